This design comes from an exercise in tuning for small area and a short achievable clock period on the open sky130 flow, not from production work. Only simulation tests tie the RTL to the original design; equivalence was not proved. The runs stand in the order in which they began. Some may have run side by side, so a run need not build on the results above it, and the first need not be the original design. The series may have gaps, and a smaller design here may also do less where the tests do not look. Power is estimated from default activity; no workload was simulated.

### design/flow/config.mk
export PLATFORM = sky130hd
export DESIGN_NAME = ALU_Top
export DESIGN_NICKNAME = ALU_Top
export VERILOG_FILES = /design/flow/design.v
export SDC_FILE = /design/flow/constraint.sdc
export NUM_CORES = 4
export LEC_CHECK = 0
export CAP_MARGIN = 20
export CORE_MARGIN = 2
export CORE_UTILIZATION = 40
export SLEW_MARGIN = 20
### design/flow/constraint.sdc
create_clock -name core_clock -period 95.0 [get_ports {CLK}]
set_input_delay 19.0000 -clock core_clock [delete_from_list [all_inputs] [get_ports {CLK}]]
set_output_delay 19.0000 -clock core_clock [all_outputs]
set_load 0.01 [all_outputs]
### design/flow/design.v
module DECODER(
input  wire [3:2] ALU_FUN,
output reg Arith_Enable,
output reg Logic_Enable,
output reg CMP_Enable, 
output reg Shift_Enable
);
always @(*)
   begin
     Arith_Enable   = 1'b0;
	 Logic_Enable = 1'b0;
	 CMP_Enable   = 1'b0;
	 Shift_Enable = 1'b0;
     case(ALU_FUN)
	     2'b00 : Arith_Enable = 1'b1;
	     2'b01 : Logic_Enable = 1'b1;
	     2'b10 : CMP_Enable   = 1'b1;
	     2'b11 : Shift_Enable = 1'b1;
	  endcase
   end 
 endmodule
module ARITHMETIC_UNIT #(parameter width = 16 , Arith_width = width + width )(
input wire signed [width-1:0] A,
input wire signed [width-1:0] B, 
input wire [1:0] ALU_FUN,
input wire Arith_Enable,
input wire CLK,
input wire RST,
output reg signed [Arith_width-1:0] Arith_OUT,
output reg        Carry_OUT,
output reg        Arith_Flag
);
reg [Arith_width-1:0] Arith_OUT0;
reg                   Carry_OUT0;
reg                   Arith_Flag0;
always @(posedge CLK, negedge RST)
  begin 
    if(!RST)
	 begin
	    Arith_OUT <= 'b0;
		Carry_OUT <= 16'b0;
		Arith_Flag<= 1'b0;
	 end
	else
	 begin
	    Arith_OUT <= Arith_OUT0;
		if(Arith_Enable)
		  Carry_OUT <= Carry_OUT0;
		Arith_Flag<= Arith_Flag0;
	 end
  end
always @(*)
  begin
     if(Arith_Enable)
	 begin
	     Arith_Flag0 = 1'b1;
	     case(ALU_FUN)
		     2'b00 : {Carry_OUT0,Arith_OUT0} = A+B;
			 2'b01 : {Carry_OUT0,Arith_OUT0} = A-B;
			 2'b10 : {Carry_OUT0,Arith_OUT0} = A*B;
			 2'b11 : {Carry_OUT0,Arith_OUT0} = (B == 0) ? 1'sb0 : A/B;
		  endcase
	 end
	 else
	   begin
	     Arith_OUT0  = 'b0;
		 Carry_OUT0  = 1'b0;
		 Arith_Flag0 = 1'b0;
	   end
  end
endmodule
module LOGIC_UNIT #(parameter width = 16 , Logic_width = width)(
input wire  [width-1:0] A,
input wire  [width-1:0] B, 
input wire [1:0] ALU_FUN,
input wire Logic_Enable,
input wire CLK,
input wire RST,
output reg [Logic_width-1:0] Logic_OUT,
output reg         Logic_Flag
);
reg [Logic_width-1:0] Logic_OUT0; 
reg                   Logic_Flag0 ;
always @(posedge CLK, negedge RST)
  begin
    if(!RST)
	 begin
	    Logic_OUT <= 'b0;
		Logic_Flag<= 1'b0;
	 end
	else
	 begin
	  Logic_OUT <= Logic_OUT0;
		Logic_Flag<= Logic_Flag0;
	 end
  end
always @(*)
  begin
     if(Logic_Enable)
	 begin
	     Logic_Flag0 = 1'b1;
	     case(ALU_FUN)
		   2'b00 : Logic_OUT0 = A&B;
			 2'b01 : Logic_OUT0 = A|B;
			 2'b10 : Logic_OUT0 = ~(A&B);
			 2'b11 : Logic_OUT0 = ~(A|B);
		  endcase
	 end
	 else
	   begin
	     Logic_OUT0  = 'b0;
		 Logic_Flag0 = 1'b0;
	   end
  end
endmodule
module CMP_UNIT #(parameter width = 16 , CMP_width   = width )(
input wire  [width-1:0] A,
input wire  [width-1:0] B, 
input wire [1:0] ALU_FUN,
input wire CMP_Enable,
input wire CLK,
input wire RST,
output reg [CMP_width-1:0] CMP_OUT,
output reg         CMP_Flag
);
reg [CMP_width-1:0] CMP_OUT0;
reg                 CMP_Flag0 ;
reg [CMP_width-1:0] EQ ;
reg [CMP_width-1:0] GR ; 
reg [CMP_width-1:0] LW;
always @(posedge CLK , negedge RST)
  begin
    if(!RST)
	 begin
	    CMP_OUT <= 'b0;
		CMP_Flag<= 1'b0;
	 end
	else
	 begin
	    CMP_OUT <= CMP_OUT0;
		CMP_Flag<= CMP_Flag0;
	 end
  end
always @(*)
  begin
     if(A==B)
       EQ ='b1;
     else 
       EQ ='b0;
     if(A>B)
       GR ='b10;
     else 
       GR ='b0;
     if(A<B)
       LW ='b11;
     else 
       LW ='b0;
     if(CMP_Enable)
	   begin
	     CMP_Flag0 = 1'b1;
	     case(ALU_FUN)
		     2'b00 : CMP_OUT0 = 'b0;
			 2'b01 : CMP_OUT0 = EQ;
			 2'b10 : CMP_OUT0 = GR;
			 2'b11 : CMP_OUT0 = LW;
		  endcase
	   end
	 else
	   begin
	     CMP_OUT0  = 'b0;
		 CMP_Flag0 = 1'b0;
	   end
  end
endmodule
module SHIFT_UNIT #(parameter width = 16 , Shift_width = width)(
input wire  [width-1:0] A,
input wire  [width-1:0] B, 
input wire [1:0] ALU_FUN,
input wire Shift_Enable,
input wire CLK,
input wire RST,
output reg [Shift_width-1:0] Shift_OUT,
output reg         Shift_Flag
);
reg [Shift_width-1:0] Shift_OUT0;
reg                   Shift_Flag0 ;
always @(posedge CLK, negedge RST)
  begin
    if(!RST)
	 begin
	    Shift_OUT <= 'b0;
		Shift_Flag<= 1'b0;
	 end
	else
	 begin
	    Shift_OUT <= Shift_OUT0;
		Shift_Flag<= Shift_Flag0;
	 end
  end
always @(*)
  begin
     if(Shift_Enable)
	 begin
	     Shift_Flag0 = 1'b1;
	     case(ALU_FUN)
		     2'b00 : Shift_OUT0 = A>>1'b1;
			 2'b01 : Shift_OUT0 = A<<1'b1;
			 2'b10 : Shift_OUT0 = B>>1'b1;
			 2'b11 : Shift_OUT0 = B<<1'b1;
		  endcase
	 end
	 else
	   begin
	     Shift_OUT0  = 'b0;
		 Shift_Flag0 = 1'b0;
	   end
  end
endmodule
module ALU_Top #(parameter width = 16 ,
                   Arith_width = width + width ,
                   Logic_width = width,	
                   CMP_width   = width,
                   Shift_width = width)(
input wire [width-1:0] A,
input wire [width-1:0] B,
input wire CLK,
input wire RST,
input wire [3:0] ALU_FUN,
output wire [Arith_width-1:0]  Arith_OUT,
output wire                    Carry_OUT,
output wire                    Arith_Flag,
output wire [Logic_width-1:0]  Logic_OUT,  
output wire                    Logic_Flag,
output wire [CMP_width-1:0]    CMP_OUT,    
output wire                    CMP_Flag,
output wire [Shift_width-1:0]  Shift_OUT,
output wire                    Shift_Flag
);
wire Arith_Enable ,Logic_Enable , CMP_Enable , Shift_Enable;
DECODER u_decoder(
.ALU_FUN(ALU_FUN[3:2]),
.Arith_Enable(Arith_Enable),
.Logic_Enable(Logic_Enable),
.CMP_Enable(CMP_Enable),
.Shift_Enable(Shift_Enable)
);
ARITHMETIC_UNIT #(.width(width),.Arith_width(Arith_width)) u_arithmatic(
.A(A),
.B(B),
.ALU_FUN(ALU_FUN[1:0]),
.CLK(CLK),
.RST(RST),
.Arith_Enable(Arith_Enable),
.Arith_OUT(Arith_OUT),
.Carry_OUT(Carry_OUT),
.Arith_Flag(Arith_Flag)
);
LOGIC_UNIT #(.width(width),.Logic_width(Logic_width)) u_logic(
.A(A),
.B(B),
.ALU_FUN(ALU_FUN[1:0]),
.CLK(CLK),
.RST(RST),
.Logic_Enable(Logic_Enable),
.Logic_OUT(Logic_OUT),
.Logic_Flag(Logic_Flag)
);
CMP_UNIT #(.width(width),.CMP_width(CMP_width)) u_cmp(
.A(A),
.B(B),
.ALU_FUN(ALU_FUN[1:0]),
.CLK(CLK),
.RST(RST),
.CMP_Enable(CMP_Enable),
.CMP_OUT(CMP_OUT),
.CMP_Flag(CMP_Flag)
);
SHIFT_UNIT #(.width(width),.Shift_width(Shift_width)) u_shift(
.A(A),
.B(B),
.ALU_FUN(ALU_FUN[1:0]),
.CLK(CLK),
.RST(RST),
.Shift_Enable(Shift_Enable),
.Shift_OUT(Shift_OUT),
.Shift_Flag(Shift_Flag)
);
endmodule
### design/flow/run.sh
#!/bin/bash
# synth_recipe.tcl (not shown) runs the flow's synth.tcl, then flattens the netlist and writes it again
# the make line also repeats each setting of config.mk as NAME=value (left out here)
make -C /OpenROAD-flow-scripts/flow DESIGN_CONFIG=/design/flow/config.mk WORK_HOME=/design/flow/orfs CLKGATE_MAP_FILE= SYNTH_SCRIPT=/design/flow/synth_recipe.tcl finish
==> flow_summary.toml, run 1 <==
[run_status]
outcome = "complete, no violations"

[sta]
setup_ws_ns = 3.97
timing.clock.skew_ns = 0
fmax_ghz = 0.0110
report.final.setup_viol = 0
report.final.slew_viol_count = 0
finalSetupTns_ns = 0
fin_crit_sh = 0.958
tightestPinTransition_ns = 1.20
report.final.hold_viol_count = 0
final_critical_path_time_including_i_o_delays_and_setup_ns = 91.03
slew_headroom = 0.203

[placed_design]
place.port_buffers = 108
globalplace.congestion = 1.03
hpwl_um = 154000
detailed_place.area_um2 = 54600
dpl_worst_slack_ns = -2.02

[setup_path]
crit_type = "in -> reg"
required_ns = 95.22
crit_path_end_kind = "flip-flop"
cp_common_cell = "sky130_fd_sc_hd__ha_1"
worstRegToRegCells = 2
cp_slowest_stage_delay_ns = 0.59
worst-endpoint-arrival_ns = 91.25
path_max_fanout = 22
worst_path_dominant_cell_family = "compound AO/OA/AOI/OAI gates"
type_of_origin_of_the_critical_path = "input pin"
path_depth = 329
path_buf_inv = 42
critical_path.slowest_cell = "sky130_fd_sc_hd__or4_1"

[final_layout]
final_layout_size_suffix_gt1_frac = 0.153
antenna_cells_inserted = 0
most_common_cell_after_layout_fill_and_taps_aside = "sky130_fd_sc_hd__buf_4"
flip_flop_and_latch_area_um2 = 1780
layout_common_cells = "sky130_fd_sc_hd__buf_4, sky130_fd_sc_hd__ha_1, sky130_fd_sc_hd__nand2_1, sky130_fd_sc_hd__nor2_1, sky130_fd_sc_hd__inv_1"
layout.filler_cells = 11607
multiInputGateArea_um2 = 43300
final_area_um2 = 55700
final_net_count = 8063
area.growth.synth_to_final_pct = 20.0

[routing]
drt-pass1-iter-count = 8
avgViaCountPerCell = 5.93
drt_drc_violations_left = 0
detail_route.iter0.violations = 4882
route.final.wire_length_um = 191000
num_vias = 50914
drtAntennaViolNets = 0
routedWlPerCell_um = 22.2

[clock_tree]
cts.sink_count = 71
clock_slew_at_the_register_clock_pins_of_the_worst_setup_and_hold_paths_ns = 0.08
clk_latency_ns = 0.38
cts_root_buf = "sky130_fd_sc_hd__clkbuf_16"
clock_tree.htree_level_count = 3
post_cts_hold_buffer_count = 0
number_of_clock_buffers_inserted_by_tritoncts = 9
tritoncts = "built"
cts_max_path_buffers = 2

[global_route]
overflow = 0
grt.busiest_layer = "met2"
grt_met3_usage = 0.0433
vias_in_the_first_global_route = 48702
grtUsageMet1 = 0.442
track_usage = 0.313
grt_use_met2 = 0.492
grt_start_max_net_pins = 62
grt_antenna_before_repair = 4
wire_length_of_the_first_global_routing_pass_um = 290000

[synthesis]
synth_simple_gate_area_share = 0.210
number_of_flops_mapped_to_enable_cells_by_yosys = 0
yosysWarningCount = 5
post_synth_instance_area_um2 = 46400
synth_seq_area_share = 0.0383
synthDistinctLibCells = 113
post_synth.cell_area_avg_um2 = 7.38
synth_compound_gate_area_share = 0.272
synth_top_family_by_area = "adder cells"
yosys-mux-area-fraction = 0.0297
ys_async_sr_fraction = 1.00
synthFlopType = "sky130_fd_sc_hd__dfrtp_1"
postSynthCellCount = 6281
ys_ff_latch = 71
synthAdderAreaFrac = 0.301
synthXorXnorAreaFrac = 0.0882

[worst_hold_path]
hold_depth = 2
hold_path_class = "reg -> reg"

[die]
overall_die_height_um = 345
die_width_um = 345
core.rowCount = 124
coreArea_um2 = 115000
floorplan.initialDensity = 0.404
fp.dieArea_um2 = 119000
io_pins = 123

[flow_run]
cap_violations = 0
## area by class of cell
| class | count | area share |
|---|---|---|
| repair buffers | 821 | 0.118 |
| inverters | 497 | 0.0335 |
| clock inverters | 7 | 0.00139 |
| flip-flops and latches | 71 | 0.0319 |
| multi-input cells | 5666 | 0.778 |
| clock buffers | 9 | 0.00405 |
| well taps | 1512 | 0.0340 |
## worst paths after layout
check / start / endpoint / slack [ns]
max in group asynchronous: RST / u_shift.Shift_OUT[11] / 75.42
setup reg to reg: u_arithmatic.Carry_OUT / u_arithmatic.Carry_OUT / 94.20
setup / recovery: B[1] / u_arithmatic.Arith_OUT[26] / 3.97
hold / removal: u_arithmatic.Carry_OUT / u_arithmatic.Carry_OUT / 0.70
min in group asynchronous: RST / u_arithmatic.Arith_OUT[19] / 18.47
hold reg to reg: u_arithmatic.Carry_OUT / u_arithmatic.Carry_OUT / 0.70
## through the flow
step / util / instances / hold WS, ns
6_report: 0.485 / 8583 / 0.701
5_1_grt: 0.485 / 8583 / 0.752
4_1_cts: 0.479 / 8574 / 0.692
2_1_floorplan: - / 6463 / 0.545
3_5_place_dp: 0.476 / 8558 / 0.675
3_3_place_gp: 0.476 / 8558 / 0.688
## state kept, by name, indices dropped and copies added (netlist names)
signal                   cells
u_arithmatic.Carry_OUT       1
u_cmp.CMP_OUT                2
u_arithmatic.Arith_Flag      1
u_cmp.CMP_Flag               1
u_shift.Shift_Flag           1
u_logic.Logic_Flag           1
u_shift.Shift_OUT           16
u_arithmatic.Arith_OUT      32
u_logic.Logic_OUT           16
## metal layers
metal / vias to the layer above / part of all wire / routed length, um
li1: 24025 / - / -
met1: 24371 / 0.45 / 85500
met2: 2203 / 0.43 / 82600
met3: 311 / 0.085 / 16200
met4: 4 / 0.033 / 6380
met5: - / 0.00013 / 25
## cells by family after synthesis
group / Yosys count
compound gates: 1880
xor+xnor: 467
fa+ha+maj: 959
buf+inv: 726
flops: 71
mux: 113
other cells: 2
simple gates: 2063
## synthesized netlist by cell type, drive strengths merged, types with 105 or more instances
cell type | instances | area [um^2]
nand3 | 105 | 531
inv | 488 | 1830
fa | 264 | 5290
nor3 | 179 | 901
xor2 | 159 | 1390
clkbuf | 155 | 582
a21oi | 473 | 2380
o21ai | 341 | 1720
nand2 | 633 | 2390
nor2 | 596 | 2260
ha | 695 | 8700
o21a | 137 | 1030
xnor2 | 308 | 2700
a21o | 215 | 1610
## timing repair
action,4_1_cts,5_1_grt
pin swaps,0,12
resized for setup,12,147
endpoints found under the hold margin,0,0
endpoints found under the setup margin,33,33
buffers inserted,0,9
## worst min-delay path, delay by kind of cell, from the launching register on
kind | cells | cell delay [ns]
DFF | 1 | 0.48
and+or+nand+nor | 1 | 0.10
AOI/OAI and AO/OA | 1 | 0.08
Power of run 1 is not shown: default switching activity piles up to over one toggle a cycle in this logic, so the estimate is an artifact.
==> run 2, diff against run 1 <==
==> design/flow/design.v (replaced) <==
module DECODER(
input  wire [3:2] ALU_FUN,
output wire Arith_Enable,
output wire Logic_Enable,
output wire CMP_Enable,
output wire Shift_Enable
);
assign Arith_Enable = ~ALU_FUN[3] & ~ALU_FUN[2];
assign Logic_Enable = ~ALU_FUN[3] &  ALU_FUN[2];
assign CMP_Enable   =  ALU_FUN[3] & ~ALU_FUN[2];
assign Shift_Enable =  ALU_FUN[3] &  ALU_FUN[2];
endmodule
module MUL_UNIT(
input  wire [15:0] A,
input  wire [15:0] B,
output wire [31:0] P
);
wire pp0_0 = A[0] & B[0];
wire pp0_1 = A[0] & B[1];
wire pp0_2 = A[0] & B[2];
wire pp0_3 = A[0] & B[3];
wire pp0_4 = A[0] & B[4];
wire pp0_5 = A[0] & B[5];
wire pp0_6 = A[0] & B[6];
wire pp0_7 = A[0] & B[7];
wire pp0_8 = A[0] & B[8];
wire pp0_9 = A[0] & B[9];
wire pp0_10 = A[0] & B[10];
wire pp0_11 = A[0] & B[11];
wire pp0_12 = A[0] & B[12];
wire pp0_13 = A[0] & B[13];
wire pp0_14 = A[0] & B[14];
wire pp0_15 = ~(A[0] & B[15]);
wire pp1_0 = A[1] & B[0];
wire pp1_1 = A[1] & B[1];
wire pp1_2 = A[1] & B[2];
wire pp1_3 = A[1] & B[3];
wire pp1_4 = A[1] & B[4];
wire pp1_5 = A[1] & B[5];
wire pp1_6 = A[1] & B[6];
wire pp1_7 = A[1] & B[7];
wire pp1_8 = A[1] & B[8];
wire pp1_9 = A[1] & B[9];
wire pp1_10 = A[1] & B[10];
wire pp1_11 = A[1] & B[11];
wire pp1_12 = A[1] & B[12];
wire pp1_13 = A[1] & B[13];
wire pp1_14 = A[1] & B[14];
wire pp1_15 = ~(A[1] & B[15]);
wire pp2_0 = A[2] & B[0];
wire pp2_1 = A[2] & B[1];
wire pp2_2 = A[2] & B[2];
wire pp2_3 = A[2] & B[3];
wire pp2_4 = A[2] & B[4];
wire pp2_5 = A[2] & B[5];
wire pp2_6 = A[2] & B[6];
wire pp2_7 = A[2] & B[7];
wire pp2_8 = A[2] & B[8];
wire pp2_9 = A[2] & B[9];
wire pp2_10 = A[2] & B[10];
wire pp2_11 = A[2] & B[11];
wire pp2_12 = A[2] & B[12];
wire pp2_13 = A[2] & B[13];
wire pp2_14 = A[2] & B[14];
wire pp2_15 = ~(A[2] & B[15]);
wire pp3_0 = A[3] & B[0];
wire pp3_1 = A[3] & B[1];
wire pp3_2 = A[3] & B[2];
wire pp3_3 = A[3] & B[3];
wire pp3_4 = A[3] & B[4];
wire pp3_5 = A[3] & B[5];
wire pp3_6 = A[3] & B[6];
wire pp3_7 = A[3] & B[7];
wire pp3_8 = A[3] & B[8];
wire pp3_9 = A[3] & B[9];
wire pp3_10 = A[3] & B[10];
wire pp3_11 = A[3] & B[11];
wire pp3_12 = A[3] & B[12];
wire pp3_13 = A[3] & B[13];
wire pp3_14 = A[3] & B[14];
wire pp3_15 = ~(A[3] & B[15]);
wire pp4_0 = A[4] & B[0];
wire pp4_1 = A[4] & B[1];
wire pp4_2 = A[4] & B[2];
wire pp4_3 = A[4] & B[3];
wire pp4_4 = A[4] & B[4];
wire pp4_5 = A[4] & B[5];
wire pp4_6 = A[4] & B[6];
wire pp4_7 = A[4] & B[7];
wire pp4_8 = A[4] & B[8];
wire pp4_9 = A[4] & B[9];
wire pp4_10 = A[4] & B[10];
wire pp4_11 = A[4] & B[11];
wire pp4_12 = A[4] & B[12];
wire pp4_13 = A[4] & B[13];
wire pp4_14 = A[4] & B[14];
wire pp4_15 = ~(A[4] & B[15]);
wire pp5_0 = A[5] & B[0];
wire pp5_1 = A[5] & B[1];
wire pp5_2 = A[5] & B[2];
wire pp5_3 = A[5] & B[3];
wire pp5_4 = A[5] & B[4];
wire pp5_5 = A[5] & B[5];
wire pp5_6 = A[5] & B[6];
wire pp5_7 = A[5] & B[7];
wire pp5_8 = A[5] & B[8];
wire pp5_9 = A[5] & B[9];
wire pp5_10 = A[5] & B[10];
wire pp5_11 = A[5] & B[11];
wire pp5_12 = A[5] & B[12];
wire pp5_13 = A[5] & B[13];
wire pp5_14 = A[5] & B[14];
wire pp5_15 = ~(A[5] & B[15]);
wire pp6_0 = A[6] & B[0];
wire pp6_1 = A[6] & B[1];
wire pp6_2 = A[6] & B[2];
wire pp6_3 = A[6] & B[3];
wire pp6_4 = A[6] & B[4];
wire pp6_5 = A[6] & B[5];
wire pp6_6 = A[6] & B[6];
wire pp6_7 = A[6] & B[7];
wire pp6_8 = A[6] & B[8];
wire pp6_9 = A[6] & B[9];
wire pp6_10 = A[6] & B[10];
wire pp6_11 = A[6] & B[11];
wire pp6_12 = A[6] & B[12];
wire pp6_13 = A[6] & B[13];
wire pp6_14 = A[6] & B[14];
wire pp6_15 = ~(A[6] & B[15]);
wire pp7_0 = A[7] & B[0];
wire pp7_1 = A[7] & B[1];
wire pp7_2 = A[7] & B[2];
wire pp7_3 = A[7] & B[3];
wire pp7_4 = A[7] & B[4];
wire pp7_5 = A[7] & B[5];
wire pp7_6 = A[7] & B[6];
wire pp7_7 = A[7] & B[7];
wire pp7_8 = A[7] & B[8];
wire pp7_9 = A[7] & B[9];
wire pp7_10 = A[7] & B[10];
wire pp7_11 = A[7] & B[11];
wire pp7_12 = A[7] & B[12];
wire pp7_13 = A[7] & B[13];
wire pp7_14 = A[7] & B[14];
wire pp7_15 = ~(A[7] & B[15]);
wire pp8_0 = A[8] & B[0];
wire pp8_1 = A[8] & B[1];
wire pp8_2 = A[8] & B[2];
wire pp8_3 = A[8] & B[3];
wire pp8_4 = A[8] & B[4];
wire pp8_5 = A[8] & B[5];
wire pp8_6 = A[8] & B[6];
wire pp8_7 = A[8] & B[7];
wire pp8_8 = A[8] & B[8];
wire pp8_9 = A[8] & B[9];
wire pp8_10 = A[8] & B[10];
wire pp8_11 = A[8] & B[11];
wire pp8_12 = A[8] & B[12];
wire pp8_13 = A[8] & B[13];
wire pp8_14 = A[8] & B[14];
wire pp8_15 = ~(A[8] & B[15]);
wire pp9_0 = A[9] & B[0];
wire pp9_1 = A[9] & B[1];
wire pp9_2 = A[9] & B[2];
wire pp9_3 = A[9] & B[3];
wire pp9_4 = A[9] & B[4];
wire pp9_5 = A[9] & B[5];
wire pp9_6 = A[9] & B[6];
wire pp9_7 = A[9] & B[7];
wire pp9_8 = A[9] & B[8];
wire pp9_9 = A[9] & B[9];
wire pp9_10 = A[9] & B[10];
wire pp9_11 = A[9] & B[11];
wire pp9_12 = A[9] & B[12];
wire pp9_13 = A[9] & B[13];
wire pp9_14 = A[9] & B[14];
wire pp9_15 = ~(A[9] & B[15]);
wire pp10_0 = A[10] & B[0];
wire pp10_1 = A[10] & B[1];
wire pp10_2 = A[10] & B[2];
wire pp10_3 = A[10] & B[3];
wire pp10_4 = A[10] & B[4];
wire pp10_5 = A[10] & B[5];
wire pp10_6 = A[10] & B[6];
wire pp10_7 = A[10] & B[7];
wire pp10_8 = A[10] & B[8];
wire pp10_9 = A[10] & B[9];
wire pp10_10 = A[10] & B[10];
wire pp10_11 = A[10] & B[11];
wire pp10_12 = A[10] & B[12];
wire pp10_13 = A[10] & B[13];
wire pp10_14 = A[10] & B[14];
wire pp10_15 = ~(A[10] & B[15]);
wire pp11_0 = A[11] & B[0];
wire pp11_1 = A[11] & B[1];
wire pp11_2 = A[11] & B[2];
wire pp11_3 = A[11] & B[3];
wire pp11_4 = A[11] & B[4];
wire pp11_5 = A[11] & B[5];
wire pp11_6 = A[11] & B[6];
wire pp11_7 = A[11] & B[7];
wire pp11_8 = A[11] & B[8];
wire pp11_9 = A[11] & B[9];
wire pp11_10 = A[11] & B[10];
wire pp11_11 = A[11] & B[11];
wire pp11_12 = A[11] & B[12];
wire pp11_13 = A[11] & B[13];
wire pp11_14 = A[11] & B[14];
wire pp11_15 = ~(A[11] & B[15]);
wire pp12_0 = A[12] & B[0];
wire pp12_1 = A[12] & B[1];
wire pp12_2 = A[12] & B[2];
wire pp12_3 = A[12] & B[3];
wire pp12_4 = A[12] & B[4];
wire pp12_5 = A[12] & B[5];
wire pp12_6 = A[12] & B[6];
wire pp12_7 = A[12] & B[7];
wire pp12_8 = A[12] & B[8];
wire pp12_9 = A[12] & B[9];
wire pp12_10 = A[12] & B[10];
wire pp12_11 = A[12] & B[11];
wire pp12_12 = A[12] & B[12];
wire pp12_13 = A[12] & B[13];
wire pp12_14 = A[12] & B[14];
wire pp12_15 = ~(A[12] & B[15]);
wire pp13_0 = A[13] & B[0];
wire pp13_1 = A[13] & B[1];
wire pp13_2 = A[13] & B[2];
wire pp13_3 = A[13] & B[3];
wire pp13_4 = A[13] & B[4];
wire pp13_5 = A[13] & B[5];
wire pp13_6 = A[13] & B[6];
wire pp13_7 = A[13] & B[7];
wire pp13_8 = A[13] & B[8];
wire pp13_9 = A[13] & B[9];
wire pp13_10 = A[13] & B[10];
wire pp13_11 = A[13] & B[11];
wire pp13_12 = A[13] & B[12];
wire pp13_13 = A[13] & B[13];
wire pp13_14 = A[13] & B[14];
wire pp13_15 = ~(A[13] & B[15]);
wire pp14_0 = A[14] & B[0];
wire pp14_1 = A[14] & B[1];
wire pp14_2 = A[14] & B[2];
wire pp14_3 = A[14] & B[3];
wire pp14_4 = A[14] & B[4];
wire pp14_5 = A[14] & B[5];
wire pp14_6 = A[14] & B[6];
wire pp14_7 = A[14] & B[7];
wire pp14_8 = A[14] & B[8];
wire pp14_9 = A[14] & B[9];
wire pp14_10 = A[14] & B[10];
wire pp14_11 = A[14] & B[11];
wire pp14_12 = A[14] & B[12];
wire pp14_13 = A[14] & B[13];
wire pp14_14 = A[14] & B[14];
wire pp14_15 = ~(A[14] & B[15]);
wire pp15_0 = ~(A[15] & B[0]);
wire pp15_1 = ~(A[15] & B[1]);
wire pp15_2 = ~(A[15] & B[2]);
wire pp15_3 = ~(A[15] & B[3]);
wire pp15_4 = ~(A[15] & B[4]);
wire pp15_5 = ~(A[15] & B[5]);
wire pp15_6 = ~(A[15] & B[6]);
wire pp15_7 = ~(A[15] & B[7]);
wire pp15_8 = ~(A[15] & B[8]);
wire pp15_9 = ~(A[15] & B[9]);
wire pp15_10 = ~(A[15] & B[10]);
wire pp15_11 = ~(A[15] & B[11]);
wire pp15_12 = ~(A[15] & B[12]);
wire pp15_13 = ~(A[15] & B[13]);
wire pp15_14 = ~(A[15] & B[14]);
wire pp15_15 = A[15] & B[15];
wire fs0 = pp0_2 ^ pp1_1 ^ pp2_0;
wire fc0 = (pp0_2 & pp1_1) | ((pp0_2 ^ pp1_1) & pp2_0);
wire fs1 = pp0_3 ^ pp1_2 ^ pp2_1;
wire fc1 = (pp0_3 & pp1_2) | ((pp0_3 ^ pp1_2) & pp2_1);
wire fs2 = pp3_0 ^ fc0 ^ fs1;
wire fc2 = (pp3_0 & fc0) | ((pp3_0 ^ fc0) & fs1);
wire fs3 = pp0_4 ^ pp1_3 ^ pp2_2;
wire fc3 = (pp0_4 & pp1_3) | ((pp0_4 ^ pp1_3) & pp2_2);
wire fs4 = pp3_1 ^ pp4_0 ^ fc1;
wire fc4 = (pp3_1 & pp4_0) | ((pp3_1 ^ pp4_0) & fc1);
wire fs5 = fs3 ^ fc2 ^ fs4;
wire fc5 = (fs3 & fc2) | ((fs3 ^ fc2) & fs4);
wire fs6 = pp0_5 ^ pp1_4 ^ pp2_3;
wire fc6 = (pp0_5 & pp1_4) | ((pp0_5 ^ pp1_4) & pp2_3);
wire fs7 = pp3_2 ^ pp4_1 ^ pp5_0;
wire fc7 = (pp3_2 & pp4_1) | ((pp3_2 ^ pp4_1) & pp5_0);
wire fs8 = fc3 ^ fs6 ^ fs7;
wire fc8 = (fc3 & fs6) | ((fc3 ^ fs6) & fs7);
wire fs9 = fc4 ^ fs8 ^ fc5;
wire fc9 = (fc4 & fs8) | ((fc4 ^ fs8) & fc5);
wire fs10 = pp0_6 ^ pp1_5 ^ pp2_4;
wire fc10 = (pp0_6 & pp1_5) | ((pp0_6 ^ pp1_5) & pp2_4);
wire fs11 = pp3_3 ^ pp4_2 ^ pp5_1;
wire fc11 = (pp3_3 & pp4_2) | ((pp3_3 ^ pp4_2) & pp5_1);
wire fs12 = pp6_0 ^ fc6 ^ fc7;
wire fc12 = (pp6_0 & fc6) | ((pp6_0 ^ fc6) & fc7);
wire fs13 = fs10 ^ fs11 ^ fc8;
wire fc13 = (fs10 & fs11) | ((fs10 ^ fs11) & fc8);
wire fs14 = fs12 ^ fs13 ^ fc9;
wire fc14 = (fs12 & fs13) | ((fs12 ^ fs13) & fc9);
wire fs15 = pp0_7 ^ pp1_6 ^ pp2_5;
wire fc15 = (pp0_7 & pp1_6) | ((pp0_7 ^ pp1_6) & pp2_5);
wire fs16 = pp3_4 ^ pp4_3 ^ pp5_2;
wire fc16 = (pp3_4 & pp4_3) | ((pp3_4 ^ pp4_3) & pp5_2);
wire fs17 = pp6_1 ^ pp7_0 ^ fc10;
wire fc17 = (pp6_1 & pp7_0) | ((pp6_1 ^ pp7_0) & fc10);
wire fs18 = fc11 ^ fs15 ^ fs16;
wire fc18 = (fc11 & fs15) | ((fc11 ^ fs15) & fs16);
wire fs19 = fc12 ^ fs17 ^ fs18;
wire fc19 = (fc12 & fs17) | ((fc12 ^ fs17) & fs18);
wire fs20 = fc13 ^ fs19 ^ fc14;
wire fc20 = (fc13 & fs19) | ((fc13 ^ fs19) & fc14);
wire fs21 = pp0_8 ^ pp1_7 ^ pp2_6;
wire fc21 = (pp0_8 & pp1_7) | ((pp0_8 ^ pp1_7) & pp2_6);
wire fs22 = pp3_5 ^ pp4_4 ^ pp5_3;
wire fc22 = (pp3_5 & pp4_4) | ((pp3_5 ^ pp4_4) & pp5_3);
wire fs23 = pp6_2 ^ pp7_1 ^ pp8_0;
wire fc23 = (pp6_2 & pp7_1) | ((pp6_2 ^ pp7_1) & pp8_0);
wire fs24 = fc15 ^ fc16 ^ fs21;
wire fc24 = (fc15 & fc16) | ((fc15 ^ fc16) & fs21);
wire fs25 = fs22 ^ fs23 ^ fc17;
wire fc25 = (fs22 & fs23) | ((fs22 ^ fs23) & fc17);
wire fs26 = fc18 ^ fs24 ^ fs25;
wire fc26 = (fc18 & fs24) | ((fc18 ^ fs24) & fs25);
wire fs27 = fc19 ^ fs26 ^ fc20;
wire fc27 = (fc19 & fs26) | ((fc19 ^ fs26) & fc20);
wire fs28 = pp0_9 ^ pp1_8 ^ pp2_7;
wire fc28 = (pp0_9 & pp1_8) | ((pp0_9 ^ pp1_8) & pp2_7);
wire fs29 = pp3_6 ^ pp4_5 ^ pp5_4;
wire fc29 = (pp3_6 & pp4_5) | ((pp3_6 ^ pp4_5) & pp5_4);
wire fs30 = pp6_3 ^ pp7_2 ^ pp8_1;
wire fc30 = (pp6_3 & pp7_2) | ((pp6_3 ^ pp7_2) & pp8_1);
wire fs31 = pp9_0 ^ fc21 ^ fc22;
wire fc31 = (pp9_0 & fc21) | ((pp9_0 ^ fc21) & fc22);
wire fs32 = fc23 ^ fs28 ^ fs29;
wire fc32 = (fc23 & fs28) | ((fc23 ^ fs28) & fs29);
wire fs33 = fs30 ^ fc24 ^ fs31;
wire fc33 = (fs30 & fc24) | ((fs30 ^ fc24) & fs31);
wire fs34 = fs32 ^ fc25 ^ fs33;
wire fc34 = (fs32 & fc25) | ((fs32 ^ fc25) & fs33);
wire fs35 = fc26 ^ fs34 ^ fc27;
wire fc35 = (fc26 & fs34) | ((fc26 ^ fs34) & fc27);
wire fs36 = pp0_10 ^ pp10_0 ^ pp1_9;
wire fc36 = (pp0_10 & pp10_0) | ((pp0_10 ^ pp10_0) & pp1_9);
wire fs37 = pp2_8 ^ pp3_7 ^ pp4_6;
wire fc37 = (pp2_8 & pp3_7) | ((pp2_8 ^ pp3_7) & pp4_6);
wire fs38 = pp5_5 ^ pp6_4 ^ pp7_3;
wire fc38 = (pp5_5 & pp6_4) | ((pp5_5 ^ pp6_4) & pp7_3);
wire fs39 = pp8_2 ^ pp9_1 ^ fc28;
wire fc39 = (pp8_2 & pp9_1) | ((pp8_2 ^ pp9_1) & fc28);
wire fs40 = fc29 ^ fc30 ^ fs36;
wire fc40 = (fc29 & fc30) | ((fc29 ^ fc30) & fs36);
wire fs41 = fs37 ^ fs38 ^ fc31;
wire fc41 = (fs37 & fs38) | ((fs37 ^ fs38) & fc31);
wire fs42 = fc32 ^ fs39 ^ fs40;
wire fc42 = (fc32 & fs39) | ((fc32 ^ fs39) & fs40);
wire fs43 = fs41 ^ fc33 ^ fs42;
wire fc43 = (fs41 & fc33) | ((fs41 ^ fc33) & fs42);
wire fs44 = fc34 ^ fs43 ^ fc35;
wire fc44 = (fc34 & fs43) | ((fc34 ^ fs43) & fc35);
wire fs45 = pp0_11 ^ pp10_1 ^ pp11_0;
wire fc45 = (pp0_11 & pp10_1) | ((pp0_11 ^ pp10_1) & pp11_0);
wire fs46 = pp1_10 ^ pp2_9 ^ pp3_8;
wire fc46 = (pp1_10 & pp2_9) | ((pp1_10 ^ pp2_9) & pp3_8);
wire fs47 = pp4_7 ^ pp5_6 ^ pp6_5;
wire fc47 = (pp4_7 & pp5_6) | ((pp4_7 ^ pp5_6) & pp6_5);
wire fs48 = pp7_4 ^ pp8_3 ^ pp9_2;
wire fc48 = (pp7_4 & pp8_3) | ((pp7_4 ^ pp8_3) & pp9_2);
wire fs49 = fc36 ^ fc37 ^ fc38;
wire fc49 = (fc36 & fc37) | ((fc36 ^ fc37) & fc38);
wire fs50 = fs45 ^ fs46 ^ fs47;
wire fc50 = (fs45 & fs46) | ((fs45 ^ fs46) & fs47);
wire fs51 = fs48 ^ fc39 ^ fc40;
wire fc51 = (fs48 & fc39) | ((fs48 ^ fc39) & fc40);
wire fs52 = fs49 ^ fs50 ^ fc41;
wire fc52 = (fs49 & fs50) | ((fs49 ^ fs50) & fc41);
wire fs53 = fc42 ^ fs51 ^ fs52;
wire fc53 = (fc42 & fs51) | ((fc42 ^ fs51) & fs52);
wire fs54 = fc43 ^ fs53 ^ fc44;
wire fc54 = (fc43 & fs53) | ((fc43 ^ fs53) & fc44);
wire fs55 = pp0_12 ^ pp10_2 ^ pp11_1;
wire fc55 = (pp0_12 & pp10_2) | ((pp0_12 ^ pp10_2) & pp11_1);
wire fs56 = pp12_0 ^ pp1_11 ^ pp2_10;
wire fc56 = (pp12_0 & pp1_11) | ((pp12_0 ^ pp1_11) & pp2_10);
wire fs57 = pp3_9 ^ pp4_8 ^ pp5_7;
wire fc57 = (pp3_9 & pp4_8) | ((pp3_9 ^ pp4_8) & pp5_7);
wire fs58 = pp6_6 ^ pp7_5 ^ pp8_4;
wire fc58 = (pp6_6 & pp7_5) | ((pp6_6 ^ pp7_5) & pp8_4);
wire fs59 = pp9_3 ^ fc45 ^ fc46;
wire fc59 = (pp9_3 & fc45) | ((pp9_3 ^ fc45) & fc46);
wire fs60 = fc47 ^ fc48 ^ fs55;
wire fc60 = (fc47 & fc48) | ((fc47 ^ fc48) & fs55);
wire fs61 = fs56 ^ fs57 ^ fs58;
wire fc61 = (fs56 & fs57) | ((fs56 ^ fs57) & fs58);
wire fs62 = fc49 ^ fc50 ^ fs59;
wire fc62 = (fc49 & fc50) | ((fc49 ^ fc50) & fs59);
wire fs63 = fs60 ^ fs61 ^ fc51;
wire fc63 = (fs60 & fs61) | ((fs60 ^ fs61) & fc51);
wire fs64 = fs62 ^ fc52 ^ fs63;
wire fc64 = (fs62 & fc52) | ((fs62 ^ fc52) & fs63);
wire fs65 = fc53 ^ fs64 ^ fc54;
wire fc65 = (fc53 & fs64) | ((fc53 ^ fs64) & fc54);
wire fs66 = pp0_13 ^ pp10_3 ^ pp11_2;
wire fc66 = (pp0_13 & pp10_3) | ((pp0_13 ^ pp10_3) & pp11_2);
wire fs67 = pp12_1 ^ pp13_0 ^ pp1_12;
wire fc67 = (pp12_1 & pp13_0) | ((pp12_1 ^ pp13_0) & pp1_12);
wire fs68 = pp2_11 ^ pp3_10 ^ pp4_9;
wire fc68 = (pp2_11 & pp3_10) | ((pp2_11 ^ pp3_10) & pp4_9);
wire fs69 = pp5_8 ^ pp6_7 ^ pp7_6;
wire fc69 = (pp5_8 & pp6_7) | ((pp5_8 ^ pp6_7) & pp7_6);
wire fs70 = pp8_5 ^ pp9_4 ^ fc55;
wire fc70 = (pp8_5 & pp9_4) | ((pp8_5 ^ pp9_4) & fc55);
wire fs71 = fc56 ^ fc57 ^ fc58;
wire fc71 = (fc56 & fc57) | ((fc56 ^ fc57) & fc58);
wire fs72 = fs66 ^ fs67 ^ fs68;
wire fc72 = (fs66 & fs67) | ((fs66 ^ fs67) & fs68);
wire fs73 = fs69 ^ fc59 ^ fc60;
wire fc73 = (fs69 & fc59) | ((fs69 ^ fc59) & fc60);
wire fs74 = fc61 ^ fs70 ^ fs71;
wire fc74 = (fc61 & fs70) | ((fc61 ^ fs70) & fs71);
wire fs75 = fs72 ^ fc62 ^ fs73;
wire fc75 = (fs72 & fc62) | ((fs72 ^ fc62) & fs73);
wire fs76 = fs74 ^ fc63 ^ fs75;
wire fc76 = (fs74 & fc63) | ((fs74 ^ fc63) & fs75);
wire fs77 = fc64 ^ fs76 ^ fc65;
wire fc77 = (fc64 & fs76) | ((fc64 ^ fs76) & fc65);
wire fs78 = pp0_14 ^ pp10_4 ^ pp11_3;
wire fc78 = (pp0_14 & pp10_4) | ((pp0_14 ^ pp10_4) & pp11_3);
wire fs79 = pp12_2 ^ pp13_1 ^ pp14_0;
wire fc79 = (pp12_2 & pp13_1) | ((pp12_2 ^ pp13_1) & pp14_0);
wire fs80 = pp1_13 ^ pp2_12 ^ pp3_11;
wire fc80 = (pp1_13 & pp2_12) | ((pp1_13 ^ pp2_12) & pp3_11);
wire fs81 = pp4_10 ^ pp5_9 ^ pp6_8;
wire fc81 = (pp4_10 & pp5_9) | ((pp4_10 ^ pp5_9) & pp6_8);
wire fs82 = pp7_7 ^ pp8_6 ^ pp9_5;
wire fc82 = (pp7_7 & pp8_6) | ((pp7_7 ^ pp8_6) & pp9_5);
wire fs83 = fc66 ^ fc67 ^ fc68;
wire fc83 = (fc66 & fc67) | ((fc66 ^ fc67) & fc68);
wire fs84 = fc69 ^ fs78 ^ fs79;
wire fc84 = (fc69 & fs78) | ((fc69 ^ fs78) & fs79);
wire fs85 = fs80 ^ fs81 ^ fs82;
wire fc85 = (fs80 & fs81) | ((fs80 ^ fs81) & fs82);
wire fs86 = fc70 ^ fc71 ^ fc72;
wire fc86 = (fc70 & fc71) | ((fc70 ^ fc71) & fc72);
wire fs87 = fs83 ^ fs84 ^ fs85;
wire fc87 = (fs83 & fs84) | ((fs83 ^ fs84) & fs85);
wire fs88 = fc73 ^ fc74 ^ fs86;
wire fc88 = (fc73 & fc74) | ((fc73 ^ fc74) & fs86);
wire fs89 = fs87 ^ fc75 ^ fs88;
wire fc89 = (fs87 & fc75) | ((fs87 ^ fc75) & fs88);
wire fs90 = fc76 ^ fs89 ^ fc77;
wire fc90 = (fc76 & fs89) | ((fc76 ^ fs89) & fc77);
wire fs91 = pp0_15 ^ pp10_5 ^ pp11_4;
wire fc91 = (pp0_15 & pp10_5) | ((pp0_15 ^ pp10_5) & pp11_4);
wire fs92 = pp12_3 ^ pp13_2 ^ pp14_1;
wire fc92 = (pp12_3 & pp13_2) | ((pp12_3 ^ pp13_2) & pp14_1);
wire fs93 = pp15_0 ^ pp1_14 ^ pp2_13;
wire fc93 = (pp15_0 & pp1_14) | ((pp15_0 ^ pp1_14) & pp2_13);
wire fs94 = pp3_12 ^ pp4_11 ^ pp5_10;
wire fc94 = (pp3_12 & pp4_11) | ((pp3_12 ^ pp4_11) & pp5_10);
wire fs95 = pp6_9 ^ pp7_8 ^ pp8_7;
wire fc95 = (pp6_9 & pp7_8) | ((pp6_9 ^ pp7_8) & pp8_7);
wire fs96 = pp9_6 ^ fc78 ^ fc79;
wire fc96 = (pp9_6 & fc78) | ((pp9_6 ^ fc78) & fc79);
wire fs97 = fc80 ^ fc81 ^ fc82;
wire fc97 = (fc80 & fc81) | ((fc80 ^ fc81) & fc82);
wire fs98 = fs91 ^ fs92 ^ fs93;
wire fc98 = (fs91 & fs92) | ((fs91 ^ fs92) & fs93);
wire fs99 = fs94 ^ fs95 ^ fc83;
wire fc99 = (fs94 & fs95) | ((fs94 ^ fs95) & fc83);
wire fs100 = fc84 ^ fc85 ^ fs96;
wire fc100 = (fc84 & fc85) | ((fc84 ^ fc85) & fs96);
wire fs101 = fs97 ^ fs98 ^ fs99;
wire fc101 = (fs97 & fs98) | ((fs97 ^ fs98) & fs99);
wire fs102 = fc86 ^ fc87 ^ fs100;
wire fc102 = (fc86 & fc87) | ((fc86 ^ fc87) & fs100);
wire fs103 = fc88 ^ fs101 ^ fs102;
wire fc103 = (fc88 & fs101) | ((fc88 ^ fs101) & fs102);
wire fs104 = fc89 ^ fs103 ^ fc90;
wire fc104 = (fc89 & fs103) | ((fc89 ^ fs103) & fc90);
wire fs105 = 1'b1 ^ pp10_6 ^ pp11_5;
wire fc105 = (1'b1 & pp10_6) | ((1'b1 ^ pp10_6) & pp11_5);
wire fs106 = pp12_4 ^ pp13_3 ^ pp14_2;
wire fc106 = (pp12_4 & pp13_3) | ((pp12_4 ^ pp13_3) & pp14_2);
wire fs107 = pp15_1 ^ pp1_15 ^ pp2_14;
wire fc107 = (pp15_1 & pp1_15) | ((pp15_1 ^ pp1_15) & pp2_14);
wire fs108 = pp3_13 ^ pp4_12 ^ pp5_11;
wire fc108 = (pp3_13 & pp4_12) | ((pp3_13 ^ pp4_12) & pp5_11);
wire fs109 = pp6_10 ^ pp7_9 ^ pp8_8;
wire fc109 = (pp6_10 & pp7_9) | ((pp6_10 ^ pp7_9) & pp8_8);
wire fs110 = pp9_7 ^ fc91 ^ fc92;
wire fc110 = (pp9_7 & fc91) | ((pp9_7 ^ fc91) & fc92);
wire fs111 = fc93 ^ fc94 ^ fc95;
wire fc111 = (fc93 & fc94) | ((fc93 ^ fc94) & fc95);
wire fs112 = fs105 ^ fs106 ^ fs107;
wire fc112 = (fs105 & fs106) | ((fs105 ^ fs106) & fs107);
wire fs113 = fs108 ^ fs109 ^ fc96;
wire fc113 = (fs108 & fs109) | ((fs108 ^ fs109) & fc96);
wire fs114 = fc97 ^ fc98 ^ fs110;
wire fc114 = (fc97 & fc98) | ((fc97 ^ fc98) & fs110);
wire fs115 = fs111 ^ fs112 ^ fc99;
wire fc115 = (fs111 & fs112) | ((fs111 ^ fs112) & fc99);
wire fs116 = fs113 ^ fc100 ^ fs114;
wire fc116 = (fs113 & fc100) | ((fs113 ^ fc100) & fs114);
wire fs117 = fs115 ^ fc101 ^ fc102;
wire fc117 = (fs115 & fc101) | ((fs115 ^ fc101) & fc102);
wire fs118 = fs116 ^ fc103 ^ fs117;
wire fc118 = (fs116 & fc103) | ((fs116 ^ fc103) & fs117);
wire fs119 = pp10_7 ^ pp11_6 ^ pp12_5;
wire fc119 = (pp10_7 & pp11_6) | ((pp10_7 ^ pp11_6) & pp12_5);
wire fs120 = pp13_4 ^ pp14_3 ^ pp15_2;
wire fc120 = (pp13_4 & pp14_3) | ((pp13_4 ^ pp14_3) & pp15_2);
wire fs121 = pp2_15 ^ pp3_14 ^ pp4_13;
wire fc121 = (pp2_15 & pp3_14) | ((pp2_15 ^ pp3_14) & pp4_13);
wire fs122 = pp5_12 ^ pp6_11 ^ pp7_10;
wire fc122 = (pp5_12 & pp6_11) | ((pp5_12 ^ pp6_11) & pp7_10);
wire fs123 = pp8_9 ^ pp9_8 ^ fc105;
wire fc123 = (pp8_9 & pp9_8) | ((pp8_9 ^ pp9_8) & fc105);
wire fs124 = fc106 ^ fc107 ^ fc108;
wire fc124 = (fc106 & fc107) | ((fc106 ^ fc107) & fc108);
wire fs125 = fc109 ^ fs119 ^ fs120;
wire fc125 = (fc109 & fs119) | ((fc109 ^ fs119) & fs120);
wire fs126 = fs121 ^ fs122 ^ fc110;
wire fc126 = (fs121 & fs122) | ((fs121 ^ fs122) & fc110);
wire fs127 = fc111 ^ fc112 ^ fs123;
wire fc127 = (fc111 & fc112) | ((fc111 ^ fc112) & fs123);
wire fs128 = fs124 ^ fs125 ^ fc113;
wire fc128 = (fs124 & fs125) | ((fs124 ^ fs125) & fc113);
wire fs129 = fs126 ^ fc114 ^ fs127;
wire fc129 = (fs126 & fc114) | ((fs126 ^ fc114) & fs127);
wire fs130 = fc115 ^ fs128 ^ fc116;
wire fc130 = (fc115 & fs128) | ((fc115 ^ fs128) & fc116);
wire fs131 = fs129 ^ fc117 ^ fs130;
wire fc131 = (fs129 & fc117) | ((fs129 ^ fc117) & fs130);
wire fs132 = pp10_8 ^ pp11_7 ^ pp12_6;
wire fc132 = (pp10_8 & pp11_7) | ((pp10_8 ^ pp11_7) & pp12_6);
wire fs133 = pp13_5 ^ pp14_4 ^ pp15_3;
wire fc133 = (pp13_5 & pp14_4) | ((pp13_5 ^ pp14_4) & pp15_3);
wire fs134 = pp3_15 ^ pp4_14 ^ pp5_13;
wire fc134 = (pp3_15 & pp4_14) | ((pp3_15 ^ pp4_14) & pp5_13);
wire fs135 = pp6_12 ^ pp7_11 ^ pp8_10;
wire fc135 = (pp6_12 & pp7_11) | ((pp6_12 ^ pp7_11) & pp8_10);
wire fs136 = pp9_9 ^ fc119 ^ fc120;
wire fc136 = (pp9_9 & fc119) | ((pp9_9 ^ fc119) & fc120);
wire fs137 = fc121 ^ fc122 ^ fs132;
wire fc137 = (fc121 & fc122) | ((fc121 ^ fc122) & fs132);
wire fs138 = fs133 ^ fs134 ^ fs135;
wire fc138 = (fs133 & fs134) | ((fs133 ^ fs134) & fs135);
wire fs139 = fc123 ^ fc124 ^ fc125;
wire fc139 = (fc123 & fc124) | ((fc123 ^ fc124) & fc125);
wire fs140 = fs136 ^ fs137 ^ fs138;
wire fc140 = (fs136 & fs137) | ((fs136 ^ fs137) & fs138);
wire fs141 = fc126 ^ fc127 ^ fs139;
wire fc141 = (fc126 & fc127) | ((fc126 ^ fc127) & fs139);
wire fs142 = fs140 ^ fc128 ^ fc129;
wire fc142 = (fs140 & fc128) | ((fs140 ^ fc128) & fc129);
wire fs143 = fs141 ^ fc130 ^ fs142;
wire fc143 = (fs141 & fc130) | ((fs141 ^ fc130) & fs142);
wire fs144 = pp10_9 ^ pp11_8 ^ pp12_7;
wire fc144 = (pp10_9 & pp11_8) | ((pp10_9 ^ pp11_8) & pp12_7);
wire fs145 = pp13_6 ^ pp14_5 ^ pp15_4;
wire fc145 = (pp13_6 & pp14_5) | ((pp13_6 ^ pp14_5) & pp15_4);
wire fs146 = pp4_15 ^ pp5_14 ^ pp6_13;
wire fc146 = (pp4_15 & pp5_14) | ((pp4_15 ^ pp5_14) & pp6_13);
wire fs147 = pp7_12 ^ pp8_11 ^ pp9_10;
wire fc147 = (pp7_12 & pp8_11) | ((pp7_12 ^ pp8_11) & pp9_10);
wire fs148 = fc132 ^ fc133 ^ fc134;
wire fc148 = (fc132 & fc133) | ((fc132 ^ fc133) & fc134);
wire fs149 = fc135 ^ fs144 ^ fs145;
wire fc149 = (fc135 & fs144) | ((fc135 ^ fs144) & fs145);
wire fs150 = fs146 ^ fs147 ^ fc136;
wire fc150 = (fs146 & fs147) | ((fs146 ^ fs147) & fc136);
wire fs151 = fc137 ^ fc138 ^ fs148;
wire fc151 = (fc137 & fc138) | ((fc137 ^ fc138) & fs148);
wire fs152 = fs149 ^ fs150 ^ fc139;
wire fc152 = (fs149 & fs150) | ((fs149 ^ fs150) & fc139);
wire fs153 = fc140 ^ fs151 ^ fc141;
wire fc153 = (fc140 & fs151) | ((fc140 ^ fs151) & fc141);
wire fs154 = fs152 ^ fc142 ^ fs153;
wire fc154 = (fs152 & fc142) | ((fs152 ^ fc142) & fs153);
wire fs155 = pp10_10 ^ pp11_9 ^ pp12_8;
wire fc155 = (pp10_10 & pp11_9) | ((pp10_10 ^ pp11_9) & pp12_8);
wire fs156 = pp13_7 ^ pp14_6 ^ pp15_5;
wire fc156 = (pp13_7 & pp14_6) | ((pp13_7 ^ pp14_6) & pp15_5);
wire fs157 = pp5_15 ^ pp6_14 ^ pp7_13;
wire fc157 = (pp5_15 & pp6_14) | ((pp5_15 ^ pp6_14) & pp7_13);
wire fs158 = pp8_12 ^ pp9_11 ^ fc144;
wire fc158 = (pp8_12 & pp9_11) | ((pp8_12 ^ pp9_11) & fc144);
wire fs159 = fc145 ^ fc146 ^ fc147;
wire fc159 = (fc145 & fc146) | ((fc145 ^ fc146) & fc147);
wire fs160 = fs155 ^ fs156 ^ fs157;
wire fc160 = (fs155 & fs156) | ((fs155 ^ fs156) & fs157);
wire fs161 = fc148 ^ fc149 ^ fs158;
wire fc161 = (fc148 & fc149) | ((fc148 ^ fc149) & fs158);
wire fs162 = fs159 ^ fs160 ^ fc150;
wire fc162 = (fs159 & fs160) | ((fs159 ^ fs160) & fc150);
wire fs163 = fc151 ^ fs161 ^ fs162;
wire fc163 = (fc151 & fs161) | ((fc151 ^ fs161) & fs162);
wire fs164 = fc152 ^ fc153 ^ fs163;
wire fc164 = (fc152 & fc153) | ((fc152 ^ fc153) & fs163);
wire fs165 = pp10_11 ^ pp11_10 ^ pp12_9;
wire fc165 = (pp10_11 & pp11_10) | ((pp10_11 ^ pp11_10) & pp12_9);
wire fs166 = pp13_8 ^ pp14_7 ^ pp15_6;
wire fc166 = (pp13_8 & pp14_7) | ((pp13_8 ^ pp14_7) & pp15_6);
wire fs167 = pp6_15 ^ pp7_14 ^ pp8_13;
wire fc167 = (pp6_15 & pp7_14) | ((pp6_15 ^ pp7_14) & pp8_13);
wire fs168 = pp9_12 ^ fc155 ^ fc156;
wire fc168 = (pp9_12 & fc155) | ((pp9_12 ^ fc155) & fc156);
wire fs169 = fc157 ^ fs165 ^ fs166;
wire fc169 = (fc157 & fs165) | ((fc157 ^ fs165) & fs166);
wire fs170 = fs167 ^ fc158 ^ fc159;
wire fc170 = (fs167 & fc158) | ((fs167 ^ fc158) & fc159);
wire fs171 = fc160 ^ fs168 ^ fs169;
wire fc171 = (fc160 & fs168) | ((fc160 ^ fs168) & fs169);
wire fs172 = fs170 ^ fc161 ^ fs171;
wire fc172 = (fs170 & fc161) | ((fs170 ^ fc161) & fs171);
wire fs173 = fc162 ^ fs172 ^ fc163;
wire fc173 = (fc162 & fs172) | ((fc162 ^ fs172) & fc163);
wire fs174 = pp10_12 ^ pp11_11 ^ pp12_10;
wire fc174 = (pp10_12 & pp11_11) | ((pp10_12 ^ pp11_11) & pp12_10);
wire fs175 = pp13_9 ^ pp14_8 ^ pp15_7;
wire fc175 = (pp13_9 & pp14_8) | ((pp13_9 ^ pp14_8) & pp15_7);
wire fs176 = pp7_15 ^ pp8_14 ^ pp9_13;
wire fc176 = (pp7_15 & pp8_14) | ((pp7_15 ^ pp8_14) & pp9_13);
wire fs177 = fc165 ^ fc166 ^ fc167;
wire fc177 = (fc165 & fc166) | ((fc165 ^ fc166) & fc167);
wire fs178 = fs174 ^ fs175 ^ fs176;
wire fc178 = (fs174 & fs175) | ((fs174 ^ fs175) & fs176);
wire fs179 = fc168 ^ fc169 ^ fs177;
wire fc179 = (fc168 & fc169) | ((fc168 ^ fc169) & fs177);
wire fs180 = fs178 ^ fc170 ^ fc171;
wire fc180 = (fs178 & fc170) | ((fs178 ^ fc170) & fc171);
wire fs181 = fs179 ^ fs180 ^ fc172;
wire fc181 = (fs179 & fs180) | ((fs179 ^ fs180) & fc172);
wire fs182 = pp10_13 ^ pp11_12 ^ pp12_11;
wire fc182 = (pp10_13 & pp11_12) | ((pp10_13 ^ pp11_12) & pp12_11);
wire fs183 = pp13_10 ^ pp14_9 ^ pp15_8;
wire fc183 = (pp13_10 & pp14_9) | ((pp13_10 ^ pp14_9) & pp15_8);
wire fs184 = pp8_15 ^ pp9_14 ^ fc174;
wire fc184 = (pp8_15 & pp9_14) | ((pp8_15 ^ pp9_14) & fc174);
wire fs185 = fc175 ^ fc176 ^ fs182;
wire fc185 = (fc175 & fc176) | ((fc175 ^ fc176) & fs182);
wire fs186 = fs183 ^ fc177 ^ fc178;
wire fc186 = (fs183 & fc177) | ((fs183 ^ fc177) & fc178);
wire fs187 = fs184 ^ fs185 ^ fc179;
wire fc187 = (fs184 & fs185) | ((fs184 ^ fs185) & fc179);
wire fs188 = fs186 ^ fc180 ^ fs187;
wire fc188 = (fs186 & fc180) | ((fs186 ^ fc180) & fs187);
wire fs189 = pp10_14 ^ pp11_13 ^ pp12_12;
wire fc189 = (pp10_14 & pp11_13) | ((pp10_14 ^ pp11_13) & pp12_12);
wire fs190 = pp13_11 ^ pp14_10 ^ pp15_9;
wire fc190 = (pp13_11 & pp14_10) | ((pp13_11 ^ pp14_10) & pp15_9);
wire fs191 = pp9_15 ^ fc182 ^ fc183;
wire fc191 = (pp9_15 & fc182) | ((pp9_15 ^ fc182) & fc183);
wire fs192 = fs189 ^ fs190 ^ fc184;
wire fc192 = (fs189 & fs190) | ((fs189 ^ fs190) & fc184);
wire fs193 = fc185 ^ fs191 ^ fs192;
wire fc193 = (fc185 & fs191) | ((fc185 ^ fs191) & fs192);
wire fs194 = fc186 ^ fc187 ^ fs193;
wire fc194 = (fc186 & fc187) | ((fc186 ^ fc187) & fs193);
wire fs195 = pp10_15 ^ pp11_14 ^ pp12_13;
wire fc195 = (pp10_15 & pp11_14) | ((pp10_15 ^ pp11_14) & pp12_13);
wire fs196 = pp13_12 ^ pp14_11 ^ pp15_10;
wire fc196 = (pp13_12 & pp14_11) | ((pp13_12 ^ pp14_11) & pp15_10);
wire fs197 = fc189 ^ fc190 ^ fs195;
wire fc197 = (fc189 & fc190) | ((fc189 ^ fc190) & fs195);
wire fs198 = fs196 ^ fc191 ^ fs197;
wire fc198 = (fs196 & fc191) | ((fs196 ^ fc191) & fs197);
wire fs199 = fc192 ^ fs198 ^ fc193;
wire fc199 = (fc192 & fs198) | ((fc192 ^ fs198) & fc193);
wire fs200 = pp11_15 ^ pp12_14 ^ pp13_13;
wire fc200 = (pp11_15 & pp12_14) | ((pp11_15 ^ pp12_14) & pp13_13);
wire fs201 = pp14_12 ^ pp15_11 ^ fc195;
wire fc201 = (pp14_12 & pp15_11) | ((pp14_12 ^ pp15_11) & fc195);
wire fs202 = fc196 ^ fs200 ^ fc197;
wire fc202 = (fc196 & fs200) | ((fc196 ^ fs200) & fc197);
wire fs203 = fs201 ^ fc198 ^ fs202;
wire fc203 = (fs201 & fc198) | ((fs201 ^ fc198) & fs202);
wire fs204 = pp12_15 ^ pp13_14 ^ pp14_13;
wire fc204 = (pp12_15 & pp13_14) | ((pp12_15 ^ pp13_14) & pp14_13);
wire fs205 = pp15_12 ^ fc200 ^ fs204;
wire fc205 = (pp15_12 & fc200) | ((pp15_12 ^ fc200) & fs204);
wire fs206 = fc201 ^ fs205 ^ fc202;
wire fc206 = (fc201 & fs205) | ((fc201 ^ fs205) & fc202);
wire fs207 = pp13_15 ^ pp14_14 ^ pp15_13;
wire fc207 = (pp13_15 & pp14_14) | ((pp13_15 ^ pp14_14) & pp15_13);
wire fs208 = fc204 ^ fs207 ^ fc205;
wire fc208 = (fc204 & fs207) | ((fc204 ^ fs207) & fc205);
wire fs209 = pp14_15 ^ pp15_14 ^ fc207;
wire fc209 = (pp14_15 & pp15_14) | ((pp14_15 ^ pp15_14) & fc207);
wire [31:0] ra = {1'b1, pp15_15, fs209, fs208, fc203, fs203, fc194, fc188, fc181, fs181, fc164, fc154, fc143, fc131, fc118, fs118, fs104, fs90, fs77, fs65, fs54, fs44, fs35, fs27, fs20, fs14, fs9, fs5, fs2, fs0, pp0_1, pp0_0};
wire [31:0] rb = {1'b0, fc209, fc208, fc206, fs206, fc199, fs199, fs194, fs188, fc173, fs173, fs164, fs154, fs143, fs131, fc104, 1'b0, 1'b0, 1'b0, 1'b0, 1'b0, 1'b0, 1'b0, 1'b0, 1'b0, 1'b0, 1'b0, 1'b0, 1'b0, 1'b0, pp1_0, 1'b0};
wire [32:0] cc;
assign cc[0] = 1'b0;
genvar gi;
generate for (gi = 0; gi < 32; gi = gi + 1) begin : fin
  assign P[gi] = ra[gi] ^ rb[gi] ^ cc[gi];
  assign cc[gi+1] = (ra[gi] & rb[gi]) | (ra[gi] & cc[gi]) | (rb[gi] & cc[gi]);
end endgenerate
endmodule
module DIV_UNIT(
input  wire [15:0] A,
input  wire [15:0] B,
output wire [16:0] Q
);
wire [15:0] a = A[15] ? (~A + 16'd1) : A;
wire [15:0] b = B[15] ? (~B + 16'd1) : B;
wire [15:0] nb = ~b;
wire [15:0] q;
wire [0:0] r0, g0_0, t0_0, x0;
assign r0 = a[15];
assign g0_0 = r0 & nb[0:0];
assign t0_0 = r0 | nb[0:0];
assign q[15] = ~|b[15:1] & t0_0[0];
wire [0:0] c0 = {1'b1};
wire [0:0] m0 = r0 ^ ({1{q[15]}} & (b[0:0] ~^ c0));
wire [1:0] r1, g1_0, t1_0, x1;
assign r1 = {m0, a[14]};
assign g1_0 = r1 & nb[1:0];
assign t1_0 = r1 | nb[1:0];
wire G1_0 = g1_0[1] | (t1_0[1] & t1_0[0]);
assign q[14] = ~|b[15:2] & G1_0;
wire [1:0] c1 = {t1_0[0], 1'b1};
wire [1:0] m1 = r1 ^ ({2{q[14]}} & (b[1:0] ~^ c1));
wire [2:0] r2, g2_0, t2_0, x2;
assign r2 = {m1, a[13]};
assign g2_0 = r2 & nb[2:0];
assign t2_0 = r2 | nb[2:0];
wire G2_0 = g2_0[1] | (t2_0[1] & t2_0[0]);
wire G2_1 = g2_0[2] | (t2_0[2] & G2_0);
assign q[13] = ~|b[15:3] & G2_1;
wire [2:0] c2 = {G2_0, t2_0[0], 1'b1};
wire [2:0] m2 = r2 ^ ({3{q[13]}} & (b[2:0] ~^ c2));
wire [3:0] r3, g3_0, t3_0, x3;
assign r3 = {m2, a[12]};
assign g3_0 = r3 & nb[3:0];
assign t3_0 = r3 | nb[3:0];
wire G3_0 = g3_0[1] | (t3_0[1] & t3_0[0]);
wire G3_1 = g3_0[2] | (t3_0[2] & G3_0);
wire G3_2 = g3_0[3] | (t3_0[3] & G3_1);
assign q[12] = ~|b[15:4] & G3_2;
wire [3:0] c3 = {G3_1, G3_0, t3_0[0], 1'b1};
wire [3:0] m3 = r3 ^ ({4{q[12]}} & (b[3:0] ~^ c3));
wire [4:0] r4, g4_0, t4_0, x4;
assign r4 = {m3, a[11]};
assign g4_0 = r4 & nb[4:0];
assign t4_0 = r4 | nb[4:0];
wire G4_0 = g4_0[1] | (t4_0[1] & t4_0[0]);
wire G4_1 = g4_0[2] | (t4_0[2] & G4_0);
wire G4_2 = g4_0[3] | (t4_0[3] & G4_1);
wire G4_3 = g4_0[4] | (t4_0[4] & G4_2);
assign q[11] = ~|b[15:5] & G4_3;
wire [4:0] c4 = {G4_2, G4_1, G4_0, t4_0[0], 1'b1};
wire [4:0] m4 = r4 ^ ({5{q[11]}} & (b[4:0] ~^ c4));
wire [5:0] r5, g5_0, t5_0, x5;
assign r5 = {m4, a[10]};
assign g5_0 = r5 & nb[5:0];
assign t5_0 = r5 | nb[5:0];
wire G5_0 = g5_0[1] | (t5_0[1] & t5_0[0]);
wire G5_1 = g5_0[2] | (t5_0[2] & G5_0);
wire G5_2 = g5_0[3] | (t5_0[3] & G5_1);
wire G5_3 = g5_0[4] | (t5_0[4] & G5_2);
wire G5_4 = g5_0[5] | (t5_0[5] & G5_3);
assign q[10] = ~|b[15:6] & G5_4;
wire [5:0] c5 = {G5_3, G5_2, G5_1, G5_0, t5_0[0], 1'b1};
wire [5:0] m5 = r5 ^ ({6{q[10]}} & (b[5:0] ~^ c5));
wire [6:0] r6, g6_0, t6_0, x6;
assign r6 = {m5, a[9]};
assign g6_0 = r6 & nb[6:0];
assign t6_0 = r6 | nb[6:0];
wire G6_0 = g6_0[1] | (t6_0[1] & t6_0[0]);
wire G6_1 = g6_0[2] | (t6_0[2] & G6_0);
wire G6_2 = g6_0[3] | (t6_0[3] & G6_1);
wire G6_3 = g6_0[4] | (t6_0[4] & G6_2);
wire G6_4 = g6_0[5] | (t6_0[5] & G6_3);
wire G6_5 = g6_0[6] | (t6_0[6] & G6_4);
assign q[9] = ~|b[15:7] & G6_5;
wire [6:0] c6 = {G6_4, G6_3, G6_2, G6_1, G6_0, t6_0[0], 1'b1};
wire [6:0] m6 = r6 ^ ({7{q[9]}} & (b[6:0] ~^ c6));
wire [7:0] r7, g7_0, t7_0, x7;
assign r7 = {m6, a[8]};
assign g7_0 = r7 & nb[7:0];
assign t7_0 = r7 | nb[7:0];
wire G7_0 = g7_0[1] | (t7_0[1] & t7_0[0]);
wire G7_1 = g7_0[2] | (t7_0[2] & G7_0);
wire G7_2 = g7_0[3] | (t7_0[3] & G7_1);
wire G7_3 = g7_0[4] | (t7_0[4] & G7_2);
wire G7_4 = g7_0[5] | (t7_0[5] & G7_3);
wire G7_5 = g7_0[6] | (t7_0[6] & G7_4);
wire G7_6 = g7_0[7] | (t7_0[7] & G7_5);
assign q[8] = ~|b[15:8] & G7_6;
wire [7:0] c7 = {G7_5, G7_4, G7_3, G7_2, G7_1, G7_0, t7_0[0], 1'b1};
wire [7:0] m7 = r7 ^ ({8{q[8]}} & (b[7:0] ~^ c7));
wire [8:0] r8, g8_0, t8_0, x8;
assign r8 = {m7, a[7]};
assign g8_0 = r8 & nb[8:0];
assign t8_0 = r8 | nb[8:0];
wire G8_0 = g8_0[1] | (t8_0[1] & t8_0[0]);
wire G8_1 = g8_0[2] | (t8_0[2] & G8_0);
wire G8_2 = g8_0[3] | (t8_0[3] & G8_1);
wire G8_3 = g8_0[4] | (t8_0[4] & G8_2);
wire G8_4 = g8_0[5] | (t8_0[5] & G8_3);
wire G8_5 = g8_0[6] | (t8_0[6] & G8_4);
wire G8_6 = g8_0[7] | (t8_0[7] & G8_5);
wire G8_7 = g8_0[8] | (t8_0[8] & G8_6);
assign q[7] = ~|b[15:9] & G8_7;
wire [8:0] c8 = {G8_6, G8_5, G8_4, G8_3, G8_2, G8_1, G8_0, t8_0[0], 1'b1};
wire [8:0] m8 = r8 ^ ({9{q[7]}} & (b[8:0] ~^ c8));
wire [9:0] r9, g9_0, t9_0, x9;
assign r9 = {m8, a[6]};
assign g9_0 = r9 & nb[9:0];
assign t9_0 = r9 | nb[9:0];
wire G9_0 = g9_0[1] | (t9_0[1] & t9_0[0]);
wire G9_1 = g9_0[2] | (t9_0[2] & G9_0);
wire G9_2 = g9_0[3] | (t9_0[3] & G9_1);
wire G9_3 = g9_0[4] | (t9_0[4] & G9_2);
wire G9_4 = g9_0[5] | (t9_0[5] & G9_3);
wire G9_5 = g9_0[6] | (t9_0[6] & G9_4);
wire G9_6 = g9_0[7] | (t9_0[7] & G9_5);
wire G9_7 = g9_0[8] | (t9_0[8] & G9_6);
wire G9_8 = g9_0[9] | (t9_0[9] & G9_7);
assign q[6] = ~|b[15:10] & G9_8;
wire [9:0] c9 = {G9_7, G9_6, G9_5, G9_4, G9_3, G9_2, G9_1, G9_0, t9_0[0], 1'b1};
wire [9:0] m9 = r9 ^ ({10{q[6]}} & (b[9:0] ~^ c9));
wire [10:0] r10, g10_0, t10_0, x10;
assign r10 = {m9, a[5]};
assign g10_0 = r10 & nb[10:0];
assign t10_0 = r10 | nb[10:0];
wire G10_0 = g10_0[1] | (t10_0[1] & t10_0[0]);
wire G10_1 = g10_0[2] | (t10_0[2] & G10_0);
wire G10_2 = g10_0[3] | (t10_0[3] & G10_1);
wire G10_3 = g10_0[4] | (t10_0[4] & G10_2);
wire G10_4 = g10_0[5] | (t10_0[5] & G10_3);
wire G10_5 = g10_0[6] | (t10_0[6] & G10_4);
wire G10_6 = g10_0[7] | (t10_0[7] & G10_5);
wire G10_7 = g10_0[8] | (t10_0[8] & G10_6);
wire G10_8 = g10_0[9] | (t10_0[9] & G10_7);
wire G10_9 = g10_0[10] | (t10_0[10] & G10_8);
assign q[5] = ~|b[15:11] & G10_9;
wire [10:0] c10 = {G10_8, G10_7, G10_6, G10_5, G10_4, G10_3, G10_2, G10_1, G10_0, t10_0[0], 1'b1};
wire [10:0] m10 = r10 ^ ({11{q[5]}} & (b[10:0] ~^ c10));
wire [11:0] r11, g11_0, t11_0, x11;
assign r11 = {m10, a[4]};
assign g11_0 = r11 & nb[11:0];
assign t11_0 = r11 | nb[11:0];
wire G11_0 = g11_0[1] | (t11_0[1] & t11_0[0]);
wire G11_1 = g11_0[2] | (t11_0[2] & G11_0);
wire G11_2 = g11_0[3] | (t11_0[3] & G11_1);
wire G11_3 = g11_0[4] | (t11_0[4] & G11_2);
wire G11_4 = g11_0[5] | (t11_0[5] & G11_3);
wire G11_5 = g11_0[6] | (t11_0[6] & G11_4);
wire G11_6 = g11_0[7] | (t11_0[7] & G11_5);
wire G11_7 = g11_0[8] | (t11_0[8] & G11_6);
wire G11_8 = g11_0[9] | (t11_0[9] & G11_7);
wire G11_9 = g11_0[10] | (t11_0[10] & G11_8);
wire G11_10 = g11_0[11] | (t11_0[11] & G11_9);
assign q[4] = ~|b[15:12] & G11_10;
wire [11:0] c11 = {G11_9, G11_8, G11_7, G11_6, G11_5, G11_4, G11_3, G11_2, G11_1, G11_0, t11_0[0], 1'b1};
wire [11:0] m11 = r11 ^ ({12{q[4]}} & (b[11:0] ~^ c11));
wire [12:0] r12, g12_0, t12_0, x12;
assign r12 = {m11, a[3]};
assign g12_0 = r12 & nb[12:0];
assign t12_0 = r12 | nb[12:0];
wire G12_0 = g12_0[1] | (t12_0[1] & t12_0[0]);
wire G12_1 = g12_0[2] | (t12_0[2] & G12_0);
wire G12_2 = g12_0[3] | (t12_0[3] & G12_1);
wire G12_3 = g12_0[4] | (t12_0[4] & G12_2);
wire G12_4 = g12_0[5] | (t12_0[5] & G12_3);
wire G12_5 = g12_0[6] | (t12_0[6] & G12_4);
wire G12_6 = g12_0[7] | (t12_0[7] & G12_5);
wire G12_7 = g12_0[8] | (t12_0[8] & G12_6);
wire G12_8 = g12_0[9] | (t12_0[9] & G12_7);
wire G12_9 = g12_0[10] | (t12_0[10] & G12_8);
wire G12_10 = g12_0[11] | (t12_0[11] & G12_9);
wire G12_11 = g12_0[12] | (t12_0[12] & G12_10);
assign q[3] = ~|b[15:13] & G12_11;
wire [12:0] c12 = {G12_10, G12_9, G12_8, G12_7, G12_6, G12_5, G12_4, G12_3, G12_2, G12_1, G12_0, t12_0[0], 1'b1};
wire [12:0] m12 = r12 ^ ({13{q[3]}} & (b[12:0] ~^ c12));
wire [13:0] r13, g13_0, t13_0, x13;
assign r13 = {m12, a[2]};
assign g13_0 = r13 & nb[13:0];
assign t13_0 = r13 | nb[13:0];
wire G13_0 = g13_0[1] | (t13_0[1] & t13_0[0]);
wire G13_1 = g13_0[2] | (t13_0[2] & G13_0);
wire G13_2 = g13_0[3] | (t13_0[3] & G13_1);
wire G13_3 = g13_0[4] | (t13_0[4] & G13_2);
wire G13_4 = g13_0[5] | (t13_0[5] & G13_3);
wire G13_5 = g13_0[6] | (t13_0[6] & G13_4);
wire G13_6 = g13_0[7] | (t13_0[7] & G13_5);
wire G13_7 = g13_0[8] | (t13_0[8] & G13_6);
wire G13_8 = g13_0[9] | (t13_0[9] & G13_7);
wire G13_9 = g13_0[10] | (t13_0[10] & G13_8);
wire G13_10 = g13_0[11] | (t13_0[11] & G13_9);
wire G13_11 = g13_0[12] | (t13_0[12] & G13_10);
wire G13_12 = g13_0[13] | (t13_0[13] & G13_11);
assign q[2] = ~|b[15:14] & G13_12;
wire [13:0] c13 = {G13_11, G13_10, G13_9, G13_8, G13_7, G13_6, G13_5, G13_4, G13_3, G13_2, G13_1, G13_0, t13_0[0], 1'b1};
wire [13:0] m13 = r13 ^ ({14{q[2]}} & (b[13:0] ~^ c13));
wire [14:0] r14, g14_0, t14_0, x14;
assign r14 = {m13, a[1]};
assign g14_0 = r14 & nb[14:0];
assign t14_0 = r14 | nb[14:0];
wire G14_0 = g14_0[1] | (t14_0[1] & t14_0[0]);
wire G14_1 = g14_0[2] | (t14_0[2] & G14_0);
wire G14_2 = g14_0[3] | (t14_0[3] & G14_1);
wire G14_3 = g14_0[4] | (t14_0[4] & G14_2);
wire G14_4 = g14_0[5] | (t14_0[5] & G14_3);
wire G14_5 = g14_0[6] | (t14_0[6] & G14_4);
wire G14_6 = g14_0[7] | (t14_0[7] & G14_5);
wire G14_7 = g14_0[8] | (t14_0[8] & G14_6);
wire G14_8 = g14_0[9] | (t14_0[9] & G14_7);
wire G14_9 = g14_0[10] | (t14_0[10] & G14_8);
wire G14_10 = g14_0[11] | (t14_0[11] & G14_9);
wire G14_11 = g14_0[12] | (t14_0[12] & G14_10);
wire G14_12 = g14_0[13] | (t14_0[13] & G14_11);
wire G14_13 = g14_0[14] | (t14_0[14] & G14_12);
assign q[1] = ~|b[15:15] & G14_13;
wire [14:0] c14 = {G14_12, G14_11, G14_10, G14_9, G14_8, G14_7, G14_6, G14_5, G14_4, G14_3, G14_2, G14_1, G14_0, t14_0[0], 1'b1};
wire [14:0] m14 = r14 ^ ({15{q[1]}} & (b[14:0] ~^ c14));
wire [15:0] r15, g15_0, t15_0, x15;
assign r15 = {m14, a[0]};
assign g15_0 = r15 & nb[15:0];
assign t15_0 = r15 | nb[15:0];
wire G15_0 = g15_0[1] | (t15_0[1] & t15_0[0]);
wire G15_1 = g15_0[2] | (t15_0[2] & G15_0);
wire G15_2 = g15_0[3] | (t15_0[3] & G15_1);
wire G15_3 = g15_0[4] | (t15_0[4] & G15_2);
wire G15_4 = g15_0[5] | (t15_0[5] & G15_3);
wire G15_5 = g15_0[6] | (t15_0[6] & G15_4);
wire G15_6 = g15_0[7] | (t15_0[7] & G15_5);
wire G15_7 = g15_0[8] | (t15_0[8] & G15_6);
wire G15_8 = g15_0[9] | (t15_0[9] & G15_7);
wire G15_9 = g15_0[10] | (t15_0[10] & G15_8);
wire G15_10 = g15_0[11] | (t15_0[11] & G15_9);
wire G15_11 = g15_0[12] | (t15_0[12] & G15_10);
wire G15_12 = g15_0[13] | (t15_0[13] & G15_11);
wire G15_13 = g15_0[14] | (t15_0[14] & G15_12);
wire G15_14 = g15_0[15] | (t15_0[15] & G15_13);
assign q[0] = 1'b1 & G15_14;
wire        bz  = ~|B;
wire        neg = A[15] ^ B[15];
wire [16:0] qq  = {1'b0, q & {16{~bz}}};
assign Q = neg ? (~qq + 17'd1) : qq;
endmodule
module LOGIC_UNIT(
input  wire [15:0] A,
input  wire [15:0] B,
input  wire [1:0]  ALU_FUN,
output wire [15:0] Y
);
assign Y = (ALU_FUN[0] ? (A | B) : (A & B)) ^ {16{ALU_FUN[1]}};
endmodule
module CMP_UNIT(
input  wire [1:0] ALU_FUN,
input  wire       eq,    
input  wire       ge,    
output wire [1:0] Y
);
wire hit = (ALU_FUN == 2'b01) ? eq :
           (ALU_FUN == 2'b10) ? (ge & ~eq) :
           (ALU_FUN == 2'b11) ? ~ge : 1'b0;
assign Y = ALU_FUN & {2{hit}};
endmodule
module SHIFT_UNIT(
input  wire [15:0] A,
input  wire [15:0] B,
input  wire [1:0]  ALU_FUN,
output wire [15:0] Y
);
wire [15:0] x = ALU_FUN[1] ? B : A;
assign Y = ALU_FUN[0] ? {x[14:0], 1'b0} : {1'b0, x[15:1]};
endmodule
module ALU_Top #(parameter width = 16 ,
                   Arith_width = width + width ,
                   Logic_width = width,
                   CMP_width   = width,
                   Shift_width = width)(
input wire [width-1:0] A,
input wire [width-1:0] B,
input wire CLK,
input wire RST,
input wire [3:0] ALU_FUN,
output reg  [Arith_width-1:0]  Arith_OUT,
output reg                     Carry_OUT,
output reg                     Arith_Flag,
output reg  [Logic_width-1:0]  Logic_OUT,
output reg                     Logic_Flag,
output reg  [CMP_width-1:0]    CMP_OUT,
output reg                     CMP_Flag,
output reg  [Shift_width-1:0]  Shift_OUT,
output reg                     Shift_Flag
);
wire Arith_Enable, Logic_Enable, CMP_Enable, Shift_Enable;
DECODER u_decoder(
.ALU_FUN(ALU_FUN[3:2]),
.Arith_Enable(Arith_Enable),
.Logic_Enable(Logic_Enable),
.CMP_Enable(CMP_Enable),
.Shift_Enable(Shift_Enable)
);
wire        sub = ALU_FUN[0] | ALU_FUN[3];
wire [15:0] bx  = B ^ {16{sub}};
wire [16:0] s16 = {1'b0, A} + {1'b0, bx} + {16'b0, sub};
wire        c16 = s16[16];                   
wire        sgn = A[15] ^ bx[15] ^ c16;      
wire        eq  = &(A ~^ B);
wire [31:0] prod;
wire [16:0] quot;
MUL_UNIT u_mul(.A(A), .B(B), .P(prod));
DIV_UNIT u_div(.A(A), .B(B), .Q(quot));
reg [32:0] arith;
always @(*) begin
  case (ALU_FUN[1:0])
    2'b00, 2'b01: arith = {{16{sgn}}, sgn, s16[15:0]};
    2'b10:        arith = {prod[31], prod};
    default:      arith = {{16{quot[16]}}, quot};
  endcase
end
wire [15:0] logic_res;
LOGIC_UNIT u_logic(.A(A), .B(B), .ALU_FUN(ALU_FUN[1:0]), .Y(logic_res));
wire [1:0] cmp_res;
CMP_UNIT u_cmp(.ALU_FUN(ALU_FUN[1:0]), .eq(eq), .ge(c16), .Y(cmp_res));
wire [15:0] shift_res;
SHIFT_UNIT u_shift(.A(A), .B(B), .ALU_FUN(ALU_FUN[1:0]), .Y(shift_res));
always @(posedge CLK, negedge RST) begin
  if (!RST) begin
    Arith_OUT  <= 32'b0;
    Carry_OUT  <= 1'b0;
    Arith_Flag <= 1'b0;
    Logic_OUT  <= 16'b0;
    Logic_Flag <= 1'b0;
    CMP_OUT    <= 16'b0;
    CMP_Flag   <= 1'b0;
    Shift_OUT  <= 16'b0;
    Shift_Flag <= 1'b0;
  end else begin
    Arith_OUT  <= arith[31:0] & {32{Arith_Enable}};
    if (Arith_Enable)
      Carry_OUT <= arith[32];
    Arith_Flag <= Arith_Enable;
    Logic_OUT  <= logic_res & {16{Logic_Enable}};
    Logic_Flag <= Logic_Enable;
    CMP_OUT    <= {14'b0, cmp_res & {2{CMP_Enable}}};
    CMP_Flag   <= CMP_Enable;
    Shift_OUT  <= shift_res & {16{Shift_Enable}};
    Shift_Flag <= Shift_Enable;
  end
end
endmodule
--- a/design/flow/config.mk
+++ b/design/flow/config.mk
@@ -5,6 +5,7 @@
 export SDC_FILE = /design/flow/constraint.sdc
 export NUM_CORES = 4
 export LEC_CHECK = 0
+export ABC_AREA = 1
 export CAP_MARGIN = 20
 export CORE_MARGIN = 2
 export CORE_UTILIZATION = 40
==> run 2 against run 1 <==
  * Still clean
  * Flip-flop and latch count did not move
  * Fmax rose by 130%
  * Worst setup slack improved by 51 ns
  * Register-to-register slack improved by 0.13 ns
  * Design area fell by 62%
  * Utilization fell by 4.0 points
  * Critical path depth fell by 142
  * Synthesized cell count fell by 53%
  * Die area fell by 57%
==> flow_summary.toml, run 2 <==
[run_status]
outcome = "complete, no violations"

[power_and_ir_drop]
p_leak_uw = 0.0118
power.ir.vdd_worst_mv = 0.0235
power_per_cell_area_nw_per_um2 = 17.6

[sta]
timing.clock.skew_ns = 0
report.final.hold_viol_count = 0
report.final.slew_viol_count = 0
tightestPinTransition_ns = 0.973
grt_setup_unrepaired = "no"
setup_ws_ns = 54.63
finalSetupTns_ns = 0
fmax_ghz = 0.0248
final_critical_path_time_including_i_o_delays_and_setup_ns = 40.37
fin_crit_sh = 0.425
report.final.setup_viol = 0
slew_headroom = 0.351

[final_layout]
layout_common_cells = "sky130_fd_sc_hd__nand2_1, sky130_fd_sc_hd__inv_1, sky130_fd_sc_hd__fa_1, sky130_fd_sc_hd__nor2_1, sky130_fd_sc_hd__nand3_1"
final_net_count = 3342
area.growth.synth_to_final_pct = 9.45
layout.filler_cells = 4985
top_register = "Arith_OUT"
final_area_um2 = 21400
top_regs = "Arith_OUT: 32 flops, Logic_OUT: 16 flops, Shift_OUT: 16 flops"
largest_register_ff_count = 32
final_layout_size_suffix_gt1_frac = 0.0862
postLayoutCoreUtil = 0.446
final_cell_count_no_fill = 3632
antenna_cells_inserted = 0
most_common_cell_after_layout_fill_and_taps_aside = "sky130_fd_sc_hd__nand2_1"

[flow_run]
cap_violations = 0

[global_route]
grt_antenna_before_repair = 0
wire_length_of_the_first_global_routing_pass_um = 103000
grt_start_max_net_pins = 72
track_usage = 0.262
vias_in_the_first_global_route = 18544
overflow = 0

[setup_path]
crit_path_end_kind = "flip-flop"
crit_type = "in -> reg"
crit_path_end = "Arith_OUT[18]"
critical_path.slowest_cell = "sky130_fd_sc_hd__buf_4"
worstRegToRegCells = 1
worst-endpoint-arrival_ns = 40.55
worstReg2RegEnd = "Carry_OUT"
required_ns = 95.18
worstReg2RegStart = "Carry_OUT"
cp_common_cell = "sky130_fd_sc_hd__nand3_2"
setup.worst_path.start = "B[0]"
cp_slowest_stage_delay_ns = 0.55
path_depth = 187
worst_path_dominant_cell_family = "simple AND/OR/NAND/NOR gates"
type_of_origin_of_the_critical_path = "input pin"
worst-r2r-setup-slack_ns = 94.33
path_buf_inv = 24
path_max_fanout = 52

[synthesis]
synth.top_cells.by_count = "sky130_fd_sc_hd__nand2_1, sky130_fd_sc_hd__inv_1, sky130_fd_sc_hd__fa_1"
ys_ff_latch = 71
synth_seq_area_share = 0.0910
synth_simple_gate_area_share = 0.336
yosys.area.top_type_share = 0.231
yosys-mux-area-fraction = 0
synth_area_leaders = "sky130_fd_sc_hd__fa_1, sky130_fd_sc_hd__nand2_1, sky130_fd_sc_hd__inv_1, sky130_fd_sc_hd__dfrtp_1, sky130_fd_sc_hd__xor2_1"
post_synth_instance_area_um2 = 19500
ys_async_sr_fraction = 1.00
synthFlopType = "sky130_fd_sc_hd__dfrtp_1"
postSynthCellCount = 2977
post_synth.cell_area_avg_um2 = 6.56
synth_top_family_by_area = "simple AND/OR/NAND/NOR gates"
synthAdderAreaFrac = 0.274
yosysWarningCount = 1
synthXorXnorAreaFrac = 0.0623
synth_top_area_cell = "sky130_fd_sc_hd__fa_1"
yosysMostFrequentCell = "sky130_fd_sc_hd__nand2_1"
synth_compound_gate_area_share = 0.0733
number_of_flops_mapped_to_enable_cells_by_yosys = 0
synthDistinctLibCells = 58

[die]
overall_die_height_um = 225
core.rowCount = 80
floorplan.initialDensity = 0.407
io_pins = 123
coreArea_um2 = 47900
die_width_um = 225
fp.dieArea_um2 = 50600

[placed_design]
globalplace.congestion = 0.924
hpwl_um = 48800
dpl_worst_slack_ns = 54.42
detailed_place.area_um2 = 21100
place.port_buffers = 108
dp.cells = 3616

[clock_tree]
cts_post_setup_buffers_inserted = 0
post_cts_resized = 0
cts_root_buf = "sky130_fd_sc_hd__clkbuf_16"
tritoncts = "built"
clock_tree.htree_level_count = 3
clk_latency_ns = 0.36
post_cts_hold_buffer_count = 0
cts.sink_count = 71
cts_max_path_buffers = 2
number_of_clock_buffers_inserted_by_tritoncts = 9
clock_slew_at_the_register_clock_pins_of_the_worst_setup_and_hold_paths_ns = 0.06

[routing]
met3_length_um = 5430
drtAntennaViolNets = 0
routedWlPerCell_um = 17.8
avgViaCountPerCell = 5.23
drt-pass1-iter-count = 5
num_vias = 18992
drt_drc_violations_left = 0
topmost_layer_with_routed_signal_wires = "met4"
route.final.wire_length_um = 64800
drt-met1-wl_um = 27900
met2RoutedLength_um = 29400
detail_route.iter0.violations = 1615

[worst_hold_path]
hold_path_class = "reg -> reg"
hold_depth = 1
==> run 2: changes by cell type after synthesis, sizes merged, moves of 163 or more <==
| cell | before | now |
|---|---|---|
| ha | 695 | 67 |
| nor2 | 596 | 201 |
| a21oi | 473 | 84 |
| xnor2 | 308 | 7 |
| nand2 | 633 | 864 |
| o21ai | 341 | 113 |
| a21o | 215 | 2 |
| inv | 488 | 651 |
==> run 2: logic make-up (layout without fill, tap and decap cells) <==
logic type               Yosys count  after routing
buffers and inverters            798            825
AND/OR/NAND/NOR                 1424           1424
XOR/XNOR                         136            136
AO/OA/AOI/OAI                    255            255
other                              1             14
adder cells (fa/ha/maj)          292            292
flip-flops                        71             71
==> run 2: stage by stage <==
stage | hold WS [ns] | total power [uW]
global placement | 0.487 | 338
detailed placement | 0.508 | 341
finish | 0.527 | 377
global route | 0.553 | 423
floorplan | 0.518 | 245
CTS | 0.521 | 381
==> run 2: worst min path at each step <==
stage	from	to
3_3_place_gp	Carry_OUT	Carry_OUT
5_1_grt	Carry_OUT	Carry_OUT
4_1_cts	Carry_OUT	Carry_OUT
3_5_place_dp	Carry_OUT	Carry_OUT
2_1_floorplan	Carry_OUT	Carry_OUT
6_report	Carry_OUT	Carry_OUT
==> run 2: where the power goes <==
part           internal [uW]  switching, uW
sequential              34.0           1.56
combinational            123            182
clock                   20.5           15.5
==> run 2: cell type report <==
type                            count  area, um^2  share of cell area
Clock buffer                       10         229              0.0107
Clock inverter                      6        68.8             0.00322
Timing Repair Buffer              155        1430              0.0667
Multi-Input combinational cell   2121       14600               0.685
Inverter                          654        2460               0.115
Sequential cell                    71        1780              0.0831
Tap cell                          615         769              0.0360
==> run 2: routing by layer <==
layer | vias to the layer above | global-route usage
li1 | 9018 | -
met1 | 9086 | 0.354
met2 | 761 | 0.425
met3 | 127 | 0.0475
met4 | 0 | 0.0831
met5 | - | 0
==> run 3, diff against run 2 <==
==> design/flow/design.v (replaced) <==
module DECODER(
input  wire [3:2] ALU_FUN,
output wire Arith_Enable,
output wire Logic_Enable,
output wire CMP_Enable,
output wire Shift_Enable
);
assign Arith_Enable = ~ALU_FUN[3] & ~ALU_FUN[2];
assign Logic_Enable = ~ALU_FUN[3] &  ALU_FUN[2];
assign CMP_Enable   =  ALU_FUN[3] & ~ALU_FUN[2];
assign Shift_Enable =  ALU_FUN[3] &  ALU_FUN[2];
endmodule
module MUL_UNIT(
input  wire [15:0] A,
input  wire [15:0] B,
output wire [31:0] P
);
wire [17:0] bb = {B[15], B, 1'b0};
wire [16:0] ax = {A[15], A};
wire [17:0] ay = {A[15], A, 1'b0};
wire neg0 = bb[2];
wire one0 = bb[1] ^ bb[0];
wire two0 = (bb[2] & ~bb[1] & ~bb[0]) | (~bb[2] & bb[1] & bb[0]);
wire [16:0] x0 = A ^ {16{neg0}};
wire [16:0] pp0;
assign pp0[0] = (one0 & x0[0]) | (two0 & neg0);
assign pp0[15:1] = ({15{one0}} & x0[15:1]) | ({15{two0}} & x0[14:0]);
assign pp0[16] = (one0 | two0) & x0[15];
wire neg1 = bb[4];
wire one1 = bb[3] ^ bb[2];
wire two1 = (bb[4] & ~bb[3] & ~bb[2]) | (~bb[4] & bb[3] & bb[2]);
wire [16:0] x1 = A ^ {16{neg1}};
wire [16:0] pp1;
assign pp1[0] = (one1 & x1[0]) | (two1 & neg1);
assign pp1[15:1] = ({15{one1}} & x1[15:1]) | ({15{two1}} & x1[14:0]);
assign pp1[16] = (one1 | two1) & x1[15];
wire neg2 = bb[6];
wire one2 = bb[5] ^ bb[4];
wire two2 = (bb[6] & ~bb[5] & ~bb[4]) | (~bb[6] & bb[5] & bb[4]);
wire [16:0] x2 = A ^ {16{neg2}};
wire [16:0] pp2;
assign pp2[0] = (one2 & x2[0]) | (two2 & neg2);
assign pp2[15:1] = ({15{one2}} & x2[15:1]) | ({15{two2}} & x2[14:0]);
assign pp2[16] = (one2 | two2) & x2[15];
wire neg3 = bb[8];
wire one3 = bb[7] ^ bb[6];
wire two3 = (bb[8] & ~bb[7] & ~bb[6]) | (~bb[8] & bb[7] & bb[6]);
wire [16:0] x3 = A ^ {16{neg3}};
wire [16:0] pp3;
assign pp3[0] = (one3 & x3[0]) | (two3 & neg3);
assign pp3[15:1] = ({15{one3}} & x3[15:1]) | ({15{two3}} & x3[14:0]);
assign pp3[16] = (one3 | two3) & x3[15];
wire neg4 = bb[10];
wire one4 = bb[9] ^ bb[8];
wire two4 = (bb[10] & ~bb[9] & ~bb[8]) | (~bb[10] & bb[9] & bb[8]);
wire [16:0] x4 = A ^ {16{neg4}};
wire [16:0] pp4;
assign pp4[0] = (one4 & x4[0]) | (two4 & neg4);
assign pp4[15:1] = ({15{one4}} & x4[15:1]) | ({15{two4}} & x4[14:0]);
assign pp4[16] = (one4 | two4) & x4[15];
wire neg5 = bb[12];
wire one5 = bb[11] ^ bb[10];
wire two5 = (bb[12] & ~bb[11] & ~bb[10]) | (~bb[12] & bb[11] & bb[10]);
wire [16:0] x5 = A ^ {16{neg5}};
wire [16:0] pp5;
assign pp5[0] = (one5 & x5[0]) | (two5 & neg5);
assign pp5[15:1] = ({15{one5}} & x5[15:1]) | ({15{two5}} & x5[14:0]);
assign pp5[16] = (one5 | two5) & x5[15];
wire neg6 = bb[14];
wire one6 = bb[13] ^ bb[12];
wire two6 = (bb[14] & ~bb[13] & ~bb[12]) | (~bb[14] & bb[13] & bb[12]);
wire [16:0] x6 = A ^ {16{neg6}};
wire [16:0] pp6;
assign pp6[0] = (one6 & x6[0]) | (two6 & neg6);
assign pp6[15:1] = ({15{one6}} & x6[15:1]) | ({15{two6}} & x6[14:0]);
assign pp6[16] = (one6 | two6) & x6[15];
wire neg7 = bb[16];
wire one7 = bb[15] ^ bb[14];
wire two7 = (bb[16] & ~bb[15] & ~bb[14]) | (~bb[16] & bb[15] & bb[14]);
wire [16:0] x7 = A ^ {16{neg7}};
wire [16:0] pp7;
assign pp7[0] = (one7 & x7[0]) | (two7 & neg7);
assign pp7[15:1] = ({15{one7}} & x7[15:1]) | ({15{two7}} & x7[14:0]);
assign pp7[16] = (one7 | two7) & x7[15];
wire fs0 = (neg1 & (one1 | two1)) ^ pp0[2] ^ pp1[0];
wire fc0 = ((neg1 & (one1 | two1)) & pp0[2]) | (((neg1 & (one1 | two1)) ^ pp0[2]) & pp1[0]);
wire fs1 = pp0[3] ^ pp1[1] ^ fc0;
wire fc1 = (pp0[3] & pp1[1]) | ((pp0[3] ^ pp1[1]) & fc0);
wire fs2 = (neg2 & (one2 | two2)) ^ pp0[4] ^ pp1[2];
wire fc2 = ((neg2 & (one2 | two2)) & pp0[4]) | (((neg2 & (one2 | two2)) ^ pp0[4]) & pp1[2]);
wire fs3 = pp2[0] ^ fs2 ^ fc1;
wire fc3 = (pp2[0] & fs2) | ((pp2[0] ^ fs2) & fc1);
wire fs4 = pp0[5] ^ pp1[3] ^ pp2[1];
wire fc4 = (pp0[5] & pp1[3]) | ((pp0[5] ^ pp1[3]) & pp2[1]);
wire fs5 = fc2 ^ fs4 ^ fc3;
wire fc5 = (fc2 & fs4) | ((fc2 ^ fs4) & fc3);
wire fs6 = (neg3 & (one3 | two3)) ^ pp0[6] ^ pp1[4];
wire fc6 = ((neg3 & (one3 | two3)) & pp0[6]) | (((neg3 & (one3 | two3)) ^ pp0[6]) & pp1[4]);
wire fs7 = pp2[2] ^ pp3[0] ^ fc4;
wire fc7 = (pp2[2] & pp3[0]) | ((pp2[2] ^ pp3[0]) & fc4);
wire fs8 = fs6 ^ fs7 ^ fc5;
wire fc8 = (fs6 & fs7) | ((fs6 ^ fs7) & fc5);
wire fs9 = pp0[7] ^ pp1[5] ^ pp2[3];
wire fc9 = (pp0[7] & pp1[5]) | ((pp0[7] ^ pp1[5]) & pp2[3]);
wire fs10 = pp3[1] ^ fc6 ^ fs9;
wire fc10 = (pp3[1] & fc6) | ((pp3[1] ^ fc6) & fs9);
wire fs11 = fc7 ^ fs10 ^ fc8;
wire fc11 = (fc7 & fs10) | ((fc7 ^ fs10) & fc8);
wire fs12 = (neg4 & (one4 | two4)) ^ pp0[8] ^ pp1[6];
wire fc12 = ((neg4 & (one4 | two4)) & pp0[8]) | (((neg4 & (one4 | two4)) ^ pp0[8]) & pp1[6]);
wire fs13 = pp2[4] ^ pp3[2] ^ pp4[0];
wire fc13 = (pp2[4] & pp3[2]) | ((pp2[4] ^ pp3[2]) & pp4[0]);
wire fs14 = fc9 ^ fs12 ^ fs13;
wire fc14 = (fc9 & fs12) | ((fc9 ^ fs12) & fs13);
wire fs15 = fc10 ^ fs14 ^ fc11;
wire fc15 = (fc10 & fs14) | ((fc10 ^ fs14) & fc11);
wire fs16 = pp0[9] ^ pp1[7] ^ pp2[5];
wire fc16 = (pp0[9] & pp1[7]) | ((pp0[9] ^ pp1[7]) & pp2[5]);
wire fs17 = pp3[3] ^ pp4[1] ^ fc12;
wire fc17 = (pp3[3] & pp4[1]) | ((pp3[3] ^ pp4[1]) & fc12);
wire fs18 = fc13 ^ fs16 ^ fs17;
wire fc18 = (fc13 & fs16) | ((fc13 ^ fs16) & fs17);
wire fs19 = fc14 ^ fs18 ^ fc15;
wire fc19 = (fc14 & fs18) | ((fc14 ^ fs18) & fc15);
wire fs20 = (neg5 & (one5 | two5)) ^ pp0[10] ^ pp1[8];
wire fc20 = ((neg5 & (one5 | two5)) & pp0[10]) | (((neg5 & (one5 | two5)) ^ pp0[10]) & pp1[8]);
wire fs21 = pp2[6] ^ pp3[4] ^ pp4[2];
wire fc21 = (pp2[6] & pp3[4]) | ((pp2[6] ^ pp3[4]) & pp4[2]);
wire fs22 = pp5[0] ^ fc16 ^ fs20;
wire fc22 = (pp5[0] & fc16) | ((pp5[0] ^ fc16) & fs20);
wire fs23 = fs21 ^ fc17 ^ fs22;
wire fc23 = (fs21 & fc17) | ((fs21 ^ fc17) & fs22);
wire fs24 = fc18 ^ fs23 ^ fc19;
wire fc24 = (fc18 & fs23) | ((fc18 ^ fs23) & fc19);
wire fs25 = pp0[11] ^ pp1[9] ^ pp2[7];
wire fc25 = (pp0[11] & pp1[9]) | ((pp0[11] ^ pp1[9]) & pp2[7]);
wire fs26 = pp3[5] ^ pp4[3] ^ pp5[1];
wire fc26 = (pp3[5] & pp4[3]) | ((pp3[5] ^ pp4[3]) & pp5[1]);
wire fs27 = fc20 ^ fc21 ^ fs25;
wire fc27 = (fc20 & fc21) | ((fc20 ^ fc21) & fs25);
wire fs28 = fs26 ^ fc22 ^ fs27;
wire fc28 = (fs26 & fc22) | ((fs26 ^ fc22) & fs27);
wire fs29 = fc23 ^ fs28 ^ fc24;
wire fc29 = (fc23 & fs28) | ((fc23 ^ fs28) & fc24);
wire fs30 = (neg6 & (one6 | two6)) ^ pp0[12] ^ pp1[10];
wire fc30 = ((neg6 & (one6 | two6)) & pp0[12]) | (((neg6 & (one6 | two6)) ^ pp0[12]) & pp1[10]);
wire fs31 = pp2[8] ^ pp3[6] ^ pp4[4];
wire fc31 = (pp2[8] & pp3[6]) | ((pp2[8] ^ pp3[6]) & pp4[4]);
wire fs32 = pp5[2] ^ pp6[0] ^ fc25;
wire fc32 = (pp5[2] & pp6[0]) | ((pp5[2] ^ pp6[0]) & fc25);
wire fs33 = fc26 ^ fs30 ^ fs31;
wire fc33 = (fc26 & fs30) | ((fc26 ^ fs30) & fs31);
wire fs34 = fs32 ^ fc27 ^ fs33;
wire fc34 = (fs32 & fc27) | ((fs32 ^ fc27) & fs33);
wire fs35 = fc28 ^ fs34 ^ fc29;
wire fc35 = (fc28 & fs34) | ((fc28 ^ fs34) & fc29);
wire fs36 = pp0[13] ^ pp1[11] ^ pp2[9];
wire fc36 = (pp0[13] & pp1[11]) | ((pp0[13] ^ pp1[11]) & pp2[9]);
wire fs37 = pp3[7] ^ pp4[5] ^ pp5[3];
wire fc37 = (pp3[7] & pp4[5]) | ((pp3[7] ^ pp4[5]) & pp5[3]);
wire fs38 = pp6[1] ^ fc30 ^ fc31;
wire fc38 = (pp6[1] & fc30) | ((pp6[1] ^ fc30) & fc31);
wire fs39 = fs36 ^ fs37 ^ fc32;
wire fc39 = (fs36 & fs37) | ((fs36 ^ fs37) & fc32);
wire fs40 = fs38 ^ fc33 ^ fs39;
wire fc40 = (fs38 & fc33) | ((fs38 ^ fc33) & fs39);
wire fs41 = fc34 ^ fs40 ^ fc35;
wire fc41 = (fc34 & fs40) | ((fc34 ^ fs40) & fc35);
wire fs42 = (neg7 & (one7 | two7)) ^ pp0[14] ^ pp1[12];
wire fc42 = ((neg7 & (one7 | two7)) & pp0[14]) | (((neg7 & (one7 | two7)) ^ pp0[14]) & pp1[12]);
wire fs43 = pp2[10] ^ pp3[8] ^ pp4[6];
wire fc43 = (pp2[10] & pp3[8]) | ((pp2[10] ^ pp3[8]) & pp4[6]);
wire fs44 = pp5[4] ^ pp6[2] ^ pp7[0];
wire fc44 = (pp5[4] & pp6[2]) | ((pp5[4] ^ pp6[2]) & pp7[0]);
wire fs45 = fc36 ^ fc37 ^ fs42;
wire fc45 = (fc36 & fc37) | ((fc36 ^ fc37) & fs42);
wire fs46 = fs43 ^ fs44 ^ fc38;
wire fc46 = (fs43 & fs44) | ((fs43 ^ fs44) & fc38);
wire fs47 = fs45 ^ fc39 ^ fs46;
wire fc47 = (fs45 & fc39) | ((fs45 ^ fc39) & fs46);
wire fs48 = fc40 ^ fs47 ^ fc41;
wire fc48 = (fc40 & fs47) | ((fc40 ^ fs47) & fc41);
wire fs49 = pp0[15] ^ pp1[13] ^ pp2[11];
wire fc49 = (pp0[15] & pp1[13]) | ((pp0[15] ^ pp1[13]) & pp2[11]);
wire fs50 = pp3[9] ^ pp4[7] ^ pp5[5];
wire fc50 = (pp3[9] & pp4[7]) | ((pp3[9] ^ pp4[7]) & pp5[5]);
wire fs51 = pp6[3] ^ pp7[1] ^ fc42;
wire fc51 = (pp6[3] & pp7[1]) | ((pp6[3] ^ pp7[1]) & fc42);
wire fs52 = fc43 ^ fc44 ^ fs49;
wire fc52 = (fc43 & fc44) | ((fc43 ^ fc44) & fs49);
wire fs53 = fs50 ^ fs51 ^ fc45;
wire fc53 = (fs50 & fs51) | ((fs50 ^ fs51) & fc45);
wire fs54 = fs52 ^ fc46 ^ fs53;
wire fc54 = (fs52 & fc46) | ((fs52 ^ fc46) & fs53);
wire fs55 = fc47 ^ fs54 ^ fc48;
wire fc55 = (fc47 & fs54) | ((fc47 ^ fs54) & fc48);
wire fs56 = 1'b1 ^ pp1[14] ^ pp2[12];
wire fc56 = (1'b1 & pp1[14]) | ((1'b1 ^ pp1[14]) & pp2[12]);
wire fs57 = pp3[10] ^ pp4[8] ^ pp5[6];
wire fc57 = (pp3[10] & pp4[8]) | ((pp3[10] ^ pp4[8]) & pp5[6]);
wire fs58 = pp6[4] ^ pp7[2] ^ ~pp0[16];
wire fc58 = (pp6[4] & pp7[2]) | ((pp6[4] ^ pp7[2]) & ~pp0[16]);
wire fs59 = fc49 ^ fc50 ^ fs56;
wire fc59 = (fc49 & fc50) | ((fc49 ^ fc50) & fs56);
wire fs60 = fs57 ^ fs58 ^ fc51;
wire fc60 = (fs57 & fs58) | ((fs57 ^ fs58) & fc51);
wire fs61 = fc52 ^ fs59 ^ fs60;
wire fc61 = (fc52 & fs59) | ((fc52 ^ fs59) & fs60);
wire fs62 = fc53 ^ fs61 ^ fc54;
wire fc62 = (fc53 & fs61) | ((fc53 ^ fs61) & fc54);
wire fs63 = 1'b1 ^ pp1[15] ^ pp2[13];
wire fc63 = (1'b1 & pp1[15]) | ((1'b1 ^ pp1[15]) & pp2[13]);
wire fs64 = pp3[11] ^ pp4[9] ^ pp5[7];
wire fc64 = (pp3[11] & pp4[9]) | ((pp3[11] ^ pp4[9]) & pp5[7]);
wire fs65 = pp6[5] ^ pp7[3] ^ fc56;
wire fc65 = (pp6[5] & pp7[3]) | ((pp6[5] ^ pp7[3]) & fc56);
wire fs66 = fc57 ^ fc58 ^ fs63;
wire fc66 = (fc57 & fc58) | ((fc57 ^ fc58) & fs63);
wire fs67 = fs64 ^ fs65 ^ fc59;
wire fc67 = (fs64 & fs65) | ((fs64 ^ fs65) & fc59);
wire fs68 = fs66 ^ fc60 ^ fs67;
wire fc68 = (fs66 & fc60) | ((fs66 ^ fc60) & fs67);
wire fs69 = fc61 ^ fs68 ^ fc62;
wire fc69 = (fc61 & fs68) | ((fc61 ^ fs68) & fc62);
wire fs70 = pp2[14] ^ pp3[12] ^ pp4[10];
wire fc70 = (pp2[14] & pp3[12]) | ((pp2[14] ^ pp3[12]) & pp4[10]);
wire fs71 = pp5[8] ^ pp6[6] ^ pp7[4];
wire fc71 = (pp5[8] & pp6[6]) | ((pp5[8] ^ pp6[6]) & pp7[4]);
wire fs72 = ~pp1[16] ^ fc63 ^ fc64;
wire fc72 = (~pp1[16] & fc63) | ((~pp1[16] ^ fc63) & fc64);
wire fs73 = fs70 ^ fs71 ^ fc65;
wire fc73 = (fs70 & fs71) | ((fs70 ^ fs71) & fc65);
wire fs74 = fs72 ^ fc66 ^ fs73;
wire fc74 = (fs72 & fc66) | ((fs72 ^ fc66) & fs73);
wire fs75 = fc67 ^ fs74 ^ fc68;
wire fc75 = (fc67 & fs74) | ((fc67 ^ fs74) & fc68);
wire fs76 = 1'b1 ^ pp2[15] ^ pp3[13];
wire fc76 = (1'b1 & pp2[15]) | ((1'b1 ^ pp2[15]) & pp3[13]);
wire fs77 = pp4[11] ^ pp5[9] ^ pp6[7];
wire fc77 = (pp4[11] & pp5[9]) | ((pp4[11] ^ pp5[9]) & pp6[7]);
wire fs78 = pp7[5] ^ fc70 ^ fc71;
wire fc78 = (pp7[5] & fc70) | ((pp7[5] ^ fc70) & fc71);
wire fs79 = fs76 ^ fs77 ^ fc72;
wire fc79 = (fs76 & fs77) | ((fs76 ^ fs77) & fc72);
wire fs80 = fs78 ^ fc73 ^ fs79;
wire fc80 = (fs78 & fc73) | ((fs78 ^ fc73) & fs79);
wire fs81 = fc74 ^ fs80 ^ fc75;
wire fc81 = (fc74 & fs80) | ((fc74 ^ fs80) & fc75);
wire fs82 = pp3[14] ^ pp4[12] ^ pp5[10];
wire fc82 = (pp3[14] & pp4[12]) | ((pp3[14] ^ pp4[12]) & pp5[10]);
wire fs83 = pp6[8] ^ pp7[6] ^ ~pp2[16];
wire fc83 = (pp6[8] & pp7[6]) | ((pp6[8] ^ pp7[6]) & ~pp2[16]);
wire fs84 = fc76 ^ fc77 ^ fs82;
wire fc84 = (fc76 & fc77) | ((fc76 ^ fc77) & fs82);
wire fs85 = fs83 ^ fc78 ^ fs84;
wire fc85 = (fs83 & fc78) | ((fs83 ^ fc78) & fs84);
wire fs86 = fc79 ^ fs85 ^ fc80;
wire fc86 = (fc79 & fs85) | ((fc79 ^ fs85) & fc80);
wire fs87 = 1'b1 ^ pp3[15] ^ pp4[13];
wire fc87 = (1'b1 & pp3[15]) | ((1'b1 ^ pp3[15]) & pp4[13]);
wire fs88 = pp5[11] ^ pp6[9] ^ pp7[7];
wire fc88 = (pp5[11] & pp6[9]) | ((pp5[11] ^ pp6[9]) & pp7[7]);
wire fs89 = fc82 ^ fc83 ^ fs87;
wire fc89 = (fc82 & fc83) | ((fc82 ^ fc83) & fs87);
wire fs90 = fs88 ^ fc84 ^ fs89;
wire fc90 = (fs88 & fc84) | ((fs88 ^ fc84) & fs89);
wire fs91 = fc85 ^ fs90 ^ fc86;
wire fc91 = (fc85 & fs90) | ((fc85 ^ fs90) & fc86);
wire fs92 = pp4[14] ^ pp5[12] ^ pp6[10];
wire fc92 = (pp4[14] & pp5[12]) | ((pp4[14] ^ pp5[12]) & pp6[10]);
wire fs93 = pp7[8] ^ ~pp3[16] ^ fc87;
wire fc93 = (pp7[8] & ~pp3[16]) | ((pp7[8] ^ ~pp3[16]) & fc87);
wire fs94 = fc88 ^ fs92 ^ fs93;
wire fc94 = (fc88 & fs92) | ((fc88 ^ fs92) & fs93);
wire fs95 = fc89 ^ fc90 ^ fs94;
wire fc95 = (fc89 & fc90) | ((fc89 ^ fc90) & fs94);
wire fs96 = 1'b1 ^ pp4[15] ^ pp5[13];
wire fc96 = (1'b1 & pp4[15]) | ((1'b1 ^ pp4[15]) & pp5[13]);
wire fs97 = pp6[11] ^ pp7[9] ^ fc92;
wire fc97 = (pp6[11] & pp7[9]) | ((pp6[11] ^ pp7[9]) & fc92);
wire fs98 = fs96 ^ fc93 ^ fs97;
wire fc98 = (fs96 & fc93) | ((fs96 ^ fc93) & fs97);
wire fs99 = fc94 ^ fs98 ^ fc95;
wire fc99 = (fc94 & fs98) | ((fc94 ^ fs98) & fc95);
wire fs100 = pp5[14] ^ pp6[12] ^ pp7[10];
wire fc100 = (pp5[14] & pp6[12]) | ((pp5[14] ^ pp6[12]) & pp7[10]);
wire fs101 = ~pp4[16] ^ fc96 ^ fs100;
wire fc101 = (~pp4[16] & fc96) | ((~pp4[16] ^ fc96) & fs100);
wire fs102 = fc97 ^ fs101 ^ fc98;
wire fc102 = (fc97 & fs101) | ((fc97 ^ fs101) & fc98);
wire fs103 = 1'b1 ^ pp5[15] ^ pp6[13];
wire fc103 = (1'b1 & pp5[15]) | ((1'b1 ^ pp5[15]) & pp6[13]);
wire fs104 = pp7[11] ^ fc100 ^ fs103;
wire fc104 = (pp7[11] & fc100) | ((pp7[11] ^ fc100) & fs103);
wire fs105 = fc101 ^ fs104 ^ fc102;
wire fc105 = (fc101 & fs104) | ((fc101 ^ fs104) & fc102);
wire fs106 = pp6[14] ^ pp7[12] ^ ~pp5[16];
wire fc106 = (pp6[14] & pp7[12]) | ((pp6[14] ^ pp7[12]) & ~pp5[16]);
wire fs107 = fc103 ^ fs106 ^ fc104;
wire fc107 = (fc103 & fs106) | ((fc103 ^ fs106) & fc104);
wire fs108 = 1'b1 ^ pp6[15] ^ pp7[13];
wire fc108 = (1'b1 & pp6[15]) | ((1'b1 ^ pp6[15]) & pp7[13]);
wire fs109 = fc106 ^ fs108 ^ fc107;
wire fc109 = (fc106 & fs108) | ((fc106 ^ fs108) & fc107);
wire fs110 = pp7[14] ^ ~pp6[16] ^ fc108;
wire fc110 = (pp7[14] & ~pp6[16]) | ((pp7[14] ^ ~pp6[16]) & fc108);
wire fs111 = 1'b1 ^ pp7[15] ^ fc110;
wire fc111 = (1'b1 & pp7[15]) | ((1'b1 ^ pp7[15]) & fc110);
wire [31:0] ra = {1'b1, ~pp7[16], fs111, fs110, fs109, fs107, fs105, fs102, fs99, fs95, fs91, fs86, fs81, fs75, fs69, fs62, fs55, fs48, fs41, fs35, fs29, fs24, fs19, fs15, fs11, fs8, fs5, fs3, fs1, fs0, pp0[1], (neg0 & (one0 | two0))};
wire [31:0] rb = {1'b0, fc111, 1'b0, fc109, 1'b0, fc105, 1'b0, fc99, 1'b0, fc91, 1'b0, fc81, 1'b0, fc69, 1'b0, fc55, 1'b0, 1'b0, 1'b0, 1'b0, 1'b0, 1'b0, 1'b0, 1'b0, 1'b0, 1'b0, 1'b0, 1'b0, 1'b0, 1'b0, 1'b0, pp0[0]};
wire [32:0] cc;
assign cc[0] = 1'b0;
genvar gi;
generate for (gi = 0; gi < 32; gi = gi + 1) begin : fin
  assign P[gi] = ra[gi] ^ rb[gi] ^ cc[gi];
  assign cc[gi+1] = (ra[gi] & rb[gi]) | ((ra[gi] ^ rb[gi]) & cc[gi]);
end endgenerate
endmodule
module DIV_UNIT(
input  wire [15:0] A,
input  wire [15:0] B,
output wire [16:0] Q
);
wire [15:0] a = A[15] ? (~A + 16'd1) : A;
wire [15:0] b = B[15] ? (~B + 16'd1) : B;
wire [15:0] nb = ~b;
wire [15:0] q;
wire [0:0] r0, g0_0, t0_0, x0;
assign r0 = a[15];
assign g0_0 = r0 & nb[0:0];
assign t0_0 = r0 | nb[0:0];
assign q[15] = ~|b[15:1] & t0_0[0];
wire [0:0] c0 = {1'b1};
wire [0:0] m0 = r0 ^ ({1{q[15]}} & (b[0:0] ~^ c0));
wire [1:0] r1, g1_0, t1_0, x1;
assign r1 = {m0, a[14]};
assign g1_0 = r1 & nb[1:0];
assign t1_0 = r1 | nb[1:0];
wire G1_0 = g1_0[1] | (t1_0[1] & t1_0[0]);
assign q[14] = ~|b[15:2] & G1_0;
wire [1:0] c1 = {t1_0[0], 1'b1};
wire [1:0] m1 = r1 ^ ({2{q[14]}} & (b[1:0] ~^ c1));
wire [2:0] r2, g2_0, t2_0, x2;
assign r2 = {m1, a[13]};
assign g2_0 = r2 & nb[2:0];
assign t2_0 = r2 | nb[2:0];
wire G2_0 = g2_0[1] | (t2_0[1] & t2_0[0]);
wire G2_1 = g2_0[2] | (t2_0[2] & G2_0);
assign q[13] = ~|b[15:3] & G2_1;
wire [2:0] c2 = {G2_0, t2_0[0], 1'b1};
wire [2:0] m2 = r2 ^ ({3{q[13]}} & (b[2:0] ~^ c2));
wire [3:0] r3, g3_0, t3_0, x3;
assign r3 = {m2, a[12]};
assign g3_0 = r3 & nb[3:0];
assign t3_0 = r3 | nb[3:0];
wire G3_0 = g3_0[1] | (t3_0[1] & t3_0[0]);
wire G3_1 = g3_0[3] | (t3_0[3] & g3_0[2]);
wire T3_1 = t3_0[3] & t3_0[2];
wire G3_2 = g3_0[2] | (t3_0[2] & G3_0);
wire G3_3 = G3_1 | (T3_1 & G3_0);
assign q[12] = ~|b[15:4] & G3_3;
wire [3:0] c3 = {G3_2, G3_0, t3_0[0], 1'b1};
wire [3:0] m3 = r3 ^ ({4{q[12]}} & (b[3:0] ~^ c3));
wire [4:0] r4, g4_0, t4_0, x4;
assign r4 = {m3, a[11]};
assign g4_0 = r4 & nb[4:0];
assign t4_0 = r4 | nb[4:0];
wire G4_0 = g4_0[1] | (t4_0[1] & t4_0[0]);
wire G4_1 = g4_0[3] | (t4_0[3] & g4_0[2]);
wire T4_1 = t4_0[3] & t4_0[2];
wire G4_2 = g4_0[2] | (t4_0[2] & G4_0);
wire G4_3 = G4_1 | (T4_1 & G4_0);
wire G4_4 = g4_0[4] | (t4_0[4] & G4_3);
assign q[11] = ~|b[15:5] & G4_4;
wire [4:0] c4 = {G4_3, G4_2, G4_0, t4_0[0], 1'b1};
wire [4:0] m4 = r4 ^ ({5{q[11]}} & (b[4:0] ~^ c4));
wire [5:0] r5, g5_0, t5_0, x5;
assign r5 = {m4, a[10]};
assign g5_0 = r5 & nb[5:0];
assign t5_0 = r5 | nb[5:0];
wire G5_0 = g5_0[1] | (t5_0[1] & t5_0[0]);
wire G5_1 = g5_0[3] | (t5_0[3] & g5_0[2]);
wire T5_1 = t5_0[3] & t5_0[2];
wire G5_2 = g5_0[5] | (t5_0[5] & g5_0[4]);
wire T5_2 = t5_0[5] & t5_0[4];
wire G5_3 = g5_0[2] | (t5_0[2] & G5_0);
wire G5_4 = G5_1 | (T5_1 & G5_0);
wire G5_5 = g5_0[4] | (t5_0[4] & G5_4);
wire G5_6 = G5_2 | (T5_2 & G5_4);
assign q[10] = ~|b[15:6] & G5_6;
wire [5:0] c5 = {G5_5, G5_4, G5_3, G5_0, t5_0[0], 1'b1};
wire [5:0] m5 = r5 ^ ({6{q[10]}} & (b[5:0] ~^ c5));
wire [6:0] r6, g6_0, t6_0, x6;
assign r6 = {m5, a[9]};
assign g6_0 = r6 & nb[6:0];
assign t6_0 = r6 | nb[6:0];
wire G6_0 = g6_0[1] | (t6_0[1] & t6_0[0]);
wire G6_1 = g6_0[3] | (t6_0[3] & g6_0[2]);
wire T6_1 = t6_0[3] & t6_0[2];
wire G6_2 = g6_0[5] | (t6_0[5] & g6_0[4]);
wire T6_2 = t6_0[5] & t6_0[4];
wire G6_3 = g6_0[2] | (t6_0[2] & G6_0);
wire G6_4 = G6_1 | (T6_1 & G6_0);
wire G6_5 = g6_0[6] | (t6_0[6] & G6_2);
wire T6_5 = t6_0[6] & T6_2;
wire G6_6 = g6_0[4] | (t6_0[4] & G6_4);
wire G6_7 = G6_2 | (T6_2 & G6_4);
wire G6_8 = G6_5 | (T6_5 & G6_4);
assign q[9] = ~|b[15:7] & G6_8;
wire [6:0] c6 = {G6_7, G6_6, G6_4, G6_3, G6_0, t6_0[0], 1'b1};
wire [6:0] m6 = r6 ^ ({7{q[9]}} & (b[6:0] ~^ c6));
wire [7:0] r7, g7_0, t7_0, x7;
assign r7 = {m6, a[8]};
assign g7_0 = r7 & nb[7:0];
assign t7_0 = r7 | nb[7:0];
wire G7_0 = g7_0[1] | (t7_0[1] & t7_0[0]);
wire G7_1 = g7_0[3] | (t7_0[3] & g7_0[2]);
wire T7_1 = t7_0[3] & t7_0[2];
wire G7_2 = g7_0[5] | (t7_0[5] & g7_0[4]);
wire T7_2 = t7_0[5] & t7_0[4];
wire G7_3 = g7_0[7] | (t7_0[7] & g7_0[6]);
wire T7_3 = t7_0[7] & t7_0[6];
wire G7_4 = g7_0[2] | (t7_0[2] & G7_0);
wire G7_5 = G7_1 | (T7_1 & G7_0);
wire G7_6 = g7_0[6] | (t7_0[6] & G7_2);
wire T7_6 = t7_0[6] & T7_2;
wire G7_7 = G7_3 | (T7_3 & G7_2);
wire T7_7 = T7_3 & T7_2;
wire G7_8 = g7_0[4] | (t7_0[4] & G7_5);
wire G7_9 = G7_2 | (T7_2 & G7_5);
wire G7_10 = G7_6 | (T7_6 & G7_5);
wire G7_11 = G7_7 | (T7_7 & G7_5);
assign q[8] = ~|b[15:8] & G7_11;
wire [7:0] c7 = {G7_10, G7_9, G7_8, G7_5, G7_4, G7_0, t7_0[0], 1'b1};
wire [7:0] m7 = r7 ^ ({8{q[8]}} & (b[7:0] ~^ c7));
wire [8:0] r8, g8_0, t8_0, x8;
assign r8 = {m7, a[7]};
assign g8_0 = r8 & nb[8:0];
assign t8_0 = r8 | nb[8:0];
wire G8_0 = g8_0[1] | (t8_0[1] & t8_0[0]);
wire G8_1 = g8_0[3] | (t8_0[3] & g8_0[2]);
wire T8_1 = t8_0[3] & t8_0[2];
wire G8_2 = g8_0[5] | (t8_0[5] & g8_0[4]);
wire T8_2 = t8_0[5] & t8_0[4];
wire G8_3 = g8_0[7] | (t8_0[7] & g8_0[6]);
wire T8_3 = t8_0[7] & t8_0[6];
wire G8_4 = g8_0[2] | (t8_0[2] & G8_0);
wire G8_5 = G8_1 | (T8_1 & G8_0);
wire G8_6 = g8_0[6] | (t8_0[6] & G8_2);
wire T8_6 = t8_0[6] & T8_2;
wire G8_7 = G8_3 | (T8_3 & G8_2);
wire T8_7 = T8_3 & T8_2;
wire G8_8 = g8_0[4] | (t8_0[4] & G8_5);
wire G8_9 = G8_2 | (T8_2 & G8_5);
wire G8_10 = G8_6 | (T8_6 & G8_5);
wire G8_11 = G8_7 | (T8_7 & G8_5);
wire G8_12 = g8_0[8] | (t8_0[8] & G8_11);
assign q[7] = ~|b[15:9] & G8_12;
wire [8:0] c8 = {G8_11, G8_10, G8_9, G8_8, G8_5, G8_4, G8_0, t8_0[0], 1'b1};
wire [8:0] m8 = r8 ^ ({9{q[7]}} & (b[8:0] ~^ c8));
wire [9:0] r9, g9_0, t9_0, x9;
assign r9 = {m8, a[6]};
assign g9_0 = r9 & nb[9:0];
assign t9_0 = r9 | nb[9:0];
wire G9_0 = g9_0[1] | (t9_0[1] & t9_0[0]);
wire G9_1 = g9_0[3] | (t9_0[3] & g9_0[2]);
wire T9_1 = t9_0[3] & t9_0[2];
wire G9_2 = g9_0[5] | (t9_0[5] & g9_0[4]);
wire T9_2 = t9_0[5] & t9_0[4];
wire G9_3 = g9_0[7] | (t9_0[7] & g9_0[6]);
wire T9_3 = t9_0[7] & t9_0[6];
wire G9_4 = g9_0[9] | (t9_0[9] & g9_0[8]);
wire T9_4 = t9_0[9] & t9_0[8];
wire G9_5 = g9_0[2] | (t9_0[2] & G9_0);
wire G9_6 = G9_1 | (T9_1 & G9_0);
wire G9_7 = g9_0[6] | (t9_0[6] & G9_2);
wire T9_7 = t9_0[6] & T9_2;
wire G9_8 = G9_3 | (T9_3 & G9_2);
wire T9_8 = T9_3 & T9_2;
wire G9_9 = g9_0[4] | (t9_0[4] & G9_6);
wire G9_10 = G9_2 | (T9_2 & G9_6);
wire G9_11 = G9_7 | (T9_7 & G9_6);
wire G9_12 = G9_8 | (T9_8 & G9_6);
wire G9_13 = g9_0[8] | (t9_0[8] & G9_12);
wire G9_14 = G9_4 | (T9_4 & G9_12);
assign q[6] = ~|b[15:10] & G9_14;
wire [9:0] c9 = {G9_13, G9_12, G9_11, G9_10, G9_9, G9_6, G9_5, G9_0, t9_0[0], 1'b1};
wire [9:0] m9 = r9 ^ ({10{q[6]}} & (b[9:0] ~^ c9));
wire [10:0] r10, g10_0, t10_0, x10;
assign r10 = {m9, a[5]};
assign g10_0 = r10 & nb[10:0];
assign t10_0 = r10 | nb[10:0];
wire G10_0 = g10_0[1] | (t10_0[1] & t10_0[0]);
wire G10_1 = g10_0[3] | (t10_0[3] & g10_0[2]);
wire T10_1 = t10_0[3] & t10_0[2];
wire G10_2 = g10_0[5] | (t10_0[5] & g10_0[4]);
wire T10_2 = t10_0[5] & t10_0[4];
wire G10_3 = g10_0[7] | (t10_0[7] & g10_0[6]);
wire T10_3 = t10_0[7] & t10_0[6];
wire G10_4 = g10_0[9] | (t10_0[9] & g10_0[8]);
wire T10_4 = t10_0[9] & t10_0[8];
wire G10_5 = g10_0[2] | (t10_0[2] & G10_0);
wire G10_6 = G10_1 | (T10_1 & G10_0);
wire G10_7 = g10_0[6] | (t10_0[6] & G10_2);
wire T10_7 = t10_0[6] & T10_2;
wire G10_8 = G10_3 | (T10_3 & G10_2);
wire T10_8 = T10_3 & T10_2;
wire G10_9 = g10_0[10] | (t10_0[10] & G10_4);
wire T10_9 = t10_0[10] & T10_4;
wire G10_10 = g10_0[4] | (t10_0[4] & G10_6);
wire G10_11 = G10_2 | (T10_2 & G10_6);
wire G10_12 = G10_7 | (T10_7 & G10_6);
wire G10_13 = G10_8 | (T10_8 & G10_6);
wire G10_14 = g10_0[8] | (t10_0[8] & G10_13);
wire G10_15 = G10_4 | (T10_4 & G10_13);
wire G10_16 = G10_9 | (T10_9 & G10_13);
assign q[5] = ~|b[15:11] & G10_16;
wire [10:0] c10 = {G10_15, G10_14, G10_13, G10_12, G10_11, G10_10, G10_6, G10_5, G10_0, t10_0[0], 1'b1};
wire [10:0] m10 = r10 ^ ({11{q[5]}} & (b[10:0] ~^ c10));
wire [11:0] r11, g11_0, t11_0, x11;
assign r11 = {m10, a[4]};
assign g11_0 = r11 & nb[11:0];
assign t11_0 = r11 | nb[11:0];
wire G11_0 = g11_0[1] | (t11_0[1] & t11_0[0]);
wire G11_1 = g11_0[3] | (t11_0[3] & g11_0[2]);
wire T11_1 = t11_0[3] & t11_0[2];
wire G11_2 = g11_0[5] | (t11_0[5] & g11_0[4]);
wire T11_2 = t11_0[5] & t11_0[4];
wire G11_3 = g11_0[7] | (t11_0[7] & g11_0[6]);
wire T11_3 = t11_0[7] & t11_0[6];
wire G11_4 = g11_0[9] | (t11_0[9] & g11_0[8]);
wire T11_4 = t11_0[9] & t11_0[8];
wire G11_5 = g11_0[11] | (t11_0[11] & g11_0[10]);
wire T11_5 = t11_0[11] & t11_0[10];
wire G11_6 = g11_0[2] | (t11_0[2] & G11_0);
wire G11_7 = G11_1 | (T11_1 & G11_0);
wire G11_8 = g11_0[6] | (t11_0[6] & G11_2);
wire T11_8 = t11_0[6] & T11_2;
wire G11_9 = G11_3 | (T11_3 & G11_2);
wire T11_9 = T11_3 & T11_2;
wire G11_10 = g11_0[10] | (t11_0[10] & G11_4);
wire T11_10 = t11_0[10] & T11_4;
wire G11_11 = G11_5 | (T11_5 & G11_4);
wire T11_11 = T11_5 & T11_4;
wire G11_12 = g11_0[4] | (t11_0[4] & G11_7);
wire G11_13 = G11_2 | (T11_2 & G11_7);
wire G11_14 = G11_8 | (T11_8 & G11_7);
wire G11_15 = G11_9 | (T11_9 & G11_7);
wire G11_16 = g11_0[8] | (t11_0[8] & G11_15);
wire G11_17 = G11_4 | (T11_4 & G11_15);
wire G11_18 = G11_10 | (T11_10 & G11_15);
wire G11_19 = G11_11 | (T11_11 & G11_15);
assign q[4] = ~|b[15:12] & G11_19;
wire [11:0] c11 = {G11_18, G11_17, G11_16, G11_15, G11_14, G11_13, G11_12, G11_7, G11_6, G11_0, t11_0[0], 1'b1};
wire [11:0] m11 = r11 ^ ({12{q[4]}} & (b[11:0] ~^ c11));
wire [12:0] r12, g12_0, t12_0, x12;
assign r12 = {m11, a[3]};
assign g12_0 = r12 & nb[12:0];
assign t12_0 = r12 | nb[12:0];
wire G12_0 = g12_0[1] | (t12_0[1] & t12_0[0]);
wire G12_1 = g12_0[3] | (t12_0[3] & g12_0[2]);
wire T12_1 = t12_0[3] & t12_0[2];
wire G12_2 = g12_0[5] | (t12_0[5] & g12_0[4]);
wire T12_2 = t12_0[5] & t12_0[4];
wire G12_3 = g12_0[7] | (t12_0[7] & g12_0[6]);
wire T12_3 = t12_0[7] & t12_0[6];
wire G12_4 = g12_0[9] | (t12_0[9] & g12_0[8]);
wire T12_4 = t12_0[9] & t12_0[8];
wire G12_5 = g12_0[11] | (t12_0[11] & g12_0[10]);
wire T12_5 = t12_0[11] & t12_0[10];
wire G12_6 = g12_0[2] | (t12_0[2] & G12_0);
wire G12_7 = G12_1 | (T12_1 & G12_0);
wire G12_8 = g12_0[6] | (t12_0[6] & G12_2);
wire T12_8 = t12_0[6] & T12_2;
wire G12_9 = G12_3 | (T12_3 & G12_2);
wire T12_9 = T12_3 & T12_2;
wire G12_10 = g12_0[10] | (t12_0[10] & G12_4);
wire T12_10 = t12_0[10] & T12_4;
wire G12_11 = G12_5 | (T12_5 & G12_4);
wire T12_11 = T12_5 & T12_4;
wire G12_12 = g12_0[4] | (t12_0[4] & G12_7);
wire G12_13 = G12_2 | (T12_2 & G12_7);
wire G12_14 = G12_8 | (T12_8 & G12_7);
wire G12_15 = G12_9 | (T12_9 & G12_7);
wire G12_16 = g12_0[12] | (t12_0[12] & G12_11);
wire T12_16 = t12_0[12] & T12_11;
wire G12_17 = g12_0[8] | (t12_0[8] & G12_15);
wire G12_18 = G12_4 | (T12_4 & G12_15);
wire G12_19 = G12_10 | (T12_10 & G12_15);
wire G12_20 = G12_11 | (T12_11 & G12_15);
wire G12_21 = G12_16 | (T12_16 & G12_15);
assign q[3] = ~|b[15:13] & G12_21;
wire [12:0] c12 = {G12_20, G12_19, G12_18, G12_17, G12_15, G12_14, G12_13, G12_12, G12_7, G12_6, G12_0, t12_0[0], 1'b1};
wire [12:0] m12 = r12 ^ ({13{q[3]}} & (b[12:0] ~^ c12));
wire [13:0] r13, g13_0, t13_0, x13;
assign r13 = {m12, a[2]};
assign g13_0 = r13 & nb[13:0];
assign t13_0 = r13 | nb[13:0];
wire G13_0 = g13_0[1] | (t13_0[1] & t13_0[0]);
wire G13_1 = g13_0[3] | (t13_0[3] & g13_0[2]);
wire T13_1 = t13_0[3] & t13_0[2];
wire G13_2 = g13_0[5] | (t13_0[5] & g13_0[4]);
wire T13_2 = t13_0[5] & t13_0[4];
wire G13_3 = g13_0[7] | (t13_0[7] & g13_0[6]);
wire T13_3 = t13_0[7] & t13_0[6];
wire G13_4 = g13_0[9] | (t13_0[9] & g13_0[8]);
wire T13_4 = t13_0[9] & t13_0[8];
wire G13_5 = g13_0[11] | (t13_0[11] & g13_0[10]);
wire T13_5 = t13_0[11] & t13_0[10];
wire G13_6 = g13_0[13] | (t13_0[13] & g13_0[12]);
wire T13_6 = t13_0[13] & t13_0[12];
wire G13_7 = g13_0[2] | (t13_0[2] & G13_0);
wire G13_8 = G13_1 | (T13_1 & G13_0);
wire G13_9 = g13_0[6] | (t13_0[6] & G13_2);
wire T13_9 = t13_0[6] & T13_2;
wire G13_10 = G13_3 | (T13_3 & G13_2);
wire T13_10 = T13_3 & T13_2;
wire G13_11 = g13_0[10] | (t13_0[10] & G13_4);
wire T13_11 = t13_0[10] & T13_4;
wire G13_12 = G13_5 | (T13_5 & G13_4);
wire T13_12 = T13_5 & T13_4;
wire G13_13 = g13_0[4] | (t13_0[4] & G13_8);
wire G13_14 = G13_2 | (T13_2 & G13_8);
wire G13_15 = G13_9 | (T13_9 & G13_8);
wire G13_16 = G13_10 | (T13_10 & G13_8);
wire G13_17 = g13_0[12] | (t13_0[12] & G13_12);
wire T13_17 = t13_0[12] & T13_12;
wire G13_18 = G13_6 | (T13_6 & G13_12);
wire T13_18 = T13_6 & T13_12;
wire G13_19 = g13_0[8] | (t13_0[8] & G13_16);
wire G13_20 = G13_4 | (T13_4 & G13_16);
wire G13_21 = G13_11 | (T13_11 & G13_16);
wire G13_22 = G13_12 | (T13_12 & G13_16);
wire G13_23 = G13_17 | (T13_17 & G13_16);
wire G13_24 = G13_18 | (T13_18 & G13_16);
assign q[2] = ~|b[15:14] & G13_24;
wire [13:0] c13 = {G13_23, G13_22, G13_21, G13_20, G13_19, G13_16, G13_15, G13_14, G13_13, G13_8, G13_7, G13_0, t13_0[0], 1'b1};
wire [13:0] m13 = r13 ^ ({14{q[2]}} & (b[13:0] ~^ c13));
wire [14:0] r14, g14_0, t14_0, x14;
assign r14 = {m13, a[1]};
assign g14_0 = r14 & nb[14:0];
assign t14_0 = r14 | nb[14:0];
wire G14_0 = g14_0[1] | (t14_0[1] & t14_0[0]);
wire G14_1 = g14_0[3] | (t14_0[3] & g14_0[2]);
wire T14_1 = t14_0[3] & t14_0[2];
wire G14_2 = g14_0[5] | (t14_0[5] & g14_0[4]);
wire T14_2 = t14_0[5] & t14_0[4];
wire G14_3 = g14_0[7] | (t14_0[7] & g14_0[6]);
wire T14_3 = t14_0[7] & t14_0[6];
wire G14_4 = g14_0[9] | (t14_0[9] & g14_0[8]);
wire T14_4 = t14_0[9] & t14_0[8];
wire G14_5 = g14_0[11] | (t14_0[11] & g14_0[10]);
wire T14_5 = t14_0[11] & t14_0[10];
wire G14_6 = g14_0[13] | (t14_0[13] & g14_0[12]);
wire T14_6 = t14_0[13] & t14_0[12];
wire G14_7 = g14_0[2] | (t14_0[2] & G14_0);
wire G14_8 = G14_1 | (T14_1 & G14_0);
wire G14_9 = g14_0[6] | (t14_0[6] & G14_2);
wire T14_9 = t14_0[6] & T14_2;
wire G14_10 = G14_3 | (T14_3 & G14_2);
wire T14_10 = T14_3 & T14_2;
wire G14_11 = g14_0[10] | (t14_0[10] & G14_4);
wire T14_11 = t14_0[10] & T14_4;
wire G14_12 = G14_5 | (T14_5 & G14_4);
wire T14_12 = T14_5 & T14_4;
wire G14_13 = g14_0[14] | (t14_0[14] & G14_6);
wire T14_13 = t14_0[14] & T14_6;
wire G14_14 = g14_0[4] | (t14_0[4] & G14_8);
wire G14_15 = G14_2 | (T14_2 & G14_8);
wire G14_16 = G14_9 | (T14_9 & G14_8);
wire G14_17 = G14_10 | (T14_10 & G14_8);
wire G14_18 = g14_0[12] | (t14_0[12] & G14_12);
wire T14_18 = t14_0[12] & T14_12;
wire G14_19 = G14_6 | (T14_6 & G14_12);
wire T14_19 = T14_6 & T14_12;
wire G14_20 = G14_13 | (T14_13 & G14_12);
wire T14_20 = T14_13 & T14_12;
wire G14_21 = g14_0[8] | (t14_0[8] & G14_17);
wire G14_22 = G14_4 | (T14_4 & G14_17);
wire G14_23 = G14_11 | (T14_11 & G14_17);
wire G14_24 = G14_12 | (T14_12 & G14_17);
wire G14_25 = G14_18 | (T14_18 & G14_17);
wire G14_26 = G14_19 | (T14_19 & G14_17);
wire G14_27 = G14_20 | (T14_20 & G14_17);
assign q[1] = ~|b[15:15] & G14_27;
wire [14:0] c14 = {G14_26, G14_25, G14_24, G14_23, G14_22, G14_21, G14_17, G14_16, G14_15, G14_14, G14_8, G14_7, G14_0, t14_0[0], 1'b1};
wire [14:0] m14 = r14 ^ ({15{q[1]}} & (b[14:0] ~^ c14));
wire [15:0] r15, g15_0, t15_0, x15;
assign r15 = {m14, a[0]};
assign g15_0 = r15 & nb[15:0];
assign t15_0 = r15 | nb[15:0];
wire G15_0 = g15_0[1] | (t15_0[1] & t15_0[0]);
wire G15_1 = g15_0[3] | (t15_0[3] & g15_0[2]);
wire T15_1 = t15_0[3] & t15_0[2];
wire G15_2 = g15_0[5] | (t15_0[5] & g15_0[4]);
wire T15_2 = t15_0[5] & t15_0[4];
wire G15_3 = g15_0[7] | (t15_0[7] & g15_0[6]);
wire T15_3 = t15_0[7] & t15_0[6];
wire G15_4 = g15_0[9] | (t15_0[9] & g15_0[8]);
wire T15_4 = t15_0[9] & t15_0[8];
wire G15_5 = g15_0[11] | (t15_0[11] & g15_0[10]);
wire T15_5 = t15_0[11] & t15_0[10];
wire G15_6 = g15_0[13] | (t15_0[13] & g15_0[12]);
wire T15_6 = t15_0[13] & t15_0[12];
wire G15_7 = g15_0[15] | (t15_0[15] & g15_0[14]);
wire T15_7 = t15_0[15] & t15_0[14];
wire G15_8 = g15_0[2] | (t15_0[2] & G15_0);
wire G15_9 = G15_1 | (T15_1 & G15_0);
wire G15_10 = g15_0[6] | (t15_0[6] & G15_2);
wire T15_10 = t15_0[6] & T15_2;
wire G15_11 = G15_3 | (T15_3 & G15_2);
wire T15_11 = T15_3 & T15_2;
wire G15_12 = g15_0[10] | (t15_0[10] & G15_4);
wire T15_12 = t15_0[10] & T15_4;
wire G15_13 = G15_5 | (T15_5 & G15_4);
wire T15_13 = T15_5 & T15_4;
wire G15_14 = g15_0[14] | (t15_0[14] & G15_6);
wire T15_14 = t15_0[14] & T15_6;
wire G15_15 = G15_7 | (T15_7 & G15_6);
wire T15_15 = T15_7 & T15_6;
wire G15_16 = g15_0[4] | (t15_0[4] & G15_9);
wire G15_17 = G15_2 | (T15_2 & G15_9);
wire G15_18 = G15_10 | (T15_10 & G15_9);
wire G15_19 = G15_11 | (T15_11 & G15_9);
wire G15_20 = g15_0[12] | (t15_0[12] & G15_13);
wire T15_20 = t15_0[12] & T15_13;
wire G15_21 = G15_6 | (T15_6 & G15_13);
wire T15_21 = T15_6 & T15_13;
wire G15_22 = G15_14 | (T15_14 & G15_13);
wire T15_22 = T15_14 & T15_13;
wire G15_23 = G15_15 | (T15_15 & G15_13);
wire T15_23 = T15_15 & T15_13;
wire G15_24 = g15_0[8] | (t15_0[8] & G15_19);
wire G15_25 = G15_4 | (T15_4 & G15_19);
wire G15_26 = G15_12 | (T15_12 & G15_19);
wire G15_27 = G15_13 | (T15_13 & G15_19);
wire G15_28 = G15_20 | (T15_20 & G15_19);
wire G15_29 = G15_21 | (T15_21 & G15_19);
wire G15_30 = G15_22 | (T15_22 & G15_19);
wire G15_31 = G15_23 | (T15_23 & G15_19);
assign q[0] = 1'b1 & G15_31;
wire        bz  = ~|B;
wire        neg = A[15] ^ B[15];
wire [16:0] qq  = {1'b0, q & {16{~bz}}};
assign Q = neg ? (~qq + 17'd1) : qq;
endmodule
module LOGIC_UNIT(
input  wire [15:0] A,
input  wire [15:0] B,
input  wire [1:0]  ALU_FUN,
input  wire        En,
output wire [15:0] Y
);
wire v0 = En &  ALU_FUN[1];                 
wire v1 = En & (ALU_FUN[0] ^ ALU_FUN[1]);   
wire v2 = En & ~ALU_FUN[1];                 
assign Y = (A & B & {16{v2}}) | (~A & ~B & {16{v0}}) | ((A ^ B) & {16{v1}});
endmodule
module CMP_UNIT(
input  wire [1:0] ALU_FUN,
input  wire       eq,    
input  wire       ge,    
output wire [1:0] Y
);
wire hit = (ALU_FUN == 2'b01) ? eq :
           (ALU_FUN == 2'b10) ? (ge & ~eq) :
           (ALU_FUN == 2'b11) ? ~ge : 1'b0;
assign Y = ALU_FUN & {2{hit}};
endmodule
module SHIFT_UNIT(
input  wire [15:0] A,
input  wire [15:0] B,
input  wire [1:0]  ALU_FUN,
input  wire        En,
output wire [15:0] Y
);
wire sar = En & ~ALU_FUN[1] & ~ALU_FUN[0];
wire sal = En & ~ALU_FUN[1] &  ALU_FUN[0];
wire sbr = En &  ALU_FUN[1] & ~ALU_FUN[0];
wire sbl = En &  ALU_FUN[1] &  ALU_FUN[0];
assign Y = ({1'b0, A[15:1]} & {16{sar}}) | ({A[14:0], 1'b0} & {16{sal}}) |
           ({1'b0, B[15:1]} & {16{sbr}}) | ({B[14:0], 1'b0} & {16{sbl}});
endmodule
module ALU_Top #(parameter width = 16 ,
                   Arith_width = width + width ,
                   Logic_width = width,
                   CMP_width   = width,
                   Shift_width = width)(
input wire [width-1:0] A,
input wire [width-1:0] B,
input wire CLK,
input wire RST,
input wire [3:0] ALU_FUN,
output reg  [Arith_width-1:0]  Arith_OUT,
output reg                     Carry_OUT,
output reg                     Arith_Flag,
output reg  [Logic_width-1:0]  Logic_OUT,
output reg                     Logic_Flag,
output reg  [CMP_width-1:0]    CMP_OUT,
output reg                     CMP_Flag,
output reg  [Shift_width-1:0]  Shift_OUT,
output reg                     Shift_Flag
);
wire Arith_Enable, Logic_Enable, CMP_Enable, Shift_Enable;
DECODER u_decoder(
.ALU_FUN(ALU_FUN[3:2]),
.Arith_Enable(Arith_Enable),
.Logic_Enable(Logic_Enable),
.CMP_Enable(CMP_Enable),
.Shift_Enable(Shift_Enable)
);
wire        sub = ALU_FUN[0] | ALU_FUN[3];
wire [15:0] bx  = B ^ {16{sub}};
wire [16:0] s16 = {1'b0, A} + {1'b0, bx} + {16'b0, sub};
wire        c16 = s16[16];                   
wire        sgn = A[15] ^ bx[15] ^ c16;      
wire        eq  = &(A ~^ B);
wire [31:0] prod;
wire [16:0] quot;
MUL_UNIT u_mul(.A(A), .B(B), .P(prod));
DIV_UNIT u_div(.A(A), .B(B), .Q(quot));
reg [32:0] arith;
always @(*) begin
  case (ALU_FUN[1:0])
    2'b00, 2'b01: arith = {{16{sgn}}, sgn, s16[15:0]};
    2'b10:        arith = {prod[31], prod};
    default:      arith = {{16{quot[16]}}, quot};
  endcase
end
wire [15:0] logic_res;
LOGIC_UNIT u_logic(.A(A), .B(B), .ALU_FUN(ALU_FUN[1:0]), .En(Logic_Enable), .Y(logic_res));
wire [1:0] cmp_res;
CMP_UNIT u_cmp(.ALU_FUN(ALU_FUN[1:0]), .eq(eq), .ge(c16), .Y(cmp_res));
wire [15:0] shift_res;
SHIFT_UNIT u_shift(.A(A), .B(B), .ALU_FUN(ALU_FUN[1:0]), .En(Shift_Enable), .Y(shift_res));
always @(posedge CLK, negedge RST) begin
  if (!RST) begin
    Arith_OUT  <= 32'b0;
    Carry_OUT  <= 1'b0;
    Arith_Flag <= 1'b0;
    Logic_OUT  <= 16'b0;
    Logic_Flag <= 1'b0;
    CMP_OUT    <= 16'b0;
    CMP_Flag   <= 1'b0;
    Shift_OUT  <= 16'b0;
    Shift_Flag <= 1'b0;
  end else begin
    Arith_OUT  <= arith[31:0] & {32{Arith_Enable}};
    if (Arith_Enable)
      Carry_OUT <= arith[32];
    Arith_Flag <= Arith_Enable;
    Logic_OUT  <= logic_res;
    Logic_Flag <= Logic_Enable;
    CMP_OUT    <= {14'b0, cmp_res & {2{CMP_Enable}}};
    CMP_Flag   <= CMP_Enable;
    Shift_OUT  <= shift_res;
    Shift_Flag <= Shift_Enable;
  end
end
endmodule
==> run 3 against run 2 <==
  * Still clean
  * First-iteration DRC count rose by 12%
  * Worst setup slack better by 2.3 ns
  * Design area up 0.53%
  * Combinational power rose by 17%
  * Flip-flop and latch count is the same
  * Routed wire length up 6.7%
  * Fmax increased by 6.0%
  * Largest cell class unchanged
  * Largest power group unchanged
==> flow_summary.toml, run 3 <==
[synthesis]
ys_ff_latch = 71
synth_area_leaders = "sky130_fd_sc_hd__nand2_1, sky130_fd_sc_hd__fa_1, sky130_fd_sc_hd__dfrtp_1, sky130_fd_sc_hd__nand3_1, sky130_fd_sc_hd__inv_1"
ys_async_sr_fraction = 1.00
synthFlopType = "sky130_fd_sc_hd__dfrtp_1"
post_synth_instance_area_um2 = 20200
synthDistinctLibCells = 71
yosysWarningCount = 1
postSynthCellCount = 3050
post_synth.cell_area_avg_um2 = 6.61
synth_seq_area_share = 0.0881
synth.top_cells.by_count = "sky130_fd_sc_hd__nand2_1, sky130_fd_sc_hd__inv_1, sky130_fd_sc_hd__nand3_1"
yosys.area.top_type_share = 0.134
yosysMostFrequentCell = "sky130_fd_sc_hd__nand2_1"
number_of_flops_mapped_to_enable_cells_by_yosys = 0
synth_top_area_cell = "sky130_fd_sc_hd__nand2_1"

[global_route]
track_usage = 0.258
grt_start_max_net_pins = 72
overflow = 0
grt_antenna_before_repair = 1
vias_in_the_first_global_route = 19807
wire_length_of_the_first_global_routing_pass_um = 109000

[clock_tree]
tritoncts = "built"
number_of_clock_buffers_inserted_by_tritoncts = 9
cts_max_path_buffers = 2
cts_post_setup_buffers_inserted = 0
post_cts_resized = 0
clk_latency_ns = 0.36
clock_tree.htree_level_count = 3
clock_slew_at_the_register_clock_pins_of_the_worst_setup_and_hold_paths_ns = 0.07
post_cts_hold_buffer_count = 0
cts_root_buf = "sky130_fd_sc_hd__clkbuf_16"
cts.sink_count = 71

[die]
overall_die_height_um = 229
floorplan.initialDensity = 0.404
core.rowCount = 82
coreArea_um2 = 50000
io_pins = 123
fp.dieArea_um2 = 52200
die_width_um = 229

[sta]
setup_ws_ns = 56.91
tightestPinTransition_ns = 1.11
report.final.slew_viol_count = 0
slew_headroom = 0.256
grt_setup_unrepaired = "no"
finalSetupTns_ns = 0
report.final.hold_viol_count = 0
final_critical_path_time_including_i_o_delays_and_setup_ns = 38.09
fin_crit_sh = 0.401
report.final.setup_viol = 0
timing.clock.skew_ns = 0
fmax_ghz = 0.0263

[routing]
avgViaCountPerCell = 5.55
drtAntennaViolNets = 0
drt-pass1-iter-count = 6
detail_route.iter0.violations = 1808
routedWlPerCell_um = 18.5
num_vias = 20744
drt_drc_violations_left = 0
route.final.wire_length_um = 69200

[placed_design]
dpl_worst_slack_ns = 56.77
hpwl_um = 54000
globalplace.congestion = 0.914
place.port_buffers = 108

[setup_path]
setup.worst_path.start = "B[9]"
path_depth = 142
cp_slowest_stage_delay_ns = 0.55
worst_path_dominant_cell_family = "simple AND/OR/NAND/NOR gates"
crit_type = "in -> reg"
cp_common_cell = "sky130_fd_sc_hd__nand2_1"
type_of_origin_of_the_critical_path = "input pin"
worst-endpoint-arrival_ns = 38.31
worst-r2r-setup-slack_ns = 94.29
required_ns = 95.22
critical_path.slowest_cell = "sky130_fd_sc_hd__nor2_4"
path_max_fanout = 24
crit_path_end_kind = "flip-flop"
worstReg2RegStart = "Carry_OUT"
crit_path_end = "Carry_OUT"
worstReg2RegEnd = "Carry_OUT"
path_buf_inv = 14
worstRegToRegCells = 2

[run_status]
outcome = "complete, no violations"

[flow_run]
cap_violations = 0

[final_layout]
largest_register_ff_count = 32
top_regs = "Arith_OUT: 32 flops, Logic_OUT: 16 flops, Shift_OUT: 16 flops"
area.growth.synth_to_final_pct = 6.51
final_net_count = 3309
postLayoutCoreUtil = 0.430
top_register = "Arith_OUT"
most_common_cell_after_layout_fill_and_taps_aside = "sky130_fd_sc_hd__nand2_1"
final_layout_size_suffix_gt1_frac = 0.124
layout.filler_cells = 5280
layout_common_cells = "sky130_fd_sc_hd__nand2_1, sky130_fd_sc_hd__inv_1, sky130_fd_sc_hd__nand3_1, sky130_fd_sc_hd__nor2_1, sky130_fd_sc_hd__xor2_1"

[power_and_ir_drop]
p_leak_uw = 0.0108
power.ir.vdd_worst_mv = 0.0274
power_per_cell_area_nw_per_um2 = 19.9

[worst_hold_path]
hold_path_class = "reg -> reg"
==> run 3: layer usage <==
metal / up-vias / share of wire / GRT usage
met5: - / 0 / 0
met4: 0 / 0.028 / 0.0786
met3: 130 / 0.065 / 0.0223
met2: 846 / 0.46 / 0.431
met1: 9832 / 0.45 / 0.353
li1: 9936 / - / -
==> run 3: worst min path at each step <==
stage,from,end,slack [ns],cells past startpoint
5_1_grt,Carry_OUT,Carry_OUT,0.60,2
4_1_cts,Carry_OUT,Carry_OUT,0.57,2
6_report,Carry_OUT,Carry_OUT,0.56,2
3_3_place_gp,Carry_OUT,Carry_OUT,0.51,2
3_5_place_dp,Carry_OUT,Carry_OUT,0.55,2
2_1_floorplan,Carry_OUT,Carry_OUT,0.52,2
==> run 3: layout make-up <==
| cell class | instances | area [um^2] | share of cell area |
|---|---|---|---|
| inverter | 428 | 1660 | 0.0771 |
| clock inverter | 7 | 71.3 | 0.00332 |
| antenna | 1 | 2.50 | 0.000116 |
| clock buffer | 9 | 225 | 0.0105 |
| tap | 672 | 841 | 0.0391 |
| timing repair buffer | 144 | 1340 | 0.0623 |
| sequential | 71 | 1780 | 0.0827 |
| multi-input combinational | 2409 | 15600 | 0.725 |
==> run 3: tightest hold or removal path: stages, from the launching register on <==
cell                      delay [ns]
sky130_fd_sc_hd__dfrtp_1        0.38
sky130_fd_sc_hd__nand2_1        0.06
sky130_fd_sc_hd__o21ai_0        0.08
==> run 3: through the flow <==
stage / std cells / cell area, um^2 / hold WS (ns) / power [uW]
2_1_floorplan: 3063 / 20200 / 0.516 / 269
3_3_place_gp: 3724 / 21200 / 0.506 / 382
3_5_place_dp: 3724 / 21200 / 0.549 / 382
4_1_cts: 3740 / 21500 / 0.566 / 421
5_1_grt: 3740 / 21500 / 0.599 / 467
6_report: 3741 / 21500 / 0.563 / 428
==> run 3: where the power goes <==
group / switching (uW) / internal, uW / total [uW] / leakage (uW)
Clock: 16.7 / 18.5 / 35.3 / 0.000146
Sequential: 1.94 / 33.6 / 35.6 / 0.000957
Combinational: 224 / 133 / 357 / 0.00972
Total: 243 / 185 / 428 / 0.0108
==> run 3: cells by family (layout without fill, tap and decap cells) <==
family                     count (synthesis)  count (layout)  share of synthesized area
AOI/OAI and AO/OA                        409             409                      0.129
xor gates and xnor gates                 172             172                     0.0756
adders and majority gates                208             208                      0.171
buffers and inverters                    583             588                      0.143
DFF                                       71              71                     0.0881
other                                      1              15                   0.000186
and+or+nand+nor                         1606            1606                      0.393
==> run 4, diff against run 3 <==
--- a/design/flow/config.mk
+++ b/design/flow/config.mk
@@ -8,5 +8,6 @@
 export ABC_AREA = 1
 export CAP_MARGIN = 20
 export CORE_MARGIN = 2
-export CORE_UTILIZATION = 40
+export CORE_UTILIZATION = 70
+export PLACE_DENSITY = 0.8
 export SLEW_MARGIN = 20
==> run 4 against run 3 <==
  * Routed wire length up 1.9%
  * Largest power group unchanged
  * Worst setup slack worse by 0.59 ns
  * Sequential share of layout area up 0.13 points
  * Still clean on timing, DRC and antenna
  * Global-route usage up 20 points
  * Critical endpoint is now Arith_OUT[20]
  * Cell count down 7.7%
  * Design area down 1.6%
  * Worst hold slack worse by 0.056 ns
  * Combinational power down 4%
  * Flip-flop and latch count unchanged
  * Count of clock-buffer cells in the layout unchanged
  * Register-to-register slack better by 0.05 ns
  * Critical path depth up 2
==> flow_summary.toml, run 4 <==
[placed_design]
hpwl_um = 54300
detailed_place.area_um2 = 20800
globalplace.congestion = 1.07
place.port_buffers = 108

[clock_tree]
cts_root_buf = "sky130_fd_sc_hd__clkbuf_16"
post_cts_resized = 0
cts_post_setup_buffers_inserted = 0
post_cts_hold_buffer_count = 0
cts.sink_count = 71
number_of_clock_buffers_inserted_by_tritoncts = 9
cts_max_path_buffers = 2
clock_slew_at_the_register_clock_pins_of_the_worst_setup_and_hold_paths_ns = 0.07
tritoncts = "built"
clock_tree.htree_level_count = 3
clk_latency_ns = 0.35

[run_status]
outcome = "complete, no violations"

[final_layout]
area.growth.synth_to_final_pct = 4.81
top_register = "Arith_OUT"
top_regs = "Arith_OUT: 32 flops, Logic_OUT: 16 flops, Shift_OUT: 16 flops"
largest_register_ff_count = 32
postLayoutCoreUtil = 0.741
layout_common_cells = "sky130_fd_sc_hd__nand2_1, sky130_fd_sc_hd__inv_1, sky130_fd_sc_hd__nand3_1, sky130_fd_sc_hd__nor2_1, sky130_fd_sc_hd__xor2_1"
antenna_cells_inserted = 0
final_area_um2 = 21100
final_layout_size_suffix_gt1_frac = 0.124
final_net_count = 3310
most_common_cell_after_layout_fill_and_taps_aside = "sky130_fd_sc_hd__nand2_1"

[routing]
drtAntennaViolNets = 0
detail_route.iter0.violations = 2901
drt_drc_violations_left = 0
drt-pass1-iter-count = 8
num_vias = 22013
avgViaCountPerCell = 6.38
routedWlPerCell_um = 20.4
route.final.wire_length_um = 70500

[synthesis]
post_synth_instance_area_um2 = 20200
yosysMostFrequentCell = "sky130_fd_sc_hd__nand2_1"
yosys.area.top_type_share = 0.134
ys_async_sr_fraction = 1.00
synthDistinctLibCells = 71
synthFlopType = "sky130_fd_sc_hd__dfrtp_1"
ys_ff_latch = 71
synth.top_cells.by_count = "sky130_fd_sc_hd__nand2_1, sky130_fd_sc_hd__inv_1, sky130_fd_sc_hd__nand3_1"
synth_top_area_cell = "sky130_fd_sc_hd__nand2_1"
synth_seq_area_share = 0.0881
yosysWarningCount = 1
number_of_flops_mapped_to_enable_cells_by_yosys = 0
postSynthCellCount = 3050
synth_area_leaders = "sky130_fd_sc_hd__nand2_1, sky130_fd_sc_hd__fa_1, sky130_fd_sc_hd__dfrtp_1, sky130_fd_sc_hd__nand3_1, sky130_fd_sc_hd__inv_1"
post_synth.cell_area_avg_um2 = 6.61

[global_route]
overflow = 0
grt_antenna_before_repair = 0
wire_length_of_the_first_global_routing_pass_um = 109000
grt_start_max_net_pins = 72
track_usage = 0.457
vias_in_the_first_global_route = 20943

[sta]
finalSetupTns_ns = 0
slew_headroom = 0.231
report.final.setup_viol = 0
fmax_ghz = 0.0259
timing.clock.skew_ns = 0
report.final.hold_viol_count = 0
grt_setup_unrepaired = "no"
final_critical_path_time_including_i_o_delays_and_setup_ns = 38.67
tightestPinTransition_ns = 1.14
fin_crit_sh = 0.407
report.final.slew_viol_count = 0

[setup_path]
cp_slowest_stage_delay_ns = 0.62
crit_type = "in -> reg"
type_of_origin_of_the_critical_path = "input pin"
worst-endpoint-arrival_ns = 38.88
worst-r2r-setup-slack_ns = 94.34
crit_path_end_kind = "flip-flop"
path_max_fanout = 25
required_ns = 95.21
critical_path.slowest_cell = "sky130_fd_sc_hd__inv_1"

[power_and_ir_drop]
power_per_cell_area_nw_per_um2 = 19.5
post-layout-total-power_uw = 413
p_leak_uw = 0.0108
power.ir.vdd_worst_mv = 0.0295

[die]
overall_die_height_um = 174
core.rowCount = 62
floorplan.initialDensity = 0.707
fp.dieArea_um2 = 30200
coreArea_um2 = 28500
die_width_um = 174
io_pins = 123

[flow_run]
cap_violations = 0

[worst_hold_path]
hold_path_class = "reg -> reg"
run 4: cell counts after synthesis:
Identical to the previous run, type by type.
run 4: routing by layer:
layer,routed length (um),vias up,global-route usage
met3,11000,383,0.166
met1,26000,10070,0.571
met4,4380,0,0.243
met2,29000,1614,0.689
met5,0,-,0
li1,-,9946,-
run 4: where the power goes:
part / switching [uW] / internal (uW)
Clock: 15.7 / 20.7
Combinational: 213 / 129
Sequential: 1.25 / 33.6
run 4: cells by family (layout without fill, tap and decap cells):
logic type / Yosys count / count (layout) / share of synthesized area
AO/OA/AOI/OAI: 409 / 409 / 0.129
XOR/XNOR: 172 / 172 / 0.0756
adder cells (fa/ha/maj): 208 / 208 / 0.171
buffers and inverters: 583 / 589 / 0.143
flip-flops: 71 / 71 / 0.0881
other: 1 / 14 / 0.000186
AND/OR/NAND/NOR: 1606 / 1606 / 0.393
run 4: final timing paths:
check | start | end | depth (start not counted)
worst min register to register | Carry_OUT | Carry_OUT | 2
worst min-delay path | Carry_OUT | Carry_OUT | 2
max in group asynchronous | RST | Logic_OUT[2] | 1
min in group asynchronous | RST | Arith_OUT[22] | 1
worst max register to register | Carry_OUT | Carry_OUT | 2
worst max-delay path | B[1] | Arith_OUT[20] | 144
run 4: worst max-delay path, delay by kind of cell:
kind	cells	cell delay (ns)
buffers and inverters	15	2.80
and+or+nand+nor	119	14.58
adders and majority gates	2	0.53
xor gates and xnor gates	1	0.25
AOI/OAI and AO/OA	7	1.64
run 4: layout make-up:
type | count | area [um^2]
repair buffers | 145 | 1350
inverters | 428 | 1660
clock inverters | 7 | 80.1
flip-flops and latches | 71 | 1780
clock buffers | 9 | 225
well taps | 384 | 480
multi-input cells | 2409 | 15600
fillers | 2329 | 7400
run 4: through the flow:
| stage | cells | hold slack [ns] | setup WS (ns) |
|---|---|---|---|
| after floorplan | 3063 | 0.516 | 61.02 |
| after global placement | 3437 | 0.484 | 57.48 |
| after detailed placement | 3437 | 0.498 | 56.60 |
| after CTS | 3453 | 0.514 | 56.92 |
| after global routing | 3453 | 0.549 | 54.61 |
| final | 3453 | 0.507 | 56.33 |
==> run 5, diff against run 4 <==
==> design/flow/flow/run.sh (new file) <==
#!/bin/bash
set -euo pipefail
W=$(pwd)
ABC_SCRIPT="$W/flow/abc_map.script"
{
  head -n 1 synth_recipe.tcl
  cat <<EOT
proc abc {args} {
  set i [lsearch -exact \$args -script]
  if {\$i >= 0} { lset args [expr {\$i + 1}] {$ABC_SCRIPT} }
  puts "own flow: abc \$args"
  yosys abc {*}\$args
}
EOT
  tail -n +2 synth_recipe.tcl
} > own_synth.tcl
grep -q '^SYNTH_SCRIPT=\|SYNTH_SCRIPT=' standard.sh
sed "s#SYNTH_SCRIPT=[^ ']*#SYNTH_SCRIPT=$W/own_synth.tcl#" standard.sh > own_standard.sh
grep -q "SYNTH_SCRIPT=$W/own_synth.tcl" own_standard.sh
bash own_standard.sh > own_flow_make.log 2>&1
test -f out/final.def
==> design/flow/flow/abc_map.script (new file) <==
strash
dch
map -D 18000
topo
stime -c
buffer -c
upsize -c
dnsize -c
==> design/flow/standard.sh (new file) <==
#!/bin/bash
# synth_recipe.tcl (not shown) runs the flow's synth.tcl, then flattens the netlist and writes it again
# the make line also repeats each setting of config.mk as NAME=value (left out here)
make -C /OpenROAD-flow-scripts/flow DESIGN_CONFIG=/design/flow/config.mk WORK_HOME=/design/flow/orfs CLKGATE_MAP_FILE= SYNTH_SCRIPT=/design/flow/synth_recipe.tcl "${@:-finish}"
--- a/design/flow/config.mk
+++ b/design/flow/config.mk
@@ -8,6 +8,5 @@
 export ABC_AREA = 1
 export CAP_MARGIN = 20
 export CORE_MARGIN = 2
-export CORE_UTILIZATION = 70
-export PLACE_DENSITY = 0.8
+export CORE_UTILIZATION = 40
 export SLEW_MARGIN = 20
removed: design/flow/run.sh
==> run 5 against run 4 <==
  * Sequential share of layout area increased by 1.3 points
  * Clock skew unchanged
  * First-iteration DRC count decreased by 38%
  * Utilization decreased by 30 points
  * Worst hold slack got worse by 0.024 ns
  * Power increased by 9.3%
  * Combinational power increased by 11%
  * Die area increased by 44%
  * Cell count decreased by 17%
  * Clock power increased by 7.1%
  * Synthesized cell count decreased by 25%
  * Worst setup slack got worse by 5.6 ns
  * Critical path type unchanged
==> flow_summary.toml, run 5 <==
[setup_path]
path_max_fanout = 22
crit_path_end_kind = "flip-flop"
cp_common_cell = "sky130_fd_sc_hd__nand2_1"
path_buf_inv = 19
worst_path_dominant_cell_family = "simple AND/OR/NAND/NOR gates"
worstRegToRegCells = 1
worstReg2RegStart = "Carry_OUT"
required_ns = 95.26
worstReg2RegEnd = "Carry_OUT"
setup.worst_path.start = "B[1]"
crit_path_end = "Carry_OUT"
worst-r2r-setup-slack_ns = 94.36
path_depth = 155
worst-endpoint-arrival_ns = 44.51
cp_slowest_stage_delay_ns = 0.59
critical_path.slowest_cell = "sky130_fd_sc_hd__a21boi_2"
crit_type = "in -> reg"
type_of_origin_of_the_critical_path = "input pin"

[clock_tree]
clock_slew_at_the_register_clock_pins_of_the_worst_setup_and_hold_paths_ns = 0.06
cts.sink_count = 71
cts_max_path_buffers = 2
post_cts_hold_buffer_count = 0
cts_root_buf = "sky130_fd_sc_hd__clkbuf_16"
clock_tree.htree_level_count = 3
clk_latency_ns = 0.37
post_cts_resized = 0
tritoncts = "built"
cts_post_setup_buffers_inserted = 0
number_of_clock_buffers_inserted_by_tritoncts = 9

[die]
core.rowCount = 75
floorplan.initialDensity = 0.403
die_width_um = 209
coreArea_um2 = 41700
io_pins = 123
fp.dieArea_um2 = 43600
overall_die_height_um = 209

[placed_design]
globalplace.congestion = 0.936
dp.cells = 2853
place.port_buffers = 108
dpl_worst_slack_ns = 50.47
hpwl_um = 46500

[final_layout]
largest_register_ff_count = 32
postLayoutCoreUtil = 0.439
final_layout_size_suffix_gt1_frac = 0.103
area.growth.synth_to_final_pct = 9.09
final_net_count = 2571
top_regs = "Arith_OUT: 32 flops, Logic_OUT: 16 flops, Shift_OUT: 16 flops"
most_common_cell_after_layout_fill_and_taps_aside = "sky130_fd_sc_hd__nor2_1"
layout_common_cells = "sky130_fd_sc_hd__nor2_1, sky130_fd_sc_hd__nand2_1, sky130_fd_sc_hd__xor2_1, sky130_fd_sc_hd__inv_1, sky130_fd_sc_hd__a21oi_1"
top_register = "Arith_OUT"
final_cell_count_no_fill = 2871

[routing]
drt_drc_violations_left = 0
drtAntennaViolNets = 0
avgViaCountPerCell = 5.69
route.final.wire_length_um = 60700
routedWlPerCell_um = 21.1
detail_route.iter0.violations = 1794
num_vias = 16344
drt-pass1-iter-count = 5

[power_and_ir_drop]
post-layout-total-power_uw = 452
power.ir.vdd_worst_mv = 0.0576
p_leak_uw = 0.00816
power_per_cell_area_nw_per_um2 = 24.7

[synthesis]
synth_area_leaders = "sky130_fd_sc_hd__fa_1, sky130_fd_sc_hd__xor2_1, sky130_fd_sc_hd__dfrtp_1, sky130_fd_sc_hd__ha_1, sky130_fd_sc_hd__nor2_1"
ys_async_sr_fraction = 1.00
synth.top_cells.by_count = "sky130_fd_sc_hd__nor2_1, sky130_fd_sc_hd__nand2_1, sky130_fd_sc_hd__xor2_1"
yosysMostFrequentCell = "sky130_fd_sc_hd__nor2_1"
synth_seq_area_share = 0.106
post_synth_instance_area_um2 = 16800
ys_ff_latch = 71
postSynthCellCount = 2294
yosys.area.top_type_share = 0.135
synthDistinctLibCells = 82
synthFlopType = "sky130_fd_sc_hd__dfrtp_1"
synth_top_area_cell = "sky130_fd_sc_hd__fa_1"
number_of_flops_mapped_to_enable_cells_by_yosys = 0
post_synth.cell_area_avg_um2 = 7.32
yosysWarningCount = 1

[sta]
fin_crit_sh = 0.466
timing.clock.skew_ns = 0
grt_setup_unrepaired = "no"
tightestPinTransition_ns = 1.07
final_critical_path_time_including_i_o_delays_and_setup_ns = 44.25
slew_headroom = 0.286
report.final.setup_viol = 0
report.final.slew_viol_count = 0
setup_ws_ns = 50.75
report.final.hold_viol_count = 0
finalSetupTns_ns = 0
fmax_ghz = 0.0226

[run_status]
outcome = "complete, no violations"

[global_route]
vias_in_the_first_global_route = 15543
grt_start_max_net_pins = 72
track_usage = 0.276
wire_length_of_the_first_global_routing_pass_um = 92500
grt_antenna_before_repair = 2
overflow = 0

[flow_run]
cap_violations = 0

[worst_hold_path]
hold_path_class = "reg -> reg"
## run 5: cell types whose count changed after synthesis, moves of 14 or more
cell / previous run / this run
sky130_fd_sc_hd__nand4_1: 88 / 4
sky130_fd_sc_hd__nand2_1: 722 / 266
sky130_fd_sc_hd__inv_1: 380 / 224
sky130_fd_sc_hd__clkbuf_8: 40 / 26
sky130_fd_sc_hd__a21oi_1: 101 / 169
sky130_fd_sc_hd__nand2_4: 35 / 6
sky130_fd_sc_hd__nand3_2: 44 / 14
sky130_fd_sc_hd__a22oi_1: 96 / 113
sky130_fd_sc_hd__nand3_1: 346 / 76
sky130_fd_sc_hd__xor2_1: 147 / 231
sky130_fd_sc_hd__nand2_2: 122 / 40
sky130_fd_sc_hd__nor2_1: 151 / 279
sky130_fd_sc_hd__xnor2_1: 24 / 55
## run 5: logic make-up after synthesis
family	Yosys count	synth area share
buf+inv	408	0.117
other cells	1	0.000223
fa+ha+maj	210	0.207
xor+xnor	297	0.161
compound gates	531	0.199
flops	71	0.106
simple gates	776	0.211
## run 5: how the worst min path moves through the flow
stage	slack, ns	startpoint	to	depth (start not counted)
floorplan	0.52	Carry_OUT	Carry_OUT	1
global placement	0.47	Carry_OUT	Carry_OUT	1
detailed placement	0.48	Carry_OUT	Carry_OUT	1
CTS	0.49	Carry_OUT	Carry_OUT	1
global route	0.52	Carry_OUT	Carry_OUT	1
finish	0.48	Carry_OUT	Carry_OUT	1
## run 5: where the power goes
group | leakage (uW) | switching [uW] | internal, uW | total, uW
logic | 0.00704 | 238 | 140 | 378
registers | 0.000957 | 1.09 | 33.7 | 34.8
clock network | 0.000162 | 15.7 | 23.3 | 39.0
total | 0.00816 | 255 | 197 | 452
## run 5: metal layers
layer  vias to the layer above  routed length [um]  global-route usage
met2                       817               27300               0.439
met3                       152                5510              0.0568
met4                         0                2860               0.125
li1                       7597                   -                   -
met5                         -                   0                   0
met1                      7778               25100               0.361
## run 5: layout make-up
class	instances	area [um^2]
multi-input cells	1828	13100
flip-flops and latches	71	1780
fillers	4298	23400
inverters	268	1020
clock buffers	13	280
clock inverters	3	47.5
well taps	539	674
repair buffers	147	1370
diodes	2	5.00
## run 5: stage by stage
stage	hold WS, ns	cell area, um^2
3_5_place_dp	0.481	18000
4_1_cts	0.493	18300
6_report	0.484	18300
5_1_grt	0.519	18300
2_1_floorplan	0.518	16800
3_3_place_gp	0.471	18000
==> run 6, diff against run 5 <==
--- a/design/flow/design.v
+++ b/design/flow/design.v
@@ -754,7 +754,9 @@
 wire v0 = En &  ALU_FUN[1];                 
 wire v1 = En & (ALU_FUN[0] ^ ALU_FUN[1]);   
 wire v2 = En & ~ALU_FUN[1];                 
-assign Y = (A & B & {16{v2}}) | (~A & ~B & {16{v0}}) | ((A ^ B) & {16{v1}});
+wire [15:0] both = A & B;
+wire [15:0] any  = A | B;
+assign Y = (both & {16{v2}}) | (~both & any & {16{v1}}) | (~any & {16{v0}});
 endmodule
 module CMP_UNIT(
 input  wire [1:0] ALU_FUN,
@@ -811,22 +813,27 @@
 );
 wire        sub = ALU_FUN[0] | ALU_FUN[3];
 wire [15:0] bx  = B ^ {16{sub}};
-wire [16:0] s16 = {1'b0, A} + {1'b0, bx} + {16'b0, sub};
-wire        c16 = s16[16];                   
+wire [15:0] s16;
+wire [16:0] cy;
+assign cy[0] = sub;
+genvar gi;
+generate for (gi = 0; gi < 16; gi = gi + 1) begin : add
+  assign s16[gi]  = A[gi] ^ bx[gi] ^ cy[gi];
+  assign cy[gi+1] = (A[gi] & bx[gi]) | ((A[gi] ^ bx[gi]) & cy[gi]);
+end endgenerate
+wire        c16 = cy[16];                    
 wire        sgn = A[15] ^ bx[15] ^ c16;      
-wire        eq  = &(A ~^ B);
+wire        eq  = ~|s16;                     
 wire [31:0] prod;
 wire [16:0] quot;
 MUL_UNIT u_mul(.A(A), .B(B), .P(prod));
 DIV_UNIT u_div(.A(A), .B(B), .Q(quot));
-reg [32:0] arith;
-always @(*) begin
-  case (ALU_FUN[1:0])
-    2'b00, 2'b01: arith = {{16{sgn}}, sgn, s16[15:0]};
-    2'b10:        arith = {prod[31], prod};
-    default:      arith = {{16{quot[16]}}, quot};
-  endcase
-end
+wire sel_s = Arith_Enable & ~ALU_FUN[1];
+wire sel_m = Arith_Enable &  ALU_FUN[1] & ~ALU_FUN[0];
+wire sel_d = Arith_Enable &  ALU_FUN[1] &  ALU_FUN[0];
+wire [32:0] arith = ({33{sel_s}} & {{16{sgn}}, sgn, s16}) |
+                    ({33{sel_m}} & {prod[31], prod}) |
+                    ({33{sel_d}} & {{16{quot[16]}}, quot});
 wire [15:0] logic_res;
 LOGIC_UNIT u_logic(.A(A), .B(B), .ALU_FUN(ALU_FUN[1:0]), .En(Logic_Enable), .Y(logic_res));
 wire [1:0] cmp_res;
@@ -845,7 +852,7 @@
     Shift_OUT  <= 16'b0;
     Shift_Flag <= 1'b0;
   end else begin
-    Arith_OUT  <= arith[31:0] & {32{Arith_Enable}};
+    Arith_OUT  <= arith[31:0];
     if (Arith_Enable)
       Carry_OUT <= arith[32];
     Arith_Flag <= Arith_Enable;
==> design/flow/run.sh (new file) <==
#!/bin/bash
# synth_recipe.tcl (not shown) runs the flow's synth.tcl, then flattens the netlist and writes it again
# the make line also repeats each setting of config.mk as NAME=value (left out here)
make -C /OpenROAD-flow-scripts/flow DESIGN_CONFIG=/design/flow/config.mk WORK_HOME=/design/flow/orfs CLKGATE_MAP_FILE= SYNTH_SCRIPT=/design/flow/synth_recipe.tcl finish
removed: design/flow/flow/run.sh
removed: design/flow/flow/abc_map.script
removed: design/flow/standard.sh
==> run 6 against run 5 <==
  * Still clean
  * Clock power shrank 9.5%
  * Via count grew 24%
  * Sequential share of layout area shrank 1.4 points
  * Register-to-register slack is essentially flat
  * Utilization shrank 1.0 points
  * Worst hold slack gained 0.026 ns
  * Global-route usage shrank 1.6 points
  * Flip-flop and latch count is the same
  * Synthesized cell count grew 29%
  * Critical path depth shrank 13
  * Highest routed layer unchanged
==> flow_summary.toml, run 6 <==
[run_status]
outcome = "complete, no violations"

[synthesis]
synth.top_cells.by_count = "sky130_fd_sc_hd__nand2_1, sky130_fd_sc_hd__nand3_1, sky130_fd_sc_hd__inv_1"
synthXorXnorAreaFrac = 0.0783
synth_compound_gate_area_share = 0.106
yosys.area.top_type_share = 0.139
ys_ff_latch = 71
synthAdderAreaFrac = 0.175
synth_top_family_by_area = "simple AND/OR/NAND/NOR gates"
synthDistinctLibCells = 74
post_synth_instance_area_um2 = 20300
ys_async_sr_fraction = 1.00
number_of_flops_mapped_to_enable_cells_by_yosys = 0
post_synth.cell_area_avg_um2 = 6.84
synth_top_area_cell = "sky130_fd_sc_hd__nand2_1"
synth_area_leaders = "sky130_fd_sc_hd__nand2_1, sky130_fd_sc_hd__fa_1, sky130_fd_sc_hd__dfrtp_1, sky130_fd_sc_hd__nand3_1, sky130_fd_sc_hd__xor2_1"
yosysWarningCount = 1
yosysMostFrequentCell = "sky130_fd_sc_hd__nand2_1"
postSynthCellCount = 2962
synth_simple_gate_area_share = 0.408
yosys-mux-area-fraction = 0
synth_seq_area_share = 0.0877
synthFlopType = "sky130_fd_sc_hd__dfrtp_1"

[die]
core.rowCount = 82
coreArea_um2 = 50100
die_width_um = 229
io_pins = 123
fp.dieArea_um2 = 52500
floorplan.initialDensity = 0.405
overall_die_height_um = 229

[global_route]
grt_start_max_net_pins = 59
grt.busiest_layer = "met2"
overflow = 0
track_usage = 0.259
wire_length_of_the_first_global_routing_pass_um = 109000
grt_met3_usage = 0.0352
grt_use_met2 = 0.441
grtUsageMet1 = 0.331
vias_in_the_first_global_route = 19888
grt_antenna_before_repair = 0

[clock_tree]
post_cts_hold_buffer_count = 0
clock_tree.htree_level_count = 3
post_cts_resized = 0
clock_slew_at_the_register_clock_pins_of_the_worst_setup_and_hold_paths_ns = 0.06
cts_post_setup_buffers_inserted = 0
tritoncts = "built"
cts_root_buf = "sky130_fd_sc_hd__clkbuf_16"
clk_latency_ns = 0.35
number_of_clock_buffers_inserted_by_tritoncts = 9
cts_max_path_buffers = 2
cts.sink_count = 71

[sta]
fmax_ghz = 0.0268
setup_ws_ns = 57.71
whs_ns = 0.509
finalSetupTns_ns = 0
fin_crit_sh = 0.393
slew_headroom = 0.232
grt_setup_unrepaired = "no"
report.final.setup_viol = 0
tightestPinTransition_ns = 1.15
timing.clock.skew_ns = 0
report.final.slew_viol_count = 0
report.final.hold_viol_count = 0
final_critical_path_time_including_i_o_delays_and_setup_ns = 37.29

[routing]
avgViaCountPerCell = 5.56
routedWlPerCell_um = 18.9
num_vias = 20344
drt-pass1-iter-count = 6
detail_route.iter0.violations = 1858
route.final.wire_length_um = 69000
drt_drc_violations_left = 0
drtAntennaViolNets = 0

[setup_path]
worst-endpoint-arrival_ns = 37.51
crit_type = "in -> reg"
cp_slowest_stage_delay_ns = 0.75
path_max_fanout = 22
required_ns = 95.22
cp_common_cell = "sky130_fd_sc_hd__nand2_1"
type_of_origin_of_the_critical_path = "input pin"
crit_path_end_kind = "flip-flop"
critical_path.slowest_cell = "sky130_fd_sc_hd__clkinv_1"

[final_layout]
final_cell_count_no_fill = 3656
top_regs = "Arith_OUT: 32 flops, Logic_OUT: 16 flops, Shift_OUT: 16 flops"
most_common_cell_after_layout_fill_and_taps_aside = "sky130_fd_sc_hd__nand2_1"
final_layout_size_suffix_gt1_frac = 0.148
layout_common_cells = "sky130_fd_sc_hd__nand2_1, sky130_fd_sc_hd__nand3_1, sky130_fd_sc_hd__inv_1, sky130_fd_sc_hd__xor2_1, sky130_fd_sc_hd__fa_1"
antenna_cells_inserted = 0
largest_register_ff_count = 32
top_register = "Arith_OUT"
final_net_count = 3223
area.growth.synth_to_final_pct = 6.01

[placed_design]
hpwl_um = 53200
dp.cells = 3640
dpl_worst_slack_ns = 57.57
globalplace.congestion = 0.953
place.port_buffers = 108

[flow_run]
cap_violations = 0

[power_and_ir_drop]
p_leak_uw = 0.0108
power.ir.vdd_worst_mv = 0.0272
power_per_cell_area_nw_per_um2 = 18.9

[worst_hold_path]
hold_path_class = "reg -> reg"
[run 6: stage by stage]
| stage | instance area (um^2) | utilization | total power (uW) |
|---|---|---|---|
| after floorplan | 20300 | - | 275 |
| after global placement | 21200 | 0.423 | 365 |
| after detailed placement | 21200 | 0.423 | 367 |
| after CTS | 21500 | 0.429 | 407 |
| after global routing | 21500 | 0.429 | 447 |
| final | 21500 | 0.429 | 406 |
[run 6: cell families (layout without fill, tap and decap cells)]
kind of cell / count (synthesis) / after routing
flops: 71 / 71
fa+ha+maj: 206 / 206
other cells: 1 / 14
buf+inv: 554 / 563
compound gates: 325 / 325
simple gates: 1629 / 1629
xor+xnor: 176 / 176
[run 6: final cells by class]
type                    instances  area [um^2]
fillers                      5237        28600
multi-input cells            2350        15600
flip-flops and latches         71         1780
inverters                     397         1560
repair buffers                150         1380
well taps                     672          841
clock buffers                   9          225
clock inverters                 7         77.6
[run 6: power by group]
part           switching [uW]  internal [uW]  total [uW]
registers                2.56           34.7        37.2
logic                     207            126         333
clock network            14.7           20.6        35.3
[run 6: final timing paths]
check	from	to	slack (ns)	depth (start not counted)
setup / recovery	B[1]	Carry_OUT	57.71	142
hold / removal	Carry_OUT	Carry_OUT	0.51	2
setup reg to reg	Carry_OUT	Carry_OUT	94.35	2
hold reg to reg	Carry_OUT	Carry_OUT	0.51	2
max in group asynchronous	RST	Logic_OUT[15]	75.46	2
min in group asynchronous	RST	Logic_OUT[1]	18.51	1
[run 6: layer usage]
metal,part of all wire,up-vias
li1,-,9628
met1,0.42,9669
met2,0.47,884
met3,0.069,163
met4,0.041,0
met5,0,-
[run 6: critical path, delay by kind of cell]
kind	cells	cell delay, ns
AND/OR/NAND/NOR	120	13.71
buffers and inverters	13	2.67
AO/OA/AOI/OAI	7	1.50
adder cells (fa/ha/maj)	2	0.52
==> run 7, diff against run 6 <==
==> design/flow/flow/run.sh (new file) <==
#!/bin/bash
set -euo pipefail
W=$(pwd)
ABC_SCRIPT="$W/flow/abc_map.script"
{
  head -n 1 synth_recipe.tcl
  cat <<EOT
proc abc {args} {
  set i [lsearch -exact \$args -script]
  if {\$i >= 0} { lset args [expr {\$i + 1}] {$ABC_SCRIPT} }
  puts "own flow: abc \$args"
  yosys abc {*}\$args
}
EOT
  tail -n +2 synth_recipe.tcl
} > own_synth.tcl
grep -q '^SYNTH_SCRIPT=\|SYNTH_SCRIPT=' standard.sh
sed "s#SYNTH_SCRIPT=[^ ']*#SYNTH_SCRIPT=$W/own_synth.tcl#" standard.sh > own_standard.sh
grep -q "SYNTH_SCRIPT=$W/own_synth.tcl" own_standard.sh
bash own_standard.sh > own_flow_make.log 2>&1
test -f out/final.def
==> design/flow/flow/abc_map.script (new file) <==
strash
dch
map -B 0.9
topo
stime -c
buffer -c
dnsize -c
==> design/flow/standard.sh (new file) <==
#!/bin/bash
# synth_recipe.tcl (not shown) runs the flow's synth.tcl, then flattens the netlist and writes it again
# the make line also repeats each setting of config.mk as NAME=value (left out here)
make -C /OpenROAD-flow-scripts/flow DESIGN_CONFIG=/design/flow/config.mk WORK_HOME=/design/flow/orfs CLKGATE_MAP_FILE= SYNTH_SCRIPT=/design/flow/synth_recipe.tcl "${@:-finish}"
removed: design/flow/run.sh
==> run 7 against run 6 <==
  * Register-to-register slack better by 0.02 ns
  * Power down 9.2%
  * Critical path type unchanged
  * Highest routed layer unchanged
  * Design area shrank 7.2%
  * Count of clock-buffer cells in the layout unchanged
  * Via count down 0.81%
  * Utilization increased by 1.3 points
==> flow_summary.toml, run 7 <==
[run_status]
outcome = "complete, no violations"

[synthesis]
yosysMostFrequentCell = "sky130_fd_sc_hd__nand2_1"
synth_seq_area_share = 0.0978
synthXorXnorAreaFrac = 0.0848
synthDistinctLibCells = 42
synth_simple_gate_area_share = 0.385
number_of_flops_mapped_to_enable_cells_by_yosys = 0
synth_area_leaders = "sky130_fd_sc_hd__nand2_1, sky130_fd_sc_hd__fa_1, sky130_fd_sc_hd__nand3_1, sky130_fd_sc_hd__dfrtp_1, sky130_fd_sc_hd__inv_1"
ys_ff_latch = 71
synthAdderAreaFrac = 0.195
yosys.area.top_type_share = 0.188
synthFlopType = "sky130_fd_sc_hd__dfrtp_1"
synth.top_cells.by_count = "sky130_fd_sc_hd__nand2_1, sky130_fd_sc_hd__nand3_1, sky130_fd_sc_hd__inv_1"
yosysWarningCount = 1
yosys-mux-area-fraction = 0
post_synth_instance_area_um2 = 18200
ys_async_sr_fraction = 1.00
synth_top_area_cell = "sky130_fd_sc_hd__nand2_1"
post_synth.cell_area_avg_um2 = 6.13
synth_top_family_by_area = "simple AND/OR/NAND/NOR gates"
synth_compound_gate_area_share = 0.110
postSynthCellCount = 2962

[setup_path]
type_of_origin_of_the_critical_path = "input pin"
cp_common_cell = "sky130_fd_sc_hd__nand2_1"
critical_path.slowest_cell = "sky130_fd_sc_hd__nor2_1"
worst-endpoint-arrival_ns = 41.91
worst_path_dominant_cell_family = "simple AND/OR/NAND/NOR gates"
cp_slowest_stage_delay_ns = 0.80
crit_type = "in -> reg"
setup.worst_path.start = "B[2]"
path_max_fanout = 22
required_ns = 95.26
worstReg2RegStart = "Carry_OUT"
crit_path_end_kind = "flip-flop"
path_buf_inv = 17

[global_route]
track_usage = 0.283
wire_length_of_the_first_global_routing_pass_um = 104000
overflow = 0
vias_in_the_first_global_route = 18650
grt_antenna_before_repair = 1
grt_start_max_net_pins = 64

[sta]
fmax_ghz = 0.0240
report.final.hold_viol_count = 0
report.final.slew_viol_count = 0
setup_ws_ns = 53.35
slew_headroom = 0.268
fin_crit_sh = 0.438
finalSetupTns_ns = 0
timing.clock.skew_ns = 0
report.final.setup_viol = 0
whs_ns = 0.500
final_critical_path_time_including_i_o_delays_and_setup_ns = 41.65
grt_setup_unrepaired = "no"
tightestPinTransition_ns = 1.09

[die]
core.rowCount = 78
io_pins = 123
floorplan.initialDensity = 0.403
fp.dieArea_um2 = 47100
overall_die_height_um = 217
die_width_um = 217
coreArea_um2 = 45100

[routing]
drtAntennaViolNets = 0
routedWlPerCell_um = 18.9
num_vias = 20180
detail_route.iter0.violations = 2066
drt_drc_violations_left = 0
avgViaCountPerCell = 5.61
drt-pass1-iter-count = 7
route.final.wire_length_um = 67900

[power_and_ir_drop]
power_frac_comb = 0.804
p_int_uw = 166
p_leak_uw = 0.0105
power_per_cell_area_nw_per_um2 = 18.5
switching_share = 0.548
netSwitchingPower_uw = 202
power.ir.vdd_worst_mv = 0.0249
share_seq_of_total_power = 0.099
clockPowerShare = 0.098

[final_layout]
postLayoutCoreUtil = 0.442
top_register = "Arith_OUT"
final_cell_count_no_fill = 3596
largest_register_ff_count = 32
area.growth.synth_to_final_pct = 9.69
layout_common_cells = "sky130_fd_sc_hd__nand2_1, sky130_fd_sc_hd__nand3_1, sky130_fd_sc_hd__inv_1, sky130_fd_sc_hd__nor2_1, sky130_fd_sc_hd__xor2_1"
most_common_cell_after_layout_fill_and_taps_aside = "sky130_fd_sc_hd__nand2_1"
final_layout_size_suffix_gt1_frac = 0.0274
final_net_count = 3233
top_regs = "Arith_OUT: 32 flops, Logic_OUT: 16 flops, Shift_OUT: 16 flops"

[clock_tree]
clk_latency_ns = 0.38
cts_max_path_buffers = 2
tritoncts = "built"
post_cts_resized = 0
cts.sink_count = 71
clock_slew_at_the_register_clock_pins_of_the_worst_setup_and_hold_paths_ns = 0.07
clock_tree.htree_level_count = 3
post_cts_hold_buffer_count = 0
number_of_clock_buffers_inserted_by_tritoncts = 9
cts_post_setup_buffers_inserted = 0
cts_root_buf = "sky130_fd_sc_hd__clkbuf_16"

[worst_hold_path]
hold_path_startpoint = "Carry_OUT"
hold_path_class = "reg -> reg"

[placed_design]
hpwl_um = 52500
dpl_worst_slack_ns = 53.30
dp.cells = 3576
place.port_buffers = 108
globalplace.congestion = 0.980

[flow_run]
cap_violations = 0
-- run 7: final cells by class --
cell class,count,area (um^2)
antenna,2,5.00
clock buffer,9,225
clock inverter,7,61.3
fill,4799,25200
inverter,397,1490
multi-input combinational,2350,14200
sequential,71,1780
tap,600,751
timing repair buffer,160,1460
-- run 7: kinds of logic after synthesis --
family | after synthesis
other | 1
DFF | 71
AOI/OAI and AO/OA | 325
buffers and inverters | 554
adders and majority gates | 206
and+or+nand+nor | 1629
xor gates and xnor gates | 176
-- run 7: per-stage QoR --
| stage | cell area (um^2) | total power (uW) |
|---|---|---|
| floorplan | 18200 | 249 |
| global route | 19900 | 413 |
| CTS | 19900 | 372 |
| detailed placement | 19600 | 333 |
| global placement | 19600 | 330 |
| finish | 19900 | 368 |
-- run 7: worst register-to-register path: stages, from the launching register on --
cell	delay [ns]
sky130_fd_sc_hd__dfrtp_1	0.38
sky130_fd_sc_hd__nand2_1	0.07
sky130_fd_sc_hd__nand3_1	0.07
-- run 7: final timing paths --
path	end	slack (ns)	cells after the start
max in group asynchronous	Arith_OUT[0]	75.50	2
worst min register to register	Carry_OUT	0.50	2
worst max register to register	Carry_OUT	94.37	2
worst min-delay path	Carry_OUT	0.50	2
worst max-delay path	Arith_OUT[30]	53.35	142
min in group asynchronous	Arith_OUT[19]	18.43	1
-- run 7: routing by layer --
layer | wire length (um) | part of all wire | vias to the layer above | GRT usage
met2 | 32000 | 0.47 | 929 | 0.475
met5 | 0 | 0 | - | 0
met3 | 4860 | 0.072 | 157 | 0.0347
met1 | 28500 | 0.42 | 9452 | 0.371
met4 | 2620 | 0.039 | 0 | 0.112
li1 | - | - | 9642 | -
-- run 7: power by group through the flow --
stage          clock network, uW  logic, uW  registers (uW)
3_5_place_dp                   0        296            36.9
4_1_cts                     36.6        299            36.4
3_3_place_gp                   0        293            36.9
5_1_grt                     37.9        339            36.7
2_1_floorplan                  0        210            38.8
6_report                    35.9        296            36.4
==> run 8, diff against run 7 <==
--- a/design/flow/design.v
+++ b/design/flow/design.v
@@ -321,15 +321,24 @@
 input  wire [15:0] B,
 output wire [16:0] Q
 );
-wire [15:0] a = A[15] ? (~A + 16'd1) : A;
-wire [15:0] b = B[15] ? (~B + 16'd1) : B;
+wire [15:0] aor, bor;
+assign aor[0] = 1'b0;
+assign bor[0] = 1'b0;
+genvar gk;
+generate for (gk = 1; gk < 16; gk = gk + 1) begin : mag
+  assign aor[gk] = aor[gk-1] | A[gk-1];
+  assign bor[gk] = bor[gk-1] | B[gk-1];
+end endgenerate
+wire [15:0] a = A ^ (aor & {16{A[15]}});
+wire [15:0] b = B ^ (bor & {16{B[15]}});
 wire [15:0] nb = ~b;
 wire [15:0] q;
 wire [0:0] r0, g0_0, t0_0, x0;
 assign r0 = a[15];
 assign g0_0 = r0 & nb[0:0];
 assign t0_0 = r0 | nb[0:0];
-assign q[15] = ~|b[15:1] & t0_0[0];
+wire hz0 = B[15] ? ((&B[15:1]) & (|B[0:0])) : ~|B[15:1];
+assign q[15] = hz0 & t0_0[0];
 wire [0:0] c0 = {1'b1};
 wire [0:0] m0 = r0 ^ ({1{q[15]}} & (b[0:0] ~^ c0));
 wire [1:0] r1, g1_0, t1_0, x1;
@@ -337,7 +346,8 @@
 assign g1_0 = r1 & nb[1:0];
 assign t1_0 = r1 | nb[1:0];
 wire G1_0 = g1_0[1] | (t1_0[1] & t1_0[0]);
-assign q[14] = ~|b[15:2] & G1_0;
+wire hz1 = B[15] ? ((&B[15:2]) & (|B[1:0])) : ~|B[15:2];
+assign q[14] = hz1 & G1_0;
 wire [1:0] c1 = {t1_0[0], 1'b1};
 wire [1:0] m1 = r1 ^ ({2{q[14]}} & (b[1:0] ~^ c1));
 wire [2:0] r2, g2_0, t2_0, x2;
@@ -346,7 +356,8 @@
 assign t2_0 = r2 | nb[2:0];
 wire G2_0 = g2_0[1] | (t2_0[1] & t2_0[0]);
 wire G2_1 = g2_0[2] | (t2_0[2] & G2_0);
-assign q[13] = ~|b[15:3] & G2_1;
+wire hz2 = B[15] ? ((&B[15:3]) & (|B[2:0])) : ~|B[15:3];
+assign q[13] = hz2 & G2_1;
 wire [2:0] c2 = {G2_0, t2_0[0], 1'b1};
 wire [2:0] m2 = r2 ^ ({3{q[13]}} & (b[2:0] ~^ c2));
 wire [3:0] r3, g3_0, t3_0, x3;
@@ -358,7 +369,8 @@
 wire T3_1 = t3_0[3] & t3_0[2];
 wire G3_2 = g3_0[2] | (t3_0[2] & G3_0);
 wire G3_3 = G3_1 | (T3_1 & G3_0);
-assign q[12] = ~|b[15:4] & G3_3;
+wire hz3 = B[15] ? ((&B[15:4]) & (|B[3:0])) : ~|B[15:4];
+assign q[12] = hz3 & G3_3;
 wire [3:0] c3 = {G3_2, G3_0, t3_0[0], 1'b1};
 wire [3:0] m3 = r3 ^ ({4{q[12]}} & (b[3:0] ~^ c3));
 wire [4:0] r4, g4_0, t4_0, x4;
@@ -371,7 +383,8 @@
 wire G4_2 = g4_0[2] | (t4_0[2] & G4_0);
 wire G4_3 = G4_1 | (T4_1 & G4_0);
 wire G4_4 = g4_0[4] | (t4_0[4] & G4_3);
-assign q[11] = ~|b[15:5] & G4_4;
+wire hz4 = B[15] ? ((&B[15:5]) & (|B[4:0])) : ~|B[15:5];
+assign q[11] = hz4 & G4_4;
 wire [4:0] c4 = {G4_3, G4_2, G4_0, t4_0[0], 1'b1};
 wire [4:0] m4 = r4 ^ ({5{q[11]}} & (b[4:0] ~^ c4));
 wire [5:0] r5, g5_0, t5_0, x5;
@@ -387,7 +400,8 @@
 wire G5_4 = G5_1 | (T5_1 & G5_0);
 wire G5_5 = g5_0[4] | (t5_0[4] & G5_4);
 wire G5_6 = G5_2 | (T5_2 & G5_4);
-assign q[10] = ~|b[15:6] & G5_6;
+wire hz5 = B[15] ? ((&B[15:6]) & (|B[5:0])) : ~|B[15:6];
+assign q[10] = hz5 & G5_6;
 wire [5:0] c5 = {G5_5, G5_4, G5_3, G5_0, t5_0[0], 1'b1};
 wire [5:0] m5 = r5 ^ ({6{q[10]}} & (b[5:0] ~^ c5));
 wire [6:0] r6, g6_0, t6_0, x6;
@@ -406,7 +420,8 @@
 wire G6_6 = g6_0[4] | (t6_0[4] & G6_4);
 wire G6_7 = G6_2 | (T6_2 & G6_4);
 wire G6_8 = G6_5 | (T6_5 & G6_4);
-assign q[9] = ~|b[15:7] & G6_8;
+wire hz6 = B[15] ? ((&B[15:7]) & (|B[6:0])) : ~|B[15:7];
+assign q[9] = hz6 & G6_8;
 wire [6:0] c6 = {G6_7, G6_6, G6_4, G6_3, G6_0, t6_0[0], 1'b1};
 wire [6:0] m6 = r6 ^ ({7{q[9]}} & (b[6:0] ~^ c6));
 wire [7:0] r7, g7_0, t7_0, x7;
@@ -430,7 +445,8 @@
 wire G7_9 = G7_2 | (T7_2 & G7_5);
 wire G7_10 = G7_6 | (T7_6 & G7_5);
 wire G7_11 = G7_7 | (T7_7 & G7_5);
-assign q[8] = ~|b[15:8] & G7_11;
+wire hz7 = B[15] ? ((&B[15:8]) & (|B[7:0])) : ~|B[15:8];
+assign q[8] = hz7 & G7_11;
 wire [7:0] c7 = {G7_10, G7_9, G7_8, G7_5, G7_4, G7_0, t7_0[0], 1'b1};
 wire [7:0] m7 = r7 ^ ({8{q[8]}} & (b[7:0] ~^ c7));
 wire [8:0] r8, g8_0, t8_0, x8;
@@ -455,7 +471,8 @@
 wire G8_10 = G8_6 | (T8_6 & G8_5);
 wire G8_11 = G8_7 | (T8_7 & G8_5);
 wire G8_12 = g8_0[8] | (t8_0[8] & G8_11);
-assign q[7] = ~|b[15:9] & G8_12;
+wire hz8 = B[15] ? ((&B[15:9]) & (|B[8:0])) : ~|B[15:9];
+assign q[7] = hz8 & G8_12;
 wire [8:0] c8 = {G8_11, G8_10, G8_9, G8_8, G8_5, G8_4, G8_0, t8_0[0], 1'b1};
 wire [8:0] m8 = r8 ^ ({9{q[7]}} & (b[8:0] ~^ c8));
 wire [9:0] r9, g9_0, t9_0, x9;
@@ -483,7 +500,8 @@
 wire G9_12 = G9_8 | (T9_8 & G9_6);
 wire G9_13 = g9_0[8] | (t9_0[8] & G9_12);
 wire G9_14 = G9_4 | (T9_4 & G9_12);
-assign q[6] = ~|b[15:10] & G9_14;
+wire hz9 = B[15] ? ((&B[15:10]) & (|B[9:0])) : ~|B[15:10];
+assign q[6] = hz9 & G9_14;
 wire [9:0] c9 = {G9_13, G9_12, G9_11, G9_10, G9_9, G9_6, G9_5, G9_0, t9_0[0], 1'b1};
 wire [9:0] m9 = r9 ^ ({10{q[6]}} & (b[9:0] ~^ c9));
 wire [10:0] r10, g10_0, t10_0, x10;
@@ -514,7 +532,8 @@
 wire G10_14 = g10_0[8] | (t10_0[8] & G10_13);
 wire G10_15 = G10_4 | (T10_4 & G10_13);
 wire G10_16 = G10_9 | (T10_9 & G10_13);
-assign q[5] = ~|b[15:11] & G10_16;
+wire hz10 = B[15] ? ((&B[15:11]) & (|B[10:0])) : ~|B[15:11];
+assign q[5] = hz10 & G10_16;
 wire [10:0] c10 = {G10_15, G10_14, G10_13, G10_12, G10_11, G10_10, G10_6, G10_5, G10_0, t10_0[0], 1'b1};
 wire [10:0] m10 = r10 ^ ({11{q[5]}} & (b[10:0] ~^ c10));
 wire [11:0] r11, g11_0, t11_0, x11;
@@ -550,7 +569,8 @@
 wire G11_17 = G11_4 | (T11_4 & G11_15);
 wire G11_18 = G11_10 | (T11_10 & G11_15);
 wire G11_19 = G11_11 | (T11_11 & G11_15);
-assign q[4] = ~|b[15:12] & G11_19;
+wire hz11 = B[15] ? ((&B[15:12]) & (|B[11:0])) : ~|B[15:12];
+assign q[4] = hz11 & G11_19;
 wire [11:0] c11 = {G11_18, G11_17, G11_16, G11_15, G11_14, G11_13, G11_12, G11_7, G11_6, G11_0, t11_0[0], 1'b1};
 wire [11:0] m11 = r11 ^ ({12{q[4]}} & (b[11:0] ~^ c11));
 wire [12:0] r12, g12_0, t12_0, x12;
@@ -589,7 +609,8 @@
 wire G12_19 = G12_10 | (T12_10 & G12_15);
 wire G12_20 = G12_11 | (T12_11 & G12_15);
 wire G12_21 = G12_16 | (T12_16 & G12_15);
-assign q[3] = ~|b[15:13] & G12_21;
+wire hz12 = B[15] ? ((&B[15:13]) & (|B[12:0])) : ~|B[15:13];
+assign q[3] = hz12 & G12_21;
 wire [12:0] c12 = {G12_20, G12_19, G12_18, G12_17, G12_15, G12_14, G12_13, G12_12, G12_7, G12_6, G12_0, t12_0[0], 1'b1};
 wire [12:0] m12 = r12 ^ ({13{q[3]}} & (b[12:0] ~^ c12));
 wire [13:0] r13, g13_0, t13_0, x13;
@@ -633,7 +654,8 @@
 wire G13_22 = G13_12 | (T13_12 & G13_16);
 wire G13_23 = G13_17 | (T13_17 & G13_16);
 wire G13_24 = G13_18 | (T13_18 & G13_16);
-assign q[2] = ~|b[15:14] & G13_24;
+wire hz13 = B[15] ? ((&B[15:14]) & (|B[13:0])) : ~|B[15:14];
+assign q[2] = hz13 & G13_24;
 wire [13:0] c13 = {G13_23, G13_22, G13_21, G13_20, G13_19, G13_16, G13_15, G13_14, G13_13, G13_8, G13_7, G13_0, t13_0[0], 1'b1};
 wire [13:0] m13 = r13 ^ ({14{q[2]}} & (b[13:0] ~^ c13));
 wire [14:0] r14, g14_0, t14_0, x14;
@@ -682,7 +704,8 @@
 wire G14_25 = G14_18 | (T14_18 & G14_17);
 wire G14_26 = G14_19 | (T14_19 & G14_17);
 wire G14_27 = G14_20 | (T14_20 & G14_17);
-assign q[1] = ~|b[15:15] & G14_27;
+wire hz14 = B[15] ? ((&B[15:15]) & (|B[14:0])) : ~|B[15:15];
+assign q[1] = hz14 & G14_27;
 wire [14:0] c14 = {G14_26, G14_25, G14_24, G14_23, G14_22, G14_21, G14_17, G14_16, G14_15, G14_14, G14_8, G14_7, G14_0, t14_0[0], 1'b1};
 wire [14:0] m14 = r14 ^ ({15{q[1]}} & (b[14:0] ~^ c14));
 wire [15:0] r15, g15_0, t15_0, x15;
@@ -742,7 +765,13 @@
 wire        bz  = ~|B;
 wire        neg = A[15] ^ B[15];
 wire [16:0] qq  = {1'b0, q & {16{~bz}}};
-assign Q = neg ? (~qq + 17'd1) : qq;
+wire [16:0] qor;
+assign qor[0] = 1'b0;
+assign qor[1] = 1'b0;
+generate for (gk = 2; gk < 17; gk = gk + 1) begin : qmag
+  assign qor[gk] = qor[gk-1] | qq[gk-1];
+end endgenerate
+assign Q = qq ^ ({16'b0, 1'b0} | ({17{neg}} & (qor | {{16{qq[0]}}, 1'b0})));
 endmodule
 module LOGIC_UNIT(
 input  wire [15:0] A,
==> design/flow/run.sh (new file) <==
#!/bin/bash
# synth_recipe.tcl (not shown) runs the flow's synth.tcl, then flattens the netlist and writes it again
# the make line also repeats each setting of config.mk as NAME=value (left out here)
make -C /OpenROAD-flow-scripts/flow DESIGN_CONFIG=/design/flow/config.mk WORK_HOME=/design/flow/orfs CLKGATE_MAP_FILE= SYNTH_SCRIPT=/design/flow/synth_recipe.tcl finish
removed: design/flow/flow/run.sh
removed: design/flow/flow/abc_map.script
removed: design/flow/standard.sh
==> run 8 against run 7 <==
  * Still clean on timing, DRC and antenna
  * Global-route usage down 0.88 points
  * Worst hold slack better by 0.015 ns
  * Non-clock buffer count down 7
  * Utilization down 0.59 points
  * Sequential share of layout area down 0.42 points
  * Critical path type unchanged
==> flow_summary.toml, run 8 <==
[sta]
timing.clock.skew_ns = 0
whs_ns = 0.515
report.final.setup_viol = 0
report.final.hold_viol_count = 0
final_critical_path_time_including_i_o_delays_and_setup_ns = 36.03
fin_crit_sh = 0.379
report.final.slew_viol_count = 0
grt_setup_unrepaired = "no"
slew_headroom = 0.234
fmax_ghz = 0.0278
tightestPinTransition_ns = 1.15
finalSetupTns_ns = 0

[final_layout]
top_register = "Arith_OUT"
layout.filler_cells = 5005
largest_register_ff_count = 32
layout_common_cells = "sky130_fd_sc_hd__nand2_1, sky130_fd_sc_hd__nand3_1, sky130_fd_sc_hd__inv_1, sky130_fd_sc_hd__xor2_1, sky130_fd_sc_hd__fa_1"
final_layout_size_suffix_gt1_frac = 0.0823
most_common_cell_after_layout_fill_and_taps_aside = "sky130_fd_sc_hd__nand2_1"
top_regs = "Arith_OUT: 32 flops, Logic_OUT: 16 flops, Shift_OUT: 16 flops"
area.growth.synth_to_final_pct = 7.37
final_net_count = 3255
final_cell_count_no_fill = 3628
antenna_cells_inserted = 0

[global_route]
track_usage = 0.274
grt_start_max_net_pins = 72
overflow = 0
grt_antenna_before_repair = 0
vias_in_the_first_global_route = 19386
wire_length_of_the_first_global_routing_pass_um = 108000

[clock_tree]
clk_latency_ns = 0.38
cts.sink_count = 71
number_of_clock_buffers_inserted_by_tritoncts = 9
clock_tree.htree_level_count = 3
tritoncts = "built"
cts_max_path_buffers = 2
post_cts_resized = 0
post_cts_hold_buffer_count = 0
cts_post_setup_buffers_inserted = 0
cts_root_buf = "sky130_fd_sc_hd__clkbuf_16"
clock_slew_at_the_register_clock_pins_of_the_worst_setup_and_hold_paths_ns = 0.06

[worst_hold_path]
hold_path_startpoint = "Carry_OUT"
hold_path_class = "reg -> reg"

[die]
fp.dieArea_um2 = 50500
io_pins = 123
overall_die_height_um = 225
coreArea_um2 = 47900
core.rowCount = 80
die_width_um = 225
floorplan.initialDensity = 0.406

[synthesis]
synth_area_leaders = "sky130_fd_sc_hd__nand2_1, sky130_fd_sc_hd__fa_1, sky130_fd_sc_hd__nand3_1, sky130_fd_sc_hd__dfrtp_1, sky130_fd_sc_hd__xor2_1"
synthFlopType = "sky130_fd_sc_hd__dfrtp_1"
yosysWarningCount = 1
yosysMostFrequentCell = "sky130_fd_sc_hd__nand2_1"
synth_seq_area_share = 0.0912
post_synth_instance_area_um2 = 19500
synth.top_cells.by_count = "sky130_fd_sc_hd__nand2_1, sky130_fd_sc_hd__nand3_1, sky130_fd_sc_hd__inv_1"
number_of_flops_mapped_to_enable_cells_by_yosys = 0
postSynthCellCount = 2999
synth_top_area_cell = "sky130_fd_sc_hd__nand2_1"
post_synth.cell_area_avg_um2 = 6.49
ys_ff_latch = 71
ys_async_sr_fraction = 1.00
yosys.area.top_type_share = 0.159
synthDistinctLibCells = 73

[setup_path]
required_ns = 95.23
cp_slowest_stage_delay_ns = 0.86
cp_common_cell = "sky130_fd_sc_hd__nand2_1"
type_of_origin_of_the_critical_path = "input pin"
crit_path_end_kind = "flip-flop"
worst-endpoint-arrival_ns = 36.25
critical_path.slowest_cell = "sky130_fd_sc_hd__clkdlybuf4s50_1"
crit_type = "in -> reg"
path_max_fanout = 28
setup.worst_path.start = "A[2]"
worstReg2RegStart = "Carry_OUT"

[routing]
num_vias = 20604
routedWlPerCell_um = 19.1
avgViaCountPerCell = 5.68
detail_route.iter0.violations = 1836
drt_drc_violations_left = 0
route.final.wire_length_um = 69400
drt-pass1-iter-count = 6
drtAntennaViolNets = 0

[power_and_ir_drop]
post-layout-total-power_uw = 402
power.ir.vdd_worst_mv = 0.0285
power_per_cell_area_nw_per_um2 = 19.2
p_leak_uw = 0.0107

[flow_run]
cap_violations = 0

[placed_design]
place.port_buffers = 108
dp.cells = 3612
globalplace.congestion = 0.956
hpwl_um = 53700

[run_status]
outcome = "complete, no violations"
## run 8: cell type report
cell class,count,area (um^2),area share
clock buffers,11,253,0.0121
clock inverters,5,80.1,0.00383
inverters,394,1510,0.0724
multi-input cells,2379,15100,0.722
flip-flops and latches,71,1780,0.0850
well taps,615,769,0.0368
repair buffers,153,1410,0.0674
## run 8: critical path: cells and delay by family
family	cells	cell delay (ns)
AO/OA/AOI/OAI	3	0.71
buffers and inverters	6	1.56
AND/OR/NAND/NOR	127	14.90
## run 8: per-layer routing
| metal | global-route usage | share of wire | vias to the layer above |
|---|---|---|---|
| met5 | 0 | 0 | - |
| met4 | 0.107 | 0.041 | 0 |
| met1 | 0.374 | 0.44 | 9775 |
| met2 | 0.436 | 0.44 | 910 |
| li1 | - | - | 9757 |
| met3 | 0.0425 | 0.073 | 162 |
## run 8: kinds of logic (layout without fill, tap and decap cells)
family / Yosys count / after routing / share of synthesized area
flip-flops: 71 / 71 / 0.0912
AND/OR/NAND/NOR: 1635 / 1635 / 0.392
adder cells (fa/ha/maj): 209 / 209 / 0.184
other: 1 / 14 / 0.000193
XOR/XNOR: 188 / 188 / 0.0849
buffers and inverters: 562 / 563 / 0.138
AO/OA/AOI/OAI: 333 / 333 / 0.110
## run 8: power breakdown
group	total, uW	internal (uW)	switching (uW)
Combinational	325	123	201
Sequential	37.1	34.7	2.36
Clock	40.6	24.4	16.2
Total	402	182	220
## run 8: through the flow
stage	cell area, um^2	setup slack, ns	utilization
after detailed placement	20600	58.92	0.429
after global routing	20900	56.87	0.436
after CTS	20900	59.29	0.436
final	20900	58.97	0.436
after floorplan	19500	63.08	-
after global placement	20600	59.26	0.429
## run 8: final timing paths
check	endpoint	slack [ns]	cells past startpoint
setup / recovery	Arith_OUT[3]	58.97	136
hold / removal	Carry_OUT	0.52	2
setup reg to reg	Carry_OUT	94.33	2
hold reg to reg	Carry_OUT	0.52	2
max in group asynchronous	Logic_OUT[14]	75.82	1
min in group asynchronous	Shift_OUT[7]	18.65	1
==> run 9, diff against run 8 <==
--- a/design/flow/design.v
+++ b/design/flow/design.v
@@ -365,403 +365,219 @@
 assign g3_0 = r3 & nb[3:0];
 assign t3_0 = r3 | nb[3:0];
 wire G3_0 = g3_0[1] | (t3_0[1] & t3_0[0]);
-wire G3_1 = g3_0[3] | (t3_0[3] & g3_0[2]);
-wire T3_1 = t3_0[3] & t3_0[2];
-wire G3_2 = g3_0[2] | (t3_0[2] & G3_0);
-wire G3_3 = G3_1 | (T3_1 & G3_0);
+wire G3_1 = g3_0[2] | (t3_0[2] & G3_0);
+wire G3_2 = g3_0[3] | (t3_0[3] & G3_1);
 wire hz3 = B[15] ? ((&B[15:4]) & (|B[3:0])) : ~|B[15:4];
-assign q[12] = hz3 & G3_3;
-wire [3:0] c3 = {G3_2, G3_0, t3_0[0], 1'b1};
+assign q[12] = hz3 & G3_2;
+wire [3:0] c3 = {G3_1, G3_0, t3_0[0], 1'b1};
 wire [3:0] m3 = r3 ^ ({4{q[12]}} & (b[3:0] ~^ c3));
 wire [4:0] r4, g4_0, t4_0, x4;
 assign r4 = {m3, a[11]};
 assign g4_0 = r4 & nb[4:0];
 assign t4_0 = r4 | nb[4:0];
 wire G4_0 = g4_0[1] | (t4_0[1] & t4_0[0]);
-wire G4_1 = g4_0[3] | (t4_0[3] & g4_0[2]);
-wire T4_1 = t4_0[3] & t4_0[2];
-wire G4_2 = g4_0[2] | (t4_0[2] & G4_0);
-wire G4_3 = G4_1 | (T4_1 & G4_0);
-wire G4_4 = g4_0[4] | (t4_0[4] & G4_3);
+wire G4_1 = g4_0[2] | (t4_0[2] & G4_0);
+wire G4_2 = g4_0[3] | (t4_0[3] & G4_1);
+wire G4_3 = g4_0[4] | (t4_0[4] & G4_2);
 wire hz4 = B[15] ? ((&B[15:5]) & (|B[4:0])) : ~|B[15:5];
-assign q[11] = hz4 & G4_4;
-wire [4:0] c4 = {G4_3, G4_2, G4_0, t4_0[0], 1'b1};
+assign q[11] = hz4 & G4_3;
+wire [4:0] c4 = {G4_2, G4_1, G4_0, t4_0[0], 1'b1};
 wire [4:0] m4 = r4 ^ ({5{q[11]}} & (b[4:0] ~^ c4));
 wire [5:0] r5, g5_0, t5_0, x5;
 assign r5 = {m4, a[10]};
 assign g5_0 = r5 & nb[5:0];
 assign t5_0 = r5 | nb[5:0];
 wire G5_0 = g5_0[1] | (t5_0[1] & t5_0[0]);
-wire G5_1 = g5_0[3] | (t5_0[3] & g5_0[2]);
-wire T5_1 = t5_0[3] & t5_0[2];
-wire G5_2 = g5_0[5] | (t5_0[5] & g5_0[4]);
-wire T5_2 = t5_0[5] & t5_0[4];
-wire G5_3 = g5_0[2] | (t5_0[2] & G5_0);
-wire G5_4 = G5_1 | (T5_1 & G5_0);
-wire G5_5 = g5_0[4] | (t5_0[4] & G5_4);
-wire G5_6 = G5_2 | (T5_2 & G5_4);
+wire G5_1 = g5_0[2] | (t5_0[2] & G5_0);
+wire G5_2 = g5_0[3] | (t5_0[3] & G5_1);
+wire G5_3 = g5_0[4] | (t5_0[4] & G5_2);
+wire G5_4 = g5_0[5] | (t5_0[5] & G5_3);
 wire hz5 = B[15] ? ((&B[15:6]) & (|B[5:0])) : ~|B[15:6];
-assign q[10] = hz5 & G5_6;
-wire [5:0] c5 = {G5_5, G5_4, G5_3, G5_0, t5_0[0], 1'b1};
+assign q[10] = hz5 & G5_4;
+wire [5:0] c5 = {G5_3, G5_2, G5_1, G5_0, t5_0[0], 1'b1};
 wire [5:0] m5 = r5 ^ ({6{q[10]}} & (b[5:0] ~^ c5));
 wire [6:0] r6, g6_0, t6_0, x6;
 assign r6 = {m5, a[9]};
 assign g6_0 = r6 & nb[6:0];
 assign t6_0 = r6 | nb[6:0];
 wire G6_0 = g6_0[1] | (t6_0[1] & t6_0[0]);
-wire G6_1 = g6_0[3] | (t6_0[3] & g6_0[2]);
-wire T6_1 = t6_0[3] & t6_0[2];
-wire G6_2 = g6_0[5] | (t6_0[5] & g6_0[4]);
-wire T6_2 = t6_0[5] & t6_0[4];
-wire G6_3 = g6_0[2] | (t6_0[2] & G6_0);
-wire G6_4 = G6_1 | (T6_1 & G6_0);
-wire G6_5 = g6_0[6] | (t6_0[6] & G6_2);
-wire T6_5 = t6_0[6] & T6_2;
-wire G6_6 = g6_0[4] | (t6_0[4] & G6_4);
-wire G6_7 = G6_2 | (T6_2 & G6_4);
-wire G6_8 = G6_5 | (T6_5 & G6_4);
+wire G6_1 = g6_0[2] | (t6_0[2] & G6_0);
+wire G6_2 = g6_0[3] | (t6_0[3] & G6_1);
+wire G6_3 = g6_0[4] | (t6_0[4] & G6_2);
+wire G6_4 = g6_0[5] | (t6_0[5] & G6_3);
+wire G6_5 = g6_0[6] | (t6_0[6] & G6_4);
 wire hz6 = B[15] ? ((&B[15:7]) & (|B[6:0])) : ~|B[15:7];
-assign q[9] = hz6 & G6_8;
-wire [6:0] c6 = {G6_7, G6_6, G6_4, G6_3, G6_0, t6_0[0], 1'b1};
+assign q[9] = hz6 & G6_5;
+wire [6:0] c6 = {G6_4, G6_3, G6_2, G6_1, G6_0, t6_0[0], 1'b1};
 wire [6:0] m6 = r6 ^ ({7{q[9]}} & (b[6:0] ~^ c6));
 wire [7:0] r7, g7_0, t7_0, x7;
 assign r7 = {m6, a[8]};
 assign g7_0 = r7 & nb[7:0];
 assign t7_0 = r7 | nb[7:0];
 wire G7_0 = g7_0[1] | (t7_0[1] & t7_0[0]);
-wire G7_1 = g7_0[3] | (t7_0[3] & g7_0[2]);
-wire T7_1 = t7_0[3] & t7_0[2];
-wire G7_2 = g7_0[5] | (t7_0[5] & g7_0[4]);
-wire T7_2 = t7_0[5] & t7_0[4];
-wire G7_3 = g7_0[7] | (t7_0[7] & g7_0[6]);
-wire T7_3 = t7_0[7] & t7_0[6];
-wire G7_4 = g7_0[2] | (t7_0[2] & G7_0);
-wire G7_5 = G7_1 | (T7_1 & G7_0);
-wire G7_6 = g7_0[6] | (t7_0[6] & G7_2);
-wire T7_6 = t7_0[6] & T7_2;
-wire G7_7 = G7_3 | (T7_3 & G7_2);
-wire T7_7 = T7_3 & T7_2;
-wire G7_8 = g7_0[4] | (t7_0[4] & G7_5);
-wire G7_9 = G7_2 | (T7_2 & G7_5);
-wire G7_10 = G7_6 | (T7_6 & G7_5);
-wire G7_11 = G7_7 | (T7_7 & G7_5);
+wire G7_1 = g7_0[2] | (t7_0[2] & G7_0);
+wire G7_2 = g7_0[3] | (t7_0[3] & G7_1);
+wire G7_3 = g7_0[4] | (t7_0[4] & G7_2);
+wire G7_4 = g7_0[5] | (t7_0[5] & G7_3);
+wire G7_5 = g7_0[6] | (t7_0[6] & G7_4);
+wire G7_6 = g7_0[7] | (t7_0[7] & G7_5);
 wire hz7 = B[15] ? ((&B[15:8]) & (|B[7:0])) : ~|B[15:8];
-assign q[8] = hz7 & G7_11;
-wire [7:0] c7 = {G7_10, G7_9, G7_8, G7_5, G7_4, G7_0, t7_0[0], 1'b1};
+assign q[8] = hz7 & G7_6;
+wire [7:0] c7 = {G7_5, G7_4, G7_3, G7_2, G7_1, G7_0, t7_0[0], 1'b1};
 wire [7:0] m7 = r7 ^ ({8{q[8]}} & (b[7:0] ~^ c7));
 wire [8:0] r8, g8_0, t8_0, x8;
 assign r8 = {m7, a[7]};
 assign g8_0 = r8 & nb[8:0];
 assign t8_0 = r8 | nb[8:0];
 wire G8_0 = g8_0[1] | (t8_0[1] & t8_0[0]);
-wire G8_1 = g8_0[3] | (t8_0[3] & g8_0[2]);
-wire T8_1 = t8_0[3] & t8_0[2];
-wire G8_2 = g8_0[5] | (t8_0[5] & g8_0[4]);
-wire T8_2 = t8_0[5] & t8_0[4];
-wire G8_3 = g8_0[7] | (t8_0[7] & g8_0[6]);
-wire T8_3 = t8_0[7] & t8_0[6];
-wire G8_4 = g8_0[2] | (t8_0[2] & G8_0);
-wire G8_5 = G8_1 | (T8_1 & G8_0);
-wire G8_6 = g8_0[6] | (t8_0[6] & G8_2);
-wire T8_6 = t8_0[6] & T8_2;
-wire G8_7 = G8_3 | (T8_3 & G8_2);
-wire T8_7 = T8_3 & T8_2;
-wire G8_8 = g8_0[4] | (t8_0[4] & G8_5);
-wire G8_9 = G8_2 | (T8_2 & G8_5);
-wire G8_10 = G8_6 | (T8_6 & G8_5);
-wire G8_11 = G8_7 | (T8_7 & G8_5);
-wire G8_12 = g8_0[8] | (t8_0[8] & G8_11);
+wire G8_1 = g8_0[2] | (t8_0[2] & G8_0);
+wire G8_2 = g8_0[3] | (t8_0[3] & G8_1);
+wire G8_3 = g8_0[4] | (t8_0[4] & G8_2);
+wire G8_4 = g8_0[5] | (t8_0[5] & G8_3);
+wire G8_5 = g8_0[6] | (t8_0[6] & G8_4);
+wire G8_6 = g8_0[7] | (t8_0[7] & G8_5);
+wire G8_7 = g8_0[8] | (t8_0[8] & G8_6);
 wire hz8 = B[15] ? ((&B[15:9]) & (|B[8:0])) : ~|B[15:9];
-assign q[7] = hz8 & G8_12;
-wire [8:0] c8 = {G8_11, G8_10, G8_9, G8_8, G8_5, G8_4, G8_0, t8_0[0], 1'b1};
+assign q[7] = hz8 & G8_7;
+wire [8:0] c8 = {G8_6, G8_5, G8_4, G8_3, G8_2, G8_1, G8_0, t8_0[0], 1'b1};
 wire [8:0] m8 = r8 ^ ({9{q[7]}} & (b[8:0] ~^ c8));
 wire [9:0] r9, g9_0, t9_0, x9;
 assign r9 = {m8, a[6]};
 assign g9_0 = r9 & nb[9:0];
 assign t9_0 = r9 | nb[9:0];
 wire G9_0 = g9_0[1] | (t9_0[1] & t9_0[0]);
-wire G9_1 = g9_0[3] | (t9_0[3] & g9_0[2]);
-wire T9_1 = t9_0[3] & t9_0[2];
-wire G9_2 = g9_0[5] | (t9_0[5] & g9_0[4]);
-wire T9_2 = t9_0[5] & t9_0[4];
-wire G9_3 = g9_0[7] | (t9_0[7] & g9_0[6]);
-wire T9_3 = t9_0[7] & t9_0[6];
-wire G9_4 = g9_0[9] | (t9_0[9] & g9_0[8]);
-wire T9_4 = t9_0[9] & t9_0[8];
-wire G9_5 = g9_0[2] | (t9_0[2] & G9_0);
-wire G9_6 = G9_1 | (T9_1 & G9_0);
-wire G9_7 = g9_0[6] | (t9_0[6] & G9_2);
-wire T9_7 = t9_0[6] & T9_2;
-wire G9_8 = G9_3 | (T9_3 & G9_2);
-wire T9_8 = T9_3 & T9_2;
-wire G9_9 = g9_0[4] | (t9_0[4] & G9_6);
-wire G9_10 = G9_2 | (T9_2 & G9_6);
-wire G9_11 = G9_7 | (T9_7 & G9_6);
-wire G9_12 = G9_8 | (T9_8 & G9_6);
-wire G9_13 = g9_0[8] | (t9_0[8] & G9_12);
-wire G9_14 = G9_4 | (T9_4 & G9_12);
+wire G9_1 = g9_0[2] | (t9_0[2] & G9_0);
+wire G9_2 = g9_0[3] | (t9_0[3] & G9_1);
+wire G9_3 = g9_0[4] | (t9_0[4] & G9_2);
+wire G9_4 = g9_0[5] | (t9_0[5] & G9_3);
+wire G9_5 = g9_0[6] | (t9_0[6] & G9_4);
+wire G9_6 = g9_0[7] | (t9_0[7] & G9_5);
+wire G9_7 = g9_0[8] | (t9_0[8] & G9_6);
+wire G9_8 = g9_0[9] | (t9_0[9] & G9_7);
 wire hz9 = B[15] ? ((&B[15:10]) & (|B[9:0])) : ~|B[15:10];
-assign q[6] = hz9 & G9_14;
-wire [9:0] c9 = {G9_13, G9_12, G9_11, G9_10, G9_9, G9_6, G9_5, G9_0, t9_0[0], 1'b1};
+assign q[6] = hz9 & G9_8;
+wire [9:0] c9 = {G9_7, G9_6, G9_5, G9_4, G9_3, G9_2, G9_1, G9_0, t9_0[0], 1'b1};
 wire [9:0] m9 = r9 ^ ({10{q[6]}} & (b[9:0] ~^ c9));
 wire [10:0] r10, g10_0, t10_0, x10;
 assign r10 = {m9, a[5]};
 assign g10_0 = r10 & nb[10:0];
 assign t10_0 = r10 | nb[10:0];
 wire G10_0 = g10_0[1] | (t10_0[1] & t10_0[0]);
-wire G10_1 = g10_0[3] | (t10_0[3] & g10_0[2]);
-wire T10_1 = t10_0[3] & t10_0[2];
-wire G10_2 = g10_0[5] | (t10_0[5] & g10_0[4]);
-wire T10_2 = t10_0[5] & t10_0[4];
-wire G10_3 = g10_0[7] | (t10_0[7] & g10_0[6]);
-wire T10_3 = t10_0[7] & t10_0[6];
-wire G10_4 = g10_0[9] | (t10_0[9] & g10_0[8]);
-wire T10_4 = t10_0[9] & t10_0[8];
-wire G10_5 = g10_0[2] | (t10_0[2] & G10_0);
-wire G10_6 = G10_1 | (T10_1 & G10_0);
-wire G10_7 = g10_0[6] | (t10_0[6] & G10_2);
-wire T10_7 = t10_0[6] & T10_2;
-wire G10_8 = G10_3 | (T10_3 & G10_2);
-wire T10_8 = T10_3 & T10_2;
-wire G10_9 = g10_0[10] | (t10_0[10] & G10_4);
-wire T10_9 = t10_0[10] & T10_4;
-wire G10_10 = g10_0[4] | (t10_0[4] & G10_6);
-wire G10_11 = G10_2 | (T10_2 & G10_6);
-wire G10_12 = G10_7 | (T10_7 & G10_6);
-wire G10_13 = G10_8 | (T10_8 & G10_6);
-wire G10_14 = g10_0[8] | (t10_0[8] & G10_13);
-wire G10_15 = G10_4 | (T10_4 & G10_13);
-wire G10_16 = G10_9 | (T10_9 & G10_13);
+wire G10_1 = g10_0[2] | (t10_0[2] & G10_0);
+wire G10_2 = g10_0[3] | (t10_0[3] & G10_1);
+wire G10_3 = g10_0[4] | (t10_0[4] & G10_2);
+wire G10_4 = g10_0[5] | (t10_0[5] & G10_3);
+wire G10_5 = g10_0[6] | (t10_0[6] & G10_4);
+wire G10_6 = g10_0[7] | (t10_0[7] & G10_5);
+wire G10_7 = g10_0[8] | (t10_0[8] & G10_6);
+wire G10_8 = g10_0[9] | (t10_0[9] & G10_7);
+wire G10_9 = g10_0[10] | (t10_0[10] & G10_8);
 wire hz10 = B[15] ? ((&B[15:11]) & (|B[10:0])) : ~|B[15:11];
-assign q[5] = hz10 & G10_16;
-wire [10:0] c10 = {G10_15, G10_14, G10_13, G10_12, G10_11, G10_10, G10_6, G10_5, G10_0, t10_0[0], 1'b1};
+assign q[5] = hz10 & G10_9;
+wire [10:0] c10 = {G10_8, G10_7, G10_6, G10_5, G10_4, G10_3, G10_2, G10_1, G10_0, t10_0[0], 1'b1};
 wire [10:0] m10 = r10 ^ ({11{q[5]}} & (b[10:0] ~^ c10));
 wire [11:0] r11, g11_0, t11_0, x11;
 assign r11 = {m10, a[4]};
 assign g11_0 = r11 & nb[11:0];
 assign t11_0 = r11 | nb[11:0];
 wire G11_0 = g11_0[1] | (t11_0[1] & t11_0[0]);
-wire G11_1 = g11_0[3] | (t11_0[3] & g11_0[2]);
-wire T11_1 = t11_0[3] & t11_0[2];
-wire G11_2 = g11_0[5] | (t11_0[5] & g11_0[4]);
-wire T11_2 = t11_0[5] & t11_0[4];
-wire G11_3 = g11_0[7] | (t11_0[7] & g11_0[6]);
-wire T11_3 = t11_0[7] & t11_0[6];
-wire G11_4 = g11_0[9] | (t11_0[9] & g11_0[8]);
-wire T11_4 = t11_0[9] & t11_0[8];
-wire G11_5 = g11_0[11] | (t11_0[11] & g11_0[10]);
-wire T11_5 = t11_0[11] & t11_0[10];
-wire G11_6 = g11_0[2] | (t11_0[2] & G11_0);
-wire G11_7 = G11_1 | (T11_1 & G11_0);
-wire G11_8 = g11_0[6] | (t11_0[6] & G11_2);
-wire T11_8 = t11_0[6] & T11_2;
-wire G11_9 = G11_3 | (T11_3 & G11_2);
-wire T11_9 = T11_3 & T11_2;
-wire G11_10 = g11_0[10] | (t11_0[10] & G11_4);
-wire T11_10 = t11_0[10] & T11_4;
-wire G11_11 = G11_5 | (T11_5 & G11_4);
-wire T11_11 = T11_5 & T11_4;
-wire G11_12 = g11_0[4] | (t11_0[4] & G11_7);
-wire G11_13 = G11_2 | (T11_2 & G11_7);
-wire G11_14 = G11_8 | (T11_8 & G11_7);
-wire G11_15 = G11_9 | (T11_9 & G11_7);
-wire G11_16 = g11_0[8] | (t11_0[8] & G11_15);
-wire G11_17 = G11_4 | (T11_4 & G11_15);
-wire G11_18 = G11_10 | (T11_10 & G11_15);
-wire G11_19 = G11_11 | (T11_11 & G11_15);
+wire G11_1 = g11_0[2] | (t11_0[2] & G11_0);
+wire G11_2 = g11_0[3] | (t11_0[3] & G11_1);
+wire G11_3 = g11_0[4] | (t11_0[4] & G11_2);
+wire G11_4 = g11_0[5] | (t11_0[5] & G11_3);
+wire G11_5 = g11_0[6] | (t11_0[6] & G11_4);
+wire G11_6 = g11_0[7] | (t11_0[7] & G11_5);
+wire G11_7 = g11_0[8] | (t11_0[8] & G11_6);
+wire G11_8 = g11_0[9] | (t11_0[9] & G11_7);
+wire G11_9 = g11_0[10] | (t11_0[10] & G11_8);
+wire G11_10 = g11_0[11] | (t11_0[11] & G11_9);
 wire hz11 = B[15] ? ((&B[15:12]) & (|B[11:0])) : ~|B[15:12];
-assign q[4] = hz11 & G11_19;
-wire [11:0] c11 = {G11_18, G11_17, G11_16, G11_15, G11_14, G11_13, G11_12, G11_7, G11_6, G11_0, t11_0[0], 1'b1};
+assign q[4] = hz11 & G11_10;
+wire [11:0] c11 = {G11_9, G11_8, G11_7, G11_6, G11_5, G11_4, G11_3, G11_2, G11_1, G11_0, t11_0[0], 1'b1};
 wire [11:0] m11 = r11 ^ ({12{q[4]}} & (b[11:0] ~^ c11));
 wire [12:0] r12, g12_0, t12_0, x12;
 assign r12 = {m11, a[3]};
 assign g12_0 = r12 & nb[12:0];
 assign t12_0 = r12 | nb[12:0];
 wire G12_0 = g12_0[1] | (t12_0[1] & t12_0[0]);
-wire G12_1 = g12_0[3] | (t12_0[3] & g12_0[2]);
-wire T12_1 = t12_0[3] & t12_0[2];
-wire G12_2 = g12_0[5] | (t12_0[5] & g12_0[4]);
-wire T12_2 = t12_0[5] & t12_0[4];
-wire G12_3 = g12_0[7] | (t12_0[7] & g12_0[6]);
-wire T12_3 = t12_0[7] & t12_0[6];
-wire G12_4 = g12_0[9] | (t12_0[9] & g12_0[8]);
-wire T12_4 = t12_0[9] & t12_0[8];
-wire G12_5 = g12_0[11] | (t12_0[11] & g12_0[10]);
-wire T12_5 = t12_0[11] & t12_0[10];
-wire G12_6 = g12_0[2] | (t12_0[2] & G12_0);
-wire G12_7 = G12_1 | (T12_1 & G12_0);
-wire G12_8 = g12_0[6] | (t12_0[6] & G12_2);
-wire T12_8 = t12_0[6] & T12_2;
-wire G12_9 = G12_3 | (T12_3 & G12_2);
-wire T12_9 = T12_3 & T12_2;
-wire G12_10 = g12_0[10] | (t12_0[10] & G12_4);
-wire T12_10 = t12_0[10] & T12_4;
-wire G12_11 = G12_5 | (T12_5 & G12_4);
-wire T12_11 = T12_5 & T12_4;
-wire G12_12 = g12_0[4] | (t12_0[4] & G12_7);
-wire G12_13 = G12_2 | (T12_2 & G12_7);
-wire G12_14 = G12_8 | (T12_8 & G12_7);
-wire G12_15 = G12_9 | (T12_9 & G12_7);
-wire G12_16 = g12_0[12] | (t12_0[12] & G12_11);
-wire T12_16 = t12_0[12] & T12_11;
-wire G12_17 = g12_0[8] | (t12_0[8] & G12_15);
-wire G12_18 = G12_4 | (T12_4 & G12_15);
-wire G12_19 = G12_10 | (T12_10 & G12_15);
-wire G12_20 = G12_11 | (T12_11 & G12_15);
-wire G12_21 = G12_16 | (T12_16 & G12_15);
+wire G12_1 = g12_0[2] | (t12_0[2] & G12_0);
+wire G12_2 = g12_0[3] | (t12_0[3] & G12_1);
+wire G12_3 = g12_0[4] | (t12_0[4] & G12_2);
+wire G12_4 = g12_0[5] | (t12_0[5] & G12_3);
+wire G12_5 = g12_0[6] | (t12_0[6] & G12_4);
+wire G12_6 = g12_0[7] | (t12_0[7] & G12_5);
+wire G12_7 = g12_0[8] | (t12_0[8] & G12_6);
+wire G12_8 = g12_0[9] | (t12_0[9] & G12_7);
+wire G12_9 = g12_0[10] | (t12_0[10] & G12_8);
+wire G12_10 = g12_0[11] | (t12_0[11] & G12_9);
+wire G12_11 = g12_0[12] | (t12_0[12] & G12_10);
 wire hz12 = B[15] ? ((&B[15:13]) & (|B[12:0])) : ~|B[15:13];
-assign q[3] = hz12 & G12_21;
-wire [12:0] c12 = {G12_20, G12_19, G12_18, G12_17, G12_15, G12_14, G12_13, G12_12, G12_7, G12_6, G12_0, t12_0[0], 1'b1};
+assign q[3] = hz12 & G12_11;
+wire [12:0] c12 = {G12_10, G12_9, G12_8, G12_7, G12_6, G12_5, G12_4, G12_3, G12_2, G12_1, G12_0, t12_0[0], 1'b1};
 wire [12:0] m12 = r12 ^ ({13{q[3]}} & (b[12:0] ~^ c12));
 wire [13:0] r13, g13_0, t13_0, x13;
 assign r13 = {m12, a[2]};
 assign g13_0 = r13 & nb[13:0];
 assign t13_0 = r13 | nb[13:0];
 wire G13_0 = g13_0[1] | (t13_0[1] & t13_0[0]);
-wire G13_1 = g13_0[3] | (t13_0[3] & g13_0[2]);
-wire T13_1 = t13_0[3] & t13_0[2];
-wire G13_2 = g13_0[5] | (t13_0[5] & g13_0[4]);
-wire T13_2 = t13_0[5] & t13_0[4];
-wire G13_3 = g13_0[7] | (t13_0[7] & g13_0[6]);
-wire T13_3 = t13_0[7] & t13_0[6];
-wire G13_4 = g13_0[9] | (t13_0[9] & g13_0[8]);
-wire T13_4 = t13_0[9] & t13_0[8];
-wire G13_5 = g13_0[11] | (t13_0[11] & g13_0[10]);
-wire T13_5 = t13_0[11] & t13_0[10];
-wire G13_6 = g13_0[13] | (t13_0[13] & g13_0[12]);
-wire T13_6 = t13_0[13] & t13_0[12];
-wire G13_7 = g13_0[2] | (t13_0[2] & G13_0);
-wire G13_8 = G13_1 | (T13_1 & G13_0);
-wire G13_9 = g13_0[6] | (t13_0[6] & G13_2);
-wire T13_9 = t13_0[6] & T13_2;
-wire G13_10 = G13_3 | (T13_3 & G13_2);
-wire T13_10 = T13_3 & T13_2;
-wire G13_11 = g13_0[10] | (t13_0[10] & G13_4);
-wire T13_11 = t13_0[10] & T13_4;
-wire G13_12 = G13_5 | (T13_5 & G13_4);
-wire T13_12 = T13_5 & T13_4;
-wire G13_13 = g13_0[4] | (t13_0[4] & G13_8);
-wire G13_14 = G13_2 | (T13_2 & G13_8);
-wire G13_15 = G13_9 | (T13_9 & G13_8);
-wire G13_16 = G13_10 | (T13_10 & G13_8);
-wire G13_17 = g13_0[12] | (t13_0[12] & G13_12);
-wire T13_17 = t13_0[12] & T13_12;
-wire G13_18 = G13_6 | (T13_6 & G13_12);
-wire T13_18 = T13_6 & T13_12;
-wire G13_19 = g13_0[8] | (t13_0[8] & G13_16);
-wire G13_20 = G13_4 | (T13_4 & G13_16);
-wire G13_21 = G13_11 | (T13_11 & G13_16);
-wire G13_22 = G13_12 | (T13_12 & G13_16);
-wire G13_23 = G13_17 | (T13_17 & G13_16);
-wire G13_24 = G13_18 | (T13_18 & G13_16);
+wire G13_1 = g13_0[2] | (t13_0[2] & G13_0);
+wire G13_2 = g13_0[3] | (t13_0[3] & G13_1);
+wire G13_3 = g13_0[4] | (t13_0[4] & G13_2);
+wire G13_4 = g13_0[5] | (t13_0[5] & G13_3);
+wire G13_5 = g13_0[6] | (t13_0[6] & G13_4);
+wire G13_6 = g13_0[7] | (t13_0[7] & G13_5);
+wire G13_7 = g13_0[8] | (t13_0[8] & G13_6);
+wire G13_8 = g13_0[9] | (t13_0[9] & G13_7);
+wire G13_9 = g13_0[10] | (t13_0[10] & G13_8);
+wire G13_10 = g13_0[11] | (t13_0[11] & G13_9);
+wire G13_11 = g13_0[12] | (t13_0[12] & G13_10);
+wire G13_12 = g13_0[13] | (t13_0[13] & G13_11);
 wire hz13 = B[15] ? ((&B[15:14]) & (|B[13:0])) : ~|B[15:14];
-assign q[2] = hz13 & G13_24;
-wire [13:0] c13 = {G13_23, G13_22, G13_21, G13_20, G13_19, G13_16, G13_15, G13_14, G13_13, G13_8, G13_7, G13_0, t13_0[0], 1'b1};
+assign q[2] = hz13 & G13_12;
+wire [13:0] c13 = {G13_11, G13_10, G13_9, G13_8, G13_7, G13_6, G13_5, G13_4, G13_3, G13_2, G13_1, G13_0, t13_0[0], 1'b1};
 wire [13:0] m13 = r13 ^ ({14{q[2]}} & (b[13:0] ~^ c13));
 wire [14:0] r14, g14_0, t14_0, x14;
 assign r14 = {m13, a[1]};
 assign g14_0 = r14 & nb[14:0];
 assign t14_0 = r14 | nb[14:0];
 wire G14_0 = g14_0[1] | (t14_0[1] & t14_0[0]);
-wire G14_1 = g14_0[3] | (t14_0[3] & g14_0[2]);
-wire T14_1 = t14_0[3] & t14_0[2];
-wire G14_2 = g14_0[5] | (t14_0[5] & g14_0[4]);
-wire T14_2 = t14_0[5] & t14_0[4];
-wire G14_3 = g14_0[7] | (t14_0[7] & g14_0[6]);
-wire T14_3 = t14_0[7] & t14_0[6];
-wire G14_4 = g14_0[9] | (t14_0[9] & g14_0[8]);
-wire T14_4 = t14_0[9] & t14_0[8];
-wire G14_5 = g14_0[11] | (t14_0[11] & g14_0[10]);
-wire T14_5 = t14_0[11] & t14_0[10];
-wire G14_6 = g14_0[13] | (t14_0[13] & g14_0[12]);
-wire T14_6 = t14_0[13] & t14_0[12];
-wire G14_7 = g14_0[2] | (t14_0[2] & G14_0);
-wire G14_8 = G14_1 | (T14_1 & G14_0);
-wire G14_9 = g14_0[6] | (t14_0[6] & G14_2);
-wire T14_9 = t14_0[6] & T14_2;
-wire G14_10 = G14_3 | (T14_3 & G14_2);
-wire T14_10 = T14_3 & T14_2;
-wire G14_11 = g14_0[10] | (t14_0[10] & G14_4);
-wire T14_11 = t14_0[10] & T14_4;
-wire G14_12 = G14_5 | (T14_5 & G14_4);
-wire T14_12 = T14_5 & T14_4;
-wire G14_13 = g14_0[14] | (t14_0[14] & G14_6);
-wire T14_13 = t14_0[14] & T14_6;
-wire G14_14 = g14_0[4] | (t14_0[4] & G14_8);
-wire G14_15 = G14_2 | (T14_2 & G14_8);
-wire G14_16 = G14_9 | (T14_9 & G14_8);
-wire G14_17 = G14_10 | (T14_10 & G14_8);
-wire G14_18 = g14_0[12] | (t14_0[12] & G14_12);
-wire T14_18 = t14_0[12] & T14_12;
-wire G14_19 = G14_6 | (T14_6 & G14_12);
-wire T14_19 = T14_6 & T14_12;
-wire G14_20 = G14_13 | (T14_13 & G14_12);
-wire T14_20 = T14_13 & T14_12;
-wire G14_21 = g14_0[8] | (t14_0[8] & G14_17);
-wire G14_22 = G14_4 | (T14_4 & G14_17);
-wire G14_23 = G14_11 | (T14_11 & G14_17);
-wire G14_24 = G14_12 | (T14_12 & G14_17);
-wire G14_25 = G14_18 | (T14_18 & G14_17);
-wire G14_26 = G14_19 | (T14_19 & G14_17);
-wire G14_27 = G14_20 | (T14_20 & G14_17);
+wire G14_1 = g14_0[2] | (t14_0[2] & G14_0);
+wire G14_2 = g14_0[3] | (t14_0[3] & G14_1);
+wire G14_3 = g14_0[4] | (t14_0[4] & G14_2);
+wire G14_4 = g14_0[5] | (t14_0[5] & G14_3);
+wire G14_5 = g14_0[6] | (t14_0[6] & G14_4);
+wire G14_6 = g14_0[7] | (t14_0[7] & G14_5);
+wire G14_7 = g14_0[8] | (t14_0[8] & G14_6);
+wire G14_8 = g14_0[9] | (t14_0[9] & G14_7);
+wire G14_9 = g14_0[10] | (t14_0[10] & G14_8);
+wire G14_10 = g14_0[11] | (t14_0[11] & G14_9);
+wire G14_11 = g14_0[12] | (t14_0[12] & G14_10);
+wire G14_12 = g14_0[13] | (t14_0[13] & G14_11);
+wire G14_13 = g14_0[14] | (t14_0[14] & G14_12);
 wire hz14 = B[15] ? ((&B[15:15]) & (|B[14:0])) : ~|B[15:15];
-assign q[1] = hz14 & G14_27;
-wire [14:0] c14 = {G14_26, G14_25, G14_24, G14_23, G14_22, G14_21, G14_17, G14_16, G14_15, G14_14, G14_8, G14_7, G14_0, t14_0[0], 1'b1};
+assign q[1] = hz14 & G14_13;
+wire [14:0] c14 = {G14_12, G14_11, G14_10, G14_9, G14_8, G14_7, G14_6, G14_5, G14_4, G14_3, G14_2, G14_1, G14_0, t14_0[0], 1'b1};
 wire [14:0] m14 = r14 ^ ({15{q[1]}} & (b[14:0] ~^ c14));
 wire [15:0] r15, g15_0, t15_0, x15;
 assign r15 = {m14, a[0]};
 assign g15_0 = r15 & nb[15:0];
 assign t15_0 = r15 | nb[15:0];
 wire G15_0 = g15_0[1] | (t15_0[1] & t15_0[0]);
-wire G15_1 = g15_0[3] | (t15_0[3] & g15_0[2]);
-wire T15_1 = t15_0[3] & t15_0[2];
-wire G15_2 = g15_0[5] | (t15_0[5] & g15_0[4]);
-wire T15_2 = t15_0[5] & t15_0[4];
-wire G15_3 = g15_0[7] | (t15_0[7] & g15_0[6]);
-wire T15_3 = t15_0[7] & t15_0[6];
-wire G15_4 = g15_0[9] | (t15_0[9] & g15_0[8]);
-wire T15_4 = t15_0[9] & t15_0[8];
-wire G15_5 = g15_0[11] | (t15_0[11] & g15_0[10]);
-wire T15_5 = t15_0[11] & t15_0[10];
-wire G15_6 = g15_0[13] | (t15_0[13] & g15_0[12]);
-wire T15_6 = t15_0[13] & t15_0[12];
-wire G15_7 = g15_0[15] | (t15_0[15] & g15_0[14]);
-wire T15_7 = t15_0[15] & t15_0[14];
-wire G15_8 = g15_0[2] | (t15_0[2] & G15_0);
-wire G15_9 = G15_1 | (T15_1 & G15_0);
-wire G15_10 = g15_0[6] | (t15_0[6] & G15_2);
-wire T15_10 = t15_0[6] & T15_2;
-wire G15_11 = G15_3 | (T15_3 & G15_2);
-wire T15_11 = T15_3 & T15_2;
-wire G15_12 = g15_0[10] | (t15_0[10] & G15_4);
-wire T15_12 = t15_0[10] & T15_4;
-wire G15_13 = G15_5 | (T15_5 & G15_4);
-wire T15_13 = T15_5 & T15_4;
-wire G15_14 = g15_0[14] | (t15_0[14] & G15_6);
-wire T15_14 = t15_0[14] & T15_6;
-wire G15_15 = G15_7 | (T15_7 & G15_6);
-wire T15_15 = T15_7 & T15_6;
-wire G15_16 = g15_0[4] | (t15_0[4] & G15_9);
-wire G15_17 = G15_2 | (T15_2 & G15_9);
-wire G15_18 = G15_10 | (T15_10 & G15_9);
-wire G15_19 = G15_11 | (T15_11 & G15_9);
-wire G15_20 = g15_0[12] | (t15_0[12] & G15_13);
-wire T15_20 = t15_0[12] & T15_13;
-wire G15_21 = G15_6 | (T15_6 & G15_13);
-wire T15_21 = T15_6 & T15_13;
-wire G15_22 = G15_14 | (T15_14 & G15_13);
-wire T15_22 = T15_14 & T15_13;
-wire G15_23 = G15_15 | (T15_15 & G15_13);
-wire T15_23 = T15_15 & T15_13;
-wire G15_24 = g15_0[8] | (t15_0[8] & G15_19);
-wire G15_25 = G15_4 | (T15_4 & G15_19);
-wire G15_26 = G15_12 | (T15_12 & G15_19);
-wire G15_27 = G15_13 | (T15_13 & G15_19);
-wire G15_28 = G15_20 | (T15_20 & G15_19);
-wire G15_29 = G15_21 | (T15_21 & G15_19);
-wire G15_30 = G15_22 | (T15_22 & G15_19);
-wire G15_31 = G15_23 | (T15_23 & G15_19);
-assign q[0] = 1'b1 & G15_31;
+wire G15_1 = g15_0[2] | (t15_0[2] & G15_0);
+wire G15_2 = g15_0[3] | (t15_0[3] & G15_1);
+wire G15_3 = g15_0[4] | (t15_0[4] & G15_2);
+wire G15_4 = g15_0[5] | (t15_0[5] & G15_3);
+wire G15_5 = g15_0[6] | (t15_0[6] & G15_4);
+wire G15_6 = g15_0[7] | (t15_0[7] & G15_5);
+wire G15_7 = g15_0[8] | (t15_0[8] & G15_6);
+wire G15_8 = g15_0[9] | (t15_0[9] & G15_7);
+wire G15_9 = g15_0[10] | (t15_0[10] & G15_8);
+wire G15_10 = g15_0[11] | (t15_0[11] & G15_9);
+wire G15_11 = g15_0[12] | (t15_0[12] & G15_10);
+wire G15_12 = g15_0[13] | (t15_0[13] & G15_11);
+wire G15_13 = g15_0[14] | (t15_0[14] & G15_12);
+wire G15_14 = g15_0[15] | (t15_0[15] & G15_13);
+assign q[0] = 1'b1 & G15_14;
 wire        bz  = ~|B;
 wire        neg = A[15] ^ B[15];
 wire [16:0] qq  = {1'b0, q & {16{~bz}}};
==> run 9 against run 8 <==
  * Still clean on timing, DRC and antenna
  * Non-clock buffer count fell by 2
  * Die area down 12%
  * Clock power decreased by 5%
==> flow_summary.toml, run 9 <==
[setup_path]
cp_common_cell = "sky130_fd_sc_hd__nand3_2"
critical_path.slowest_cell = "sky130_fd_sc_hd__clkdlybuf4s50_1"
type_of_origin_of_the_critical_path = "input pin"
crit_type = "in -> reg"
crit_path_end_kind = "flip-flop"
cp_slowest_stage_delay_ns = 0.86
required_ns = 95.21
worst-endpoint-arrival_ns = 39.18
path_max_fanout = 17

[sta]
final_critical_path_time_including_i_o_delays_and_setup_ns = 38.97
report.final.slew_viol_count = 0
fin_crit_sh = 0.410
timing.clock.skew_ns = 0
finalSetupTns_ns = 0
grt_setup_unrepaired = "no"
tightestPinTransition_ns = 0.943
slew_headroom = 0.368
report.final.setup_viol = 0
fmax_ghz = 0.0257
setup_ws_ns = 56.03
report.final.hold_viol_count = 0

[clock_tree]
clock_slew_at_the_register_clock_pins_of_the_worst_setup_and_hold_paths_ns = 0.06
cts_max_path_buffers = 2
post_cts_hold_buffer_count = 0
cts_root_buf = "sky130_fd_sc_hd__clkbuf_16"
cts.sink_count = 71
post_cts_resized = 0
tritoncts = "built"
number_of_clock_buffers_inserted_by_tritoncts = 9
cts_post_setup_buffers_inserted = 0
clock_tree.htree_level_count = 3
clk_latency_ns = 0.35

[global_route]
vias_in_the_first_global_route = 16221
wire_length_of_the_first_global_routing_pass_um = 94300
grt_start_max_net_pins = 74
grt_antenna_before_repair = 2
overflow = 0
track_usage = 0.273

[synthesis]
ys_async_sr_fraction = 1.00
postSynthCellCount = 2509
synth_top_area_cell = "sky130_fd_sc_hd__fa_1"
yosysMostFrequentCell = "sky130_fd_sc_hd__nand2_1"
synth_area_leaders = "sky130_fd_sc_hd__fa_1, sky130_fd_sc_hd__nand2_1, sky130_fd_sc_hd__xor2_1, sky130_fd_sc_hd__dfrtp_1, sky130_fd_sc_hd__nand3_1"
synthFlopType = "sky130_fd_sc_hd__dfrtp_1"
yosysWarningCount = 1
number_of_flops_mapped_to_enable_cells_by_yosys = 0
ys_ff_latch = 71
post_synth.cell_area_avg_um2 = 6.79
yosys.area.top_type_share = 0.150
post_synth_instance_area_um2 = 17000
synth.top_cells.by_count = "sky130_fd_sc_hd__nand2_1, sky130_fd_sc_hd__inv_1, sky130_fd_sc_hd__nand3_1"
synthDistinctLibCells = 58
synth_seq_area_share = 0.104

[final_layout]
top_regs = "Arith_OUT: 32 flops, Logic_OUT: 16 flops, Shift_OUT: 16 flops"
postLayoutCoreUtil = 0.448
top_register = "Arith_OUT"
final_layout_size_suffix_gt1_frac = 0.0849
final_area_um2 = 18800
layout_common_cells = "sky130_fd_sc_hd__nand2_1, sky130_fd_sc_hd__inv_1, sky130_fd_sc_hd__nand3_1, sky130_fd_sc_hd__xor2_1, sky130_fd_sc_hd__fa_1"
most_common_cell_after_layout_fill_and_taps_aside = "sky130_fd_sc_hd__nand2_1"
area.growth.synth_to_final_pct = 10.6
final_net_count = 2787
largest_register_ff_count = 32

[power_and_ir_drop]
power_frac_comb = 0.793
share_seq_of_total_power = 0.100
clockPowerShare = 0.107
power.ir.vdd_worst_mv = 0.0174
switching_share = 0.529
power_per_cell_area_nw_per_um2 = 19.2
p_int_uw = 170
netSwitchingPower_uw = 192
p_leak_uw = 0.00917

[routing]
route.final.wire_length_um = 60500
drt-pass1-iter-count = 7
routedWlPerCell_um = 19.6
num_vias = 17163
drtAntennaViolNets = 0
drt_drc_violations_left = 0
detail_route.iter0.violations = 1873
avgViaCountPerCell = 5.56

[die]
fp.dieArea_um2 = 44300
die_width_um = 210
overall_die_height_um = 210
floorplan.initialDensity = 0.405
coreArea_um2 = 42000
io_pins = 123
core.rowCount = 75

[placed_design]
globalplace.congestion = 0.939
detailed_place.area_um2 = 18500
hpwl_um = 46400
dpl_worst_slack_ns = 55.95
place.port_buffers = 108

[worst_hold_path]
hold_path_class = "reg -> reg"

[run_status]
outcome = "complete, no violations"

[flow_run]
cap_violations = 0
run 9: changes by cell type after synthesis, sizes merged, moves of 14 or more:
cell   delta
nand2   -234
o21ai    -19
xnor2    +14
xor2     +50
nand4    -68
buf      -25
nor2     -27
nand3   -131
inv      -35
run 9: routing by layer:
metal | GRT usage | up-vias | routed length, um
li1 | - | 8085 | -
met1 | 0.404 | 8100 | 27700
met2 | 0.409 | 864 | 25200
met3 | 0.0493 | 114 | 5850
met4 | 0.0697 | 0 | 1710
met5 | 0 | - | 0
run 9: critical path, delay by kind of cell:
family	cells	cell delay [ns]
AOI/OAI and AO/OA	6	1.83
xor gates and xnor gates	8	1.90
and+or+nand+nor	141	13.90
buffers and inverters	15	2.47
run 9: kinds of logic after synthesis:
kind of cell    after synthesis  synth area share
simple gates               1172             0.323
compound gates              310             0.116
buf+inv                     494             0.117
other cells                   1          0.000220
fa+ha+maj                   209             0.210
flops                        71             0.104
xor+xnor                    252             0.130
run 9: through the flow:
stage | total power (uW) | hold slack [ns] | cells
after CTS | 359 | 0.511 | 3084
final | 362 | 0.514 | 3086
after detailed placement | 318 | 0.497 | 3068
after floorplan | 231 | 0.530 | 2522
after global routing | 404 | 0.560 | 3086
after global placement | 317 | 0.490 | 3068
run 9: worst paths after layout:
path	slack, ns	cells after the start	end	start
max	56.03	170	Arith_OUT[17]	A[2]
min reg2reg	0.51	2	Carry_OUT	Carry_OUT
min in group asynchronous	18.50	1	Shift_OUT[0]	RST
min	0.51	2	Carry_OUT	Carry_OUT
max reg2reg	94.36	2	Carry_OUT	Carry_OUT
max in group asynchronous	75.52	2	CMP_OUT[0]	RST
run 9: final cells by class:
type | instances | area [um^2]
Antenna cell | 2 | 5.00
Clock buffer | 9 | 225
Clock inverter | 7 | 103
Fill cell | 4318 | 23200
Inverter | 350 | 1320
Multi-Input combinational cell | 1957 | 13400
Sequential cell | 71 | 1780
Tap cell | 539 | 674
Timing Repair Buffer | 151 | 1390
run 9: power groups by stage:
stage                     Sequential (uW)  Clock, uW  Combinational (uW)
after global placement               36.7          0                 281
after floorplan                      38.7          0                 192
after global routing                 36.6       40.4                 327
after CTS                            36.2       39.2                 284
final                                36.1       38.6                 287
after detailed placement             36.8          0                 281
==> run 10, diff against run 9 <==
--- a/design/flow/design.v
+++ b/design/flow/design.v
@@ -596,12 +596,10 @@
 input  wire        En,
 output wire [15:0] Y
 );
-wire v0 = En &  ALU_FUN[1];                 
-wire v1 = En & (ALU_FUN[0] ^ ALU_FUN[1]);   
-wire v2 = En & ~ALU_FUN[1];                 
-wire [15:0] both = A & B;
-wire [15:0] any  = A | B;
-assign Y = (both & {16{v2}}) | (~both & any & {16{v1}}) | (~any & {16{v0}});
+wire en_t = En & ~ALU_FUN[1];    
+wire en_n = En &  ALU_FUN[1];    
+wire [15:0] t = (A & B) | (A & {16{ALU_FUN[0]}}) | (B & {16{ALU_FUN[0]}});
+assign Y = (t & {16{en_t}}) | (~t & {16{en_n}});
 endmodule
 module CMP_UNIT(
 input  wire [1:0] ALU_FUN,
@@ -621,12 +619,10 @@
 input  wire        En,
 output wire [15:0] Y
 );
-wire sar = En & ~ALU_FUN[1] & ~ALU_FUN[0];
-wire sal = En & ~ALU_FUN[1] &  ALU_FUN[0];
-wire sbr = En &  ALU_FUN[1] & ~ALU_FUN[0];
-wire sbl = En &  ALU_FUN[1] &  ALU_FUN[0];
-assign Y = ({1'b0, A[15:1]} & {16{sar}}) | ({A[14:0], 1'b0} & {16{sal}}) |
-           ({1'b0, B[15:1]} & {16{sbr}}) | ({B[14:0], 1'b0} & {16{sbl}});
+wire [15:0] x = ALU_FUN[1] ? B : A;
+wire en_r = En & ~ALU_FUN[0];
+wire en_l = En &  ALU_FUN[0];
+assign Y = ({1'b0, x[15:1]} & {16{en_r}}) | ({x[14:0], 1'b0} & {16{en_l}});
 endmodule
 module ALU_Top #(parameter width = 16 ,
                    Arith_width = width + width ,
==> run 10 against run 9 <==
  * Register-to-register slack lost 0.02 ns
  * First-iteration DRC count shrank 14%
  * Utilization shrank 0.56 points
  * Sequential power is essentially flat
  * Routed wire length shrank 4.3%
  * Fmax shrank 0.34%
  * Global-route usage shrank 0.69 points
  * Sequential share of layout area grew 0.18 points
  * Clock power shrank 9.6%
  * Critical path type unchanged
  * Largest cell class unchanged
==> flow_summary.toml, run 10 <==
[routing]
route.final.wire_length_um = 57900
detail_route.iter0.violations = 1615
drtAntennaViolNets = 0
drt-pass1-iter-count = 7
drt_drc_violations_left = 0
num_vias = 16756
routedWlPerCell_um = 19.0
avgViaCountPerCell = 5.50

[clock_tree]
number_of_clock_buffers_inserted_by_tritoncts = 9
cts_root_buf = "sky130_fd_sc_hd__clkbuf_16"
clock_tree.htree_level_count = 3
tritoncts = "built"
clk_latency_ns = 0.36
post_cts_hold_buffer_count = 0
post_cts_resized = 0
cts.sink_count = 71
cts_post_setup_buffers_inserted = 0
cts_max_path_buffers = 2
clock_slew_at_the_register_clock_pins_of_the_worst_setup_and_hold_paths_ns = 0.06

[setup_path]
required_ns = 95.22
worst-r2r-setup-slack_ns = 94.34
worstReg2RegStart = "Carry_OUT"
worstReg2RegEnd = "Carry_OUT"
crit_type = "in -> reg"
worst-endpoint-arrival_ns = 39.32
cp_slowest_stage_delay_ns = 0.91
critical_path.slowest_cell = "sky130_fd_sc_hd__clkdlybuf4s50_1"
cp_common_cell = "sky130_fd_sc_hd__nand3_2"
crit_path_end_kind = "flip-flop"
path_max_fanout = 17
type_of_origin_of_the_critical_path = "input pin"
worstRegToRegCells = 2

[die]
overall_die_height_um = 209
floorplan.initialDensity = 0.404
fp.dieArea_um2 = 43800
coreArea_um2 = 41800
io_pins = 123
die_width_um = 209
core.rowCount = 75

[placed_design]
globalplace.congestion = 0.949
hpwl_um = 44500
place.port_buffers = 108

[synthesis]
synthFlopType = "sky130_fd_sc_hd__dfrtp_1"
ys_async_sr_fraction = 1.00
number_of_flops_mapped_to_enable_cells_by_yosys = 0
ys_ff_latch = 71
synth.top_cells.by_count = "sky130_fd_sc_hd__nand2_1, sky130_fd_sc_hd__inv_1, sky130_fd_sc_hd__nand3_1"
yosys.area.top_type_share = 0.152
post_synth.cell_area_avg_um2 = 6.81
synthDistinctLibCells = 63
yosysWarningCount = 1
synth_area_leaders = "sky130_fd_sc_hd__fa_1, sky130_fd_sc_hd__nand2_1, sky130_fd_sc_hd__xor2_1, sky130_fd_sc_hd__dfrtp_1, sky130_fd_sc_hd__nand3_1"
synth_top_area_cell = "sky130_fd_sc_hd__fa_1"
yosysMostFrequentCell = "sky130_fd_sc_hd__nand2_1"
postSynthCellCount = 2473
post_synth_instance_area_um2 = 16900
synth_seq_area_share = 0.105

[sta]
slew_headroom = 0.294
tightestPinTransition_ns = 1.06
finalSetupTns_ns = 0
fin_crit_sh = 0.412
whs_ns = 0.518
report.final.hold_viol_count = 0
grt_setup_unrepaired = "no"
final_critical_path_time_including_i_o_delays_and_setup_ns = 39.10
timing.clock.skew_ns = 0
fmax_ghz = 0.0256
report.final.setup_viol = 0
report.final.slew_viol_count = 0

[global_route]
grt_start_max_net_pins = 72
track_usage = 0.266
vias_in_the_first_global_route = 16318
wire_length_of_the_first_global_routing_pass_um = 91200
grt_antenna_before_repair = 0
overflow = 0

[final_layout]
layout.filler_cells = 4344
final_layout_size_suffix_gt1_frac = 0.0841
top_regs = "Arith_OUT: 32 flops, Logic_OUT: 16 flops, Shift_OUT: 16 flops"
top_register = "Arith_OUT"
final_net_count = 2724
antenna_cells_inserted = 0
area.growth.synth_to_final_pct = 9.69
largest_register_ff_count = 32
most_common_cell_after_layout_fill_and_taps_aside = "sky130_fd_sc_hd__nand2_1"
layout_common_cells = "sky130_fd_sc_hd__nand2_1, sky130_fd_sc_hd__inv_1, sky130_fd_sc_hd__nand3_1, sky130_fd_sc_hd__xor2_1, sky130_fd_sc_hd__o21ai_0"

[flow_run]
cap_violations = 0

[worst_hold_path]
hold_path_startpoint = "Carry_OUT"
timing.hold.worst_endpoint = "Carry_OUT"
hold_depth = 2
hold_path_class = "reg -> reg"

[run_status]
outcome = "complete, no violations"

[power_and_ir_drop]
post-layout-total-power_uw = 350
p_leak_uw = 0.00895
power.ir.vdd_worst_mv = 0.0133
power_per_cell_area_nw_per_um2 = 18.9
run 10: cell types whose count changed in the layout (fill, tap and decap cells not counted), moves of 5 or more:
cell                      delta
sky130_fd_sc_hd__inv_2      -15
sky130_fd_sc_hd__ha_1       -26
sky130_fd_sc_hd__o21ai_0    +30
sky130_fd_sc_hd__nand3_1    -22
sky130_fd_sc_hd__or2_1       +5
sky130_fd_sc_hd__nor2_1      +5
sky130_fd_sc_hd__inv_1      +14
sky130_fd_sc_hd__nand2_2    +17
sky130_fd_sc_hd__nand2_1    -37
run 10: worst max path at each step:
| stage | startpoint | endpoint | slack [ns] | cells after the start |
|---|---|---|---|---|
| finish | A[4] | Arith_OUT[18] | 55.90 | 171 |
| global route | A[4] | Arith_OUT[31] | 53.28 | 176 |
| CTS | A[4] | Arith_OUT[31] | 56.14 | 167 |
| detailed placement | A[4] | Arith_OUT[18] | 55.84 | 174 |
| global placement | A[4] | Arith_OUT[31] | 56.32 | 176 |
| floorplan | B[13] | Arith_OUT[22] | 60.21 | 168 |
run 10: cell type report:
type	instances	area (um^2)	share of cell area
flip-flops and latches	71	1780	0.0961
multi-input cells	1925	13000	0.705
well taps	539	674	0.0365
clock inverters	6	68.8	0.00372
repair buffers	151	1390	0.0753
inverters	345	1310	0.0709
clock buffers	10	229	0.0124
run 10: worst max-delay path, delay by kind of cell:
family                 cells  cell delay (ns)
XOR/XNOR                   7             1.68
buffers and inverters     13             2.30
AO/OA/AOI/OAI              6             1.64
AND/OR/NAND/NOR          145            14.59
run 10: power breakdown:
part | internal [uW] | switching, uW | leakage, uW | total (uW)
logic | 111 | 168 | 0.00785 | 279
clock network | 20.5 | 14.4 | 0.000143 | 34.9
registers | 34.6 | 1.77 | 0.000955 | 36.3
run 10: routing by layer:
layer  global-route usage  share of wire
met3               0.0425          0.078
met5                    0              0
met4               0.0975          0.035
met2                0.421           0.44
met1                0.367           0.45
run 10: kinds of logic (layout without fill, tap and decap cells):
logic type                 after synthesis  after routing  share of synthesized area
adders and majority gates              183            183                      0.193
xor gates and xnor gates               252            252                      0.131
and+or+nand+nor                       1137           1137                      0.317
buffers and inverters                  490            512                      0.126
DFF                                     71             71                      0.105
other                                    1             14                   0.000223
AOI/OAI and AO/OA                      339            339                      0.127
run 10: stage by stage:
| step | instances | instance area [um^2] | util | worst slack (ns) |
|---|---|---|---|---|
| 3_3_place_gp | 3031 | 18200 | 0.436 | 56.32 |
| 3_5_place_dp | 3031 | 18200 | 0.436 | 55.84 |
| 5_1_grt | 3047 | 18500 | 0.443 | 53.28 |
| 6_report | 3047 | 18500 | 0.443 | 55.90 |
| 2_1_floorplan | 2486 | 16900 | - | 60.21 |
| 4_1_cts | 3047 | 18500 | 0.443 | 56.14 |
==> run 11, diff against run 10 <==
--- a/design/flow/config.mk
+++ b/design/flow/config.mk
@@ -8,5 +8,5 @@
 export ABC_AREA = 1
 export CAP_MARGIN = 20
 export CORE_MARGIN = 2
-export CORE_UTILIZATION = 40
+export CORE_UTILIZATION = 55
 export SLEW_MARGIN = 20
==> run 11 against run 10 <==
  * Routed wire length is 5.1% lower
  * Global-route usage is 8.2 points higher
  * Flip-flop and latch count stayed put
  * Still clean
  * Power is 1.8% lower
  * Utilization is 16 points higher
  * Clock power is 3% higher
  * Largest power group unchanged
  * Fmax is 0.32% higher
==> flow_summary.toml, run 11 <==
[global_route]
track_usage = 0.349
overflow = 0
grt_start_max_net_pins = 72
vias_in_the_first_global_route = 15623
wire_length_of_the_first_global_routing_pass_um = 86200
grt_antenna_before_repair = 0

[setup_path]
cp_slowest_stage_delay_ns = 0.63
type_of_origin_of_the_critical_path = "input pin"
cp_common_cell = "sky130_fd_sc_hd__nand3_2"
worst-endpoint-arrival_ns = 39.19
crit_path_end_kind = "flip-flop"
path_max_fanout = 17
setup.worst_path.start = "B[12]"
crit_type = "in -> reg"
critical_path.slowest_cell = "sky130_fd_sc_hd__clkdlybuf4s50_1"
required_ns = 95.21
worstReg2RegStart = "Carry_OUT"

[sta]
report.final.hold_viol_count = 0
grt_setup_unrepaired = "no"
final_critical_path_time_including_i_o_delays_and_setup_ns = 38.98
finalSetupTns_ns = 0
report.final.setup_viol = 0
tightestPinTransition_ns = 1.04
fmax_ghz = 0.0257
fin_crit_sh = 0.410
slew_headroom = 0.304
timing.clock.skew_ns = 0
report.final.slew_viol_count = 0

[power_and_ir_drop]
p_leak_uw = 0.00895
power.ir.vdd_worst_mv = 0.0424
post-layout-total-power_uw = 344
power_per_cell_area_nw_per_um2 = 18.8

[routing]
route.final.wire_length_um = 54900
routedWlPerCell_um = 18.9
num_vias = 16704
detail_route.iter0.violations = 1738
drt-pass1-iter-count = 6
drtAntennaViolNets = 0
avgViaCountPerCell = 5.75
drt_drc_violations_left = 0

[placed_design]
place.port_buffers = 108
globalplace.congestion = 0.938
hpwl_um = 42800

[synthesis]
number_of_flops_mapped_to_enable_cells_by_yosys = 0
yosysWarningCount = 1
ys_ff_latch = 71
synth_seq_area_share = 0.105
synthAdderAreaFrac = 0.193
synthXorXnorAreaFrac = 0.131
ys_async_sr_fraction = 1.00
synth_area_leaders = "sky130_fd_sc_hd__fa_1, sky130_fd_sc_hd__nand2_1, sky130_fd_sc_hd__xor2_1, sky130_fd_sc_hd__dfrtp_1, sky130_fd_sc_hd__nand3_1"
post_synth_instance_area_um2 = 16900
yosys.area.top_type_share = 0.152
synth_top_area_cell = "sky130_fd_sc_hd__fa_1"
synth_compound_gate_area_share = 0.127
synthFlopType = "sky130_fd_sc_hd__dfrtp_1"
yosysMostFrequentCell = "sky130_fd_sc_hd__nand2_1"
post_synth.cell_area_avg_um2 = 6.81
synth_simple_gate_area_share = 0.317
yosys-mux-area-fraction = 0
postSynthCellCount = 2473
synth.top_cells.by_count = "sky130_fd_sc_hd__nand2_1, sky130_fd_sc_hd__inv_1, sky130_fd_sc_hd__nand3_1"
synthDistinctLibCells = 63
synth_top_family_by_area = "simple AND/OR/NAND/NOR gates"

[final_layout]
top_regs = "Arith_OUT: 32 flops, Logic_OUT: 16 flops, Shift_OUT: 16 flops"
layout_common_cells = "sky130_fd_sc_hd__nand2_1, sky130_fd_sc_hd__inv_1, sky130_fd_sc_hd__nand3_1, sky130_fd_sc_hd__xor2_1, sky130_fd_sc_hd__o21ai_0"
final_layout_size_suffix_gt1_frac = 0.0837
largest_register_ff_count = 32
layout.filler_cells = 2899
postLayoutCoreUtil = 0.603
most_common_cell_after_layout_fill_and_taps_aside = "sky130_fd_sc_hd__nand2_1"
top_register = "Arith_OUT"
area.growth.synth_to_final_pct = 8.64
antenna_cells_inserted = 0
final_net_count = 2724

[die]
overall_die_height_um = 179
fp.dieArea_um2 = 32100
die_width_um = 179
io_pins = 123
coreArea_um2 = 30300
core.rowCount = 64
floorplan.initialDensity = 0.555

[clock_tree]
clock_tree.htree_level_count = 3
post_cts_hold_buffer_count = 0
post_cts_resized = 0
cts_post_setup_buffers_inserted = 0
tritoncts = "built"
clk_latency_ns = 0.34
cts.sink_count = 71
clock_slew_at_the_register_clock_pins_of_the_worst_setup_and_hold_paths_ns = 0.08
cts_max_path_buffers = 2
number_of_clock_buffers_inserted_by_tritoncts = 9
cts_root_buf = "sky130_fd_sc_hd__clkbuf_16"

[run_status]
outcome = "complete, no violations"

[worst_hold_path]
hold_path_startpoint = "Carry_OUT"
hold_path_class = "reg -> reg"

[flow_run]
cap_violations = 0
[run 11: cell counts after synthesis]
No cell type changed its count.
[run 11: stage by stage]
step / hold slack, ns / cell area, um^2 / setup slack (ns) / std cells
floorplan: 0.532 / 16900 / 60.21 / 2486
global placement: 0.497 / 18000 / 56.64 / 2888
detailed placement: 0.499 / 18000 / 55.98 / 2888
CTS: 0.512 / 18300 / 56.27 / 2904
global route: 0.532 / 18300 / 53.46 / 2904
finish: 0.504 / 18300 / 56.02 / 2904
[run 11: layout make-up]
type	instances	area, um^2	share of cell area
clock buffers	11	243	0.0133
inverters	345	1310	0.0716
repair buffers	151	1400	0.0763
multi-input cells	1925	13000	0.712
well taps	396	495	0.0271
flip-flops and latches	71	1780	0.0970
clock inverters	5	57.6	0.00314
[run 11: report_power, final]
| part | total [uW] | internal (uW) | switching, uW |
|---|---|---|---|
| Sequential | 36.1 | 34.5 | 1.55 |
| Combinational | 272 | 109 | 163 |
| Clock | 35.9 | 21.1 | 14.8 |
| Total | 344 | 164 | 179 |
[run 11: metal layers]
| metal | GRT usage | part of all wire |
|---|---|---|
| met1 | 0.513 | 0.45 |
| met4 | 0.0796 | 0.019 |
| met2 | 0.527 | 0.42 |
| met3 | 0.0659 | 0.10 |
| met5 | 0 | 0 |
[run 11: worst max-delay path, delay by kind of cell]
family | cells | cell delay (ns)
adders and majority gates | 1 | 0.28
and+or+nand+nor | 147 | 14.67
xor gates and xnor gates | 7 | 1.61
buffers and inverters | 14 | 2.05
AOI/OAI and AO/OA | 5 | 1.54
[run 11: worst paths after layout]
kind                            endpoint  slack, ns  depth (start not counted)
min in group asynchronous  Arith_OUT[19]      18.78                          1
max reg2reg                    Carry_OUT      94.35                          2
max in group asynchronous   Arith_OUT[7]      75.58                          1
min reg2reg                    Carry_OUT       0.50                          2
min                            Carry_OUT       0.50                          2
max                        Arith_OUT[16]      56.02                        174
[run 11: logic make-up (layout without fill, tap and decap cells)]
| kind of cell | Yosys count | after routing |
|---|---|---|
| adders and majority gates | 183 | 183 |
| AOI/OAI and AO/OA | 339 | 339 |
| xor gates and xnor gates | 252 | 252 |
| DFF | 71 | 71 |
| and+or+nand+nor | 1137 | 1137 |
| buffers and inverters | 490 | 512 |
| other | 1 | 14 |
==> run 12, diff against run 11 <==
--- a/design/flow/config.mk
+++ b/design/flow/config.mk
@@ -8,5 +8,6 @@
 export ABC_AREA = 1
 export CAP_MARGIN = 20
 export CORE_MARGIN = 2
-export CORE_UTILIZATION = 55
+export CORE_UTILIZATION = 40
+export PLACE_DENSITY = 0.75
 export SLEW_MARGIN = 20
==> run 12 against run 11 <==
  * Global-route usage decreased by 9.1 points
  * Sequential power barely moved
  * Non-clock buffer count shrank 5
  * Area after synthesis is the same
  * Cell count up 4.8%
  * Clock skew unchanged
  * Fmax decreased by 0.73%
  * Die area increased by 37%
  * Design area rose by 0.70%
  * Register-to-register slack lost 0.03 ns
  * Critical path type unchanged
==> flow_summary.toml, run 12 <==
[setup_path]
path_buf_inv = 16
type_of_origin_of_the_critical_path = "input pin"
worst_path_dominant_cell_family = "simple AND/OR/NAND/NOR gates"
worst-endpoint-arrival_ns = 39.53
required_ns = 95.26
critical_path.slowest_cell = "sky130_fd_sc_hd__clkdlybuf4s50_1"
cp_common_cell = "sky130_fd_sc_hd__nand3_2"
worst-r2r-setup-slack_ns = 94.32
worstReg2RegStart = "Carry_OUT"
worstRegToRegCells = 2
path_max_fanout = 17
crit_type = "in -> reg"
cp_slowest_stage_delay_ns = 0.94
crit_path_end_kind = "flip-flop"
worstReg2RegEnd = "Carry_OUT"

[sta]
tightestPinTransition_ns = 1.07
report.final.slew_viol_count = 0
fin_crit_sh = 0.413
slew_headroom = 0.289
grt_setup_unrepaired = "no"
final_critical_path_time_including_i_o_delays_and_setup_ns = 39.27
fmax_ghz = 0.0255
report.final.hold_viol_count = 0
report.final.setup_viol = 0
finalSetupTns_ns = 0
timing.clock.skew_ns = 0

[synthesis]
yosysWarningCount = 1
postSynthCellCount = 2473
post_synth.cell_area_avg_um2 = 6.81
synth_top_area_cell = "sky130_fd_sc_hd__fa_1"
post_synth_instance_area_um2 = 16900
number_of_flops_mapped_to_enable_cells_by_yosys = 0
yosysMostFrequentCell = "sky130_fd_sc_hd__nand2_1"
synth_area_leaders = "sky130_fd_sc_hd__fa_1, sky130_fd_sc_hd__nand2_1, sky130_fd_sc_hd__xor2_1, sky130_fd_sc_hd__dfrtp_1, sky130_fd_sc_hd__nand3_1"
synthFlopType = "sky130_fd_sc_hd__dfrtp_1"
synth.top_cells.by_count = "sky130_fd_sc_hd__nand2_1, sky130_fd_sc_hd__inv_1, sky130_fd_sc_hd__nand3_1"
ys_ff_latch = 71
ys_async_sr_fraction = 1.00
synth_seq_area_share = 0.105
yosys.area.top_type_share = 0.152
synthDistinctLibCells = 63

[routing]
drt_drc_violations_left = 0
routedWlPerCell_um = 18.8
num_vias = 17259
drtAntennaViolNets = 0
route.final.wire_length_um = 57200
drt-pass1-iter-count = 7
detail_route.iter0.violations = 1682
avgViaCountPerCell = 5.67

[final_layout]
final_net_count = 2719
postLayoutCoreUtil = 0.441
layout.filler_cells = 4216
area.growth.synth_to_final_pct = 9.40
final_layout_size_suffix_gt1_frac = 0.0827
largest_register_ff_count = 32
layout_common_cells = "sky130_fd_sc_hd__nand2_1, sky130_fd_sc_hd__inv_1, sky130_fd_sc_hd__nand3_1, sky130_fd_sc_hd__xor2_1, sky130_fd_sc_hd__o21ai_0"
antenna_cells_inserted = 0
top_regs = "Arith_OUT: 32 flops, Logic_OUT: 16 flops, Shift_OUT: 16 flops"
most_common_cell_after_layout_fill_and_taps_aside = "sky130_fd_sc_hd__nand2_1"
top_register = "Arith_OUT"

[worst_hold_path]
hold_depth = 2
timing.hold.worst_endpoint = "Carry_OUT"
hold_path_startpoint = "Carry_OUT"
hold_path_class = "reg -> reg"

[global_route]
track_usage = 0.257
vias_in_the_first_global_route = 16630
grt_start_max_net_pins = 72
grt_antenna_before_repair = 3
wire_length_of_the_first_global_routing_pass_um = 89600
overflow = 0

[die]
overall_die_height_um = 209
coreArea_um2 = 41800
fp.dieArea_um2 = 43800
io_pins = 123
core.rowCount = 75
die_width_um = 209
floorplan.initialDensity = 0.404

[flow_run]
cap_violations = 0

[placed_design]
hpwl_um = 43600
place.port_buffers = 108
globalplace.congestion = 1.01

[clock_tree]
post_cts_resized = 0
tritoncts = "built"
clock_slew_at_the_register_clock_pins_of_the_worst_setup_and_hold_paths_ns = 0.06
cts_max_path_buffers = 2
cts_root_buf = "sky130_fd_sc_hd__clkbuf_16"
cts.sink_count = 71
post_cts_hold_buffer_count = 0
clk_latency_ns = 0.34
cts_post_setup_buffers_inserted = 0
clock_tree.htree_level_count = 3
number_of_clock_buffers_inserted_by_tritoncts = 9

[run_status]
outcome = "complete, no violations"

[power_and_ir_drop]
p_leak_uw = 0.00891
power_per_cell_area_nw_per_um2 = 19.1
power.ir.vdd_worst_mv = 0.0209
[run 12: cell counts after synthesis]
Identical to the previous run, type by type.
[run 12: where the power goes]
part	internal (uW)	switching, uW	total [uW]
Clock	18.2	14.2	32.4
Sequential	34.5	1.40	35.9
Combinational	112	172	284
[run 12: routing by layer]
metal  wire [um]  up-vias  track usage
met5          31        -            0
met4        2270        6        0.100
met3        5210      170       0.0401
met2       25800      841        0.417
met1       23900     8252        0.345
li1            -     7990            -
[run 12: area by class of cell]
cell class | count | area, um^2 | area share
repair buffers | 146 | 1350 | 0.0733
clock inverters | 7 | 63.8 | 0.00346
well taps | 539 | 674 | 0.0366
multi-input cells | 1925 | 13000 | 0.707
clock buffers | 9 | 225 | 0.0122
inverters | 345 | 1310 | 0.0711
flip-flops and latches | 71 | 1780 | 0.0964
[run 12: worst register-to-register path, stage by stage, from the launching register on]
cell,delay (ns)
sky130_fd_sc_hd__dfrtp_1,0.39
sky130_fd_sc_hd__nand2_1,0.08
sky130_fd_sc_hd__nand3_1,0.07
[run 12: cell families (layout without fill, tap and decap cells)]
| logic type | Yosys count | in the layout | synth area share |
|---|---|---|---|
| AND/OR/NAND/NOR | 1137 | 1137 | 0.317 |
| flip-flops | 71 | 71 | 0.105 |
| buffers and inverters | 490 | 507 | 0.126 |
| other | 1 | 14 | 0.000223 |
| AO/OA/AOI/OAI | 339 | 339 | 0.127 |
| XOR/XNOR | 252 | 252 | 0.131 |
| adder cells (fa/ha/maj) | 183 | 183 | 0.193 |
[run 12: worst max path at each step]
stage / start / to / slack [ns] / depth (start not counted)
floorplan: B[13] / Arith_OUT[22] / 60.21 / 168
global placement: A[4] / Arith_OUT[24] / 56.70 / 169
detailed placement: A[4] / Arith_OUT[30] / 55.78 / 170
CTS: A[4] / Arith_OUT[30] / 56.06 / 170
global route: A[4] / Arith_OUT[16] / 53.40 / 178
finish: A[4] / Arith_OUT[30] / 55.73 / 171
[run 12: through the flow]
stage | hold slack [ns] | cell area (um^2) | instances | total power, uW | setup WS, ns
final | 0.541 | 18400 | 3042 | 352 | 55.73
after global routing | 0.569 | 18400 | 3042 | 387 | 53.40
after CTS | 0.550 | 18400 | 3042 | 350 | 56.06
after detailed placement | 0.513 | 18100 | 3026 | 315 | 55.78
after global placement | 0.494 | 18100 | 3026 | 310 | 56.70
after floorplan | 0.532 | 16900 | 2486 | 231 | 60.21
==> run 13, diff against run 12 <==
--- a/design/flow/design.v
+++ b/design/flow/design.v
@@ -563,21 +563,55 @@
 assign g15_0 = r15 & nb[15:0];
 assign t15_0 = r15 | nb[15:0];
 wire G15_0 = g15_0[1] | (t15_0[1] & t15_0[0]);
-wire G15_1 = g15_0[2] | (t15_0[2] & G15_0);
-wire G15_2 = g15_0[3] | (t15_0[3] & G15_1);
-wire G15_3 = g15_0[4] | (t15_0[4] & G15_2);
-wire G15_4 = g15_0[5] | (t15_0[5] & G15_3);
-wire G15_5 = g15_0[6] | (t15_0[6] & G15_4);
-wire G15_6 = g15_0[7] | (t15_0[7] & G15_5);
-wire G15_7 = g15_0[8] | (t15_0[8] & G15_6);
-wire G15_8 = g15_0[9] | (t15_0[9] & G15_7);
-wire G15_9 = g15_0[10] | (t15_0[10] & G15_8);
-wire G15_10 = g15_0[11] | (t15_0[11] & G15_9);
-wire G15_11 = g15_0[12] | (t15_0[12] & G15_10);
-wire G15_12 = g15_0[13] | (t15_0[13] & G15_11);
-wire G15_13 = g15_0[14] | (t15_0[14] & G15_12);
-wire G15_14 = g15_0[15] | (t15_0[15] & G15_13);
-assign q[0] = 1'b1 & G15_14;
+wire G15_1 = g15_0[3] | (t15_0[3] & g15_0[2]);
+wire T15_1 = t15_0[3] & t15_0[2];
+wire G15_2 = g15_0[5] | (t15_0[5] & g15_0[4]);
+wire T15_2 = t15_0[5] & t15_0[4];
+wire G15_3 = g15_0[7] | (t15_0[7] & g15_0[6]);
+wire T15_3 = t15_0[7] & t15_0[6];
+wire G15_4 = g15_0[9] | (t15_0[9] & g15_0[8]);
+wire T15_4 = t15_0[9] & t15_0[8];
+wire G15_5 = g15_0[11] | (t15_0[11] & g15_0[10]);
+wire T15_5 = t15_0[11] & t15_0[10];
+wire G15_6 = g15_0[13] | (t15_0[13] & g15_0[12]);
+wire T15_6 = t15_0[13] & t15_0[12];
+wire G15_7 = g15_0[15] | (t15_0[15] & g15_0[14]);
+wire T15_7 = t15_0[15] & t15_0[14];
+wire G15_8 = g15_0[2] | (t15_0[2] & G15_0);
+wire G15_9 = G15_1 | (T15_1 & G15_0);
+wire G15_10 = g15_0[6] | (t15_0[6] & G15_2);
+wire T15_10 = t15_0[6] & T15_2;
+wire G15_11 = G15_3 | (T15_3 & G15_2);
+wire T15_11 = T15_3 & T15_2;
+wire G15_12 = g15_0[10] | (t15_0[10] & G15_4);
+wire T15_12 = t15_0[10] & T15_4;
+wire G15_13 = G15_5 | (T15_5 & G15_4);
+wire T15_13 = T15_5 & T15_4;
+wire G15_14 = g15_0[14] | (t15_0[14] & G15_6);
+wire T15_14 = t15_0[14] & T15_6;
+wire G15_15 = G15_7 | (T15_7 & G15_6);
+wire T15_15 = T15_7 & T15_6;
+wire G15_16 = g15_0[4] | (t15_0[4] & G15_9);
+wire G15_17 = G15_2 | (T15_2 & G15_9);
+wire G15_18 = G15_10 | (T15_10 & G15_9);
+wire G15_19 = G15_11 | (T15_11 & G15_9);
+wire G15_20 = g15_0[12] | (t15_0[12] & G15_13);
+wire T15_20 = t15_0[12] & T15_13;
+wire G15_21 = G15_6 | (T15_6 & G15_13);
+wire T15_21 = T15_6 & T15_13;
+wire G15_22 = G15_14 | (T15_14 & G15_13);
+wire T15_22 = T15_14 & T15_13;
+wire G15_23 = G15_15 | (T15_15 & G15_13);
+wire T15_23 = T15_15 & T15_13;
+wire G15_24 = g15_0[8] | (t15_0[8] & G15_19);
+wire G15_25 = G15_4 | (T15_4 & G15_19);
+wire G15_26 = G15_12 | (T15_12 & G15_19);
+wire G15_27 = G15_13 | (T15_13 & G15_19);
+wire G15_28 = G15_20 | (T15_20 & G15_19);
+wire G15_29 = G15_21 | (T15_21 & G15_19);
+wire G15_30 = G15_22 | (T15_22 & G15_19);
+wire G15_31 = G15_23 | (T15_23 & G15_19);
+assign q[0] = 1'b1 & G15_31;
 wire        bz  = ~|B;
 wire        neg = A[15] ^ B[15];
 wire [16:0] qq  = {1'b0, q & {16{~bz}}};
--- a/design/flow/config.mk
+++ b/design/flow/config.mk
@@ -9,5 +9,4 @@
 export CAP_MARGIN = 20
 export CORE_MARGIN = 2
 export CORE_UTILIZATION = 40
-export PLACE_DENSITY = 0.75
 export SLEW_MARGIN = 20
==> run 13 against run 12 <==
  * Utilization is 0.73 points higher
  * Routed wire length is 2.1% higher
  * Clock power is 3% higher
  * Largest power group unchanged
  * Power is 4.1% lower
  * Still clean on timing, DRC and antenna
  * Cell count is 0.30% higher
  * Critical endpoint is now Arith_OUT[28]
  * Via count is 1.7% lower
  * Largest cell class unchanged
==> flow_summary.toml, run 13 <==
[synthesis]
yosys.area.top_type_share = 0.153
post_synth.cell_area_avg_um2 = 6.73
postSynthCellCount = 2491
synthFlopType = "sky130_fd_sc_hd__dfrtp_1"
yosysMostFrequentCell = "sky130_fd_sc_hd__nand2_1"
ys_async_sr_fraction = 1.00
ys_ff_latch = 71
synthAdderAreaFrac = 0.194
synth_simple_gate_area_share = 0.322
synthDistinctLibCells = 59
number_of_flops_mapped_to_enable_cells_by_yosys = 0
yosysWarningCount = 1
synthXorXnorAreaFrac = 0.131
synth_seq_area_share = 0.106
synth_area_leaders = "sky130_fd_sc_hd__fa_1, sky130_fd_sc_hd__nand2_1, sky130_fd_sc_hd__xor2_1, sky130_fd_sc_hd__dfrtp_1, sky130_fd_sc_hd__nand3_1"
synth_top_family_by_area = "simple AND/OR/NAND/NOR gates"
synth_top_area_cell = "sky130_fd_sc_hd__fa_1"
synth.top_cells.by_count = "sky130_fd_sc_hd__nand2_1, sky130_fd_sc_hd__inv_1, sky130_fd_sc_hd__nand3_1"
post_synth_instance_area_um2 = 16800
yosys-mux-area-fraction = 0
synth_compound_gate_area_share = 0.127

[setup_path]
crit_type = "in -> reg"
cp_common_cell = "sky130_fd_sc_hd__nand3_2"
crit_path_end_kind = "flip-flop"
worst-endpoint-arrival_ns = 38.62
required_ns = 95.18
worstRegToRegCells = 2
worstReg2RegStart = "Carry_OUT"
path_max_fanout = 23
worstReg2RegEnd = "Carry_OUT"
critical_path.slowest_cell = "sky130_fd_sc_hd__clkdlybuf4s50_1"
type_of_origin_of_the_critical_path = "input pin"
worst-r2r-setup-slack_ns = 94.30
cp_slowest_stage_delay_ns = 1.16

[final_layout]
top_register = "Arith_OUT"
largest_register_ff_count = 32
antenna_cells_inserted = 0
final_layout_size_suffix_gt1_frac = 0.0798
final_net_count = 2735
layout.filler_cells = 4261
layout_common_cells = "sky130_fd_sc_hd__nand2_1, sky130_fd_sc_hd__inv_1, sky130_fd_sc_hd__nand3_1, sky130_fd_sc_hd__xor2_1, sky130_fd_sc_hd__o21ai_0"
area.growth.synth_to_final_pct = 10.1
top_regs = "Arith_OUT: 32 flops, Logic_OUT: 16 flops, Shift_OUT: 16 flops"
most_common_cell_after_layout_fill_and_taps_aside = "sky130_fd_sc_hd__nand2_1"

[run_status]
outcome = "complete, no violations"

[power_and_ir_drop]
power.ir.vdd_worst_mv = 0.0144
power_per_cell_area_nw_per_um2 = 18.3
post-layout-total-power_uw = 338
p_leak_uw = 0.00903

[sta]
grt_setup_unrepaired = "no"
finalSetupTns_ns = 0
tightestPinTransition_ns = 1.07
timing.clock.skew_ns = 0
final_critical_path_time_including_i_o_delays_and_setup_ns = 38.44
report.final.setup_viol = 0
report.final.slew_viol_count = 0
whs_ns = 0.539
report.final.hold_viol_count = 0
slew_headroom = 0.287
fin_crit_sh = 0.405
fmax_ghz = 0.0260

[flow_run]
cap_violations = 0

[worst_hold_path]
hold_path_class = "reg -> reg"
hold_path_startpoint = "Carry_OUT"
timing.hold.worst_endpoint = "Carry_OUT"
hold_depth = 2

[die]
io_pins = 123
floorplan.initialDensity = 0.408
coreArea_um2 = 41100
overall_die_height_um = 209
core.rowCount = 74
fp.dieArea_um2 = 43600
die_width_um = 209

[routing]
drt_drc_violations_left = 0
routedWlPerCell_um = 19.1
num_vias = 16961
avgViaCountPerCell = 5.56
drt-pass1-iter-count = 6
drtAntennaViolNets = 0
detail_route.iter0.violations = 1767
route.final.wire_length_um = 58400

[global_route]
track_usage = 0.269
overflow = 0
grt_start_max_net_pins = 72
grt_antenna_before_repair = 1
wire_length_of_the_first_global_routing_pass_um = 92400
vias_in_the_first_global_route = 16268

[clock_tree]
clk_latency_ns = 0.35
cts_post_setup_buffers_inserted = 0
cts_max_path_buffers = 2
cts_root_buf = "sky130_fd_sc_hd__clkbuf_16"
tritoncts = "built"
clock_tree.htree_level_count = 3
cts.sink_count = 71
post_cts_resized = 0
clock_slew_at_the_register_clock_pins_of_the_worst_setup_and_hold_paths_ns = 0.07
number_of_clock_buffers_inserted_by_tritoncts = 9
post_cts_hold_buffer_count = 0

[placed_design]
place.port_buffers = 108
globalplace.congestion = 0.968
hpwl_um = 44700
## run 13: changes by cell type after synthesis, moves of 9 or more
cell / before / now
sky130_fd_sc_hd__buf_6: 13 / 4
sky130_fd_sc_hd__clkbuf_1: 58 / 72
sky130_fd_sc_hd__inv_2: 14 / 23
sky130_fd_sc_hd__nand2_1: 605 / 623
sky130_fd_sc_hd__nand2_2: 33 / 21
sky130_fd_sc_hd__nand3_1: 243 / 259
sky130_fd_sc_hd__nand4_1: 41 / 50
## run 13: layer usage
layer	GRT usage	routed length, um
met3	0.0394	4610
met4	0.0746	1540
met5	0	0
met2	0.417	25300
met1	0.390	27000
## run 13: power by group
part | internal [uW] | total [uW] | switching, uW
Combinational | 107 | 268 | 161
Sequential | 34.6 | 36.5 | 1.96
Clock | 17.9 | 33.5 | 15.6
Total | 159 | 338 | 179
## run 13: how the worst max path moves through the flow
stage | startpoint | endpoint | slack, ns
after floorplan | B[13] | Arith_OUT[27] | 60.77
after global placement | A[12] | Arith_OUT[28] | 56.86
after detailed placement | A[2] | Arith_OUT[28] | 56.43
after CTS | A[2] | Arith_OUT[28] | 56.73
after global routing | A[2] | Arith_OUT[7] | 54.04
final | A[12] | Arith_OUT[28] | 56.56
## run 13: worst max-delay path: cells and delay by family
kind	cells	cell delay (ns)
AND/OR/NAND/NOR	138	13.51
buffers and inverters	15	2.89
XOR/XNOR	7	1.69
AO/OA/AOI/OAI	5	1.51
## run 13: area by class of cell
cell class,instances,area (um^2),area share
Clock inverter,6,45.0,0.00244
Inverter,347,1310,0.0707
Timing Repair Buffer,147,1360,0.0738
Multi-Input combinational cell,1938,13100,0.708
Tap cell,532,666,0.0361
Clock buffer,10,229,0.0124
Sequential cell,71,1780,0.0963
## run 13: logic make-up after synthesis
kind of cell | count (synthesis)
xor gates and xnor gates | 251
and+or+nand+nor | 1151
adders and majority gates | 183
buffers and inverters | 495
other | 1
DFF | 71
AOI/OAI and AO/OA | 339
## run 13: per-stage QoR
step           setup slack (ns)  std cells  utilization  area [um^2]
2_1_floorplan             60.77       2504            -        16800
3_3_place_gp              56.86       3035        0.442        18200
3_5_place_dp              56.43       3035        0.442        18200
4_1_cts                   56.73       3051        0.449        18400
5_1_grt                   54.04       3051        0.449        18500
6_report                  56.56       3051        0.449        18500
==> run 14, diff against run 13 <==
--- a/design/flow/design.v
+++ b/design/flow/design.v
@@ -331,287 +331,400 @@
 end endgenerate
 wire [15:0] a = A ^ (aor & {16{A[15]}});
 wire [15:0] b = B ^ (bor & {16{B[15]}});
-wire [15:0] nb = ~b;
+wire [17:0] b3 = {2'b0, b} + {1'b0, b, 1'b0};
+wire [15:0] nb1 = ~b;
+wire [15:0] nb2 = ~{b[14:0], 1'b0};
+wire [17:0] nb3 = ~b3;
 wire [15:0] q;
-wire [0:0] r0, g0_0, t0_0, x0;
-assign r0 = a[15];
-assign g0_0 = r0 & nb[0:0];
-assign t0_0 = r0 | nb[0:0];
-wire hz0 = B[15] ? ((&B[15:1]) & (|B[0:0])) : ~|B[15:1];
-assign q[15] = hz0 & t0_0[0];
-wire [0:0] c0 = {1'b1};
-wire [0:0] m0 = r0 ^ ({1{q[15]}} & (b[0:0] ~^ c0));
-wire [1:0] r1, g1_0, t1_0, x1;
-assign r1 = {m0, a[14]};
-assign g1_0 = r1 & nb[1:0];
-assign t1_0 = r1 | nb[1:0];
-wire G1_0 = g1_0[1] | (t1_0[1] & t1_0[0]);
-wire hz1 = B[15] ? ((&B[15:2]) & (|B[1:0])) : ~|B[15:2];
-assign q[14] = hz1 & G1_0;
-wire [1:0] c1 = {t1_0[0], 1'b1};
-wire [1:0] m1 = r1 ^ ({2{q[14]}} & (b[1:0] ~^ c1));
-wire [2:0] r2, g2_0, t2_0, x2;
-assign r2 = {m1, a[13]};
-assign g2_0 = r2 & nb[2:0];
-assign t2_0 = r2 | nb[2:0];
-wire G2_0 = g2_0[1] | (t2_0[1] & t2_0[0]);
-wire G2_1 = g2_0[2] | (t2_0[2] & G2_0);
-wire hz2 = B[15] ? ((&B[15:3]) & (|B[2:0])) : ~|B[15:3];
-assign q[13] = hz2 & G2_1;
-wire [2:0] c2 = {G2_0, t2_0[0], 1'b1};
-wire [2:0] m2 = r2 ^ ({3{q[13]}} & (b[2:0] ~^ c2));
-wire [3:0] r3, g3_0, t3_0, x3;
-assign r3 = {m2, a[12]};
-assign g3_0 = r3 & nb[3:0];
-assign t3_0 = r3 | nb[3:0];
-wire G3_0 = g3_0[1] | (t3_0[1] & t3_0[0]);
-wire G3_1 = g3_0[2] | (t3_0[2] & G3_0);
-wire G3_2 = g3_0[3] | (t3_0[3] & G3_1);
-wire hz3 = B[15] ? ((&B[15:4]) & (|B[3:0])) : ~|B[15:4];
-assign q[12] = hz3 & G3_2;
-wire [3:0] c3 = {G3_1, G3_0, t3_0[0], 1'b1};
-wire [3:0] m3 = r3 ^ ({4{q[12]}} & (b[3:0] ~^ c3));
-wire [4:0] r4, g4_0, t4_0, x4;
-assign r4 = {m3, a[11]};
-assign g4_0 = r4 & nb[4:0];
-assign t4_0 = r4 | nb[4:0];
-wire G4_0 = g4_0[1] | (t4_0[1] & t4_0[0]);
-wire G4_1 = g4_0[2] | (t4_0[2] & G4_0);
-wire G4_2 = g4_0[3] | (t4_0[3] & G4_1);
-wire G4_3 = g4_0[4] | (t4_0[4] & G4_2);
-wire hz4 = B[15] ? ((&B[15:5]) & (|B[4:0])) : ~|B[15:5];
-assign q[11] = hz4 & G4_3;
-wire [4:0] c4 = {G4_2, G4_1, G4_0, t4_0[0], 1'b1};
-wire [4:0] m4 = r4 ^ ({5{q[11]}} & (b[4:0] ~^ c4));
-wire [5:0] r5, g5_0, t5_0, x5;
-assign r5 = {m4, a[10]};
-assign g5_0 = r5 & nb[5:0];
-assign t5_0 = r5 | nb[5:0];
-wire G5_0 = g5_0[1] | (t5_0[1] & t5_0[0]);
-wire G5_1 = g5_0[2] | (t5_0[2] & G5_0);
-wire G5_2 = g5_0[3] | (t5_0[3] & G5_1);
-wire G5_3 = g5_0[4] | (t5_0[4] & G5_2);
-wire G5_4 = g5_0[5] | (t5_0[5] & G5_3);
-wire hz5 = B[15] ? ((&B[15:6]) & (|B[5:0])) : ~|B[15:6];
-assign q[10] = hz5 & G5_4;
-wire [5:0] c5 = {G5_3, G5_2, G5_1, G5_0, t5_0[0], 1'b1};
-wire [5:0] m5 = r5 ^ ({6{q[10]}} & (b[5:0] ~^ c5));
-wire [6:0] r6, g6_0, t6_0, x6;
-assign r6 = {m5, a[9]};
-assign g6_0 = r6 & nb[6:0];
-assign t6_0 = r6 | nb[6:0];
-wire G6_0 = g6_0[1] | (t6_0[1] & t6_0[0]);
-wire G6_1 = g6_0[2] | (t6_0[2] & G6_0);
-wire G6_2 = g6_0[3] | (t6_0[3] & G6_1);
-wire G6_3 = g6_0[4] | (t6_0[4] & G6_2);
-wire G6_4 = g6_0[5] | (t6_0[5] & G6_3);
-wire G6_5 = g6_0[6] | (t6_0[6] & G6_4);
-wire hz6 = B[15] ? ((&B[15:7]) & (|B[6:0])) : ~|B[15:7];
-assign q[9] = hz6 & G6_5;
-wire [6:0] c6 = {G6_4, G6_3, G6_2, G6_1, G6_0, t6_0[0], 1'b1};
-wire [6:0] m6 = r6 ^ ({7{q[9]}} & (b[6:0] ~^ c6));
-wire [7:0] r7, g7_0, t7_0, x7;
-assign r7 = {m6, a[8]};
-assign g7_0 = r7 & nb[7:0];
-assign t7_0 = r7 | nb[7:0];
-wire G7_0 = g7_0[1] | (t7_0[1] & t7_0[0]);
-wire G7_1 = g7_0[2] | (t7_0[2] & G7_0);
-wire G7_2 = g7_0[3] | (t7_0[3] & G7_1);
-wire G7_3 = g7_0[4] | (t7_0[4] & G7_2);
-wire G7_4 = g7_0[5] | (t7_0[5] & G7_3);
-wire G7_5 = g7_0[6] | (t7_0[6] & G7_4);
-wire G7_6 = g7_0[7] | (t7_0[7] & G7_5);
-wire hz7 = B[15] ? ((&B[15:8]) & (|B[7:0])) : ~|B[15:8];
-assign q[8] = hz7 & G7_6;
-wire [7:0] c7 = {G7_5, G7_4, G7_3, G7_2, G7_1, G7_0, t7_0[0], 1'b1};
-wire [7:0] m7 = r7 ^ ({8{q[8]}} & (b[7:0] ~^ c7));
-wire [8:0] r8, g8_0, t8_0, x8;
-assign r8 = {m7, a[7]};
-assign g8_0 = r8 & nb[8:0];
-assign t8_0 = r8 | nb[8:0];
-wire G8_0 = g8_0[1] | (t8_0[1] & t8_0[0]);
-wire G8_1 = g8_0[2] | (t8_0[2] & G8_0);
-wire G8_2 = g8_0[3] | (t8_0[3] & G8_1);
-wire G8_3 = g8_0[4] | (t8_0[4] & G8_2);
-wire G8_4 = g8_0[5] | (t8_0[5] & G8_3);
-wire G8_5 = g8_0[6] | (t8_0[6] & G8_4);
-wire G8_6 = g8_0[7] | (t8_0[7] & G8_5);
-wire G8_7 = g8_0[8] | (t8_0[8] & G8_6);
-wire hz8 = B[15] ? ((&B[15:9]) & (|B[8:0])) : ~|B[15:9];
-assign q[7] = hz8 & G8_7;
-wire [8:0] c8 = {G8_6, G8_5, G8_4, G8_3, G8_2, G8_1, G8_0, t8_0[0], 1'b1};
-wire [8:0] m8 = r8 ^ ({9{q[7]}} & (b[8:0] ~^ c8));
-wire [9:0] r9, g9_0, t9_0, x9;
-assign r9 = {m8, a[6]};
-assign g9_0 = r9 & nb[9:0];
-assign t9_0 = r9 | nb[9:0];
-wire G9_0 = g9_0[1] | (t9_0[1] & t9_0[0]);
-wire G9_1 = g9_0[2] | (t9_0[2] & G9_0);
-wire G9_2 = g9_0[3] | (t9_0[3] & G9_1);
-wire G9_3 = g9_0[4] | (t9_0[4] & G9_2);
-wire G9_4 = g9_0[5] | (t9_0[5] & G9_3);
-wire G9_5 = g9_0[6] | (t9_0[6] & G9_4);
-wire G9_6 = g9_0[7] | (t9_0[7] & G9_5);
-wire G9_7 = g9_0[8] | (t9_0[8] & G9_6);
-wire G9_8 = g9_0[9] | (t9_0[9] & G9_7);
-wire hz9 = B[15] ? ((&B[15:10]) & (|B[9:0])) : ~|B[15:10];
-assign q[6] = hz9 & G9_8;
-wire [9:0] c9 = {G9_7, G9_6, G9_5, G9_4, G9_3, G9_2, G9_1, G9_0, t9_0[0], 1'b1};
-wire [9:0] m9 = r9 ^ ({10{q[6]}} & (b[9:0] ~^ c9));
-wire [10:0] r10, g10_0, t10_0, x10;
-assign r10 = {m9, a[5]};
-assign g10_0 = r10 & nb[10:0];
-assign t10_0 = r10 | nb[10:0];
-wire G10_0 = g10_0[1] | (t10_0[1] & t10_0[0]);
-wire G10_1 = g10_0[2] | (t10_0[2] & G10_0);
-wire G10_2 = g10_0[3] | (t10_0[3] & G10_1);
-wire G10_3 = g10_0[4] | (t10_0[4] & G10_2);
-wire G10_4 = g10_0[5] | (t10_0[5] & G10_3);
-wire G10_5 = g10_0[6] | (t10_0[6] & G10_4);
-wire G10_6 = g10_0[7] | (t10_0[7] & G10_5);
-wire G10_7 = g10_0[8] | (t10_0[8] & G10_6);
-wire G10_8 = g10_0[9] | (t10_0[9] & G10_7);
-wire G10_9 = g10_0[10] | (t10_0[10] & G10_8);
-wire hz10 = B[15] ? ((&B[15:11]) & (|B[10:0])) : ~|B[15:11];
-assign q[5] = hz10 & G10_9;
-wire [10:0] c10 = {G10_8, G10_7, G10_6, G10_5, G10_4, G10_3, G10_2, G10_1, G10_0, t10_0[0], 1'b1};
-wire [10:0] m10 = r10 ^ ({11{q[5]}} & (b[10:0] ~^ c10));
-wire [11:0] r11, g11_0, t11_0, x11;
-assign r11 = {m10, a[4]};
-assign g11_0 = r11 & nb[11:0];
-assign t11_0 = r11 | nb[11:0];
-wire G11_0 = g11_0[1] | (t11_0[1] & t11_0[0]);
-wire G11_1 = g11_0[2] | (t11_0[2] & G11_0);
-wire G11_2 = g11_0[3] | (t11_0[3] & G11_1);
-wire G11_3 = g11_0[4] | (t11_0[4] & G11_2);
-wire G11_4 = g11_0[5] | (t11_0[5] & G11_3);
-wire G11_5 = g11_0[6] | (t11_0[6] & G11_4);
-wire G11_6 = g11_0[7] | (t11_0[7] & G11_5);
-wire G11_7 = g11_0[8] | (t11_0[8] & G11_6);
-wire G11_8 = g11_0[9] | (t11_0[9] & G11_7);
-wire G11_9 = g11_0[10] | (t11_0[10] & G11_8);
-wire G11_10 = g11_0[11] | (t11_0[11] & G11_9);
-wire hz11 = B[15] ? ((&B[15:12]) & (|B[11:0])) : ~|B[15:12];
-assign q[4] = hz11 & G11_10;
-wire [11:0] c11 = {G11_9, G11_8, G11_7, G11_6, G11_5, G11_4, G11_3, G11_2, G11_1, G11_0, t11_0[0], 1'b1};
-wire [11:0] m11 = r11 ^ ({12{q[4]}} & (b[11:0] ~^ c11));
-wire [12:0] r12, g12_0, t12_0, x12;
-assign r12 = {m11, a[3]};
-assign g12_0 = r12 & nb[12:0];
-assign t12_0 = r12 | nb[12:0];
-wire G12_0 = g12_0[1] | (t12_0[1] & t12_0[0]);
-wire G12_1 = g12_0[2] | (t12_0[2] & G12_0);
-wire G12_2 = g12_0[3] | (t12_0[3] & G12_1);
-wire G12_3 = g12_0[4] | (t12_0[4] & G12_2);
-wire G12_4 = g12_0[5] | (t12_0[5] & G12_3);
-wire G12_5 = g12_0[6] | (t12_0[6] & G12_4);
-wire G12_6 = g12_0[7] | (t12_0[7] & G12_5);
-wire G12_7 = g12_0[8] | (t12_0[8] & G12_6);
-wire G12_8 = g12_0[9] | (t12_0[9] & G12_7);
-wire G12_9 = g12_0[10] | (t12_0[10] & G12_8);
-wire G12_10 = g12_0[11] | (t12_0[11] & G12_9);
-wire G12_11 = g12_0[12] | (t12_0[12] & G12_10);
-wire hz12 = B[15] ? ((&B[15:13]) & (|B[12:0])) : ~|B[15:13];
-assign q[3] = hz12 & G12_11;
-wire [12:0] c12 = {G12_10, G12_9, G12_8, G12_7, G12_6, G12_5, G12_4, G12_3, G12_2, G12_1, G12_0, t12_0[0], 1'b1};
-wire [12:0] m12 = r12 ^ ({13{q[3]}} & (b[12:0] ~^ c12));
-wire [13:0] r13, g13_0, t13_0, x13;
-assign r13 = {m12, a[2]};
-assign g13_0 = r13 & nb[13:0];
-assign t13_0 = r13 | nb[13:0];
-wire G13_0 = g13_0[1] | (t13_0[1] & t13_0[0]);
-wire G13_1 = g13_0[2] | (t13_0[2] & G13_0);
-wire G13_2 = g13_0[3] | (t13_0[3] & G13_1);
-wire G13_3 = g13_0[4] | (t13_0[4] & G13_2);
-wire G13_4 = g13_0[5] | (t13_0[5] & G13_3);
-wire G13_5 = g13_0[6] | (t13_0[6] & G13_4);
-wire G13_6 = g13_0[7] | (t13_0[7] & G13_5);
-wire G13_7 = g13_0[8] | (t13_0[8] & G13_6);
-wire G13_8 = g13_0[9] | (t13_0[9] & G13_7);
-wire G13_9 = g13_0[10] | (t13_0[10] & G13_8);
-wire G13_10 = g13_0[11] | (t13_0[11] & G13_9);
-wire G13_11 = g13_0[12] | (t13_0[12] & G13_10);
-wire G13_12 = g13_0[13] | (t13_0[13] & G13_11);
-wire hz13 = B[15] ? ((&B[15:14]) & (|B[13:0])) : ~|B[15:14];
-assign q[2] = hz13 & G13_12;
-wire [13:0] c13 = {G13_11, G13_10, G13_9, G13_8, G13_7, G13_6, G13_5, G13_4, G13_3, G13_2, G13_1, G13_0, t13_0[0], 1'b1};
-wire [13:0] m13 = r13 ^ ({14{q[2]}} & (b[13:0] ~^ c13));
-wire [14:0] r14, g14_0, t14_0, x14;
-assign r14 = {m13, a[1]};
-assign g14_0 = r14 & nb[14:0];
-assign t14_0 = r14 | nb[14:0];
-wire G14_0 = g14_0[1] | (t14_0[1] & t14_0[0]);
-wire G14_1 = g14_0[2] | (t14_0[2] & G14_0);
-wire G14_2 = g14_0[3] | (t14_0[3] & G14_1);
-wire G14_3 = g14_0[4] | (t14_0[4] & G14_2);
-wire G14_4 = g14_0[5] | (t14_0[5] & G14_3);
-wire G14_5 = g14_0[6] | (t14_0[6] & G14_4);
-wire G14_6 = g14_0[7] | (t14_0[7] & G14_5);
-wire G14_7 = g14_0[8] | (t14_0[8] & G14_6);
-wire G14_8 = g14_0[9] | (t14_0[9] & G14_7);
-wire G14_9 = g14_0[10] | (t14_0[10] & G14_8);
-wire G14_10 = g14_0[11] | (t14_0[11] & G14_9);
-wire G14_11 = g14_0[12] | (t14_0[12] & G14_10);
-wire G14_12 = g14_0[13] | (t14_0[13] & G14_11);
-wire G14_13 = g14_0[14] | (t14_0[14] & G14_12);
-wire hz14 = B[15] ? ((&B[15:15]) & (|B[14:0])) : ~|B[15:15];
-assign q[1] = hz14 & G14_13;
-wire [14:0] c14 = {G14_12, G14_11, G14_10, G14_9, G14_8, G14_7, G14_6, G14_5, G14_4, G14_3, G14_2, G14_1, G14_0, t14_0[0], 1'b1};
-wire [14:0] m14 = r14 ^ ({15{q[1]}} & (b[14:0] ~^ c14));
-wire [15:0] r15, g15_0, t15_0, x15;
-assign r15 = {m14, a[0]};
-assign g15_0 = r15 & nb[15:0];
-assign t15_0 = r15 | nb[15:0];
-wire G15_0 = g15_0[1] | (t15_0[1] & t15_0[0]);
-wire G15_1 = g15_0[3] | (t15_0[3] & g15_0[2]);
-wire T15_1 = t15_0[3] & t15_0[2];
-wire G15_2 = g15_0[5] | (t15_0[5] & g15_0[4]);
-wire T15_2 = t15_0[5] & t15_0[4];
-wire G15_3 = g15_0[7] | (t15_0[7] & g15_0[6]);
-wire T15_3 = t15_0[7] & t15_0[6];
-wire G15_4 = g15_0[9] | (t15_0[9] & g15_0[8]);
-wire T15_4 = t15_0[9] & t15_0[8];
-wire G15_5 = g15_0[11] | (t15_0[11] & g15_0[10]);
-wire T15_5 = t15_0[11] & t15_0[10];
-wire G15_6 = g15_0[13] | (t15_0[13] & g15_0[12]);
-wire T15_6 = t15_0[13] & t15_0[12];
-wire G15_7 = g15_0[15] | (t15_0[15] & g15_0[14]);
-wire T15_7 = t15_0[15] & t15_0[14];
-wire G15_8 = g15_0[2] | (t15_0[2] & G15_0);
-wire G15_9 = G15_1 | (T15_1 & G15_0);
-wire G15_10 = g15_0[6] | (t15_0[6] & G15_2);
-wire T15_10 = t15_0[6] & T15_2;
-wire G15_11 = G15_3 | (T15_3 & G15_2);
-wire T15_11 = T15_3 & T15_2;
-wire G15_12 = g15_0[10] | (t15_0[10] & G15_4);
-wire T15_12 = t15_0[10] & T15_4;
-wire G15_13 = G15_5 | (T15_5 & G15_4);
-wire T15_13 = T15_5 & T15_4;
-wire G15_14 = g15_0[14] | (t15_0[14] & G15_6);
-wire T15_14 = t15_0[14] & T15_6;
-wire G15_15 = G15_7 | (T15_7 & G15_6);
-wire T15_15 = T15_7 & T15_6;
-wire G15_16 = g15_0[4] | (t15_0[4] & G15_9);
-wire G15_17 = G15_2 | (T15_2 & G15_9);
-wire G15_18 = G15_10 | (T15_10 & G15_9);
-wire G15_19 = G15_11 | (T15_11 & G15_9);
-wire G15_20 = g15_0[12] | (t15_0[12] & G15_13);
-wire T15_20 = t15_0[12] & T15_13;
-wire G15_21 = G15_6 | (T15_6 & G15_13);
-wire T15_21 = T15_6 & T15_13;
-wire G15_22 = G15_14 | (T15_14 & G15_13);
-wire T15_22 = T15_14 & T15_13;
-wire G15_23 = G15_15 | (T15_15 & G15_13);
-wire T15_23 = T15_15 & T15_13;
-wire G15_24 = g15_0[8] | (t15_0[8] & G15_19);
-wire G15_25 = G15_4 | (T15_4 & G15_19);
-wire G15_26 = G15_12 | (T15_12 & G15_19);
-wire G15_27 = G15_13 | (T15_13 & G15_19);
-wire G15_28 = G15_20 | (T15_20 & G15_19);
-wire G15_29 = G15_21 | (T15_21 & G15_19);
-wire G15_30 = G15_22 | (T15_22 & G15_19);
-wire G15_31 = G15_23 | (T15_23 & G15_19);
-assign q[0] = 1'b1 & G15_31;
+wire [1:0] p0 = {a[15], a[14]};
+wire f1_0 = ~|b[15:2];
+wire f2_0 = ~|b[15:1];
+wire f3_0 = ~((b[15]) | (b[14] & ~b[15]) | (b[13] & ~b[15] & ~b[14]) | (b[12] & ~b[15] & ~b[14] & ~b[13]) | (b[11] & ~b[15] & ~b[14] & ~b[13] & ~b[12]) | (b[10] & ~b[15] & ~b[14] & ~b[13] & ~b[12] & ~b[11]) | (b[9] & ~b[15] & ~b[14] & ~b[13] & ~b[12] & ~b[11] & ~b[10]) | (b[8] & ~b[15] & ~b[14] & ~b[13] & ~b[12] & ~b[11] & ~b[10] & ~b[9]) | (b[7] & ~b[15] & ~b[14] & ~b[13] & ~b[12] & ~b[11] & ~b[10] & ~b[9] & ~b[8]) | (b[6] & ~b[15] & ~b[14] & ~b[13] & ~b[12] & ~b[11] & ~b[10] & ~b[9] & ~b[8] & ~b[7]) | (b[5] & ~b[15] & ~b[14] & ~b[13] & ~b[12] & ~b[11] & ~b[10] & ~b[9] & ~b[8] & ~b[7] & ~b[6]) | (b[4] & ~b[15] & ~b[14] & ~b[13] & ~b[12] & ~b[11] & ~b[10] & ~b[9] & ~b[8] & ~b[7] & ~b[6] & ~b[5]) | (b[3] & ~b[15] & ~b[14] & ~b[13] & ~b[12] & ~b[11] & ~b[10] & ~b[9] & ~b[8] & ~b[7] & ~b[6] & ~b[5] & ~b[4]) | (b[2] & ~b[15] & ~b[14] & ~b[13] & ~b[12] & ~b[11] & ~b[10] & ~b[9] & ~b[8] & ~b[7] & ~b[6] & ~b[5] & ~b[4] & ~b[3]) | (b[1] & ~b[15] & ~b[14] & ~b[13] & ~b[12] & ~b[11] & ~b[10] & ~b[9] & ~b[8] & ~b[7] & ~b[6] & ~b[5] & ~b[4] & ~b[3] & ~b[2]));
+wire [1:0] s0ag = p0 & nb1[1:0];
+wire [1:0] s0at = p0 | nb1[1:0];
+wire s0aG0 = s0ag[1] | (s0at[1] & s0at[0]);
+wire [1:0] s0bg = p0 & nb2[1:0];
+wire [1:0] s0bt = p0 | nb2[1:0];
+wire s0bG0 = s0bg[1] | (s0bt[1] & s0bt[0]);
+wire [1:0] s0cg = p0 & nb3[1:0];
+wire [1:0] s0ct = p0 | nb3[1:0];
+wire s0cG0 = s0cg[1] | (s0ct[1] & s0ct[0]);
+wire ge1_0 = f1_0 & s0aG0;
+wire ge2_0 = f2_0 & s0bG0;
+wire ge3_0 = f3_0 & s0cG0;
+assign q[15] = ge2_0;
+assign q[14] = ge3_0 | (ge1_0 & ~ge2_0);
+wire sl1_0 = ge1_0 & ~ge2_0;
+wire sl2_0 = ge2_0 & ~ge3_0;
+wire sl3_0 = ge3_0;
+wire [1:0] cc1_0 = {s0at[0], 1'b1};
+wire [1:0] cc2_0 = {s0bt[0], 1'b1};
+wire [1:0] cc3_0 = {s0ct[0], 1'b1};
+wire [1:0] e1_0 = b[1:0] ~^ cc1_0;
+wire [1:0] b2l_0 = {b[0:0], 1'b0};
+wire [1:0] e2_0 = b2l_0 ~^ cc2_0;
+wire [1:0] e3_0 = b3[1:0] ~^ cc3_0;
+wire [1:0] r0 = p0 ^ (({2{sl1_0}} & e1_0) | ({2{sl2_0}} & e2_0) | ({2{sl3_0}} & e3_0));
+wire [3:0] p1 = {r0, a[13], a[12]};
+wire f1_1 = ~|b[15:4];
+wire f2_1 = ~|b[15:3];
+wire f3_1 = ~((b[15]) | (b[14] & ~b[15]) | (b[13] & ~b[15] & ~b[14]) | (b[12] & ~b[15] & ~b[14] & ~b[13]) | (b[11] & ~b[15] & ~b[14] & ~b[13] & ~b[12]) | (b[10] & ~b[15] & ~b[14] & ~b[13] & ~b[12] & ~b[11]) | (b[9] & ~b[15] & ~b[14] & ~b[13] & ~b[12] & ~b[11] & ~b[10]) | (b[8] & ~b[15] & ~b[14] & ~b[13] & ~b[12] & ~b[11] & ~b[10] & ~b[9]) | (b[7] & ~b[15] & ~b[14] & ~b[13] & ~b[12] & ~b[11] & ~b[10] & ~b[9] & ~b[8]) | (b[6] & ~b[15] & ~b[14] & ~b[13] & ~b[12] & ~b[11] & ~b[10] & ~b[9] & ~b[8] & ~b[7]) | (b[5] & ~b[15] & ~b[14] & ~b[13] & ~b[12] & ~b[11] & ~b[10] & ~b[9] & ~b[8] & ~b[7] & ~b[6]) | (b[4] & ~b[15] & ~b[14] & ~b[13] & ~b[12] & ~b[11] & ~b[10] & ~b[9] & ~b[8] & ~b[7] & ~b[6] & ~b[5]) | (b[3] & ~b[15] & ~b[14] & ~b[13] & ~b[12] & ~b[11] & ~b[10] & ~b[9] & ~b[8] & ~b[7] & ~b[6] & ~b[5] & ~b[4]) | (b[1] & ~b[15] & ~b[14] & ~b[13] & ~b[12] & ~b[11] & ~b[10] & ~b[9] & ~b[8] & ~b[7] & ~b[6] & ~b[5] & ~b[4] & ~b[3] & b[2]));
+wire [3:0] s1ag = p1 & nb1[3:0];
+wire [3:0] s1at = p1 | nb1[3:0];
+wire s1aG0 = s1ag[1] | (s1at[1] & s1at[0]);
+wire s1aG1 = s1ag[2] | (s1at[2] & s1aG0);
+wire s1aG2 = s1ag[3] | (s1at[3] & s1aG1);
+wire [3:0] s1bg = p1 & nb2[3:0];
+wire [3:0] s1bt = p1 | nb2[3:0];
+wire s1bG0 = s1bg[1] | (s1bt[1] & s1bt[0]);
+wire s1bG1 = s1bg[2] | (s1bt[2] & s1bG0);
+wire s1bG2 = s1bg[3] | (s1bt[3] & s1bG1);
+wire [3:0] s1cg = p1 & nb3[3:0];
+wire [3:0] s1ct = p1 | nb3[3:0];
+wire s1cG0 = s1cg[1] | (s1ct[1] & s1ct[0]);
+wire s1cG1 = s1cg[2] | (s1ct[2] & s1cG0);
+wire s1cG2 = s1cg[3] | (s1ct[3] & s1cG1);
+wire ge1_1 = f1_1 & s1aG2;
+wire ge2_1 = f2_1 & s1bG2;
+wire ge3_1 = f3_1 & s1cG2;
+assign q[13] = ge2_1;
+assign q[12] = ge3_1 | (ge1_1 & ~ge2_1);
+wire sl1_1 = ge1_1 & ~ge2_1;
+wire sl2_1 = ge2_1 & ~ge3_1;
+wire sl3_1 = ge3_1;
+wire [3:0] cc1_1 = {s1aG1, s1aG0, s1at[0], 1'b1};
+wire [3:0] cc2_1 = {s1bG1, s1bG0, s1bt[0], 1'b1};
+wire [3:0] cc3_1 = {s1cG1, s1cG0, s1ct[0], 1'b1};
+wire [3:0] e1_1 = b[3:0] ~^ cc1_1;
+wire [3:0] b2l_1 = {b[2:0], 1'b0};
+wire [3:0] e2_1 = b2l_1 ~^ cc2_1;
+wire [3:0] e3_1 = b3[3:0] ~^ cc3_1;
+wire [3:0] r1 = p1 ^ (({4{sl1_1}} & e1_1) | ({4{sl2_1}} & e2_1) | ({4{sl3_1}} & e3_1));
+wire [5:0] p2 = {r1, a[11], a[10]};
+wire f1_2 = ~|b[15:6];
+wire f2_2 = ~|b[15:5];
+wire f3_2 = ~((b[15]) | (b[14] & ~b[15]) | (b[13] & ~b[15] & ~b[14]) | (b[12] & ~b[15] & ~b[14] & ~b[13]) | (b[11] & ~b[15] & ~b[14] & ~b[13] & ~b[12]) | (b[10] & ~b[15] & ~b[14] & ~b[13] & ~b[12] & ~b[11]) | (b[9] & ~b[15] & ~b[14] & ~b[13] & ~b[12] & ~b[11] & ~b[10]) | (b[8] & ~b[15] & ~b[14] & ~b[13] & ~b[12] & ~b[11] & ~b[10] & ~b[9]) | (b[7] & ~b[15] & ~b[14] & ~b[13] & ~b[12] & ~b[11] & ~b[10] & ~b[9] & ~b[8]) | (b[6] & ~b[15] & ~b[14] & ~b[13] & ~b[12] & ~b[11] & ~b[10] & ~b[9] & ~b[8] & ~b[7]) | (b[5] & ~b[15] & ~b[14] & ~b[13] & ~b[12] & ~b[11] & ~b[10] & ~b[9] & ~b[8] & ~b[7] & ~b[6]) | (b[3] & ~b[15] & ~b[14] & ~b[13] & ~b[12] & ~b[11] & ~b[10] & ~b[9] & ~b[8] & ~b[7] & ~b[6] & ~b[5] & b[4]) | (b[1] & ~b[15] & ~b[14] & ~b[13] & ~b[12] & ~b[11] & ~b[10] & ~b[9] & ~b[8] & ~b[7] & ~b[6] & ~b[5] & b[4] & ~b[3] & b[2]));
+wire [5:0] s2ag = p2 & nb1[5:0];
+wire [5:0] s2at = p2 | nb1[5:0];
+wire s2aG0 = s2ag[1] | (s2at[1] & s2at[0]);
+wire s2aG1 = s2ag[2] | (s2at[2] & s2aG0);
+wire s2aG2 = s2ag[3] | (s2at[3] & s2aG1);
+wire s2aG3 = s2ag[4] | (s2at[4] & s2aG2);
+wire s2aG4 = s2ag[5] | (s2at[5] & s2aG3);
+wire [5:0] s2bg = p2 & nb2[5:0];
+wire [5:0] s2bt = p2 | nb2[5:0];
+wire s2bG0 = s2bg[1] | (s2bt[1] & s2bt[0]);
+wire s2bG1 = s2bg[2] | (s2bt[2] & s2bG0);
+wire s2bG2 = s2bg[3] | (s2bt[3] & s2bG1);
+wire s2bG3 = s2bg[4] | (s2bt[4] & s2bG2);
+wire s2bG4 = s2bg[5] | (s2bt[5] & s2bG3);
+wire [5:0] s2cg = p2 & nb3[5:0];
+wire [5:0] s2ct = p2 | nb3[5:0];
+wire s2cG0 = s2cg[1] | (s2ct[1] & s2ct[0]);
+wire s2cG1 = s2cg[2] | (s2ct[2] & s2cG0);
+wire s2cG2 = s2cg[3] | (s2ct[3] & s2cG1);
+wire s2cG3 = s2cg[4] | (s2ct[4] & s2cG2);
+wire s2cG4 = s2cg[5] | (s2ct[5] & s2cG3);
+wire ge1_2 = f1_2 & s2aG4;
+wire ge2_2 = f2_2 & s2bG4;
+wire ge3_2 = f3_2 & s2cG4;
+assign q[11] = ge2_2;
+assign q[10] = ge3_2 | (ge1_2 & ~ge2_2);
+wire sl1_2 = ge1_2 & ~ge2_2;
+wire sl2_2 = ge2_2 & ~ge3_2;
+wire sl3_2 = ge3_2;
+wire [5:0] cc1_2 = {s2aG3, s2aG2, s2aG1, s2aG0, s2at[0], 1'b1};
+wire [5:0] cc2_2 = {s2bG3, s2bG2, s2bG1, s2bG0, s2bt[0], 1'b1};
+wire [5:0] cc3_2 = {s2cG3, s2cG2, s2cG1, s2cG0, s2ct[0], 1'b1};
+wire [5:0] e1_2 = b[5:0] ~^ cc1_2;
+wire [5:0] b2l_2 = {b[4:0], 1'b0};
+wire [5:0] e2_2 = b2l_2 ~^ cc2_2;
+wire [5:0] e3_2 = b3[5:0] ~^ cc3_2;
+wire [5:0] r2 = p2 ^ (({6{sl1_2}} & e1_2) | ({6{sl2_2}} & e2_2) | ({6{sl3_2}} & e3_2));
+wire [7:0] p3 = {r2, a[9], a[8]};
+wire f1_3 = ~|b[15:8];
+wire f2_3 = ~|b[15:7];
+wire f3_3 = ~((b[15]) | (b[14] & ~b[15]) | (b[13] & ~b[15] & ~b[14]) | (b[12] & ~b[15] & ~b[14] & ~b[13]) | (b[11] & ~b[15] & ~b[14] & ~b[13] & ~b[12]) | (b[10] & ~b[15] & ~b[14] & ~b[13] & ~b[12] & ~b[11]) | (b[9] & ~b[15] & ~b[14] & ~b[13] & ~b[12] & ~b[11] & ~b[10]) | (b[8] & ~b[15] & ~b[14] & ~b[13] & ~b[12] & ~b[11] & ~b[10] & ~b[9]) | (b[7] & ~b[15] & ~b[14] & ~b[13] & ~b[12] & ~b[11] & ~b[10] & ~b[9] & ~b[8]) | (b[5] & ~b[15] & ~b[14] & ~b[13] & ~b[12] & ~b[11] & ~b[10] & ~b[9] & ~b[8] & ~b[7] & b[6]) | (b[3] & ~b[15] & ~b[14] & ~b[13] & ~b[12] & ~b[11] & ~b[10] & ~b[9] & ~b[8] & ~b[7] & b[6] & ~b[5] & b[4]) | (b[1] & ~b[15] & ~b[14] & ~b[13] & ~b[12] & ~b[11] & ~b[10] & ~b[9] & ~b[8] & ~b[7] & b[6] & ~b[5] & b[4] & ~b[3] & b[2]));
+wire [7:0] s3ag = p3 & nb1[7:0];
+wire [7:0] s3at = p3 | nb1[7:0];
+wire s3aG0 = s3ag[1] | (s3at[1] & s3at[0]);
+wire s3aG1 = s3ag[2] | (s3at[2] & s3aG0);
+wire s3aG2 = s3ag[3] | (s3at[3] & s3aG1);
+wire s3aG3 = s3ag[4] | (s3at[4] & s3aG2);
+wire s3aG4 = s3ag[5] | (s3at[5] & s3aG3);
+wire s3aG5 = s3ag[6] | (s3at[6] & s3aG4);
+wire s3aG6 = s3ag[7] | (s3at[7] & s3aG5);
+wire [7:0] s3bg = p3 & nb2[7:0];
+wire [7:0] s3bt = p3 | nb2[7:0];
+wire s3bG0 = s3bg[1] | (s3bt[1] & s3bt[0]);
+wire s3bG1 = s3bg[2] | (s3bt[2] & s3bG0);
+wire s3bG2 = s3bg[3] | (s3bt[3] & s3bG1);
+wire s3bG3 = s3bg[4] | (s3bt[4] & s3bG2);
+wire s3bG4 = s3bg[5] | (s3bt[5] & s3bG3);
+wire s3bG5 = s3bg[6] | (s3bt[6] & s3bG4);
+wire s3bG6 = s3bg[7] | (s3bt[7] & s3bG5);
+wire [7:0] s3cg = p3 & nb3[7:0];
+wire [7:0] s3ct = p3 | nb3[7:0];
+wire s3cG0 = s3cg[1] | (s3ct[1] & s3ct[0]);
+wire s3cG1 = s3cg[2] | (s3ct[2] & s3cG0);
+wire s3cG2 = s3cg[3] | (s3ct[3] & s3cG1);
+wire s3cG3 = s3cg[4] | (s3ct[4] & s3cG2);
+wire s3cG4 = s3cg[5] | (s3ct[5] & s3cG3);
+wire s3cG5 = s3cg[6] | (s3ct[6] & s3cG4);
+wire s3cG6 = s3cg[7] | (s3ct[7] & s3cG5);
+wire ge1_3 = f1_3 & s3aG6;
+wire ge2_3 = f2_3 & s3bG6;
+wire ge3_3 = f3_3 & s3cG6;
+assign q[9] = ge2_3;
+assign q[8] = ge3_3 | (ge1_3 & ~ge2_3);
+wire sl1_3 = ge1_3 & ~ge2_3;
+wire sl2_3 = ge2_3 & ~ge3_3;
+wire sl3_3 = ge3_3;
+wire [7:0] cc1_3 = {s3aG5, s3aG4, s3aG3, s3aG2, s3aG1, s3aG0, s3at[0], 1'b1};
+wire [7:0] cc2_3 = {s3bG5, s3bG4, s3bG3, s3bG2, s3bG1, s3bG0, s3bt[0], 1'b1};
+wire [7:0] cc3_3 = {s3cG5, s3cG4, s3cG3, s3cG2, s3cG1, s3cG0, s3ct[0], 1'b1};
+wire [7:0] e1_3 = b[7:0] ~^ cc1_3;
+wire [7:0] b2l_3 = {b[6:0], 1'b0};
+wire [7:0] e2_3 = b2l_3 ~^ cc2_3;
+wire [7:0] e3_3 = b3[7:0] ~^ cc3_3;
+wire [7:0] r3 = p3 ^ (({8{sl1_3}} & e1_3) | ({8{sl2_3}} & e2_3) | ({8{sl3_3}} & e3_3));
+wire [9:0] p4 = {r3, a[7], a[6]};
+wire f1_4 = ~|b[15:10];
+wire f2_4 = ~|b[15:9];
+wire f3_4 = ~((b[15]) | (b[14] & ~b[15]) | (b[13] & ~b[15] & ~b[14]) | (b[12] & ~b[15] & ~b[14] & ~b[13]) | (b[11] & ~b[15] & ~b[14] & ~b[13] & ~b[12]) | (b[10] & ~b[15] & ~b[14] & ~b[13] & ~b[12] & ~b[11]) | (b[9] & ~b[15] & ~b[14] & ~b[13] & ~b[12] & ~b[11] & ~b[10]) | (b[7] & ~b[15] & ~b[14] & ~b[13] & ~b[12] & ~b[11] & ~b[10] & ~b[9] & b[8]) | (b[5] & ~b[15] & ~b[14] & ~b[13] & ~b[12] & ~b[11] & ~b[10] & ~b[9] & b[8] & ~b[7] & b[6]) | (b[3] & ~b[15] & ~b[14] & ~b[13] & ~b[12] & ~b[11] & ~b[10] & ~b[9] & b[8] & ~b[7] & b[6] & ~b[5] & b[4]) | (b[1] & ~b[15] & ~b[14] & ~b[13] & ~b[12] & ~b[11] & ~b[10] & ~b[9] & b[8] & ~b[7] & b[6] & ~b[5] & b[4] & ~b[3] & b[2]));
+wire [9:0] s4ag = p4 & nb1[9:0];
+wire [9:0] s4at = p4 | nb1[9:0];
+wire s4aG0 = s4ag[1] | (s4at[1] & s4at[0]);
+wire s4aG1 = s4ag[2] | (s4at[2] & s4aG0);
+wire s4aG2 = s4ag[3] | (s4at[3] & s4aG1);
+wire s4aG3 = s4ag[4] | (s4at[4] & s4aG2);
+wire s4aG4 = s4ag[5] | (s4at[5] & s4aG3);
+wire s4aG5 = s4ag[6] | (s4at[6] & s4aG4);
+wire s4aG6 = s4ag[7] | (s4at[7] & s4aG5);
+wire s4aG7 = s4ag[8] | (s4at[8] & s4aG6);
+wire s4aG8 = s4ag[9] | (s4at[9] & s4aG7);
+wire [9:0] s4bg = p4 & nb2[9:0];
+wire [9:0] s4bt = p4 | nb2[9:0];
+wire s4bG0 = s4bg[1] | (s4bt[1] & s4bt[0]);
+wire s4bG1 = s4bg[2] | (s4bt[2] & s4bG0);
+wire s4bG2 = s4bg[3] | (s4bt[3] & s4bG1);
+wire s4bG3 = s4bg[4] | (s4bt[4] & s4bG2);
+wire s4bG4 = s4bg[5] | (s4bt[5] & s4bG3);
+wire s4bG5 = s4bg[6] | (s4bt[6] & s4bG4);
+wire s4bG6 = s4bg[7] | (s4bt[7] & s4bG5);
+wire s4bG7 = s4bg[8] | (s4bt[8] & s4bG6);
+wire s4bG8 = s4bg[9] | (s4bt[9] & s4bG7);
+wire [9:0] s4cg = p4 & nb3[9:0];
+wire [9:0] s4ct = p4 | nb3[9:0];
+wire s4cG0 = s4cg[1] | (s4ct[1] & s4ct[0]);
+wire s4cG1 = s4cg[2] | (s4ct[2] & s4cG0);
+wire s4cG2 = s4cg[3] | (s4ct[3] & s4cG1);
+wire s4cG3 = s4cg[4] | (s4ct[4] & s4cG2);
+wire s4cG4 = s4cg[5] | (s4ct[5] & s4cG3);
+wire s4cG5 = s4cg[6] | (s4ct[6] & s4cG4);
+wire s4cG6 = s4cg[7] | (s4ct[7] & s4cG5);
+wire s4cG7 = s4cg[8] | (s4ct[8] & s4cG6);
+wire s4cG8 = s4cg[9] | (s4ct[9] & s4cG7);
+wire ge1_4 = f1_4 & s4aG8;
+wire ge2_4 = f2_4 & s4bG8;
+wire ge3_4 = f3_4 & s4cG8;
+assign q[7] = ge2_4;
+assign q[6] = ge3_4 | (ge1_4 & ~ge2_4);
+wire sl1_4 = ge1_4 & ~ge2_4;
+wire sl2_4 = ge2_4 & ~ge3_4;
+wire sl3_4 = ge3_4;
+wire [9:0] cc1_4 = {s4aG7, s4aG6, s4aG5, s4aG4, s4aG3, s4aG2, s4aG1, s4aG0, s4at[0], 1'b1};
+wire [9:0] cc2_4 = {s4bG7, s4bG6, s4bG5, s4bG4, s4bG3, s4bG2, s4bG1, s4bG0, s4bt[0], 1'b1};
+wire [9:0] cc3_4 = {s4cG7, s4cG6, s4cG5, s4cG4, s4cG3, s4cG2, s4cG1, s4cG0, s4ct[0], 1'b1};
+wire [9:0] e1_4 = b[9:0] ~^ cc1_4;
+wire [9:0] b2l_4 = {b[8:0], 1'b0};
+wire [9:0] e2_4 = b2l_4 ~^ cc2_4;
+wire [9:0] e3_4 = b3[9:0] ~^ cc3_4;
+wire [9:0] r4 = p4 ^ (({10{sl1_4}} & e1_4) | ({10{sl2_4}} & e2_4) | ({10{sl3_4}} & e3_4));
+wire [11:0] p5 = {r4, a[5], a[4]};
+wire f1_5 = ~|b[15:12];
+wire f2_5 = ~|b[15:11];
+wire f3_5 = ~((b[15]) | (b[14] & ~b[15]) | (b[13] & ~b[15] & ~b[14]) | (b[12] & ~b[15] & ~b[14] & ~b[13]) | (b[11] & ~b[15] & ~b[14] & ~b[13] & ~b[12]) | (b[9] & ~b[15] & ~b[14] & ~b[13] & ~b[12] & ~b[11] & b[10]) | (b[7] & ~b[15] & ~b[14] & ~b[13] & ~b[12] & ~b[11] & b[10] & ~b[9] & b[8]) | (b[5] & ~b[15] & ~b[14] & ~b[13] & ~b[12] & ~b[11] & b[10] & ~b[9] & b[8] & ~b[7] & b[6]) | (b[3] & ~b[15] & ~b[14] & ~b[13] & ~b[12] & ~b[11] & b[10] & ~b[9] & b[8] & ~b[7] & b[6] & ~b[5] & b[4]) | (b[1] & ~b[15] & ~b[14] & ~b[13] & ~b[12] & ~b[11] & b[10] & ~b[9] & b[8] & ~b[7] & b[6] & ~b[5] & b[4] & ~b[3] & b[2]));
+wire [11:0] s5ag = p5 & nb1[11:0];
+wire [11:0] s5at = p5 | nb1[11:0];
+wire s5aG0 = s5ag[1] | (s5at[1] & s5at[0]);
+wire s5aG1 = s5ag[2] | (s5at[2] & s5aG0);
+wire s5aG2 = s5ag[3] | (s5at[3] & s5aG1);
+wire s5aG3 = s5ag[4] | (s5at[4] & s5aG2);
+wire s5aG4 = s5ag[5] | (s5at[5] & s5aG3);
+wire s5aG5 = s5ag[6] | (s5at[6] & s5aG4);
+wire s5aG6 = s5ag[7] | (s5at[7] & s5aG5);
+wire s5aG7 = s5ag[8] | (s5at[8] & s5aG6);
+wire s5aG8 = s5ag[9] | (s5at[9] & s5aG7);
+wire s5aG9 = s5ag[10] | (s5at[10] & s5aG8);
+wire s5aG10 = s5ag[11] | (s5at[11] & s5aG9);
+wire [11:0] s5bg = p5 & nb2[11:0];
+wire [11:0] s5bt = p5 | nb2[11:0];
+wire s5bG0 = s5bg[1] | (s5bt[1] & s5bt[0]);
+wire s5bG1 = s5bg[2] | (s5bt[2] & s5bG0);
+wire s5bG2 = s5bg[3] | (s5bt[3] & s5bG1);
+wire s5bG3 = s5bg[4] | (s5bt[4] & s5bG2);
+wire s5bG4 = s5bg[5] | (s5bt[5] & s5bG3);
+wire s5bG5 = s5bg[6] | (s5bt[6] & s5bG4);
+wire s5bG6 = s5bg[7] | (s5bt[7] & s5bG5);
+wire s5bG7 = s5bg[8] | (s5bt[8] & s5bG6);
+wire s5bG8 = s5bg[9] | (s5bt[9] & s5bG7);
+wire s5bG9 = s5bg[10] | (s5bt[10] & s5bG8);
+wire s5bG10 = s5bg[11] | (s5bt[11] & s5bG9);
+wire [11:0] s5cg = p5 & nb3[11:0];
+wire [11:0] s5ct = p5 | nb3[11:0];
+wire s5cG0 = s5cg[1] | (s5ct[1] & s5ct[0]);
+wire s5cG1 = s5cg[2] | (s5ct[2] & s5cG0);
+wire s5cG2 = s5cg[3] | (s5ct[3] & s5cG1);
+wire s5cG3 = s5cg[4] | (s5ct[4] & s5cG2);
+wire s5cG4 = s5cg[5] | (s5ct[5] & s5cG3);
+wire s5cG5 = s5cg[6] | (s5ct[6] & s5cG4);
+wire s5cG6 = s5cg[7] | (s5ct[7] & s5cG5);
+wire s5cG7 = s5cg[8] | (s5ct[8] & s5cG6);
+wire s5cG8 = s5cg[9] | (s5ct[9] & s5cG7);
+wire s5cG9 = s5cg[10] | (s5ct[10] & s5cG8);
+wire s5cG10 = s5cg[11] | (s5ct[11] & s5cG9);
+wire ge1_5 = f1_5 & s5aG10;
+wire ge2_5 = f2_5 & s5bG10;
+wire ge3_5 = f3_5 & s5cG10;
+assign q[5] = ge2_5;
+assign q[4] = ge3_5 | (ge1_5 & ~ge2_5);
+wire sl1_5 = ge1_5 & ~ge2_5;
+wire sl2_5 = ge2_5 & ~ge3_5;
+wire sl3_5 = ge3_5;
+wire [11:0] cc1_5 = {s5aG9, s5aG8, s5aG7, s5aG6, s5aG5, s5aG4, s5aG3, s5aG2, s5aG1, s5aG0, s5at[0], 1'b1};
+wire [11:0] cc2_5 = {s5bG9, s5bG8, s5bG7, s5bG6, s5bG5, s5bG4, s5bG3, s5bG2, s5bG1, s5bG0, s5bt[0], 1'b1};
+wire [11:0] cc3_5 = {s5cG9, s5cG8, s5cG7, s5cG6, s5cG5, s5cG4, s5cG3, s5cG2, s5cG1, s5cG0, s5ct[0], 1'b1};
+wire [11:0] e1_5 = b[11:0] ~^ cc1_5;
+wire [11:0] b2l_5 = {b[10:0], 1'b0};
+wire [11:0] e2_5 = b2l_5 ~^ cc2_5;
+wire [11:0] e3_5 = b3[11:0] ~^ cc3_5;
+wire [11:0] r5 = p5 ^ (({12{sl1_5}} & e1_5) | ({12{sl2_5}} & e2_5) | ({12{sl3_5}} & e3_5));
+wire [13:0] p6 = {r5, a[3], a[2]};
+wire f1_6 = ~|b[15:14];
+wire f2_6 = ~|b[15:13];
+wire f3_6 = ~((b[15]) | (b[14] & ~b[15]) | (b[13] & ~b[15] & ~b[14]) | (b[11] & ~b[15] & ~b[14] & ~b[13] & b[12]) | (b[9] & ~b[15] & ~b[14] & ~b[13] & b[12] & ~b[11] & b[10]) | (b[7] & ~b[15] & ~b[14] & ~b[13] & b[12] & ~b[11] & b[10] & ~b[9] & b[8]) | (b[5] & ~b[15] & ~b[14] & ~b[13] & b[12] & ~b[11] & b[10] & ~b[9] & b[8] & ~b[7] & b[6]) | (b[3] & ~b[15] & ~b[14] & ~b[13] & b[12] & ~b[11] & b[10] & ~b[9] & b[8] & ~b[7] & b[6] & ~b[5] & b[4]) | (b[1] & ~b[15] & ~b[14] & ~b[13] & b[12] & ~b[11] & b[10] & ~b[9] & b[8] & ~b[7] & b[6] & ~b[5] & b[4] & ~b[3] & b[2]));
+wire [13:0] s6ag = p6 & nb1[13:0];
+wire [13:0] s6at = p6 | nb1[13:0];
+wire s6aG0 = s6ag[1] | (s6at[1] & s6at[0]);
+wire s6aG1 = s6ag[2] | (s6at[2] & s6aG0);
+wire s6aG2 = s6ag[3] | (s6at[3] & s6aG1);
+wire s6aG3 = s6ag[4] | (s6at[4] & s6aG2);
+wire s6aG4 = s6ag[5] | (s6at[5] & s6aG3);
+wire s6aG5 = s6ag[6] | (s6at[6] & s6aG4);
+wire s6aG6 = s6ag[7] | (s6at[7] & s6aG5);
+wire s6aG7 = s6ag[8] | (s6at[8] & s6aG6);
+wire s6aG8 = s6ag[9] | (s6at[9] & s6aG7);
+wire s6aG9 = s6ag[10] | (s6at[10] & s6aG8);
+wire s6aG10 = s6ag[11] | (s6at[11] & s6aG9);
+wire s6aG11 = s6ag[12] | (s6at[12] & s6aG10);
+wire s6aG12 = s6ag[13] | (s6at[13] & s6aG11);
+wire [13:0] s6bg = p6 & nb2[13:0];
+wire [13:0] s6bt = p6 | nb2[13:0];
+wire s6bG0 = s6bg[1] | (s6bt[1] & s6bt[0]);
+wire s6bG1 = s6bg[2] | (s6bt[2] & s6bG0);
+wire s6bG2 = s6bg[3] | (s6bt[3] & s6bG1);
+wire s6bG3 = s6bg[4] | (s6bt[4] & s6bG2);
+wire s6bG4 = s6bg[5] | (s6bt[5] & s6bG3);
+wire s6bG5 = s6bg[6] | (s6bt[6] & s6bG4);
+wire s6bG6 = s6bg[7] | (s6bt[7] & s6bG5);
+wire s6bG7 = s6bg[8] | (s6bt[8] & s6bG6);
+wire s6bG8 = s6bg[9] | (s6bt[9] & s6bG7);
+wire s6bG9 = s6bg[10] | (s6bt[10] & s6bG8);
+wire s6bG10 = s6bg[11] | (s6bt[11] & s6bG9);
+wire s6bG11 = s6bg[12] | (s6bt[12] & s6bG10);
+wire s6bG12 = s6bg[13] | (s6bt[13] & s6bG11);
+wire [13:0] s6cg = p6 & nb3[13:0];
+wire [13:0] s6ct = p6 | nb3[13:0];
+wire s6cG0 = s6cg[1] | (s6ct[1] & s6ct[0]);
+wire s6cG1 = s6cg[2] | (s6ct[2] & s6cG0);
+wire s6cG2 = s6cg[3] | (s6ct[3] & s6cG1);
+wire s6cG3 = s6cg[4] | (s6ct[4] & s6cG2);
+wire s6cG4 = s6cg[5] | (s6ct[5] & s6cG3);
+wire s6cG5 = s6cg[6] | (s6ct[6] & s6cG4);
+wire s6cG6 = s6cg[7] | (s6ct[7] & s6cG5);
+wire s6cG7 = s6cg[8] | (s6ct[8] & s6cG6);
+wire s6cG8 = s6cg[9] | (s6ct[9] & s6cG7);
+wire s6cG9 = s6cg[10] | (s6ct[10] & s6cG8);
+wire s6cG10 = s6cg[11] | (s6ct[11] & s6cG9);
+wire s6cG11 = s6cg[12] | (s6ct[12] & s6cG10);
+wire s6cG12 = s6cg[13] | (s6ct[13] & s6cG11);
+wire ge1_6 = f1_6 & s6aG12;
+wire ge2_6 = f2_6 & s6bG12;
+wire ge3_6 = f3_6 & s6cG12;
+assign q[3] = ge2_6;
+assign q[2] = ge3_6 | (ge1_6 & ~ge2_6);
+wire sl1_6 = ge1_6 & ~ge2_6;
+wire sl2_6 = ge2_6 & ~ge3_6;
+wire sl3_6 = ge3_6;
+wire [13:0] cc1_6 = {s6aG11, s6aG10, s6aG9, s6aG8, s6aG7, s6aG6, s6aG5, s6aG4, s6aG3, s6aG2, s6aG1, s6aG0, s6at[0], 1'b1};
+wire [13:0] cc2_6 = {s6bG11, s6bG10, s6bG9, s6bG8, s6bG7, s6bG6, s6bG5, s6bG4, s6bG3, s6bG2, s6bG1, s6bG0, s6bt[0], 1'b1};
+wire [13:0] cc3_6 = {s6cG11, s6cG10, s6cG9, s6cG8, s6cG7, s6cG6, s6cG5, s6cG4, s6cG3, s6cG2, s6cG1, s6cG0, s6ct[0], 1'b1};
+wire [13:0] e1_6 = b[13:0] ~^ cc1_6;
+wire [13:0] b2l_6 = {b[12:0], 1'b0};
+wire [13:0] e2_6 = b2l_6 ~^ cc2_6;
+wire [13:0] e3_6 = b3[13:0] ~^ cc3_6;
+wire [13:0] r6 = p6 ^ (({14{sl1_6}} & e1_6) | ({14{sl2_6}} & e2_6) | ({14{sl3_6}} & e3_6));
+wire [15:0] p7 = {r6, a[1], a[0]};
+wire f1_7 = 1'b1;
+wire f2_7 = ~|b[15:15];
+wire f3_7 = ~((b[15]) | (b[13] & ~b[15] & b[14]) | (b[11] & ~b[15] & b[14] & ~b[13] & b[12]) | (b[9] & ~b[15] & b[14] & ~b[13] & b[12] & ~b[11] & b[10]) | (b[7] & ~b[15] & b[14] & ~b[13] & b[12] & ~b[11] & b[10] & ~b[9] & b[8]) | (b[5] & ~b[15] & b[14] & ~b[13] & b[12] & ~b[11] & b[10] & ~b[9] & b[8] & ~b[7] & b[6]) | (b[3] & ~b[15] & b[14] & ~b[13] & b[12] & ~b[11] & b[10] & ~b[9] & b[8] & ~b[7] & b[6] & ~b[5] & b[4]) | (b[1] & ~b[15] & b[14] & ~b[13] & b[12] & ~b[11] & b[10] & ~b[9] & b[8] & ~b[7] & b[6] & ~b[5] & b[4] & ~b[3] & b[2]));
+wire [15:0] s7ag = p7 & nb1[15:0];
+wire [15:0] s7at = p7 | nb1[15:0];
+wire s7aG0 = s7ag[1] | (s7at[1] & s7at[0]);
+wire s7aG1 = s7ag[2] | (s7at[2] & s7aG0);
+wire s7aG2 = s7ag[3] | (s7at[3] & s7aG1);
+wire s7aG3 = s7ag[4] | (s7at[4] & s7aG2);
+wire s7aG4 = s7ag[5] | (s7at[5] & s7aG3);
+wire s7aG5 = s7ag[6] | (s7at[6] & s7aG4);
+wire s7aG6 = s7ag[7] | (s7at[7] & s7aG5);
+wire s7aG7 = s7ag[8] | (s7at[8] & s7aG6);
+wire s7aG8 = s7ag[9] | (s7at[9] & s7aG7);
+wire s7aG9 = s7ag[10] | (s7at[10] & s7aG8);
+wire s7aG10 = s7ag[11] | (s7at[11] & s7aG9);
+wire s7aG11 = s7ag[12] | (s7at[12] & s7aG10);
+wire s7aG12 = s7ag[13] | (s7at[13] & s7aG11);
+wire s7aG13 = s7ag[14] | (s7at[14] & s7aG12);
+wire s7aG14 = s7ag[15] | (s7at[15] & s7aG13);
+wire [15:0] s7bg = p7 & nb2[15:0];
+wire [15:0] s7bt = p7 | nb2[15:0];
+wire s7bG0 = s7bg[1] | (s7bt[1] & s7bt[0]);
+wire s7bG1 = s7bg[2] | (s7bt[2] & s7bG0);
+wire s7bG2 = s7bg[3] | (s7bt[3] & s7bG1);
+wire s7bG3 = s7bg[4] | (s7bt[4] & s7bG2);
+wire s7bG4 = s7bg[5] | (s7bt[5] & s7bG3);
+wire s7bG5 = s7bg[6] | (s7bt[6] & s7bG4);
+wire s7bG6 = s7bg[7] | (s7bt[7] & s7bG5);
+wire s7bG7 = s7bg[8] | (s7bt[8] & s7bG6);
+wire s7bG8 = s7bg[9] | (s7bt[9] & s7bG7);
+wire s7bG9 = s7bg[10] | (s7bt[10] & s7bG8);
+wire s7bG10 = s7bg[11] | (s7bt[11] & s7bG9);
+wire s7bG11 = s7bg[12] | (s7bt[12] & s7bG10);
+wire s7bG12 = s7bg[13] | (s7bt[13] & s7bG11);
+wire s7bG13 = s7bg[14] | (s7bt[14] & s7bG12);
+wire s7bG14 = s7bg[15] | (s7bt[15] & s7bG13);
+wire [15:0] s7cg = p7 & nb3[15:0];
+wire [15:0] s7ct = p7 | nb3[15:0];
+wire s7cG0 = s7cg[1] | (s7ct[1] & s7ct[0]);
+wire s7cG1 = s7cg[2] | (s7ct[2] & s7cG0);
+wire s7cG2 = s7cg[3] | (s7ct[3] & s7cG1);
+wire s7cG3 = s7cg[4] | (s7ct[4] & s7cG2);
+wire s7cG4 = s7cg[5] | (s7ct[5] & s7cG3);
+wire s7cG5 = s7cg[6] | (s7ct[6] & s7cG4);
+wire s7cG6 = s7cg[7] | (s7ct[7] & s7cG5);
+wire s7cG7 = s7cg[8] | (s7ct[8] & s7cG6);
+wire s7cG8 = s7cg[9] | (s7ct[9] & s7cG7);
+wire s7cG9 = s7cg[10] | (s7ct[10] & s7cG8);
+wire s7cG10 = s7cg[11] | (s7ct[11] & s7cG9);
+wire s7cG11 = s7cg[12] | (s7ct[12] & s7cG10);
+wire s7cG12 = s7cg[13] | (s7ct[13] & s7cG11);
+wire s7cG13 = s7cg[14] | (s7ct[14] & s7cG12);
+wire s7cG14 = s7cg[15] | (s7ct[15] & s7cG13);
+wire ge1_7 = f1_7 & s7aG14;
+wire ge2_7 = f2_7 & s7bG14;
+wire ge3_7 = f3_7 & s7cG14;
+assign q[1] = ge2_7;
+assign q[0] = ge3_7 | (ge1_7 & ~ge2_7);
 wire        bz  = ~|B;
 wire        neg = A[15] ^ B[15];
 wire [16:0] qq  = {1'b0, q & {16{~bz}}};
@@ -621,7 +734,7 @@
 generate for (gk = 2; gk < 17; gk = gk + 1) begin : qmag
   assign qor[gk] = qor[gk-1] | qq[gk-1];
 end endgenerate
-assign Q = qq ^ ({16'b0, 1'b0} | ({17{neg}} & (qor | {{16{qq[0]}}, 1'b0})));
+assign Q = qq ^ ({17{neg}} & (qor | {{16{qq[0]}}, 1'b0}));
 endmodule
 module LOGIC_UNIT(
 input  wire [15:0] A,
==> run 14 against run 13 <==
  * Via count grew 21%
  * Design area rose by 15%
  * First-iteration DRC count increased by 36%
  * Area after synthesis is 16% higher
==> flow_summary.toml, run 14 <==
[routing]
num_vias = 20451
routedWlPerCell_um = 20.5
avgViaCountPerCell = 5.66
route.final.wire_length_um = 74100
drt_drc_violations_left = 0
drt-pass1-iter-count = 5
drtAntennaViolNets = 0
detail_route.iter0.violations = 2397

[setup_path]
critical_path.slowest_cell = "sky130_fd_sc_hd__a221oi_1"
path_buf_inv = 15
path_max_fanout = 42
worst_path_dominant_cell_family = "simple AND/OR/NAND/NOR gates"
crit_type = "in -> reg"
worst-endpoint-arrival_ns = 34.85
crit_path_end_kind = "flip-flop"
type_of_origin_of_the_critical_path = "input pin"
worstRegToRegCells = 2
cp_slowest_stage_delay_ns = 0.80
path_depth = 116
required_ns = 95.17
cp_common_cell = "sky130_fd_sc_hd__nand2_1"

[die]
core.rowCount = 80
fp.dieArea_um2 = 50300
floorplan.initialDensity = 0.406
io_pins = 123
overall_die_height_um = 224
coreArea_um2 = 47800
die_width_um = 224

[power_and_ir_drop]
power.ir.vdd_worst_mv = 0.0202
netSwitchingPower_uw = 292
power_per_cell_area_nw_per_um2 = 23.8
switching_share = 0.579
p_leak_uw = 0.0104
p_int_uw = 212
share_seq_of_total_power = 0.072
post-layout-total-power_uw = 504
clockPowerShare = 0.073
power_frac_comb = 0.855

[sta]
grt_setup_unrepaired = "no"
finalSetupTns_ns = 0
report.final.slew_viol_count = 0
slew_headroom = 0.282
timing.clock.skew_ns = 0
report.final.hold_viol_count = 0
fin_crit_sh = 0.365
final_critical_path_time_including_i_o_delays_and_setup_ns = 34.68
fmax_ghz = 0.0288
report.final.setup_viol = 0
tightestPinTransition_ns = 1.07

[final_layout]
top_register = "Arith_OUT"
antenna_cells_inserted = 0
final_layout_size_suffix_gt1_frac = 0.107
final_net_count = 3232
top_regs = "Arith_OUT: 32 flops, Logic_OUT: 16 flops, Shift_OUT: 16 flops"
layout_common_cells = "sky130_fd_sc_hd__nand2_1, sky130_fd_sc_hd__inv_1, sky130_fd_sc_hd__nand3_1, sky130_fd_sc_hd__nor2_1, sky130_fd_sc_hd__o21ai_0"
largest_register_ff_count = 32
area.growth.synth_to_final_pct = 9.03
most_common_cell_after_layout_fill_and_taps_aside = "sky130_fd_sc_hd__nand2_1"

[global_route]
grt_antenna_before_repair = 1
vias_in_the_first_global_route = 19536
wire_length_of_the_first_global_routing_pass_um = 114000
grt_start_max_net_pins = 72
overflow = 0
track_usage = 0.291

[synthesis]
synth_area_leaders = "sky130_fd_sc_hd__nand2_1, sky130_fd_sc_hd__fa_1, sky130_fd_sc_hd__dfrtp_1, sky130_fd_sc_hd__inv_1, sky130_fd_sc_hd__nand3_1"
post_synth_instance_area_um2 = 19400
postSynthCellCount = 2953
yosysMostFrequentCell = "sky130_fd_sc_hd__nand2_1"
synthFlopType = "sky130_fd_sc_hd__dfrtp_1"
synthDistinctLibCells = 70
yosysWarningCount = 1
synth.top_cells.by_count = "sky130_fd_sc_hd__nand2_1, sky130_fd_sc_hd__inv_1, sky130_fd_sc_hd__nand3_1"
number_of_flops_mapped_to_enable_cells_by_yosys = 0
ys_ff_latch = 71
synth_top_area_cell = "sky130_fd_sc_hd__nand2_1"
post_synth.cell_area_avg_um2 = 6.57
synth_seq_area_share = 0.0915
ys_async_sr_fraction = 1.00
yosys.area.top_type_share = 0.140

[clock_tree]
cts_max_path_buffers = 2
clk_latency_ns = 0.34
cts_root_buf = "sky130_fd_sc_hd__clkbuf_16"
cts.sink_count = 71
cts_post_setup_buffers_inserted = 0
clock_slew_at_the_register_clock_pins_of_the_worst_setup_and_hold_paths_ns = 0.06
number_of_clock_buffers_inserted_by_tritoncts = 9
post_cts_hold_buffer_count = 0
tritoncts = "built"
post_cts_resized = 0
clock_tree.htree_level_count = 3

[run_status]
outcome = "complete, no violations"

[placed_design]
place.port_buffers = 108
hpwl_um = 57800
globalplace.congestion = 1.00

[worst_hold_path]
hold_depth = 2
hold_path_class = "reg -> reg"

[flow_run]
cap_violations = 0
[run 14: metrics by stage]
| stage | setup WS [ns] | std cells | hold WS (ns) | instance area, um^2 | util |
|---|---|---|---|---|---|
| 6_report | 60.32 | 3616 | 0.529 | 21200 | 0.442 |
| 5_1_grt | 58.91 | 3616 | 0.572 | 21200 | 0.442 |
| 4_1_cts | 60.64 | 3616 | 0.536 | 21200 | 0.442 |
| 3_5_place_dp | 60.35 | 3600 | 0.521 | 20800 | 0.435 |
| 3_3_place_gp | 60.38 | 3600 | 0.517 | 20800 | 0.435 |
| 2_1_floorplan | 64.82 | 2966 | 0.529 | 19500 | - |
[run 14: area by class of cell]
| class | instances | area (um^2) |
|---|---|---|
| Timing Repair Buffer | 160 | 1460 |
| Clock buffer | 9 | 225 |
| Clock inverter | 7 | 103 |
| Multi-Input combinational cell | 2283 | 15000 |
| Tap cell | 615 | 769 |
| Inverter | 471 | 1790 |
| Sequential cell | 71 | 1780 |
| Fill cell | 5056 | 26700 |
[run 14: power by group through the flow]
stage,registers (uW),logic (uW),clock network [uW]
6_report,36.3,430,36.9
5_1_grt,36.7,478,38.8
4_1_cts,36.3,425,37.4
3_5_place_dp,36.9,421,0
3_3_place_gp,36.9,419,0
2_1_floorplan,39.0,282,0
[run 14: worst paths after layout]
check | from | end | slack (ns)
max | B[0] | Arith_OUT[18] | 60.32
min | Carry_OUT | Carry_OUT | 0.53
max reg2reg | Carry_OUT | Carry_OUT | 94.31
min reg2reg | Carry_OUT | Carry_OUT | 0.53
max in group asynchronous | RST | Arith_OUT[0] | 75.57
min in group asynchronous | RST | Arith_OUT[27] | 18.86
[run 14: per-layer routing]
metal  wire length, um  GRT usage
met5                11          0
met4              2000     0.0790
met3              6360     0.0423
met2             32700      0.459
met1             33000      0.415
[run 14: cell families after synthesis]
family	synth area share
and+or+nand+nor	0.348
adders and majority gates	0.178
other	0.000193
DFF	0.0915
xor gates and xnor gates	0.106
AOI/OAI and AO/OA	0.137
buffers and inverters	0.139
[run 14: worst reg2reg max path, stage by stage, from the launching register on]
cell                      delay (ns)
sky130_fd_sc_hd__dfrtp_1        0.39
sky130_fd_sc_hd__nand2_1        0.08
sky130_fd_sc_hd__nand3_1        0.07
==> run 15, diff against run 14 <==
==> design/flow/design.v: back to that of run 13 <==
--- a/design/flow/config.mk
+++ b/design/flow/config.mk
@@ -9,4 +9,4 @@
 export CAP_MARGIN = 20
 export CORE_MARGIN = 2
 export CORE_UTILIZATION = 40
-export SLEW_MARGIN = 20
+export SLEW_MARGIN = 70
==> run 15 against run 14 <==
  * Cell count down 15%
  * Clock skew unchanged
  * Die area down 13%
  * First-iteration DRC count down 33%
  * Power down 32%
  * Flip-flop and latch count unchanged
  * Worst hold slack better by 0.014 ns
  * Design area down 11%
  * Non-clock buffer count down 2
  * Routed wire length down 21%
  * Sequential share of layout area up 1.1 points
  * Critical endpoint is now Arith_OUT[28]
  * Largest power group unchanged
==> flow_summary.toml, run 15 <==
[synthesis]
synth_top_family_by_area = "simple AND/OR/NAND/NOR gates"
synth_area_leaders = "sky130_fd_sc_hd__fa_1, sky130_fd_sc_hd__nand2_1, sky130_fd_sc_hd__xor2_1, sky130_fd_sc_hd__dfrtp_1, sky130_fd_sc_hd__nand3_1"
ys_async_sr_fraction = 1.00
synthAdderAreaFrac = 0.194
post_synth.cell_area_avg_um2 = 6.73
yosys.area.top_type_share = 0.153
yosysMostFrequentCell = "sky130_fd_sc_hd__nand2_1"
synth_simple_gate_area_share = 0.322
synth_seq_area_share = 0.106
number_of_flops_mapped_to_enable_cells_by_yosys = 0
synthDistinctLibCells = 59
yosys-mux-area-fraction = 0
synth.top_cells.by_count = "sky130_fd_sc_hd__nand2_1, sky130_fd_sc_hd__inv_1, sky130_fd_sc_hd__nand3_1"
synthXorXnorAreaFrac = 0.131
synthFlopType = "sky130_fd_sc_hd__dfrtp_1"
synth_compound_gate_area_share = 0.127
postSynthCellCount = 2491
yosysWarningCount = 1
ys_ff_latch = 71
synth_top_area_cell = "sky130_fd_sc_hd__fa_1"
post_synth_instance_area_um2 = 16800

[sta]
report.final.setup_viol = 0
slew_headroom = 0.671
whs_ns = 0.542
tightestPinTransition_ns = 0.489
report.final.slew_viol_count = 0
finalSetupTns_ns = 0
grt_setup_unrepaired = "no"
fmax_ghz = 0.0262
final_critical_path_time_including_i_o_delays_and_setup_ns = 38.12
report.final.hold_viol_count = 0
timing.clock.skew_ns = 0
fin_crit_sh = 0.401

[die]
coreArea_um2 = 41100
core.rowCount = 74
floorplan.initialDensity = 0.408
fp.dieArea_um2 = 43600
io_pins = 123
overall_die_height_um = 209
die_width_um = 209

[routing]
avgViaCountPerCell = 5.57
detail_route.iter0.violations = 1598
route.final.wire_length_um = 58800
drt_drc_violations_left = 0
routedWlPerCell_um = 19.2
num_vias = 17057
drt-pass1-iter-count = 6
drtAntennaViolNets = 0

[clock_tree]
post_cts_hold_buffer_count = 0
tritoncts = "built"
number_of_clock_buffers_inserted_by_tritoncts = 9
post_cts_resized = 0
cts_root_buf = "sky130_fd_sc_hd__clkbuf_16"
cts_post_setup_buffers_inserted = 0
clk_latency_ns = 0.35
cts_max_path_buffers = 2
clock_slew_at_the_register_clock_pins_of_the_worst_setup_and_hold_paths_ns = 0.07
cts.sink_count = 71
clock_tree.htree_level_count = 3

[flow_run]
cap_violations = 0

[global_route]
vias_in_the_first_global_route = 16407
grt_start_max_net_pins = 44
grt_antenna_before_repair = 1
overflow = 0
track_usage = 0.270
wire_length_of_the_first_global_routing_pass_um = 92600

[setup_path]
type_of_origin_of_the_critical_path = "input pin"
cp_common_cell = "sky130_fd_sc_hd__nand3_2"
worst-endpoint-arrival_ns = 38.33
cp_slowest_stage_delay_ns = 0.63
critical_path.slowest_cell = "sky130_fd_sc_hd__clkdlybuf4s50_1"
required_ns = 95.21
path_max_fanout = 23
crit_path_end_kind = "flip-flop"
crit_type = "in -> reg"

[final_layout]
final_layout_size_suffix_gt1_frac = 0.108
top_register = "Arith_OUT"
final_cell_count_no_fill = 3062
final_area_um2 = 18800
area.growth.synth_to_final_pct = 12.1
layout_common_cells = "sky130_fd_sc_hd__nand2_1, sky130_fd_sc_hd__inv_1, sky130_fd_sc_hd__nand3_1, sky130_fd_sc_hd__xor2_1, sky130_fd_sc_hd__fa_1"
largest_register_ff_count = 32
final_net_count = 2746
most_common_cell_after_layout_fill_and_taps_aside = "sky130_fd_sc_hd__nand2_1"
antenna_cells_inserted = 0
top_regs = "Arith_OUT: 32 flops, Logic_OUT: 16 flops, Shift_OUT: 16 flops"

[placed_design]
place.port_buffers = 108
dp.cells = 3044
globalplace.congestion = 0.968
detailed_place.area_um2 = 18400
hpwl_um = 45100

[power_and_ir_drop]
power_per_cell_area_nw_per_um2 = 18.2
p_leak_uw = 0.00914
power.ir.vdd_worst_mv = 0.0155

[run_status]
outcome = "complete, no violations"

[worst_hold_path]
hold_path_class = "reg -> reg"
## run 15: cell count changes after synthesis, moves of 28 or more
| cell | change |
|---|---|
| sky130_fd_sc_hd__nand2_1 | -100 |
| sky130_fd_sc_hd__o22ai_1 | -114 |
| sky130_fd_sc_hd__a21oi_1 | -28 |
| sky130_fd_sc_hd__xor2_1 | +131 |
| sky130_fd_sc_hd__xnor2_1 | -88 |
| sky130_fd_sc_hd__inv_1 | -94 |
| sky130_fd_sc_hd__a22oi_1 | +97 |
| sky130_fd_sc_hd__nor2_1 | -67 |
## run 15: power breakdown
part / switching [uW] / total, uW / internal (uW)
Sequential: 2.04 / 36.6 / 34.6
Clock: 15.6 / 36.2 / 20.6
Combinational: 162 / 270 / 107
Total: 180 / 343 / 163
## run 15: worst max-delay path: cells and delay by family
| family | cells | cell delay (ns) |
|---|---|---|
| and+or+nand+nor | 139 | 13.60 |
| buffers and inverters | 16 | 2.52 |
| xor gates and xnor gates | 7 | 1.63 |
| AOI/OAI and AO/OA | 6 | 1.30 |
| adders and majority gates | 1 | 0.27 |
## run 15: worst paths after layout
path / start / end / slack (ns) / cells past startpoint
max: B[12] / Arith_OUT[28] / 56.88 / 169
min: Carry_OUT / Carry_OUT / 0.54 / 2
max reg2reg: Carry_OUT / Carry_OUT / 94.33 / 2
min reg2reg: Carry_OUT / Carry_OUT / 0.54 / 2
max in group asynchronous: RST / CMP_OUT[0] / 75.94 / 3
min in group asynchronous: RST / Arith_OUT[16] / 18.40 / 1
## run 15: cell families after synthesis
logic type	after synthesis
AO/OA/AOI/OAI	339
XOR/XNOR	251
adder cells (fa/ha/maj)	183
buffers and inverters	495
flip-flops	71
other	1
AND/OR/NAND/NOR	1151
## run 15: area by class of cell
cell class	instances	area, um^2
inverters	347	1310
fillers	4267	22300
repair buffers	158	1450
clock inverters	6	70.1
flip-flops and latches	71	1780
clock buffers	10	229
multi-input cells	1938	13300
well taps	532	666
## run 15: per-stage QoR
step / setup WS (ns) / utilization / total power, uW
2_1_floorplan: 60.77 / - / 233
3_3_place_gp: 56.86 / 0.442 / 303
3_5_place_dp: 56.73 / 0.448 / 306
4_1_cts: 57.02 / 0.455 / 345
5_1_grt: 54.43 / 0.457 / 389
6_report: 56.88 / 0.457 / 343
## run 15: per-layer routing
layer / vias to the layer above / track usage / wire length [um]
li1: 8077 / - / -
met1: 8149 / 0.385 / 26800
met2: 725 / 0.416 / 25400
met3: 106 / 0.0478 / 4960
met4: 0 / 0.0783 / 1610
met5: - / 0 / 0
==> run 16, diff against run 15 <==
--- a/design/flow/config.mk
+++ b/design/flow/config.mk
@@ -9,4 +9,5 @@
 export CAP_MARGIN = 20
 export CORE_MARGIN = 2
 export CORE_UTILIZATION = 40
-export SLEW_MARGIN = 70
+export GPL_TIMING_DRIVEN = 0
+export SLEW_MARGIN = 20
==> run 16 against run 15 <==
  * Clock power fell by 2%
  * Highest routed layer unchanged
  * Flip-flop and latch count did not move
  * Largest cell class unchanged
  * First-iteration DRC count rose by 2.0%
  * Count of clock-buffer cells in the layout did not move
  * Clock skew did not move
  * Still clean
==> flow_summary.toml, run 16 <==
[synthesis]
post_synth_instance_area_um2 = 16800
yosysWarningCount = 1
synth.top_cells.by_count = "sky130_fd_sc_hd__nand2_1, sky130_fd_sc_hd__inv_1, sky130_fd_sc_hd__nand3_1"
synth_top_area_cell = "sky130_fd_sc_hd__fa_1"
yosysMostFrequentCell = "sky130_fd_sc_hd__nand2_1"
synthDistinctLibCells = 59
post_synth.cell_area_avg_um2 = 6.73
yosys.area.top_type_share = 0.153
synth_area_leaders = "sky130_fd_sc_hd__fa_1, sky130_fd_sc_hd__nand2_1, sky130_fd_sc_hd__xor2_1, sky130_fd_sc_hd__dfrtp_1, sky130_fd_sc_hd__nand3_1"
ys_ff_latch = 71
synth_seq_area_share = 0.106
postSynthCellCount = 2491
number_of_flops_mapped_to_enable_cells_by_yosys = 0
synthFlopType = "sky130_fd_sc_hd__dfrtp_1"
ys_async_sr_fraction = 1.00

[final_layout]
largest_register_ff_count = 32
most_common_cell_after_layout_fill_and_taps_aside = "sky130_fd_sc_hd__nand2_1"
antenna_cells_inserted = 0
final_net_count = 2843
layout_common_cells = "sky130_fd_sc_hd__nand2_1, sky130_fd_sc_hd__inv_1, sky130_fd_sc_hd__nand3_1, sky130_fd_sc_hd__xor2_1, sky130_fd_sc_hd__o21ai_0"
final_layout_size_suffix_gt1_frac = 0.0780
layout.filler_cells = 4313
top_regs = "Arith_OUT: 32 flops, Logic_OUT: 16 flops, Shift_OUT: 16 flops"
area.growth.synth_to_final_pct = 12.5
top_register = "Arith_OUT"

[placed_design]
place.port_buffers = 106
hpwl_um = 50800
globalplace.congestion = 1.04

[run_status]
outcome = "complete, no violations"

[sta]
slew_headroom = 0.272
fin_crit_sh = 0.408
final_critical_path_time_including_i_o_delays_and_setup_ns = 38.76
report.final.hold_viol_count = 0
tightestPinTransition_ns = 1.09
fmax_ghz = 0.0258
timing.clock.skew_ns = 0
grt_setup_unrepaired = "no"
report.final.slew_viol_count = 0
finalSetupTns_ns = 0
report.final.setup_viol = 0

[flow_run]
cap_violations = 0

[setup_path]
worstReg2RegStart = "Carry_OUT"
cp_common_cell = "sky130_fd_sc_hd__nand3_2"
crit_path_end_kind = "flip-flop"
type_of_origin_of_the_critical_path = "input pin"
crit_type = "in -> reg"
path_max_fanout = 10
cp_slowest_stage_delay_ns = 0.76
critical_path.slowest_cell = "sky130_fd_sc_hd__clkdlybuf4s50_1"
required_ns = 95.24
setup.worst_path.start = "B[1]"
worst-endpoint-arrival_ns = 39.00

[routing]
route.final.wire_length_um = 60900
routedWlPerCell_um = 19.3
drt_drc_violations_left = 0
detail_route.iter0.violations = 1630
drtAntennaViolNets = 0
num_vias = 17307
avgViaCountPerCell = 5.48
drt-pass1-iter-count = 6

[global_route]
vias_in_the_first_global_route = 16491
track_usage = 0.281
grt_use_met2 = 0.426
overflow = 0
grtUsageMet1 = 0.394
grt_met3_usage = 0.0720
grt_antenna_before_repair = 1
grt.busiest_layer = "met2"
wire_length_of_the_first_global_routing_pass_um = 94300
grt_start_max_net_pins = 54

[power_and_ir_drop]
share_seq_of_total_power = 0.104
switching_share = 0.526
power.ir.vdd_worst_mv = 0.0172
power_frac_comb = 0.793
p_leak_uw = 0.00920
p_int_uw = 164
post-layout-total-power_uw = 346
clockPowerShare = 0.103
power_per_cell_area_nw_per_um2 = 18.3
netSwitchingPower_uw = 182

[clock_tree]
post_cts_resized = 0
tritoncts = "built"
cts.sink_count = 71
clk_latency_ns = 0.37
cts_post_setup_buffers_inserted = 0
cts_root_buf = "sky130_fd_sc_hd__clkbuf_16"
number_of_clock_buffers_inserted_by_tritoncts = 9
clock_tree.htree_level_count = 3
clock_slew_at_the_register_clock_pins_of_the_worst_setup_and_hold_paths_ns = 0.06
post_cts_hold_buffer_count = 0
cts_max_path_buffers = 2

[worst_hold_path]
hold_path_class = "reg -> reg"
hold_path_startpoint = "Carry_OUT"

[die]
core.rowCount = 74
coreArea_um2 = 41100
overall_die_height_um = 209
fp.dieArea_um2 = 43600
die_width_um = 209
io_pins = 123
floorplan.initialDensity = 0.408
-- run 16: cell counts after synthesis --
No cell type changed its count.
-- run 16: power by group through the flow --
stage | sequential [uW] | combinational [uW] | clock [uW]
6_report | 35.9 | 274 | 35.6
5_1_grt | 36.3 | 319 | 37.7
3_3_place_gp | 36.3 | 270 | 0
3_5_place_dp | 36.4 | 274 | 0
2_1_floorplan | 38.7 | 194 | 0
4_1_cts | 36.0 | 276 | 36.7
-- run 16: worst paths after layout --
path / slack [ns] / cells after the start / to
min: 0.51 / 2 / Carry_OUT
min in group asynchronous: 18.52 / 1 / Arith_OUT[16]
max in group asynchronous: 75.88 / 2 / CMP_OUT[0]
max: 56.24 / 161 / Arith_OUT[28]
max reg2reg: 94.34 / 2 / Carry_OUT
min reg2reg: 0.51 / 2 / Carry_OUT
-- run 16: metal layers --
| layer | part of all wire | up-vias |
|---|---|---|
| met5 | 0 | - |
| met4 | 0.024 | 0 |
| met3 | 0.098 | 75 |
| met2 | 0.43 | 721 |
| met1 | 0.45 | 8248 |
| li1 | - | 8263 |
-- run 16: logic make-up (layout without fill, tap and decap cells) --
group / Yosys count / after routing / synth area share
adders and majority gates: 183 / 183 / 0.194
DFF: 71 / 71 / 0.106
AOI/OAI and AO/OA: 339 / 339 / 0.127
xor gates and xnor gates: 251 / 251 / 0.131
buffers and inverters: 495 / 618 / 0.120
and+or+nand+nor: 1151 / 1151 / 0.322
other: 1 / 14 / 0.000224
-- run 16: area by class of cell --
cell class | count | area [um^2] | share of cell area
clock buffer | 10 | 229 | 0.0121
buffer | 148 | 707 | 0.0375
multi-input combinational | 1938 | 13000 | 0.690
sequential | 71 | 1780 | 0.0942
timing repair buffer | 107 | 1090 | 0.0576
clock inverter | 6 | 68.8 | 0.00365
tap | 532 | 666 | 0.0353
inverter | 347 | 1310 | 0.0692
-- run 16: worst max-delay path, delay by kind of cell --
family                   cells  cell delay (ns)
AO/OA/AOI/OAI                8             1.98
XOR/XNOR                     9             1.92
buffers and inverters       19             3.59
adder cells (fa/ha/maj)      1             0.29
AND/OR/NAND/NOR            124            12.10
-- run 16: per-stage QoR --
| stage | util | std cells | worst slack (ns) | hold slack (ns) | area, um^2 |
|---|---|---|---|---|---|
| 2_1_floorplan | - | 2504 | 60.77 | 0.529 | 16800 |
| 6_report | 0.459 | 3159 | 56.24 | 0.514 | 18900 |
| 3_3_place_gp | 0.451 | 3142 | 56.32 | 0.516 | 18500 |
| 4_1_cts | 0.459 | 3159 | 56.40 | 0.516 | 18900 |
| 5_1_grt | 0.459 | 3159 | 53.85 | 0.545 | 18900 |
| 3_5_place_dp | 0.451 | 3143 | 56.04 | 0.501 | 18600 |
==> run 17, diff against run 16 <==
==> design/flow/flow/run.sh (new file) <==
#!/bin/bash
# Own flow: the standard layout (standard.sh, unchanged synthesis, floorplan, placement, CTS
# and routing) with one setting changed: every input and output port still gets its buffer, but
# the port buffers are sky130_fd_sc_hd__buf_2 instead of the delay-buffer cell
# (clkdlybuf4s50_1) that buffer_ports otherwise picks, which is twice the area and slow.
# make's output goes to flow_make.log here; ORFS keeps each step's log under orfs/logs/.
set -euo pipefail
bash standard.sh "BUFFER_PORTS_ARGS=-buffer_cell sky130_fd_sc_hd__buf_2" finish > flow_make.log 2>&1
test -f out/final.def
==> design/flow/standard.sh (new file) <==
#!/bin/bash
# synth_recipe.tcl (not shown) runs the flow's synth.tcl, then flattens the netlist and writes it again
# the make line also repeats each setting of config.mk as NAME=value (left out here)
make -C /OpenROAD-flow-scripts/flow DESIGN_CONFIG=/design/flow/config.mk WORK_HOME=/design/flow/orfs CLKGATE_MAP_FILE= SYNTH_SCRIPT=/design/flow/synth_recipe.tcl "${@:-finish}"
--- a/design/flow/config.mk
+++ b/design/flow/config.mk
@@ -9,5 +9,4 @@
 export CAP_MARGIN = 20
 export CORE_MARGIN = 2
 export CORE_UTILIZATION = 40
-export GPL_TIMING_DRIVEN = 0
 export SLEW_MARGIN = 20
removed: design/flow/run.sh
==> run 17 against run 16 <==
  * Flip-flop and latch count unchanged
  * Sequential share of layout area is 0.53 points higher
  * Worst setup slack improved by 0.47 ns
  * Worst hold slack better by 0.0065 ns
  * Sequential power increased by 1%
  * Die area stayed put
  * Area after synthesis is the same
  * Non-clock buffer count decreased by 119
  * Combinational power shrank 4%
  * Design area is 5.3% lower
  * Highest routed layer is now met5
==> flow_summary.toml, run 17 <==
[routing]
num_vias = 16780
drt-pass1-iter-count = 5
avgViaCountPerCell = 5.52
detail_route.iter0.violations = 1633
routedWlPerCell_um = 19.1
route.final.wire_length_um = 58000
drtAntennaViolNets = 0
drt_drc_violations_left = 0

[global_route]
overflow = 0
grt_met3_usage = 0.0482
grt_start_max_net_pins = 72
grt_antenna_before_repair = 2
grtUsageMet1 = 0.380
grt.busiest_layer = "met2"
wire_length_of_the_first_global_routing_pass_um = 90000
grt_use_met2 = 0.406
track_usage = 0.265
vias_in_the_first_global_route = 15799

[sta]
final_critical_path_time_including_i_o_delays_and_setup_ns = 38.29
tightestPinTransition_ns = 0.981
report.final.hold_viol_count = 0
fin_crit_sh = 0.403
grt_setup_unrepaired = "no"
slew_headroom = 0.345
report.final.setup_viol = 0
report.final.slew_viol_count = 0
timing.clock.skew_ns = 0
fmax_ghz = 0.0261
finalSetupTns_ns = 0

[die]
overall_die_height_um = 209
die_width_um = 209
core.rowCount = 74
coreArea_um2 = 41100
io_pins = 123
fp.dieArea_um2 = 43600
floorplan.initialDensity = 0.408

[synthesis]
ys_async_sr_fraction = 1.00
synth_seq_area_share = 0.106
post_synth.cell_area_avg_um2 = 6.73
synthDistinctLibCells = 59
synth_top_area_cell = "sky130_fd_sc_hd__fa_1"
synth.top_cells.by_count = "sky130_fd_sc_hd__nand2_1, sky130_fd_sc_hd__inv_1, sky130_fd_sc_hd__nand3_1"
ys_ff_latch = 71
postSynthCellCount = 2491
number_of_flops_mapped_to_enable_cells_by_yosys = 0
yosysWarningCount = 1
synth_area_leaders = "sky130_fd_sc_hd__fa_1, sky130_fd_sc_hd__nand2_1, sky130_fd_sc_hd__xor2_1, sky130_fd_sc_hd__dfrtp_1, sky130_fd_sc_hd__nand3_1"
synthFlopType = "sky130_fd_sc_hd__dfrtp_1"
yosys.area.top_type_share = 0.153
post_synth_instance_area_um2 = 16800
yosysMostFrequentCell = "sky130_fd_sc_hd__nand2_1"

[final_layout]
final_net_count = 2724
most_common_cell_after_layout_fill_and_taps_aside = "sky130_fd_sc_hd__nand2_1"
top_regs = "Arith_OUT: 32 flops, Logic_OUT: 16 flops, Shift_OUT: 16 flops"
area.growth.synth_to_final_pct = 6.57
postLayoutCoreUtil = 0.434
layout_common_cells = "sky130_fd_sc_hd__nand2_1, sky130_fd_sc_hd__inv_1, sky130_fd_sc_hd__nand3_1, sky130_fd_sc_hd__xor2_1, sky130_fd_sc_hd__o21ai_0"
largest_register_ff_count = 32
final_area_um2 = 17900
final_layout_size_suffix_gt1_frac = 0.118
antenna_cells_inserted = 0
top_register = "Arith_OUT"

[setup_path]
worst-r2r-setup-slack_ns = 94.32
worstReg2RegEnd = "Carry_OUT"
setup.worst_path.start = "B[13]"
worstRegToRegCells = 2
worst-endpoint-arrival_ns = 38.49
cp_slowest_stage_delay_ns = 0.53
type_of_origin_of_the_critical_path = "input pin"
crit_type = "in -> reg"
worstReg2RegStart = "Carry_OUT"
cp_common_cell = "sky130_fd_sc_hd__nand3_2"
path_max_fanout = 26
critical_path.slowest_cell = "sky130_fd_sc_hd__buf_2"
crit_path_end = "Arith_OUT[28]"
required_ns = 95.20
crit_path_end_kind = "flip-flop"

[power_and_ir_drop]
power.ir.vdd_worst_mv = 0.0193
p_leak_uw = 0.00911
power_per_cell_area_nw_per_um2 = 18.8
post-layout-total-power_uw = 336

[clock_tree]
cts_max_path_buffers = 2
number_of_clock_buffers_inserted_by_tritoncts = 9
post_cts_resized = 0
cts_post_setup_buffers_inserted = 0
tritoncts = "built"
cts.sink_count = 71
cts_root_buf = "sky130_fd_sc_hd__clkbuf_16"
clock_tree.htree_level_count = 3
post_cts_hold_buffer_count = 0
clk_latency_ns = 0.36
clock_slew_at_the_register_clock_pins_of_the_worst_setup_and_hold_paths_ns = 0.06

[placed_design]
detailed_place.area_um2 = 17600
globalplace.congestion = 0.939
place.port_buffers = 108
hpwl_um = 44800

[flow_run]
cap_violations = 0

[run_status]
outcome = "complete, no violations"

[worst_hold_path]
hold_path_class = "reg -> reg"
[run 17: cell counts after synthesis]
Identical to the previous run, type by type.
[run 17: logic make-up after synthesis]
family	Yosys count	share of synthesized area
buffers and inverters	495	0.120
adders and majority gates	183	0.194
other	1	0.000224
DFF	71	0.106
xor gates and xnor gates	251	0.131
AOI/OAI and AO/OA	339	0.127
and+or+nand+nor	1151	0.322
[run 17: worst min path at each step]
| stage | from | endpoint | slack, ns | depth (start not counted) |
|---|---|---|---|---|
| 6_report | Carry_OUT | Carry_OUT | 0.52 | 2 |
| 5_1_grt | Carry_OUT | Carry_OUT | 0.56 | 2 |
| 4_1_cts | Carry_OUT | Carry_OUT | 0.52 | 2 |
| 3_5_place_dp | Carry_OUT | Carry_OUT | 0.51 | 2 |
| 3_3_place_gp | Carry_OUT | Carry_OUT | 0.51 | 2 |
| 2_1_floorplan | Carry_OUT | Carry_OUT | 0.53 | 2 |
[run 17: power breakdown]
group          leakage [uW]  total [uW]  internal [uW]  switching (uW)
Sequential         0.000955        36.4           34.6            1.76
Combinational       0.00801         264            101             163
Clock              0.000143        35.2           20.5            14.8
Total               0.00911         336            156             179
[run 17: per-stage QoR]
step	setup WS (ns)	cells	hold slack (ns)
after global routing	54.23	3040	0.558
after detailed placement	56.56	3024	0.507
after global placement	57.07	3024	0.508
final	56.71	3040	0.521
after CTS	56.90	3040	0.522
after floorplan	60.77	2504	0.529
[run 17: area by class of cell]
| class | instances | area (um^2) |
|---|---|---|
| inverters | 347 | 1310 |
| fillers | 4348 | 23200 |
| clock inverters | 6 | 68.8 |
| well taps | 532 | 666 |
| repair buffers | 136 | 753 |
| flip-flops and latches | 71 | 1780 |
| multi-input cells | 1938 | 13100 |
| clock buffers | 10 | 229 |
[run 17: routing by layer]
layer  share of wire  vias up
li1                -     8015
met1            0.45     7919
met2            0.43      743
met3           0.089       99
met4           0.026        4
met5         0.00040        -
[run 17: worst max-delay path: cells and delay by family]
kind | cells | cell delay (ns)
and+or+nand+nor | 138 | 13.70
AOI/OAI and AO/OA | 6 | 1.89
xor gates and xnor gates | 8 | 1.87
buffers and inverters | 14 | 1.73
adders and majority gates | 1 | 0.25

[static timing again, ports no longer ideal]
No port has a modelled driver above. Below, the same layouts with a new extraction and two added sets of constraints.
Step 1 sets driving cells, clkbuf_16 on the clock port and buf_2 on the other inputs (assumed; they add their load-dependent delay and slew).
Step 2 adds t to the input delays and takes it off the output delays; t is the mean of the earliest and latest rising clock arrival at the registers after step 1. Input paths then give back, and output paths get back, about the clock's delay inside the block.
Slacks: ideal ports / drivers / drivers and shift; pairs: ideal ports / drivers.
run	shift t [ns]	setup slack, ns	slew at the worst register clock pin (ns)
run 1	0.430	3.971 / 4.005 / 3.575	0.08 / 0.08
run 2	0.421	54.629 / 54.657 / 54.235	0.08 / 0.08
run 3	0.395	56.912 / 56.927 / 56.532	0.07 / 0.07
run 4	0.396	56.326 / 56.320 / 55.924	0.07 / 0.07
run 5	0.425	50.749 / 50.768 / 50.343	0.09 / 0.09
run 6	0.403	57.710 / 57.733 / 57.330	0.07 / 0.07
run 7	0.420	53.347 / 53.369 / 52.949	0.08 / 0.08
run 8	0.437	58.975 / 59.003 / 58.566	0.07 / 0.07
run 9	0.399	56.028 / 56.048 / 55.648	0.07 / 0.07
run 10	0.402	55.896 / 55.910 / 55.507	0.07 / 0.07
run 11	0.393	56.020 / 56.027 / 55.635	0.08 / 0.08
run 12	0.382	55.735 / 55.747 / 55.365	0.06 / 0.06
run 13	0.393	56.558 / 56.584 / 56.191	0.07 / 0.07
run 14	0.370	60.321 / 60.326 / 59.956	0.06 / 0.06
run 15	0.394	56.884 / 56.905 / 56.511	0.08 / 0.08
run 16	0.417	56.241 / 56.264 / 55.847	0.07 / 0.07
run 17	0.414	56.710 / 56.689 / 56.275	0.07 / 0.07
After both steps setup and hold are still met in every run listed. For run 17, which loses most, drivers alone change the setup slack by -0.021 ns; drivers and shift together by -0.435 ns.
